Background: an optimization exercise with open tools, aiming at small area, a short achievable clock period and few clock cycles per item. Do not read the settings as production practice.
RTL that was checked went through simulation tests only; none was proved equivalent to the original.
Runs are listed by start time; runs that overlapped did not see each other's results, and the first one shown may already differ from the original design.
Some runs may be left out. An edit can pass the tests and still lose a function that they never use.
No functional check of the RTL was part of runs 1, 3 to 6, 8 to 13, 16, 17, 20 to 26, 29 to 32, 34, 36, 39, 40, 45 and 46.

==> flow/design.v <==
module register (
    input wire clk,
    input wire load,
    input wire inc,
    input wire clr,
    input wire [15:0] data_in,
    output wire [15:0] data_out
);
reg [15:0] tmp;
always @(posedge clk) begin
    if (clr) tmp <= 16'b0;
    else if (load) tmp <= data_in;
    else if (inc) tmp <= tmp + 1;
    else tmp <= tmp;
end
assign data_out = tmp;
endmodule
module flipflop (
    input wire set,
    input wire clear,
    input wire clk,
    output wire Q
);
    reg tmp;
    always @(posedge clk) begin
        if (set) tmp <= 1'b1;
        else if (clear) tmp <= 1'b0;
        else tmp <= tmp;
    end
    assign Q = tmp;
endmodule
module mult (
    input [15:0] a,
    input [15:0] b,
    output wire[15:0] product
);
    reg [31:0] tmp;
    reg sign;
    reg [15:0]a_norm;
    reg [15:0]b_norm;
    always @(*) begin
        sign = a[15] ^ b[15];
        a_norm = a;
        b_norm = b;
        if(a[15]) 
            a_norm = -a;
        if(b[15]) 
            b_norm = -b;
        tmp = a_norm * b_norm;
        if(sign) 
            tmp = -tmp;
    end
    assign product = tmp[26:11];
endmodule
module adder (
    input wire [15:0]a,
    input wire [15:0]b,
    output wire [15:0]sum
);
    assign sum = a + b;
endmodule
module CMP (
    input wire [15:0] a,
    output wire g,
    output wire e,
    output wire l
);
   assign g = (a > 16'd8);
   assign e = (a == 16'd8);
   assign l = (a < 16'd8); 
endmodule
module ROM (
    input wire [3:0]address,
    output wire [15:0] data_out
);
    reg [15:0]tmp;
    always @(*) begin
        case (address)
            0 : tmp <= -16'd1024;
            1 : tmp <= -16'd170;
            2 : tmp <= -16'd68;
            3 : tmp <= -16'd36;
            4 : tmp <= -16'd23;
            5 : tmp <= -16'd16;
            6 : tmp <= -16'd11;
            7 : tmp <= 16'b0;
            8 : tmp <= 16'b0;
            9 : tmp <= 16'b0;
            10 : tmp <= 16'b0;
            11 : tmp <= 16'b0;
            12 : tmp <= 16'b0;
            13 : tmp <= 16'b0;
            14 : tmp <= 16'b0;
            15 : tmp <= 16'b0;
            default: tmp <= 0;
        endcase
    end
    assign data_out = tmp;
endmodule
module MUX2_1 (
    input wire s,
    input wire [15:0]d0,
    input wire [15:0]d1,
    output wire [15:0]data_out
);
    assign data_out = s ? d1 : d0;
endmodule
module MUX4_2 (
    input wire s1,
    input wire s0,
    input wire [15:0] d3,
    input wire [15:0] d2,
    input wire [15:0] d1,
    input wire [15:0] d0,
    output wire [15:0] data_out
);
    reg [15:0]tmp;
    always @(*) begin
        if (s1 == 1'b1)begin
            if (s0 == 1'b1) tmp <= d3;
            else tmp <= d2;
        end
        else begin
            if (s0 == 1'b1) tmp <= d1;
            else tmp <= d0;
        end
    end
    assign data_out = tmp;
endmodule
module datapath (
    input wire [15:0]v, x,
    input wire clk, reset,
    input wire ld_R1,ld_R2,ld_R4,ld_R5,ld_R6,ld_R7,
    input wire clr_R1,clr_R2,clr_R4,clr_R5,clr_R6,clr_R7,
    input wire inc_R4,
    input wire set_done, clear_done,
    input wire S0, S1, S5,
    output wire is_R4_greater_than_eight,
    output wire done,
    output wire [15:0]final_result
);
    wire [15:0] R1_out, R2_out,R4_out, R5_out, R6_out;
    wire [15:0] mux_0_out, mux_1_out, mux_2_out;
    wire [15:0] mult_result, adder_out;
    wire [15:0] rom_out;
    wire g,e,l;
    wire [15:0] one;
    assign one = 16'b0000100000000000;
    register R1 (.clk(clk), .load(ld_R1), .clr(clr_R1), .inc(1'b0), .data_in(mult_result), .data_out(R1_out));
    register R2 (.clk(clk), .load(ld_R2), .clr(clr_R2), .inc(1'b0), .data_in(v), .data_out(R2_out));
    register R4 (.clk(clk), .load(ld_R4), .clr(clr_R4), .inc(inc_R4), .data_in(16'b0), .data_out(R4_out));
    register R5 (.clk(clk), .load(ld_R5), .clr(clr_R5), .inc(1'b0), .data_in(mux_0_out), .data_out(R5_out));
    register R6 (.clk(clk), .load(ld_R6), .clr(clr_R6), .inc(1'b0), .data_in(adder_out), .data_out(R6_out));
    register R7 (.clk(clk), .load(ld_R7), .clr(clr_R7), .inc(1'b0), .data_in(mult_result), .data_out(final_result));
    ROM rom (.address(R4_out[3:0]), .data_out(rom_out));
    CMP cmp (.a(R4_out), .g(g), .e(e), .l(l));
    or or_gate(is_R4_greater_than_eight, g, e);
    flipflop is_done (.set(set_done), .clear(clear_done), .clk(clk), .Q(done));
    adder add (.a(R5_out), .b(R6_out), .sum(adder_out));
    mult multiplier (.a(mux_1_out), .b(mux_2_out), .product(mult_result));
    MUX2_1 mux_0 (.s(S5), .d0(one), .d1(mult_result), .data_out(mux_0_out));
    MUX4_2 mux_1 (.s1(S1), .s0(S0), .d0(x), .d1(R5_out), .d2(R5_out), .d3(R6_out), .data_out(mux_1_out));
    MUX4_2 mux_2 (.s1(S1), .s0(S0), .d0(x), .d1(rom_out), .d2(R1_out), .d3(R2_out), .data_out(mux_2_out));
endmodule
module control_unit (
    input wire reset,
    input wire clk,
    input wire start,
    input wire is_R4_greater_than_eight,
    output wire set_done, clear_done,
    output wire ld_R1, clr_R1,
    output wire ld_R2, clr_R2,
    output wire ld_R4, clr_R4, inc_R4,
    output wire ld_R5, clr_R5,
    output wire ld_R6, clr_R6,
    output wire ld_R7, clr_R7,
    output wire S0, S1, S5
    );
    parameter PRE1 = 3'b000;
    parameter PRE2 = 3'b001;
    parameter INIT = 3'b010;
    parameter CALC1 = 3'b011;
    parameter CALC2 = 3'b100;
    parameter FIN = 3'b101;
    reg [2:0]next_state;
    reg [2:0]state;
    assign set_done = (state == FIN) && !reset;
    assign clear_done = (state == INIT) || reset || ((state == PRE1) && start);
    assign ld_R1 = (state == INIT);
    assign clr_R1 = (reset);
    assign ld_R2 = (state == INIT);
    assign clr_R2 = reset;
    assign ld_R4 = 0;
    assign clr_R4 = ((state == INIT) || reset);
    assign inc_R4 = (state == CALC2);
    assign ld_R5 = ((state == INIT) || (state == CALC1) || (state == CALC2));
    assign clr_R5 = reset;
    assign ld_R6 = (state == CALC1);
    assign clr_R6 = ((state == INIT) || reset);
    assign ld_R7 = (state == FIN);
    assign clr_R7 = reset;
    assign S1 = ((state == CALC2) || (state == FIN));
    assign S0 = ((state == CALC1) || (state == FIN));
    assign S5 = (state != INIT);
    always @(*) begin
            case (state)
            PRE1:begin
                if(start) next_state =  PRE2;
                else next_state = PRE1;
            end 
            PRE2:begin
                if(start) next_state = PRE2;
                else next_state = INIT;
            end
            INIT: next_state = CALC1;
            CALC1: begin
                if (is_R4_greater_than_eight) next_state = FIN;
                else next_state = CALC2;
            end
            CALC2: next_state = CALC1;
            FIN : next_state = PRE1;
            default: next_state = PRE1;
        endcase
    end
    always @(posedge clk) begin
        if (reset) state <= PRE1;
        else state <= next_state;
    end
endmodule
module main (
    input wire [15:0] v, x,
    input wire clk, reset, start,
    output wire done,
    output wire [15:0]final_result
);
    wire ld_R1, ld_R2, ld_R4, ld_R5, ld_R6, ld_R7;
    wire clr_R1, clr_R2, clr_R4, clr_R5, clr_R6, clr_R7;
    wire inc_R4;
    wire set_done, clear_done;
    wire S0, S1, S5;
    wire is_R4_greater_than_eight;
    wire [2:0] next_state;
    datapath dp(.v(v), .x(x), .clk(clk), .reset(reset),
    .ld_R1(ld_R1), .ld_R2(ld_R2), .ld_R4(ld_R4), .ld_R5(ld_R5), .ld_R6(ld_R6), .ld_R7(ld_R7)
    , .clr_R1(clr_R1), .clr_R2(clr_R2), .clr_R4(clr_R4),
    .clr_R5(clr_R5), .clr_R6(clr_R6), .clr_R7(clr_R7),
    .inc_R4(inc_R4), .set_done(set_done), .clear_done(clear_done),
    .S0(S0), .S1(S1), .S5(S5), .is_R4_greater_than_eight(is_R4_greater_than_eight),
    .done(done), .final_result(final_result));
    control_unit cu(.reset(reset),
    .clk(clk), .start(start), .is_R4_greater_than_eight(is_R4_greater_than_eight),
    .set_done(set_done), .clear_done(clear_done),
    .ld_R1(ld_R1), .ld_R2(ld_R2), .ld_R4(ld_R4), .ld_R5(ld_R5),
    .ld_R6(ld_R6), .ld_R7(ld_R7),
    .clr_R1(clr_R1), .clr_R2(clr_R2), .clr_R4(clr_R4),
    .clr_R5(clr_R5), .clr_R6(clr_R6), .clr_R7(clr_R7),
    .inc_R4(inc_R4),
    .S0(S0), .S1(S1), .S5(S5));
endmodule
==> flow/run.sh <==
#!/bin/bash
# synth_recipe.tcl (not shown) runs the flow's synth.tcl, then flattens the netlist and writes it again
# the make line also repeats each setting of config.mk as NAME=value (left out here)
make -C /OpenROAD-flow-scripts/flow DESIGN_CONFIG=/design/flow/config.mk WORK_HOME=/design/flow/orfs CLKGATE_MAP_FILE= SYNTH_SCRIPT=/design/flow/synth_recipe.tcl finish
==> flow/config.mk <==
export PLATFORM = sky130hd
export DESIGN_NAME = main
export DESIGN_NICKNAME = main
export VERILOG_FILES = /design/flow/design.v
export SDC_FILE = /design/flow/constraint.sdc
export NUM_CORES = 4
export LEC_CHECK = 0
export CAP_MARGIN = 20
export CORE_MARGIN = 2
export CORE_UTILIZATION = 40
export SLEW_MARGIN = 20
==> flow/constraint.sdc <==
create_clock -name core_clock -period 13.0 [get_ports {clk}]
set_input_delay 2.6000 -clock core_clock [delete_from_list [all_inputs] [get_ports {clk}]]
set_output_delay 2.6000 -clock core_clock [all_outputs]
set_load 0.01 [all_outputs]
==> run summary, run 1 <==
status=complete, no violations; Slowest-stage cell, CP=nor4_1; Worst R2R Setup Slack=2.06 ns; met2 Use GR=40.2%; crit path launch=x[0]; vias in the first global route=12300; Simple-Gate Fraction of Synth Area=18.3%; Setup Buffers After CTS=0; clock latency on the worst-skew pair=0.36 ns; Core ar.=34700 sq um; Adder-Cell Fraction of Synth Area=35.3%; Initial Util=40.8%; post-synthesis mux area share=1.96%; Mapped Nets=2003; GR Util met1=33.3%; synthesized area=14200 sq um; first-pass GRT wire length=69100 um; Synth Instances=roughly 1700; Mapped Avg Cell Area=8.42 sq um; Setup TNS=0 ns; XOR/XNOR share of the synthesized area=under 10%; CP most frequent cell=fa_1; Post-synth top flop=dfxtp_1; Worst-Margin Slew=1.08 ns; Max Cap Violations=0; H-tree levels=3; initial antenna violation count=0; drt first pass iters=7; die width=192 um; flops & latches, synth=110; Worst R2R Start=cu.state[1]; RR Endpoint=dp.R5.tmp[15]; CP required=about 13 ns; clock root buffer master=clkbuf_16; die area=36900 sq um; clk sinks=110; kind of start point of the critical path=primary input; minimum clock period=~12 ns; Setup crit end kind=flip-flop; Post-route DRC=0; pin count of the biggest net entering global routing=50; share of cells above drive strength 1=6.49%; Synth cell types=77; Post-synth EDFFs=0; post-cts sizing count=0; main combinational cell family by area after synthesis=adder cells; GPL Wtd Cong=0.945; Final Setup Violations=0; Tot GR Track Use=between 20 and 25%; Top Ports=52; critical path class=primary input to flip-flop; Routed Antenna Nets=0; global route hottest layer=met2; data arrival time of the critical path=12.19 ns; drt first-iter violations=896; Nets=2058; HPWL Detailed=about 34000 um; DRT Wirelength=42700 um; Final Cycle Share=91.5%; Die Span Y=192 um; Ys Warns=6; antenna cells=0; Port Buf Inserts=51; DR WL/cell=between 15 and 20 um; Hold Buf Count CTS=0; register area share after synthesis=15.6%; max incr delay on CP=0.74 ns; via/cell ratio=~5.4; Fin. Hold Viols=0; worst r2r path cells=30; CTS Buf Count=9; Compound-Gate Fraction of Synth Area=13.6%; Area Overhead vs Synth=11.2%; CTS tree=built; Async SR Flop Fraction=0%; worst hold path class=flip-flop to flip-flop; hold_sp=dp.R1.tmp[10]; Hold EP=dp.R1.tmp[10]; DR vias=11900; met3 usage=between 3 and 4%; Remaining Overflow, GRT=0; final slew viol count=0; Clock Path Buffers=2; clock slew at reported path FFs=roughly 0.07 ns; Crit Path Max Fanout=9; Fmax=84.1 MHz; Hold Path Depth=2; headroom to the max-slew limit=27.7%; minimum hold slack=0.464 ns; std cell rows=68; setup skew after layout=around 0.011 ns; RSZ-0062 raised after global routing=no
-- worst max-delay path: cells and delay by family --
kind | cells | cell delay, ns
xor gates and xnor gates | 1 | 0.73
and+or+nand+nor | 7 | 2.44
adders and majority gates | 7 | 3.33
AOI/OAI and AO/OA | 8 | 1.89
buffers and inverters | 7 | 1.21
-- worst max path at each step --
stage,cells after the start,endpoint,slack (ns)
after floorplan,28,dp.R5.tmp[15],2.00
after global placement,30,dp.R5.tmp[15],0.99
after detailed placement,30,dp.R5.tmp[15],0.87
after CTS,30,dp.R5.tmp[15],1.17
after global routing,29,dp.R7.tmp[14],0.49
final,30,dp.R5.tmp[15],1.11
-- state kept, by name, summed over array words and instances (netlist names), 3 cells and up --
register	count
dp.R4.tmp	16
dp.R5.tmp	16
dp.R2.tmp	16
dp.mux_2.d1	10
dp.R7.tmp	16
dp.R6.tmp	16
dp.R1.tmp	16
cu.state	3
-- Yosys cell counts (14+ instances only) --
library cell	number	area (sq um)
nand3_1	17	85.1
inv_1	251	942
o21ai_0	57	285
o22ai_1	18	113
nor2_1	201	754
a22o_1	23	201
nor2b_1	19	119
nand2b_1	38	238
a211oi_1	19	143
clkbuf_1	56	210
and2_1	16	100
xor2_1	38	333
dfxtp_1	110	2200
a21oi_1	62	310
nand2_1	169	634
fa_1	187	3740
xnor2_1	62	543
a22oi_1	14	105
nor3_1	21	105
ha_1	100	1250
-- cell type report --
class | count | area, sq um
inverters | 253 | 950
clock inverters | 5 | 75.1
fillers | 3496 | 19000
well taps | 455 | 569
clock buffers | 11 | 243
multi-input cells | 1252 | 10800
flip-flops and latches | 110 | 2200
repair buffers | 110 | 948
-- layer usage --
metal  part of all wire, %  wire length [um]  up-vias
li1                      -                 -     5583
met3                   5.7              2430       75
met2                    46             19700      383
met1                    45             19200     5893
met4                   3.1              1320        0
met5                     0                 0        -
-- cells by family after synthesis --
| family | Yosys count |
|---|---|
| AO/OA/AOI/OAI | 287 |
| XOR/XNOR | 104 |
| AND/OR/NAND/NOR | 555 |
| multiplexers | 19 |
| flip-flops | 110 |
| buffers and inverters | 319 |
| adder cells (fa/ha/maj) | 287 |
-- per-stage QoR --
| stage | util [%] | cells | worst slack, ns | cell area [sq um] |
|---|---|---|---|---|
| floorplan | - | 1681 | 2.00 | 14200 |
| global placement | 44.4 | 2180 | 0.988 | 15400 |
| detailed placement | 44.4 | 2180 | 0.868 | 15400 |
| CTS | 45.4 | 2196 | 1.17 | 15700 |
| global route | 45.4 | 2196 | 0.492 | 15700 |
| finish | 45.4 | 2196 | 1.11 | 15700 |
-- cells in the final DEF, fill, tap and decap left out, drive strengths merged, types with 50 or more instances in the layout --
master | synthesis | layout
nor2 | 202 | 202
nand2 | 170 | 170
o21ai | 60 | 60
inv | 251 | 254
a21oi | 62 | 62
xnor2 | 63 | 63
fa | 187 | 187
buf | 10 | 60
ha | 100 | 100
dfxtp | 110 | 110
clkdlybuf4s50 | 0 | 50
Power of run 1 is not shown: default switching activity piles up to over one toggle a cycle in this logic, so the estimate is an artifact.
==> run 2, diff against run 1 <==
==> flow/design.v (replaced) <==
module main (
    input wire [15:0] v, x,
    input wire clk, reset, start,
    output wire done,
    output wire [15:0] final_result
);
    reg [2:0] ph;
    reg done_r;
    reg [14:0] X2;
    reg [13:0] T;
    reg [15:0] F;
    wire [13:0] m1 = X2[14:1] + X2[0];
    wire [20:0] p170 = {m1, 7'b0} + {m1, 5'b0} + {m1, 3'b0} + {m1, 1'b0};
    wire [19:0] p68  = {T, 6'b0} + {T, 2'b0} + 20'd2047;
    wire [18:0] p36  = {T, 5'b0} + {T, 2'b0};
    wire [18:0] p23  = {T, 4'b0} + {T, 3'b0} - T + 19'd2047;
    wire [13:0] accm = F[13:0] - T;
    reg signed [13:0] A;
    reg signed [15:0] B;
    reg rnd;
    always @(*) begin
        A = x[13:0]; B = {{2{x[13]}}, x[13:0]}; rnd = 1'b0;
        case (ph)
            3'd1: begin A = {3'b0, p170[20:11]}; B = {1'b0, X2}; end
            3'd2: begin A = {5'b0, p68[19:11]};  B = {1'b0, X2}; rnd = 1'b1; end
            3'd3: begin A = {6'b0, p36[18:11]};  B = {1'b0, X2}; end
            3'd4: begin A = {6'b0, p23[18:11]};  B = {1'b0, X2}; rnd = 1'b1; end
            3'd5: begin A = accm; B = v; end
            default: ;
        endcase
    end
    wire signed [11:0] R = {1'b0, {11{rnd}}};
    wire signed [29:0] P = A * B + R;
    wire add = (ph == 3'd2) || (ph == 3'd4);
    wire [13:0] acc_a = (ph == 3'd1) ? 14'd2048 : F[13:0];
    wire [13:0] acc_b = (ph == 3'd1) ? m1 : T;
    wire [13:0] acc_n = add ? acc_a + acc_b : acc_a - acc_b;
    always @(posedge clk) begin
        if (reset) begin
            ph <= 3'd0;
            done_r <= 1'b0;
        end else begin
            case (ph)
                3'd0: if (start) begin ph <= 3'd1; done_r <= 1'b0; end
                3'd5: begin ph <= 3'd0; done_r <= 1'b1; end
                default: ph <= ph + 3'd1;
            endcase
        end
    end
    always @(posedge clk) begin
        if (ph == 3'd0) X2 <= P[25:11];
        if (ph != 3'd0 && ph != 3'd5) T <= P[24:11];
        if (ph == 3'd5) F <= P[26:11];
        else if (ph != 3'd0) F <= {{2{acc_n[13]}}, acc_n};
    end
    assign done = done_r;
    assign final_result = F;
endmodule
==> run 2 against run 1 <==
  * Largest cell class unchanged
  * Highest routed layer unchanged
  * Synthesized cell count up 4.4%
  * Synthesized area increased by 6.9%
  * Still clean on timing, DRC and antenna
  * Clock skew down 0.0017 ns
==> run summary, run 2 <==
pin count of the biggest net entering global routing=36 (-28%); post-cts sizing count=0 (unchanged); hold_sp=done_r; area fraction of the dominant cell type after synthesis=30.5% (+4.1 points); DR vias=12200 (+2.0%); CP most frequent cell=fa_1; Top Ports=52 (unchanged); top flop regs=F x16, X2 x15, T x14; Crit Path Max Fanout=15 (+6); top cells by count, synth=inv_1, fa_1, ha_1; clock slew at reported path FFs=0.08 ns (about the same); Synth cell types=75 (-2.6%); Mapped Nets=2209 (+10%); leading area contributor after synthesis=fa_1; die area=39400 sq um (+6.8%); Routed Antenna Nets=0 (unchanged); Initial Util=40.4% (-0.40 points); CTS tree=built; Post-route DRC=0 (unchanged); register area share after synthesis=9.46% (-6.1 points); CTS Buf Count=5 (-4); post-route cell area=16400 sq um (+4.3%); most frequent cells in the layout=inv_1, fa_1, ha_1, nor2_1, nand2_1; drt first pass iters=5 (-2); worst hold path class=flip-flop to flip-flop; data arrival time of the critical path=12.16 ns (-0.03 ns); Remaining Overflow, GRT=0 (unchanged); Core ar.=37500 sq um (+8.0%); Post-synth top flop=edfxtp_1; Fin. Hold Viols=0 (unchanged); Setup TNS=0 ns (unchanged); Worst R2R Setup Slack=0.91 ns (-1.15 ns); RSZ-0062 raised after global routing=no; top cells by area, synth=fa_1, ha_1, edfxtp_1; top-count cell post-synth=inv_1; final slew viol count=0 (unchanged); Hold Path Depth=2 (unchanged); synthesized area=15100 sq um (+6.9%); Final Setup Violations=0 (unchanged); Fmax=82.7 MHz (-1.6%); critical path class=flip-flop to flip-flop; RR Endpoint=F[9]; worst r2r path cells=40 (+33%); GPL Wtd Cong=0.912 (-3.5%); max reg flops=16; Slowest-stage cell, CP=nor3b_1; share of cells above drive strength 1=3.36% (-3.1 points); Async SR Flop Fraction=0% (unchanged); Tot GR Track Use=23.4% (-1.0 points); Setup Buffers After CTS=0 (unchanged); H-tree levels=2 (-1); HPWL Detailed=36200 um (+7.1%); DRT Wirelength=44000 um (+3.3%); flops & latches, synth=49 (-55%); max incr delay on CP=0.64 ns (-0.10 ns); commonest non-fill, non-tap cell in the layout=inv_1; initial antenna violation count=0 (unchanged); Synth Instances=1755 (+4.4%); DR WL/cell=19.2 um (-1.2%); Mapped Avg Cell Area=8.63 sq um (+2.4%); headroom to the max-slew limit=29.6% (+1.9 points); Die Span Y=199 um (+3.3%); Setup crit end kind=flip-flop; Nets=2237 (+8.7%); Port Buf Inserts=49 (-3.9%); die width=199 um (+3.3%); antenna cells=0 (unchanged); Worst R2R Start=X2[0]; vias in the first global route=12500 (+1.6%); Hold EP=done_r; clock latency on the worst-skew pair=0.31 ns (-0.05 ns); Area Overhead vs Synth=8.50%; std cell rows=71 (+4.4%); CP required=13.07 ns (-0.23 ns); first-pass GRT wire length=70100 um (+1.5%); clock root buffer master=clkbuf_16; minimum clock period=12.09 ns (+0.194 ns); Final Cycle Share=93.0% (+1.5 points); Ys Warns=1 (-5); setup skew after layout=0.00936 ns (-0.00172 ns); Post-synth EDFFs=45 (+45); Top reg by flops=F; drt first-iter violations=859 (-4.1%); via/cell ratio=5.30 (-2.4%); Post-DP Area=16300 sq um (+5.4%); clk sinks=49 (-55%); Hold Buf Count CTS=0 (unchanged); Worst-Margin Slew=1.05 ns (-0.0249 ns); Max Cap Violations=0 (unchanged); kind of start point of the critical path=flip-flop; status=complete, no violations; Clock Path Buffers=2 (unchanged)
-- run 2: changes by cell type after synthesis, moves of 22 or more --
cell	before	now
a22o_1	23	0
and2_1	16	38
dfxtp_1	110	4
edfxtp_1	0	45
fa_1	187	231
ha_1	100	188
inv_1	251	356
nand2_1	169	137
nor2_1	201	170
-- run 2: layout make-up --
| cell class | instances | area, sq um |
|---|---|---|
| inverter | 357 | 1340 |
| clock buffer | 5 | 125 |
| clock inverter | 3 | 41.3 |
| fill | 3765 | 21100 |
| multi-input combinational | 1296 | 12200 |
| sequential | 49 | 1430 |
| tap | 511 | 639 |
| timing repair buffer | 74 | 678 |
-- run 2: metal layers --
| metal | up-vias | routed length (um) | global-route usage, % |
|---|---|---|---|
| li1 | 5669 | - | - |
| met1 | 6056 | 19300 | 31.2 |
| met5 | - | 0 | 0 |
| met2 | 353 | 20600 | 38.8 |
| met3 | 95 | 2110 | 2.20 |
| met4 | 0 | 2020 | 10.1 |
-- run 2: cell families after synthesis --
group / synth area share [%]
fa+ha+maj: 46.2
buf+inv: 10.2
compound gates: 11.4
flops: 9.46
xor+xnor: 6.06
mux: 0.636
simple gates: 16.0
-- run 2: how the worst max path moves through the flow --
stage | startpoint | cells after the start | to
floorplan | X2[0] | 41 | F[15]
global placement | X2[0] | 40 | F[9]
detailed placement | X2[0] | 40 | F[9]
CTS | X2[0] | 40 | F[9]
global route | X2[0] | 40 | F[9]
finish | X2[0] | 40 | F[9]
-- run 2: worst max-delay path, delay by kind of cell, from the launching register on --
| kind | cells | cell delay (ns) |
|---|---|---|
| muxes | 1 | 0.31 |
| adders and majority gates | 12 | 5.17 |
| DFF | 1 | 0.42 |
| AOI/OAI and AO/OA | 15 | 3.84 |
| buffers and inverters | 5 | 0.25 |
| and+or+nand+nor | 5 | 1.15 |
| xor gates and xnor gates | 2 | 0.70 |
-- run 2: metrics by stage --
| stage | utilization [%] | hold slack (ns) | std cells | worst slack (ns) |
|---|---|---|---|---|
| after floorplan | - | 0.515 | 1755 | 2.52 |
| after global placement | 43.4 | 0.491 | 2287 | 1.10 |
| after detailed placement | 43.4 | 0.503 | 2287 | 0.967 |
| after CTS | 43.8 | 0.515 | 2295 | 0.938 |
| after global routing | 43.8 | 0.530 | 2295 | 0.361 |
| final | 43.8 | 0.504 | 2295 | 0.912 |
Testbench counts for the RTL of run 2, summed over its fixed seeds: cycles 14,400, items 2,400.
Power of run 2 is left out for the same reason.
==> run 3, diff against run 2 <==
==> flow/design.v (replaced) <==
module bmul (
    input wire [13:0] a,
    input wire [15:0] b,
    input wire rnd,
    output wire [26:0] s,
    output wire [26:0] c
);
    wire [14:0] ae = {a, 1'b0};
    wire [16:0] be = {b[15], b};
    wire n0 = ae[2];
    wire o0 = ae[1] ^ ae[0];
    wire t0 = (ae[2] & ~ae[1] & ~ae[0]) | (~ae[2] & ae[1] & ae[0]);
    wire p0_0 = (o0 & be[0]) ^ n0;
    wire p0_1 = ((o0 & be[1]) | (t0 & be[0])) ^ n0;
    wire p0_2 = ((o0 & be[2]) | (t0 & be[1])) ^ n0;
    wire p0_3 = ((o0 & be[3]) | (t0 & be[2])) ^ n0;
    wire p0_4 = ((o0 & be[4]) | (t0 & be[3])) ^ n0;
    wire p0_5 = ((o0 & be[5]) | (t0 & be[4])) ^ n0;
    wire p0_6 = ((o0 & be[6]) | (t0 & be[5])) ^ n0;
    wire p0_7 = ((o0 & be[7]) | (t0 & be[6])) ^ n0;
    wire p0_8 = ((o0 & be[8]) | (t0 & be[7])) ^ n0;
    wire p0_9 = ((o0 & be[9]) | (t0 & be[8])) ^ n0;
    wire p0_10 = ((o0 & be[10]) | (t0 & be[9])) ^ n0;
    wire p0_11 = ((o0 & be[11]) | (t0 & be[10])) ^ n0;
    wire p0_12 = ((o0 & be[12]) | (t0 & be[11])) ^ n0;
    wire p0_13 = ((o0 & be[13]) | (t0 & be[12])) ^ n0;
    wire p0_14 = ((o0 & be[14]) | (t0 & be[13])) ^ n0;
    wire p0_15 = ((o0 & be[15]) | (t0 & be[14])) ^ n0;
    wire p0_16 = ~(((o0 & be[16]) | (t0 & be[15])) ^ n0);
    wire n1 = ae[4];
    wire o1 = ae[3] ^ ae[2];
    wire t1 = (ae[4] & ~ae[3] & ~ae[2]) | (~ae[4] & ae[3] & ae[2]);
    wire p1_0 = (o1 & be[0]) ^ n1;
    wire p1_1 = ((o1 & be[1]) | (t1 & be[0])) ^ n1;
    wire p1_2 = ((o1 & be[2]) | (t1 & be[1])) ^ n1;
    wire p1_3 = ((o1 & be[3]) | (t1 & be[2])) ^ n1;
    wire p1_4 = ((o1 & be[4]) | (t1 & be[3])) ^ n1;
    wire p1_5 = ((o1 & be[5]) | (t1 & be[4])) ^ n1;
    wire p1_6 = ((o1 & be[6]) | (t1 & be[5])) ^ n1;
    wire p1_7 = ((o1 & be[7]) | (t1 & be[6])) ^ n1;
    wire p1_8 = ((o1 & be[8]) | (t1 & be[7])) ^ n1;
    wire p1_9 = ((o1 & be[9]) | (t1 & be[8])) ^ n1;
    wire p1_10 = ((o1 & be[10]) | (t1 & be[9])) ^ n1;
    wire p1_11 = ((o1 & be[11]) | (t1 & be[10])) ^ n1;
    wire p1_12 = ((o1 & be[12]) | (t1 & be[11])) ^ n1;
    wire p1_13 = ((o1 & be[13]) | (t1 & be[12])) ^ n1;
    wire p1_14 = ((o1 & be[14]) | (t1 & be[13])) ^ n1;
    wire p1_15 = ((o1 & be[15]) | (t1 & be[14])) ^ n1;
    wire p1_16 = ~(((o1 & be[16]) | (t1 & be[15])) ^ n1);
    wire n2 = ae[6];
    wire o2 = ae[5] ^ ae[4];
    wire t2 = (ae[6] & ~ae[5] & ~ae[4]) | (~ae[6] & ae[5] & ae[4]);
    wire p2_0 = (o2 & be[0]) ^ n2;
    wire p2_1 = ((o2 & be[1]) | (t2 & be[0])) ^ n2;
    wire p2_2 = ((o2 & be[2]) | (t2 & be[1])) ^ n2;
    wire p2_3 = ((o2 & be[3]) | (t2 & be[2])) ^ n2;
    wire p2_4 = ((o2 & be[4]) | (t2 & be[3])) ^ n2;
    wire p2_5 = ((o2 & be[5]) | (t2 & be[4])) ^ n2;
    wire p2_6 = ((o2 & be[6]) | (t2 & be[5])) ^ n2;
    wire p2_7 = ((o2 & be[7]) | (t2 & be[6])) ^ n2;
    wire p2_8 = ((o2 & be[8]) | (t2 & be[7])) ^ n2;
    wire p2_9 = ((o2 & be[9]) | (t2 & be[8])) ^ n2;
    wire p2_10 = ((o2 & be[10]) | (t2 & be[9])) ^ n2;
    wire p2_11 = ((o2 & be[11]) | (t2 & be[10])) ^ n2;
    wire p2_12 = ((o2 & be[12]) | (t2 & be[11])) ^ n2;
    wire p2_13 = ((o2 & be[13]) | (t2 & be[12])) ^ n2;
    wire p2_14 = ((o2 & be[14]) | (t2 & be[13])) ^ n2;
    wire p2_15 = ((o2 & be[15]) | (t2 & be[14])) ^ n2;
    wire p2_16 = ~(((o2 & be[16]) | (t2 & be[15])) ^ n2);
    wire n3 = ae[8];
    wire o3 = ae[7] ^ ae[6];
    wire t3 = (ae[8] & ~ae[7] & ~ae[6]) | (~ae[8] & ae[7] & ae[6]);
    wire p3_0 = (o3 & be[0]) ^ n3;
    wire p3_1 = ((o3 & be[1]) | (t3 & be[0])) ^ n3;
    wire p3_2 = ((o3 & be[2]) | (t3 & be[1])) ^ n3;
    wire p3_3 = ((o3 & be[3]) | (t3 & be[2])) ^ n3;
    wire p3_4 = ((o3 & be[4]) | (t3 & be[3])) ^ n3;
    wire p3_5 = ((o3 & be[5]) | (t3 & be[4])) ^ n3;
    wire p3_6 = ((o3 & be[6]) | (t3 & be[5])) ^ n3;
    wire p3_7 = ((o3 & be[7]) | (t3 & be[6])) ^ n3;
    wire p3_8 = ((o3 & be[8]) | (t3 & be[7])) ^ n3;
    wire p3_9 = ((o3 & be[9]) | (t3 & be[8])) ^ n3;
    wire p3_10 = ((o3 & be[10]) | (t3 & be[9])) ^ n3;
    wire p3_11 = ((o3 & be[11]) | (t3 & be[10])) ^ n3;
    wire p3_12 = ((o3 & be[12]) | (t3 & be[11])) ^ n3;
    wire p3_13 = ((o3 & be[13]) | (t3 & be[12])) ^ n3;
    wire p3_14 = ((o3 & be[14]) | (t3 & be[13])) ^ n3;
    wire p3_15 = ((o3 & be[15]) | (t3 & be[14])) ^ n3;
    wire p3_16 = ~(((o3 & be[16]) | (t3 & be[15])) ^ n3);
    wire n4 = ae[10];
    wire o4 = ae[9] ^ ae[8];
    wire t4 = (ae[10] & ~ae[9] & ~ae[8]) | (~ae[10] & ae[9] & ae[8]);
    wire p4_0 = (o4 & be[0]) ^ n4;
    wire p4_1 = ((o4 & be[1]) | (t4 & be[0])) ^ n4;
    wire p4_2 = ((o4 & be[2]) | (t4 & be[1])) ^ n4;
    wire p4_3 = ((o4 & be[3]) | (t4 & be[2])) ^ n4;
    wire p4_4 = ((o4 & be[4]) | (t4 & be[3])) ^ n4;
    wire p4_5 = ((o4 & be[5]) | (t4 & be[4])) ^ n4;
    wire p4_6 = ((o4 & be[6]) | (t4 & be[5])) ^ n4;
    wire p4_7 = ((o4 & be[7]) | (t4 & be[6])) ^ n4;
    wire p4_8 = ((o4 & be[8]) | (t4 & be[7])) ^ n4;
    wire p4_9 = ((o4 & be[9]) | (t4 & be[8])) ^ n4;
    wire p4_10 = ((o4 & be[10]) | (t4 & be[9])) ^ n4;
    wire p4_11 = ((o4 & be[11]) | (t4 & be[10])) ^ n4;
    wire p4_12 = ((o4 & be[12]) | (t4 & be[11])) ^ n4;
    wire p4_13 = ((o4 & be[13]) | (t4 & be[12])) ^ n4;
    wire p4_14 = ((o4 & be[14]) | (t4 & be[13])) ^ n4;
    wire p4_15 = ((o4 & be[15]) | (t4 & be[14])) ^ n4;
    wire p4_16 = ~(((o4 & be[16]) | (t4 & be[15])) ^ n4);
    wire n5 = ae[12];
    wire o5 = ae[11] ^ ae[10];
    wire t5 = (ae[12] & ~ae[11] & ~ae[10]) | (~ae[12] & ae[11] & ae[10]);
    wire p5_0 = (o5 & be[0]) ^ n5;
    wire p5_1 = ((o5 & be[1]) | (t5 & be[0])) ^ n5;
    wire p5_2 = ((o5 & be[2]) | (t5 & be[1])) ^ n5;
    wire p5_3 = ((o5 & be[3]) | (t5 & be[2])) ^ n5;
    wire p5_4 = ((o5 & be[4]) | (t5 & be[3])) ^ n5;
    wire p5_5 = ((o5 & be[5]) | (t5 & be[4])) ^ n5;
    wire p5_6 = ((o5 & be[6]) | (t5 & be[5])) ^ n5;
    wire p5_7 = ((o5 & be[7]) | (t5 & be[6])) ^ n5;
    wire p5_8 = ((o5 & be[8]) | (t5 & be[7])) ^ n5;
    wire p5_9 = ((o5 & be[9]) | (t5 & be[8])) ^ n5;
    wire p5_10 = ((o5 & be[10]) | (t5 & be[9])) ^ n5;
    wire p5_11 = ((o5 & be[11]) | (t5 & be[10])) ^ n5;
    wire p5_12 = ((o5 & be[12]) | (t5 & be[11])) ^ n5;
    wire p5_13 = ((o5 & be[13]) | (t5 & be[12])) ^ n5;
    wire p5_14 = ((o5 & be[14]) | (t5 & be[13])) ^ n5;
    wire p5_15 = ((o5 & be[15]) | (t5 & be[14])) ^ n5;
    wire p5_16 = ~(((o5 & be[16]) | (t5 & be[15])) ^ n5);
    wire n6 = ae[14];
    wire o6 = ae[13] ^ ae[12];
    wire t6 = (ae[14] & ~ae[13] & ~ae[12]) | (~ae[14] & ae[13] & ae[12]);
    wire p6_0 = (o6 & be[0]) ^ n6;
    wire p6_1 = ((o6 & be[1]) | (t6 & be[0])) ^ n6;
    wire p6_2 = ((o6 & be[2]) | (t6 & be[1])) ^ n6;
    wire p6_3 = ((o6 & be[3]) | (t6 & be[2])) ^ n6;
    wire p6_4 = ((o6 & be[4]) | (t6 & be[3])) ^ n6;
    wire p6_5 = ((o6 & be[5]) | (t6 & be[4])) ^ n6;
    wire p6_6 = ((o6 & be[6]) | (t6 & be[5])) ^ n6;
    wire p6_7 = ((o6 & be[7]) | (t6 & be[6])) ^ n6;
    wire p6_8 = ((o6 & be[8]) | (t6 & be[7])) ^ n6;
    wire p6_9 = ((o6 & be[9]) | (t6 & be[8])) ^ n6;
    wire p6_10 = ((o6 & be[10]) | (t6 & be[9])) ^ n6;
    wire p6_11 = ((o6 & be[11]) | (t6 & be[10])) ^ n6;
    wire p6_12 = ((o6 & be[12]) | (t6 & be[11])) ^ n6;
    wire p6_13 = ((o6 & be[13]) | (t6 & be[12])) ^ n6;
    wire p6_14 = ((o6 & be[14]) | (t6 & be[13])) ^ n6;
    wire w1 = rnd ^ n0 ^ p0_0;
    wire w2 = (rnd & n0) | (rnd & p0_0) | (n0 & p0_0);
    wire w3 = rnd ^ n1 ^ p0_2;
    wire w4 = (rnd & n1) | (rnd & p0_2) | (n1 & p0_2);
    wire w5 = rnd ^ p0_3 ^ p1_1;
    wire w6 = (rnd & p0_3) | (rnd & p1_1) | (p0_3 & p1_1);
    wire w7 = rnd ^ n2 ^ p0_4;
    wire w8 = (rnd & n2) | (rnd & p0_4) | (n2 & p0_4);
    wire w9 = rnd ^ p0_5 ^ p1_3;
    wire w10 = (rnd & p0_5) | (rnd & p1_3) | (p0_5 & p1_3);
    wire w11 = rnd ^ n3 ^ p0_6;
    wire w12 = (rnd & n3) | (rnd & p0_6) | (n3 & p0_6);
    wire w13 = p1_4 ^ p2_2 ^ p3_0;
    wire w14 = (p1_4 & p2_2) | (p1_4 & p3_0) | (p2_2 & p3_0);
    wire w15 = rnd ^ p0_7 ^ p1_5;
    wire w16 = (rnd & p0_7) | (rnd & p1_5) | (p0_7 & p1_5);
    wire w17 = rnd ^ n4 ^ p0_8;
    wire w18 = (rnd & n4) | (rnd & p0_8) | (n4 & p0_8);
    wire w19 = p1_6 ^ p2_4 ^ p3_2;
    wire w20 = (p1_6 & p2_4) | (p1_6 & p3_2) | (p2_4 & p3_2);
    wire w21 = rnd ^ p0_9 ^ p1_7;
    wire w22 = (rnd & p0_9) | (rnd & p1_7) | (p0_9 & p1_7);
    wire w23 = p2_5 ^ p3_3 ^ p4_1;
    wire w24 = (p2_5 & p3_3) | (p2_5 & p4_1) | (p3_3 & p4_1);
    wire w25 = rnd ^ n5 ^ p0_10;
    wire w26 = (rnd & n5) | (rnd & p0_10) | (n5 & p0_10);
    wire w27 = p1_8 ^ p2_6 ^ p3_4;
    wire w28 = (p1_8 & p2_6) | (p1_8 & p3_4) | (p2_6 & p3_4);
    wire w29 = p0_11 ^ p1_9 ^ p2_7;
    wire w30 = (p0_11 & p1_9) | (p0_11 & p2_7) | (p1_9 & p2_7);
    wire w31 = p3_5 ^ p4_3 ^ p5_1;
    wire w32 = (p3_5 & p4_3) | (p3_5 & p5_1) | (p4_3 & p5_1);
    wire w33 = n6 ^ p0_12 ^ p1_10;
    wire w34 = (n6 & p0_12) | (n6 & p1_10) | (p0_12 & p1_10);
    wire w35 = p2_8 ^ p3_6 ^ p4_4;
    wire w36 = (p2_8 & p3_6) | (p2_8 & p4_4) | (p3_6 & p4_4);
    wire w37 = p0_13 ^ p1_11 ^ p2_9;
    wire w38 = (p0_13 & p1_11) | (p0_13 & p2_9) | (p1_11 & p2_9);
    wire w39 = p3_7 ^ p4_5 ^ p5_3;
    wire w40 = (p3_7 & p4_5) | (p3_7 & p5_3) | (p4_5 & p5_3);
    wire w41 = p0_14 ^ p1_12 ^ p2_10;
    wire w42 = (p0_14 & p1_12) | (p0_14 & p2_10) | (p1_12 & p2_10);
    wire w43 = p3_8 ^ p4_6 ^ p5_4;
    wire w44 = (p3_8 & p4_6) | (p3_8 & p5_4) | (p4_6 & p5_4);
    wire w45 = p0_15 ^ p1_13 ^ p2_11;
    wire w46 = (p0_15 & p1_13) | (p0_15 & p2_11) | (p1_13 & p2_11);
    wire w47 = p3_9 ^ p4_7 ^ p5_5;
    wire w48 = (p3_9 & p4_7) | (p3_9 & p5_5) | (p4_7 & p5_5);
    wire w49 = 1'b1 ^ p0_16 ^ p1_14;
    wire w50 = (1'b1 & p0_16) | (1'b1 & p1_14) | (p0_16 & p1_14);
    wire w51 = p2_12 ^ p3_10 ^ p4_8;
    wire w52 = (p2_12 & p3_10) | (p2_12 & p4_8) | (p3_10 & p4_8);
    wire w53 = 1'b1 ^ p1_15 ^ p2_13;
    wire w54 = (1'b1 & p1_15) | (1'b1 & p2_13) | (p1_15 & p2_13);
    wire w55 = p3_11 ^ p4_9 ^ p5_7;
    wire w56 = (p3_11 & p4_9) | (p3_11 & p5_7) | (p4_9 & p5_7);
    wire w57 = p1_16 ^ p2_14 ^ p3_12;
    wire w58 = (p1_16 & p2_14) | (p1_16 & p3_12) | (p2_14 & p3_12);
    wire w59 = p4_10 ^ p5_8 ^ p6_6;
    wire w60 = (p4_10 & p5_8) | (p4_10 & p6_6) | (p5_8 & p6_6);
    wire w61 = 1'b1 ^ p2_15 ^ p3_13;
    wire w62 = (1'b1 & p2_15) | (1'b1 & p3_13) | (p2_15 & p3_13);
    wire w63 = p4_11 ^ p5_9 ^ p6_7;
    wire w64 = (p4_11 & p5_9) | (p4_11 & p6_7) | (p5_9 & p6_7);
    wire w65 = p2_16 ^ p3_14 ^ p4_12;
    wire w66 = (p2_16 & p3_14) | (p2_16 & p4_12) | (p3_14 & p4_12);
    wire w67 = 1'b1 ^ p3_15 ^ p4_13;
    wire w68 = (1'b1 & p3_15) | (1'b1 & p4_13) | (p3_15 & p4_13);
    wire w69 = p3_16 ^ p4_14 ^ p5_12;
    wire w70 = (p3_16 & p4_14) | (p3_16 & p5_12) | (p4_14 & p5_12);
    wire w71 = 1'b1 ^ p4_15 ^ p5_13;
    wire w72 = (1'b1 & p4_15) | (1'b1 & p5_13) | (p4_15 & p5_13);
    wire w73 = p4_16 ^ p5_14 ^ p6_12;
    wire w74 = (p4_16 & p5_14) | (p4_16 & p6_12) | (p5_14 & p6_12);
    wire w75 = 1'b1 ^ p5_15 ^ p6_13;
    wire w76 = (1'b1 & p5_15) | (1'b1 & p6_13) | (p5_15 & p6_13);
    wire w77 = rnd ^ p0_1 ^ w2;
    wire w78 = (rnd & p0_1) | (rnd & w2) | (p0_1 & w2);
    wire w79 = p1_2 ^ p2_0 ^ w6;
    wire w80 = (p1_2 & p2_0) | (p1_2 & w6) | (p2_0 & w6);
    wire w81 = p2_1 ^ w8 ^ w9;
    wire w82 = (p2_1 & w8) | (p2_1 & w9) | (w8 & w9);
    wire w83 = w10 ^ w11 ^ w13;
    wire w84 = (w10 & w11) | (w10 & w13) | (w11 & w13);
    wire w85 = p2_3 ^ p3_1 ^ w12;
    wire w86 = (p2_3 & p3_1) | (p2_3 & w12) | (p3_1 & w12);
    wire w87 = p4_0 ^ w16 ^ w17;
    wire w88 = (p4_0 & w16) | (p4_0 & w17) | (w16 & w17);
    wire w89 = w18 ^ w20 ^ w21;
    wire w90 = (w18 & w20) | (w18 & w21) | (w20 & w21);
    wire w91 = p4_2 ^ p5_0 ^ w22;
    wire w92 = (p4_2 & p5_0) | (p4_2 & w22) | (p5_0 & w22);
    wire w93 = w24 ^ w25 ^ w27;
    wire w94 = (w24 & w25) | (w24 & w27) | (w25 & w27);
    wire w95 = w26 ^ w28 ^ w29;
    wire w96 = (w26 & w28) | (w26 & w29) | (w28 & w29);
    wire w97 = p5_2 ^ p6_0 ^ w30;
    wire w98 = (p5_2 & p6_0) | (p5_2 & w30) | (p6_0 & w30);
    wire w99 = w32 ^ w33 ^ w35;
    wire w100 = (w32 & w33) | (w32 & w35) | (w33 & w35);
    wire w101 = p6_1 ^ w34 ^ w36;
    wire w102 = (p6_1 & w34) | (p6_1 & w36) | (w34 & w36);
    wire w103 = p6_2 ^ w38 ^ w40;
    wire w104 = (p6_2 & w38) | (p6_2 & w40) | (w38 & w40);
    wire w105 = p6_3 ^ w42 ^ w44;
    wire w106 = (p6_3 & w42) | (p6_3 & w44) | (w42 & w44);
    wire w107 = p5_6 ^ p6_4 ^ w46;
    wire w108 = (p5_6 & p6_4) | (p5_6 & w46) | (p6_4 & w46);
    wire w109 = w48 ^ w49 ^ w51;
    wire w110 = (w48 & w49) | (w48 & w51) | (w49 & w51);
    wire w111 = p6_5 ^ w50 ^ w52;
    wire w112 = (p6_5 & w50) | (p6_5 & w52) | (w50 & w52);
    wire w113 = w54 ^ w56 ^ w57;
    wire w114 = (w54 & w56) | (w54 & w57) | (w56 & w57);
    wire w115 = w58 ^ w60 ^ w61;
    wire w116 = (w58 & w60) | (w58 & w61) | (w60 & w61);
    wire w117 = p5_10 ^ p6_8 ^ w62;
    wire w118 = (p5_10 & p6_8) | (p5_10 & w62) | (p6_8 & w62);
    wire w119 = p5_11 ^ p6_9 ^ w66;
    wire w120 = (p5_11 & p6_9) | (p5_11 & w66) | (p6_9 & w66);
    wire w121 = p6_10 ^ w68 ^ w69;
    wire w122 = (p6_10 & w68) | (p6_10 & w69) | (w68 & w69);
    wire w123 = p6_11 ^ w70 ^ w71;
    wire w124 = (p6_11 & w70) | (p6_11 & w71) | (w70 & w71);
    wire w125 = p5_16 ^ p6_14 ^ w76;
    wire w126 = (p5_16 & p6_14) | (p5_16 & w76) | (p6_14 & w76);
    wire w127 = p1_0 ^ w3 ^ w78;
    wire w128 = (p1_0 & w3) | (p1_0 & w78) | (w3 & w78);
    wire w129 = w14 ^ w15 ^ w84;
    wire w130 = (w14 & w15) | (w14 & w84) | (w15 & w84);
    wire w131 = w19 ^ w86 ^ w87;
    wire w132 = (w19 & w86) | (w19 & w87) | (w86 & w87);
    wire w133 = w23 ^ w88 ^ w89;
    wire w134 = (w23 & w88) | (w23 & w89) | (w88 & w89);
    wire w135 = w90 ^ w91 ^ w93;
    wire w136 = (w90 & w91) | (w90 & w93) | (w91 & w93);
    wire w137 = w31 ^ w92 ^ w94;
    wire w138 = (w31 & w92) | (w31 & w94) | (w92 & w94);
    wire w139 = w96 ^ w97 ^ w99;
    wire w140 = (w96 & w97) | (w96 & w99) | (w97 & w99);
    wire w141 = w37 ^ w39 ^ w98;
    wire w142 = (w37 & w39) | (w37 & w98) | (w39 & w98);
    wire w143 = w41 ^ w43 ^ w102;
    wire w144 = (w41 & w43) | (w41 & w102) | (w43 & w102);
    wire w145 = w45 ^ w47 ^ w104;
    wire w146 = (w45 & w47) | (w45 & w104) | (w47 & w104);
    wire w147 = w106 ^ w107 ^ w109;
    wire w148 = (w106 & w107) | (w106 & w109) | (w107 & w109);
    wire w149 = w53 ^ w55 ^ w108;
    wire w150 = (w53 & w55) | (w53 & w108) | (w55 & w108);
    wire w151 = w59 ^ w112 ^ w113;
    wire w152 = (w59 & w112) | (w59 & w113) | (w112 & w113);
    wire w153 = w63 ^ w114 ^ w115;
    wire w154 = (w63 & w114) | (w63 & w115) | (w114 & w115);
    wire w155 = w64 ^ w65 ^ w116;
    wire w156 = (w64 & w65) | (w64 & w116) | (w65 & w116);
    wire w157 = w67 ^ w118 ^ w119;
    wire w158 = (w67 & w118) | (w67 & w119) | (w118 & w119);
    wire w159 = w72 ^ w73 ^ w124;
    wire w160 = (w72 & w73) | (w72 & w124) | (w73 & w124);
    wire w161 = w4 ^ w5 ^ w128;
    wire w162 = (w4 & w5) | (w4 & w128) | (w5 & w128);
    wire w163 = w95 ^ w136 ^ w137;
    wire w164 = (w95 & w136) | (w95 & w137) | (w136 & w137);
    wire w165 = w100 ^ w101 ^ w140;
    wire w166 = (w100 & w101) | (w100 & w140) | (w101 & w140);
    wire w167 = w103 ^ w142 ^ w143;
    wire w168 = (w103 & w142) | (w103 & w143) | (w142 & w143);
    wire w169 = w105 ^ w144 ^ w145;
    wire w170 = (w105 & w144) | (w105 & w145) | (w144 & w145);
    wire w171 = w110 ^ w111 ^ w148;
    wire w172 = (w110 & w111) | (w110 & w148) | (w111 & w148);
    wire w173 = w117 ^ w154 ^ w155;
    wire w174 = (w117 & w154) | (w117 & w155) | (w154 & w155);
    wire w175 = w120 ^ w121 ^ w158;
    wire w176 = (w120 & w121) | (w120 & w158) | (w121 & w158);
    wire w177 = w74 ^ w75 ^ w160;
    wire w178 = (w74 & w75) | (w74 & w160) | (w75 & w160);
    wire w179 = w7 ^ w79 ^ w162;
    wire w180 = (w7 & w79) | (w7 & w162) | (w79 & w162);
    wire w181 = w138 ^ w139 ^ w164;
    wire w182 = (w138 & w139) | (w138 & w164) | (w139 & w164);
    wire w183 = w146 ^ w147 ^ w170;
    wire w184 = (w146 & w147) | (w146 & w170) | (w147 & w170);
    wire w185 = w150 ^ w151 ^ w172;
    wire w186 = (w150 & w151) | (w150 & w172) | (w151 & w172);
    wire w187 = w156 ^ w157 ^ w174;
    wire w188 = (w156 & w157) | (w156 & w174) | (w157 & w174);
    wire w189 = w122 ^ w123 ^ w176;
    wire w190 = (w122 & w123) | (w122 & w176) | (w123 & w176);
    wire w191 = w80 ^ w81 ^ w180;
    wire w192 = (w80 & w81) | (w80 & w180) | (w81 & w180);
    wire w193 = w141 ^ w165 ^ w182;
    wire w194 = (w141 & w165) | (w141 & w182) | (w165 & w182);
    wire w195 = w149 ^ w171 ^ w184;
    wire w196 = (w149 & w171) | (w149 & w184) | (w171 & w184);
    wire w197 = w152 ^ w153 ^ w186;
    wire w198 = (w152 & w153) | (w152 & w186) | (w153 & w186);
    wire w199 = w82 ^ w83 ^ w192;
    wire w200 = (w82 & w83) | (w82 & w192) | (w83 & w192);
    wire w201 = w166 ^ w167 ^ w194;
    wire w202 = (w166 & w167) | (w166 & w194) | (w167 & w194);
    wire w203 = w85 ^ w129 ^ w200;
    wire w204 = (w85 & w129) | (w85 & w200) | (w129 & w200);
    wire w205 = w168 ^ w169 ^ w202;
    wire w206 = (w168 & w169) | (w168 & w202) | (w169 & w202);
    wire w207 = w130 ^ w131 ^ w204;
    wire w208 = (w130 & w131) | (w130 & w204) | (w131 & w204);
    wire w209 = w132 ^ w133 ^ w208;
    wire w210 = (w132 & w133) | (w132 & w208) | (w133 & w208);
    wire w211 = w134 ^ w135 ^ w210;
    wire w212 = (w134 & w135) | (w134 & w210) | (w135 & w210);
    assign s = {w125, w177, w159, w189, w175, w187, w173, w197, w185, w195, w183, w205, w201, w193, w181, w212, w211, w209, w207, w203, w199, w191, w179, w161, w127, w77, w1};
    assign c = {w178, 1'b0, w190, 1'b0, w188, 1'b0, w198, 1'b0, w196, 1'b0, w206, 1'b0, 1'b0, 1'b0, 1'b0, w163, 1'b0, 1'b0, 1'b0, 1'b0, 1'b0, 1'b0, 1'b0, 1'b0, 1'b0, 1'b0, 1'b0};
endmodule
module main (
    input wire [15:0] v, x,
    input wire clk, reset, start,
    output wire done,
    output wire [15:0] final_result
);
    reg [2:0] ph;
    reg done_r;
    reg [14:0] X2;
    reg [13:0] T;
    reg [15:0] F;
    wire [20:0] p85  = {X2, 6'b0} + {X2, 4'b0} + {X2, 2'b0} + X2 + (X2[0] ? 21'd85 : 21'd0);
    wire [17:0] p17  = {T, 4'b0} + T + 18'd511;
    wire [17:0] p9   = {T, 3'b0} + T;
    wire [18:0] p23  = {T, 4'b0} + {T, 2'b0} + {T, 1'b0} + T + 19'd2047;
    wire [13:0] accm = F[13:0] - T;
    reg [13:0] A;
    reg [15:0] B;
    reg rnd;
    always @(*) begin
        A = x[13:0]; B = {{2{x[13]}}, x[13:0]}; rnd = 1'b0;
        case (ph)
            3'd1: begin A = {4'b0, p85[20:11]}; B = {1'b0, X2}; end
            3'd2: begin A = {5'b0, p17[17:9]};  B = {1'b0, X2}; rnd = 1'b1; end
            3'd3: begin A = {8'b0, p9[14:9]};   B = {1'b0, X2}; end
            3'd4: begin A = {11'b0, p23[13:11]}; B = {1'b0, X2}; rnd = 1'b1; end
            3'd5: begin A = accm; B = v; end
            default: ;
        endcase
    end
    wire [26:0] ps, pc;
    bmul mul (.a(A), .b(B), .rnd(rnd), .s(ps), .c(pc));
    wire [26:0] P = ps + pc;
    wire add = (ph == 3'd2) || (ph == 3'd4);
    wire [13:0] m1 = X2[14:1] + X2[0];
    wire [13:0] acc_a = (ph == 3'd1) ? 14'd2048 : F[13:0];
    wire [13:0] acc_b = (ph == 3'd1) ? m1 : T;
    wire [13:0] acc_n = add ? acc_a + acc_b : acc_a - acc_b;
    always @(posedge clk) begin
        if (reset) begin
            ph <= 3'd0;
            done_r <= 1'b0;
        end else begin
            case (ph)
                3'd0: if (start) begin ph <= 3'd1; done_r <= 1'b0; end
                3'd5: begin ph <= 3'd0; done_r <= 1'b1; end
                default: ph <= ph + 3'd1;
            endcase
        end
    end
    always @(posedge clk) begin
        if (ph == 3'd0) X2 <= P[25:11];
        if (ph != 3'd0 && ph != 3'd5) T <= P[24:11];
        if (ph == 3'd5) F <= P[26:11];
        else if (ph != 3'd0) F <= {{2{acc_n[13]}}, acc_n};
    end
    assign done = done_r;
    assign final_result = F;
endmodule
--- a/flow/config.mk
+++ b/flow/config.mk
@@ -6,4 +6,5 @@
 export NUM_CORES = 4
 export LEC_CHECK = 0
+export ABC_CLOCK_PERIOD_IN_PS = 4000
 export CAP_MARGIN = 20
 export CORE_MARGIN = 2
==> run 3 against run 2 <==
  * Sequential cell count unchanged
  * Design area is 5.3% lower
  * Die area is 4.6% lower
  * Hold slack improved by 0.0080 ns
  * Cell count down 1.0%
  * Setup slack better by 0.54 ns
  * Critical path depth is 1 lower
  * Utilization decreased by 0.063 points
  * Routed wire length is 12% higher
  * First-iteration DRC count grew 83%
  * Maximum frequency increased by 4.6%
  * Synthesized cell count is 5.2% higher
  * Critical path type unchanged
  * Critical endpoint is now F[15]
  * Largest cell class unchanged
==> run summary, run 3 <==
H-tree levels=2 (unchanged); Setup crit end kind=flip-flop; RSZ-0062 raised after global routing=no; Top reg by flops=F; Worst-Margin Slew=0.962 ns (-0.0924 ns); final slew viol count=0 (unchanged); Final Cycle Share=88.9% (-4.1 points); Top Ports=52 (unchanged); Ys Warns=1 (unchanged); Final Setup Violations=0 (unchanged); pin count of the biggest net entering global routing=60 (+67%); DRT Wirelength=49500 um (+12%); clk sinks=49 (unchanged); Post-synth top flop=edfxtp_1; Remaining Overflow, GRT=0 (unchanged); Mapped Nets=2149 (-2.7%); Setup Buffers After CTS=0 (unchanged); Post-route DRC=0 (unchanged); synthesized area=14400 sq um (-4.7%); headroom to the max-slew limit=35.8% (+6.2 points); max incr delay on CP=0.73 ns (+0.09 ns); dpl cells=2264 (-1.0%); CTS Buf Count=5 (unchanged); status=complete, no violations; top cells by area, synth=fa_1, ha_1, edfxtp_1; Synth cell types=86 (+15%); max reg flops=16 (unchanged); Core ar.=35600 sq um (-5.1%); minimum clock period=11.55 ns (-0.537 ns); Fmax=86.6 MHz (+4.6%); vias in the first global route=13200 (+5.7%); Routed Antenna Nets=0 (unchanged); setup skew after layout=0.0159 ns (+0.00650 ns); Setup TNS=0 ns (unchanged); clock latency on the worst-skew pair=0.32 ns (about the same); kind of start point of the critical path=flip-flop; die width=194 um (-2.3%); Crit Path Max Fanout=16 (+1); commonest non-fill, non-tap cell in the layout=inv_1; Tot GR Track Use=25.8% (+2.4 points); share of cells above drive strength 1=5.80% (+2.4 points); first-pass GRT wire length=76500 um (+9.2%); Non-Filler Instances=2272 (-1.0%); most frequent cells in the layout=inv_1, o21ai_0, a21oi_1, ha_1, fa_1; Final Core Density=43.7% (-0.063 points); worst hold path class=flip-flop to flip-flop; register area share after synthesis=9.92% (+0.47 points); Nets=2113 (-5.5%); Initial Util=40.6% (+0.18 points); post-cts sizing count=0 (unchanged); drt first-iter violations=1570 (+83%); leading area contributor after synthesis=fa_1; antenna cells=0 (unchanged); Slowest-stage cell, CP=nor2_1; HPWL Detailed=37600 um (+3.8%); Die Span Y=194 um (-2.3%); flops & latches, synth=49 (unchanged); Clock Path Buffers=2 (unchanged); via/cell ratio=6.20 (+17%); area fraction of the dominant cell type after synthesis=17.9% (-13 points); DR WL/cell=21.8 um (+14%); top flop regs=F x16, X2 x15, T x14; DR vias=14100 (+16%); drt first pass iters=6 (+1); Async SR Flop Fraction=0% (unchanged); clock slew at reported path FFs=0.08 ns (about the same); top-count cell post-synth=inv_1; Hold Buf Count CTS=0 (unchanged); Mapped Avg Cell Area=7.81 sq um (-9.4%); CP required=13.02 ns (-0.05 ns); Post-DP Area=15400 sq um (-5.3%); post-route cell area=15600 sq um (-5.3%); die area=37600 sq um (-4.6%); CP most frequent cell=fa_1; Area Overhead vs Synth=7.87%; clock root buffer master=clkbuf_16; initial antenna violation count=0 (unchanged); Synth Instances=1846 (+5.2%); Max Cap Violations=0 (unchanged); data arrival time of the critical path=11.57 ns (-0.59 ns); Port Buf Inserts=49 (unchanged); top cells by count, synth=inv_1, o21ai_0, a21oi_1; CTS tree=built; GPL Wtd Cong=0.924 (+1.3%); Fin. Hold Viols=0 (unchanged); Post-synth EDFFs=45 (unchanged); critical path class=flip-flop to flip-flop; std cell rows=69 (-2.8%)
[run 3: critical path: cells and delay by family, from the launching register on]
| family | cells | cell delay (ns) |
|---|---|---|
| AOI/OAI and AO/OA | 14 | 3.07 |
| DFF | 1 | 0.56 |
| and+or+nand+nor | 5 | 1.62 |
| xor gates and xnor gates | 4 | 0.71 |
| buffers and inverters | 5 | 0.72 |
| adders and majority gates | 11 | 4.55 |
[run 3: cell type report]
cell class | instances | area [sq um]
multi-input cells | 1468 | 11800
clock buffers | 5 | 125
repair buffers | 95 | 836
fillers | 3584 | 20000
clock inverters | 3 | 43.8
well taps | 461 | 577
flip-flops and latches | 49 | 1430
inverters | 191 | 717
[run 3: worst paths after layout]
kind / slack (ns) / from / depth (start not counted) / endpoint
max: 1.45 / X2[4] / 39 / F[15]
min: 0.51 / done_r / 2 / done_r
min reg2reg: 0.51 / done_r / 2 / done_r
max reg2reg: 1.45 / X2[4] / 39 / F[15]
[run 3: through the flow]
step	hold WS, ns	setup slack [ns]
final	0.512	1.45
after global routing	0.575	0.668
after CTS	0.512	1.51
after detailed placement	0.500	1.54
after global placement	0.487	1.63
after floorplan	0.515	3.05
[run 3: per-layer routing]
metal  global-route usage, %  part of all wire, %
met4                    9.34                  3.6
met5                       0                    0
met1                    35.8                   43
met2                    41.1                   45
met3                    3.32                  7.6
[run 3: cell families (layout without fill, tap and decap cells)]
family,Yosys count,in the layout,synth area share (%)
AO/OA/AOI/OAI,639,639,29.2
XOR/XNOR,84,84,5.15
buffers and inverters,329,294,8.78
AND/OR/NAND/NOR,447,447,14.8
multiplexers,7,7,0.555
adder cells (fa/ha/maj),291,291,31.6
flip-flops,49,49,9.92
Power of run 3 is left out for the same reason.
==> run 4, diff against run 3 <==
--- a/flow/config.mk
+++ b/flow/config.mk
@@ -6,5 +6,4 @@
 export NUM_CORES = 4
 export LEC_CHECK = 0
-export ABC_CLOCK_PERIOD_IN_PS = 4000
 export CAP_MARGIN = 20
 export CORE_MARGIN = 2
==> run 4 against run 3 <==
  * Maximum frequency is the same
  * Utilization is the same
  * Critical path depth is the same
  * First-iteration DRC count is the same
  * Setup slack is the same
  * Critical path type unchanged
  * Critical endpoint unchanged
==> run summary, run 4 <==
status=complete, no violations; Top Ports=52 (unchanged); Ys Warns=1 (unchanged); die width=194 um (unchanged); Hold Buf Count CTS=0 (unchanged); drt first pass iters=6 (unchanged); critical path endpoint=F[15]; RSZ-0062 raised after global routing=no; Final Cycle Share=88.9% (unchanged); CP required=13.02 ns (about the same); top-count cell post-synth=inv_1; dpl cells=2264 (unchanged); vias in the first global route=13200 (unchanged); Post-synth top flop=edfxtp_1; Setup Buffers After CTS=0 (unchanged); drt first-iter violations=1570 (unchanged); final slew viol count=0 (unchanged); Die Span Y=194 um (unchanged); pin count of the biggest net entering global routing=60 (unchanged); crit path launch=X2[4]; synthesized area=14400 sq um (unchanged); CP most frequent cell=fa_1; minimum clock period=11.55 ns (unchanged); leading area contributor after synthesis=fa_1; Remaining Overflow, GRT=0 (unchanged); most frequent cells in the layout=inv_1, o21ai_0, a21oi_1, ha_1, fa_1; sequential cell area=1430 sq um (unchanged); Worst R2R Setup Slack=1.45 ns (about the same); DR WL/cell=21.8 um (unchanged); Mapped Avg Cell Area=7.81 sq um (unchanged); Mapped Nets=2149 (unchanged); max incr delay on CP=0.73 ns (about the same); Post-route DRC=0 (unchanged); clk sinks=49 (unchanged); via/cell ratio=6.20 (unchanged); worst r2r path cells=39 (unchanged); Final Core Density=43.7% (unchanged); Area Overhead vs Synth=7.87% (unchanged); Slowest-stage cell, CP=nor2_1; initial antenna violation count=0 (unchanged); Routed Antenna Nets=0 (unchanged); Crit Path Max Fanout=16 (unchanged); kind of start point of the critical path=flip-flop; DRT Wirelength=49500 um (unchanged); clock latency on the worst-skew pair=0.32 ns (about the same); flops & latches, synth=49 (unchanged); Synth cell types=86 (unchanged); first-pass GRT wire length=76500 um (unchanged); std cell rows=69 (unchanged); Setup TNS=0 ns (unchanged); Post-DP Area=15400 sq um (unchanged); clock root buffer master=clkbuf_16; Worst-Margin Slew=0.962 ns (unchanged); Async SR Flop Fraction=0% (unchanged); DR vias=14100 (unchanged); Max Cap Violations=0 (unchanged); Worst R2R Start=X2[4]; GPL Wtd Cong=0.924 (unchanged); register area share after synthesis=9.92% (unchanged); Final Setup Violations=0 (unchanged); Non-Filler Instances=2272 (unchanged); Port Buf Inserts=49 (unchanged); headroom to the max-slew limit=35.8% (unchanged); Synth Instances=1846 (unchanged); die area=37600 sq um (unchanged); top flop regs=F x16, X2 x15, T x14; antenna cells=0 (unchanged); top cells by area, synth=fa_1, ha_1, edfxtp_1; top cells by count, synth=inv_1, o21ai_0, a21oi_1; Top reg by flops=F; commonest non-fill, non-tap cell in the layout=inv_1; H-tree levels=2 (unchanged); worst hold path class=flip-flop to flip-flop; Multi-input gate area=11800 sq um (unchanged); post-route cell area=15600 sq um (unchanged); Clock Path Buffers=2 (unchanged); clock slew at reported path FFs=0.08 ns (about the same); Fmax=86.6 MHz (unchanged); max reg flops=16 (unchanged); share of cells above drive strength 1=5.80% (unchanged); Nets=2113 (unchanged); CTS Buf Count=5 (unchanged); Fin. Hold Viols=0 (unchanged); data arrival time of the critical path=11.57 ns (about the same); post-cts sizing count=0 (unchanged); Post-synth EDFFs=45 (unchanged); Setup crit end kind=flip-flop; HPWL Detailed=37600 um (unchanged); critical path class=flip-flop to flip-flop; Initial Util=40.6% (unchanged); area fraction of the dominant cell type after synthesis=17.9% (unchanged); RR Endpoint=F[15]; Tot GR Track Use=25.8% (unchanged); # fillers=3584 (unchanged); Core ar.=35600 sq um (unchanged); CTS tree=built; setup skew after layout=0.0159 ns (unchanged)
[run 4: cell counts in the layout (fill, tap and decap cells not counted)]
Identical to the previous run, type by type.
[run 4: area by class of cell]
class	count	share of cell area [%]
clock buffer	5	0.804
clock inverter	3	0.281
inverter	191	4.61
multi-input combinational	1468	76.0
sequential	49	9.20
tap	461	3.71
timing repair buffer	95	5.37
[run 4: how the worst min path moves through the flow]
stage / endpoint / cells past startpoint / startpoint / slack (ns)
floorplan: done_r / 2 / done_r / 0.52
global placement: done_r / 2 / done_r / 0.49
detailed placement: done_r / 2 / done_r / 0.50
CTS: done_r / 2 / done_r / 0.51
global route: done_r / 2 / done_r / 0.57
finish: done_r / 2 / done_r / 0.51
[run 4: cell families (layout without fill, tap and decap cells)]
logic type / Yosys count / count (layout) / synth area share, %
xor gates and xnor gates: 84 / 84 / 5.15
buffers and inverters: 329 / 294 / 8.78
adders and majority gates: 291 / 291 / 31.6
AOI/OAI and AO/OA: 639 / 639 / 29.2
muxes: 7 / 7 / 0.555
and+or+nand+nor: 447 / 447 / 14.8
DFF: 49 / 49 / 9.92
[run 4: through the flow]
| stage | hold slack [ns] | setup WS [ns] |
|---|---|---|
| floorplan | 0.515 | 3.05 |
| detailed placement | 0.500 | 1.54 |
| finish | 0.512 | 1.45 |
| global placement | 0.487 | 1.63 |
| CTS | 0.512 | 1.51 |
| global route | 0.575 | 0.668 |
[run 4: critical path: cells and delay by family (launching register included)]
| kind | cells | cell delay (ns) |
|---|---|---|
| buf+inv | 5 | 0.72 |
| fa+ha+maj | 11 | 4.55 |
| simple gates | 5 | 1.62 |
| flops | 1 | 0.56 |
| compound gates | 14 | 3.07 |
| xor+xnor | 4 | 0.71 |
[run 4: routing by layer]
metal  part of all wire (%)  GRT usage (%)
met5                      0              0
met4                    3.6           9.34
met3                    7.6           3.32
met2                     45           41.1
met1                     43           35.8
Power of run 4 is left out for the same reason.
--- run 5: outline of the changes from run 4 ---
flow/design.v: 421 -> 540 lines; modules unchanged: 0
  bmul: edited, 362 -> 481 lines, not shown
  main: edited, 59 -> 59 lines
==> module main, changes in run 5 <==
@@ -29,7 +29,7 @@
         endcase
     end
-    wire [26:0] ps, pc;
-    bmul mul (.a(A), .b(B), .rnd(rnd), .s(ps), .c(pc));
-    wire [26:0] P = ps + pc;
+    wire [15:0] Ph;
+    bmul mul (.a(A), .b(B), .rnd(rnd), .p(Ph));
+    wire [26:0] P = {Ph, 11'b0};
     wire add = (ph == 3'd2) || (ph == 3'd4);
     wire [13:0] m1 = X2[14:1] + X2[0];
==> run 5 against run 4 <==
  * Hold slack better by 0.0068 ns
  * Still clean
  * Critical path depth up 3
  * Non-clock buffer count down 10
  * Register-to-register slack better by 1.1 ns
  * Die area down 2.1%
  * Design area down 2.4%
  * Utilization up 0.12 points
  * Clock-buffer cell count unchanged
==> run summary, run 5 <==
status=complete, no violations; leading area contributor after synthesis=fa_1; main combinational cell family by area after synthesis=adder cells; Fmax=95.5 MHz (+10%); antenna cells=0 (unchanged); top cells by area, synth=fa_1, ha_1, edfxtp_1; commonest non-fill, non-tap cell in the layout=inv_1; flops & latches, synth=49 (unchanged); DR vias=13700 (-2.4%); drt first-iter violations=1404 (-11%); clock slew at reported path FFs=0.07 ns (about the same); Compound-Gate Fraction of Synth Area=27.7% (-1.5 points); post-cts sizing count=0 (unchanged); most frequent cells in the layout=inv_1, a21oi_1, nand2_1, ha_1, fa_1; XOR/XNOR share of the synthesized area=4.72% (-0.44 points); clock latency on the worst-skew pair=0.31 ns (about the same); setup skew after layout=0.00548 ns (-0.0104 ns); Initial Util=40.8% (+0.20 points); via/cell ratio=6.19 (-0.12%); Die Span Y=192 um (-1.1%); Worst-Margin Slew=1.07 ns (+0.112 ns); top flop regs=F x16, X2 x15, T x14; RSZ-0062 raised after global routing=no; DRT Wirelength=48500 um (-1.9%); std cell rows=68 (-1.4%); Top reg by flops=F; Post-synth top flop=edfxtp_1; minimum clock period=10.47 ns (-1.08 ns); first-pass GRT wire length=75600 um (-1.3%); Setup crit end kind=flip-flop; Final Cycle Share=80.6% (-8.3 points); Core ar.=34600 sq um (-2.6%); max reg flops=16 (unchanged); Hold Path Depth=2 (unchanged); Final Setup Violations=0 (unchanged); Setup Buffers After CTS=0 (unchanged); Max Cap Violations=0 (unchanged); die width=192 um (-1.1%); Slowest-stage cell, CP=a21oi_2; Clock Path Buffers=2 (unchanged); worst hold path class=flip-flop to flip-flop; area fraction of the dominant cell type after synthesis=18.6% (+0.68 points); Mapped Avg Cell Area=7.91 sq um (+1.2%); vias in the first global route=13000 (-1.5%); Buf+Inv Stages, Crit Path=5 (unchanged); stages on the worst setup path=42 (+7.7%); Crit Path Max Fanout=14 (-2); Hold Buf Count CTS=0 (unchanged); Port Buf Inserts=49 (unchanged); critical path class=flip-flop to flip-flop; Post-route DRC=0 (unchanged); # fillers=3487 (-2.7%); H-tree levels=2 (unchanged); Mapped Nets=2092 (-2.7%); DR WL/cell=21.9 um (+0.38%); HPWL Detailed=37900 um (+0.93%); Setup TNS=0 ns (unchanged); Tot GR Track Use=26.5% (+0.72 points); GPL Wtd Cong=0.951 (+3.0%); final slew viol count=0 (unchanged); Simple-Gate Fraction of Synth Area=15.7% (+0.89 points); Nets=2071 (-2.0%); drt first pass iters=9 (+3); Synth cell types=94 (+9.3%); Ys Warns=1 (unchanged); data arrival time of the critical path=10.54 ns (-1.03 ns); Routed Antenna Nets=0 (unchanged); share of cells above drive strength 1=5.16% (-0.64 points); top-count cell post-synth=inv_1; top cells by count, synth=inv_1, a21oi_1, nand2_1; register area share after synthesis=10.1% (+0.22 points); Post-synth EDFFs=45 (unchanged); CTS Buf Count=5 (unchanged); pin count of the biggest net entering global routing=41 (-32%); synthesized area=14100 sq um (-2.2%); headroom to the max-slew limit=28.1% (-7.8 points); CP required=13.07 ns (+0.05 ns); worst r2r path cells=42 (+7.7%); CTS tree=built; Adder-Cell Fraction of Synth Area=31.7% (+0.17 points); post-synthesis mux area share=1.24% (+0.69 points); Area Overhead vs Synth=7.61%; Synth Instances=1785 (-3.3%); max incr delay on CP=0.82 ns (+0.09 ns); initial antenna violation count=0 (unchanged); die area=36800 sq um (-2.1%); clock root buffer master=clkbuf_16; Top delay family on crit path=compound AO/OA/AOI/OAI gates; kind of start point of the critical path=flip-flop; clk sinks=49 (unchanged); Fin. Hold Viols=0 (unchanged); Remaining Overflow, GRT=0 (unchanged); Top Ports=52 (unchanged); Async SR Flop Fraction=0% (unchanged)
-- run 5: through the flow --
stage / hold WS, ns / instances / setup slack (ns) / instance area, sq um / utilization, %
floorplan: 0.515 / 1785 / 4.11 / 14100 / -
global placement: 0.495 / 2211 / 2.44 / 15000 / 43.3
detailed placement: 0.503 / 2212 / 2.38 / 15000 / 43.4
CTS: 0.520 / 2220 / 2.53 / 15200 / 43.8
global route: 0.553 / 2220 / 1.70 / 15200 / 43.9
finish: 0.519 / 2220 / 2.53 / 15200 / 43.9
-- run 5: worst min-delay path, delay by kind of cell (launching register included) --
kind,cells,cell delay [ns]
AND/OR/NAND/NOR,1,0.10
flip-flops,1,0.32
AO/OA/AOI/OAI,1,0.06
-- run 5: cell families (layout without fill, tap and decap cells) --
| logic type | Yosys count | count (layout) |
|---|---|---|
| DFF | 49 | 49 |
| buffers and inverters | 316 | 296 |
| AOI/OAI and AO/OA | 583 | 583 |
| muxes | 17 | 17 |
| xor gates and xnor gates | 76 | 76 |
| and+or+nand+nor | 463 | 463 |
| adders and majority gates | 281 | 281 |
-- run 5: worst paths after layout --
| check | start | end | slack, ns |
|---|---|---|---|
| worst min-delay path | done_r | done_r | 0.52 |
| worst max register to register | T[1] | F[14] | 2.53 |
| worst min register to register | done_r | done_r | 0.52 |
| worst max-delay path | T[1] | F[14] | 2.53 |
-- run 5: area by class of cell --
type	instances	area [sq um]	area share (%)
Timing Repair Buffer	85	761	5.01
Tap cell	455	569	3.75
Clock buffer	5	125	0.824
Sequential cell	49	1430	9.42
Inverter	203	762	5.02
Clock inverter	3	41.3	0.272
Multi-Input combinational cell	1420	11500	75.7
-- run 5: routing by layer --
metal	up-vias	routed length (um)	global-route usage, %	share of wire, %
li1	6391	-	-	-
met1	6604	21100	36.3	43
met2	640	22200	43.2	46
met3	106	3300	2.32	6.8
met4	0	1990	10.5	4.1
met5	-	0	0	0
Power of run 5 is left out for the same reason.
==> run 6, diff against run 5 <==
--- a/flow/config.mk
+++ b/flow/config.mk
@@ -6,4 +6,5 @@
 export NUM_CORES = 4
 export LEC_CHECK = 0
+export ABC_AREA = 1
 export CAP_MARGIN = 20
 export CORE_MARGIN = 2
==> run 6 against run 5 <==
  * Still clean
  * Utilization fell by 0.43 points
  * Hold slack got worse by 0.0088 ns
  * Critical path depth rose by 11
  * Clock skew rose by 0.0032 ns
  * Critical path type unchanged
==> run summary, run 6 <==
Top delay family on crit path=adder cells; Hold Path Depth=2 (unchanged); top cells by count, synth=nand2_1, inv_1, nand3_1; Fin. Hold Viols=0 (unchanged); DR WL/cell=18.6 um (-15%); Mapped Nets=2199 (+5.1%); clock slew at reported path FFs=0.08 ns (about the same); CTS Buf Count=5 (unchanged); Post-synth top flop=edfxtp_1; Core ar.=33300 sq um (-3.9%); first-pass GRT wire length=69000 um (-8.7%); Worst R2R Setup Slack=2.81 ns (+0.28 ns); Final Cycle Share=78.4% (-2.2 points); DRT Wirelength=43700 um (-10%); synthesized area=13400 sq um (-5.1%); clock latency on the worst-skew pair=0.31 ns (about the same); antenna cells=0 (unchanged); Top Ports=52 (unchanged); CTS tree=built; vias in the first global route=12600 (-3.2%); register area share after synthesis=10.7% (+0.54 points); Max Cap Violations=0 (unchanged); Crit Path Max Fanout=17 (+3); Post-synth EDFFs=45 (unchanged); Routed Antenna Nets=0 (unchanged); top cells by area, synth=fa_1, ha_1, nand2_1; Final WS setup=2.81 ns (+0.283 ns); setup skew after layout=0.00866 ns (+0.00319 ns); Worst R2R Start=X2[3]; kind of start point of the critical path=flip-flop; drt first pass iters=6 (-3); area fraction of the dominant cell type after synthesis=19.6% (+0.99 points); final slew viol count=0 (unchanged); data arrival time of the critical path=10.34 ns (-0.20 ns); Buf+Inv Stages, Crit Path=8 (+3); Hold Buf Count CTS=0 (unchanged); critical path class=flip-flop to flip-flop; commonest non-fill, non-tap cell in the layout=nand2_1; Initial Util=40.3% (-0.50 points); post-cts sizing count=0 (unchanged); status=complete, no violations; Fmax=98.1 MHz (+2.8%); RSZ-0062 raised after global routing=no; Clock Path Buffers=2 (unchanged); leading area contributor after synthesis=fa_1; pin count of the biggest net entering global routing=42 (+2.4%); Port Buf Inserts=49 (unchanged); CP most frequent cell=nand2_1; Setup TNS=0 ns (unchanged); die area=35000 sq um (-5.0%); CP required=13.15 ns (+0.08 ns); hold_sp=done_r; minimum hold slack=0.510 ns (-0.00879 ns); Mapped Avg Cell Area=7.08 sq um (-10%); Tot GR Track Use=25.1% (-1.4 points); std cell rows=67 (-1.5%); most frequent cells in the layout=nand2_1, inv_1, nand3_1, ha_1, fa_1; Top reg by flops=F; minimum clock period=10.19 ns (-0.283 ns); Synth Instances=1892 (+6.0%); Async SR Flop Fraction=0% (unchanged); Setup crit end kind=flip-flop; Final Setup Violations=0 (unchanged); max reg flops=16 (unchanged); Worst-Margin Slew=1.03 ns (-0.0449 ns); clock root buffer master=clkbuf_16; DP Worst Slack=2.68 ns (+0.296 ns); initial antenna violation count=0 (unchanged); GPL Wtd Cong=0.932 (-2.1%); Die Span Y=187 um (-2.5%); Nets=2210 (+6.7%); top flop regs=F x16, X2 x15, T x14; headroom to the max-slew limit=31.2% (+3.1 points); flops & latches, synth=49 (unchanged); top-count cell post-synth=nand2_1; Area Overhead vs Synth=7.87%; share of cells above drive strength 1=4.41% (-0.74 points); Post-route DRC=0 (unchanged); Hold EP=done_r; Ys Warns=1 (unchanged); Remaining Overflow, GRT=0 (unchanged); worst hold path class=flip-flop to flip-flop; worst r2r path cells=53 (+26%); drt first-iter violations=1041 (-26%); die width=187 um (-2.5%); Slowest-stage cell, CP=nand4_2; Setup Buffers After CTS=0 (unchanged); via/cell ratio=5.44 (-12%); max incr delay on CP=0.62 ns (-0.20 ns); Final Core Density=43.4% (-0.43 points); clk sinks=49 (unchanged); DR vias=12800 (-7.0%); Synth cell types=52 (-45%); HPWL Detailed=34900 um (-8.1%); H-tree levels=2 (unchanged); RR Endpoint=F[12]
==> run 6: worst register-to-register path, delay by kind of cell (launching register included) <==
family | cells | cell delay, ns
xor+xnor | 1 | 0.40
buf+inv | 8 | 0.50
flops | 1 | 0.59
simple gates | 31 | 3.51
fa+ha+maj | 10 | 4.51
compound gates | 3 | 0.52
==> run 6: cells by family (layout without fill, tap and decap cells) <==
| group | Yosys count | after routing | synth area share [%] |
|---|---|---|---|
| buffers and inverters | 406 | 418 | 11.6 |
| XOR/XNOR | 113 | 113 | 7.39 |
| adder cells (fa/ha/maj) | 272 | 272 | 32.7 |
| flip-flops | 49 | 49 | 10.7 |
| AO/OA/AOI/OAI | 270 | 270 | 12.8 |
| AND/OR/NAND/NOR | 782 | 782 | 24.8 |
==> run 6: per-stage QoR <==
stage | area (sq um) | instances
6_report | 14500 | 2352
5_1_grt | 14500 | 2352
4_1_cts | 14500 | 2352
3_5_place_dp | 14300 | 2344
3_3_place_gp | 14300 | 2344
2_1_floorplan | 13400 | 1892
==> run 6: routing by layer <==
| layer | global-route usage [%] | share of wire (%) |
|---|---|---|
| met1 | 30.5 | 41 |
| met2 | 44.1 | 48 |
| met3 | 3.30 | 6.4 |
| met4 | 11.9 | 4.8 |
| met5 | 0 | 0 |
==> run 6: cell type report <==
type	count	area, sq um
Timing Repair Buffer	60	573
Multi-Input combinational cell	1437	10400
Tap cell	448	561
Inverter	350	1310
Clock buffer	5	125
Sequential cell	49	1430
Fill cell	3476	18800
Clock inverter	3	41.3
==> run 6: how the worst max path moves through the flow <==
stage	start	endpoint	slack, ns	cells past startpoint
3_5_place_dp	v[0]	F[12]	2.68	32
5_1_grt	X2[3]	F[12]	2.05	53
2_1_floorplan	X2[3]	F[13]	4.36	55
4_1_cts	X2[3]	F[12]	2.88	53
3_3_place_gp	v[0]	F[12]	2.75	32
6_report	X2[3]	F[12]	2.81	53
Power of run 6 is left out for the same reason.
==> run 7, diff against run 6 <==
--- a/flow/design.v
+++ b/flow/design.v
@@ -491,9 +491,31 @@
     reg [13:0] T;
     reg [15:0] F;
-    wire [20:0] p85  = {X2, 6'b0} + {X2, 4'b0} + {X2, 2'b0} + X2 + (X2[0] ? 21'd85 : 21'd0);
-    wire [17:0] p17  = {T, 4'b0} + T + 18'd511;
-    wire [17:0] p9   = {T, 3'b0} + T;
-    wire [18:0] p23  = {T, 4'b0} + {T, 2'b0} + {T, 1'b0} + T + 19'd2047;
-    wire [13:0] accm = F[13:0] - T;
+    wire ph1 = (ph == 3'd1);
+    wire ph2 = (ph == 3'd2);
+    wire ph3 = (ph == 3'd3);
+    wire ph4 = (ph == 3'd4);
+    wire ph5 = (ph == 3'd5);
+    wire [20:0] r0 = {X2, 6'b0};
+    wire [20:0] r1 = {2'b0, X2, 4'b0};
+    wire [20:0] r2 = {4'b0, X2, 2'b0};
+    wire [20:0] r3 = {6'b0, X2};
+    wire [20:0] r4 = {14'b0, X2[0], 1'b0, X2[0], 1'b0, X2[0], 1'b0, X2[0]};
+    wire [20:0] s0 = r0 ^ r1 ^ r2;
+    wire [20:0] c0 = {(r0[19:0] & r1[19:0]) | (r0[19:0] & r2[19:0]) | (r1[19:0] & r2[19:0]), 1'b0};
+    wire [20:0] s1 = s0 ^ c0 ^ r3;
+    wire [20:0] c1 = {(s0[19:0] & c0[19:0]) | (s0[19:0] & r3[19:0]) | (c0[19:0] & r3[19:0]), 1'b0};
+    wire [20:0] p85 = s1 + c1 + r4;
+    wire [9:0] u1 = p85[20:11];
+    wire [17:0] q = (ph2 ? {T, 4'b0} : {1'b0, T, 3'b0}) + {4'b0, T} + {9'b0, {9{ph2}}};
+    wire [8:0] a23 = q[17:9];
+    wire [8:0] t9 = T[8:0];
+    wire k1 = (t9 != 9'd0), k2 = (t9 >= 9'd90), k3 = (t9 >= 9'd179);
+    wire k4 = (t9 >= 9'd268), k5 = (t9 >= 9'd357), k6 = (t9 >= 9'd446);
+    wire [2:0] a4 = {k4, (k2 & ~k4) | k6, (k1 & ~k2) | (k3 & ~k4) | (k5 & ~k6)};
+    wire sub = ph3 | ph5;
+    wire [13:0] acc_a = ph1 ? 14'd2048 : F[13:0];
+    wire [13:0] acc_b = ph1 ? {1'b1, ~X2[14:1]} : (sub ? ~T : T);
+    wire acc_ci = ph1 ? ~X2[0] : sub;
+    wire [13:0] acc_n = acc_a + acc_b + {13'b0, acc_ci};
     reg [13:0] A;
     reg [15:0] B;
@@ -501,21 +523,12 @@
     always @(*) begin
         A = x[13:0]; B = {{2{x[13]}}, x[13:0]}; rnd = 1'b0;
-        case (ph)
-            3'd1: begin A = {4'b0, p85[20:11]}; B = {1'b0, X2}; end
-            3'd2: begin A = {5'b0, p17[17:9]};  B = {1'b0, X2}; rnd = 1'b1; end
-            3'd3: begin A = {8'b0, p9[14:9]};   B = {1'b0, X2}; end
-            3'd4: begin A = {11'b0, p23[13:11]}; B = {1'b0, X2}; rnd = 1'b1; end
-            3'd5: begin A = accm; B = v; end
-            default: ;
-        endcase
+        if (ph1) begin A = {4'b0, u1}; B = {1'b0, X2}; end
+        if (ph2) begin A = {5'b0, a23}; B = {1'b0, X2}; rnd = 1'b1; end
+        if (ph3) begin A = {5'b0, a23}; B = {1'b0, X2}; end
+        if (ph4) begin A = {11'b0, a4}; B = {1'b0, X2}; rnd = 1'b1; end
+        if (ph5) begin A = acc_n; B = v; end
     end
-    wire [15:0] Ph;
-    bmul mul (.a(A), .b(B), .rnd(rnd), .p(Ph));
-    wire [26:0] P = {Ph, 11'b0};
-    wire add = (ph == 3'd2) || (ph == 3'd4);
-    wire [13:0] m1 = X2[14:1] + X2[0];
-    wire [13:0] acc_a = (ph == 3'd1) ? 14'd2048 : F[13:0];
-    wire [13:0] acc_b = (ph == 3'd1) ? m1 : T;
-    wire [13:0] acc_n = add ? acc_a + acc_b : acc_a - acc_b;
+    wire [15:0] P;
+    bmul mul (.a(A), .b(B), .rnd(rnd), .p(P));
     always @(posedge clk) begin
         if (reset) begin
@@ -531,8 +544,8 @@
     end
     always @(posedge clk) begin
-        if (ph == 3'd0) X2 <= P[25:11];
-        if (ph != 3'd0 && ph != 3'd5) T <= P[24:11];
-        if (ph == 3'd5) F <= P[26:11];
-        else if (ph != 3'd0) F <= {{2{acc_n[13]}}, acc_n};
+        if (ph == 3'd0) X2 <= P[14:0];
+        T <= P[13:0];
+        if (ph5) F <= P;
+        else if (ph != 3'd0) F[13:0] <= acc_n;
     end
     assign done = done_r;
==> run 7 against run 6 <==
  * Global-route usage decreased by 1.1 points
  * Still clean
  * Clock-buffer cell count increased by 2
  * Setup slack improved by 0.17 ns
  * Maximum frequency increased by 1.7%
==> run summary, run 7 <==
status=complete, no violations; data arrival time of the critical path=10.16 ns (-0.18 ns); flops & latches, synth=49 (unchanged); Tot GR Track Use=24.0% (-1.1 points); minimum clock period=10.02 ns (-0.173 ns); Hold Buf Count CTS=0 (unchanged); Post-route DRC=0 (unchanged); commonest non-fill, non-tap cell in the layout=nand2_1; GPL Wtd Cong=0.899 (-3.5%); Top reg by flops=F; max incr delay on CP=0.58 ns (-0.04 ns); post-route cell area=12400 sq um (-14%); Initial Util=40.8% (+0.49 points); clock latency on the worst-skew pair=0.30 ns (about the same); CTS Buf Count=5 (unchanged); CP most frequent cell=fa_1; Mapped Nets=1846 (-16%); antenna cells=0 (unchanged); most frequent cells in the layout=nand2_1, inv_1, fa_1, xor2_1, ha_1; DR vias=10400 (-18%); DRT Wirelength=34300 um (-21%); Worst-Margin Slew=1.00 ns (-0.0248 ns); Port Buf Inserts=49 (unchanged); share of cells above drive strength 1=5.67% (+1.3 points); clk sinks=49 (unchanged); DR WL/cell=17.1 um (-7.7%); Final Setup Violations=0 (unchanged); Core ar.=27900 sq um (-16%); pin count of the biggest net entering global routing=44 (+4.8%); CP required=13.14 ns (about the same); Final Cycle Share=77.0% (-1.3 points); max reg flops=16 (unchanged); register area share after synthesis=11.4% (+0.69 points); Nets=1874 (-15%); setup skew after layout=0.0122 ns (+0.00358 ns); Compound-Gate Fraction of Synth Area=14.1% (+1.3 points); Post-DP Area=12200 sq um (-15%); top-count cell post-synth=nand2_1; Die Span Y=172 um (-7.8%); post-synthesis mux area share=0% (unchanged); post-cts sizing count=0 (unchanged); Clock Path Buffers=2 (unchanged); Setup TNS=0 ns (unchanged); headroom to the max-slew limit=33.0% (+1.8 points); Setup crit end kind=flip-flop; Area Overhead vs Synth=9.14%; leading area contributor after synthesis=fa_1; Fmax=99.8 MHz (+1.7%); std cell rows=61 (-9.0%); final slew viol count=0 (unchanged); Simple-Gate Fraction of Synth Area=23.0% (-1.8 points); sequential cell area=1290 sq um (-9.8%); first-pass GRT wire length=55000 um (-20%); initial antenna violation count=0 (unchanged); RSZ-0062 raised after global routing=no; Max Cap Violations=0 (unchanged); Setup Buffers After CTS=0 (unchanged); Crit Path Max Fanout=9 (-8); worst hold path class=flip-flop to flip-flop; top cells by count, synth=nand2_1, inv_1, fa_1; Adder-Cell Fraction of Synth Area=31.8% (-0.93 points); XOR/XNOR share of the synthesized area=8.30% (+0.91 points); main combinational cell family by area after synthesis=adder cells; die area=29700 sq um (-15%); Routed Antenna Nets=0 (unchanged); Mapped Avg Cell Area=7.12 sq um (+0.51%); Ys Warns=1 (unchanged); Top Ports=52 (unchanged); Post-synth EDFFs=31 (-31%); Async SR Flop Fraction=0% (unchanged); clock slew at reported path FFs=0.08 ns (about the same); drt first-iter violations=904 (-13%); Remaining Overflow, GRT=0 (unchanged); drt first pass iters=5 (-1); critical path class=flip-flop to flip-flop; Fin. Hold Viols=0 (unchanged); clock root buffer master=clkbuf_16; Multi-input gate area=8770 sq um (-16%); synthesized area=11400 sq um (-15%); via/cell ratio=5.21 (-4.1%); die width=172 um (-7.8%); # fillers=2844 (-18%); Slowest-stage cell, CP=fa_1; Synth Instances=1595 (-16%); vias in the first global route=10100 (-20%); area fraction of the dominant cell type after synthesis=21.3% (+1.8 points); H-tree levels=2 (unchanged); CTS tree=built; Post-synth top flop=edfxtp_1; top flop regs=F x16, X2 x15, T x14; Synth cell types=53 (+1.9%); kind of start point of the critical path=flip-flop; top cells by area, synth=fa_1, nand2_1, ha_1; HPWL Detailed=27500 um (-21%)
## run 7: area by class of cell
type                       count  area share (%)
inverter                     272            8.34
sequential                    49            10.4
clock buffer                   7            1.41
timing repair buffer          69            5.17
clock inverter                 1          0.0707
multi-input combinational   1226            70.8
tap                          378            3.82
## run 7: per-stage QoR
step | hold WS [ns] | util, % | worst slack, ns | cells
global placement | 0.458 | 43.8 | 3.05 | 1994
finish | 0.467 | 44.5 | 2.98 | 2002
global route | 0.495 | 44.5 | 2.15 | 2002
CTS | 0.470 | 44.5 | 2.98 | 2002
floorplan | 0.470 | - | 4.47 | 1595
detailed placement | 0.457 | 43.8 | 3.03 | 1994
## run 7: final timing paths
check | slack (ns) | cells past startpoint | endpoint | startpoint
worst max register to register | 2.98 | 42 | F[13] | X2[5]
worst max-delay path | 2.98 | 42 | F[13] | X2[5]
worst min register to register | 0.47 | 2 | done_r | done_r
worst min-delay path | 0.47 | 2 | done_r | done_r
## run 7: routing by layer
metal | wire length, um | track usage (%) | up-vias
li1 | - | - | 5135
met1 | 16200 | 35.3 | 4901
met2 | 15300 | 38.5 | 359
met3 | 2150 | 2.24 | 40
met4 | 638 | 4.60 | 0
met5 | 0 | 0 | -
## run 7: kinds of logic (layout without fill, tap and decap cells)
family,Yosys count,after routing
xor+xnor,106,106
fa+ha+maj,216,216
simple gates,632,632
flops,49,49
compound gates,272,272
buf+inv,320,349
## run 7: critical path, delay by kind of cell, from the launching register on
kind / cells / cell delay (ns)
AOI/OAI and AO/OA: 10 / 1.42
adders and majority gates: 10 / 4.42
DFF: 1 / 0.56
buffers and inverters: 7 / 0.94
xor gates and xnor gates: 2 / 0.46
and+or+nand+nor: 13 / 2.04
Testbench counts for the RTL of run 7, summed over its fixed seeds: cycles 14,400, items 2,400.
Power of run 7 is left out for the same reason.
--- run 8: outline of the changes from run 7 ---
flow/design.v: 553 -> 842 lines; modules unchanged: 0
  bmul: edited, 481 -> 518 lines, shown in part
  pre85: new, 147 lines, not shown
  pre2: new, 119 lines, not shown
  main: edited, 72 -> 58 lines, not shown
==> module bmul, changes in run 8, first 28 of 706 lines <==
@@ -2,10 +2,13 @@
     input wire [13:0] a,
     input wire [15:0] b,
+    input wire neg,
     input wire rnd,
+    input wire [15:0] ea,
+    input wire [8:0] eb,
     output wire [15:0] p
 );
     wire [16:0] be = {b, 1'b0};
     wire [14:0] ae = {a[13], a};
-    wire n0 = be[2];
+    wire n0 = be[2] ^ neg;
     wire o0 = be[1] ^ be[0];
     wire t0 = (be[2] & ~be[1] & ~be[0]) | (~be[2] & be[1] & be[0]);
@@ -25,5 +28,5 @@
     wire p0_13 = ((o0 & ae[13]) | (t0 & ae[12])) ^ n0;
     wire p0_14 = ~(((o0 & ae[14]) | (t0 & ae[13])) ^ n0);
-    wire n1 = be[4];
+    wire n1 = be[4] ^ neg;
     wire o1 = be[3] ^ be[2];
     wire t1 = (be[4] & ~be[3] & ~be[2]) | (~be[4] & be[3] & be[2]);
@@ -43,5 +46,5 @@
     wire p1_13 = ((o1 & ae[13]) | (t1 & ae[12])) ^ n1;
     wire p1_14 = ~(((o1 & ae[14]) | (t1 & ae[13])) ^ n1);
-    wire n2 = be[6];
+    wire n2 = be[6] ^ neg;
     wire o2 = be[5] ^ be[4];
--- a/flow/config.mk
+++ b/flow/config.mk
@@ -10,3 +10,4 @@
 export CORE_MARGIN = 2
 export CORE_UTILIZATION = 40
+export SETUP_SLACK_MARGIN = 5
 export SLEW_MARGIN = 20
==> run 8 against run 7 <==
  * Still clean on timing, DRC and antenna
  * Die area decreased by 0.51%
  * Non-clock buffer count rose by 50
  * Setup slack worse by 0.17 ns
  * Hold slack better by 0.011 ns
  * Synthesized area is 0.52% lower
  * Design area rose by 8.1%
  * Cell count fell by 0.80%
  * Largest cell class unchanged
==> run summary, run 8 <==
Remaining Overflow, GRT=0 (unchanged); clock latency on the worst-skew pair=0.30 ns (about the same); std cell rows=61 (unchanged); die width=172 um (-0.26%); DRT Wirelength=34800 um (+1.4%); flops & latches, synth=49 (unchanged); initial antenna violation count=0 (unchanged); Die Span Y=172 um (-0.26%); Core ar.=27800 sq um (-0.27%); DR WL/cell=17.5 um (+2.2%); Setup crit end kind=flip-flop; CTS Buf Count=5 (unchanged); via/cell ratio=5.20 (-0.14%); # fillers=2744 (-3.5%); Synth Instances=1523 (-4.5%); first-pass GRT wire length=55700 um (+1.3%); clock slew at reported path FFs=0.07 ns (about the same); final slew viol count=0 (unchanged); area fraction of the dominant cell type after synthesis=28.5% (+7.2 points); H-tree levels=2 (unchanged); Post-synth top flop=edfxtp_1; Worst-Margin Slew=0.956 ns (-0.0486 ns); Setup TNS=0 ns (unchanged); Tot GR Track Use=24.5% (+0.48 points); Post-route DRC=0 (unchanged); CTS tree=built; Top reg by flops=F; Routed Antenna Nets=0 (unchanged); Final Setup Violations=0 (unchanged); critical path class=flip-flop to flip-flop; kind of start point of the critical path=flip-flop; Max Cap Violations=0 (unchanged); Fmax=98.2 MHz (-1.7%); Port Buf Inserts=49 (unchanged); CP required=13.05 ns (-0.09 ns); Post-synth EDFFs=31 (unchanged); drt first-iter violations=773 (-14%); Mapped Nets=1766 (-4.3%); top-count cell post-synth=nand2_1; vias in the first global route=10200 (+0.82%); worst hold path class=flip-flop to flip-flop; GPL Wtd Cong=0.906 (+0.80%); status=complete, no violations; Area Overhead vs Synth=18.6%; Initial Util=40.7% (-0.10 points); Final Cycle Share=78.4% (+1.3 points); Synth cell types=51 (-3.8%); Crit Path Max Fanout=4 (-5); Mapped Avg Cell Area=7.42 sq um (+4.2%); synthesized area=11300 sq um (-0.52%); data arrival time of the critical path=10.24 ns (+0.08 ns); DR vias=10300 (-0.94%); share of cells above drive strength 1=15.7% (+10 points); minimum clock period=10.19 ns (+0.169 ns); max reg flops=16 (unchanged); drt first pass iters=6 (+1); setup skew after layout=0.00959 ns (-0.00266 ns); top cells by area, synth=fa_1, nand2_1, inv_1; RSZ-0062 raised after global routing=yes; commonest non-fill, non-tap cell in the layout=nand2_1; Final WS setup=2.81 ns (-0.169 ns); clk sinks=49 (unchanged); Slowest-stage cell, CP=fa_1; Clock Path Buffers=2 (unchanged); register area share after synthesis=11.4% (+0.059 points); DP Worst Slack=1.64 ns (-1.39 ns); HPWL Detailed=27400 um (-0.44%); leading area contributor after synthesis=fa_1; antenna cells=0 (unchanged); max incr delay on CP=0.56 ns (-0.02 ns); most frequent cells in the layout=nand2_1, inv_1, fa_1, xor2_1, nor2_1; headroom to the max-slew limit=36.2% (+3.2 points); pin count of the biggest net entering global routing=35 (-20%); top flop regs=F x16, X2 x15, T x14; Hold Buf Count CTS=0 (unchanged); Ys Warns=1 (unchanged); die area=29600 sq um (-0.51%); Final Core Density=48.2% (+3.7 points); Async SR Flop Fraction=0% (unchanged); clock root buffer master=clkbuf_16; top cells by count, synth=nand2_1, inv_1, fa_1; Fin. Hold Viols=0 (unchanged); Nets=1850 (-1.3%); Top Ports=52 (unchanged); CP most frequent cell=fa_2
run 8: changes by cell type after synthesis, moves of 12 or more:
| cell | previous run | this run |
|---|---|---|
| o211ai_1 | 17 | 0 |
| a21oi_1 | 60 | 42 |
| ha_1 | 95 | 47 |
| xor2_1 | 96 | 108 |
| nand2_1 | 438 | 394 |
| o21ai_1 | 42 | 6 |
| fa_1 | 121 | 161 |
| inv_1 | 246 | 300 |
| a31oi_1 | 14 | 1 |
| o22ai_1 | 28 | 64 |
run 8: final timing paths:
check | slack, ns | to | startpoint | cells past startpoint
min reg2reg | 0.48 | done_r | done_r | 2
min | 0.48 | done_r | done_r | 2
max reg2reg | 2.81 | F[15] | X2[0] | 50
max | 2.81 | F[15] | X2[0] | 50
run 8: kinds of logic (layout without fill, tap and decap cells):
group                    Yosys count  count (layout)  share of synthesized area [%]
AO/OA/AOI/OAI                    210             210                           11.3
multiplexers                       1               1                         0.0886
flip-flops                        49              49                           11.4
buffers and inverters            362             447                           12.6
adder cells (fa/ha/maj)          208             208                           33.7
XOR/XNOR                         128             128                           10.3
AND/OR/NAND/NOR                  565             565                           20.5
run 8: metrics by stage:
| stage | area (sq um) | hold WS, ns | std cells |
|---|---|---|---|
| 2_1_floorplan | 11400 | 0.488 | 1523 |
| 3_3_place_gp | 12200 | 0.469 | 1923 |
| 3_5_place_dp | 12200 | 0.470 | 1923 |
| 4_1_cts | 13100 | 0.480 | 1976 |
| 5_1_grt | 13400 | 0.510 | 1986 |
| 6_report | 13400 | 0.478 | 1986 |
run 8: layer usage:
layer	part of all wire (%)	vias to the layer above	GRT usage, %
li1	-	4854	-
met1	43	4999	34.1
met2	47	421	40.8
met3	7.1	63	2.98
met4	3.1	0	5.74
met5	0	-	0
run 8: cell type report:
cell class	count	area (sq um)	share of cell area, %
Clock inverter	3	21.3	0.159
Clock buffer	5	125	0.934
Multi-Input combinational cell	1112	9160	68.3
Timing Repair Buffer	119	1120	8.34
Inverter	320	1210	9.06
Sequential cell	49	1290	9.64
Tap cell	378	473	3.53
run 8: repair_timing:
action,in CTS,in global routing
resized for setup,82,54
setup buffers,45,10
pin swaps,40,30
endpoints found under the setup margin,45,45
run 8: critical path: cells and delay by family, from the launching register on:
kind                     cells  cell delay (ns)
flip-flops                   1             0.49
XOR/XNOR                     3             0.46
AO/OA/AOI/OAI                6             0.55
buffers and inverters        7             0.53
AND/OR/NAND/NOR             15             1.46
adder cells (fa/ha/maj)     19             6.42
Power of run 8 is left out for the same reason.
==> run 9, diff against run 8 <==
--- a/flow/config.mk
+++ b/flow/config.mk
@@ -10,4 +10,3 @@
 export CORE_MARGIN = 2
 export CORE_UTILIZATION = 40
-export SETUP_SLACK_MARGIN = 5
 export SLEW_MARGIN = 20
==> run 9 against run 8 <==
  * Non-clock buffer count is 54 lower
  * First-iteration DRC count is 2.8% higher
  * Setup slack worse by 1.4 ns
  * Utilization is 3.8 points lower
  * Hold slack better by 0.0084 ns
  * Global-route usage is 0.17 points higher
  * Via count is 3.4% lower
==> run summary, run 9 <==
status=complete, no violations; Synth Instances=1523 (unchanged); Mapped Nets=1766 (unchanged); max reg flops=16 (unchanged); die width=172 um (unchanged); Initial Util=40.7% (unchanged); Post-synth top flop=edfxtp_1; Mapped Avg Cell Area=7.42 sq um (unchanged); worst r2r path cells=51 (+2.0%); CTS Buf Count=5 (unchanged); Routed Antenna Nets=0 (unchanged); kind of start point of the critical path=flip-flop; Post-synth EDFFs=31 (unchanged); Top delay family on crit path=adder cells; die area=29600 sq um (unchanged); post-cts sizing count=0 (-100%); DRT Wirelength=34900 um (+0.29%); top cells by area, synth=fa_1, nand2_1, inv_1; Final Setup Violations=0 (unchanged); register area share after synthesis=11.4% (unchanged); Post-route DRC=0 (unchanged); Hold Buf Count CTS=0 (unchanged); std cell rows=61 (unchanged); DP Worst Slack=1.41 ns (-0.228 ns); area fraction of the dominant cell type after synthesis=28.5% (unchanged); Setup Buffers After CTS=0 (-100%); flops & latches, synth=49 (unchanged); Clock Path Buffers=2 (unchanged); Worst-Margin Slew=0.899 ns (-0.0570 ns); clock latency on the worst-skew pair=0.31 ns (about the same); Ys Warns=1 (unchanged); most frequent cells in the layout=nand2_1, inv_1, fa_1, xor2_1, nor2_1; Slowest-stage cell, CP=edfxtp_1; Setup TNS=0 ns (unchanged); minimum hold slack=0.487 ns (+0.00838 ns); Worst R2R Start=X2[2]; synthesized area=11300 sq um (unchanged); Final WS setup=1.44 ns (-1.38 ns); Buf+Inv Stages, Crit Path=8 (+1); worst hold path class=flip-flop to flip-flop; Core ar.=27800 sq um (unchanged); Synth cell types=51 (unchanged); Top reg by flops=F; commonest non-fill, non-tap cell in the layout=nand2_1; Setup crit end kind=flip-flop; clock root buffer master=clkbuf_16; HPWL Detailed=28000 um (+2.2%); Hold Path Depth=2 (unchanged); Fmax=86.5 MHz (-12%); Nets=1796 (-2.9%); drt first-iter violations=795 (+2.8%); CP required=13.06 ns (about the same); # fillers=2890 (+5.3%); Area Overhead vs Synth=9.19%; stages on the worst setup path=51 (+2.0%); vias in the first global route=10100 (-1.1%); leading area contributor after synthesis=fa_1; pin count of the biggest net entering global routing=35 (unchanged); Crit Path Max Fanout=16 (+12); H-tree levels=2 (unchanged); top flop regs=F x16, X2 x15, T x14; data arrival time of the critical path=11.62 ns (+1.38 ns); share of cells above drive strength 1=5.21% (-11 points); Tot GR Track Use=24.7% (+0.17 points); headroom to the max-slew limit=40.0% (+3.9 points); max incr delay on CP=0.57 ns (about the same); DR WL/cell=18.1 um (+3.1%); RSZ-0062 raised after global routing=no; hold_sp=done_r; minimum clock period=11.56 ns (+1.38 ns); top cells by count, synth=nand2_1, inv_1, fa_1; DR vias=9984 (-3.4%); Top Ports=52 (unchanged); setup skew after layout=0.00950 ns (-0.0000853 ns); first-pass GRT wire length=55600 um (-0.15%); antenna cells=0 (unchanged); Fin. Hold Viols=0 (unchanged); drt first pass iters=5 (-1); CTS tree=built; via/cell ratio=5.17 (-0.72%); GPL Wtd Cong=0.907 (+0.12%); Die Span Y=172 um (unchanged); final slew viol count=0 (unchanged); Port Buf Inserts=49 (unchanged); Final Cycle Share=88.9% (+11 points); Remaining Overflow, GRT=0 (unchanged); top-count cell post-synth=nand2_1; crit path launch=X2[2]; clk sinks=49 (unchanged); clock slew at reported path FFs=0.08 ns (about the same); CP most frequent cell=fa_1; Max Cap Violations=0 (unchanged); Async SR Flop Fraction=0% (unchanged); initial antenna violation count=0 (unchanged); critical path class=flip-flop to flip-flop
run 9: cell counts after synthesis:
No cell type changed its count.
run 9: logic make-up (layout without fill, tap and decap cells):
kind of cell               Yosys count  in the layout  share of synthesized area [%]
xor gates and xnor gates           128            128                           10.3
AOI/OAI and AO/OA                  210            210                           11.3
buffers and inverters              362            393                           12.6
DFF                                 49             49                           11.4
and+or+nand+nor                    565            565                           20.5
adders and majority gates          208            208                           33.7
muxes                                1              1                         0.0886
run 9: cell type report:
type,instances,area [sq um],area share [%]
clock inverters,2,38.8,0.314
well taps,378,473,3.83
clock buffers,6,129,1.04
flip-flops and latches,49,1290,10.5
inverters,320,1210,9.80
multi-input cells,1112,8580,69.6
repair buffers,65,611,4.95
run 9: metrics by stage:
step	cell area (sq um)	util, %	std cells
6_report	12300	44.4	1932
5_1_grt	12300	44.4	1932
2_1_floorplan	11300	-	1523
3_5_place_dp	12200	43.8	1924
3_3_place_gp	12200	43.8	1924
4_1_cts	12300	44.4	1932
run 9: final timing paths:
check	endpoint	slack (ns)
worst max-delay path	F[15]	1.44
worst min-delay path	done_r	0.49
worst max register to register	F[15]	1.44
worst min register to register	done_r	0.49
run 9: metal layers:
metal / vias up / routed length, um / track usage, % / part of all wire, %
met2: 387 / 16300 / 41.3 / 47
li1: 4745 / - / - / -
met1: 4787 / 15200 / 34.2 / 43
met3: 65 / 2380 / 2.45 / 6.8
met4: 0 / 993 / 6.54 / 2.8
met5: - / 0 / 0 / 0
run 9: tightest hold or removal path, delay by kind of cell, from the launching register on:
family         cells  cell delay (ns)
AO/OA/AOI/OAI      2             0.13
flip-flops         1             0.31
Power of run 9 is left out for the same reason.
--- run 10: outline of the changes from run 9 ---
flow/design.v: 842 -> 976 lines; modules unchanged: 1
  bmul: edited, 518 -> 587 lines, not shown
  pre85: edited, 147 -> 196 lines, not shown
  pre2: edited, 119 -> 135 lines, not shown
==> run 10 against run 9 <==
  * Still clean on timing, DRC and antenna
  * Synthesized cell count rose by 13%
  * Clock-buffer cell count did not move
  * Sequential cell count did not move
  * Global-route usage fell by 0.41 points
  * Non-clock buffer count fell by 6
  * Critical path depth fell by 6
  * Register-to-register slack improved by 1.6 ns
  * Hold slack improved by 0.0020 ns
  * Clock skew fell by 0.0011 ns
  * Cell count rose by 10%
  * Critical path type unchanged
  * Critical endpoint unchanged
==> run summary, run 10 <==
status=complete, no violations; Die Span Y=178 um (+3.5%); critical path class=flip-flop to flip-flop; Fin. Hold Viols=0 (unchanged); final slew viol count=0 (unchanged); Routed Antenna Nets=0 (unchanged); top flop regs=F x16, X2 x15, T x14; std cell rows=63 (+3.3%); initial antenna violation count=0 (unchanged); CTS tree=built; Mapped Nets=2012 (+14%); Remaining Overflow, GRT=0 (unchanged); clock root buffer master=clkbuf_16; Clock Path Buffers=2 (unchanged); Mapped Avg Cell Area=7.03 sq um (-5.2%); DR vias=11100 (+11%); antenna cells=0 (unchanged); flops & latches, synth=49 (unchanged); DP Worst Slack=2.94 ns (+1.53 ns); Worst-Margin Slew=0.972 ns (+0.0729 ns); Final WS setup=3.02 ns (+1.59 ns); Setup Buffers After CTS=0 (unchanged); H-tree levels=2 (unchanged); Tot GR Track Use=24.2% (-0.41 points); Ys Warns=1 (unchanged); share of cells above drive strength 1=3.57% (-1.6 points); sequential cell area=1290 sq um (unchanged); CP required=13.06 ns (about the same); data arrival time of the critical path=10.04 ns (-1.58 ns); worst hold path class=flip-flop to flip-flop; die width=178 um (+3.5%); Slowest-stage cell, CP=nand4_1; max incr delay on CP=0.73 ns (+0.16 ns); Async SR Flop Fraction=0% (unchanged); register area share after synthesis=10.7% (-0.77 points); leading area contributor after synthesis=fa_1; drt first pass iters=7 (+2); Fmax=100 MHz (+16%); Hold Buf Count CTS=0 (unchanged); Top Ports=52 (unchanged); Top reg by flops=F; clk sinks=49 (unchanged); Post-synth top flop=edfxtp_1; drt first-iter violations=879 (+11%); top cells by area, synth=fa_1, nand2_1, ha_1; clock latency on the worst-skew pair=0.30 ns (about the same); synthesized area=12100 sq um (+7.2%); CP most frequent cell=nor2_1; area fraction of the dominant cell type after synthesis=22.6% (-5.9 points); post-cts sizing count=0 (unchanged); Area Overhead vs Synth=7.95%; Nets=2027 (+13%); DR WL/cell=17.2 um (-4.5%); kind of start point of the critical path=flip-flop; via/cell ratio=5.21 (+0.86%); minimum clock period=9.98 ns (-1.59 ns); first-pass GRT wire length=59400 um (+6.8%); Max Cap Violations=0 (unchanged); Post-synth EDFFs=31 (unchanged); HPWL Detailed=29500 um (+5.2%); max reg flops=16 (unchanged); # fillers=3035 (+5.0%); Post-DP Area=12900 sq um (+6.2%); die area=31700 sq um (+7.1%); Crit Path Max Fanout=31 (+15); headroom to the max-slew limit=35.2% (-4.9 points); setup skew after layout=0.00841 ns (-0.00109 ns); Final Setup Violations=0 (unchanged); post-route cell area=13100 sq um (+6.0%); Multi-input gate area=9420 sq um (+9.8%); CTS Buf Count=5 (unchanged); DRT Wirelength=36700 um (+5.3%); commonest non-fill, non-tap cell in the layout=nand2_1; pin count of the biggest net entering global routing=36 (+2.9%); Post-route DRC=0 (unchanged); RSZ-0062 raised after global routing=no; Synth Instances=1723 (+13%); Core ar.=29700 sq um (+7.0%); Port Buf Inserts=49 (unchanged); Setup crit end kind=flip-flop; Initial Util=40.8% (+0.11 points); clock slew at reported path FFs=0.07 ns (about the same); most frequent cells in the layout=nand2_1, inv_1, fa_1, ha_1, nor2_1; Setup TNS=0 ns (unchanged); vias in the first global route=11300 (+12%); top-count cell post-synth=nand2_1; GPL Wtd Cong=0.929 (+2.4%); Synth cell types=52 (+2.0%); top cells by count, synth=nand2_1, inv_1, fa_1; Final Cycle Share=76.7% (-12 points)
run 10: metrics by stage:
step,hold slack (ns),util (%),std cells
after global routing,0.518,44.0,2129
after global placement,0.469,43.5,2121
after detailed placement,0.474,43.5,2121
after floorplan,0.488,-,1723
final,0.489,44.0,2129
after CTS,0.489,44.0,2129
run 10: cells by family (layout without fill, tap and decap cells):
family | Yosys count | in the layout | share of synthesized area, %
adder cells (fa/ha/maj) | 254 | 254 | 34.7
AO/OA/AOI/OAI | 199 | 199 | 9.50
buffers and inverters | 360 | 376 | 11.6
XOR/XNOR | 111 | 111 | 8.09
AND/OR/NAND/NOR | 748 | 748 | 25.3
flip-flops | 49 | 49 | 10.7
multiplexers | 2 | 2 | 0.165
run 10: area by class of cell:
type | instances | share of cell area [%]
Timing Repair Buffer | 59 | 4.32
Tap cell | 390 | 3.73
Inverter | 309 | 8.87
Clock inverter | 2 | 0.105
Multi-Input combinational cell | 1314 | 72.0
Sequential cell | 49 | 9.87
Clock buffer | 6 | 1.06
run 10: metal layers:
metal / GRT usage (%) / share of wire [%] / vias to the layer above
met3: 3.41 / 6.3 / 73
li1: - / - / 5378
met5: 0 / 0 / -
met1: 32.8 / 45 / 5273
met2: 40.1 / 46 / 373
met4: 7.41 / 3.1 / 0
run 10: final timing paths:
| kind | slack [ns] | cells after the start | end | from |
|---|---|---|---|---|
| worst min-delay path | 0.49 | 2 | done_r | done_r |
| worst max-delay path | 3.02 | 45 | F[15] | ph[0] |
| worst min register to register | 0.49 | 2 | done_r | done_r |
| worst max register to register | 3.02 | 45 | F[15] | ph[0] |
run 10: worst max-delay path, delay by kind of cell (launching register included):
kind                     cells  cell delay, ns
XOR/XNOR                     1            0.20
AO/OA/AOI/OAI                7            1.28
buffers and inverters        4            1.13
flip-flops                   1            0.34
adder cells (fa/ha/maj)      8            3.45
AND/OR/NAND/NOR             25            3.28
Power of run 10 is left out for the same reason.
==> run 11, diff against run 10 <==
--- a/flow/config.mk
+++ b/flow/config.mk
@@ -10,3 +10,4 @@
 export CORE_MARGIN = 2
 export CORE_UTILIZATION = 40
+export SETUP_SLACK_MARGIN = 5
 export SLEW_MARGIN = 20
==> run 11 against run 10 <==
  * Die area is the same
  * Maximum frequency grew 14%
  * Setup slack gained 1.2 ns
  * Sequential cell count is the same
  * Via count grew 6.3%
  * Design area grew 13%
  * Utilization grew 5.9 points
  * Cell count grew 4.7%
  * Clock-buffer cell count shrank 1
  * Sequential share of layout area shrank 1.2 points
  * Critical path type unchanged
  * Synthesized area is the same
  * Non-clock buffer count grew 101
==> run summary, run 11 <==
Fin. Hold Viols=0 (unchanged); Routed Antenna Nets=0 (unchanged); max reg flops=16 (unchanged); Nets=2128 (+5.0%); Setup crit end kind=flip-flop; Post-DP Area=13000 sq um (+0.72%); Core ar.=29700 sq um (unchanged); status=complete, no violations; initial antenna violation count=0 (unchanged); DP Worst Slack=2.98 ns (+0.0429 ns); dpl cells=2122 (+0.047%); Max Cap Violations=0 (unchanged); DR WL/cell=17.6 um (+1.8%); Area Overhead vs Synth=22.3%; Hold Buf Count CTS=0 (unchanged); clock slew at reported path FFs=0.07 ns (about the same); Post-synth top flop=edfxtp_1; Final Cycle Share=67.4% (-9.4 points); area fraction of the dominant cell type after synthesis=22.6% (unchanged); Slowest-stage cell, CP=fa_2; CTS Buf Count=5 (unchanged); DRT Wirelength=39200 um (+6.6%); Post-synth EDFFs=31 (unchanged); Crit Path Max Fanout=3 (-90%); setup skew after layout=0.0101 ns (+0.00166 ns); headroom to the max-slew limit=46.1% (+11 points); share of cells above drive strength 1=18.0% (+14 points); std cell rows=63 (unchanged); kind of start point of the critical path=flip-flop; clock root buffer master=clkbuf_16; Synth cell types=52 (unchanged); CP required=13.06 ns (about the same); minimum clock period=8.76 ns (-1.22 ns); H-tree levels=2 (unchanged); commonest non-fill, non-tap cell in the layout=nand2_1; die width=178 um (unchanged); synthesized area=12100 sq um (unchanged); GPL Wtd Cong=0.921 (-0.83%); worst r2r path cells=50 (+11%); DR vias=11800 (+6.3%); Clock Path Buffers=2 (unchanged); Non-Filler Instances=2230 (+4.7%); Mapped Avg Cell Area=7.03 sq um (unchanged); worst hold path class=flip-flop to flip-flop; data arrival time of the critical path=8.82 ns (-1.22 ns); via/cell ratio=5.29 (+1.5%); Worst-Margin Slew=0.806 ns (-0.167 ns); register area share after synthesis=10.7% (unchanged); CTS tree=built; Synth Instances=1723 (unchanged); first-pass GRT wire length=61200 um (+3.0%); max incr delay on CP=0.54 ns (-0.19 ns); Top Ports=52 (unchanged); top cells by area, synth=fa_1, nand2_1, ha_1; Port Buf Inserts=49 (unchanged); Mapped Nets=2012 (unchanged); Fmax=114 MHz (+14%); clk sinks=49 (unchanged); drt first-iter violations=920 (+4.7%); vias in the first global route=11600 (+3.4%); top-count cell post-synth=nand2_1; RSZ-0062 raised after global routing=yes; drt first pass iters=5 (-2); top flop regs=F x16, X2 x15, T x14; Hold Path Depth=2 (unchanged); Initial Util=40.8% (unchanged); Top reg by flops=F; top cells by count, synth=nand2_1, inv_1, fa_1; Final WS setup=4.24 ns (+1.22 ns); critical path class=flip-flop to flip-flop; Ys Warns=1 (unchanged); pin count of the biggest net entering global routing=36 (unchanged); flops & latches, synth=49 (unchanged); antenna cells=0 (unchanged); Setup TNS=0 ns (unchanged); clock latency on the worst-skew pair=0.30 ns (about the same); Die Span Y=178 um (unchanged); Async SR Flop Fraction=0% (unchanged); HPWL Detailed=29600 um (+0.60%); most frequent cells in the layout=nand2_1, inv_1, fa_1, ha_1, buf_4; Final Setup Violations=0 (unchanged); final slew viol count=0 (unchanged); Post-route DRC=0 (unchanged); Tot GR Track Use=24.9% (+0.67 points); leading area contributor after synthesis=fa_1; post-route cell area=14800 sq um (+13%); Remaining Overflow, GRT=0 (unchanged); die area=31700 sq um (unchanged)
[run 11: cell counts after synthesis]
Identical to the previous run, type by type.
[run 11: final cells by class]
cell class / count / area (sq um)
inverter: 309 / 1170
clock inverter: 3 / 43.8
tap: 390 / 488
sequential: 49 / 1290
clock buffer: 5 / 125
timing repair buffer: 160 / 1440
multi-input combinational: 1314 / 10300
fill: 2859 / 14900
[run 11: repair_timing]
| item | in CTS | in global routing |
|---|---|---|
| resized for setup | 94 | 128 |
| setup endpoints to repair | 44 | 43 |
| buffers inserted | 69 | 31 |
| pin swaps | 37 | 49 |
[run 11: critical path: cells and delay by family, from the launching register on]
family	cells	cell delay, ns
compound gates	7	1.02
xor+xnor	1	0.19
fa+ha+maj	10	3.95
buf+inv	12	1.06
flops	1	0.48
simple gates	20	1.82
[run 11: per-layer routing]
layer / up-vias / GRT usage, % / share of wire (%)
met5: - / 0 / 0
met4: 0 / 7.65 / 3.5
met3: 90 / 2.96 / 7.1
met2: 455 / 42.3 / 47
met1: 5673 / 33.2 / 42
li1: 5576 / - / -
[run 11: cells by family (layout without fill, tap and decap cells)]
logic type,after synthesis,after routing,synth area share [%]
and+or+nand+nor,748,748,25.3
buffers and inverters,360,477,11.6
adders and majority gates,254,254,34.7
AOI/OAI and AO/OA,199,199,9.50
xor gates and xnor gates,111,111,8.09
DFF,49,49,10.7
muxes,2,2,0.165
[run 11: worst paths after layout]
check / start / endpoint / slack, ns
max reg2reg: X2[2] / X2[11] / 4.24
min: done_r / done_r / 0.49
max: X2[2] / X2[11] / 4.24
min reg2reg: done_r / done_r / 0.49
[run 11: through the flow]
step | hold slack, ns | util, %
after floorplan | 0.488 | -
after global placement | 0.467 | 43.8
after detailed placement | 0.478 | 43.8
after CTS | 0.494 | 47.5
after global routing | 0.510 | 49.9
final | 0.486 | 49.9
Power of run 11 is left out for the same reason.
==> run 12, diff against run 11 <==
--- a/flow/config.mk
+++ b/flow/config.mk
@@ -6,8 +6,6 @@
 export NUM_CORES = 4
 export LEC_CHECK = 0
-export ABC_AREA = 1
 export CAP_MARGIN = 20
 export CORE_MARGIN = 2
 export CORE_UTILIZATION = 40
-export SETUP_SLACK_MARGIN = 5
 export SLEW_MARGIN = 20
==> run 12 against run 11 <==
  * Critical path type unchanged
  * Cell count shrank 19%
  * Maximum frequency shrank 17%
  * Non-clock buffer count shrank 73
  * Clock-buffer cell count grew 1
  * Design area shrank 11%
  * Utilization shrank 5.4 points
  * Sequential cell count is the same
  * Sequential share of layout area grew 1.0 points
  * Largest cell class unchanged
  * Still clean on timing, DRC and antenna
  * Global-route usage shrank 0.85 points
==> run summary, run 12 <==
pin count of the biggest net entering global routing=36 (unchanged); leading area contributor after synthesis=fa_1; CTS Buf Count=5 (unchanged); clock slew at reported path FFs=0.08 ns (about the same); GPL Wtd Cong=0.922 (+0.16%); clk sinks=49 (unchanged); CTS tree=built; Max Cap Violations=0 (unchanged); max incr delay on CP=0.58 ns (+0.04 ns); top-count cell post-synth=inv_1; Top Ports=52 (unchanged); Die Span Y=178 um (+0.18%); Compound-Gate Fraction of Synth Area=18.2% (+8.7 points); top cells by area, synth=fa_1, ha_1, xnor2_1; critical path class=flip-flop to flip-flop; clock root buffer master=clkbuf_16; Async SR Flop Fraction=0% (unchanged); # fillers=2973 (+4.0%); first-pass GRT wire length=58500 um (-4.3%); max reg flops=16 (unchanged); Post-DP Area=13100 sq um (+0.40%); Top reg by flops=F; share of cells above drive strength 1=7.17% (-11 points); vias in the first global route=10200 (-12%); post-route cell area=13200 sq um (-11%); drt first pass iters=7 (+2); Post-route DRC=0 (unchanged); Fin. Hold Viols=0 (unchanged); minimum clock period=10.51 ns (+1.75 ns); post-cts sizing count=0 (-100%); H-tree levels=2 (unchanged); Crit Path Max Fanout=30 (+27); Setup Buffers After CTS=0 (-100%); Ys Warns=1 (unchanged); Port Buf Inserts=49 (unchanged); drt first-iter violations=896 (-2.6%); worst r2r path cells=38 (-24%); area fraction of the dominant cell type after synthesis=22.6% (-0.082 points); Hold Buf Count CTS=0 (unchanged); worst hold path class=flip-flop to flip-flop; DR WL/cell=20.4 um (+16%); register area share after synthesis=10.6% (-0.038 points); Post-synth EDFFs=31 (unchanged); Simple-Gate Fraction of Synth Area=11.5% (-14 points); Post-synth top flop=edfxtp_1; commonest non-fill, non-tap cell in the layout=inv_1; Setup TNS=0 ns (unchanged); DP Worst Slack=2.57 ns (-0.416 ns); std cell rows=63 (unchanged); Worst-Margin Slew=1.12 ns (+0.313 ns); Buf+Inv Stages, Crit Path=6 (-6); via/cell ratio=5.64 (+6.7%); Final Core Density=44.4% (-5.4 points); Area Overhead vs Synth=8.93%; initial antenna violation count=0 (unchanged); Top delay family on crit path=adder cells; die area=31800 sq um (+0.35%); DRT Wirelength=36700 um (-6.3%); most frequent cells in the layout=inv_1, fa_1, xnor2_1, ha_1, a21oi_1; Remaining Overflow, GRT=0 (unchanged); Synth Instances=1389 (-19%); Hold Path Depth=2 (unchanged); Initial Util=40.8% (about the same); synthesized area=12200 sq um (+0.36%); Fmax=95.1 MHz (-17%); final slew viol count=0 (unchanged); Slowest-stage cell, CP=nand2b_2; stages on the worst setup path=38 (-24%); clock latency on the worst-skew pair=0.32 ns (+0.02 ns); Tot GR Track Use=24.1% (-0.85 points); data arrival time of the critical path=10.59 ns (+1.77 ns); RSZ-0062 raised after global routing=no; die width=178 um (+0.18%); Setup crit end kind=flip-flop; HPWL Detailed=28600 um (-3.4%); status=complete, no violations; Mapped Avg Cell Area=8.75 sq um (+24%); post-synthesis mux area share=2.51% (+2.3 points); headroom to the max-slew limit=25.4% (-21 points); CP required=13.07 ns (about the same); Final Setup Violations=0 (unchanged); top flop regs=F x16, X2 x15, T x14; CP most frequent cell=fa_1; antenna cells=0 (unchanged); XOR/XNOR share of the synthesized area=13.4% (+5.4 points); DR vias=10200 (-14%); Final WS setup=2.49 ns (-1.75 ns); Final Cycle Share=80.9% (+13 points); main combinational cell family by area after synthesis=adder cells; top cells by count, synth=inv_1, fa_1, xnor2_1; Clock Path Buffers=2 (unchanged); flops & latches, synth=49 (unchanged); Nets=1697 (-20%); setup skew after layout=0.00774 ns (-0.00233 ns); Adder-Cell Fraction of Synth Area=34.6% (-0.13 points); Routed Antenna Nets=0 (unchanged); Mapped Nets=1678 (-17%); kind of start point of the critical path=flip-flop; Synth cell types=83 (+60%); Core ar.=29800 sq um (+0.27%)
==> run 12: through the flow <==
| stage | cells | hold slack (ns) |
|---|---|---|
| floorplan | 1389 | 0.525 |
| global placement | 1791 | 0.475 |
| detailed placement | 1791 | 0.496 |
| CTS | 1799 | 0.513 |
| global route | 1799 | 0.543 |
| finish | 1799 | 0.501 |
==> run 12: path summary, 6_finish.rpt <==
| path | start | end | slack, ns |
|---|---|---|---|
| hold / removal | done_r | done_r | 0.50 |
| setup reg to reg | ph[2] | F[13] | 2.49 |
| setup / recovery | ph[2] | F[13] | 2.49 |
| hold reg to reg | done_r | done_r | 0.50 |
==> run 12: routing by layer <==
| layer | routed length, um | vias up | track usage (%) |
|---|---|---|---|
| li1 | - | 4738 | - |
| met5 | 0 | - | 0 |
| met2 | 16800 | 337 | 38.4 |
| met1 | 16800 | 5020 | 34.1 |
| met4 | 1060 | 0 | 6.50 |
| met3 | 2120 | 56 | 3.32 |
==> run 12: area by class of cell <==
class	instances	area (sq um)	area share, %
multi-input cells	1064	9760	73.7
inverters	201	754	5.70
repair buffers	87	776	5.86
clock buffers	6	150	1.13
clock inverters	2	20.0	0.151
well taps	390	488	3.68
flip-flops and latches	49	1290	9.75
==> run 12: cell families (layout without fill, tap and decap cells) <==
logic type                 after synthesis  after routing
xor gates and xnor gates               184            184
buffers and inverters                  276            296
muxes                                   29             29
adders and majority gates              254            254
and+or+nand+nor                        282            282
AOI/OAI and AO/OA                      315            315
DFF                                     49             49
==> run 12: worst reg2reg max path, delay by kind of cell, from the launching register on <==
family | cells | cell delay [ns]
fa+ha+maj | 8 | 3.29
buf+inv | 6 | 1.55
xor+xnor | 3 | 0.47
simple gates | 4 | 1.00
compound gates | 15 | 3.22
mux | 2 | 0.45
flops | 1 | 0.31
Power of run 12 is left out for the same reason.
==> run 13, diff against run 12 <==
--- a/flow/config.mk
+++ b/flow/config.mk
@@ -9,3 +9,4 @@
 export CORE_MARGIN = 2
 export CORE_UTILIZATION = 40
+export SETUP_SLACK_MARGIN = 5
 export SLEW_MARGIN = 20
==> run 13 against run 12 <==
  * Still clean on timing, DRC and antenna
  * Register-to-register slack better by 1.8 ns
  * Utilization up 6.7 points
  * Setup slack better by 1.8 ns
  * Synthesized cell count unchanged
  * Via count up 6.7%
  * First-iteration DRC count unchanged
  * Sequential share of layout area down 1.2 points
  * Global-route usage up 1.9 points
  * Synthesized area unchanged
  * Hold slack better by 0.0066 ns
  * Die area unchanged
  * Critical path type unchanged
  * Critical endpoint unchanged
==> run summary, run 13 <==
share of cells above drive strength 1=22.7% (+16 points); Die Span Y=178 um (unchanged); pin count of the biggest net entering global routing=41 (+14%); Hold EP=done_r; Mapped Avg Cell Area=8.75 sq um (unchanged); Ys Warns=1 (unchanged); max incr delay on CP=0.54 ns (-0.04 ns); final slew viol count=0 (unchanged); post-route cell area=15200 sq um (+15%); DR vias=10800 (+6.7%); drt first-iter violations=896 (unchanged); die width=178 um (unchanged); clock latency on the worst-skew pair=0.31 ns (about the same); Async SR Flop Fraction=0% (unchanged); Setup crit end kind=flip-flop; Initial Util=40.8% (unchanged); critical path class=flip-flop to flip-flop; headroom to the max-slew limit=27.3% (+1.9 points); Fin. Hold Viols=0 (unchanged); sequential cell area=1300 sq um (+0.48%); Top Ports=52 (unchanged); DRT Wirelength=40300 um (+9.7%); Mapped Nets=1678 (unchanged); met3 usage=3.54% (+0.21 points); CTS Buf Count=5 (unchanged); Hold Buf Count CTS=0 (unchanged); RR Endpoint=F[13]; H-tree levels=2 (unchanged); synthesized area=12200 sq um (unchanged); RSZ-0062 raised after global routing=yes; max reg flops=16 (unchanged); worst hold path class=flip-flop to flip-flop; hold_sp=done_r; setup skew after layout=0.0101 ns (+0.00238 ns); Top reg by flops=F; met2 Use GR=42.7% (+4.3 points); Routed Antenna Nets=0 (unchanged); Hold Path Depth=2 (unchanged); Worst R2R Setup Slack=4.30 ns (+1.81 ns); GPL Wtd Cong=0.879 (-4.8%); Port Buf Inserts=49 (unchanged); Area Overhead vs Synth=25.4%; Clock Path Buffers=2 (unchanged); clock slew at reported path FFs=0.08 ns (about the same); minimum clock period=8.70 ns (-1.81 ns); kind of start point of the critical path=flip-flop; Max Cap Violations=0 (unchanged); top flop regs=F x16, X2 x15, T x14; leading area contributor after synthesis=fa_1; commonest non-fill, non-tap cell in the layout=inv_1; Slowest-stage cell, CP=fa_1; Nets=1796 (+5.8%); std cell rows=63 (unchanged); Remaining Overflow, GRT=0 (unchanged); flops & latches, synth=49 (unchanged); die area=31800 sq um (unchanged); CP required=13.06 ns (about the same); Worst-Margin Slew=1.09 ns (-0.0282 ns); Synth Instances=1389 (unchanged); Post-route DRC=0 (unchanged); most frequent cells in the layout=inv_1, xnor2_1, fa_1, buf_4, ha_1; # fillers=2766 (-7.0%); Core ar.=29800 sq um (unchanged); area fraction of the dominant cell type after synthesis=22.6% (unchanged); Multi-input gate area=10800 sq um (+11%); first-pass GRT wire length=63500 um (+8.4%); CTS tree=built; HPWL Detailed=28300 um (-0.94%); Synth cell types=83 (unchanged); Worst R2R Start=ph[0]; Fmax=115 MHz (+21%); via/cell ratio=5.71 (+1.2%); Post-synth EDFFs=31 (unchanged); register area share after synthesis=10.6% (unchanged); GR Util met1=35.4% (+1.3 points); Tot GR Track Use=26.0% (+1.9 points); Post-synth top flop=edfxtp_1; clk sinks=49 (unchanged); Post-DP Area=13200 sq um (+1.0%); DR WL/cell=21.2 um (+4.0%); Crit Path Max Fanout=7 (-77%); vias in the first global route=11300 (+11%); drt first pass iters=6 (-1); Final Cycle Share=66.9% (-14 points); global route hottest layer=met2; status=complete, no violations; data arrival time of the critical path=8.76 ns (-1.83 ns); top cells by area, synth=fa_1, ha_1, xnor2_1; clock root buffer master=clkbuf_16; Setup TNS=0 ns (unchanged); top cells by count, synth=inv_1, fa_1, xnor2_1; antenna cells=0 (unchanged); initial antenna violation count=0 (unchanged); top-count cell post-synth=inv_1; worst r2r path cells=40 (+5.3%); Final Setup Violations=0 (unchanged)
-- run 13: worst max path at each step --
| stage | slack, ns | cells after the start | from | to |
|---|---|---|---|---|
| floorplan | 4.61 | 27 | x[1] | F[13] |
| global placement | 3.20 | 27 | x[1] | F[13] |
| detailed placement | 3.19 | 27 | x[1] | F[13] |
| CTS | 4.41 | 40 | ph[0] | F[13] |
| global route | 3.97 | 40 | ph[0] | F[13] |
| finish | 4.30 | 40 | ph[0] | F[13] |
-- run 13: kinds of logic (layout without fill, tap and decap cells) --
logic type | after synthesis | after routing | share of synthesized area (%)
AO/OA/AOI/OAI | 315 | 315 | 18.2
XOR/XNOR | 184 | 184 | 13.4
adder cells (fa/ha/maj) | 254 | 254 | 34.6
buffers and inverters | 276 | 395 | 9.16
flip-flops | 49 | 49 | 10.6
multiplexers | 29 | 29 | 2.51
AND/OR/NAND/NOR | 282 | 282 | 11.5
-- run 13: area by class of cell --
cell class / count / share of cell area, %
multi-input cells: 1064 / 70.8
flip-flops and latches: 49 / 8.51
repair buffers: 185 / 11.3
well taps: 390 / 3.20
inverters: 201 / 5.05
clock inverters: 3 / 0.189
clock buffers: 5 / 0.821
repair inverters: 1 / 0.0575
-- run 13: stage by stage --
step | instances | hold slack (ns) | util (%) | setup WS [ns]
after CTS | 1882 | 0.516 | 50.1 | 4.41
final | 1898 | 0.507 | 51.2 | 4.30
after global placement | 1783 | 0.467 | 44.3 | 3.20
after floorplan | 1389 | 0.510 | - | 4.61
after detailed placement | 1783 | 0.497 | 44.3 | 3.19
after global routing | 1898 | 0.575 | 51.2 | 3.97
-- run 13: what timing repair did --
item / CTS / global route
setup endpoints to repair: 45 / 45
gates cloned: 4 / 0
pin swaps: 84 / 44
setup buffers: 87 / 16
gates resized for setup: 159 / 34
-- run 13: per-layer routing --
metal	wire, um	vias to the layer above
met5	0	-
met4	1360	0
met3	2510	90
met2	18900	408
met1	17500	5399
li1	-	4938
-- run 13: worst max-delay path, delay by kind of cell (launching register included) --
kind | cells | cell delay, ns
xor+xnor | 3 | 0.38
fa+ha+maj | 9 | 3.29
compound gates | 14 | 2.78
buf+inv | 7 | 0.65
mux | 2 | 0.39
flops | 1 | 0.34
simple gates | 5 | 0.57
Power of run 13 is left out for the same reason.
--- run 14: outline of the changes from run 13 ---
flow/design.v: 976 -> 990 lines; modules unchanged: 1
  bmul: edited, 587 -> 562 lines, not shown
  pre2: edited, 135 -> 170 lines, not shown
  main: edited, 58 -> 62 lines, not shown
--- a/flow/config.mk
+++ b/flow/config.mk
@@ -6,4 +6,5 @@
 export NUM_CORES = 4
 export LEC_CHECK = 0
+export ABC_AREA = 1
 export CAP_MARGIN = 20
 export CORE_MARGIN = 2
==> run 14 against run 13 <==
  * Hold slack worse by 0.040 ns
  * Synthesized cell count grew 22%
  * Clock-buffer cell count is the same
  * Synthesized area fell by 1.1%
  * Critical path type unchanged
  * Global-route usage is 1.0 points lower
  * Sequential cell count is 3 higher
  * First-iteration DRC count is 4.2% lower
  * Design area decreased by 2.7%
  * Still clean on timing, DRC and antenna
  * Via count is 6.7% higher
==> run summary, run 14 <==
RSZ-0062 raised after global routing=yes; minimum clock period=8.34 ns (-0.359 ns); headroom to the max-slew limit=37.9% (+11 points); DR vias=11600 (+6.7%); Post-route DRC=0 (unchanged); Post-synth EDFFs=31 (unchanged); top cells by area, synth=fa_1, nand2_1, ha_1; kind of start point of the critical path=flip-flop; data arrival time of the critical path=8.48 ns (-0.28 ns); Top Layer Used=met5; status=complete, no violations; drt first pass iters=6 (unchanged); Tot GR Track Use=25.0% (-1.0 points); top flop regs=F x16, X2 x15, T x14; Top Ports=52 (unchanged); setup skew after layout=0.00605 ns (-0.00408 ns); initial antenna violation count=1 (+1); clock latency on the worst-skew pair=0.30 ns (about the same); pin count of the biggest net entering global routing=33 (-20%); Buf+Inv Stages, Crit Path=19 (+12); max incr delay on CP=0.51 ns (-0.03 ns); worst hold path class=flip-flop to flip-flop; Crit Path Max Fanout=5 (-2); top-count cell post-synth=nand2_1; register area share after synthesis=11.2% (+0.62 points); Routed Antenna Nets=0 (unchanged); Max Cap Violations=0 (unchanged); synthesized area=12000 sq um (-1.1%); Die Span Y=177 um (-0.55%); most frequent cells in the layout=nand2_1, inv_1, fa_1, buf_4, ha_1; H-tree levels=2 (unchanged); flops & latches, synth=52 (+6.1%); Nets=2110 (+17%); Synth Instances=1692 (+22%); CP most frequent cell=buf_4; Remaining Overflow, GRT=0 (unchanged); clk sinks=52 (+6.1%); leading area contributor after synthesis=fa_1; CTS Buf Count=5 (unchanged); CTS tree=built; Setup crit end kind=flip-flop; Core ar.=29600 sq um (-0.53%); std cell rows=63 (unchanged); dpl cells=2107 (+18%); critical path class=flip-flop to flip-flop; crit path launch=X2[4]; GPL Wtd Cong=0.885 (+0.72%); met2 wire length=17900 um (-5.0%); Synth cell types=50 (-40%); Async SR Flop Fraction=0% (unchanged); via/cell ratio=5.21 (-8.7%); Initial Util=40.6% (-0.24 points); vias in the first global route=11300 (-0.82%); hold_sp=done_r; Worst-Margin Slew=0.930 ns (-0.161 ns); Worst R2R Start=X2[4]; wire length on met3=2860 um (+14%); clock root buffer master=clkbuf_16; Clock Path Buffers=2 (unchanged); Top reg by flops=F; Final Cycle Share=64.1% (-2.8 points); top cells by count, synth=nand2_1, inv_1, fa_1; Hold Buf Count CTS=0 (unchanged); drt first-iter violations=858 (-4.2%); Setup TNS=0 ns (unchanged); sequential cell area=1360 sq um (+4.7%); Slowest-stage cell, CP=fa_1; # fillers=2937 (+6.2%); max reg flops=16 (unchanged); die area=31500 sq um (-1.1%); final slew viol count=0 (unchanged); Fmax=120 MHz (+4.3%); HPWL Detailed=28500 um (+0.61%); Non-Filler Instances=2219 (+17%); Final Setup Violations=0 (unchanged); Ys Warns=1 (unchanged); Mapped Nets=1974 (+18%); Area Overhead vs Synth=23.4%; Post-synth top flop=edfxtp_1; DR WL/cell=17.5 um (-17%); share of cells above drive strength 1=20.7% (-2.0 points); die width=177 um (-0.55%); antenna cells=0 (unchanged); commonest non-fill, non-tap cell in the layout=nand2_1; CP required=13.14 ns (+0.08 ns); area fraction of the dominant cell type after synthesis=23.1% (+0.59 points); first-pass GRT wire length=60500 um (-4.6%); Multi-input gate area=10000 sq um (-7.2%); DRT Wirelength=38900 um (-3.5%); Mapped Avg Cell Area=7.10 sq um (-19%); Top delay family on crit path=adder cells; wl on met1=16600 um (-4.9%); Fin. Hold Viols=0 (unchanged); Port Buf Inserts=49 (unchanged); clock slew at reported path FFs=0.08 ns (about the same)
run 14: cell types whose count changed after synthesis, moves of 18 or more:
| cell | delta |
|---|---|
| nand2_1 | +444 |
| xnor2_1 | -126 |
| inv_1 | +109 |
| nand3_1 | +70 |
| a21oi_1 | -42 |
| o22ai_1 | -42 |
| xor2_1 | +32 |
| nand2_2 | +27 |
| mux2i_1 | -21 |
| and3_1 | -20 |
| clkbuf_1 | -20 |
| nor2b_1 | -18 |
run 14: final timing paths:
| check | slack [ns] | depth (start not counted) | endpoint |
|---|---|---|---|
| worst min register to register | 0.47 | 2 | done_r |
| worst max register to register | 4.66 | 41 | F[5] |
| worst min-delay path | 0.47 | 2 | done_r |
| worst max-delay path | 4.66 | 41 | F[5] |
run 14: timing repair:
action	in CTS	in global routing
cloned	3	0
resized for setup	141	98
endpoints found under the setup margin	32	38
pin swaps	36	51
setup buffers	84	17
run 14: kinds of logic after synthesis:
kind of cell	count (synthesis)	synth area share, %
compound gates	181	9.06
xor+xnor	88	6.47
fa+ha+maj	247	34.4
buf+inv	368	12.2
flops	52	11.2
simple gates	756	26.6
run 14: cell type report:
class	count	share of cell area, %
clock buffers	5	0.843
clock inverters	3	0.177
inverters	324	8.42
multi-input cells	1273	67.5
flip-flops and latches	52	9.16
well taps	390	3.29
repair buffers	172	10.6
run 14: worst register-to-register path: cells and delay by family (launching register included):
family / cells / cell delay (ns)
buffers and inverters: 19 / 2.12
AND/OR/NAND/NOR: 5 / 0.60
AO/OA/AOI/OAI: 6 / 1.07
adder cells (fa/ha/maj): 10 / 3.84
XOR/XNOR: 1 / 0.16
flip-flops: 1 / 0.43
run 14: stage by stage:
stage / hold WS [ns] / utilization (%) / cell area (sq um) / worst slack [ns]
2_1_floorplan: 0.477 / - / 12000 / 5.03
3_3_place_gp: 0.452 / 43.5 / 12900 / 3.65
4_1_cts: 0.472 / 48.3 / 14300 / 4.90
6_report: 0.468 / 50.1 / 14800 / 4.66
3_5_place_dp: 0.461 / 43.5 / 12900 / 3.64
5_1_grt: 0.535 / 50.1 / 14800 / 4.40
run 14: per-layer routing:
metal / vias to the layer above / GRT usage [%]
met5: - / 0
met1: 5524 / 33.3
met4: 2 / 8.16
met2: 442 / 40.8
met3: 93 / 4.61
li1: 5504 / -
Testbench counts for the RTL of run 14, summed over its fixed seeds: cycles 14,400, items 2,400.
Power of run 14 is left out for the same reason.
==> run 15, diff against run 14 <==
==> flow/design.v: back to that of run 7 <==
==> run 15 against run 14 <==
  * Register-to-register slack got worse by 0.62 ns
  * Synthesized area fell by 5.5%
  * Routed wire length fell by 7.2%
  * Critical path depth fell by 5
  * Via count fell by 5.2%
==> run summary, run 15 <==
status=complete, no violations; top-count cell post-synth=nand2_1; clock latency on the worst-skew pair=0.30 ns (about the same); max reg flops=16 (unchanged); Post-route DRC=0 (unchanged); via/cell ratio=5.28 (+1.3%); Final Setup Violations=0 (unchanged); H-tree levels=2 (unchanged); Nets=1948 (-7.7%); DRT Wirelength=36000 um (-7.2%); Slowest-stage cell, CP=fa_1; Async SR Flop Fraction=0% (unchanged); leading area contributor after synthesis=fa_1; Synth Instances=1595 (-5.7%); Area Overhead vs Synth=20.3%; Fin. Hold Viols=0 (unchanged); pin count of the biggest net entering global routing=44 (+33%); drt first pass iters=6 (unchanged); Die Span Y=172 um (-2.7%); CTS Buf Count=5 (unchanged); DR vias=11000 (-5.2%); Hold Buf Count CTS=0 (unchanged); max incr delay on CP=0.47 ns (-0.04 ns); initial antenna violation count=0 (-1); share of cells above drive strength 1=16.7% (-4.1 points); critical path class=primary input to flip-flop; clock root buffer master=clkbuf_16; Top Ports=52 (unchanged); Remaining Overflow, GRT=0 (unchanged); Ys Warns=1 (unchanged); DR WL/cell=17.4 um (-0.85%); antenna cells=0 (unchanged); Synth cell types=53 (+6.0%); Tot GR Track Use=24.5% (-0.41 points); GPL Wtd Cong=0.904 (+2.1%); Setup crit end kind=flip-flop; Core ar.=27900 sq um (-6.0%); kind of start point of the critical path=primary input; HPWL Detailed=27400 um (-3.8%); Setup TNS=0 ns (unchanged); Mapped Nets=1846 (-6.5%); first-pass GRT wire length=55800 um (-7.8%); Initial Util=40.8% (+0.20 points); CP required=13.04 ns (-0.10 ns); synthesized area=11400 sq um (-5.5%); Clock Path Buffers=2 (unchanged); Port Buf Inserts=49 (unchanged); Post-synth top flop=edfxtp_1; Post-synth EDFFs=31 (unchanged); Crit Path Max Fanout=13 (+8); top cells by area, synth=fa_1, nand2_1, ha_1; Fmax=112 MHz (-6.9%); Top reg by flops=F; most frequent cells in the layout=nand2_1, inv_1, fa_1, xor2_1, ha_1; worst hold path class=flip-flop to flip-flop; area fraction of the dominant cell type after synthesis=21.3% (-1.8 points); die area=29700 sq um (-5.4%); register area share after synthesis=11.4% (+0.13 points); die width=172 um (-2.7%); clock slew at reported path FFs=0.07 ns (about the same); commonest non-fill, non-tap cell in the layout=nand2_1; data arrival time of the critical path=9.00 ns (+0.52 ns); RSZ-0062 raised after global routing=yes; CTS tree=built; final slew viol count=0 (unchanged); flops & latches, synth=49 (-5.8%); top flop regs=F x16, X2 x15, T x14; headroom to the max-slew limit=47.5% (+9.6 points); vias in the first global route=10200 (-9.2%); CP most frequent cell=fa_2; Worst-Margin Slew=0.785 ns (-0.145 ns); setup skew after layout=0.0111 ns (+0.00502 ns); drt first-iter violations=917 (+6.9%); std cell rows=61 (-3.2%); top cells by count, synth=nand2_1, inv_1, fa_1; Max Cap Violations=0 (unchanged); clk sinks=49 (-5.8%); Final Cycle Share=68.9% (+4.7 points); Mapped Avg Cell Area=7.12 sq um (+0.20%); Routed Antenna Nets=0 (unchanged); minimum clock period=8.95 ns (+0.615 ns)
## run 15: cell count changes after synthesis, sizes merged, moves of 14 or more
cell / delta
o21ai: +57
a31oi: +14
fa: -18
nand2: -104
o211ai: +17
nand3: -20
xor2: +17
inv: -49
## run 15: area by class of cell
type | instances | area [sq um]
Clock buffer | 6 | 139
Clock inverter | 2 | 37.5
Fill cell | 2743 | 14200
Inverter | 272 | 1060
Multi-Input combinational cell | 1226 | 9370
Sequential cell | 49 | 1290
Tap cell | 378 | 473
Timing Repair Buffer | 143 | 1280
## run 15: worst paths after layout
kind	slack [ns]	start	cells after the start	to
worst min register to register	0.47	done_r	2	done_r
worst max-delay path	4.05	x[7]	36	F[10]
worst min-delay path	0.47	done_r	2	done_r
worst max register to register	4.05	X2[3]	52	F[10]
## run 15: stage by stage
step	hold WS [ns]	util, %	worst slack (ns)	area [sq um]	std cells
after floorplan	0.470	-	4.71	11500	1595
after global placement	0.453	44.1	3.38	12300	1990
after detailed placement	0.455	44.1	3.30	12300	1990
after CTS	0.470	47.2	4.13	13100	2050
after global routing	0.506	49.0	3.69	13700	2076
final	0.467	49.0	4.05	13700	2076
## run 15: worst max-delay path: cells and delay by family
family | cells | cell delay, ns
xor gates and xnor gates | 1 | 0.17
AOI/OAI and AO/OA | 8 | 1.13
and+or+nand+nor | 10 | 0.83
adders and majority gates | 6 | 2.41
buffers and inverters | 11 | 1.82
## run 15: layer usage
layer  vias up  GRT usage [%]  part of all wire, %
li1       5283              -                    -
met1      5204           34.8                   44
met2       410           39.4                   46
met3        61           3.48                  7.5
met4         0           5.92                  2.2
met5         -              0                    0
## run 15: logic make-up after synthesis
kind of cell / synth area share, %
buffers and inverters: 11.4
AOI/OAI and AO/OA: 14.1
and+or+nand+nor: 23.0
xor gates and xnor gates: 8.30
DFF: 11.4
adders and majority gates: 31.8
## run 15: what timing repair did
action	CTS	global route
resized for setup	79	62
cloned	0	1
endpoints found under the setup margin	39	41
pin swaps	55	40
buffers inserted	52	25
Testbench counts for the RTL of run 15, summed over its fixed seeds: cycles 14,400, items 2,400.
Power of run 15 is left out for the same reason.
--- run 16: outline of the changes from run 15 ---
flow/design.v: 553 -> 627 lines; modules unchanged: 0
  bmul: edited, 481 -> 403 lines, not shown
  pre85: new, 87 lines, not shown
  pre2: new, 75 lines, not shown
  main: edited, 72 -> 62 lines, not shown
==> run 16 against run 15 <==
  * Still clean
  * Die area is 16% higher
  * Non-clock buffer count is 54 higher
  * Register-to-register slack better by 1.2 ns
  * Design area is 21% higher
  * First-iteration DRC count is 12% higher
  * Setup slack better by 1.1 ns
  * Critical path type unchanged
  * Highest routed layer unchanged
==> run summary, run 16 <==
data arrival time of the critical path=7.88 ns (-1.12 ns); worst hold path class=flip-flop to flip-flop; kind of start point of the critical path=primary input; register area share after synthesis=10.2% (-1.2 points); Clock Path Buffers=2 (unchanged); die area=34600 sq um (+16%); status=complete, no violations; die width=186 um (+7.9%); max reg flops=16 (unchanged); HPWL Detailed=37500 um (+37%); clock latency on the worst-skew pair=0.30 ns (about the same); synthesized area=13300 sq um (+17%); antenna cells=0 (unchanged); Final Setup Violations=0 (unchanged); top cells by area, synth=fa_1, nand2_1, ha_1; Post-route DRC=0 (unchanged); leading area contributor after synthesis=fa_1; Tot GR Track Use=28.0% (+3.4 points); DR vias=13700 (+25%); setup skew after layout=0.00997 ns (-0.00110 ns); pin count of the biggest net entering global routing=38 (-14%); Remaining Overflow, GRT=0 (unchanged); CTS tree=built; DR WL/cell=19.3 um (+11%); share of cells above drive strength 1=18.9% (+2.2 points); DRT Wirelength=49700 um (+38%); top flop regs=F x16, X2 x15, T x14; Synth Instances=1973 (+24%); Routed Antenna Nets=0 (unchanged); drt first-iter violations=1027 (+12%); Async SR Flop Fraction=0% (unchanged); crit path launch=x[13]; RSZ-0062 raised after global routing=yes; Worst R2R Start=X2[4]; Area Overhead vs Synth=24.2%; CTS Buf Count=5 (unchanged); clock root buffer master=clkbuf_16; final slew viol count=0 (unchanged); Ys Warns=1 (unchanged); Max Cap Violations=0 (unchanged); first-pass GRT wire length=72300 um (+30%); Core ar.=32600 sq um (+17%); top cells by count, synth=nand2_1, inv_1, fa_1; Top reg by flops=F; std cell rows=66 (+8.2%); Final Cycle Share=60.3% (-8.6 points); top-count cell post-synth=nand2_1; post-route cell area=16500 sq um (+21%); Top Ports=52 (unchanged); critical path endpoint=X2[13]; Die Span Y=186 um (+7.9%); Post-synth top flop=edfxtp_1; flops & latches, synth=52 (+6.1%); Mapped Nets=2253 (+22%); Setup TNS=0 ns (unchanged); most frequent cells in the layout=nand2_1, inv_1, fa_1, buf_4, nand3_1; H-tree levels=2 (unchanged); initial antenna violation count=0 (unchanged); Worst R2R Setup Slack=5.23 ns (+1.18 ns); Synth cell types=61 (+15%); Fin. Hold Viols=0 (unchanged); Port Buf Inserts=49 (unchanged); Hold Buf Count CTS=0 (unchanged); commonest non-fill, non-tap cell in the layout=nand2_1; Setup crit end kind=flip-flop; Nets=2414 (+24%); via/cell ratio=5.30 (+0.48%); minimum hold slack=0.494 ns (+0.0277 ns); RR Endpoint=X2[13]; Final WS setup=5.17 ns (+1.12 ns); CP required=13.05 ns (about the same); area fraction of the dominant cell type after synthesis=20.5% (-0.82 points); Initial Util=40.7% (-0.076 points); Fmax=128 MHz (+14%); Post-synth EDFFs=31 (unchanged); DP Worst Slack=3.94 ns (+0.642 ns); headroom to the max-slew limit=38.1% (-9.4 points); GPL Wtd Cong=0.971 (+7.4%); Worst-Margin Slew=0.927 ns (+0.142 ns); vias in the first global route=12700 (+24%); worst r2r path cells=37 (-29%); Crit Path Max Fanout=5 (-8); clock slew at reported path FFs=0.08 ns (about the same); critical path class=primary input to flip-flop; Mapped Avg Cell Area=6.73 sq um (-5.5%); Post-DP Area=14200 sq um (+16%); minimum clock period=7.83 ns (-1.12 ns); drt first pass iters=5 (-1); clk sinks=52 (+6.1%)
[run 16: cell types whose count changed in the layout (fill, tap and decap cells not counted), moves of 16 or more]
cell and change:
o211ai_1 -16, nand2_2 +20, nand2_1 +179, buf_4 +43, inv_1 +92, fa_1 +28
nand3_1 +42
[run 16: cell type report]
cell class                 count  area (sq um)
fill                        3267         16100
multi-input combinational   1506         11200
timing repair buffer         197          1810
inverter                     372          1440
sequential                    52          1350
tap                          442           553
clock buffer                   5           125
clock inverter                 3          46.3
[run 16: metrics by stage]
stage | instances | utilization (%)
floorplan | 1973 | -
global placement | 2437 | 43.5
detailed placement | 2437 | 43.5
CTS | 2488 | 45.8
global route | 2577 | 50.5
finish | 2577 | 50.5
[run 16: what timing repair did]
action,in CTS,in global routing
setup endpoints to repair,37,36
resized for setup,52,195
gates cloned,0,3
pin swaps,16,86
buffers inserted,43,86
[run 16: cells by family after synthesis]
family,Yosys count,synth area share (%)
buffers and inverters,417,12.4
adder cells (fa/ha/maj),245,30.8
flip-flops,52,10.2
AND/OR/NAND/NOR,921,29.3
AO/OA/AOI/OAI,249,11.1
XOR/XNOR,89,6.19
[run 16: worst min path at each step]
stage / from / end / slack, ns / depth (start not counted)
floorplan: p[3] / p[4] / 0.45 / 2
global placement: done_r / done_r / 0.46 / 2
detailed placement: done_r / done_r / 0.47 / 2
CTS: done_r / done_r / 0.48 / 2
global route: p[3] / p[4] / 0.53 / 2
finish: done_r / done_r / 0.49 / 2
[run 16: worst max-delay path, cell delays in order]
cell	delay (ns)
clkdlybuf4s50_1	0.50
nand2_4	0.10
buf_12	0.17
o21ai_0	0.08
buf_4	0.25
nand2_1	0.10
xor2_1	0.24
fa_1	0.47
fa_1	0.54
inv_2	0.05
fa_2	0.35
inv_2	0.06
fa_1	0.39
fa_1	0.54
ha_4	0.24
a21oi_4	0.15
inv_2	0.07
a21oi_2	0.13
o21a_1	0.19
o21ai_1	0.08
a31oi_1	0.24
nand3_1	0.14
and2_1	0.19
[run 16: routing by layer]
layer / vias up / wire length (um) / GRT usage, %
met5: - / 0 / 0
met3: 124 / 4030 / 4.42
met4: 0 / 2330 / 9.89
met1: 6519 / 20000 / 36.3
met2: 549 / 23400 / 47.3
li1: 6476 / - / -
Power of run 16 is left out for the same reason.
==> run 17: too many edits to list; what changed since run 16 <==
flow/design.v: 627 -> 935 lines; modules unchanged: 1
  bmul: edited, 403 -> 507 lines, not shown
  pre85: edited, 87 -> 196 lines, not shown
  pre2: edited, 75 -> 170 lines, not shown
==> run 17 against run 16 <==
  * Clock skew fell by 0.0048 ns
  * Register-to-register slack got worse by 1.3 ns
  * Sequential cell count did not move
  * Maximum frequency fell by 13%
  * Still clean on timing, DRC and antenna
  * Clock-buffer cell count did not move
==> run summary, run 17 <==
Worst R2R Setup Slack=3.96 ns (-1.27 ns); std cell rows=61 (-7.6%); top-count cell post-synth=nand2_1; Slowest-stage cell, CP=fa_1; Worst R2R Start=X2[4]; Tot GR Track Use=23.4% (-4.5 points); share of cells above drive strength 1=18.2% (-0.66 points); Crit Path Max Fanout=5 (unchanged); post-route cell area=14000 sq um (-15%); CTS tree=built; minimum hold slack=0.472 ns (-0.0221 ns); max reg flops=16 (unchanged); headroom to the max-slew limit=35.4% (-2.7 points); RSZ-0062 raised after global routing=yes; top flop regs=F x16, X2 x15, T x14; clock root buffer master=clkbuf_16; Top Layer Used=met4; top cells by area, synth=fa_1, nand2_1, inv_1; first-pass GRT wire length=55700 um (-23%); H-tree levels=2 (unchanged); Multi-input gate area=9330 sq um (-16%); pin count of the biggest net entering global routing=38 (unchanged); commonest non-fill, non-tap cell in the layout=nand2_1; Ys Warns=1 (unchanged); Fmax=111 MHz (-13%); Synth Instances=1575 (-20%); most frequent cells in the layout=nand2_1, inv_1, fa_1, buf_4, xor2_1; Setup TNS=0 ns (unchanged); CP required=13.06 ns (about the same); clock slew at reported path FFs=0.08 ns (about the same); area fraction of the dominant cell type after synthesis=26.9% (+6.4 points); Nets=1963 (-19%); Hold EP=done_r; Final Cycle Share=69.5% (+9.3 points); Worst-Margin Slew=0.968 ns (+0.0405 ns); Remaining Overflow, GRT=0 (unchanged); DRT Wirelength=35500 um (-29%); status=complete, no violations; Post-synth EDFFs=31 (unchanged); Core ar.=28000 sq um (-14%); Mapped Avg Cell Area=7.28 sq um (+8.3%); met2 wire length=16400 um (-30%); data arrival time of the critical path=9.10 ns (+1.22 ns); Final Setup Violations=0 (unchanged); flops & latches, synth=52 (unchanged); Async SR Flop Fraction=0% (unchanged); clock latency on the worst-skew pair=0.31 ns (about the same); wl on met1=15700 um (-22%); leading area contributor after synthesis=fa_1; Area Overhead vs Synth=22.1%; DR vias=10800 (-21%); worst hold path class=flip-flop to flip-flop; Die Span Y=173 um (-6.9%); top cells by count, synth=nand2_1, inv_1, fa_1; vias in the first global route=10400 (-18%); Port Buf Inserts=49 (unchanged); Non-Filler Instances=2080 (-19%); RR Endpoint=F[14]; max incr delay on CP=0.60 ns (+0.06 ns); initial antenna violation count=0 (unchanged); Synth cell types=51 (-16%); CTS Buf Count=5 (unchanged); hold_sp=done_r; critical path class=flip-flop to flip-flop; clk sinks=52 (unchanged); via/cell ratio=5.17 (-2.5%); drt first-iter violations=887 (-14%); sequential cell area=1360 sq um (+0.28%); Mapped Nets=1837 (-18%); register area share after synthesis=11.8% (+1.6 points); crit path launch=X2[4]; final slew viol count=0 (unchanged); CP most frequent cell=inv_2; setup skew after layout=0.00517 ns (-0.00480 ns); die area=30100 sq um (-13%); HPWL Detailed=26900 um (-28%); dpl cells=1970 (-19%); GPL Wtd Cong=0.909 (-6.4%); wire length on met3=2170 um (-46%); minimum clock period=9.04 ns (+1.20 ns); Fin. Hold Viols=0 (unchanged); Initial Util=41.0% (+0.28 points); Post-DP Area=12500 sq um (-12%); Top Ports=52 (unchanged); DR WL/cell=17.1 um (-12%); Max Cap Violations=0 (unchanged); antenna cells=0 (unchanged); Routed Antenna Nets=0 (unchanged); Top reg by flops=F; Clock Path Buffers=2 (unchanged); Hold Path Depth=2 (unchanged); die width=173 um (-6.9%); Post-synth top flop=edfxtp_1; synthesized area=11500 sq um (-14%); kind of start point of the critical path=flip-flop; # fillers=2753 (-16%); worst r2r path cells=49 (+32%); drt first pass iters=7 (+2); Post-route DRC=0 (unchanged); Setup crit end kind=flip-flop
run 17: changes by cell type in the layout (fill, tap and decap cells not counted), sizes merged, moves of 11 or more:
cell and delta:
nand2 -206, ha -36, inv -55, fa +18
nor2 -18, buf -35, xor2 +11, a21oi -50
nand4 -11, nand3 -22, o21ai -28, o22ai +30
run 17: logic make-up (layout without fill, tap and decap cells):
| group | count (synthesis) | after routing | share of synthesized area (%) |
|---|---|---|---|
| AOI/OAI and AO/OA | 184 | 185 | 9.59 |
| xor gates and xnor gates | 100 | 100 | 7.93 |
| adders and majority gates | 227 | 227 | 34.8 |
| buffers and inverters | 359 | 485 | 12.2 |
| DFF | 52 | 52 | 11.8 |
| muxes | 2 | 2 | 0.175 |
| and+or+nand+nor | 651 | 651 | 23.5 |
run 17: layout make-up:
| type | instances | area share [%] |
|---|---|---|
| multi-input cells | 1165 | 66.7 |
| repair buffers | 162 | 10.5 |
| flip-flops and latches | 52 | 9.68 |
| inverters | 315 | 8.73 |
| well taps | 378 | 3.38 |
| clock buffers | 5 | 0.894 |
| clock inverters | 3 | 0.206 |
run 17: stage by stage:
stage | worst slack (ns) | util, %
after global routing | 3.67 | 50.0
final | 3.96 | 50.0
after global placement | 3.29 | 44.5
after CTS | 4.01 | 48.8
after detailed placement | 3.17 | 44.5
after floorplan | 4.56 | -
run 17: worst max path at each step:
stage / endpoint / slack, ns
floorplan: F[5] / 4.56
global placement: X2[14] / 3.29
detailed placement: X2[14] / 3.17
CTS: F[5] / 4.01
global route: F[6] / 3.67
finish: F[14] / 3.96
run 17: routing by layer:
layer / up-vias / global-route usage [%]
met5: - / 0
met4: 0 / 7.31
met3: 59 / 2.65
met2: 375 / 38.6
met1: 5211 / 32.4
li1: 5109 / -
run 17: what timing repair did:
action                     in CTS  in global routing
pin swaps                      66                 31
setup buffers                  74                 26
setup endpoints to repair      45                 45
resized for setup             118                 35
cloned                          2                  0
hold buffers                    0                  0
run 17: critical path: cells and delay by family (launching register included):
kind            cells  cell delay, ns
simple gates       14            1.54
xor+xnor            1            0.09
compound gates      5            0.73
fa+ha+maj          13            4.80
flops               1            0.50
buf+inv            16            1.12
Power of run 17 is left out for the same reason.
==> run 18, diff against run 17 <==
==> flow/design.v: back to that of run 14 <==
--- a/flow/config.mk
+++ b/flow/config.mk
@@ -9,5 +9,5 @@
 export CAP_MARGIN = 20
 export CORE_MARGIN = 2
-export CORE_UTILIZATION = 40
+export CORE_UTILIZATION = 60
 export SETUP_SLACK_MARGIN = 5
 export SLEW_MARGIN = 20
==> run 18 against run 17 <==
  * Die area fell by 30%
  * Sequential share of layout area shrank 0.41 points
  * Register-to-register slack better by 0.75 ns
  * Via count grew 10%
  * Utilization increased by 25 points
  * Synthesized cell count increased by 7.4%
  * Still clean
  * Setup slack better by 0.75 ns
  * Largest cell class unchanged
==> run summary, run 18 <==
critical path class=flip-flop to flip-flop; top-count cell post-synth=nand2_1; H-tree levels=2 (unchanged); CP most frequent cell=nand2_2; Fin. Hold Viols=0 (unchanged); Slowest-stage cell, CP=fa_1; Synth cell types=50 (-2.0%); Final Core Density=74.9% (+25 points); Remaining Overflow, GRT=0 (unchanged); worst r2r path cells=44 (-10%); Mapped Avg Cell Area=7.10 sq um (-2.5%); Die Span Y=146 um (-16%); setup skew after layout=0.00637 ns (+0.00120 ns); Post-synth EDFFs=31 (unchanged); pin count of the biggest net entering global routing=37 (-2.6%); top cells by area, synth=fa_1, nand2_1, ha_1; Tot GR Track Use=35.0% (+12 points); HPWL Detailed=26900 um (about the same); worst hold path class=flip-flop to flip-flop; # fillers=1548 (-44%); global route hottest layer=met2; DR WL/cell=18.3 um (+7.2%); Worst-Margin Slew=1.08 ns (+0.112 ns); GR Util met1=47.2% (+15 points); Final Setup Violations=0 (unchanged); Core ar.=19600 sq um (-30%); Synth Instances=1692 (+7.4%); Post-synth top flop=edfxtp_1; Clock Path Buffers=2 (unchanged); minimum clock period=8.29 ns (-0.751 ns); top flop regs=F x16, X2 x15, T x14; clock latency on the worst-skew pair=0.30 ns (about the same); top cells by count, synth=nand2_1, inv_1, fa_1; area fraction of the dominant cell type after synthesis=23.1% (-3.7 points); std cell rows=51 (-16%); Area Overhead vs Synth=22.1% (about the same); RR Endpoint=F[5]; sequential cell area=1360 sq um (+0.37%); drt first pass iters=6 (-1); GPL Wtd Cong=0.960 (+5.6%); Crit Path Max Fanout=4 (-1); Non-Filler Instances=2107 (+1.3%); Worst R2R Start=X2[3]; die area=21200 sq um (-30%); initial antenna violation count=0 (unchanged); synthesized area=12000 sq um (+4.8%); final slew viol count=0 (unchanged); Routed Antenna Nets=0 (unchanged); data arrival time of the critical path=8.32 ns (-0.78 ns); max incr delay on CP=0.53 ns (-0.07 ns); Multi-input gate area=9950 sq um (+6.6%); critical path endpoint=F[5]; Setup crit end kind=flip-flop; drt first-iter violations=1404 (+58%); RSZ-0062 raised after global routing=yes; DR vias=11900 (+10%); Port Buf Inserts=49 (unchanged); first-pass GRT wire length=58000 um (+4.2%); Async SR Flop Fraction=0% (unchanged); Top reg by flops=F; Ys Warns=1 (unchanged); flops & latches, synth=52 (unchanged); Final Cycle Share=63.8% (-5.8 points); antenna cells=0 (unchanged); vias in the first global route=10900 (+4.7%); CTS Buf Count=5 (unchanged); met2 Use GR=55.9% (+17 points); headroom to the max-slew limit=27.9% (-7.5 points); most frequent cells in the layout=nand2_1, inv_1, fa_1, buf_4, ha_1; CTS tree=built; Mapped Nets=1974 (+7.5%); status=complete, no violations; clock slew at reported path FFs=0.08 ns (about the same); CP required=13.03 ns (-0.03 ns); DRT Wirelength=38500 um (+8.6%); die width=146 um (-16%); dpl cells=1982 (+0.61%); Max Cap Violations=0 (unchanged); register area share after synthesis=11.2% (-0.54 points); Initial Util=61.4% (+20 points); Setup TNS=0 ns (unchanged); Nets=2123 (+8.2%); max reg flops=16 (unchanged); via/cell ratio=5.63 (+8.8%); Post-route DRC=0 (unchanged); share of cells above drive strength 1=21.2% (+3.0 points); clk sinks=52 (unchanged); leading area contributor after synthesis=fa_1; Fmax=121 MHz (+9.1%); clock root buffer master=clkbuf_16; kind of start point of the critical path=flip-flop; Worst R2R Setup Slack=4.71 ns (+0.75 ns); Top Ports=52 (unchanged); commonest non-fill, non-tap cell in the layout=nand2_1; crit path launch=X2[3]; met3 usage=6.43% (+3.8 points)
==> run 18: what timing repair did <==
| item | in CTS | in global routing |
|---|---|---|
| hold buffers | 0 | 0 |
| setup buffers | 87 | 27 |
| cloned | 2 | 1 |
| pin swaps | 52 | 65 |
| endpoints found under the setup margin | 32 | 32 |
| gates resized for setup | 126 | 105 |
| hold endpoints to repair | 0 | 0 |
==> run 18: stage by stage <==
step | setup slack [ns] | cell area [sq um] | hold slack, ns
after floorplan | 5.03 | 12000 | 0.477
after global placement | 3.75 | 12700 | 0.448
after detailed placement | 3.69 | 12700 | 0.457
after CTS | 4.88 | 14100 | 0.469
after global routing | 4.43 | 14700 | 0.519
final | 4.71 | 14700 | 0.463
==> run 18: critical path, delay by kind of cell (launching register included) <==
kind / cells / cell delay (ns)
adders and majority gates: 11 / 4.74
and+or+nand+nor: 20 / 1.77
buffers and inverters: 8 / 0.55
AOI/OAI and AO/OA: 5 / 0.47
DFF: 1 / 0.47
==> run 18: area by class of cell <==
class / count / area share [%]
clock buffer: 7 / 1.05
clock inverter: 1 / 0.0597
inverter: 324 / 8.48
multi-input combinational: 1273 / 67.8
sequential: 52 / 9.26
tap: 265 / 2.26
timing repair buffer: 185 / 11.1
==> run 18: layer usage <==
| metal | vias up | wire, um |
|---|---|---|
| met5 | - | 0 |
| met4 | 0 | 2000 |
| met3 | 142 | 3800 |
| met2 | 674 | 17600 |
| met1 | 5508 | 15100 |
| li1 | 5531 | - |
==> run 18: worst min-delay path by stage <==
| stage | from | to | slack (ns) | cells after the start |
|---|---|---|---|---|
| 2_1_floorplan | done_r | done_r | 0.48 | 2 |
| 3_3_place_gp | done_r | done_r | 0.45 | 2 |
| 3_5_place_dp | done_r | done_r | 0.46 | 2 |
| 4_1_cts | done_r | done_r | 0.47 | 2 |
| 5_1_grt | done_r | done_r | 0.52 | 2 |
| 6_report | done_r | done_r | 0.46 | 2 |
==> run 18: cell families after synthesis <==
kind of cell             count (synthesis)  share of synthesized area, %
buffers and inverters                  368                          12.2
XOR/XNOR                                88                          6.47
AO/OA/AOI/OAI                          181                          9.06
AND/OR/NAND/NOR                        756                          26.6
adder cells (fa/ha/maj)                247                          34.4
flip-flops                              52                          11.2
Testbench counts for the RTL of run 18, summed over its fixed seeds: cycles 14,400, items 2,400.
Power of run 18 is left out for the same reason.
==> run 19, diff against run 18 <==
==> flow/design.v: back to that of run 7 <==
==> run 19 against run 18 <==
  * Synthesized cell count down 5.7%
  * Sequential cell count is 3 lower
  * Synthesized area decreased by 5.5%
  * Setup slack worse by 0.60 ns
  * Hold slack improved by 0.012 ns
  * Maximum frequency is 6.8% lower
  * Cell count decreased by 7.8%
  * Register-to-register slack worse by 0.57 ns
  * First-iteration DRC count is 18% lower
==> run summary, run 19 <==
worst hold path class=flip-flop to flip-flop; Setup crit end kind=flip-flop; drt first-iter violations=1147 (-18%); minimum clock period=8.89 ns (+0.600 ns); Final Setup Violations=0 (unchanged); minimum hold slack=0.476 ns (+0.0124 ns); Max Cap Violations=0 (unchanged); CTS Buf Count=5 (unchanged); clock slew at reported path FFs=0.08 ns (about the same); Post-route DRC=0 (unchanged); Mapped Avg Cell Area=7.12 sq um (+0.20%); XOR/XNOR share of the synthesized area=8.30% (+1.8 points); Nets=1958 (-7.8%); antenna cells=0 (unchanged); clk sinks=49 (-5.8%); Crit Path Max Fanout=16 (+12); Final WS setup=4.11 ns (-0.600 ns); Synth cell types=53 (+6.0%); Worst R2R Start=X2[4]; Worst-Margin Slew=0.867 ns (-0.214 ns); top cells by count, synth=nand2_1, inv_1, fa_1; max reg flops=16 (unchanged); Clock Path Buffers=2 (unchanged); max incr delay on CP=0.54 ns (about the same); Post-synth EDFFs=31 (unchanged); Routed Antenna Nets=0 (unchanged); Async SR Flop Fraction=0% (unchanged); DRT Wirelength=36700 um (-4.8%); top-count cell post-synth=nand2_1; Port Buf Inserts=49 (unchanged); Die Span Y=142 um (-2.7%); status=complete, no violations; Setup TNS=0 ns (unchanged); Non-Filler Instances=1942 (-7.8%); CP required=13.07 ns (+0.04 ns); Worst R2R Setup Slack=4.14 ns (-0.57 ns); Fmax=113 MHz (-6.8%); Compound-Gate Fraction of Synth Area=14.1% (+5.0 points); flops & latches, synth=49 (-5.8%); DP Worst Slack=3.24 ns (-0.451 ns); post-synthesis mux area share=0% (unchanged); die width=142 um (-2.7%); initial antenna violation count=0 (unchanged); critical path class=primary input to flip-flop; Hold EP=done_r; H-tree levels=2 (unchanged); commonest non-fill, non-tap cell in the layout=nand2_1; worst r2r path cells=48 (+9.1%); die area=20000 sq um (-5.4%); Simple-Gate Fraction of Synth Area=23.0% (-3.6 points); synthesized area=11400 sq um (-5.5%); clock root buffer master=clkbuf_16; RSZ-0062 raised after global routing=yes; Slowest-stage cell, CP=clkdlybuf4s50_1; dpl cells=1842 (-7.1%); Ys Warns=1 (unchanged); Initial Util=60.9% (-0.46 points); Adder-Cell Fraction of Synth Area=31.8% (-2.6 points); RR Endpoint=F[12]; Remaining Overflow, GRT=0 (unchanged); DR WL/cell=18.9 um (+3.3%); hold_sp=done_r; area fraction of the dominant cell type after synthesis=21.3% (-1.8 points); HPWL Detailed=26800 um (-0.15%); vias in the first global route=10600 (-2.9%); Fin. Hold Viols=0 (unchanged); main combinational cell family by area after synthesis=adder cells; leading area contributor after synthesis=fa_1; top flop regs=F x16, X2 x15, T x14; headroom to the max-slew limit=42.1% (+14 points); kind of start point of the critical path=primary input; DR vias=11400 (-4.1%); data arrival time of the critical path=8.96 ns (+0.64 ns); first-pass GRT wire length=55400 um (-4.6%); Core ar.=18600 sq um (-4.8%); via/cell ratio=5.85 (+4.0%); Area Overhead vs Synth=21.6%; drt first pass iters=6 (unchanged); top cells by area, synth=fa_1, nand2_1, ha_1; Final Cycle Share=68.4% (+4.6 points); clock latency on the worst-skew pair=0.31 ns (about the same); Top reg by flops=F; most frequent cells in the layout=nand2_1, inv_1, fa_1, xor2_1, ha_1; Hold Path Depth=2 (unchanged); Post-synth top flop=edfxtp_1; Mapped Nets=1846 (-6.5%); Synth Instances=1595 (-5.7%); setup skew after layout=0.00902 ns (+0.00265 ns); final slew viol count=0 (unchanged); Top Ports=52 (unchanged); register area share after synthesis=11.4% (+0.13 points); share of cells above drive strength 1=19.2% (-2.0 points); Tot GR Track Use=35.3% (+0.37 points); CTS tree=built; pin count of the biggest net entering global routing=44 (+19%); GPL Wtd Cong=0.966 (+0.67%); std cell rows=50 (-2.0%)
[run 19: changes by cell type after synthesis, sizes merged, moves of 13 or more]
cell | before | now
a31oi | 0 | 14
fa | 139 | 121
ha | 108 | 95
inv | 318 | 269
nand2 | 549 | 445
nand3 | 90 | 70
nor2 | 76 | 89
o211ai | 1 | 18
o21ai | 71 | 128
xor2 | 79 | 96
[run 19: layout make-up]
type,instances,area (sq um)
clock buffer,5,125
fill,1546,4830
multi-input combinational,1226,9590
clock inverter,3,68.8
tap,234,293
sequential,49,1290
timing repair buffer,153,1380
inverter,272,1050
[run 19: how the worst max path moves through the flow]
stage	start	endpoint	slack, ns	depth (start not counted)
3_3_place_gp	x[11]	F[13]	3.30	34
6_report	x[5]	F[12]	4.11	36
4_1_cts	X2[4]	F[13]	4.21	50
2_1_floorplan	X2[2]	F[13]	4.71	51
5_1_grt	X2[4]	F[15]	3.83	47
3_5_place_dp	x[11]	F[13]	3.24	34
[run 19: logic make-up (layout without fill, tap and decap cells)]
| family | after synthesis | in the layout |
|---|---|---|
| simple gates | 632 | 632 |
| fa+ha+maj | 216 | 216 |
| flops | 49 | 49 |
| buf+inv | 320 | 433 |
| compound gates | 272 | 272 |
| xor+xnor | 106 | 106 |
[run 19: layer usage]
metal | up-vias | wire length, um | track usage (%)
met1 | 5405 | 14200 | 46.1
met5 | - | 0 | 0
met2 | 551 | 18200 | 62.3
li1 | 5288 | - | -
met4 | 0 | 1480 | 12.2
met3 | 120 | 2740 | 2.77
[run 19: critical path: cells and delay by family]
kind | cells | cell delay (ns)
AOI/OAI and AO/OA | 7 | 0.79
xor gates and xnor gates | 2 | 0.35
adders and majority gates | 6 | 2.54
and+or+nand+nor | 11 | 1.14
buffers and inverters | 10 | 1.48
[run 19: what timing repair did]
action | 4_1_cts | 5_1_grt
gates resized for setup | 94 | 104
gates cloned | 0 | 1
setup buffers | 51 | 40
hold buffers | 0 | 0
pin swaps | 53 | 49
setup endpoints to repair | 40 | 40
[run 19: metrics by stage]
step	utilization, %	area [sq um]
final	74.1	13800
after global routing	74.1	13800
after CTS	70.0	13000
after detailed placement	64.7	12100
after global placement	64.7	12100
after floorplan	-	11500
Testbench counts for the RTL of run 19, summed over its fixed seeds: cycles 14,400, items 2,400.
Power of run 19 is left out for the same reason.
## Run 20: large edit since run 19, in outline
flow/design.v: 553 -> 823 lines; modules unchanged: 0
  bmul: edited, 481 -> 395 lines, shown in part
  pre85: new, 196 lines, not shown
  pre2: new, 170 lines, not shown
  main: edited, 72 -> 62 lines, not shown
==> module bmul, changes in run 20, first 27 of 684 lines <==
@@ -1,11 +1,13 @@
 module bmul (
-    input wire [13:0] a,
-    input wire [15:0] b,
-    input wire rnd,
+    input wire [15:0] a,
+    input wire [13:0] b,
+    input wire neg,
+    input wire [15:0] ea,
+    input wire [8:0] eb,
     output wire [15:0] p
 );
-    wire [16:0] be = {b, 1'b0};
-    wire [14:0] ae = {a[13], a};
-    wire n0 = be[2];
+    wire [14:0] be = {b, 1'b0};
+    wire [16:0] ae = {a[15], a};
+    wire n0 = be[2] ^ neg;
     wire o0 = be[1] ^ be[0];
     wire t0 = (be[2] & ~be[1] & ~be[0]) | (~be[2] & be[1] & be[0]);
@@ -24,6 +26,8 @@
     wire p0_12 = ((o0 & ae[12]) | (t0 & ae[11])) ^ n0;
     wire p0_13 = ((o0 & ae[13]) | (t0 & ae[12])) ^ n0;
-    wire p0_14 = ~(((o0 & ae[14]) | (t0 & ae[13])) ^ n0);
-    wire n1 = be[4];
+    wire p0_14 = ((o0 & ae[14]) | (t0 & ae[13])) ^ n0;
+    wire p0_15 = ((o0 & ae[15]) | (t0 & ae[14])) ^ n0;
--- a/flow/config.mk
+++ b/flow/config.mk
@@ -9,5 +9,5 @@
 export CAP_MARGIN = 20
 export CORE_MARGIN = 2
-export CORE_UTILIZATION = 60
+export CORE_UTILIZATION = 40
 export SETUP_SLACK_MARGIN = 5
 export SLEW_MARGIN = 20
==> run 20 against run 19 <==
  * Critical endpoint is now F[15]
  * Critical path type is now flip-flop to flip-flop
  * Synthesized cell count up 10%
  * Design area up 10%
  * Largest cell class unchanged
  * Sequential cell count up 3
  * Clock skew about the same
  * Cell count up 15%
  * Maximum frequency up 8.7%
  * Global-route usage down 8.9 points
==> run summary, run 20 <==
status=complete, no violations; CP required=13.04 ns (-0.03 ns); clock latency on the worst-skew pair=0.30 ns (about the same); Fmax=122 MHz (+8.7%); clock root buffer master=clkbuf_16; Worst-Margin Slew=1.07 ns (+0.207 ns); commonest non-fill, non-tap cell in the layout=nand2_1; Clock Path Buffers=2 (unchanged); Async SR Flop Fraction=0% (unchanged); worst r2r path cells=42 (-13%); RR Endpoint=F[15]; HPWL Detailed=34500 um (+29%); Post-synth EDFFs=31 (unchanged); Nets=2124 (+8.5%); CTS tree=built; Final Cycle Share=62.9% (-5.5 points); Core ar.=30700 sq um (+65%); first-pass GRT wire length=67100 um (+21%); final slew viol count=0 (unchanged); clk sinks=52 (+6.1%); Tot GR Track Use=26.4% (-8.9 points); most frequent cells in the layout=nand2_1, inv_1, fa_1, nand3_1, xor2_1; std cell rows=64 (+28%); H-tree levels=2 (unchanged); top cells by count, synth=nand2_1, inv_1, fa_1; DR WL/cell=19.7 um (+4.2%); Worst R2R Start=X2[2]; Ys Warns=1 (unchanged); Fin. Hold Viols=0 (unchanged); share of cells above drive strength 1=20.0% (+0.84 points); Setup TNS=0 ns (unchanged); sequential cell area=1350 sq um (+4.6%); Die Span Y=181 um (+28%); Remaining Overflow, GRT=0 (unchanged); GR Util met1=36.6% (-9.4 points); hold_sp=done_r; pin count of the biggest net entering global routing=38 (-14%); setup skew after layout=0.00941 ns (+0.000398 ns); Max Cap Violations=0 (unchanged); Initial Util=40.9% (-20 points); Final Core Density=49.5% (-25 points); top-count cell post-synth=nand2_1; critical path class=flip-flop to flip-flop; max incr delay on CP=0.57 ns (+0.03 ns); headroom to the max-slew limit=28.4% (-14 points); data arrival time of the critical path=8.21 ns (-0.75 ns); Synth cell types=55 (+3.8%); CP most frequent cell=nand2_1; register area share after synthesis=10.8% (-0.62 points); Final Setup Violations=0 (unchanged); Hold EP=done_r; kind of start point of the critical path=flip-flop; RSZ-0062 raised after global routing=yes; Hold Buf Count CTS=0 (unchanged); DR vias=12200 (+7.6%); antenna cells=0 (unchanged); worst hold path class=flip-flop to flip-flop; # fillers=3034 (+96%); die area=32900 sq um (+64%); met2 Use GR=42.8% (-20 points); Hold Path Depth=2 (unchanged); leading area contributor after synthesis=fa_1; initial antenna violation count=0 (unchanged); Port Buf Inserts=49 (unchanged); met3 usage=3.12% (+0.36 points); global route hottest layer=met2; clock slew at reported path FFs=0.08 ns (about the same); synthesized area=12600 sq um (+11%); top flop regs=F x16, X2 x15, T x14; Multi-input gate area=10700 sq um (+11%); drt first-iter violations=925 (-19%); top cells by area, synth=fa_1, nand2_1, ha_1; Mapped Avg Cell Area=7.15 sq um (+0.39%); CTS Buf Count=5 (unchanged); Worst R2R Setup Slack=4.83 ns (+0.69 ns); Post-route DRC=0 (unchanged); Slowest-stage cell, CP=edfxtp_1; GPL Wtd Cong=0.919 (-4.9%); die width=181 um (+28%); flops & latches, synth=52 (+6.1%); drt first pass iters=5 (-1); Routed Antenna Nets=0 (unchanged); Crit Path Max Fanout=5 (-11); DRT Wirelength=44100 um (+20%); Synth Instances=1759 (+10%); vias in the first global route=11700 (+9.9%); area fraction of the dominant cell type after synthesis=21.7% (+0.32 points); max reg flops=16 (unchanged); Post-synth top flop=edfxtp_1; Mapped Nets=2038 (+10%); minimum clock period=8.17 ns (-0.715 ns); via/cell ratio=5.45 (-6.8%); Area Overhead vs Synth=21.2%; Top reg by flops=F; Top Ports=52 (unchanged); Setup crit end kind=flip-flop
-- run 20: how the worst max path moves through the flow --
stage	from	to	depth (start not counted)
global placement	X2[2]	F[15]	40
CTS	X2[2]	F[15]	42
detailed placement	X2[4]	F[15]	40
finish	X2[2]	F[15]	42
floorplan	p[2]	X2[13]	39
global route	X2[2]	X2[14]	44
-- run 20: metal layers --
layer | vias up | wire length (um) | part of all wire [%]
li1 | 5706 | - | -
met1 | 5883 | 19200 | 43
met2 | 524 | 20100 | 46
met3 | 111 | 3030 | 6.9
met4 | 0 | 1790 | 4.0
met5 | - | 0 | 0
-- run 20: final cells by class --
| class | instances | share of cell area, % |
|---|---|---|
| clock buffers | 7 | 0.936 |
| well taps | 396 | 3.25 |
| repair inverters | 1 | 0.0493 |
| repair buffers | 127 | 7.66 |
| inverters | 358 | 9.03 |
| clock inverters | 1 | 0.0493 |
| multi-input cells | 1300 | 70.1 |
| flip-flops and latches | 52 | 8.87 |
-- run 20: critical path, delay by kind of cell (launching register included) --
kind | cells | cell delay, ns
AO/OA/AOI/OAI | 6 | 0.79
XOR/XNOR | 2 | 0.46
adder cells (fa/ha/maj) | 10 | 4.10
buffers and inverters | 10 | 0.84
flip-flops | 1 | 0.57
AND/OR/NAND/NOR | 14 | 1.15
-- run 20: cell families (layout without fill, tap and decap cells) --
group	after synthesis	count (layout)	share of synthesized area, %
adder cells (fa/ha/maj)	244	244	32.4
multiplexers	2	2	0.159
flip-flops	52	52	10.8
buffers and inverters	407	494	12.8
AO/OA/AOI/OAI	229	229	10.8
AND/OR/NAND/NOR	710	710	24.4
XOR/XNOR	115	115	8.58
-- run 20: through the flow --
step	std cells	setup slack (ns)	hold slack (ns)	instance area (sq um)
final	2242	4.83	0.478	15200
after global routing	2242	4.43	0.527	15200
after CTS	2221	4.89	0.483	14500
after detailed placement	2176	3.50	0.472	13400
after global placement	2176	3.53	0.457	13400
after floorplan	1759	5.38	0.453	12600
-- run 20: timing repair --
action                                  in CTS  in global routing
setup buffers                               36                 21
resized for setup                          155                173
endpoints found under the setup margin      45                 43
pin swaps                                   61                 83
cloned                                       1                  0
Power of run 20 is left out for the same reason.
--- run 21: outline of the changes from run 20 ---
flow/design.v: 823 -> 768 lines; modules unchanged: 2
  bmul: edited, 395 -> 341 lines, not shown
  main: edited, 62 -> 61 lines, not shown
==> run 21 against run 20 <==
  * Still clean on timing, DRC and antenna
  * Non-clock buffer count increased by 17
  * Synthesized cell count grew 2.6%
  * Synthesized area about the same
  * Die area hardly changed
  * Hold slack got worse by 0.024 ns
  * Cell count increased by 3.1%
  * Maximum frequency rose by 4.2%
==> run summary, run 21 <==
commonest non-fill, non-tap cell in the layout=nand2_1; DR vias=12700 (+3.8%); RSZ-0062 raised after global routing=yes; top cells by count, synth=nand2_1, inv_1, nand3_1; clock slew at reported path FFs=0.07 ns (about the same); drt first-iter violations=1091 (+18%); leading area contributor after synthesis=fa_1; Max Cap Violations=0 (unchanged); DR WL/cell=19.1 um (-2.7%); Post-DP Area=13400 sq um (about the same); Top Ports=52 (unchanged); Final Setup Violations=0 (unchanged); headroom to the max-slew limit=35.5% (+7.1 points); Fmax=128 MHz (+4.2%); CTS tree=built; HPWL Detailed=34000 um (-1.4%); Mapped Avg Cell Area=6.97 sq um (-2.5%); Area Overhead vs Synth=21.5%; RR Endpoint=F[7]; antenna cells=0 (unchanged); Post-synth top flop=edfxtp_1; post-route cell area=15300 sq um (+0.31%); top cells by area, synth=fa_1, nand2_1, ha_1; Worst R2R Start=X2[4]; max reg flops=16 (unchanged); register area share after synthesis=10.7% (about the same); CTS Buf Count=5 (unchanged); Hold EP=done_r; minimum clock period=7.84 ns (-0.332 ns); Hold Buf Count CTS=0 (unchanged); setup skew after layout=0.00280 ns (-0.00661 ns); die area=32900 sq um (about the same); Initial Util=40.9% (about the same); share of cells above drive strength 1=18.7% (-1.4 points); Post-route DRC=0 (unchanged); kind of start point of the critical path=flip-flop; final slew viol count=0 (unchanged); Nets=2182 (+2.7%); H-tree levels=2 (unchanged); most frequent cells in the layout=nand2_1, inv_1, nand3_1, fa_1, ha_1; worst hold path class=flip-flop to flip-flop; synthesized area=12600 sq um (about the same); Hold Path Depth=2 (unchanged); crit path launch=X2[4]; flops & latches, synth=52 (unchanged); Synth Instances=1805 (+2.6%); drt first pass iters=6 (+1); CP required=13.02 ns (-0.02 ns); Synth cell types=59 (+7.3%); clk sinks=52 (unchanged); vias in the first global route=12100 (+3.8%); Final Cycle Share=60.3% (-2.6 points); Routed Antenna Nets=0 (unchanged); top flop regs=F x16, X2 x15, T x14; Setup TNS=0 ns (unchanged); CP most frequent cell=fa_1; area fraction of the dominant cell type after synthesis=18.5% (-3.2 points); Setup crit end kind=flip-flop; top-count cell post-synth=nand2_1; initial antenna violation count=1 (+1); max incr delay on CP=0.59 ns (+0.02 ns); Worst-Margin Slew=0.968 ns (-0.106 ns); first-pass GRT wire length=67100 um (about the same); Port Buf Inserts=49 (unchanged); die width=181 um (about the same); Fin. Hold Viols=0 (unchanged); Mapped Nets=2072 (+1.7%); GPL Wtd Cong=0.982 (+7.0%); Worst R2R Setup Slack=5.16 ns (+0.33 ns); Slowest-stage cell, CP=fa_1; DP Worst Slack=3.98 ns (+0.477 ns); Core ar.=30700 sq um (unchanged); Tot GR Track Use=26.1% (-0.33 points); Ys Warns=1 (unchanged); Remaining Overflow, GRT=0 (unchanged); Top reg by flops=F; std cell rows=64 (unchanged); Async SR Flop Fraction=0% (unchanged); Crit Path Max Fanout=7 (+2); Die Span Y=181 um (about the same); clock root buffer master=clkbuf_16; hold_sp=done_r; critical path class=flip-flop to flip-flop; clock latency on the worst-skew pair=0.29 ns (about the same); Final WS setup=5.16 ns (+0.332 ns); data arrival time of the critical path=7.86 ns (-0.35 ns); DRT Wirelength=44200 um (+0.30%); worst r2r path cells=40 (-4.8%); pin count of the biggest net entering global routing=55 (+45%); Post-synth EDFFs=31 (unchanged); Clock Path Buffers=2 (unchanged); via/cell ratio=5.49 (+0.70%); status=complete, no violations
[run 21: cell types whose count changed in the layout (fill, tap and decap cells not counted), moves of 12 or more]
cell / before / now
nand3_1: 105 / 162
nand2_1: 378 / 427
inv_1: 299 / 259
buf_4: 63 / 84
inv_2: 49 / 28
xor2_1: 96 / 78
fa_2: 15 / 3
nor2_1: 68 / 80
o21ai_0: 41 / 53
[run 21: kinds of logic after synthesis]
group | share of synthesized area, %
and+or+nand+nor | 28.9
buffers and inverters | 11.0
AOI/OAI and AO/OA | 12.1
adders and majority gates | 30.0
xor gates and xnor gates | 7.28
DFF | 10.7
[run 21: layout make-up]
class | instances | area [sq um]
multi-input combinational | 1412 | 10800
tap | 396 | 495
timing repair buffer | 144 | 1260
timing repair inverter | 1 | 7.51
fill | 3044 | 15500
sequential | 52 | 1360
clock inverter | 2 | 16.3
inverter | 299 | 1160
clock buffer | 6 | 129
[run 21: layer usage]
layer | vias to the layer above | track usage [%] | routed length [um]
met5 | - | 0 | 0
met4 | 0 | 6.50 | 1050
met3 | 69 | 4.15 | 3770
met2 | 482 | 41.4 | 20000
met1 | 6103 | 37.0 | 19400
li1 | 6040 | - | -
[run 21: critical path: cells and delay by family (launching register included)]
family / cells / cell delay [ns]
compound gates: 8 / 1.08
simple gates: 11 / 1.00
flops: 1 / 0.53
xor+xnor: 3 / 0.56
fa+ha+maj: 9 / 3.68
buf+inv: 9 / 0.68
[run 21: worst max path at each step]
stage	slack [ns]	end	depth (start not counted)
after global routing	4.92	F[9]	38
after CTS	4.99	F[7]	37
after detailed placement	3.98	F[10]	36
final	5.16	F[7]	40
after global placement	4.00	X2[11]	35
after floorplan	5.49	X2[13]	35
[run 21: metrics by stage]
step           instances  utilization, %  hold WS (ns)
2_1_floorplan       1805               -         0.460
3_3_place_gp        2223            43.7         0.438
3_5_place_dp        2223            43.7         0.448
4_1_cts             2260            45.8         0.461
5_1_grt             2312            49.7         0.488
6_report            2312            49.7         0.454
[run 21: timing repair]
action	CTS	global route
setup endpoints to repair	45	43
buffers inserted	28	49
pin swaps	10	73
resized for setup	61	194
hold endpoints to repair	0	0
cloned	1	3
Power of run 21 is left out for the same reason.
## Run 22: large edit since run 21, in outline
flow/design.v: 768 -> 778 lines; modules unchanged: 2
  bmul: edited, 341 -> 351 lines, not shown
  main: edited, 61 -> 61 lines, not shown
--- a/flow/config.mk
+++ b/flow/config.mk
@@ -10,4 +10,4 @@
 export CORE_MARGIN = 2
 export CORE_UTILIZATION = 40
-export SETUP_SLACK_MARGIN = 5
+export SETUP_SLACK_MARGIN = 3.5
 export SLEW_MARGIN = 20
==> run 22 against run 21 <==
  * Still clean on timing, DRC and antenna
  * Global-route usage is 0.98 points lower
  * Synthesized cell count is 0.50% higher
  * Hold slack better by 0.010 ns
  * Sequential share of layout area is 1.1 points higher
  * Clock skew is 0.0034 ns higher
  * Non-clock buffer count is 83 lower
  * Critical path type is now primary input to flip-flop
  * Largest cell class unchanged
==> run summary, run 22 <==
Synth Instances=1814 (+0.50%); status=complete, no violations; Clock Path Buffers=2 (unchanged); Hold Path Depth=2 (unchanged); commonest non-fill, non-tap cell in the layout=nand2_1; leading area contributor after synthesis=fa_1; vias in the first global route=11600 (-4.5%); max reg flops=16 (unchanged); final slew viol count=0 (unchanged); drt first-iter violations=1056 (-3.2%); post-cts sizing count=0 (-100%); Non-Filler Instances=2242 (-3.0%); initial antenna violation count=1 (unchanged); DR vias=12000 (-5.7%); share of cells above drive strength 1=5.53% (-13 points); Fin. Hold Viols=0 (unchanged); critical path cell sequence=clkdlybuf4s50_1 > nand2_1 > o21ai_1 > a21oi_2 > inv_2 > nor2_2 > inv_1 > o22ai_1 > xor2_1 > fa_1 > fa_1 > fa_1 > fa_1 > ha_1 > a21oi_1 > o21ai_0 > inv_1 > a21oi_1 > a211oi_1 > nand3_1 > and2_1; Hold Buf Count CTS=0 (unchanged); Die Span Y=180 um (-0.47%); Slowest-stage cell, CP=nor2_2; data arrival time of the critical path=8.88 ns (+1.02 ns); H-tree levels=2 (unchanged); headroom to the max-slew limit=31.8% (-3.6 points); GPL Wtd Cong=0.961 (-2.2%); dpl cells=2233 (+0.45%); RSZ-0062 raised after global routing=no; flops & latches, synth=52 (unchanged); Worst-Margin Slew=1.02 ns (+0.0509 ns); Buf+Inv Stages, Crit Path=4 (-5); CTS Buf Count=5 (unchanged); area fraction of the dominant cell type after synthesis=19.1% (+0.66 points); # fillers=3235 (+6.3%); most frequent cells in the layout=nand2_1, inv_1, fa_1, ha_1, nor2_1; Nets=2113 (-3.2%); die width=180 um (-0.47%); worst r2r path cells=43 (+7.5%); critical path class=primary input to flip-flop; Setup crit end kind=flip-flop; Final Setup Violations=0 (unchanged); Post-synth top flop=edfxtp_1; Post-synth EDFFs=31 (unchanged); Post-route DRC=0 (unchanged); minimum clock period=8.83 ns (+0.989 ns); Fmax=113 MHz (-11%); HPWL Detailed=33700 um (-1.0%); minimum hold slack=0.464 ns (+0.0100 ns); Setup TNS=0 ns (unchanged); drt first pass iters=5 (-1); std cell rows=64 (unchanged); CTS tree=built; DR WL/cell=18.3 um (-4.5%); max incr delay on CP=0.56 ns (-0.03 ns); worst hold path class=flip-flop to flip-flop; Port Buf Inserts=49 (unchanged); Area Overhead vs Synth=8.09%; Crit Path Max Fanout=11 (+4); first-pass GRT wire length=64400 um (-4.1%); Max Cap Violations=0 (unchanged); Ys Warns=1 (unchanged); clk sinks=52 (unchanged); Initial Util=40.7% (-0.18 points); pin count of the biggest net entering global routing=54 (-1.8%); Core ar.=30600 sq um (-0.52%); Top delay family on crit path=adder cells; top flop regs=F x16, X2 x15, T x14; top cells by count, synth=nand2_1, inv_1, fa_1; Final Cycle Share=67.9% (+7.6 points); DRT Wirelength=41000 um (-7.4%); stages on the worst setup path=21 (-48%); clock slew at reported path FFs=0.07 ns (about the same); die area=32600 sq um (-0.94%); Synth cell types=55 (-6.8%); setup skew after layout=0.00617 ns (+0.00337 ns); Mapped Nets=2083 (+0.53%); CP most frequent cell=fa_1; Async SR Flop Fraction=0% (unchanged); CP required=13.05 ns (+0.03 ns); Top Ports=52 (unchanged); Routed Antenna Nets=0 (unchanged); Setup Buffers After CTS=0 (-100%); Tot GR Track Use=25.1% (-0.98 points); Remaining Overflow, GRT=0 (unchanged); post-route cell area=13500 sq um (-12%); via/cell ratio=5.34 (-2.8%); kind of start point of the critical path=primary input; clock latency on the worst-skew pair=0.30 ns (about the same); Mapped Avg Cell Area=6.87 sq um (-1.4%); top cells by area, synth=fa_1, nand2_1, ha_1; Top reg by flops=F; top-count cell post-synth=nand2_1; Post-DP Area=13300 sq um (-0.98%); clock root buffer master=clkbuf_16; register area share after synthesis=10.8% (+0.10 points); synthesized area=12500 sq um (-0.96%)
==> run 22: cell count changes after synthesis, moves of 5 or more <==
cell     before  now
nand2_1     454  503
nand2_4       5    0
o22ai_1      54   48
nor3_1       11   16
nor2_2        4    9
o21a_1        3    8
o21ai_0      69   78
inv_1       279  326
inv_2        15    9
buf_2        21   14
nand3_1     171   96
or2_2         9   14
==> run 22: area by class of cell <==
| type | instances | area, sq um | share of cell area (%) |
|---|---|---|---|
| repair buffers | 61 | 581 | 4.31 |
| inverters | 337 | 1270 | 9.43 |
| diodes | 1 | 2.50 | 0.0186 |
| clock inverters | 2 | 16.3 | 0.121 |
| multi-input cells | 1387 | 9620 | 71.4 |
| flip-flops and latches | 52 | 1350 | 10.0 |
| well taps | 396 | 495 | 3.68 |
| clock buffers | 6 | 129 | 0.957 |
==> run 22: worst register-to-register path, delay by kind of cell (launching register included) <==
| family | cells | cell delay (ns) |
|---|---|---|
| AND/OR/NAND/NOR | 19 | 2.01 |
| buffers and inverters | 8 | 0.47 |
| adder cells (fa/ha/maj) | 10 | 4.35 |
| flip-flops | 1 | 0.60 |
| AO/OA/AOI/OAI | 4 | 0.64 |
| XOR/XNOR | 2 | 0.52 |
==> run 22: worst paths after layout <==
kind / startpoint / end / slack, ns
setup / recovery: x[0] / X2[12] / 4.17
setup reg to reg: X2[4] / F[7] / 4.25
hold / removal: done_r / done_r / 0.46
hold reg to reg: done_r / done_r / 0.46
==> run 22: through the flow <==
stage               utilization, %  setup WS [ns]
CTS                           44.0           4.14
detailed placement            43.5           3.86
global placement              43.5           3.88
finish                        44.0           4.17
global route                  44.0           3.58
floorplan                        -           4.95
==> run 22: cells by family (layout without fill, tap and decap cells) <==
family | after synthesis | in the layout | synth area share [%]
flops | 52 | 52 | 10.8
xor+xnor | 101 | 101 | 7.40
buf+inv | 375 | 406 | 11.9
simple gates | 798 | 798 | 27.3
fa+ha+maj | 234 | 234 | 30.7
other cells | 0 | 1 | 0
compound gates | 254 | 254 | 11.8
==> run 22: metal layers <==
layer | part of all wire (%) | global-route usage [%]
met5 | 0 | 0
met4 | 1.9 | 5.00
met3 | 7.3 | 3.76
met2 | 45 | 40.3
met1 | 46 | 35.9
Power of run 22 is left out for the same reason.
==> run 23, diff against run 22 <==
==> flow/design.v: back to that of run 21 <==
==> run 23 against run 22 <==
  * Routed wire length increased by 0.62%
  * Utilization up 0.21 points
  * Non-clock buffer count up 6
  * Critical path depth up 13
  * Clock-buffer cell count did not move
  * Design area rose by 1.0%
  * Die area is 0.94% higher
  * Clock skew decreased by 0.0025 ns
  * Synthesized cell count fell by 0.50%
  * Largest cell class unchanged
==> run summary, run 23 <==
share of cells above drive strength 1=6.49% (+0.96 points); drt first-iter violations=1121 (+6.2%); most frequent cells in the layout=nand2_1, inv_1, nand3_1, fa_1, ha_1; top flop regs=F x16, X2 x15, T x14; Crit Path Max Fanout=16 (+5); CP required=13.05 ns (about the same); Initial Util=40.9% (+0.18 points); minimum clock period=8.90 ns (+0.0653 ns); max reg flops=16 (unchanged); std cell rows=64 (unchanged); DR vias=12100 (+1.1%); first-pass GRT wire length=65700 um (+2.0%); top-count cell post-synth=nand2_1; die width=181 um (+0.47%); max incr delay on CP=0.58 ns (+0.02 ns); GPL Wtd Cong=0.982 (+2.3%); Worst-Margin Slew=1.07 ns (+0.0501 ns); Post-synth EDFFs=31 (unchanged); flops & latches, synth=52 (unchanged); Core ar.=30700 sq um (+0.52%); # fillers=3201 (-1.1%); area fraction of the dominant cell type after synthesis=18.5% (-0.66 points); Worst R2R Setup Slack=4.10 ns (-0.15 ns); Routed Antenna Nets=0 (unchanged); DRT Wirelength=41200 um (+0.62%); crit path launch=X2[3]; Top reg by flops=F; synthesized area=12600 sq um (+0.96%); antenna cells=0 (-1); HPWL Detailed=34000 um (+1.0%); Tot GR Track Use=25.4% (+0.27 points); headroom to the max-slew limit=28.7% (-3.1 points); worst r2r path cells=34 (-21%); worst hold path class=flip-flop to flip-flop; die area=32900 sq um (+0.94%); leading area contributor after synthesis=fa_1; Post-route DRC=0 (unchanged); CTS Buf Count=5 (unchanged); Nets=2101 (-0.57%); commonest non-fill, non-tap cell in the layout=nand2_1; Mapped Nets=2072 (-0.53%); Hold Buf Count CTS=0 (unchanged); H-tree levels=2 (unchanged); status=complete, no violations; data arrival time of the critical path=8.94 ns (+0.06 ns); Top delay family on crit path=adder cells; initial antenna violation count=1 (unchanged); register area share after synthesis=10.7% (-0.10 points); clock slew at reported path FFs=0.07 ns (about the same); setup skew after layout=0.00371 ns (-0.00245 ns); via/cell ratio=5.43 (+1.6%); final slew viol count=0 (unchanged); Multi-input gate area=9850 sq um (+2.4%); Top Ports=52 (unchanged); kind of start point of the critical path=flip-flop; Mapped Avg Cell Area=6.97 sq um (+1.5%); Setup Buffers After CTS=0 (unchanged); top cells by count, synth=nand2_1, inv_1, nand3_1; Final Cycle Share=68.4% (+0.50 points); RSZ-0062 raised after global routing=no; Area Overhead vs Synth=8.13% (about the same); Synth cell types=59 (+7.3%); clock latency on the worst-skew pair=0.29 ns (about the same); Die Span Y=181 um (+0.47%); critical path class=flip-flop to flip-flop; DR WL/cell=18.5 um (+1.1%); stages on the worst setup path=34 (+62%); Port Buf Inserts=49 (unchanged); Setup TNS=0 ns (unchanged); RR Endpoint=X2[11]; vias in the first global route=11900 (+2.7%); Max Cap Violations=0 (unchanged); sequential cell area=1350 sq um (about the same); Slowest-stage cell, CP=edfxtp_1; Buf+Inv Stages, Crit Path=7 (+3); Fin. Hold Viols=0 (unchanged); Remaining Overflow, GRT=0 (unchanged); pin count of the biggest net entering global routing=55 (+1.9%); Async SR Flop Fraction=0% (unchanged); Setup crit end kind=flip-flop; Post-synth top flop=edfxtp_1; clock root buffer master=clkbuf_16; critical path endpoint=X2[11]; clk sinks=52 (unchanged); Worst R2R Start=X2[3]; Ys Warns=1 (unchanged); Final Setup Violations=0 (unchanged); Fmax=112 MHz (-0.73%); post-cts sizing count=0 (unchanged); CTS tree=built; Clock Path Buffers=2 (unchanged); hold_sp=done_r; Synth Instances=1805 (-0.50%); drt first pass iters=5 (unchanged); top cells by area, synth=fa_1, nand2_1, ha_1
## run 23: cell count changes in the layout (fill, tap and decap cells not counted), moves of 6 or more
cell,before,now
buf_4,12,18
inv_1,326,279
inv_2,9,15
nand2_1,503,454
nand3_1,96,170
o21ai_0,78,69
o22ai_1,48,54
## run 23: area by class of cell
| type | count | share of cell area, % |
|---|---|---|
| Clock inverter | 2 | 0.120 |
| Timing Repair Buffer | 67 | 4.60 |
| Clock buffer | 6 | 0.948 |
| Sequential cell | 52 | 9.95 |
| Inverter | 299 | 8.33 |
| Multi-Input combinational cell | 1409 | 72.4 |
| Tap cell | 396 | 3.64 |
## run 23: worst min-delay path by stage
| stage | endpoint | slack, ns | cells past startpoint |
|---|---|---|---|
| finish | done_r | 0.46 | 2 |
| CTS | done_r | 0.46 | 2 |
| detailed placement | done_r | 0.45 | 2 |
| global placement | done_r | 0.44 | 2 |
| floorplan | F[14] | 0.46 | 0 |
| global route | done_r | 0.49 | 2 |
## run 23: logic make-up after synthesis
family,after synthesis,synth area share [%]
simple gates,822,28.9
buf+inv,344,11.0
compound gates,256,12.1
fa+ha+maj,232,30.0
xor+xnor,99,7.28
flops,52,10.7
## run 23: metrics by stage
step                      util [%]  hold WS (ns)  area, sq um  std cells  worst slack, ns
after CTS                     44.2         0.461        13600       2231             3.91
final                         44.2         0.455        13600       2231             4.10
after global routing          44.2         0.488        13600       2231             3.60
after detailed placement      43.7         0.448        13400       2223             3.98
after global placement        43.7         0.438        13400       2223             4.00
after floorplan                  -         0.460        12600       1805             5.49
## run 23: metal layers
metal	routed length (um)	GRT usage (%)	up-vias	share of wire, %
li1	-	-	5876	-
met1	18500	35.8	5718	45
met2	18300	40.4	444	44
met3	3400	4.27	67	8.2
met4	1020	6.18	0	2.5
met5	0	0	-	0
## run 23: tightest hold or removal path: stages, from the launching register on
cell     delay, ns
dfxtp_1       0.31
inv_1         0.05
a21oi_1       0.05
Power of run 23 is left out for the same reason.
==> run 24: too many edits to list; what changed since run 23 <==
flow/design.v: 768 -> 810 lines; modules unchanged: 2
  bmul: edited, 341 -> 383 lines, not shown
  main: edited, 61 -> 61 lines, not shown
==> run 24 against run 23 <==
  * Utilization shrank 0.23 points
  * Non-clock buffer count shrank 2
  * Synthesized area grew 1.7%
  * Design area grew 2.1%
  * Critical path depth shrank 10
  * Synthesized cell count is essentially flat
  * Sequential cell count is the same
  * Global-route usage shrank 0.37 points
==> run summary, run 24 <==
Top Layer Used=met4; Async SR Flop Fraction=0% (unchanged); wl on met1=17800 um (-4.0%); Top Ports=52 (unchanged); top cells by count, synth=nand2_1, inv_1, xor2_1; hold_sp=done_r; clock latency on the worst-skew pair=0.30 ns (about the same); worst r2r path cells=35 (+2.9%); minimum clock period=8.91 ns (+0.0114 ns); top-count cell post-synth=nand2_1; DR WL/cell=18.3 um (-0.85%); RR Endpoint=F[15]; Slowest-stage cell, CP=xor2_2; clk sinks=52 (unchanged); std cell rows=65 (+1.6%); most frequent cells in the layout=nand2_1, inv_1, xor2_1, fa_1, ha_1; kind of start point of the critical path=primary input; Setup TNS=0 ns (unchanged); Initial Util=40.5% (-0.38 points); status=complete, no violations; top flop regs=F x16, X2 x15, T x14; Post-route DRC=0 (unchanged); Worst R2R Start=X2[9]; GPL Wtd Cong=0.964 (-1.8%); critical path class=primary input to flip-flop; Post-synth EDFFs=31 (unchanged); Setup crit end kind=flip-flop; Ys Warns=1 (unchanged); Hold Buf Count CTS=0 (unchanged); Mapped Avg Cell Area=7.08 sq um (+1.6%); Synth cell types=55 (-6.8%); top cells by area, synth=fa_1, nand2_1, ha_1; die area=33400 sq um (+1.6%); worst hold path class=flip-flop to flip-flop; Crit Path Max Fanout=11 (-5); pin count of the biggest net entering global routing=52 (-5.5%); initial antenna violation count=0 (-1); headroom to the max-slew limit=31.2% (+2.5 points); Fmax=112 MHz (-0.13%); Core ar.=31600 sq um (+2.6%); critical path cell sequence=clkdlybuf4s50_1 > nand2_1 > a21boi_0 > nand2_1 > xor2_2 > inv_2 > xor2_1 > fa_1 > fa_1 > inv_1 > fa_1 > inv_1 > fa_1 > inv_1 > ha_1 > a21oi_1 > inv_1 > nor2_1 > nand2_1 > a21oi_1 > o21ai_2 > a21oi_1 > nand3b_1 > nand2_1; Final Cycle Share=68.5% (+0.088 points); HPWL Detailed=34500 um (+1.5%); Mapped Nets=2086 (+0.68%); antenna cells=0 (unchanged); Tot GR Track Use=25.0% (-0.37 points); Hold Path Depth=2 (unchanged); Area Overhead vs Synth=8.58%; drt first pass iters=6 (+1); Routed Antenna Nets=0 (unchanged); leading area contributor after synthesis=fa_1; share of cells above drive strength 1=4.35% (-2.1 points); setup skew after layout=0.0125 ns (+0.00879 ns); final slew viol count=0 (unchanged); vias in the first global route=11700 (-1.8%); flops & latches, synth=52 (unchanged); clock root buffer master=clkbuf_16; Port Buf Inserts=49 (unchanged); clock slew at reported path FFs=0.07 ns (about the same); DRT Wirelength=41100 um (-0.32%); commonest non-fill, non-tap cell in the layout=nand2_1; DR vias=11900 (-1.4%); Hold EP=done_r; Post-synth top flop=edfxtp_1; RSZ-0062 raised after global routing=no; data arrival time of the critical path=8.92 ns (-0.02 ns); max reg flops=16 (unchanged); Final Setup Violations=0 (unchanged); H-tree levels=2 (unchanged); Remaining Overflow, GRT=0 (unchanged); CTS tree=built; area fraction of the dominant cell type after synthesis=19.9% (+1.4 points); CP required=13.01 ns (-0.04 ns); Clock Path Buffers=2 (unchanged); Die Span Y=183 um (+0.81%); Synth Instances=1806 (+0.055%); Fin. Hold Viols=0 (unchanged); register area share after synthesis=10.6% (-0.18 points); wire length on met3=2770 um (-18%); # fillers=3337 (+4.2%); Worst-Margin Slew=1.03 ns (-0.0374 ns); via/cell ratio=5.32 (-1.9%); Worst R2R Setup Slack=4.22 ns (+0.12 ns); drt first-iter violations=1193 (+6.4%); max incr delay on CP=0.70 ns (+0.12 ns); synthesized area=12800 sq um (+1.7%); CTS Buf Count=5 (unchanged); die width=183 um (+0.81%); Max Cap Violations=0 (unchanged); Final Core Density=44.0% (-0.23 points); Nets=2120 (+0.90%); first-pass GRT wire length=65000 um (-1.1%); met2 wire length=19000 um (+3.8%); Top reg by flops=F
==> run 24: worst max-delay path by stage <==
stage / depth (start not counted) / end / slack, ns / start
after floorplan: 23 / F[15] / 5.68 / x[9]
after global placement: 34 / F[15] / 3.80 / X2[9]
after detailed placement: 34 / F[15] / 3.77 / X2[9]
after CTS: 34 / F[15] / 3.71 / X2[9]
after global routing: 36 / F[15] / 3.67 / X2[4]
final: 24 / F[15] / 4.09 / x[7]
==> run 24: area by class of cell <==
type	instances	area [sq um]	area share (%)
clock buffer	5	125	0.901
tap	402	503	3.62
sequential	52	1350	9.74
clock inverter	3	28.8	0.207
multi-input combinational	1368	9950	71.7
timing repair buffer	65	611	4.40
inverter	348	1310	9.44
==> run 24: what timing repair did <==
action,in CTS,in global routing
endpoints found under the setup margin,0,2
setup buffers,0,4
resized for setup,0,0
==> run 24: metal layers <==
metal / vias up / GRT usage [%]
met2: 444 / 41.8
met5: - / 0
met1: 5647 / 33.8
li1: 5767 / -
met3: 76 / 2.84
met4: 0 / 8.13
==> run 24: critical path, delay by kind of cell <==
kind	cells	cell delay [ns]
adder cells (fa/ha/maj)	5	2.23
AO/OA/AOI/OAI	5	1.22
buffers and inverters	6	0.99
XOR/XNOR	2	0.97
AND/OR/NAND/NOR	6	0.88
==> run 24: cell families after synthesis <==
family	count (synthesis)	share of synthesized area, %
adder cells (fa/ha/maj)	245	31.4
AO/OA/AOI/OAI	271	12.5
flip-flops	52	10.6
AND/OR/NAND/NOR	708	23.3
buffers and inverters	386	11.6
XOR/XNOR	143	10.6
multiplexers	1	0.0783
==> run 24: metrics by stage <==
step | instance area, sq um | hold slack [ns] | setup slack, ns | cells
2_1_floorplan | 12800 | 0.471 | 5.68 | 1806
3_3_place_gp | 13700 | 0.438 | 3.80 | 2231
5_1_grt | 13900 | 0.467 | 3.67 | 2243
4_1_cts | 13900 | 0.451 | 3.71 | 2239
6_report | 13900 | 0.448 | 4.09 | 2243
3_5_place_dp | 13700 | 0.440 | 3.77 | 2231
Power of run 24 is left out for the same reason.
==> run 25, diff against run 24 <==
==> flow/design.v: back to that of run 21 <==
--- a/flow/config.mk
+++ b/flow/config.mk
@@ -10,4 +10,5 @@
 export CORE_MARGIN = 2
 export CORE_UTILIZATION = 40
-export SETUP_SLACK_MARGIN = 3.5
+export SETUP_SLACK_MARGIN = 5
 export SLEW_MARGIN = 20
+export TNS_END_PERCENT = 5
==> run 25 against run 24 <==
  * Still clean on timing, DRC and antenna
  * Hold slack gained 0.0050 ns
  * Design area grew 7.1%
  * Utilization up 4.4 points
  * Register-to-register slack better by 0.80 ns
  * Synthesized area down 1.6%
  * Routed wire length is 6.9% higher
  * Non-clock buffer count up 59
  * Via count grew 5.5%
  * Setup slack better by 0.82 ns
  * Critical endpoint is now F[6]
==> run summary, run 25 <==
worst hold path class=flip-flop to flip-flop; HPWL Detailed=34000 um (-1.5%); Remaining Overflow, GRT=0 (unchanged); pin count of the biggest net entering global routing=55 (+5.8%); die area=32900 sq um (-1.6%); Port Buf Inserts=49 (unchanged); first-pass GRT wire length=67100 um (+3.3%); dpl cells=2223 (-0.36%); sequential cell area=1360 sq um (+0.55%); Post-synth EDFFs=31 (unchanged); Final Setup Violations=0 (unchanged); Compound-Gate Fraction of Synth Area=12.1% (-0.43 points); Mapped Nets=2072 (-0.67%); Non-Filler Instances=2292 (+2.2%); clock root buffer master=clkbuf_16; status=complete, no violations; critical path class=primary input to flip-flop; area fraction of the dominant cell type after synthesis=18.5% (-1.4 points); synthesized area=12600 sq um (-1.6%); leading area contributor after synthesis=fa_1; XOR/XNOR share of the synthesized area=7.28% (-3.3 points); Async SR Flop Fraction=0% (unchanged); Initial Util=40.9% (+0.38 points); clock latency on the worst-skew pair=0.30 ns (about the same); std cell rows=64 (-1.5%); Area Overhead vs Synth=18.2%; via/cell ratio=5.49 (+3.3%); Mapped Avg Cell Area=6.97 sq um (-1.6%); clk sinks=52 (unchanged); Synth Instances=1805 (-0.055%); die width=181 um (-0.81%); Top Ports=52 (unchanged); minimum clock period=8.09 ns (-0.822 ns); data arrival time of the critical path=8.13 ns (-0.79 ns); Synth cell types=59 (+7.3%); Crit Path Max Fanout=18 (+7); wire length on met3=4050 um (+46%); antenna cells=0 (unchanged); Simple-Gate Fraction of Synth Area=28.9% (+5.6 points); Adder-Cell Fraction of Synth Area=30.0% (-1.4 points); Ys Warns=1 (unchanged); clock slew at reported path FFs=0.07 ns (about the same); share of cells above drive strength 1=15.5% (+11 points); register area share after synthesis=10.7% (+0.18 points); RSZ-0062 raised after global routing=yes; Final Cycle Share=62.2% (-6.3 points); Fin. Hold Viols=0 (unchanged); initial antenna violation count=1 (+1); Final Core Density=48.4% (+4.4 points); top flop regs=F x16, X2 x15, T x14; kind of start point of the critical path=primary input; commonest non-fill, non-tap cell in the layout=nand2_1; Post-route DRC=0 (unchanged); minimum hold slack=0.453 ns (+0.00501 ns); Top reg by flops=F; H-tree levels=2 (unchanged); top-count cell post-synth=nand2_1; Tot GR Track Use=26.1% (+1.1 points); DR WL/cell=19.2 um (+4.7%); vias in the first global route=12100 (+3.7%); Clock Path Buffers=2 (unchanged); CP required=13.05 ns (+0.04 ns); DRT Wirelength=43900 um (+6.9%); Nets=2162 (+2.0%); top cells by count, synth=nand2_1, inv_1, nand3_1; Die Span Y=181 um (-0.81%); drt first-iter violations=1264 (+6.0%); post-synthesis mux area share=0% (-0.078 points); headroom to the max-slew limit=35.4% (+4.2 points); Fmax=124 MHz (+10%); Max Cap Violations=0 (unchanged); CTS Buf Count=5 (unchanged); Post-synth top flop=edfxtp_1; DR vias=12600 (+5.5%); drt first pass iters=6 (unchanged); wl on met1=19000 um (+7.1%); Setup crit end kind=flip-flop; top cells by area, synth=fa_1, nand2_1, ha_1; main combinational cell family by area after synthesis=adder cells; met2 wire length=19700 um (+3.5%); max reg flops=16 (unchanged); most frequent cells in the layout=nand2_1, inv_1, nand3_1, fa_1, ha_1; GPL Wtd Cong=0.982 (+1.9%); final slew viol count=0 (unchanged); Top Layer Used=met4; Routed Antenna Nets=0 (unchanged); setup skew after layout=0.00516 ns (-0.00735 ns); Worst-Margin Slew=0.969 ns (-0.0629 ns); flops & latches, synth=52 (unchanged); # fillers=3077 (-7.8%); CTS tree=built; Core ar.=30700 sq um (-2.6%); Setup TNS=0 ns (unchanged); Multi-input gate area=10600 sq um (+6.5%)
run 25: final timing paths:
path	slack [ns]	from	end	cells after the start
hold reg to reg	0.45	done_r	done_r	2
setup reg to reg	5.02	X2[7]	F[7]	37
hold / removal	0.45	done_r	done_r	2
setup / recovery	4.91	x[9]	F[6]	24
run 25: layout make-up:
cell class                      instances  area share, %
Clock buffer                            6          0.867
Clock inverter                          2          0.109
Inverter                              299           7.82
Multi-Input combinational cell       1412           71.3
Sequential cell                        52           9.15
Tap cell                              396           3.33
Timing Repair Buffer                  124           7.40
Timing Repair inverter                  1         0.0505
run 25: cell families after synthesis:
| group | after synthesis |
|---|---|
| buffers and inverters | 344 |
| AO/OA/AOI/OAI | 256 |
| flip-flops | 52 |
| XOR/XNOR | 99 |
| AND/OR/NAND/NOR | 822 |
| adder cells (fa/ha/maj) | 232 |
run 25: routing by layer:
layer,vias to the layer above,GRT usage (%)
li1,6011,-
met1,5979,37.0
met4,0,6.50
met3,72,4.15
met5,-,0
met2,530,41.3
run 25: worst max-delay path: stages:
cell and delay (ns):
clkdlybuf4s50_1 0.40, nand2_1 0.14, nand2_1 0.09, inv_1 0.37, nand2_4 0.18, xor2_2 0.17, buf_4 0.23, inv_2 0.33
nand3_1 0.14, nand2_1 0.12, ha_1 0.16, inv_1 0.05, fa_1 0.49, inv_1 0.06, fa_1 0.54, fa_1 0.44
ha_2 0.37, a21oi_2 0.25, o21ai_0 0.17, a21oi_1 0.26, a21boi_2 0.24, nand3_1 0.11, nand3_1 0.15, nand2_1 0.07
run 25: what timing repair did:
item,in CTS,in global routing
setup buffers,28,29
setup endpoints to repair,45,43
resized for setup,58,131
gates cloned,1,3
pin swaps,9,68
hold buffers,0,0
run 25: per-stage QoR:
| step | setup WS, ns | area, sq um |
|---|---|---|
| detailed placement | 3.98 | 13400 |
| finish | 4.91 | 14900 |
| floorplan | 5.49 | 12600 |
| global placement | 4.00 | 13400 |
| global route | 4.71 | 14900 |
| CTS | 4.97 | 14100 |
Power of run 25 is left out for the same reason.
--- run 26: outline of the changes from run 25 ---
flow/design.v: 768 -> 786 lines; modules unchanged: 0
  bmul: edited, 341 -> 562 lines, shown in part
  pre85: edited, 196 -> 87 lines, not shown
  pre2: edited, 170 -> 75 lines, not shown
  main: edited, 61 -> 62 lines, not shown
==> module bmul, changes in run 26, first 13 of 696 lines <==
@@ -1,10 +1,12 @@
 module bmul (
-    input wire [15:0] a,
-    input wire [13:0] b,
+    input wire [13:0] a,
+    input wire [15:0] b,
     input wire neg,
+    input wire [15:0] ea,
+    input wire [8:0] eb,
     output wire [15:0] p
 );
-    wire [14:0] be = {b, 1'b0};
-    wire [16:0] ae = {a[15], a};
removed: flow/run.sh
==> flow/flow/run.sh (new file) <==
#!/bin/bash
# The standard layout, with plain buffers on the ports instead of the delay
# cells buffer_ports picks by default. Every tool's output goes to
# standard_flow.log in this folder.
set -euo pipefail
export BUFFER_PORTS_ARGS="-buffer_cell sky130_fd_sc_hd__buf_2"
bash standard.sh > standard_flow.log 2>&1
==> flow/standard.sh (new file) <==
#!/bin/bash
# synth_recipe.tcl (not shown) runs the flow's synth.tcl, then flattens the netlist and writes it again
# the make line also repeats each setting of config.mk as NAME=value (left out here)
make -C /OpenROAD-flow-scripts/flow DESIGN_CONFIG=/design/flow/config.mk WORK_HOME=/design/flow/orfs CLKGATE_MAP_FILE= SYNTH_SCRIPT=/design/flow/synth_recipe.tcl "${@:-finish}"
--- a/flow/config.mk
+++ b/flow/config.mk
@@ -10,5 +10,4 @@
 export CORE_MARGIN = 2
 export CORE_UTILIZATION = 40
-export SETUP_SLACK_MARGIN = 5
+export SETUP_SLACK_MARGIN = 3.5
 export SLEW_MARGIN = 20
-export TNS_END_PERCENT = 5
==> run 26 against run 25 <==
  * Still clean
  * Utilization fell by 4.6 points
  * Clock skew rose by 0.0028 ns
  * Clock-buffer cell count fell by 1
  * Critical path type unchanged
==> run summary, run 26 <==
status=complete, no violations; Post-route DRC=0 (unchanged); Setup TNS=0 ns (unchanged); Tot GR Track Use=23.2% (-2.9 points); Buf+Inv Stages, Crit Path=7 (+1); headroom to the max-slew limit=25.1% (-10 points); HPWL Detailed=29000 um (-15%); flops & latches, synth=52 (unchanged); Max Cap Violations=0 (unchanged); Final Cycle Share=68.7% (+6.5 points); initial antenna violation count=1 (unchanged); critical path class=primary input to flip-flop; top-count cell post-synth=nand2_1; RR Endpoint=X2[14]; via/cell ratio=5.10 (-7.2%); final slew viol count=0 (unchanged); Core ar.=29900 sq um (-2.8%); Hold Path Depth=2 (unchanged); GPL Wtd Cong=0.916 (-6.7%); first-pass GRT wire length=57100 um (-15%); Simple-Gate Fraction of Synth Area=24.2% (-4.7 points); Synth cell types=50 (-15%); Post-synth top flop=edfxtp_1; clk sinks=52 (unchanged); Top delay family on crit path=adder cells; max reg flops=16 (unchanged); leading area contributor after synthesis=fa_1; CTS tree=built; Worst R2R Start=p[2]; die width=179 um (-1.5%); minimum clock period=8.93 ns (+0.844 ns); max incr delay on CP=0.49 ns (-0.05 ns); clock root buffer master=clkbuf_16; top cells by area, synth=fa_1, nand2_1, ha_1; Mapped Avg Cell Area=7.11 sq um (+2.1%); Hold EP=done_r; CP required=13.03 ns (-0.02 ns); hold_sp=done_r; Fmax=112 MHz (-9.5%); Setup crit end kind=flip-flop; DRT Wirelength=35400 um (-19%); CTS Buf Count=5 (unchanged); H-tree levels=2 (unchanged); antenna cells=0 (unchanged); DR WL/cell=16.6 um (-14%); post-synthesis mux area share=0% (unchanged); Async SR Flop Fraction=0% (unchanged); data arrival time of the critical path=8.96 ns (+0.83 ns); Ys Warns=1 (unchanged); Crit Path Max Fanout=9 (-9); Remaining Overflow, GRT=0 (unchanged); clock slew at reported path FFs=0.07 ns (about the same); Top Ports=52 (unchanged); DR vias=10900 (-13%); most frequent cells in the layout=nand2_1, inv_1, fa_1, ha_1, xor2_1; main combinational cell family by area after synthesis=adder cells; commonest non-fill, non-tap cell in the layout=nand2_1; worst r2r path cells=39 (+5.4%); top flop regs=F x16, X2 x15, T x14; Adder-Cell Fraction of Synth Area=33.6% (+3.6 points); Top reg by flops=F; Worst-Margin Slew=1.12 ns (+0.151 ns); Routed Antenna Nets=0 (unchanged); Worst R2R Setup Slack=4.19 ns (-0.83 ns); setup skew after layout=0.00798 ns (+0.00282 ns); Nets=2029 (-6.2%); top cells by count, synth=nand2_1, inv_1, fa_1; Compound-Gate Fraction of Synth Area=10.3% (-1.7 points); RSZ-0062 raised after global routing=no; XOR/XNOR share of the synthesized area=8.24% (+0.96 points); Area Overhead vs Synth=7.01%; Final Setup Violations=0 (unchanged); register area share after synthesis=11.1% (+0.33 points); Post-synth EDFFs=31 (unchanged); vias in the first global route=10600 (-13%); area fraction of the dominant cell type after synthesis=22.5% (+4.0 points); Synth Instances=1716 (-4.9%); std cell rows=63 (-1.6%); drt first-iter violations=810 (-36%); Initial Util=40.9% (-0.051 points); die area=31900 sq um (-2.9%); Port Buf Inserts=49 (unchanged); share of cells above drive strength 1=7.72% (-7.8 points); synthesized area=12200 sq um (-3.0%); Fin. Hold Viols=0 (unchanged); Die Span Y=179 um (-1.5%); Mapped Nets=1997 (-3.6%); Slowest-stage cell, CP=nor2_1; clock latency on the worst-skew pair=0.30 ns (about the same); drt first pass iters=5 (-1); kind of start point of the critical path=primary input; worst hold path class=flip-flop to flip-flop; pin count of the biggest net entering global routing=38 (-31%); Clock Path Buffers=2 (unchanged)
-- run 26: metrics by stage --
step                worst slack (ns)  area [sq um]  hold WS (ns)  std cells  utilization [%]
global route                    3.59         13100         0.509       2139             43.7
CTS                             3.91         13000         0.489       2133             43.5
finish                          4.07         13100         0.485       2139             43.7
detailed placement              3.80         12800         0.471       2125             42.9
floorplan                       4.92         12200         0.477       1716                -
global placement                3.91         12800         0.460       2125             42.9
-- run 26: worst min-delay path, delay by kind of cell, from the launching register on --
kind / cells / cell delay, ns
flops: 1 / 0.32
simple gates: 1 / 0.06
compound gates: 1 / 0.06
-- run 26: per-layer routing --
metal | share of wire (%) | up-vias | global-route usage (%)
li1 | - | 5395 | -
met1 | 45 | 5154 | 31.8
met2 | 47 | 318 | 38.8
met3 | 6.6 | 44 | 2.99
met4 | 2.2 | 0 | 5.49
met5 | 0 | - | 0
-- run 26: logic make-up after synthesis --
group / Yosys count
compound gates: 214
flops: 52
fa+ha+maj: 246
xor+xnor: 111
simple gates: 701
buf+inv: 392
-- run 26: worst max-delay path by stage --
| stage | to | start | cells after the start | slack (ns) |
|---|---|---|---|---|
| 2_1_floorplan | F[14] | x[3] | 29 | 4.92 |
| 3_3_place_gp | X2[14] | x[2] | 32 | 3.91 |
| 3_5_place_dp | X2[14] | x[2] | 32 | 3.80 |
| 4_1_cts | X2[14] | p[2] | 40 | 3.91 |
| 5_1_grt | X2[13] | X2[0] | 46 | 3.59 |
| 6_report | X2[14] | x[2] | 32 | 4.07 |
-- run 26: what timing repair did --
item	in CTS	in global routing
gates resized for setup	0	3
hold buffers	0	0
setup endpoints to repair	0	8
setup buffers	0	6
-- run 26: area by class of cell --
cell class / count / area (sq um)
Clock buffer: 5 / 125
Clock inverter: 3 / 42.5
Fill cell: 3134 / 16800
Inverter: 348 / 1310
Multi-Input combinational cell: 1272 / 9340
Sequential cell: 52 / 1350
Tap cell: 390 / 488
Timing Repair Buffer: 69 / 408
Power of run 26 is left out for the same reason.
==> run 27, diff against run 26 <==
==> flow/design.v: back to that of run 14 <==
==> run 27 against run 26 <==
  * Cell count down 1.2%
  * Die area down 1.5%
  * Utilization down 0.42 points
  * Register-to-register slack worse by 0.12 ns
==> run summary, run 27 <==
Max Cap Violations=0 (unchanged); die width=177 um (-0.74%); top-count cell post-synth=nand2_1; setup skew after layout=0.00715 ns (-0.000832 ns); drt first pass iters=5 (unchanged); sequential cell area=1350 sq um (unchanged); Routed Antenna Nets=0 (unchanged); status=complete, no violations; clock root buffer master=clkbuf_16; pin count of the biggest net entering global routing=37 (-2.6%); Final Cycle Share=68.7% (about the same); Die Span Y=177 um (-0.74%); Fmax=112 MHz (about the same); top cells by count, synth=nand2_1, inv_1, fa_1; worst hold path class=flip-flop to flip-flop; clock slew at reported path FFs=0.08 ns (about the same); CP most frequent cell=nand2_1; first-pass GRT wire length=55600 um (-2.6%); die area=31500 sq um (-1.5%); Setup TNS=0 ns (unchanged); H-tree levels=2 (unchanged); Top Ports=52 (unchanged); Non-Filler Instances=2113 (-1.2%); flops & latches, synth=52 (unchanged); data arrival time of the critical path=9.06 ns (+0.10 ns); Tot GR Track Use=22.6% (-0.54 points); Mapped Avg Cell Area=7.10 sq um (-0.11%); Final WS setup=4.07 ns (-0.00295 ns); share of cells above drive strength 1=9.05% (+1.3 points); final slew viol count=0 (unchanged); Final Setup Violations=0 (unchanged); GPL Wtd Cong=0.866 (-5.4%); clk sinks=52 (unchanged); Worst-Margin Slew=1.14 ns (+0.0200 ns); Area Overhead vs Synth=6.77%; most frequent cells in the layout=nand2_1, inv_1, fa_1, ha_1, nand3_1; max reg flops=16 (unchanged); clock latency on the worst-skew pair=0.30 ns (about the same); CTS tree=built; CP required=13.13 ns (+0.10 ns); top flop regs=F x16, X2 x15, T x14; Mapped Nets=1974 (-1.2%); Top reg by flops=F; Fin. Hold Viols=0 (unchanged); minimum clock period=8.93 ns (+0.00295 ns); DR vias=10900 (-0.31%); Clock Path Buffers=2 (unchanged); minimum hold slack=0.478 ns (-0.00690 ns); top cells by area, synth=fa_1, nand2_1, ha_1; drt first-iter violations=898 (+11%); Crit Path Max Fanout=10 (+1); Synth Instances=1692 (-1.4%); initial antenna violation count=0 (-1); headroom to the max-slew limit=23.2% (-1.9 points); leading area contributor after synthesis=fa_1; Port Buf Inserts=49 (unchanged); Remaining Overflow, GRT=0 (unchanged); DP Worst Slack=3.46 ns (-0.344 ns); max incr delay on CP=0.56 ns (+0.07 ns); critical path class=flip-flop to flip-flop; Setup crit end kind=flip-flop; Ys Warns=1 (unchanged); dpl cells=2105 (-0.94%); Post-synth EDFFs=31 (unchanged); Core ar.=29600 sq um (-0.79%); register area share after synthesis=11.2% (+0.17 points); std cell rows=63 (unchanged); RSZ-0062 raised after global routing=yes; Nets=2004 (-1.2%); Async SR Flop Fraction=0% (unchanged); HPWL Detailed=28100 um (-3.1%); Slowest-stage cell, CP=fa_1; vias in the first global route=10400 (-1.6%); area fraction of the dominant cell type after synthesis=23.1% (+0.68 points); via/cell ratio=5.15 (+0.92%); Synth cell types=50 (unchanged); CTS Buf Count=5 (unchanged); antenna cells=0 (unchanged); Multi-input gate area=9210 sq um (-1.4%); # fillers=3088 (-1.5%); commonest non-fill, non-tap cell in the layout=nand2_1; kind of start point of the critical path=flip-flop; Post-synth top flop=edfxtp_1; Initial Util=40.6% (-0.29 points); Post-route DRC=0 (unchanged); DRT Wirelength=34600 um (-2.3%); DR WL/cell=16.4 um (-1.1%); synthesized area=12000 sq um (-1.5%); Setup Buffers After CTS=0 (unchanged)
run 27: changes by cell type after synthesis, moves of 7 or more:
| cell | before | now |
|---|---|---|
| nand2_1 | 477 | 518 |
| nand2_2 | 1 | 28 |
| inv_1 | 331 | 305 |
| o22ai_1 | 58 | 35 |
| nor2_1 | 88 | 66 |
| xor2_1 | 98 | 78 |
| nand3_1 | 76 | 87 |
| a21oi_1 | 55 | 45 |
| nand4_1 | 12 | 4 |
| a22o_1 | 0 | 7 |
run 27: per-layer routing:
| metal | global-route usage, % | share of wire (%) | up-vias |
|---|---|---|---|
| met5 | 0 | 0 | - |
| met4 | 3.38 | 1.4 | 0 |
| met3 | 2.63 | 6.1 | 35 |
| met2 | 38.1 | 47 | 369 |
| met1 | 31.8 | 46 | 5179 |
| li1 | - | - | 5294 |
run 27: through the flow:
step	utilization, %	area [sq um]
final	43.3	12800
after global routing	43.3	12800
after CTS	43.3	12800
after detailed placement	42.6	12600
after global placement	42.6	12600
after floorplan	-	12000
run 27: critical path: cells and delay by family, from the launching register on:
family                   cells  cell delay [ns]
AO/OA/AOI/OAI                5             1.09
flip-flops                   1             0.50
AND/OR/NAND/NOR             18             1.83
buffers and inverters        9             0.81
adder cells (fa/ha/maj)     11             4.52
run 27: cell type report:
class,instances,area share [%]
clock buffer,7,1.36
clock inverter,1,0.0682
inverter,324,9.52
multi-input combinational,1272,71.8
sequential,52,10.5
tap,390,3.80
timing repair buffer,67,2.96
run 27: path summary, 6_finish.rpt:
path	startpoint	end	slack, ns	depth (start not counted)
max	X2[1]	F[5]	4.07	43
min	done_r	done_r	0.48	2
max reg2reg	X2[1]	F[5]	4.07	43
min reg2reg	done_r	done_r	0.48	2
run 27: kinds of logic (layout without fill, tap and decap cells):
family	after synthesis	count (layout)	share of synthesized area, %
DFF	52	52	11.2
AOI/OAI and AO/OA	181	181	9.06
and+or+nand+nor	756	756	26.6
adders and majority gates	247	247	34.4
xor gates and xnor gates	88	88	6.47
buffers and inverters	368	399	12.2
run 27: repair_timing:
action                     in CTS  in global routing
hold buffers                    0                  0
resized for setup               0                  2
setup endpoints to repair       0                  5
hold endpoints to repair        0                  0
Testbench counts for the RTL of run 27, summed over its fixed seeds: cycles 14,400, items 2,400.
Power of run 27 is left out for the same reason.
==> run 28, diff against run 27 <==
==> flow/run.sh (new file) <==
#!/bin/bash
# synth_recipe.tcl (not shown) runs the flow's synth.tcl, then flattens the netlist and writes it again
# the make line also repeats each setting of config.mk as NAME=value (left out here)
make -C /OpenROAD-flow-scripts/flow DESIGN_CONFIG=/design/flow/config.mk WORK_HOME=/design/flow/orfs CLKGATE_MAP_FILE= SYNTH_SCRIPT=/design/flow/synth_recipe.tcl finish
removed: flow/flow/run.sh
removed: flow/standard.sh
==> run 28 against run 27 <==
  * Still clean
  * Synthesized cell count stayed put
  * Die area stayed put
  * Routed wire length is 1.4% higher
  * Non-clock buffer count is 2 higher
  * Utilization is 0.79 points higher
  * Global-route usage is 0.42 points higher
  * Via count is 0.64% lower
  * Sequential cell count stayed put
  * Hold slack worse by 0.012 ns
==> run summary, run 28 <==
status=complete, no violations; CP most frequent cell=nand2_1; leading area contributor after synthesis=fa_1; most frequent cells in the layout=nand2_1, inv_1, fa_1, ha_1, nand3_1; DR WL/cell=16.6 um (+1.3%); die area=31500 sq um (unchanged); Top reg by flops=F; Worst-Margin Slew=0.904 ns (-0.236 ns); H-tree levels=2 (unchanged); Async SR Flop Fraction=0% (unchanged); Top Ports=52 (unchanged); post-cts sizing count=0 (unchanged); CP required=13.06 ns (-0.07 ns); drt first-iter violations=867 (-3.5%); flops & latches, synth=52 (unchanged); # fillers=3149 (+2.0%); headroom to the max-slew limit=39.6% (+16 points); Setup Buffers After CTS=0 (unchanged); Synth Instances=1692 (unchanged); top cells by count, synth=nand2_1, inv_1, fa_1; Remaining Overflow, GRT=0 (unchanged); data arrival time of the critical path=9.10 ns (+0.04 ns); max reg flops=16 (unchanged); Routed Antenna Nets=0 (unchanged); Post-synth top flop=edfxtp_1; Final Cycle Share=69.5% (+0.80 points); Crit Path Max Fanout=9 (-1); area fraction of the dominant cell type after synthesis=23.1% (unchanged); Tot GR Track Use=23.0% (+0.42 points); kind of start point of the critical path=primary input; DR vias=10800 (-0.64%); Area Overhead vs Synth=8.71%; Fmax=111 MHz (-1.1%); initial antenna violation count=0 (unchanged); final slew viol count=0 (unchanged); minimum clock period=9.04 ns (+0.104 ns); share of cells above drive strength 1=6.26% (-2.8 points); Setup TNS=0 ns (unchanged); Clock Path Buffers=2 (unchanged); Fin. Hold Viols=0 (unchanged); CTS Buf Count=5 (unchanged); top cells by area, synth=fa_1, nand2_1, ha_1; top-count cell post-synth=nand2_1; Initial Util=40.6% (unchanged); CTS tree=built; std cell rows=63 (unchanged); Post-route DRC=0 (unchanged); top flop regs=F x16, X2 x15, T x14; critical path class=primary input to flip-flop; clk sinks=52 (unchanged); worst hold path class=flip-flop to flip-flop; GPL Wtd Cong=0.885 (+2.1%); via/cell ratio=5.11 (-0.74%); Synth cell types=50 (unchanged); clock slew at reported path FFs=0.08 ns (about the same); vias in the first global route=10400 (-0.048%); synthesized area=12000 sq um (unchanged); drt first pass iters=5 (unchanged); first-pass GRT wire length=56300 um (+1.3%); register area share after synthesis=11.2% (unchanged); clock latency on the worst-skew pair=0.30 ns (about the same); Setup crit end kind=flip-flop; Die Span Y=177 um (unchanged); Hold Buf Count CTS=0 (unchanged); die width=177 um (unchanged); Final Setup Violations=0 (unchanged); antenna cells=0 (unchanged); Port Buf Inserts=49 (unchanged); Slowest-stage cell, CP=a21oi_1; DRT Wirelength=35100 um (+1.4%); Mapped Avg Cell Area=7.10 sq um (unchanged); Max Cap Violations=0 (unchanged); Mapped Nets=1974 (unchanged); Core ar.=29600 sq um (unchanged); pin count of the biggest net entering global routing=33 (-11%); Nets=2006 (+0.10%); RSZ-0062 raised after global routing=no; max incr delay on CP=0.55 ns (about the same); commonest non-fill, non-tap cell in the layout=nand2_1; setup skew after layout=0.00500 ns (-0.00215 ns); HPWL Detailed=28500 um (+1.4%); clock root buffer master=clkbuf_16; Ys Warns=1 (unchanged); Post-synth EDFFs=31 (unchanged)
[run 28: cell counts after synthesis]
Identical to the previous run, type by type.
[run 28: area by class of cell]
cell class,instances,area [sq um],share of cell area [%]
Multi-Input combinational cell,1272,9220,70.5
Inverter,324,1220,9.35
Timing Repair Buffer,69,641,4.90
Clock inverter,3,26.3,0.201
Clock buffer,5,125,0.957
Sequential cell,52,1350,10.3
Tap cell,390,488,3.73
[run 28: critical path: cells and delay by family]
family          cells  cell delay (ns)
buf+inv             6             1.16
compound gates      5             1.51
simple gates       16             1.61
fa+ha+maj           5             2.21
[run 28: metal layers]
layer  vias up  share of wire, %  global-route usage [%]
met3        44               6.5                    3.96
met2       312                46                    38.2
li1       5287                 -                       -
met4         0               2.2                    4.51
met5         -                 0                       0
met1      5164                45                    31.7
[run 28: worst paths after layout]
kind	startpoint	endpoint	slack (ns)	depth (start not counted)
min reg2reg	done_r	done_r	0.47	2
max reg2reg	X2[1]	F[5]	4.11	43
min	done_r	done_r	0.47	2
max	x[9]	F[15]	3.96	32
[run 28: cells by family after synthesis]
group	Yosys count	synth area share (%)
simple gates	756	26.6
fa+ha+maj	247	34.4
compound gates	181	9.06
flops	52	11.2
buf+inv	368	12.2
xor+xnor	88	6.47
[run 28: per-stage QoR]
| step | std cells | instance area, sq um | setup WS, ns | hold WS (ns) | util (%) |
|---|---|---|---|---|---|
| after global routing | 2115 | 13100 | 3.51 | 0.535 | 44.1 |
| after detailed placement | 2107 | 12900 | 3.64 | 0.461 | 43.5 |
| after CTS | 2115 | 13100 | 3.95 | 0.472 | 44.0 |
| after global placement | 2107 | 12900 | 3.65 | 0.452 | 43.5 |
| after floorplan | 1692 | 12000 | 5.03 | 0.477 | - |
| final | 2115 | 13100 | 3.96 | 0.467 | 44.1 |
Power of run 28 is left out for the same reason.
==> run 29, diff against run 28 <==
==> flow/design.v: back to that of run 21 <==
==> flow/flow/run.sh (new file) <==
#!/bin/bash
# The standard layout, with plain buffers on the ports instead of the delay
# cells buffer_ports picks by default. Every tool's output goes to
# standard_flow.log in this folder.
set -euo pipefail
export BUFFER_PORTS_ARGS="-buffer_cell sky130_fd_sc_hd__buf_2"
bash standard.sh > standard_flow.log 2>&1
==> flow/standard.sh (new file) <==
#!/bin/bash
# synth_recipe.tcl (not shown) runs the flow's synth.tcl, then flattens the netlist and writes it again
# the make line also repeats each setting of config.mk as NAME=value (left out here)
make -C /OpenROAD-flow-scripts/flow DESIGN_CONFIG=/design/flow/config.mk WORK_HOME=/design/flow/orfs CLKGATE_MAP_FILE= SYNTH_SCRIPT=/design/flow/synth_recipe.tcl "${@:-finish}"
--- a/flow/config.mk
+++ b/flow/config.mk
@@ -10,4 +10,4 @@
 export CORE_MARGIN = 2
 export CORE_UTILIZATION = 40
-export SETUP_SLACK_MARGIN = 3.5
+export SETUP_SLACK_MARGIN = 4
 export SLEW_MARGIN = 20
removed: flow/run.sh
==> run 29 against run 28 <==
  * Utilization is 0.21 points lower
  * Register-to-register slack improved by 0.32 ns
  * Die area rose by 4.5%
  * Critical endpoint is now F[12]
==> run summary, run 29 <==
status=complete, no violations; Async SR Flop Fraction=0% (unchanged); Area Overhead vs Synth=7.29%; Mapped Avg Cell Area=6.97 sq um (-1.9%); via/cell ratio=5.42 (+6.1%); top cells by area, synth=fa_1, nand2_1, ha_1; CP required=13.02 ns (-0.04 ns); Max Cap Violations=0 (unchanged); Mapped Nets=2072 (+5.0%); Slowest-stage cell, CP=edfxtp_1; worst hold path class=flip-flop to flip-flop; headroom to the max-slew limit=33.2% (-6.4 points); clock latency on the worst-skew pair=0.30 ns (about the same); Worst R2R Setup Slack=4.43 ns (+0.32 ns); DRT Wirelength=41200 um (+17%); die area=32900 sq um (+4.5%); area fraction of the dominant cell type after synthesis=18.5% (-4.7 points); critical path endpoint=F[12]; register area share after synthesis=10.7% (-0.50 points); antenna cells=0 (unchanged); Clock Path Buffers=2 (unchanged); Setup TNS=0 ns (unchanged); Fmax=117 MHz (+5.4%); Synth cell types=59 (+18%); Worst-Margin Slew=1.00 ns (+0.0987 ns); kind of start point of the critical path=flip-flop; Ys Warns=1 (unchanged); data arrival time of the critical path=8.59 ns (-0.51 ns); HPWL Detailed=34000 um (+19%); CTS Buf Count=5 (unchanged); max incr delay on CP=0.57 ns (+0.02 ns); # fillers=3171 (+0.70%); initial antenna violation count=0 (unchanged); Post-route DRC=0 (unchanged); max reg flops=16 (unchanged); Worst R2R Start=X2[10]; Fin. Hold Viols=0 (unchanged); Post-synth top flop=edfxtp_1; critical path class=flip-flop to flip-flop; CP most frequent cell=fa_1; clock root buffer master=clkbuf_16; crit path launch=X2[10]; Routed Antenna Nets=0 (unchanged); Nets=2114 (+5.4%); RR Endpoint=F[12]; clock slew at reported path FFs=0.07 ns (about the same); Remaining Overflow, GRT=0 (unchanged); DR vias=12200 (+13%); CTS tree=built; Die Span Y=181 um (+2.2%); Final Cycle Share=66.0% (-3.6 points); synthesized area=12600 sq um (+4.6%); Top Ports=52 (unchanged); die width=181 um (+2.2%); first-pass GRT wire length=64900 um (+15%); vias in the first global route=11600 (+12%); commonest non-fill, non-tap cell in the layout=nand2_1; RSZ-0062 raised after global routing=no; std cell rows=64 (+1.6%); share of cells above drive strength 1=10.1% (+3.8 points); final slew viol count=0 (unchanged); worst r2r path cells=34 (-21%); top-count cell post-synth=nand2_1; top cells by count, synth=nand2_1, inv_1, nand3_1; flops & latches, synth=52 (unchanged); Top reg by flops=F; GPL Wtd Cong=0.914 (+3.3%); most frequent cells in the layout=nand2_1, inv_1, nand3_1, fa_1, ha_1; drt first pass iters=6 (+1); Synth Instances=1805 (+6.7%); H-tree levels=2 (unchanged); DR WL/cell=18.4 um (+11%); leading area contributor after synthesis=fa_1; Port Buf Inserts=49 (unchanged); setup skew after layout=0.00652 ns (+0.00152 ns); Post-synth EDFFs=31 (unchanged); pin count of the biggest net entering global routing=54 (+64%); Core ar.=30700 sq um (+3.7%); Final Setup Violations=0 (unchanged); minimum clock period=8.57 ns (-0.462 ns); Hold Buf Count CTS=0 (unchanged); drt first-iter violations=1052 (+21%); post-route cell area=13500 sq um (+3.3%); Tot GR Track Use=25.3% (+2.2 points); Crit Path Max Fanout=18 (+9); clk sinks=52 (unchanged); top flop regs=F x16, X2 x15, T x14; Setup crit end kind=flip-flop; Initial Util=40.9% (+0.35 points); Post-DP Area=13200 sq um (+2.5%)
run 29: cell count changes after synthesis, sizes merged, moves of 7 or more:
cell,change
nand3,+88
nand2,-64
a21oi,+26
nor2,+26
fa,-23
o22ai,+22
inv,-21
xor2,+13
o21ai,+12
ha,+8
a22o,-7
a31oi,+7
run 29: per-layer routing:
metal  track usage [%]  vias to the layer above  routed length (um)
li1                  -                     5910                   -
met1              35.6                     5755               18700
met2              40.5                      457               18600
met3              4.70                       38                3360
met4              4.94                        0                 586
met5                 0                        -                   0
run 29: critical path, delay by kind of cell (launching register included):
family | cells | cell delay (ns)
fa+ha+maj | 9 | 3.99
simple gates | 9 | 1.22
compound gates | 6 | 1.21
buf+inv | 9 | 1.13
flops | 1 | 0.57
xor+xnor | 1 | 0.14
run 29: worst min path at each step:
| stage | end | from | cells past startpoint | slack, ns |
|---|---|---|---|---|
| 3_5_place_dp | done_r | done_r | 2 | 0.45 |
| 3_3_place_gp | done_r | done_r | 2 | 0.44 |
| 5_1_grt | done_r | done_r | 2 | 0.50 |
| 2_1_floorplan | F[14] | p[5] | 0 | 0.46 |
| 6_report | done_r | done_r | 2 | 0.46 |
| 4_1_cts | done_r | done_r | 2 | 0.46 |
run 29: kinds of logic (layout without fill, tap and decap cells):
| logic type | after synthesis | in the layout | share of synthesized area (%) |
|---|---|---|---|
| compound gates | 256 | 256 | 12.1 |
| xor+xnor | 99 | 99 | 7.28 |
| fa+ha+maj | 232 | 232 | 30.0 |
| buf+inv | 344 | 387 | 11.0 |
| flops | 52 | 52 | 10.7 |
| simple gates | 822 | 822 | 28.9 |
run 29: layout make-up:
type                       instances  area [sq um]  share of cell area (%)
tap                              396           495                    3.67
multi-input combinational       1409          9860                    73.1
clock inverter                     3          46.3                   0.343
sequential                        52          1350                    10.0
clock buffer                       5           125                   0.927
inverter                         299          1130                    8.39
timing repair buffer              80           478                    3.54
run 29: per-stage QoR:
step	std cells	hold WS [ns]	setup slack, ns	utilization, %
2_1_floorplan	1805	0.460	5.49	-
3_3_place_gp	2226	0.438	4.35	43.0
3_5_place_dp	2226	0.448	4.33	43.0
4_1_cts	2234	0.460	4.25	43.6
5_1_grt	2244	0.501	4.00	43.9
6_report	2244	0.457	4.43	43.9
run 29: timing repair:
item	4_1_cts	5_1_grt
setup endpoints to repair	0	22
buffers inserted	0	10
gates resized for setup	0	7
Power of run 29 is left out for the same reason.
==> run 30, diff against run 29 <==
==> flow/design.v: back to that of run 22 <==
--- a/flow/config.mk
+++ b/flow/config.mk
@@ -10,4 +10,4 @@
 export CORE_MARGIN = 2
 export CORE_UTILIZATION = 40
-export SETUP_SLACK_MARGIN = 4
+export SETUP_SLACK_MARGIN = 3.5
 export SLEW_MARGIN = 20
==> run 30 against run 29 <==
  * Still clean on timing, DRC and antenna
  * Cell count down 0.18%
  * Synthesized area shrank 0.96%
  * Clock-buffer cell count unchanged
  * Setup slack got worse by 0.25 ns
  * Sequential cell count did not move
  * Utilization is 0.67 points lower
  * Clock skew increased by 0.0024 ns
  * Non-clock buffer count down 20
  * Sequential share of layout area up 0.21 points
  * Highest routed layer unchanged
==> run summary, run 30 <==
top cells by area, synth=fa_1, nand2_1, ha_1; Fin. Hold Viols=0 (unchanged); Synth Instances=1814 (+0.50%); Mapped Nets=2083 (+0.53%); Area Overhead vs Synth=6.11%; XOR/XNOR share of the synthesized area=7.40% (+0.12 points); CTS Buf Count=5 (unchanged); register area share after synthesis=10.8% (+0.10 points); Synth cell types=55 (-6.8%); die width=180 um (-0.47%); headroom to the max-slew limit=41.7% (+8.6 points); flops & latches, synth=52 (unchanged); Nets=2112 (-0.095%); DP Worst Slack=4.22 ns (-0.115 ns); DR vias=12000 (-1.3%); Setup TNS=0 ns (unchanged); CTS tree=built; worst r2r path cells=43 (+26%); Fmax=113 MHz (-2.9%); Top Ports=52 (unchanged); Port Buf Inserts=49 (unchanged); top flop regs=F x16, X2 x15, T x14; clk sinks=52 (unchanged); first-pass GRT wire length=63700 um (-1.8%); clock latency on the worst-skew pair=0.31 ns (about the same); Crit Path Max Fanout=16 (-2); Post-synth top flop=edfxtp_1; Hold Buf Count CTS=0 (unchanged); GPL Wtd Cong=0.943 (+3.2%); Post-route DRC=0 (unchanged); Slowest-stage cell, CP=edfxtp_1; top-count cell post-synth=nand2_1; Ys Warns=1 (unchanged); H-tree levels=2 (unchanged); setup skew after layout=0.00887 ns (+0.00235 ns); clock slew at reported path FFs=0.08 ns (about the same); vias in the first global route=11500 (-0.73%); Final WS setup=4.17 ns (-0.254 ns); Worst R2R Setup Slack=4.17 ns (-0.25 ns); RSZ-0062 raised after global routing=no; Core ar.=30600 sq um (-0.52%); Remaining Overflow, GRT=0 (unchanged); Setup Buffers After CTS=0 (unchanged); CP required=13.15 ns (+0.13 ns); Simple-Gate Fraction of Synth Area=27.3% (-1.5 points); Final Setup Violations=0 (unchanged); clock root buffer master=clkbuf_16; final slew viol count=0 (unchanged); top cells by count, synth=nand2_1, inv_1, fa_1; Adder-Cell Fraction of Synth Area=30.7% (+0.67 points); main combinational cell family by area after synthesis=adder cells; status=complete, no violations; critical path class=flip-flop to flip-flop; initial antenna violation count=0 (unchanged); Top reg by flops=F; sequential cell area=1350 sq um (unchanged); max incr delay on CP=0.65 ns (+0.08 ns); wire length on met3=2630 um (-22%); drt first-iter violations=1028 (-2.3%); worst hold path class=flip-flop to flip-flop; Multi-input gate area=9620 sq um (-2.5%); met2 wire length=19200 um (+3.0%); share of cells above drive strength 1=8.19% (-1.9 points); leading area contributor after synthesis=fa_1; wl on met1=17500 um (-6.6%); Post-DP Area=13100 sq um (-1.2%); Routed Antenna Nets=0 (unchanged); Post-synth EDFFs=31 (unchanged); RR Endpoint=F[7]; synthesized area=12500 sq um (-0.96%); # fillers=3180 (+0.28%); Hold Path Depth=2 (unchanged); Worst R2R Start=X2[6]; Hold EP=done_r; antenna cells=0 (unchanged); Clock Path Buffers=2 (unchanged); drt first pass iters=5 (-1); most frequent cells in the layout=nand2_1, inv_1, fa_1, ha_1, nor2_1; Mapped Avg Cell Area=6.87 sq um (-1.4%); pin count of the biggest net entering global routing=54 (unchanged); Die Span Y=180 um (-0.47%); die area=32600 sq um (-0.94%); kind of start point of the critical path=flip-flop; Tot GR Track Use=24.7% (-0.57 points); Final Cycle Share=67.9% (+2.0 points); DRT Wirelength=40500 um (-1.7%); area fraction of the dominant cell type after synthesis=19.1% (+0.66 points); Max Cap Violations=0 (unchanged); post-route cell area=13200 sq um (-2.0%); data arrival time of the critical path=8.98 ns (+0.39 ns); DR WL/cell=18.1 um (-1.6%); Top Layer Used=met4; Initial Util=40.7% (-0.18 points); hold_sp=done_r; HPWL Detailed=33200 um (-2.5%); post-synthesis mux area share=0% (unchanged); Async SR Flop Fraction=0% (unchanged); Worst-Margin Slew=0.871 ns (-0.131 ns); std cell rows=64 (unchanged); max reg flops=16 (unchanged); post-cts sizing count=0 (unchanged); via/cell ratio=5.36 (-1.1%); minimum clock period=8.83 ns (+0.254 ns); Setup crit end kind=flip-flop; commonest non-fill, non-tap cell in the layout=nand2_1; Compound-Gate Fraction of Synth Area=11.8% (-0.27 points)
-- run 30: cell count changes in the layout (fill, tap and decap cells not counted), moves of 6 or more --
cell,change
nand2_1,+52
inv_1,+47
inv_2,-6
o22ai_1,-6
buf_4,-20
nand3_1,-74
o21ai_0,+9
-- run 30: kinds of logic (layout without fill, tap and decap cells) --
kind of cell	count (synthesis)	after routing
AND/OR/NAND/NOR	798	798
buffers and inverters	375	405
AO/OA/AOI/OAI	254	254
adder cells (fa/ha/maj)	234	234
XOR/XNOR	101	101
flip-flops	52	52
-- run 30: worst max-delay path, delay by kind of cell (launching register included) --
kind	cells	cell delay, ns
buffers and inverters	8	0.46
and+or+nand+nor	19	2.06
xor gates and xnor gates	2	0.52
adders and majority gates	10	4.33
DFF	1	0.65
AOI/OAI and AO/OA	4	0.64
-- run 30: how the worst max path moves through the flow --
stage                     depth (start not counted)    to  startpoint
after floorplan                                  44  F[7]       X2[5]
after global placement                           43  F[7]       X2[5]
after detailed placement                         43  F[7]       X2[5]
after CTS                                        43  F[7]       X2[5]
after global routing                             44  F[7]       X2[5]
final                                            43  F[7]       X2[6]
-- run 30: per-layer routing --
layer / GRT usage (%) / vias to the layer above
met4: 8.10 / 0
met1: 33.4 / 5693
met3: 2.18 / 69
li1: - / 5772
met2: 41.7 / 469
met5: 0 / -
-- run 30: cell type report --
type,count,share of cell area [%]
clock buffer,5,0.947
clock inverter,3,0.218
inverter,337,9.61
multi-input combinational,1387,72.8
sequential,52,10.2
tap,396,3.75
timing repair buffer,60,2.48
-- run 30: metrics by stage --
step           utilization, %  hold slack, ns  std cells
4_1_cts                  43.2           0.459       2240
5_1_grt                  43.2           0.472       2240
6_report                 43.2           0.452       2240
2_1_floorplan               -           0.471       1814
3_5_place_dp             42.7           0.448       2232
3_3_place_gp             42.7           0.445       2232
Power of run 30 is left out for the same reason.
==> run 31: too many edits to list; what changed since run 30 <==
flow/design.v: 778 -> 881 lines; modules unchanged: 0
  bmul: edited, 351 -> 562 lines, not shown
  pre85: edited, 196 -> 87 lines, not shown
  pre2: edited, 170 -> 170 lines, not shown
  main: edited, 61 -> 62 lines, not shown
==> run 31 against run 30 <==
  * Setup slack worse by 0.057 ns
  * Still clean on timing, DRC and antenna
  * Sequential share of layout area is 0.17 points higher
  * Design area is 1.7% lower
  * Largest cell class unchanged
  * Hold slack better by 0.022 ns
  * Non-clock buffer count is 5 higher
  * Register-to-register slack worse by 0.03 ns
  * Die area is 2.5% lower
  * Synthesized cell count is 7.2% lower
  * Critical path depth is 9 lower
==> run summary, run 31 <==
clock slew at reported path FFs=0.08 ns (about the same); Tot GR Track Use=23.4% (-1.3 points); Setup TNS=0 ns (unchanged); HPWL Detailed=29700 um (-11%); Fmax=113 MHz (-0.64%); antenna cells=0 (unchanged); DR vias=10800 (-9.7%); Port Buf Inserts=49 (unchanged); minimum clock period=8.88 ns (+0.0572 ns); Setup crit end kind=flip-flop; Crit Path Max Fanout=8 (-8); Core ar.=29800 sq um (-2.6%); top cells by count, synth=nand2_1, inv_1, fa_1; Top reg by flops=F; flops & latches, synth=52 (unchanged); CP required=13.05 ns (-0.10 ns); Ys Warns=1 (unchanged); top cells by area, synth=fa_1, nand2_1, ha_1; GPL Wtd Cong=0.896 (-5.0%); CP most frequent cell=inv_1; die width=178 um (-1.3%); Final Cycle Share=68.3% (+0.44 points); commonest non-fill, non-tap cell in the layout=nand2_1; Mapped Nets=1966 (-5.6%); die area=31700 sq um (-2.5%); worst r2r path cells=39 (-9.3%); DRT Wirelength=36200 um (-11%); drt first pass iters=5 (unchanged); setup skew after layout=0.0152 ns (+0.00636 ns); max reg flops=16 (unchanged); Worst R2R Setup Slack=4.14 ns (-0.03 ns); critical path class=primary input to flip-flop; Area Overhead vs Synth=7.02%; Final Setup Violations=0 (unchanged); drt first-iter violations=986 (-4.1%); data arrival time of the critical path=8.93 ns (-0.05 ns); Hold EP=done_r; clock latency on the worst-skew pair=0.30 ns (about the same); Post-synth EDFFs=31 (unchanged); clk sinks=52 (unchanged); Synth Instances=1684 (-7.2%); synthesized area=12100 sq um (-2.6%); final slew viol count=0 (unchanged); leading area contributor after synthesis=fa_1; Worst R2R Start=X2[11]; Fin. Hold Viols=0 (unchanged); most frequent cells in the layout=nand2_1, inv_1, fa_1, ha_1, xor2_1; first-pass GRT wire length=56800 um (-11%); headroom to the max-slew limit=38.1% (-3.6 points); Synth cell types=53 (-3.6%); Async SR Flop Fraction=0% (unchanged); top flop regs=F x16, X2 x15, T x14; RSZ-0062 raised after global routing=no; top-count cell post-synth=nand2_1; std cell rows=63 (-1.6%); CTS Buf Count=5 (unchanged); Clock Path Buffers=2 (unchanged); initial antenna violation count=0 (unchanged); Hold Buf Count CTS=0 (unchanged); share of cells above drive strength 1=8.75% (+0.56 points); H-tree levels=2 (unchanged); Multi-input gate area=9290 sq um (-3.4%); Top Ports=52 (unchanged); Slowest-stage cell, CP=fa_1; vias in the first global route=10400 (-9.9%); pin count of the biggest net entering global routing=37 (-31%); worst hold path class=flip-flop to flip-flop; sequential cell area=1350 sq um (about the same); CTS tree=built; Worst-Margin Slew=0.928 ns (+0.0567 ns); Nets=1996 (-5.5%); Post-synth top flop=edfxtp_1; Hold Path Depth=2 (unchanged); via/cell ratio=5.15 (-3.9%); Mapped Avg Cell Area=7.21 sq um (+4.9%); hold_sp=done_r; # fillers=3126 (-1.7%); kind of start point of the critical path=primary input; status=complete, no violations; Max Cap Violations=0 (unchanged); clock root buffer master=clkbuf_16; RR Endpoint=X2[14]; Post-route DRC=0 (unchanged); area fraction of the dominant cell type after synthesis=22.8% (+3.6 points); Die Span Y=178 um (-1.3%); register area share after synthesis=11.1% (+0.29 points); Remaining Overflow, GRT=0 (unchanged); Initial Util=40.7% (about the same); max incr delay on CP=0.49 ns (-0.16 ns); Routed Antenna Nets=0 (unchanged); DR WL/cell=17.2 um (-4.9%)
==> run 31: cell count changes after synthesis, sizes merged, moves of 6 or more <==
cell | previous run | this run
o22ai | 48 | 58
buf | 24 | 30
ha | 115 | 109
nand3 | 100 | 88
nor3 | 17 | 7
nor2 | 108 | 85
o21ai | 89 | 64
fa | 119 | 138
a21oi | 84 | 56
o21a | 8 | 1
nand2 | 530 | 484
==> run 31: layout make-up <==
type                    instances  share of cell area [%]
repair buffers                 65                    2.91
well taps                     390                    3.76
inverters                     341                    9.91
flip-flops and latches         52                    10.4
multi-input cells            1249                    71.6
clock inverters                 2                   0.462
clock buffers                   6                   0.992
==> run 31: critical path, delay by kind of cell <==
kind | cells | cell delay, ns
fa+ha+maj | 6 | 2.42
compound gates | 10 | 1.82
simple gates | 8 | 0.95
buf+inv | 9 | 0.89
xor+xnor | 1 | 0.24
==> run 31: metrics by stage <==
step	instance area [sq um]	util, %	std cells	setup WS (ns)	hold slack [ns]
3_3_place_gp	12700	42.8	2096	3.60	0.469
5_1_grt	13000	43.6	2105	3.52	0.512
6_report	13000	43.6	2105	4.12	0.474
4_1_cts	12900	43.4	2104	3.69	0.473
2_1_floorplan	12100	-	1684	4.63	0.477
3_5_place_dp	12700	42.8	2096	3.47	0.461
==> run 31: cells by family (layout without fill, tap and decap cells) <==
group                    count (synthesis)  after routing  synth area share [%]
XOR/XNOR                               102            102                  7.55
AO/OA/AOI/OAI                          198            198                  10.1
adder cells (fa/ha/maj)                247            247                  34.0
AND/OR/NAND/NOR                        702            702                  24.7
flip-flops                              52             52                  11.1
buffers and inverters                  383            414                  12.5
==> run 31: worst max-delay path by stage <==
stage	from	to	slack, ns	depth (start not counted)
6_report	x[1]	X2[14]	4.12	34
5_1_grt	X2[11]	X2[14]	3.52	39
4_1_cts	p[2]	X2[14]	3.69	47
3_5_place_dp	x[1]	X2[14]	3.47	32
3_3_place_gp	x[1]	X2[14]	3.60	34
2_1_floorplan	p[2]	F[14]	4.63	46
==> run 31: metal layers <==
metal / routed length [um] / GRT usage [%]
met3: 2950 / 3.67
met4: 798 / 5.69
met2: 16200 / 37.0
met1: 16200 / 33.6
met5: 0 / 0
==> run 31: what timing repair did <==
item | 4_1_cts | 5_1_grt
setup endpoints to repair | 2 | 14
pin swaps | 0 | 1
buffers inserted | 0 | 1
cloned | 0 | 0
resized for setup | 1 | 12
Power of run 31 is left out for the same reason.
==> run 32, diff against run 31 <==
==> flow/design.v: back to that of run 24 <==
==> run 32 against run 31 <==
  * Synthesized area up 5.4%
  * Non-clock buffer count is 2 lower
  * Global-route usage increased by 1.6 points
  * Largest cell class unchanged
  * Highest routed layer unchanged
  * Still clean on timing, DRC and antenna
  * Routed wire length is 13% higher
  * Critical endpoint is now F[15]
  * Sequential cell count unchanged
  * Maximum frequency down 1.2%
==> run summary, run 32 <==
commonest non-fill, non-tap cell in the layout=nand2_1; first-pass GRT wire length=64700 um (+14%); most frequent cells in the layout=nand2_1, inv_1, xor2_1, fa_1, ha_1; std cell rows=65 (+3.2%); Post-synth top flop=edfxtp_1; CTS tree=built; final slew viol count=0 (unchanged); headroom to the max-slew limit=40.0% (+2.0 points); Initial Util=40.5% (-0.20 points); setup skew after layout=0.0118 ns (-0.00347 ns); clock latency on the worst-skew pair=0.30 ns (about the same); Core ar.=31600 sq um (+5.9%); Hold Buf Count CTS=0 (unchanged); Nets=2118 (+6.1%); Top reg by flops=F; GPL Wtd Cong=0.989 (+10%); initial antenna violation count=0 (unchanged); critical path class=flip-flop to flip-flop; clock slew at reported path FFs=0.08 ns (about the same); Mapped Avg Cell Area=7.08 sq um (-1.7%); die area=33400 sq um (+5.2%); vias in the first global route=11700 (+12%); area fraction of the dominant cell type after synthesis=19.9% (-2.9 points); CP required=13.01 ns (-0.04 ns); kind of start point of the critical path=flip-flop; Top Ports=52 (unchanged); Max Cap Violations=0 (unchanged); Async SR Flop Fraction=0% (unchanged); Post-synth EDFFs=31 (unchanged); Remaining Overflow, GRT=0 (unchanged); clock root buffer master=clkbuf_16; top cells by count, synth=nand2_1, inv_1, xor2_1; Setup crit end kind=flip-flop; Final Setup Violations=0 (unchanged); Synth Instances=1806 (+7.2%); Final Cycle Share=69.2% (+0.84 points); Area Overhead vs Synth=6.55%; Slowest-stage cell, CP=nand4_1; top-count cell post-synth=nand2_1; data arrival time of the critical path=9.00 ns (+0.07 ns); worst hold path class=flip-flop to flip-flop; drt first-iter violations=778 (-21%); RSZ-0062 raised after global routing=no; DR vias=12000 (+10%); Worst-Margin Slew=0.899 ns (-0.0294 ns); share of cells above drive strength 1=6.91% (-1.8 points); dpl cells=2233 (+6.5%); Clock Path Buffers=2 (unchanged); Tot GR Track Use=25.0% (+1.6 points); Non-Filler Instances=2241 (+6.5%); pin count of the biggest net entering global routing=52 (+41%); Synth cell types=55 (+3.8%); status=complete, no violations; die width=183 um (+2.6%); antenna cells=0 (unchanged); top flop regs=F x16, X2 x15, T x14; minimum hold slack=0.448 ns (-0.0263 ns); DRT Wirelength=41000 um (+13%); DR WL/cell=18.3 um (+6.4%); Port Buf Inserts=49 (unchanged); Post-route DRC=0 (unchanged); Mapped Nets=2086 (+6.1%); post-cts sizing count=0 (-1); max reg flops=16 (unchanged); top cells by area, synth=fa_1, nand2_1, ha_1; max incr delay on CP=0.67 ns (+0.18 ns); flops & latches, synth=52 (unchanged); via/cell ratio=5.34 (+3.6%); Die Span Y=183 um (+2.6%); Setup Buffers After CTS=0 (unchanged); Setup TNS=0 ns (unchanged); Fmax=111 MHz (-1.2%); clk sinks=52 (unchanged); minimum clock period=8.99 ns (+0.109 ns); register area share after synthesis=10.6% (-0.57 points); CTS Buf Count=5 (unchanged); drt first pass iters=5 (unchanged); leading area contributor after synthesis=fa_1; Fin. Hold Viols=0 (unchanged); synthesized area=12800 sq um (+5.4%); Crit Path Max Fanout=13 (+5); HPWL Detailed=34200 um (+15%); H-tree levels=2 (unchanged); Ys Warns=1 (unchanged); Routed Antenna Nets=0 (unchanged)
[run 32: changes by cell type after synthesis, sizes merged, moves of 11 or more]
cell	delta
a21oi	+20
fa	-11
o21ai	+28
a22oi	+11
nor2	+23
nand2	-35
xor2	+44
[run 32: final timing paths]
path	endpoint	cells past startpoint	slack, ns	startpoint
max	F[15]	35	4.01	X2[4]
max reg2reg	F[15]	35	4.01	X2[4]
min reg2reg	done_r	2	0.45	done_r
min	done_r	2	0.45	done_r
[run 32: layout make-up]
type                    count  area [sq um]
fillers                  3320         17900
inverters                 348          1310
clock inverters             3          28.8
flip-flops and latches     52          1350
well taps                 402           503
multi-input cells        1368          9950
clock buffers               5           125
repair buffers             63           350
[run 32: logic make-up after synthesis]
logic type | after synthesis | share of synthesized area, %
muxes | 1 | 0.0783
and+or+nand+nor | 708 | 23.3
AOI/OAI and AO/OA | 271 | 12.5
adders and majority gates | 245 | 31.4
buffers and inverters | 386 | 11.6
DFF | 52 | 10.6
xor gates and xnor gates | 143 | 10.6
[run 32: layer usage]
layer	track usage [%]	vias to the layer above	routed length [um]
li1	-	5775	-
met1	33.6	5712	17600
met2	41.4	386	18800
met3	2.16	86	2430
met4	11.2	0	2110
met5	0	-	0
[run 32: worst max-delay path: cells and delay by family, from the launching register on]
| family | cells | cell delay, ns |
|---|---|---|
| fa+ha+maj | 10 | 4.14 |
| simple gates | 10 | 1.91 |
| compound gates | 5 | 0.90 |
| buf+inv | 8 | 0.77 |
| flops | 1 | 0.60 |
| xor+xnor | 2 | 0.33 |
[run 32: through the flow]
| stage | instance area (sq um) | util [%] | worst slack (ns) |
|---|---|---|---|
| 6_report | 13600 | 43.2 | 4.01 |
| 5_1_grt | 13600 | 43.2 | 3.58 |
| 4_1_cts | 13600 | 43.2 | 4.07 |
| 3_5_place_dp | 13500 | 42.7 | 4.10 |
| 3_3_place_gp | 13500 | 42.7 | 4.12 |
| 2_1_floorplan | 12800 | - | 5.68 |
Power of run 32 is left out for the same reason.
==> run 33, diff against run 32 <==
==> flow/design.v: back to that of run 14 <==
==> flow/flow/run.sh (replaced) <==
#!/bin/bash
# The standard layout (standard.sh) with two changes:
#  - the ports get plain buf_2 buffers instead of the delay cells buffer_ports
#    picks by default (every port still gets its buffer);
#  - after the standard synthesis, flow/polopt.py chooses the polarity of each
#    full-adder cell (a full adder is self-dual) so that fewer inverters are
#    needed between adder cells. Registers and their names are untouched.
# Each tool's output goes to its own log file in this folder.
set -euo pipefail
export BUFFER_PORTS_ARGS="-buffer_cell sky130_fd_sc_hd__buf_2"
RES="$PWD/orfs/results/sky130hd/main/base"
bash standard.sh "$RES/1_2_yosys.v" > synth.log 2>&1
python3 flow/polopt.py "$RES/1_2_yosys.v" "$RES/1_2_yosys_pol.v" > polopt.log 2>&1
mv "$RES/1_2_yosys_pol.v" "$RES/1_2_yosys.v"
bash standard.sh > standard_flow.log 2>&1
==> flow/flow/polopt.py (new file) <==
#!/usr/bin/env python3
"""Full-adder polarity pass for a Yosys gate netlist (one flat module).

A full adder is self-dual: FA(~a,~b,~c) = (~sum, ~cout). Yosys's adder
extraction leaves inverters between adder cells; this pass chooses, for each
sky130 fa cell, whether to use it in inverted form so that as few inverters as
possible are needed, then rebuilds the inverters (one per signal and polarity).
The logic function of every net that is a port or a register input is unchanged.

usage: polopt.py IN.v OUT.v
"""
import re, sys
from collections import defaultdict

src = open(sys.argv[1]).read()
m = re.search(r'module\s+(\w+)\s*\((.*?)\);(.*)endmodule', src, re.S)
top, portlist, body = m.group(1), m.group(2), m.group(3)

# statements: declarations and cell instances
cell_re = re.compile(r'\s*(sky130_fd_sc_hd__\w+)\s+(\S+)\s*\((.*?)\);', re.S)
decl_re = re.compile(r'\s*(input|output|inout|wire)\b[^;]*;', re.S)
pin_re = re.compile(r'\.(\w+)\(\s*([^()]*?)\s*\)')

stmts = []
pos = 0
decls = []
cells = []
for mm in re.finditer(r'[^;]*;', body, re.S):
    st = mm.group(0)
    if decl_re.fullmatch(st):
        decls.append(st.strip())
    else:
        cm = cell_re.fullmatch(st)
        if not cm:
            if st.strip():
                raise SystemExit("unparsed statement: " + st.strip()[:200])
            continue
        pins = dict(pin_re.findall(cm.group(3)))
        cells.append([cm.group(1), cm.group(2), pins])

OUTPINS = {'X', 'Y', 'Q', 'Q_N', 'SUM', 'COUT', 'HI', 'LO'}
def is_inv(t):
    return re.match(r'sky130_fd_sc_hd__(clk)?inv_\d+$', t) is not None
def is_fa(t):
    return re.match(r'sky130_fd_sc_hd__fa_\d+$', t) is not None

outputs = set()
for d in decls:
    if d.startswith('output'):
        mm = re.match(r'output\s*(\[(\d+):(\d+)\])?\s*(\w+)\s*;', d)
        if mm.group(1):
            hi, lo = int(mm.group(2)), int(mm.group(3))
            for i in range(min(hi, lo), max(hi, lo) + 1):
                outputs.add(f"{mm.group(4)}[{i}]")
        else:
            outputs.add(mm.group(4))

# driver map
drv = {}
for c in cells:
    for p, n in c[2].items():
        if p in OUTPINS:
            drv[n] = c
inv_of = {}   # inverter output net -> input net
for c in cells:
    if is_inv(c[0]):
        inv_of[c[2]['Y']] = c[2]['A']

def root(n):
    """(root net, polarity): n == root ^ pol"""
    pol = 0
    while n in inv_of:
        n = inv_of[n]
        pol ^= 1
    return n, pol

# inverters that drive an output port stay as they are (their net names are fixed)
keep_inv = set()
for c in cells:
    if is_inv(c[0]) and c[2]['Y'] in outputs:
        keep_inv.add(c[1])

fas = [c for c in cells if is_fa(c[0])]
fa_of_out = {}
for c in fas:
    fa_of_out[c[2]['SUM']] = c
    fa_of_out[c[2]['COUT']] = c

# consumers: every input pin of a non-inverter cell (and kept inverters), wanting (root, pol)
cons = []   # [cell, pin, root, pol]
for c in cells:
    if is_inv(c[0]) and c[1] not in keep_inv:
        continue
    for p, n in c[2].items():
        if p in OUTPINS or n == '':
            continue
        r, q = root(n)
        cons.append([c, p, r, q])
cons_by_root = defaultdict(list)
for k in cons:
    cons_by_root[k[2]].append(k)

flip = {c[1]: 0 for c in fas}
def is_const(r):
    return r in ("1'h0", "1'h1", "1'b0", "1'b1")

def phys_pol(r):
    c = fa_of_out.get(r)
    return flip[c[1]] if c is not None else 0

def need(k):
    """polarity (relative to the root's function) this consumer needs"""
    c = k[0]
    return k[3] ^ (flip[c[1]] if is_fa(c[0]) else 0)

def root_cost(r):
    if is_const(r):
        return 0
    pp = phys_pol(r)
    return 1 if any(need(k) != pp for k in cons_by_root[r]) else 0

def local_roots(c):
    rs = set()
    for p in ('A', 'B', 'CIN'):
        rs.add(root(c[2][p])[0])
    rs.add(c[2]['SUM']); rs.add(c[2]['COUT'])
    return rs

total0 = sum(root_cost(r) for r in cons_by_root)
improved = True
rounds = 0
while improved and rounds < 50:
    improved = False
    rounds += 1
    for c in fas:
        rs = local_roots(c)
        before = sum(root_cost(r) for r in rs)
        flip[c[1]] ^= 1
        after = sum(root_cost(r) for r in rs)
        if after < before:
            improved = True
        else:
            flip[c[1]] ^= 1
total1 = sum(root_cost(r) for r in cons_by_root)
ninv0 = sum(1 for c in cells if is_inv(c[0]))
sys.stderr.write(f"polopt: {ninv0} inverters before; signals needing an inverter {total0} -> {total1}; "
                 f"{sum(flip.values())} of {len(fas)} adders flipped\n")

# rebuild
new_cells = []
inv_net = {}
newwires = []
def inverted(r):
    if r in ("1'h0", "1'b0"):
        return "1'h1"
    if r in ("1'h1", "1'b1"):
        return "1'h0"
    if r not in inv_net:
        nm = f"_polinv{len(inv_net)}_"
        inv_net[r] = nm
        newwires.append(nm)
        new_cells.append(['sky130_fd_sc_hd__inv_1', f"_polinv_cell{len(inv_net)}_", {'A': r, 'Y': nm}])
    return inv_net[r]

for c in cells:
    if is_inv(c[0]) and c[1] not in keep_inv:
        continue
    new_cells.append(c)
for k in cons:
    c, p, r, q = k
    want = need(k)
    c[2][p] = r if want == phys_pol(r) else inverted(r)
# a flipped adder keeps its output nets: they now carry the inverted function, which
# phys_pol accounts for; every consumer was rewired above.

out = [f"module {top}({portlist});"]
out += ["  " + d for d in decls]
out += [f"  wire {w};" for w in newwires]
for t, nm, pins in new_cells:
    pl = ",\n".join(f"    .{p}({n}{' ' if n.startswith(chr(92)) else ''})" for p, n in pins.items())
    out.append(f"  {t} {nm} (\n{pl}\n  );")
out.append("endmodule")
open(sys.argv[2], 'w').write("\n".join(out) + "\n")
==> run 33 against run 32 <==
  * Sequential share of layout area increased by 0.91 points
  * First-iteration DRC count increased by 12%
  * Clock skew decreased by 0.0053 ns
  * Design area decreased by 8.5%
  * Die area decreased by 8.8%
  * Routed wire length decreased by 16%
  * Register-to-register slack improved by 0.03 ns
==> run summary, run 33 <==
max incr delay on CP=0.53 ns (-0.14 ns); CP most frequent cell=nand2_1; Ys Warns=1 (unchanged); clock root buffer master=clkbuf_16; Worst R2R Start=X2[2]; DRT Wirelength=34300 um (-16%); top flop regs=F x16, X2 x15, T x14; Core ar.=28700 sq um (-9.0%); Top reg by flops=F; Tot GR Track Use=23.1% (-1.9 points); headroom to the max-slew limit=25.4% (-15 points); Worst R2R Setup Slack=4.04 ns (+0.03 ns); Port Buf Inserts=49 (unchanged); initial antenna violation count=0 (unchanged); GPL Wtd Cong=0.885 (-10%); Remaining Overflow, GRT=0 (unchanged); share of cells above drive strength 1=9.33% (+2.4 points); critical path class=flip-flop to flip-flop; CTS tree=built; Hold Path Depth=2 (unchanged); Setup crit end kind=flip-flop; HPWL Detailed=27400 um (-20%); Final Setup Violations=0 (unchanged); Post-route DRC=0 (unchanged); worst hold path class=flip-flop to flip-flop; antenna cells=0 (unchanged); std cell rows=62 (-4.6%); max reg flops=16 (unchanged); Routed Antenna Nets=0 (unchanged); die area=30500 sq um (-8.8%); worst r2r path cells=44 (+26%); status=complete, no violations; commonest non-fill, non-tap cell in the layout=nand2_1; Die Span Y=175 um (-4.5%); Synth Instances=1591 (-12%); Mapped Nets=1873 (-10%); data arrival time of the critical path=9.03 ns (+0.03 ns); CTS Buf Count=5 (unchanged); synthesized area=11600 sq um (-9.0%); Hold EP=done_r; setup skew after layout=0.00644 ns (-0.00531 ns); clk sinks=52 (unchanged); dpl cells=1999 (-10%); Max Cap Violations=0 (unchanged); final slew viol count=0 (unchanged); Slowest-stage cell, CP=fa_1; DR WL/cell=17.0 um (-6.8%); drt first pass iters=5 (unchanged); vias in the first global route=10400 (-11%); RR Endpoint=F[15]; Setup TNS=0 ns (unchanged); RSZ-0062 raised after global routing=yes; CP required=13.07 ns (+0.06 ns); Non-Filler Instances=2014 (-10%); Nets=1911 (-9.8%); kind of start point of the critical path=flip-flop; Crit Path Max Fanout=10 (-3); clock latency on the worst-skew pair=0.31 ns (about the same); minimum clock period=8.96 ns (-0.0341 ns); Final Cycle Share=68.9% (-0.26 points); pin count of the biggest net entering global routing=38 (-27%); via/cell ratio=5.22 (-2.2%); Initial Util=40.5% (about the same); hold_sp=done_r; Worst-Margin Slew=1.11 ns (+0.208 ns); Mapped Avg Cell Area=7.31 sq um (+3.3%); H-tree levels=2 (unchanged); Area Overhead vs Synth=7.16%; clock slew at reported path FFs=0.08 ns (about the same); first-pass GRT wire length=55200 um (-15%); Fin. Hold Viols=0 (unchanged); drt first-iter violations=870 (+12%); die width=175 um (-4.5%); Clock Path Buffers=2 (unchanged); Top Ports=52 (unchanged); Fmax=112 MHz (+0.38%); most frequent cells in the layout=nand2_1, inv_1, fa_1, ha_1, nand3_1; Hold Buf Count CTS=0 (unchanged); DR vias=10500 (-12%)
run 33: metal layers:
| metal | up-vias | GRT usage, % | wire length, um |
|---|---|---|---|
| li1 | 5089 | - | - |
| met1 | 5006 | 32.6 | 15700 |
| met2 | 361 | 37.6 | 15700 |
| met3 | 58 | 2.17 | 1970 |
| met4 | 0 | 6.94 | 918 |
| met5 | - | 0 | 0 |
run 33: worst max-delay path by stage:
stage	startpoint	endpoint	slack (ns)	cells after the start
3_5_place_dp	x[1]	F[15]	3.96	29
2_1_floorplan	p[2]	X2[12]	5.06	50
3_3_place_gp	x[1]	F[15]	4.04	29
5_1_grt	X2[2]	F[15]	3.45	44
4_1_cts	p[2]	F[15]	3.94	50
6_report	X2[2]	F[15]	4.04	44
run 33: through the flow:
stage | util [%] | hold slack [ns] | setup WS, ns | instance area (sq um)
detailed placement | 42.7 | 0.460 | 3.96 | 12300
finish | 43.4 | 0.463 | 4.04 | 12500
global placement | 42.7 | 0.451 | 4.04 | 12300
global route | 43.4 | 0.527 | 3.45 | 12500
floorplan | - | 0.477 | 5.06 | 11600
CTS | 43.2 | 0.472 | 3.94 | 12400
run 33: final cells by class:
| class | instances | area [sq um] |
|---|---|---|
| Multi-Input combinational cell | 1272 | 9200 |
| Clock inverter | 3 | 28.8 |
| Timing Repair Buffer | 73 | 429 |
| Fill cell | 3015 | 16200 |
| Timing Repair inverter | 2 | 12.5 |
| Clock buffer | 5 | 125 |
| Inverter | 223 | 845 |
| Tap cell | 384 | 480 |
| Sequential cell | 52 | 1350 |
run 33: repair_timing:
| action | in CTS | in global routing |
|---|---|---|
| buffers inserted | 0 | 5 |
| resized for setup | 0 | 4 |
| setup endpoints to repair | 0 | 19 |
run 33: worst max-delay path, delay by kind of cell, from the launching register on:
family,cells,cell delay (ns)
adder cells (fa/ha/maj),10,4.21
AND/OR/NAND/NOR,23,2.20
AO/OA/AOI/OAI,6,1.22
buffers and inverters,5,0.56
flip-flops,1,0.48
Testbench counts for the RTL of run 33, summed over its fixed seeds: cycles 14,400, items 2,400.
Power of run 33 is left out for the same reason.
==> run 34, diff against run 33 <==
==> flow/design.v: back to that of run 21 <==
--- a/flow/flow/run.sh
+++ b/flow/flow/run.sh
@@ -5,5 +5,7 @@
 #  - after the standard synthesis, flow/polopt.py chooses the polarity of each
 #    full-adder cell (a full adder is self-dual) so that fewer inverters are
-#    needed between adder cells. Registers and their names are untouched.
+#    needed between adder cells, and rebuilds a half adder from plain gates
+#    (xnor2, nand2) where its outputs are wanted inverted. Registers and their
+#    names are untouched.
 # Each tool's output goes to its own log file in this folder.
 set -euo pipefail
--- a/flow/flow/polopt.py
+++ b/flow/flow/polopt.py
@@ -147,4 +147,26 @@
                  f"{sum(flip.values())} of {len(fas)} adders flipped\n")
 
+# half adders whose outputs are wanted inverted: build them from plain gates
+# (xnor2 / nand2 give the inverted sum / carry directly), when that is smaller
+def is_ha(t):
+    return re.match(r'sky130_fd_sc_hd__ha_\d+$', t) is not None
+ha_remap = {}   # HA cell name -> {'SUM': set(pols), 'COUT': set(pols)}
+for c in cells:
+    if not is_ha(c[0]):
+        continue
+    needs = {}
+    for p in ('SUM', 'COUT'):
+        r = c[2].get(p, '')
+        needs[p] = {need(k) for k in cons_by_root.get(r, [])} if r else set()
+    # area: ha 12.5, inv 3.75, xor2/xnor2 8.76, and2 6.26, nand2 3.75
+    keep = 12.51 + 3.75 * (1 in needs['SUM']) + 3.75 * (1 in needs['COUT'])
+    if len(needs['SUM']) > 1 or len(needs['COUT']) > 1:
+        continue
+    gates = 0.0
+    gates += 8.76 if needs['SUM'] else 0.0
+    gates += (3.75 if needs['COUT'] == {1} else 6.26) if needs['COUT'] else 0.0
+    if gates < keep:
+        ha_remap[c[1]] = needs
+
 # rebuild
 new_cells = []
@@ -163,6 +185,19 @@
     return inv_net[r]
 
+gate_out = {}   # (root net, polarity) -> replacement net driven by a plain gate
+pending = []    # plain gates replacing half adders; built once the adders' inputs are rewired
 for c in cells:
     if is_inv(c[0]) and c[1] not in keep_inv:
+        continue
+    if c[1] in ha_remap:
+        needs = ha_remap[c[1]]
+        for p, pols in needs.items():
+            if not pols:
+                continue
+            pol = next(iter(pols))
+            nm = f"_polg{len(gate_out)}_"
+            newwires.append(nm)
+            gate_out[(c[2][p], pol)] = nm
+            pending.append((c, p, pol, nm, len(gate_out)))
         continue
     new_cells.append(c)
@@ -170,5 +205,15 @@
     c, p, r, q = k
     want = need(k)
-    c[2][p] = r if want == phys_pol(r) else inverted(r)
+    if (r, want) in gate_out:
+        c[2][p] = gate_out[(r, want)]
+    else:
+        c[2][p] = r if want == phys_pol(r) else inverted(r)
+for c, p, pol, nm, i in pending:
+    a, b = c[2]['A'], c[2]['B']
+    if p == 'SUM':
+        t = 'sky130_fd_sc_hd__xnor2_1' if pol else 'sky130_fd_sc_hd__xor2_1'
+    else:
+        t = 'sky130_fd_sc_hd__nand2_1' if pol else 'sky130_fd_sc_hd__and2_1'
+    new_cells.append([t, f"_polg_cell{i}_", {'A': a, 'B': b, ('Y' if pol else 'X'): nm}])
 # a flipped adder keeps its output nets: they now carry the inverted function, which
 # phys_pol accounts for; every consumer was rewired above.
--- a/flow/config.mk
+++ b/flow/config.mk
@@ -10,4 +10,4 @@
 export CORE_MARGIN = 2
 export CORE_UTILIZATION = 40
-export SETUP_SLACK_MARGIN = 3.5
+export SETUP_SLACK_MARGIN = 4
 export SLEW_MARGIN = 20
==> run 34 against run 33 <==
  * Clock-buffer cell count unchanged
  * Utilization up 1.0 points
  * Synthesized cell count up 7.2%
  * Setup slack better by 0.34 ns
  * Sequential cell count unchanged
  * Maximum frequency up 4.0%
  * Design area up 6.0%
==> run summary, run 34 <==
status=complete, no violations; Initial Util=40.8% (+0.29 points); GPL Wtd Cong=0.997 (+13%); CTS Buf Count=5 (unchanged); CP most frequent cell=fa_1; Mapped Nets=1957 (+4.5%); max incr delay on CP=0.63 ns (+0.10 ns); RSZ-0062 raised after global routing=no; final slew viol count=0 (unchanged); Setup TNS=0 ns (unchanged); clock latency on the worst-skew pair=0.30 ns (about the same); Port Buf Inserts=49 (unchanged); Remaining Overflow, GRT=0 (unchanged); DR WL/cell=18.8 um (+11%); vias in the first global route=11200 (+7.4%); initial antenna violation count=0 (unchanged); Setup crit end kind=flip-flop; Worst R2R Start=X2[7]; sequential cell area=1360 sq um (+0.37%); Top Ports=52 (unchanged); Nets=2008 (+5.1%); DR vias=12000 (+15%); DRT Wirelength=40500 um (+18%); Crit Path Max Fanout=19 (+9); Fin. Hold Viols=0 (unchanged); Synth Instances=1705 (+7.2%); crit path launch=X2[7]; HPWL Detailed=32700 um (+19%); antenna cells=0 (unchanged); data arrival time of the critical path=8.66 ns (-0.37 ns); drt first-iter violations=1168 (+34%); Post-route DRC=0 (unchanged); setup skew after layout=0.00787 ns (+0.00143 ns); Core ar.=29700 sq um (+3.5%); Max Cap Violations=0 (unchanged); most frequent cells in the layout=nand2_1, inv_1, nand3_1, fa_1, ha_1; share of cells above drive strength 1=10.5% (+1.1 points); via/cell ratio=5.61 (+7.5%); clk sinks=52 (unchanged); die width=178 um (+2.1%); # fillers=3009 (-0.20%); Clock Path Buffers=2 (unchanged); headroom to the max-slew limit=26.2% (+0.73 points); Top reg by flops=F; commonest non-fill, non-tap cell in the layout=nand2_1; top flop regs=F x16, X2 x15, T x14; die area=31700 sq um (+4.2%); clock slew at reported path FFs=0.07 ns (about the same); hold_sp=done_r; Final Cycle Share=66.3% (-2.6 points); Multi-input gate area=9880 sq um (+7.4%); critical path class=flip-flop to flip-flop; max reg flops=16 (unchanged); Routed Antenna Nets=0 (unchanged); Tot GR Track Use=25.4% (+2.3 points); pin count of the biggest net entering global routing=55 (+45%); Final Setup Violations=0 (unchanged); first-pass GRT wire length=61900 um (+12%); Worst-Margin Slew=1.11 ns (+0.000687 ns); Ys Warns=1 (unchanged); CP required=13.04 ns (-0.03 ns); clock root buffer master=clkbuf_16; CTS tree=built; Fmax=116 MHz (+4.0%); Die Span Y=178 um (+2.1%); std cell rows=63 (+1.6%); Slowest-stage cell, CP=edfxtp_1; worst hold path class=flip-flop to flip-flop; minimum clock period=8.62 ns (-0.342 ns); Area Overhead vs Synth=8.91%; drt first pass iters=6 (+1); synthesized area=12100 sq um (+4.3%); Mapped Avg Cell Area=7.12 sq um (-2.7%); kind of start point of the critical path=flip-flop; H-tree levels=2 (unchanged)
-- run 34: what timing repair did --
action | 4_1_cts | 5_1_grt
hold buffers | 0 | 0
gates resized for setup | 4 | 14
setup endpoints to repair | 39 | 31
hold endpoints to repair | 0 | 0
buffers inserted | 0 | 20
cloned | 0 | 2
-- run 34: final cells by class --
cell class,count,area share [%]
clock buffers,5,0.947
flip-flops and latches,52,10.3
well taps,390,3.69
multi-input cells,1421,74.8
repair inverters,2,0.0758
repair buffers,87,4.11
inverters,187,5.45
clock inverters,3,0.682
-- run 34: per-layer routing --
layer / share of wire, % / GRT usage (%)
met1: 45 / 36.1
met2: 44 / 40.0
met3: 8.5 / 3.88
met4: 2.6 / 7.17
met5: 0 / 0
-- run 34: per-stage QoR --
stage / utilization [%] / hold WS [ns] / cell area, sq um / worst slack, ns / std cells
2_1_floorplan: - / 0.460 / 12100 / 5.53 / 1705
3_3_place_gp: 42.9 / 0.438 / 12700 / 3.44 / 2117
3_5_place_dp: 42.9 / 0.452 / 12700 / 3.38 / 2117
4_1_cts: 43.7 / 0.462 / 13000 / 4.12 / 2125
5_1_grt: 44.5 / 0.497 / 13200 / 4.04 / 2147
6_report: 44.5 / 0.465 / 13200 / 4.38 / 2147
-- run 34: path summary, 6_finish.rpt --
check        slack, ns  depth (start not counted)      to
max               4.38                         31    F[6]
min               0.46                          2  done_r
max reg2reg       4.38                         31    F[6]
min reg2reg       0.46                          2  done_r
-- run 34: worst max-delay path: cells and delay by family, from the launching register on --
family / cells / cell delay [ns]
buf+inv: 5 / 0.85
simple gates: 7 / 0.93
compound gates: 8 / 1.62
xor+xnor: 1 / 0.14
fa+ha+maj: 10 / 4.16
flops: 1 / 0.63
Power of run 34 is left out for the same reason.
==> run 35, diff against run 34 <==
==> flow/design.v: back to that of run 14 <==
--- a/flow/config.mk
+++ b/flow/config.mk
@@ -10,4 +10,4 @@
 export CORE_MARGIN = 2
 export CORE_UTILIZATION = 40
-export SETUP_SLACK_MARGIN = 4
+export SETUP_SLACK_MARGIN = 3.5
 export SLEW_MARGIN = 20
==> run 35 against run 34 <==
  * Sequential cell count unchanged
  * Utilization shrank 1.2 points
  * Maximum frequency decreased by 3.5%
  * Design area decreased by 6.5%
  * Global-route usage decreased by 2.8 points
  * Still clean
  * Non-clock buffer count fell by 13
  * Critical path type unchanged
  * Critical path depth grew 10
  * Hold slack better by 0.0080 ns
  * Largest cell class unchanged
  * Clock-buffer cell count is the same
==> run summary, run 35 <==
Hold Path Depth=2 (unchanged); initial antenna violation count=0 (unchanged); Mapped Avg Cell Area=7.27 sq um (+2.2%); RR Endpoint=F[6]; clock latency on the worst-skew pair=0.30 ns (about the same); Setup crit end kind=flip-flop; Max Cap Violations=0 (unchanged); Final Cycle Share=68.7% (+2.4 points); share of cells above drive strength 1=9.43% (-1.0 points); DRT Wirelength=33900 um (-16%); Final Setup Violations=0 (unchanged); Setup TNS=0 ns (unchanged); Worst-Margin Slew=1.09 ns (-0.0174 ns); Routed Antenna Nets=0 (unchanged); Post-DP Area=12100 sq um (-4.8%); top flop regs=F x16, X2 x15, T x14; CTS tree=built; Top Ports=52 (unchanged); Crit Path Max Fanout=11 (-8); commonest non-fill, non-tap cell in the layout=nand2_1; Nets=1877 (-6.5%); headroom to the max-slew limit=26.5% (+0.39 points); Remaining Overflow, GRT=0 (unchanged); setup skew after layout=0.00621 ns (-0.00167 ns); Mapped Nets=1838 (-6.1%); Die Span Y=174 um (-2.5%); Fin. Hold Viols=0 (unchanged); data arrival time of the critical path=8.95 ns (+0.29 ns); drt first pass iters=5 (-1); minimum clock period=8.93 ns (+0.316 ns); CTS Buf Count=5 (unchanged); # fillers=2988 (-0.70%); Hold Buf Count CTS=0 (unchanged); post-route cell area=12400 sq um (-6.5%); Tot GR Track Use=22.6% (-2.8 points); vias in the first global route=9867 (-12%); max reg flops=16 (unchanged); Fmax=112 MHz (-3.5%); die area=30100 sq um (-5.0%); Worst R2R Setup Slack=4.07 ns (-0.32 ns); CP most frequent cell=nand2_1; most frequent cells in the layout=nand2_1, inv_1, fa_1, xor2_1, nand3_1; DR WL/cell=16.9 um (-10%); H-tree levels=2 (unchanged); antenna cells=0 (unchanged); Top reg by flops=F; clock root buffer master=clkbuf_16; sequential cell area=1350 sq um (-0.37%); Area Overhead vs Synth=7.32%; Worst R2R Start=X2[1]; pin count of the biggest net entering global routing=34 (-38%); std cell rows=62 (-1.6%); minimum hold slack=0.473 ns (+0.00796 ns); crit path launch=X2[1]; max incr delay on CP=0.56 ns (-0.07 ns); Post-route DRC=0 (unchanged); drt first-iter violations=904 (-23%); Ys Warns=1 (unchanged); RSZ-0062 raised after global routing=no; DR vias=10400 (-14%); final slew viol count=0 (unchanged); Synth Instances=1583 (-7.2%); synthesized area=11500 sq um (-5.1%); Clock Path Buffers=2 (unchanged); worst r2r path cells=41 (+32%); HPWL Detailed=27200 um (-17%); Port Buf Inserts=49 (unchanged); via/cell ratio=5.19 (-7.5%); CP required=13.02 ns (-0.02 ns); clk sinks=52 (unchanged); GPL Wtd Cong=0.875 (-12%); status=complete, no violations; critical path endpoint=F[6]; die width=174 um (-2.5%); worst hold path class=flip-flop to flip-flop; Core ar.=28500 sq um (-3.9%); clock slew at reported path FFs=0.07 ns (about the same); critical path class=flip-flop to flip-flop; Multi-input gate area=9200 sq um (-6.9%); first-pass GRT wire length=53800 um (-13%); Slowest-stage cell, CP=fa_1; kind of start point of the critical path=flip-flop; Initial Util=40.3% (-0.51 points)
## run 35: changes by cell type in the layout (fill, tap and decap cells not counted), moves of 19 or more
cell	delta
nand3_1	-83
nand2_1	+75
nor2_1	-31
a21oi_1	-30
fa_1	+23
ha_1	-20
o22ai_1	-19
## run 35: how the worst min path moves through the flow
| stage | from | endpoint | slack [ns] |
|---|---|---|---|
| floorplan | done_r | done_r | 0.48 |
| global placement | done_r | done_r | 0.45 |
| detailed placement | done_r | done_r | 0.47 |
| CTS | done_r | done_r | 0.48 |
| global route | done_r | done_r | 0.53 |
| finish | done_r | done_r | 0.47 |
## run 35: timing repair
| action | 4_1_cts | 5_1_grt |
|---|---|---|
| gates resized for setup | 0 | 5 |
| setup endpoints to repair | 0 | 24 |
| buffers inserted | 0 | 5 |
## run 35: metal layers
metal,global-route usage [%],wire length [um],vias to the layer above
li1,-,-,5089
met1,32.8,15400,4912
met2,37.2,15700,376
met3,2.39,2280,41
met4,3.64,476,0
met5,0,0,-
## run 35: area by class of cell
type                    instances  area share (%)
clock buffers                   5            1.01
clock inverters                 3           0.162
inverters                     191            5.87
multi-input cells            1296            74.5
flip-flops and latches         52            10.9
well taps                     384            3.89
repair buffers                 74            3.54
repair inverters                2          0.0810
## run 35: stage by stage
stage	setup WS, ns	utilization [%]	instances
CTS	3.83	43.0	2000
global route	3.50	43.3	2007
finish	4.07	43.3	2007
floorplan	4.99	-	1583
detailed placement	3.85	42.5	1992
global placement	3.98	42.5	1992
## run 35: critical path, delay by kind of cell (launching register included)
family | cells | cell delay, ns
compound gates | 6 | 1.21
xor+xnor | 1 | 0.10
fa+ha+maj | 11 | 4.73
buf+inv | 4 | 0.42
flops | 1 | 0.50
simple gates | 19 | 1.68
Testbench counts for the RTL of run 35, summed over its fixed seeds: cycles 14,400, items 2,400.
Power of run 35 is left out for the same reason.
==> run 36, diff against run 35 <==
==> flow/design.v: back to that of run 22 <==
==> run 36 against run 35 <==
  * Via count grew 10%
  * Critical path depth shrank 2
  * Sequential share of layout area shrank 0.27 points
  * Non-clock buffer count shrank 14
  * Synthesized area grew 3.8%
  * Clock-buffer cell count grew 1
  * Global-route usage grew 3.3 points
  * Sequential cell count is the same
==> run summary, run 36 <==
final slew viol count=0 (unchanged); max incr delay on CP=0.61 ns (+0.05 ns); Non-Filler Instances=2115 (+5.4%); status=complete, no violations; Worst-Margin Slew=0.892 ns (-0.198 ns); Setup crit end kind=flip-flop; Fin. Hold Viols=0 (unchanged); Post-DP Area=12500 sq um (+3.4%); Area Overhead vs Synth=6.22%; antenna cells=0 (unchanged); setup skew after layout=0.00509 ns (-0.00112 ns); Final Cycle Share=65.9% (-2.8 points); share of cells above drive strength 1=8.17% (-1.3 points); drt first pass iters=5 (unchanged); most frequent cells in the layout=nand2_1, inv_1, fa_1, xor2_1, ha_1; GPL Wtd Cong=0.948 (+8.3%); Initial Util=40.5% (+0.19 points); Core ar.=29500 sq um (+3.3%); Final WS setup=4.44 ns (+0.369 ns); CTS tree=built; std cell rows=63 (+1.6%); H-tree levels=2 (unchanged); die width=177 um (+1.8%); Tot GR Track Use=25.9% (+3.3 points); DP Worst Slack=4.01 ns (+0.157 ns); top flop regs=F x16, X2 x15, T x14; Nets=1977 (+5.3%); minimum clock period=8.56 ns (-0.369 ns); dpl cells=2107 (+5.8%); Port Buf Inserts=49 (unchanged); Die Span Y=177 um (+1.8%); clock latency on the worst-skew pair=0.31 ns (about the same); DR vias=11500 (+10%); Remaining Overflow, GRT=0 (unchanged); Fmax=117 MHz (+4.3%); pin count of the biggest net entering global routing=54 (+59%); Mapped Nets=1948 (+6.0%); Mapped Avg Cell Area=7.05 sq um (-3.1%); data arrival time of the critical path=8.60 ns (-0.35 ns); Post-route DRC=0 (unchanged); Final Setup Violations=0 (unchanged); die area=31300 sq um (+3.7%); Hold Buf Count CTS=0 (unchanged); Ys Warns=1 (unchanged); Slowest-stage cell, CP=edfxtp_1; Clock Path Buffers=2 (unchanged); worst hold path class=flip-flop to flip-flop; via/cell ratio=5.43 (+4.6%); first-pass GRT wire length=62100 um (+15%); drt first-iter violations=1087 (+20%); CP most frequent cell=nand2_1; synthesized area=11900 sq um (+3.8%); vias in the first global route=11100 (+12%); critical path class=flip-flop to flip-flop; Setup TNS=0 ns (unchanged); initial antenna violation count=0 (unchanged); RSZ-0062 raised after global routing=no; DRT Wirelength=39700 um (+17%); Top reg by flops=F; Max Cap Violations=0 (unchanged); clk sinks=52 (unchanged); post-route cell area=12700 sq um (+2.7%); # fillers=3085 (+3.2%); clock root buffer master=clkbuf_16; Top Ports=52 (unchanged); CTS Buf Count=5 (unchanged); HPWL Detailed=32100 um (+18%); CP required=13.04 ns (+0.02 ns); Synth Instances=1695 (+7.1%); max reg flops=16 (unchanged); headroom to the max-slew limit=40.2% (+14 points); kind of start point of the critical path=flip-flop; Crit Path Max Fanout=16 (+5); clock slew at reported path FFs=0.07 ns (about the same); Routed Antenna Nets=0 (unchanged); DR WL/cell=18.8 um (+11%); commonest non-fill, non-tap cell in the layout=nand2_1
run 36: through the flow:
| stage | utilization, % | hold slack [ns] |
|---|---|---|
| finish | 43.0 | 0.447 |
| floorplan | - | 0.471 |
| global placement | 42.5 | 0.439 |
| CTS | 43.0 | 0.450 |
| detailed placement | 42.5 | 0.439 |
| global route | 43.0 | 0.461 |
run 36: area by class of cell:
class | instances | area, sq um | area share (%)
clock buffer | 6 | 129 | 1.02
clock inverter | 2 | 13.8 | 0.108
inverter | 205 | 769 | 6.07
multi-input combinational | 1400 | 9600 | 75.7
sequential | 52 | 1350 | 10.7
tap | 390 | 488 | 3.85
timing repair buffer | 60 | 328 | 2.58
run 36: path summary, 6_finish.rpt:
check	startpoint	to	slack (ns)	depth (start not counted)
hold reg to reg	done_r	done_r	0.45	2
hold / removal	done_r	done_r	0.45	2
setup reg to reg	X2[4]	F[7]	4.44	39
setup / recovery	X2[4]	F[7]	4.44	39
run 36: metal layers:
layer / global-route usage (%) / vias up / part of all wire, %
met1: 36.2 / 5416 / 45
met3: 4.79 / 67 / 8.6
met2: 41.0 / 470 / 44
met4: 7.16 / 0 / 2.8
met5: 0 / - / 0
li1: - / 5527 / -
run 36: worst max-delay path, delay by kind of cell, from the launching register on:
| kind | cells | cell delay (ns) |
|---|---|---|
| fa+ha+maj | 10 | 4.26 |
| buf+inv | 4 | 0.27 |
| simple gates | 19 | 2.10 |
| flops | 1 | 0.61 |
| compound gates | 4 | 0.65 |
| xor+xnor | 2 | 0.38 |
run 36: what timing repair did:
action                                  4_1_cts  5_1_grt
gates resized for setup                       0        1
endpoints found under the setup margin        0        7
buffers inserted                              0        0
Power of run 36 is left out for the same reason.
==> run 37, diff against run 36 <==
==> flow/design.v: back to that of run 14 <==
--- a/flow/config.mk
+++ b/flow/config.mk
@@ -10,4 +10,4 @@
 export CORE_MARGIN = 2
 export CORE_UTILIZATION = 40
-export SETUP_SLACK_MARGIN = 3.5
+export SETUP_SLACK_MARGIN = 4.5
 export SLEW_MARGIN = 20
==> run 37 against run 36 <==
  * Clock-buffer cell count is 1 lower
  * Synthesized area is 3.6% lower
  * Synthesized cell count is 6.6% lower
  * Critical endpoint is now F[6]
==> run summary, run 37 <==
status=complete, no violations; kind of start point of the critical path=flip-flop; Synth Instances=1583 (-6.6%); Top Ports=52 (unchanged); Area Overhead vs Synth=15.0%; clock latency on the worst-skew pair=0.30 ns (about the same); data arrival time of the critical path=8.30 ns (-0.30 ns); DR WL/cell=17.2 um (-8.5%); setup skew after layout=0.00526 ns (+0.000176 ns); RR Endpoint=F[6]; stages on the worst setup path=38 (-2.6%); antenna cells=0 (unchanged); Port Buf Inserts=49 (unchanged); Worst R2R Start=X2[3]; minimum clock period=8.27 ns (-0.293 ns); Setup TNS=0 ns (unchanged); Clock Path Buffers=2 (unchanged); Setup crit end kind=flip-flop; Remaining Overflow, GRT=0 (unchanged); crit path launch=X2[3]; dpl cells=1992 (-5.5%); clock slew at reported path FFs=0.08 ns (about the same); Mapped Avg Cell Area=7.27 sq um (+3.2%); CTS tree=built; initial antenna violation count=0 (unchanged); share of cells above drive strength 1=17.5% (+9.3 points); die area=30100 sq um (-3.5%); drt first-iter violations=1026 (-5.6%); GPL Wtd Cong=0.875 (-7.7%); H-tree levels=2 (unchanged); most frequent cells in the layout=nand2_1, inv_1, fa_1, xor2_1, nand3_1; Nets=1939 (-1.9%); via/cell ratio=5.20 (-4.3%); final slew viol count=0 (unchanged); Max Cap Violations=0 (unchanged); Worst R2R Setup Slack=4.73 ns (+0.29 ns); clk sinks=52 (unchanged); Core ar.=28500 sq um (-3.2%); pin count of the biggest net entering global routing=34 (-37%); die width=174 um (-1.8%); Mapped Nets=1838 (-5.6%); Ys Warns=1 (unchanged); headroom to the max-slew limit=23.5% (-17 points); Fmax=121 MHz (+3.5%); HPWL Detailed=27200 um (-15%); drt first pass iters=6 (+1); vias in the first global route=9978 (-10%); Initial Util=40.3% (-0.19 points); Post-route DRC=0 (unchanged); DP Worst Slack=3.85 ns (-0.157 ns); Top reg by flops=F; Post-DP Area=12100 sq um (-3.2%); clock root buffer master=clkbuf_16; Die Span Y=174 um (-1.8%); CTS Buf Count=5 (unchanged); Crit Path Max Fanout=7 (-9); post-route cell area=13200 sq um (+4.4%); DR vias=10700 (-6.4%); synthesized area=11500 sq um (-3.6%); first-pass GRT wire length=54400 um (-12%); Tot GR Track Use=22.9% (-3.0 points); worst r2r path cells=38 (-2.6%); Final Cycle Share=63.6% (-2.3 points); Slowest-stage cell, CP=fa_1; Final WS setup=4.73 ns (+0.293 ns); Buf+Inv Stages, Crit Path=3 (-1); DRT Wirelength=35500 um (-10%); commonest non-fill, non-tap cell in the layout=nand2_1; Fin. Hold Viols=0 (unchanged); critical path class=flip-flop to flip-flop; max incr delay on CP=0.58 ns (-0.03 ns); Non-Filler Instances=2069 (-2.2%); critical path endpoint=F[6]; std cell rows=62 (-1.6%); # fillers=2916 (-5.5%); top flop regs=F x16, X2 x15, T x14; CP required=13.03 ns (about the same); Multi-input gate area=9540 sq um (-0.68%); Final Setup Violations=0 (unchanged); Routed Antenna Nets=0 (unchanged); max reg flops=16 (unchanged); sequential cell area=1360 sq um (+0.28%); worst hold path class=flip-flop to flip-flop; Top delay family on crit path=adder cells; Worst-Margin Slew=1.13 ns (+0.243 ns); CP most frequent cell=nand2_2; RSZ-0062 raised after global routing=no
==> run 37: worst min-delay path, cell delays in order, from the launching register on <==
cell	delay, ns
dfxtp_1	0.31
nand2_1	0.06
a21oi_1	0.05
==> run 37: worst min path at each step <==
stage	from	end	cells past startpoint
after floorplan	done_r	done_r	2
after global placement	done_r	done_r	2
after detailed placement	done_r	done_r	2
after CTS	done_r	done_r	2
after global routing	done_r	done_r	2
final	done_r	done_r	2
==> run 37: metal layers <==
metal | vias up | routed length (um) | GRT usage (%)
li1 | 5214 | - | -
met1 | 5097 | 15700 | 33.0
met2 | 382 | 16500 | 37.6
met3 | 56 | 2550 | 2.81
met4 | 0 | 731 | 3.89
met5 | - | 0 | 0
==> run 37: final cells by class <==
type | count | area share (%)
Tap cell | 384 | 3.63
Clock buffer | 5 | 0.945
Timing Repair Buffer | 136 | 7.41
Multi-Input combinational cell | 1296 | 72.1
Clock inverter | 3 | 0.151
Inverter | 191 | 5.46
Sequential cell | 52 | 10.3
Timing Repair inverter | 2 | 0.0945
==> run 37: metrics by stage <==
stage / hold WS (ns) / util [%]
3_3_place_gp: 0.448 / 42.5
5_1_grt: 0.529 / 46.4
3_5_place_dp: 0.466 / 42.5
2_1_floorplan: 0.477 / -
4_1_cts: 0.477 / 43.6
6_report: 0.472 / 46.4
==> run 37: timing repair <==
action                     CTS  global route
gates resized for setup     13            97
buffers inserted            12            54
pin swaps                    2            50
gates cloned                 2             1
hold buffers                 0             0
setup endpoints to repair   30            30
Testbench counts for the RTL of run 37, summed over its fixed seeds: cycles 14,400, items 2,400.
Power of run 37 is left out for the same reason.
==> run 38, diff against run 37 <==
--- a/flow/config.mk
+++ b/flow/config.mk
@@ -10,4 +10,4 @@
 export CORE_MARGIN = 2
 export CORE_UTILIZATION = 40
-export SETUP_SLACK_MARGIN = 4.5
+export SETUP_SLACK_MARGIN = 3.0
 export SLEW_MARGIN = 20
==> run 38 against run 37 <==
  * Clock skew up 0.00096 ns
  * Global-route usage shrank 0.30 points
  * Die area is the same
  * Sequential cell count unchanged
  * Utilization fell by 3.4 points
  * Largest cell class unchanged
  * Maximum frequency decreased by 10%
  * Critical path depth is 10 higher
  * Critical path type unchanged
  * First-iteration DRC count is 9.8% lower
  * Sequential share of layout area increased by 0.75 points
==> run summary, run 38 <==
worst hold path class=flip-flop to flip-flop; status=complete, no violations; Port Buf Inserts=49 (unchanged); DR WL/cell=16.8 um (-2.3%); clock slew at reported path FFs=0.08 ns (about the same); data arrival time of the critical path=9.27 ns (+0.97 ns); clock latency on the worst-skew pair=0.30 ns (about the same); # fillers=2992 (+2.6%); pin count of the biggest net entering global routing=34 (unchanged); GPL Wtd Cong=0.875 (unchanged); Ys Warns=1 (unchanged); Mapped Nets=1838 (unchanged); die width=174 um (unchanged); CTS Buf Count=5 (unchanged); via/cell ratio=5.19 (-0.14%); wire length on met3=2310 um (-9.5%); Setup crit end kind=flip-flop; Crit Path Max Fanout=27 (+20); setup skew after layout=0.00622 ns (+0.000961 ns); commonest non-fill, non-tap cell in the layout=nand2_1; Routed Antenna Nets=0 (unchanged); most frequent cells in the layout=nand2_1, inv_1, fa_1, xor2_1, nand3_1; final slew viol count=0 (unchanged); max incr delay on CP=0.59 ns (about the same); Clock Path Buffers=2 (unchanged); max reg flops=16 (unchanged); Top Layer Used=met4; Hold Buf Count CTS=0 (unchanged); Max Cap Violations=0 (unchanged); Fin. Hold Viols=0 (unchanged); clk sinks=52 (unchanged); DR vias=10400 (-3.5%); Worst-Margin Slew=1.11 ns (-0.0287 ns); Top Ports=52 (unchanged); Mapped Avg Cell Area=7.27 sq um (unchanged); minimum hold slack=0.473 ns (+0.000889 ns); share of cells above drive strength 1=8.91% (-8.6 points); met2 wire length=15700 um (-5.3%); minimum clock period=9.21 ns (+0.935 ns); antenna cells=0 (unchanged); top flop regs=F x16, X2 x15, T x14; Initial Util=40.3% (unchanged); Tot GR Track Use=22.6% (-0.30 points); std cell rows=62 (unchanged); synthesized area=11500 sq um (unchanged); clock root buffer master=clkbuf_16; first-pass GRT wire length=53800 um (-1.1%); Setup Buffers After CTS=0 (-12); Final Setup Violations=0 (unchanged); CP most frequent cell=nand2_1; kind of start point of the critical path=flip-flop; RSZ-0062 raised after global routing=no; Core ar.=28500 sq um (unchanged); CTS tree=built; initial antenna violation count=0 (unchanged); Synth Instances=1583 (unchanged); drt first-iter violations=925 (-9.8%); wl on met1=15100 um (-4.0%); Remaining Overflow, GRT=0 (unchanged); DRT Wirelength=33600 um (-5.5%); Top reg by flops=F; Slowest-stage cell, CP=fa_1; Fmax=109 MHz (-10%); HPWL Detailed=27200 um (unchanged); CP required=13.06 ns (+0.03 ns); post-cts sizing count=0 (-13); Nets=1870 (-3.6%); Post-route DRC=0 (unchanged); Die Span Y=174 um (unchanged); Setup TNS=0 ns (unchanged); headroom to the max-slew limit=25.5% (+1.9 points); vias in the first global route=9867 (-1.1%); Final Cycle Share=70.8% (+7.2 points); Area Overhead vs Synth=6.70%; H-tree levels=2 (unchanged); drt first pass iters=7 (+1); die area=30100 sq um (unchanged); critical path class=flip-flop to flip-flop
run 38: critical path: cells and delay by family (launching register included):
family                   cells  cell delay [ns]
adder cells (fa/ha/maj)      8             3.51
buffers and inverters        5             1.05
AND/OR/NAND/NOR             28             2.48
AO/OA/AOI/OAI                7             1.62
flip-flops                   1             0.30
run 38: final timing paths:
path / startpoint / end / slack (ns) / cells past startpoint
max reg2reg: p[2] / F[15] / 3.79 / 48
min: done_r / done_r / 0.47 / 2
min reg2reg: done_r / done_r / 0.47 / 2
max: p[2] / F[15] / 3.79 / 48
run 38: area by class of cell:
class / count / area (sq um) / share of cell area [%]
Sequential cell: 52 / 1350 / 11.0
Tap cell: 384 / 480 / 3.91
Clock buffer: 5 / 125 / 1.02
Multi-Input combinational cell: 1296 / 9190 / 74.8
Timing Repair Buffer: 69 / 395 / 3.22
Inverter: 191 / 717 / 5.84
Clock inverter: 3 / 20.0 / 0.163
run 38: routing by layer:
metal / GRT usage [%] / up-vias
met5: 0 / -
met4: 3.64 / 0
met3: 2.39 / 45
met2: 37.2 / 391
met1: 32.8 / 4867
li1: - / 5073
run 38: per-stage QoR:
step	util [%]	setup slack, ns	instances	cell area [sq um]
global route	43.0	3.00	2000	12300
global placement	42.5	3.98	1992	12100
CTS	43.0	3.83	2000	12300
detailed placement	42.5	3.85	1992	12100
finish	43.0	3.79	2000	12300
floorplan	-	4.99	1583	11500
Power of run 38 is left out for the same reason.
==> run 39, diff against run 38 <==
==> flow/design.v: back to that of run 22 <==
--- a/flow/config.mk
+++ b/flow/config.mk
@@ -10,4 +10,4 @@
 export CORE_MARGIN = 2
 export CORE_UTILIZATION = 40
-export SETUP_SLACK_MARGIN = 3.0
+export SETUP_SLACK_MARGIN = 4.0
 export SLEW_MARGIN = 20
==> run 39 against run 38 <==
  * Cell count up 6.1%
  * Global-route usage is 3.3 points higher
  * First-iteration DRC count up 21%
  * Synthesized cell count rose by 7.1%
  * Still clean
  * Synthesized area grew 3.8%
  * Die area rose by 3.7%
  * Critical path type unchanged
  * Critical endpoint is now X2[13]
  * Via count is 11% higher
  * Design area grew 3.8%
  * Routed wire length grew 19%
  * Utilization rose by 0.23 points
  * Clock skew decreased by 0.0025 ns
  * Critical path depth shrank 12
==> run summary, run 39 <==
Ys Warns=1 (unchanged); clock slew at reported path FFs=0.07 ns (about the same); crit path launch=X2[4]; DRT Wirelength=40000 um (+19%); Top delay family on crit path=adder cells; kind of start point of the critical path=flip-flop; most frequent cells in the layout=nand2_1, inv_1, fa_1, ha_1; die area=31300 sq um (+3.7%); pin count of the biggest net entering global routing=54 (+59%); Slowest-stage cell, CP=edfxtp_1; Tot GR Track Use=25.9% (+3.3 points); std cell rows=63 (+1.6%); Non-Filler Instances=2122 (+6.1%); via/cell ratio=5.43 (+4.6%); antenna cells=0 (unchanged); post-route cell area=12700 sq um (+3.8%); Fin. Hold Viols=0 (unchanged); DR WL/cell=18.8 um (+12%); Post-route DRC=0 (unchanged); stages on the worst setup path=36 (-25%); Die Span Y=177 um (+1.8%); Area Overhead vs Synth=6.76% (about the same); Post-DP Area=12500 sq um (+3.4%); Clock Path Buffers=2 (unchanged); Setup TNS=0 ns (unchanged); RSZ-0062 raised after global routing=no; Setup crit end kind=flip-flop; Top Ports=52 (unchanged); worst r2r path cells=36 (-25%); RR Endpoint=X2[13]; max reg flops=16 (unchanged); Routed Antenna Nets=0 (unchanged); Core ar.=29500 sq um (+3.3%); clk sinks=52 (unchanged); Final Setup Violations=0 (unchanged); H-tree levels=2 (unchanged); initial antenna violation count=0 (unchanged); CTS Buf Count=5 (unchanged); # fillers=3079 (+2.9%); headroom to the max-slew limit=41.5% (+16 points); critical path class=flip-flop to flip-flop; Mapped Avg Cell Area=7.05 sq um (-3.1%); drt first pass iters=6 (-1); setup skew after layout=0.00369 ns (-0.00253 ns); minimum clock period=8.49 ns (-0.713 ns); Mapped Nets=1948 (+6.0%); dpl cells=2107 (+5.8%); DR vias=11500 (+11%); worst hold path class=flip-flop to flip-flop; vias in the first global route=11100 (+12%); clock root buffer master=clkbuf_16; Port Buf Inserts=49 (unchanged); status=complete, no violations; commonest non-fill, non-tap cell in the layout=nand2_1; Final Cycle Share=65.3% (-5.5 points); Worst R2R Start=X2[4]; Final WS setup=4.51 ns (+0.713 ns); CTS tree=built; Remaining Overflow, GRT=0 (unchanged); synthesized area=11900 sq um (+3.8%); share of cells above drive strength 1=8.66% (-0.25 points); DP Worst Slack=4.01 ns (+0.157 ns); Synth Instances=1695 (+7.1%); Top reg by flops=F; Nets=1984 (+6.1%); critical path endpoint=X2[13]; Worst-Margin Slew=0.875 ns (-0.232 ns); CP required=13.06 ns (about the same); HPWL Detailed=32100 um (+18%); drt first-iter violations=1118 (+21%); Worst R2R Setup Slack=4.51 ns (+0.71 ns); die width=177 um (+1.8%); Crit Path Max Fanout=16 (-41%); clock latency on the worst-skew pair=0.30 ns (about the same); first-pass GRT wire length=62100 um (+15%); Max Cap Violations=0 (unchanged); Buf+Inv Stages, Crit Path=3 (-2); Fmax=118 MHz (+8.4%); top flop regs=F x16, X2 x15, T x14; data arrival time of the critical path=8.55 ns (-0.72 ns); GPL Wtd Cong=0.948 (+8.3%); final slew viol count=0 (unchanged); max incr delay on CP=0.56 ns (-0.03 ns); Initial Util=40.5% (+0.19 points)
## run 39: worst min-delay path by stage
| stage | from | to | slack (ns) | cells after the start |
|---|---|---|---|---|
| after global routing | done_r | done_r | 0.46 | 2 |
| after CTS | done_r | done_r | 0.45 | 2 |
| after floorplan | done_r | done_r | 0.47 | 2 |
| after global placement | done_r | done_r | 0.44 | 2 |
| final | done_r | done_r | 0.45 | 2 |
| after detailed placement | done_r | done_r | 0.44 | 2 |
## run 39: through the flow
step | hold WS (ns) | util [%]
4_1_cts | 0.450 | 43.0
3_5_place_dp | 0.439 | 42.5
2_1_floorplan | 0.471 | -
3_3_place_gp | 0.439 | 42.5
5_1_grt | 0.461 | 43.2
6_report | 0.447 | 43.2
## run 39: tightest hold or removal path: cells and delay by family (launching register included)
kind | cells | cell delay (ns)
AOI/OAI and AO/OA | 1 | 0.05
buffers and inverters | 1 | 0.05
DFF | 1 | 0.31
## run 39: layer usage
metal	routed length (um)	up-vias	global-route usage (%)
li1	-	5541	-
met1	18000	5430	36.2
met2	17600	476	41.0
met3	3310	65	4.79
met4	1060	0	7.16
met5	0	-	0
## run 39: final cells by class
cell class | count | area, sq um | area share, %
clock buffers | 6 | 129 | 1.01
clock inverters | 2 | 13.8 | 0.108
inverters | 205 | 773 | 6.06
multi-input cells | 1400 | 9610 | 75.4
flip-flops and latches | 52 | 1360 | 10.6
well taps | 390 | 488 | 3.83
repair buffers | 66 | 373 | 2.92
repair inverters | 1 | 5.00 | 0.0393
## run 39: timing repair
| action | in CTS | in global routing |
|---|---|---|
| hold buffers | 0 | 0 |
| setup buffers | 0 | 6 |
| cloned | 0 | 1 |
| pin swaps | 0 | 0 |
| resized for setup | 1 | 3 |
| setup endpoints to repair | 2 | 5 |
Power of run 39 is left out for the same reason.
==> run 40, diff against run 39 <==
--- a/flow/config.mk
+++ b/flow/config.mk
@@ -10,4 +10,4 @@
 export CORE_MARGIN = 2
 export CORE_UTILIZATION = 40
-export SETUP_SLACK_MARGIN = 4.0
+export SETUP_SLACK_MARGIN = 3.0
 export SLEW_MARGIN = 20
==> run 40 against run 39 <==
  * Clock-buffer cell count unchanged
  * Register-to-register slack worse by 0.51 ns
  * Still clean on timing, DRC and antenna
  * Global-route usage unchanged
  * Die area unchanged
  * Cell count down 0.33%
  * Maximum frequency down 5.7%
  * First-iteration DRC count down 2.8%
  * Sequential cell count unchanged
  * Non-clock buffer count down 6
  * Clock skew up 0.0011 ns
  * Utilization down 0.22 points
  * Synthesized cell count unchanged
==> run summary, run 40 <==
Core ar.=29500 sq um (unchanged); headroom to the max-slew limit=28.2% (-13 points); CP required=13.04 ns (-0.02 ns); Nets=1977 (-0.35%); Final Cycle Share=69.3% (+3.9 points); Remaining Overflow, GRT=0 (unchanged); Hold Buf Count CTS=0 (unchanged); GPL Wtd Cong=0.948 (unchanged); kind of start point of the critical path=flip-flop; drt first-iter violations=1087 (-2.8%); CTS tree=built; die width=177 um (unchanged); Fmax=111 MHz (-5.7%); die area=31300 sq um (unchanged); final slew viol count=0 (unchanged); vias in the first global route=11100 (unchanged); setup skew after layout=0.00481 ns (+0.00112 ns); RR Endpoint=F[7]; Die Span Y=177 um (unchanged); crit path launch=p[2]; worst r2r path cells=35 (-2.8%); Area Overhead vs Synth=6.21%; Max Cap Violations=0 (unchanged); DRT Wirelength=39700 um (-0.64%); initial antenna violation count=0 (unchanged); Top delay family on crit path=adder cells; first-pass GRT wire length=62100 um (unchanged); Top reg by flops=F; RSZ-0062 raised after global routing=no; Initial Util=40.5% (unchanged); minimum clock period=9.00 ns (+0.511 ns); status=complete, no violations; critical path class=flip-flop to flip-flop; clock slew at reported path FFs=0.07 ns (about the same); clock root buffer master=clkbuf_16; std cell rows=63 (unchanged); # fillers=3086 (+0.23%); pin count of the biggest net entering global routing=54 (unchanged); Synth Instances=1695 (unchanged); Hold EP=done_r; Slowest-stage cell, CP=dfxtp_1; Setup crit end kind=flip-flop; Multi-input gate area=9600 sq um (about the same); share of cells above drive strength 1=8.12% (-0.54 points); sequential cell area=1350 sq um (-0.28%); Hold Path Depth=2 (unchanged); worst hold path class=flip-flop to flip-flop; Worst R2R Setup Slack=4.00 ns (-0.51 ns); antenna cells=0 (unchanged); Final WS setup=4.00 ns (-0.511 ns); Top Ports=52 (unchanged); max reg flops=16 (unchanged); Worst-Margin Slew=1.07 ns (+0.200 ns); Setup Buffers After CTS=0 (unchanged); Mapped Nets=1948 (unchanged); commonest non-fill, non-tap cell in the layout=nand2_1; Port Buf Inserts=49 (unchanged); Clock Path Buffers=2 (unchanged); post-cts sizing count=0 (-1); Setup TNS=0 ns (unchanged); DR vias=11500 (-0.29%); Buf+Inv Stages, Crit Path=5 (+2); top flop regs=F x16, X2 x15, T x14; hold_sp=done_r; Ys Warns=1 (unchanged); HPWL Detailed=32100 um (unchanged); DR WL/cell=18.8 um (-0.31%); H-tree levels=2 (unchanged); CP most frequent cell=nand2_1; drt first pass iters=5 (-1); Crit Path Max Fanout=27 (+11); most frequent cells in the layout=nand2_1, inv_1, fa_1, xor2_1, ha_1; Routed Antenna Nets=0 (unchanged); Mapped Avg Cell Area=7.05 sq um (unchanged); Tot GR Track Use=25.9% (unchanged); DP Worst Slack=4.01 ns (unchanged); CTS Buf Count=5 (unchanged); synthesized area=11900 sq um (unchanged); Post-route DRC=0 (unchanged); clock latency on the worst-skew pair=0.31 ns (about the same); max incr delay on CP=1.03 ns (+0.47 ns); Fin. Hold Viols=0 (unchanged); via/cell ratio=5.43 (about the same); clk sinks=52 (unchanged); Final Core Density=43.0% (-0.22 points); data arrival time of the critical path=9.04 ns (+0.49 ns); Final Setup Violations=0 (unchanged); Worst R2R Start=p[2]
-- run 40: worst reg2reg max path, delay by kind of cell (launching register included) --
| family | cells | cell delay (ns) |
|---|---|---|
| buf+inv | 5 | 0.94 |
| compound gates | 7 | 1.26 |
| flops | 1 | 1.03 |
| simple gates | 14 | 1.93 |
| fa+ha+maj | 8 | 3.34 |
| xor+xnor | 1 | 0.23 |
-- run 40: how the worst max path moves through the flow --
stage          depth (start not counted)  slack (ns)  endpoint
3_3_place_gp                          34        4.13      F[7]
3_5_place_dp                          34        4.01      F[7]
5_1_grt                               35        3.25      F[7]
6_report                              35        4.00      F[7]
4_1_cts                               34        3.97      F[7]
2_1_floorplan                         41        5.30      F[7]
-- run 40: cell type report --
cell class,instances,share of cell area (%)
Sequential cell,52,10.7
Tap cell,390,3.85
Timing Repair Buffer,60,2.58
Multi-Input combinational cell,1400,75.7
Inverter,205,6.07
Clock inverter,2,0.109
Clock buffer,6,1.02
-- run 40: stage by stage --
stage	cells	hold WS, ns	cell area, sq um
2_1_floorplan	1695	0.471	11900
4_1_cts	2115	0.450	12700
3_3_place_gp	2107	0.439	12500
5_1_grt	2115	0.461	12700
3_5_place_dp	2107	0.439	12500
6_report	2115	0.447	12700
-- run 40: layer usage --
layer / global-route usage, % / vias up / part of all wire, %
met5: 0 / - / 0
met1: 36.2 / 5416 / 45
met3: 4.79 / 67 / 8.6
met4: 7.16 / 0 / 2.8
li1: - / 5526 / -
met2: 41.0 / 470 / 44
Power of run 40 is left out for the same reason.
==> run 41, diff against run 40 <==
--- a/flow/design.v
+++ b/flow/design.v
@@ -432,117 +432,8 @@
     wire w77 = X2[12] ^ X2[14];
     wire w78 = X2[12] & X2[14];
-    wire w79 = X2[0] & X2[0];
-    wire w80 = X2[0] ^ X2[0];
-    wire w81 = w45 & X2[0];
-    wire w82 = w45 ^ X2[0];
-    wire w83 = w46 & w47;
-    wire w84 = w46 ^ w47;
-    wire w85 = w48 & w49;
-    wire w86 = w48 ^ w49;
-    wire w87 = w50 & w51;
-    wire w88 = w50 ^ w51;
-    wire w89 = w52 & w53;
-    wire w90 = w52 ^ w53;
-    wire w91 = w54 & w55;
-    wire w92 = w54 ^ w55;
-    wire w93 = w56 & w57;
-    wire w94 = w56 ^ w57;
-    wire w95 = w58 & w59;
-    wire w96 = w58 ^ w59;
-    wire w97 = w60 & w61;
-    wire w98 = w60 ^ w61;
-    wire w99 = w62 & w63;
-    wire w100 = w62 ^ w63;
-    wire w101 = w64 & w65;
-    wire w102 = w64 ^ w65;
-    wire w103 = w66 & w67;
-    wire w104 = w66 ^ w67;
-    wire w105 = w68 & w69;
-    wire w106 = w68 ^ w69;
-    wire w107 = w70 & w71;
-    wire w108 = w70 ^ w71;
-    wire w109 = w72 & w73;
-    wire w110 = w72 ^ w73;
-    wire w111 = w74 & w75;
-    wire w112 = w74 ^ w75;
-    wire w113 = w76 & w77;
-    wire w114 = w76 ^ w77;
-    wire w115 = w78 & X2[13];
-    wire w116 = w78 ^ X2[13];
-    wire w117 = X2[1] & w79;
-    wire w118 = w83 | (w84 & w81);
-    wire w119 = w84 & w82;
-    wire w120 = w87 | (w88 & w85);
-    wire w121 = w88 & w86;
-    wire w122 = w91 | (w92 & w89);
-    wire w123 = w92 & w90;
-    wire w124 = w95 | (w96 & w93);
-    wire w125 = w96 & w94;
-    wire w126 = w99 | (w100 & w97);
-    wire w127 = w100 & w98;
-    wire w128 = w103 | (w104 & w101);
-    wire w129 = w104 & w102;
-    wire w130 = w107 | (w108 & w105);
-    wire w131 = w108 & w106;
-    wire w132 = w111 | (w112 & w109);
-    wire w133 = w112 & w110;
-    wire w134 = w115 | (w116 & w113);
-    wire w135 = w116 & w114;
-    wire w136 = w81 | (w82 & w117);
-    wire w137 = w118 | (w119 & w117);
-    wire w138 = w89 | (w90 & w120);
-    wire w139 = w90 & w121;
-    wire w140 = w122 | (w123 & w120);
-    wire w141 = w123 & w121;
-    wire w142 = w97 | (w98 & w124);
-    wire w143 = w98 & w125;
-    wire w144 = w126 | (w127 & w124);
-    wire w145 = w127 & w125;
-    wire w146 = w105 | (w106 & w128);
-    wire w147 = w106 & w129;
-    wire w148 = w130 | (w131 & w128);
-    wire w149 = w131 & w129;
-    wire w150 = w113 | (w114 & w132);
-    wire w151 = w114 & w133;
-    wire w152 = w134 | (w135 & w132);
-    wire w153 = w135 & w133;
-    wire w154 = w85 | (w86 & w137);
-    wire w155 = w120 | (w121 & w137);
-    wire w156 = w138 | (w139 & w137);
-    wire w157 = w140 | (w141 & w137);
-    wire w158 = w101 | (w102 & w144);
-    wire w159 = w102 & w145;
-    wire w160 = w128 | (w129 & w144);
-    wire w161 = w129 & w145;
-    wire w162 = w146 | (w147 & w144);
-    wire w163 = w147 & w145;
-    wire w164 = w148 | (w149 & w144);
-    wire w165 = w149 & w145;
-    wire w166 = X2[14] & w152;
-    wire w167 = X2[14] & w153;
-    wire w168 = w93 | (w94 & w157);
-    wire w169 = w124 | (w125 & w157);
-    wire w170 = w142 | (w143 & w157);
-    wire w171 = w144 | (w145 & w157);
-    wire w172 = w158 | (w159 & w157);
-    wire w173 = w160 | (w161 & w157);
-    wire w174 = w162 | (w163 & w157);
-    wire w175 = w164 | (w165 & w157);
-    wire w176 = w109 | (w110 & w175);
-    wire w177 = w132 | (w133 & w175);
-    wire w178 = w150 | (w151 & w175);
-    wire w179 = w152 | (w153 & w175);
-    wire w180 = w166 | (w167 & w175);
-    wire w181 = w100 ^ w170;
-    wire w182 = w102 ^ w171;
-    wire w183 = w104 ^ w172;
-    wire w184 = w106 ^ w173;
-    wire w185 = w108 ^ w174;
-    wire w186 = w110 ^ w175;
-    wire w187 = w112 ^ w176;
-    wire w188 = w114 ^ w177;
-    wire w189 = w116 ^ w178;
-    wire w190 = X2[14] ^ w179;
-    assign u1 = {w190, w189, w188, w187, w186, w185, w184, w183, w182, w181};
+    wire [20:0] sx = {X2[14], w78, w76, w74, w72, w70, w68, w66, w64, w62, w60, w58, w56, w54, w52, w50, w48, w46, w45, X2[1], X2[0]};
+    wire [20:0] sy = {1'b0, X2[13], w77, w75, w73, w71, w69, w67, w65, w63, w61, w59, w57, w55, w53, w51, w49, w47, X2[0], 1'b0, X2[0]};
+    wire [20:0] sum = sx + sy;
+    assign u1 = sum[20:11];
 endmodule
 module pre2 (
@@ -552,5 +443,5 @@
 );
     wire [13:0] Tn = T ^ {14{~s}};
-    wire sx = ~s & Tn[13];
+    wire sgn = ~s & Tn[13];
     wire m3 = ~s & Tn[0];
     wire m4 = s ? T[0] : Tn[1];
@@ -567,5 +458,5 @@
     wire m15 = s ? T[11] : Tn[12];
     wire m16 = s ? T[12] : Tn[13];
-    wire m17 = s ? T[13] : sx;
+    wire m17 = s ? T[13] : sgn;
     wire w1 = s ^ ~s;
     wire w2 = s & ~s;
@@ -608,12 +499,12 @@
     wire w39 = m13 ^ Tn[13];
     wire w40 = m13 & Tn[13];
-    wire w41 = m14 ^ sx;
-    wire w42 = m14 & sx;
-    wire w43 = m15 ^ sx;
-    wire w44 = m15 & sx;
-    wire w45 = m16 ^ sx;
-    wire w46 = m16 & sx;
-    wire w47 = m17 ^ sx;
-    wire w48 = m17 & sx;
+    wire w41 = m14 ^ sgn;
+    wire w42 = m14 & sgn;
+    wire w43 = m15 ^ sgn;
+    wire w44 = m15 & sgn;
+    wire w45 = m16 ^ sgn;
+    wire w46 = m16 & sgn;
+    wire w47 = m17 ^ sgn;
+    wire w48 = m17 & sgn;
     wire w49 = w13 & Tn[0];
     wire w50 = w13 ^ Tn[0];
--- a/flow/config.mk
+++ b/flow/config.mk
@@ -10,4 +10,4 @@
 export CORE_MARGIN = 2
 export CORE_UTILIZATION = 40
-export SETUP_SLACK_MARGIN = 3.0
+export SETUP_SLACK_MARGIN = 3.5
 export SLEW_MARGIN = 20
==> run 41 against run 40 <==
  * Still clean
  * Routed wire length is 0.58% lower
  * Clock skew grew 0.0044 ns
  * Clock-buffer cell count shrank 1
  * Critical path depth shrank 2
  * Sequential share of layout area about the same
  * Cell count grew 1.0%
  * Register-to-register slack better by 0.20 ns
  * Maximum frequency is 2.2% higher
  * Synthesized area decreased by 0.56%
  * Utilization up 0.20 points
  * Global-route usage fell by 0.38 points
  * Sequential cell count is the same
  * Critical path type unchanged
  * Critical endpoint unchanged
==> run summary, run 41 <==
commonest non-fill, non-tap cell in the layout=nand2_1; CTS Buf Count=5 (unchanged); Setup crit end kind=flip-flop; DP Worst Slack=3.69 ns (-0.325 ns); worst hold path class=flip-flop to flip-flop; minimum clock period=8.81 ns (-0.195 ns); std cell rows=63 (unchanged); Worst R2R Setup Slack=4.19 ns (+0.20 ns); Hold Path Depth=2 (unchanged); Hold EP=done_r; RSZ-0062 raised after global routing=no; Setup Buffers After CTS=0 (unchanged); first-pass GRT wire length=61600 um (-0.85%); Tot GR Track Use=25.5% (-0.38 points); Die Span Y=176 um (-0.27%); Crit Path Max Fanout=16 (-41%); top flop regs=F x16, X2 x15, T x14; final slew viol count=0 (unchanged); clock root buffer master=clkbuf_16; headroom to the max-slew limit=33.0% (+4.7 points); initial antenna violation count=0 (unchanged); clock slew at reported path FFs=0.08 ns (about the same); Mapped Avg Cell Area=6.93 sq um (-1.7%); Fin. Hold Viols=0 (unchanged); Final Setup Violations=0 (unchanged); Synth Instances=1715 (+1.2%); Clock Path Buffers=2 (unchanged); Worst R2R Start=X2[4]; status=complete, no violations; setup skew after layout=0.00917 ns (+0.00437 ns); share of cells above drive strength 1=6.07% (-2.0 points); die width=176 um (-0.27%); antenna cells=0 (unchanged); Final Cycle Share=67.8% (-1.5 points); via/cell ratio=5.38 (-0.95%); Fmax=114 MHz (+2.2%); Area Overhead vs Synth=7.01%; Mapped Nets=1970 (+1.1%); Setup TNS=0 ns (unchanged); GPL Wtd Cong=0.959 (+1.1%); CP most frequent cell=nand2_1; Max Cap Violations=0 (unchanged); Slowest-stage cell, CP=nand4_1; post-cts sizing count=0 (unchanged); worst r2r path cells=33 (-5.7%); most frequent cells in the layout=nand2_1, inv_1, fa_1, xor2_1, nor2_1; Port Buf Inserts=49 (unchanged); H-tree levels=2 (unchanged); clock latency on the worst-skew pair=0.30 ns (about the same); Nets=2001 (+1.2%); critical path class=flip-flop to flip-flop; RR Endpoint=F[7]; Core ar.=29400 sq um (-0.27%); Top Ports=52 (unchanged); DRT Wirelength=39500 um (-0.58%); CTS tree=built; HPWL Detailed=32500 um (+1.2%); Top reg by flops=F; Routed Antenna Nets=0 (unchanged); kind of start point of the critical path=flip-flop; Hold Buf Count CTS=0 (unchanged); DR vias=11500 (+0.078%); max reg flops=16 (unchanged); hold_sp=done_r; vias in the first global route=11300 (+1.7%); Ys Warns=1 (unchanged); clk sinks=52 (unchanged); Final WS setup=4.19 ns (+0.195 ns); DR WL/cell=18.5 um (-1.6%); pin count of the biggest net entering global routing=50 (-7.4%); drt first-iter violations=1186 (+9.1%); Post-route DRC=0 (unchanged); die area=31100 sq um (-0.54%); Worst-Margin Slew=1.00 ns (-0.0733 ns); max incr delay on CP=0.78 ns (-0.25 ns); data arrival time of the critical path=8.96 ns (-0.08 ns); CP required=13.16 ns (+0.12 ns); Initial Util=40.4% (-0.12 points); drt first pass iters=5 (unchanged); Remaining Overflow, GRT=0 (unchanged); synthesized area=11900 sq um (-0.56%)
run 41: area by class of cell:
class | instances | area [sq um]
clock inverters | 3 | 28.8
clock buffers | 5 | 125
repair buffers | 66 | 373
inverters | 213 | 800
fillers | 3099 | 16700
well taps | 390 | 488
multi-input cells | 1408 | 9540
flip-flops and latches | 52 | 1350
run 41: worst max path at each step:
stage          startpoint  endpoint  slack [ns]
6_report            X2[4]      F[7]        4.19
3_3_place_gp         p[2]    X2[13]        3.73
3_5_place_dp         p[2]      F[7]        3.69
2_1_floorplan        p[2]     F[15]        5.25
4_1_cts              p[2]      F[7]        3.65
5_1_grt             X2[4]    X2[13]        3.58
run 41: layer usage:
metal	GRT usage [%]	wire length [um]	vias up
li1	-	-	5589
met1	33.1	16600	5403
met4	9.61	1560	0
met3	2.43	2350	81
met2	44.2	18900	415
met5	0	0	-
run 41: critical path, delay by kind of cell, from the launching register on:
family,cells,cell delay [ns]
xor gates and xnor gates,1,0.46
and+or+nand+nor,16,2.57
DFF,1,0.59
adders and majority gates,9,3.85
AOI/OAI and AO/OA,5,1.03
buffers and inverters,2,0.12
run 41: stage by stage:
stage / hold WS, ns / cell area, sq um / cells / utilization [%]
floorplan: 0.471 / 11900 / 1715 / -
global placement: 0.435 / 12500 / 2127 / 42.6
detailed placement: 0.443 / 12500 / 2127 / 42.6
CTS: 0.455 / 12700 / 2135 / 43.2
global route: 0.467 / 12700 / 2137 / 43.2
finish: 0.450 / 12700 / 2137 / 43.2
Testbench counts for the RTL of run 41, summed over its fixed seeds: cycles 14,400, items 2,400.
Power of run 41 is left out for the same reason.
==> run 42, diff against run 41 <==
--- a/flow/config.mk
+++ b/flow/config.mk
@@ -10,4 +10,4 @@
 export CORE_MARGIN = 2
 export CORE_UTILIZATION = 40
-export SETUP_SLACK_MARGIN = 3.5
+export SETUP_SLACK_MARGIN = 4.0
 export SLEW_MARGIN = 20
==> run 42 against run 41 <==
  * Critical path type is now primary input to flip-flop
  * First-iteration DRC count shrank 12%
  * Critical path depth fell by 6
  * Non-clock buffer count rose by 6
  * Design area up 0.49%
  * Sequential cell count unchanged
  * Utilization up 0.21 points
  * Register-to-register slack better by 0.45 ns
  * Maximum frequency rose by 4.6%
  * Routed wire length is 0.15% lower
  * Die area is the same
  * Cell count up 0.28%
==> run summary, run 42 <==
Max Cap Violations=0 (unchanged); kind of start point of the critical path=primary input; hold_sp=done_r; Nets=2007 (+0.30%); CTS Buf Count=5 (unchanged); # fillers=3092 (-0.23%); Core ar.=29400 sq um (unchanged); Top Ports=52 (unchanged); final slew viol count=0 (unchanged); DR WL/cell=18.4 um (-0.43%); DR vias=11600 (+0.61%); Synth Instances=1715 (unchanged); most frequent cells in the layout=nand2_1, inv_1, fa_1, nor2_1, xor2_1; Remaining Overflow, GRT=0 (unchanged); Routed Antenna Nets=0 (unchanged); RSZ-0062 raised after global routing=no; headroom to the max-slew limit=36.4% (+3.4 points); Final Setup Violations=0 (unchanged); Fmax=119 MHz (+4.6%); pin count of the biggest net entering global routing=50 (unchanged); Area Overhead vs Synth=7.53%; Ys Warns=1 (unchanged); Mapped Nets=1970 (unchanged); Die Span Y=176 um (unchanged); Tot GR Track Use=25.6% (about the same); vias in the first global route=11300 (-0.027%); clock latency on the worst-skew pair=0.30 ns (about the same); status=complete, no violations; Crit Path Max Fanout=8 (-8); Top reg by flops=F; CTS tree=built; worst hold path class=flip-flop to flip-flop; Clock Path Buffers=2 (unchanged); HPWL Detailed=32500 um (unchanged); critical path endpoint=F[15]; data arrival time of the critical path=8.51 ns (-0.45 ns); die width=176 um (unchanged); via/cell ratio=5.39 (+0.33%); H-tree levels=2 (unchanged); share of cells above drive strength 1=6.56% (+0.49 points); Hold Buf Count CTS=0 (unchanged); drt first-iter violations=1044 (-12%); die area=31100 sq um (unchanged); first-pass GRT wire length=61600 um (about the same); Final Cycle Share=64.8% (-3.0 points); Post-route DRC=0 (unchanged); Setup crit end kind=flip-flop; Mapped Avg Cell Area=6.93 sq um (unchanged); drt first pass iters=5 (unchanged); clk sinks=52 (unchanged); Port Buf Inserts=49 (unchanged); Worst-Margin Slew=0.951 ns (-0.0504 ns); Worst R2R Start=p[2]; Worst R2R Setup Slack=4.64 ns (+0.45 ns); std cell rows=63 (unchanged); Initial Util=40.4% (unchanged); critical path class=primary input to flip-flop; top flop regs=F x16, X2 x15, T x14; crit path launch=x[5]; clock root buffer master=clkbuf_16; clock slew at reported path FFs=0.08 ns (about the same); GPL Wtd Cong=0.959 (unchanged); setup skew after layout=0.00820 ns (-0.000978 ns); RR Endpoint=X2[13]; Setup TNS=0 ns (unchanged); synthesized area=11900 sq um (unchanged); minimum clock period=8.42 ns (-0.389 ns); max reg flops=16 (unchanged); antenna cells=0 (unchanged); DRT Wirelength=39400 um (-0.15%); commonest non-fill, non-tap cell in the layout=nand2_1; Fin. Hold Viols=0 (unchanged); worst r2r path cells=38 (+15%); CP required=13.09 ns (-0.07 ns); initial antenna violation count=0 (unchanged)
==> run 42: worst min path at each step <==
stage	end	slack, ns	cells past startpoint
2_1_floorplan	done_r	0.47	2
4_1_cts	done_r	0.45	2
5_1_grt	done_r	0.47	2
6_report	done_r	0.45	2
3_5_place_dp	done_r	0.44	2
3_3_place_gp	done_r	0.44	2
==> run 42: cell type report <==
type,instances,area (sq um),share of cell area (%)
Tap cell,390,488,3.82
Inverter,213,803,6.29
Sequential cell,52,1350,10.6
Multi-Input combinational cell,1408,9560,74.8
Timing Repair Buffer,72,418,3.27
Clock inverter,3,28.8,0.225
Clock buffer,5,125,0.980
==> run 42: metal layers <==
| metal | wire length [um] | global-route usage (%) | vias to the layer above |
|---|---|---|---|
| li1 | - | - | 5603 |
| met1 | 16600 | 33.1 | 5435 |
| met2 | 18700 | 43.9 | 423 |
| met3 | 2420 | 2.58 | 97 |
| met4 | 1720 | 10.0 | 0 |
| met5 | 0 | 0 | - |
==> run 42: through the flow <==
step	instance area [sq um]	instances	hold WS, ns	setup slack, ns	utilization [%]
global route	12800	2143	0.467	4.00	43.4
finish	12800	2143	0.451	4.58	43.4
CTS	12700	2138	0.455	4.25	43.2
floorplan	11900	1715	0.471	5.25	-
global placement	12500	2127	0.435	3.73	42.6
detailed placement	12500	2127	0.443	3.69	42.6
==> run 42: what timing repair did <==
action                                  4_1_cts  5_1_grt
pin swaps                                     1        1
gates resized for setup                       0        4
endpoints found under the setup margin       16       15
buffers inserted                              3        5
==> run 42: critical path, cell delays in order <==
cell and delay (ns):
buf_2 0.10, nand2_1 0.10, nand2_1 0.08, a21oi_1 0.31, inv_1 0.16, nor2_1 0.19, nand2_1 0.07, o21ai_1 0.42
inv_1 0.33, o22ai_1 0.27, xor2_1 0.20, fa_1 0.48, fa_1 0.40, inv_1 0.08, fa_1 0.43, fa_1 0.45
ha_1 0.40, nand2_1 0.14, nor2_1 0.07, inv_1 0.07, nor2_1 0.06, o21a_1 0.11, a2111oi_0 0.32, nand2_1 0.18
nand2_1 0.09, o211ai_1 0.09, xor2_1 0.30
Power of run 42 is left out for the same reason.
==> run 43, diff against run 42 <==
--- a/flow/config.mk
+++ b/flow/config.mk
@@ -12,2 +12,3 @@
 export SETUP_SLACK_MARGIN = 4.0
 export SLEW_MARGIN = 20
+export SYNTH_HIERARCHICAL = 1
==> run 43 against run 42 <==
  * Setup slack got worse by 0.017 ns
  * Routed wire length rose by 0.89%
  * Synthesized area rose by 7.4%
  * Synthesized cell count grew 4.5%
  * Die area grew 7.2%
  * Critical path depth up 7
  * Via count increased by 3.1%
  * Global-route usage decreased by 1.6 points
  * Clock-buffer cell count did not move
  * First-iteration DRC count up 3.4%
==> run summary, run 43 <==
status=complete, no violations; via/cell ratio=5.43 (+0.67%); Area Overhead vs Synth=4.67%; Tot GR Track Use=23.9% (-1.6 points); DRT Wirelength=39800 um (+0.89%); clk sinks=52 (unchanged); RR Endpoint=F[12]; RSZ-0062 raised after global routing=no; synthesized area=12800 sq um (+7.4%); Setup TNS=0 ns (unchanged); most frequent cells in the layout=nand2_1, inv_1, nor2_1, xor2_1, fa_1; Fin. Hold Viols=0 (unchanged); first-pass GRT wire length=62300 um (+1.2%); Die Span Y=183 um (+3.6%); max reg flops=16 (unchanged); CP required=13.03 ns (-0.06 ns); initial antenna violation count=0 (unchanged); Setup crit end kind=flip-flop; Crit Path Max Fanout=16 (+8); drt first pass iters=6 (+1); CP most frequent cell=nand2_1; Hold EP=done_r; Core ar.=31500 sq um (+7.0%); Hold Buf Count CTS=0 (unchanged); Final Setup Violations=0 (unchanged); worst r2r path cells=34 (-11%); worst hold path class=flip-flop to flip-flop; Nets=2049 (+2.1%); clock latency on the worst-skew pair=0.30 ns (about the same); CTS Buf Count=5 (unchanged); Mapped Avg Cell Area=7.12 sq um (+2.8%); top flop regs=F x16, X2 x15, T x14; clock slew at reported path FFs=0.08 ns (about the same); HPWL Detailed=32600 um (+0.56%); drt first-iter violations=1079 (+3.4%); kind of start point of the critical path=flip-flop; Fmax=119 MHz (-0.20%); minimum clock period=8.44 ns (+0.0167 ns); Final Core Density=42.4% (-1.0 points); Final Cycle Share=64.9% (+0.13 points); commonest non-fill, non-tap cell in the layout=nand2_1; Post-route DRC=0 (unchanged); share of cells above drive strength 1=8.53% (+2.0 points); DR WL/cell=18.1 um (-1.5%); DR vias=11900 (+3.1%); Worst-Margin Slew=1.08 ns (+0.131 ns); Remaining Overflow, GRT=0 (unchanged); Synth Instances=1792 (+4.5%); Hold Path Depth=2 (unchanged); Multi-input gate area=10100 sq um (+6.1%); clock root buffer master=clkbuf_16; die area=33300 sq um (+7.2%); Port Buf Inserts=49 (unchanged); Routed Antenna Nets=0 (unchanged); GPL Wtd Cong=0.967 (+0.90%); CTS tree=built; critical path class=flip-flop to flip-flop; Clock Path Buffers=2 (unchanged); Worst R2R Start=X2[4]; data arrival time of the critical path=8.47 ns (-0.04 ns); Initial Util=40.5% (+0.14 points); pin count of the biggest net entering global routing=54 (+8.0%); setup skew after layout=0.0115 ns (+0.00326 ns); H-tree levels=2 (unchanged); die width=183 um (+3.6%); Max Cap Violations=0 (unchanged); Ys Warns=7 (+6); Slowest-stage cell, CP=inv_1; crit path launch=X2[4]; hold_sp=done_r; std cell rows=65 (+3.2%); final slew viol count=0 (unchanged); Top Ports=52 (unchanged); headroom to the max-slew limit=27.9% (-8.5 points); # fillers=3228 (+4.4%); Top reg by flops=F; antenna cells=0 (unchanged); max incr delay on CP=0.61 ns (+0.13 ns); vias in the first global route=11200 (-0.78%); sequential cell area=1350 sq um (unchanged); Mapped Nets=2049 (+4.0%); Worst R2R Setup Slack=4.56 ns (-0.08 ns)
[run 43: layer usage]
layer | vias up | share of wire, % | routed length (um) | global-route usage, %
li1 | 5773 | - | - | -
met1 | 5630 | 45 | 18100 | 34.8
met2 | 461 | 44 | 17400 | 37.2
met3 | 54 | 7.4 | 2960 | 2.45
met4 | 0 | 3.3 | 1300 | 7.77
met5 | - | 0 | 0 | 0
[run 43: area by class of cell]
cell class	instances	area share [%]
Multi-Input combinational cell	1436	75.9
Sequential cell	52	10.1
Inverter	241	6.83
Tap cell	402	3.77
Timing Repair Buffer	56	2.23
Clock buffer	5	0.937
Clock inverter	3	0.206
[run 43: how the worst max path moves through the flow]
stage,to,depth (start not counted)
3_5_place_dp,F[13],24
6_report,F[12],34
5_1_grt,F[12],34
4_1_cts,F[13],35
2_1_floorplan,F[10],36
3_3_place_gp,F[13],24
[run 43: worst max-delay path: cells and delay by family, from the launching register on]
family / cells / cell delay, ns
compound gates: 4 / 0.69
flops: 1 / 0.57
xor+xnor: 1 / 0.20
buf+inv: 4 / 0.85
fa+ha+maj: 9 / 3.86
simple gates: 16 / 1.99
[run 43: metrics by stage]
stage	std cells	hold slack (ns)	setup slack [ns]	area, sq um
floorplan	1792	0.448	5.45	12800
global placement	2185	0.462	4.53	13200
detailed placement	2185	0.472	4.44	13200
CTS	2193	0.479	4.63	13300
global route	2195	0.505	4.04	13400
finish	2195	0.478	4.56	13400
[run 43: repair_timing]
item / in CTS / in global routing
setup buffers: 0 / 2
resized for setup: 0 / 2
endpoints found under the setup margin: 0 / 2
hold endpoints to repair: 0 / 0
Power of run 43 is left out for the same reason.
==> run 44, diff against run 43 <==
==> flow/flow/run.sh (replaced) <==
#!/bin/bash
# The standard layout (standard.sh) with three changes:
#  - the ports get plain buf_2 buffers instead of the delay cells buffer_ports
#    picks by default (every port still gets its buffer);
#  - after the standard synthesis, flow/polopt.py chooses the polarity of each
#    full-adder cell (a full adder is self-dual) so that fewer inverters are
#    needed between adder cells, and rebuilds a half adder from plain gates
#    (xnor2, nand2) where its outputs are wanted inverted;
#  - flow/remap.sh maps the plain logic between registers and adder cells
#    again with an area-oriented ABC script; the timing repair of the layout
#    steps sizes it afterwards.
# Registers, adder cells and their names are untouched.
# Each tool's output goes to its own log file in this folder.
set -euo pipefail
export BUFFER_PORTS_ARGS="-buffer_cell sky130_fd_sc_hd__buf_2"
RES="$PWD/orfs/results/sky130hd/main/base"
bash standard.sh "$RES/1_2_yosys.v" > synth.log 2>&1
python3 flow/polopt.py "$RES/1_2_yosys.v" "$RES/1_2_yosys_pol.v" > polopt.log 2>&1
bash flow/remap.sh "$RES/1_2_yosys_pol.v" "$RES/1_2_yosys_remap.v" '+strash;dch;amap;topo;upsize,-c;dnsize,-c' > remap.log 2>&1
rm -f "$RES/1_2_yosys_pol.v"
mv "$RES/1_2_yosys_remap.v" "$RES/1_2_yosys.v"
bash standard.sh > standard_flow.log 2>&1
==> flow/flow/remap.sh (new file) <==
#!/bin/bash
# Maps the synthesized netlist's plain logic again with ABC, keeping every
# register, full adder and half adder instance (and its name) as it is.
# usage: remap.sh IN.v OUT.v ABC_SCRIPT
set -euo pipefail
LIB="$FLOW_HOME/platforms/sky130hd/lib/sky130_fd_sc_hd__tt_025C_1v80.lib"
DONT_USE=""
for c in sky130_fd_sc_hd__lpflow_bleeder_1 sky130_fd_sc_hd__lpflow_clkbufkapwr_1 sky130_fd_sc_hd__lpflow_clkbufkapwr_16 sky130_fd_sc_hd__lpflow_clkbufkapwr_2 sky130_fd_sc_hd__lpflow_clkbufkapwr_4 sky130_fd_sc_hd__lpflow_clkbufkapwr_8 sky130_fd_sc_hd__lpflow_clkinvkapwr_1 sky130_fd_sc_hd__lpflow_clkinvkapwr_16 sky130_fd_sc_hd__lpflow_clkinvkapwr_2 sky130_fd_sc_hd__lpflow_clkinvkapwr_4 sky130_fd_sc_hd__lpflow_clkinvkapwr_8 sky130_fd_sc_hd__lpflow_decapkapwr_12 sky130_fd_sc_hd__lpflow_decapkapwr_3 sky130_fd_sc_hd__lpflow_decapkapwr_4 sky130_fd_sc_hd__lpflow_decapkapwr_6 sky130_fd_sc_hd__lpflow_decapkapwr_8 sky130_fd_sc_hd__lpflow_inputiso0n_1 sky130_fd_sc_hd__lpflow_inputiso0p_1 sky130_fd_sc_hd__lpflow_inputiso1n_1 sky130_fd_sc_hd__lpflow_inputiso1p_1 sky130_fd_sc_hd__lpflow_inputisolatch_1 sky130_fd_sc_hd__lpflow_isobufsrc_1 sky130_fd_sc_hd__lpflow_isobufsrc_16 sky130_fd_sc_hd__lpflow_isobufsrc_2 sky130_fd_sc_hd__lpflow_isobufsrc_4 sky130_fd_sc_hd__lpflow_isobufsrc_8 sky130_fd_sc_hd__lpflow_isobufsrckapwr_16 sky130_fd_sc_hd__lpflow_lsbuf_lh_hl_isowell_tap_1 sky130_fd_sc_hd__lpflow_lsbuf_lh_hl_isowell_tap_2 sky130_fd_sc_hd__lpflow_lsbuf_lh_hl_isowell_tap_4 sky130_fd_sc_hd__lpflow_lsbuf_lh_isowell_4 sky130_fd_sc_hd__lpflow_lsbuf_lh_isowell_tap_1 sky130_fd_sc_hd__lpflow_lsbuf_lh_isowell_tap_2 sky130_fd_sc_hd__lpflow_lsbuf_lh_isowell_tap_4 sky130_fd_sc_hd__probe_p_8 sky130_fd_sc_hd__probec_p_8 ; do DONT_USE="$DONT_USE -dont_use $c"; done
cat > remap.ys <<EOT
read_liberty -ignore_miss_func $LIB
read_verilog $1
hierarchy -top main
setattr -mod -set keep_hierarchy 1 sky130_fd_sc_hd__fa_1 sky130_fd_sc_hd__ha_1 sky130_fd_sc_hd__dfxtp_1 sky130_fd_sc_hd__edfxtp_1 sky130_fd_sc_hd__conb_1
flatten
opt_clean
abc -liberty $LIB $DONT_USE -script $3
opt_clean -purge
select main
write_verilog -selected -noattr -noexpr -nohex -nodec $2
EOT
"$FLOW_HOME/../tools/install/yosys/bin/yosys" -s remap.ys
--- a/flow/config.mk
+++ b/flow/config.mk
@@ -12,3 +12,2 @@
 export SETUP_SLACK_MARGIN = 4.0
 export SLEW_MARGIN = 20
-export SYNTH_HIERARCHICAL = 1
==> run 44 against run 43 <==
  * Sequential cell count unchanged
  * Setup slack got worse by 0.56 ns
  * Non-clock buffer count increased by 75
  * Critical path depth increased by 6
  * Cell count decreased by 21%
  * Synthesized cell count decreased by 29%
  * Hold slack got worse by 0.00074 ns
  * Design area decreased by 6.2%
==> run summary, run 44 <==
RSZ-0062 raised after global routing=yes; minimum clock period=8.99 ns (+0.557 ns); status=complete, no violations; Final Cycle Share=69.2% (+4.3 points); Core ar.=25300 sq um (-20%); Slowest-stage cell, CP=fa_1; Fmax=111 MHz (-6.2%); RR Endpoint=F[15]; Worst R2R Start=X2[3]; data arrival time of the critical path=9.05 ns (+0.58 ns); antenna cells=0 (unchanged); first-pass GRT wire length=55100 um (-12%); pin count of the biggest net entering global routing=40 (-26%); Tot GR Track Use=26.3% (+2.4 points); Setup TNS=0 ns (unchanged); Remaining Overflow, GRT=0 (unchanged); CTS Buf Count=5 (unchanged); critical path endpoint=F[15]; Ys Warns=1 (-6); commonest non-fill, non-tap cell in the layout=nor2_1; Fin. Hold Viols=0 (unchanged); drt first-iter violations=804 (-25%); initial antenna violation count=0 (unchanged); most frequent cells in the layout=nor2_1, a21oi_1, o22ai_1, fa_1, clkinv_1; Area Overhead vs Synth=21.3%; headroom to the max-slew limit=35.5% (+7.6 points); Post-route DRC=0 (unchanged); Setup crit end kind=flip-flop; Mapped Avg Cell Area=8.10 sq um (+14%); HPWL Detailed=26500 um (-19%); setup skew after layout=0.00978 ns (-0.00168 ns); # fillers=2472 (-23%); Top Ports=52 (unchanged); DRT Wirelength=35800 um (-9.9%); CTS tree=built; Crit Path Max Fanout=6 (-10); stages on the worst setup path=40 (+18%); crit path launch=X2[3]; DR WL/cell=20.5 um (+13%); vias in the first global route=10000 (-10%); Synth Instances=1275 (-29%); Buf+Inv Stages, Crit Path=5 (+1); Routed Antenna Nets=0 (unchanged); Final Setup Violations=0 (unchanged); Hold Buf Count CTS=0 (unchanged); H-tree levels=2 (unchanged); DR vias=10700 (-10%); max incr delay on CP=0.57 ns (-0.04 ns); clock latency on the worst-skew pair=0.31 ns (about the same); Multi-input gate area=9170 sq um (-9.5%); worst hold path class=flip-flop to flip-flop; clk sinks=52 (unchanged); Max Cap Violations=0 (unchanged); sequential cell area=1360 sq um (+0.37%); Initial Util=40.9% (+0.35 points); GPL Wtd Cong=0.932 (-3.6%); Top delay family on crit path=adder cells; Clock Path Buffers=2 (unchanged); synthesized area=10300 sq um (-19%); Mapped Nets=1530 (-25%); Port Buf Inserts=49 (unchanged); max reg flops=16 (unchanged); Die Span Y=165 um (-9.8%); final slew viol count=0 (unchanged); share of cells above drive strength 1=20.1% (+12 points); top flop regs=F x16, X2 x15, T x14; critical path class=flip-flop to flip-flop; kind of start point of the critical path=flip-flop; worst r2r path cells=40 (+18%); die width=165 um (-9.8%); CP required=13.05 ns (+0.02 ns); clock slew at reported path FFs=0.07 ns (about the same); Worst-Margin Slew=0.968 ns (-0.114 ns); Worst R2R Setup Slack=4.01 ns (-0.56 ns); CP most frequent cell=fa_1; clock root buffer master=clkbuf_16; minimum hold slack=0.478 ns (-0.000736 ns); via/cell ratio=6.12 (+13%); die area=27100 sq um (-19%); Nets=1668 (-19%); Top reg by flops=F; drt first pass iters=7 (+1); std cell rows=58 (-11%)
## run 44: changes by cell type in the layout (fill, tap and decap cells not counted), sizes merged, moves of 20 or more
cell	delta
nand2	-436
buf	+73
nand3	-116
xnor2	-20
clkinv	+104
o22ai	+30
xor2	-122
nor2	+69
a21oi	+105
inv	-223
nor2b	+23
## run 44: tightest hold or removal path, cell delays in order, from the launching register on
cell     delay (ns)
dfxtp_1        0.33
nor2_1         0.04
nor2_1         0.07
## run 44: cell type report
type,count,area share [%]
Tap cell,330,3.30
Sequential cell,52,10.8
Clock inverter,2,0.110
Clock buffer,6,1.11
Timing Repair Buffer,131,7.59
Multi-Input combinational cell,1101,73.3
Inverter,122,3.80
## run 44: repair_timing
item / in CTS / in global routing
gates resized for setup: 53 / 101
setup endpoints to repair: 44 / 44
gates cloned: 0 / 1
pin swaps: 12 / 42
buffers inserted: 19 / 24
## run 44: worst min path at each step
stage             end    from  cells after the start
2_1_floorplan    p[5]    p[4]                      2
3_3_place_gp   done_r  done_r                      2
3_5_place_dp   done_r  done_r                      2
4_1_cts        done_r  done_r                      2
5_1_grt        done_r  done_r                      2
6_report       done_r  done_r                      2
## run 44: per-stage QoR
step           cell area [sq um]  util (%)  setup slack [ns]  std cells
2_1_floorplan              10300         -              4.03       1275
3_3_place_gp               11300      44.8              2.79       1692
3_5_place_dp               11300      44.8              2.71       1692
4_1_cts                    11900      47.1              3.76       1719
5_1_grt                    12500      49.6              3.66       1744
6_report                   12500      49.6              4.01       1744
## run 44: per-layer routing
metal  track usage, %  up-vias  share of wire, %
met2             45.7      399                49
met3             2.18       42               5.9
li1                 -     5047                 -
met5                0        -                 0
met1             35.7     5193                43
met4             5.85        0               1.7
Power of run 44 is left out for the same reason.
==> run 45, diff against run 44 <==
--- a/flow/design.v
+++ b/flow/design.v
@@ -616,10 +616,10 @@
     reg done_r;
     reg [14:0] X2;
-    reg [13:0] T;
+    reg [14:0] T;    
     reg [15:0] F;
     wire [9:0] u1;
-    pre85 p85 (.X2(X2), .u1(u1));
+    pre85 p85 (.X2(T), .u1(u1));    
     wire [8:0] a23;
-    pre2 p23 (.T(T), .s(p[2]), .q(a23));
+    pre2 p23 (.T(T[13:0]), .s(p[2]), .q(a23));
     wire [8:0] t9 = T[8:0];
     wire k1 = (t9 != 9'd0), k2 = (t9 >= 9'd90), k3 = (t9 >= 9'd179);
@@ -627,8 +627,8 @@
     wire [2:0] a4 = {k4, (k2 & ~k4) | k6, (k1 & ~k2) | (k3 & ~k4) | (k5 & ~k6)};
     wire [13:0] ra = p[1] ? 14'd2048 : F[13:0];
-    wire [13:0] rb = p[1] ? {1'b1, ~X2[14:1]} : T;
+    wire [13:0] rb = p[1] ? {1'b1, ~T[14:1]} : T[13:0];
     wire [14:0] rc;
     wire [13:0] acc_n;
-    assign rc[0] = p[1] & ~X2[0];
+    assign rc[0] = p[1] & ~T[0];
     genvar i;
     generate
@@ -638,5 +638,5 @@
         end
     endgenerate
-    wire [13:0] accf = F[13:0] + T;
+    wire [13:0] accf = F[13:0] + T[13:0];
     wire [13:0] A = ({14{p[0]}} & x[13:0]) | ({14{p[1]}} & {4'b0, u1}) |
                     ({14{p[2] | p[3]}} & {5'b0, a23}) | ({14{p[4]}} & {11'b0, a4}) |
@@ -661,5 +661,5 @@
     always @(posedge clk) begin
         if (p[0]) X2 <= P[14:0];
-        T <= P[13:0];
+        T <= P[14:0];
         if (p[5]) F <= P;
         else if (!p[0]) F[13:0] <= acc_n;
==> flow/flow/run.sh (replaced) <==
#!/bin/bash
# The standard layout (standard.sh) with two changes:
#  - the ports get plain buf_2 buffers instead of the delay cells buffer_ports
#    picks by default (every port still gets its buffer);
#  - after the standard synthesis, flow/polopt.py chooses the polarity of each
#    full-adder cell (a full adder is self-dual) so that fewer inverters are
#    needed between adder cells, and rebuilds a half adder from plain gates
#    (xnor2, nand2) where its outputs are wanted inverted. Registers and their
#    names are untouched.
# Each tool's output goes to its own log file in this folder.
set -euo pipefail
export BUFFER_PORTS_ARGS="-buffer_cell sky130_fd_sc_hd__buf_2"
RES="$PWD/orfs/results/sky130hd/main/base"
bash standard.sh "$RES/1_2_yosys.v" > synth.log 2>&1
python3 flow/polopt.py "$RES/1_2_yosys.v" "$RES/1_2_yosys_pol.v" > polopt.log 2>&1
mv "$RES/1_2_yosys_pol.v" "$RES/1_2_yosys.v"
bash standard.sh > standard_flow.log 2>&1
removed: flow/flow/remap.sh
==> run 45 against run 44 <==
  * Global-route usage decreased by 1.7 points
  * Sequential cell count up 1
  * Clock skew grew 0.0042 ns
  * Routed wire length rose by 6.0%
  * Non-clock buffer count decreased by 64
  * Via count grew 9.2%
  * Synthesized area is 17% higher
  * Critical endpoint is now F[13]
  * Largest cell class unchanged
==> run summary, run 45 <==
headroom to the max-slew limit=43.1% (+7.6 points); Nets=2023 (+21%); RR Endpoint=F[13]; synthesized area=12100 sq um (+17%); worst r2r path cells=31 (-23%); Clock Path Buffers=2 (unchanged); Fmax=118 MHz (+6.3%); commonest non-fill, non-tap cell in the layout=nand2_1; final slew viol count=0 (unchanged); # fillers=3085 (+25%); most frequent cells in the layout=nand2_1, inv_1, fa_1, nand3_1, ha_1; crit path launch=T[4]; Final Cycle Share=65.1% (-4.1 points); die area=31600 sq um (+17%); kind of start point of the critical path=flip-flop; via/cell ratio=5.41 (-12%); DR WL/cell=17.6 um (-14%); Synth Instances=1738 (+36%); Ys Warns=1 (unchanged); DRT Wirelength=38000 um (+6.0%); Slowest-stage cell, CP=dfxtp_1; drt first-iter violations=1075 (+34%); Routed Antenna Nets=0 (unchanged); GPL Wtd Cong=0.930 (-0.19%); initial antenna violation count=0 (unchanged); worst hold path class=flip-flop to flip-flop; std cell rows=63 (+8.6%); first-pass GRT wire length=60400 um (+9.7%); Setup crit end kind=flip-flop; Top Ports=52 (unchanged); data arrival time of the critical path=8.52 ns (-0.53 ns); max incr delay on CP=0.88 ns (+0.31 ns); Hold Buf Count CTS=0 (unchanged); die width=178 um (+8.0%); Worst-Margin Slew=0.853 ns (-0.115 ns); Worst R2R Start=T[4]; max reg flops=16 (unchanged); minimum clock period=8.46 ns (-0.536 ns); critical path class=flip-flop to flip-flop; Post-DP Area=12700 sq um (+13%); drt first pass iters=5 (-2); share of cells above drive strength 1=8.09% (-12 points); Port Buf Inserts=49 (unchanged); Final Setup Violations=0 (unchanged); Area Overhead vs Synth=6.68%; RSZ-0062 raised after global routing=yes; CP required=13.07 ns (+0.02 ns); Setup TNS=0 ns (unchanged); CP most frequent cell=fa_1; Die Span Y=178 um (+8.0%); Mapped Nets=1995 (+30%); Initial Util=40.7% (-0.17 points); Top reg by flops=F; CTS Buf Count=5 (unchanged); Mapped Avg Cell Area=6.96 sq um (-14%); clock latency on the worst-skew pair=0.31 ns (about the same); post-route cell area=12900 sq um (+3.1%); clk sinks=53 (+1.9%); sequential cell area=1370 sq um (+1.1%); Core ar.=29700 sq um (+18%); antenna cells=0 (unchanged); Fin. Hold Viols=0 (unchanged); pin count of the biggest net entering global routing=52 (+30%); status=complete, no violations; vias in the first global route=11200 (+12%); Tot GR Track Use=24.6% (-1.7 points); clock slew at reported path FFs=0.08 ns (about the same); clock root buffer master=clkbuf_16; Crit Path Max Fanout=16 (+10); top flop regs=F x16, T x15, X2 x15; CTS tree=built; Worst R2R Setup Slack=4.54 ns (+0.54 ns); Multi-input gate area=9710 sq um (+5.9%); Remaining Overflow, GRT=0 (unchanged); critical path endpoint=F[13]; H-tree levels=2 (unchanged); setup skew after layout=0.0140 ns (+0.00418 ns); Post-route DRC=0 (unchanged); HPWL Detailed=30600 um (+15%); Max Cap Violations=0 (unchanged); DR vias=11700 (+9.2%)
run 45: layout make-up:
class | count | share of cell area (%)
clock buffers | 5 | 0.970
clock inverters | 3 | 0.223
inverters | 211 | 6.17
multi-input cells | 1428 | 75.3
flip-flops and latches | 53 | 10.6
well taps | 390 | 3.78
repair buffers | 67 | 2.95
run 45: how the worst min path moves through the flow:
stage | startpoint | to | slack [ns] | depth (start not counted)
floorplan | done_r | done_r | 0.48 | 2
global placement | done_r | done_r | 0.47 | 2
detailed placement | done_r | done_r | 0.47 | 2
CTS | done_r | done_r | 0.48 | 2
global route | done_r | done_r | 0.51 | 2
finish | done_r | done_r | 0.48 | 2
run 45: worst max-delay path: cells and delay by family (launching register included):
family                   cells  cell delay, ns
AO/OA/AOI/OAI                6            1.03
flip-flops                   1            0.88
XOR/XNOR                     1            0.20
adder cells (fa/ha/maj)      9            3.91
AND/OR/NAND/NOR             12            1.57
buffers and inverters        3            0.64
run 45: metrics by stage:
step	utilization, %	cells	worst slack, ns	hold slack, ns
2_1_floorplan	-	1738	5.56	0.477
3_3_place_gp	42.8	2147	4.29	0.470
3_5_place_dp	42.8	2147	4.26	0.471
4_1_cts	43.3	2155	4.23	0.482
5_1_grt	43.4	2157	4.00	0.511
6_report	43.4	2157	4.54	0.485
run 45: what timing repair did:
action / in CTS / in global routing
resized for setup: 0 / 2
buffers inserted: 0 / 2
setup endpoints to repair: 0 / 30
run 45: routing by layer:
layer	vias to the layer above	wire, um	track usage [%]
li1	5677	-	-
met1	5498	17100	34.5
met2	426	17500	40.3
met3	66	2410	2.96
met4	0	881	5.98
met5	-	0	0
Power of run 45 is left out for the same reason.
--- run 46: outline of the changes from run 45 ---
flow/design.v: 669 -> 667 lines; modules unchanged: 2
  bmul: edited, 351 -> 349 lines, not shown
  main: edited, 61 -> 61 lines, not shown
==> run 46 against run 45 <==
  * Sequential cell count is 1 lower
  * Via count is 6.5% lower
  * Clock-buffer cell count is 2 higher
  * Synthesized cell count is 12% lower
  * Maximum frequency is 7.3% lower
  * Cell count is 7.0% lower
  * Register-to-register slack worse by 0.61 ns
  * First-iteration DRC count is 6.0% lower
  * Critical path depth is 2 higher
  * Setup slack worse by 0.66 ns
  * Hold slack worse by 0.030 ns
  * Clock skew is 0.0064 ns lower
  * Critical endpoint is now F[7]
  * Highest routed layer unchanged
==> run summary, run 46 <==
status=complete, no violations; minimum clock period=9.12 ns (+0.661 ns); critical path class=primary input to flip-flop; dpl cells=1918 (-11%); Non-Filler Instances=2005 (-7.0%); RSZ-0062 raised after global routing=yes; DRT Wirelength=38000 um (+0.13%); pin count of the biggest net entering global routing=37 (-29%); DR WL/cell=19.0 um (+7.7%); via/cell ratio=5.44 (+0.61%); Fmax=110 MHz (-7.3%); Nets=1865 (-7.8%); most frequent cells in the layout=nand2_1, inv_1, xor2_1, fa_1, o21ai_0; kind of start point of the critical path=primary input; Top Ports=52 (unchanged); DR vias=10900 (-6.5%); Clock Path Buffers=2 (unchanged); Setup crit end kind=flip-flop; worst r2r path cells=41 (+32%); first-pass GRT wire length=59600 um (-1.4%); synthesized area=11300 sq um (-6.8%); Final Setup Violations=0 (unchanged); Crit Path Max Fanout=9 (-7); max incr delay on CP=0.50 ns (-0.38 ns); drt first pass iters=5 (unchanged); Mapped Nets=1762 (-12%); H-tree levels=2 (unchanged); crit path launch=x[2]; Core ar.=27800 sq um (-6.5%); HPWL Detailed=28700 um (-6.3%); GPL Wtd Cong=0.934 (+0.35%); worst hold path class=flip-flop to flip-flop; CP required=13.05 ns (-0.02 ns); Routed Antenna Nets=0 (unchanged); clk sinks=52 (-1.9%); vias in the first global route=10800 (-3.7%); final slew viol count=0 (unchanged); die area=29500 sq um (-6.7%); CTS Buf Count=5 (unchanged); CTS tree=built; std cell rows=61 (-3.2%); commonest non-fill, non-tap cell in the layout=nand2_1; Port Buf Inserts=49 (unchanged); initial antenna violation count=0 (unchanged); data arrival time of the critical path=9.16 ns (+0.64 ns); Ys Warns=1 (unchanged); Worst-Margin Slew=0.776 ns (-0.0768 ns); Hold Buf Count CTS=0 (unchanged); Fin. Hold Viols=0 (unchanged); Remaining Overflow, GRT=0 (unchanged); top flop regs=F x16, X2 x15, T x14; max reg flops=16 (unchanged); Slowest-stage cell, CP=fa_1; Top reg by flops=F; hold_sp=done_r; drt first-iter violations=1010 (-6.0%); Hold Path Depth=2 (unchanged); Final Cycle Share=70.1% (+5.1 points); Die Span Y=172 um (-3.4%); Worst R2R Start=X2[6]; Worst R2R Setup Slack=3.93 ns (-0.61 ns); critical path endpoint=F[7]; Area Overhead vs Synth=19.0%; share of cells above drive strength 1=21.1% (+13 points); Max Cap Violations=0 (unchanged); CP most frequent cell=fa_2; Post-route DRC=0 (unchanged); headroom to the max-slew limit=48.1% (+5.0 points); antenna cells=0 (unchanged); clock latency on the worst-skew pair=0.29 ns (-0.02 ns); clock slew at reported path FFs=0.07 ns (about the same); RR Endpoint=F[7]; setup skew after layout=0.00755 ns (-0.00641 ns); Mapped Avg Cell Area=7.40 sq um (+6.3%); Setup TNS=0 ns (unchanged); Tot GR Track Use=26.4% (+1.8 points); die width=172 um (-3.4%); clock root buffer master=clkbuf_16; Initial Util=40.6% (-0.13 points); Synth Instances=1523 (-12%)
[run 46: how the worst min path moves through the flow]
stage / to
floorplan: done_r
global placement: done_r
detailed placement: done_r
CTS: done_r
global route: done_r
finish: done_r
[run 46: timing repair]
action | 4_1_cts | 5_1_grt
gates cloned | 1 | 0
buffers inserted | 60 | 18
endpoints found under the hold margin | 0 | 0
gates resized for setup | 125 | 68
setup endpoints to repair | 44 | 39
pin swaps | 41 | 28
[run 46: critical path, delay by kind of cell]
family                   cells  cell delay [ns]
AO/OA/AOI/OAI                3             0.43
XOR/XNOR                     1             0.21
adder cells (fa/ha/maj)     12             4.25
buffers and inverters        6             0.53
AND/OR/NAND/NOR             11             1.11
[run 46: cell type report]
| type | count | area (sq um) |
|---|---|---|
| Sequential cell | 52 | 1360 |
| Multi-Input combinational cell | 1203 | 9540 |
| Inverter | 227 | 900 |
| Clock buffer | 7 | 133 |
| Timing Repair Buffer | 137 | 1000 |
| Clock inverter | 1 | 8.76 |
| Fill cell | 2841 | 14400 |
| Tap cell | 378 | 473 |
[run 46: metrics by stage]
stage	instance area (sq um)	hold slack [ns]	utilization (%)	setup slack [ns]
finish	13400	0.454	48.3	3.88
global route	13400	0.487	48.3	3.67
CTS	13000	0.456	46.9	3.92
detailed placement	11900	0.446	42.9	2.86
global placement	11900	0.436	42.9	2.83
floorplan	11300	0.471	-	4.03
[run 46: layer usage]
layer	wire [um]	track usage [%]	vias to the layer above
li1	-	-	5120
met1	15700	34.0	5221
met2	17900	45.1	472
met3	2510	2.68	98
met4	1860	11.5	0
met5	0	0	-
Power of run 46 is left out for the same reason.
==> run 47, diff against run 46 <==
==> flow/design.v: back to that of run 41 <==
--- a/flow/config.mk
+++ b/flow/config.mk
@@ -10,4 +10,4 @@
 export CORE_MARGIN = 2
 export CORE_UTILIZATION = 40
-export SETUP_SLACK_MARGIN = 4.0
+export SETUP_SLACK_MARGIN = 4.5
 export SLEW_MARGIN = 20
==> run 47 against run 46 <==
  * Cell count up 7.1%
  * Routed wire length is 4.8% higher
  * Utilization is 4.4 points lower
  * Setup slack gained 0.87 ns
==> run summary, run 47 <==
status=complete, no violations; data arrival time of the critical path=8.34 ns (-0.82 ns); CP required=13.09 ns (+0.04 ns); Worst-Margin Slew=0.930 ns (+0.154 ns); worst r2r path cells=43 (+4.9%); Initial Util=40.4% (-0.18 points); Core ar.=29400 sq um (+5.8%); clock latency on the worst-skew pair=0.30 ns (about the same); first-pass GRT wire length=61800 um (+3.6%); RR Endpoint=F[15]; Tot GR Track Use=25.6% (-0.76 points); Top reg by flops=F; worst hold path class=flip-flop to flip-flop; Routed Antenna Nets=0 (unchanged); drt first pass iters=6 (+1); # fillers=3086 (+8.6%); Die Span Y=176 um (+2.6%); synthesized area=11900 sq um (+5.4%); initial antenna violation count=0 (unchanged); setup skew after layout=0.00871 ns (+0.00116 ns); Nets=2012 (+7.9%); top flop regs=F x16, X2 x15, T x14; Clock Path Buffers=2 (unchanged); kind of start point of the critical path=primary input; DRT Wirelength=39800 um (+4.8%); minimum clock period=8.25 ns (-0.872 ns); Setup TNS=0 ns (unchanged); GPL Wtd Cong=0.959 (+2.7%); CTS Buf Count=5 (unchanged); Final Setup Violations=0 (unchanged); Mapped Avg Cell Area=6.93 sq um (-6.4%); via/cell ratio=5.37 (-1.4%); GR Util met1=33.2% (-0.80 points); H-tree levels=2 (unchanged); critical path class=primary input to flip-flop; std cell rows=63 (+3.3%); Max Cap Violations=0 (unchanged); pin count of the biggest net entering global routing=50 (+35%); Crit Path Max Fanout=10 (+1); share of cells above drive strength 1=7.68% (-13 points); CTS tree=built; headroom to the max-slew limit=37.8% (-10 points); hold_sp=done_r; Hold Path Depth=2 (unchanged); Mapped Nets=1970 (+12%); die width=176 um (+2.6%); Remaining Overflow, GRT=0 (unchanged); Worst R2R Setup Slack=4.91 ns (+0.98 ns); drt first-iter violations=1072 (+6.1%); met3 usage=2.71% (+0.035 points); Post-route DRC=0 (unchanged); most frequent cells in the layout=nand2_1, inv_1, fa_1, xor2_1, nor2_1; Hold Buf Count CTS=0 (unchanged); final slew viol count=0 (unchanged); Setup crit end kind=flip-flop; Port Buf Inserts=49 (unchanged); clk sinks=52 (unchanged); clock slew at reported path FFs=0.08 ns (about the same); Worst R2R Start=p[2]; max reg flops=16 (unchanged); die area=31100 sq um (+5.2%); Hold EP=done_r; global route hottest layer=met2; met2 Use GR=44.1% (-1.0 points); Area Overhead vs Synth=8.67%; Fin. Hold Viols=0 (unchanged); Final Cycle Share=63.4% (-6.7 points); Fmax=121 MHz (+11%); Top Ports=52 (unchanged); RSZ-0062 raised after global routing=yes; DR WL/cell=18.5 um (-2.2%); Synth Instances=1715 (+13%); HPWL Detailed=32500 um (+13%); antenna cells=0 (unchanged); commonest non-fill, non-tap cell in the layout=nand2_1; vias in the first global route=11300 (+4.3%); DR vias=11500 (+5.6%); Ys Warns=1 (unchanged); clock root buffer master=clkbuf_16
[run 47: changes by cell type in the layout (fill, tap and decap cells not counted), moves of 17 or more]
cell	before	now
xor2_1	124	105
o22ai_1	62	42
nor2_1	78	103
o21ai_1	6	23
buf_4	76	25
nand3_1	69	86
ha_1	63	98
nand2_2	35	5
a21oi_1	50	79
inv_2	17	0
nand3_2	18	0
nand2_1	318	531
[run 47: layout make-up]
| type | count | area (sq um) | share of cell area (%) |
|---|---|---|---|
| inverters | 213 | 807 | 6.25 |
| well taps | 390 | 488 | 3.78 |
| repair buffers | 77 | 489 | 3.79 |
| flip-flops and latches | 52 | 1350 | 10.5 |
| multi-input cells | 1408 | 9610 | 74.5 |
| clock buffers | 5 | 125 | 0.969 |
| clock inverters | 3 | 28.8 | 0.223 |
[run 47: per-stage QoR]
stage	setup WS, ns	cells	hold WS (ns)	area [sq um]	util (%)
3_3_place_gp	3.73	2127	0.435	12500	42.6
2_1_floorplan	5.25	1715	0.471	11900	-
6_report	4.75	2148	0.450	12900	43.9
4_1_cts	4.51	2144	0.455	12800	43.4
3_5_place_dp	3.69	2127	0.443	12500	42.6
5_1_grt	4.48	2148	0.467	12900	43.9
[run 47: worst max path at each step]
stage,start,endpoint
2_1_floorplan,p[2],F[15]
3_3_place_gp,p[2],X2[13]
4_1_cts,X2[8],F[7]
6_report,x[3],F[15]
5_1_grt,x[7],X2[13]
3_5_place_dp,p[2],F[7]
[run 47: layer usage]
layer | up-vias | share of wire, %
met2 | 416 | 48
met4 | 0 | 4.3
met1 | 5401 | 42
met3 | 94 | 6.5
li1 | 5614 | -
met5 | - | 0
[run 47: critical path, stage by stage]
cell and delay, ns:
buf_2 0.10, nand2_1 0.08, nand2_1 0.07, a21oi_1 0.34
xor2_2 0.60, inv_1 0.45, xor2_1 0.43, fa_1 0.49
fa_1 0.40, inv_1 0.08, fa_1 0.43, fa_1 0.50
ha_2 0.31, nand2_1 0.12, nor2_1 0.07, inv_1 0.07
nor2_1 0.06, o21a_1 0.11, a2111oi_1 0.29, nand2_1 0.17
nand2_1 0.10, o211ai_1 0.10, xor2_1 0.32
[run 47: repair_timing]
| action | in CTS | in global routing |
|---|---|---|
| buffers inserted | 9 | 3 |
| gates resized for setup | 1 | 25 |
| setup endpoints to repair | 45 | 31 |
| hold endpoints to repair | 0 | 0 |
| pin swaps | 2 | 2 |
| cloned | 0 | 1 |
Testbench counts for the RTL of run 47, summed over its fixed seeds: cycles 14,400, items 2,400.
Power of run 47 is left out for the same reason.

## port drivers added, routing unchanged
The results above use ideal ports. As a check the final layouts listed here were re-extracted and re-timed, cells and wires unchanged.
Step 1, drivers: a clkbuf_16 drives clk and a buf_2 each remaining input, both assumed.
Step 2 also shifts input and output timing later by t, the mid clock arrival at the registers, as if the neighbouring blocks saw the same clock.
a / b / c = no drivers / after step 1 / after step 2; a / b = the first two.
run | t, ns | slack for setup (ns) | worst setup path after step 2 | latest minus earliest clock arrival (ns)
run 1 | 0.403 | 1.107 / 1.131 / 0.728 | input to register | 0.011 / 0.011
run 2 | 0.349 | 0.912 / 0.912 / 0.912 | register to register | 0.010 / 0.010
run 3 | 0.347 | 1.449 / 1.449 / 1.449 | register to register | 0.016 / 0.016
run 4 | 0.347 | 1.449 / 1.449 / 1.449 | register to register | 0.016 / 0.016
run 5 | 0.346 | 2.528 / 2.528 / 2.286 | input to register | 0.005 / 0.005
run 6 | 0.350 | 2.811 / 2.811 / 2.657 | input to register | 0.009 / 0.009
run 7 | 0.335 | 2.984 / 2.984 / 2.984 | register to register | 0.012 / 0.012
run 8 | 0.335 | 2.814 / 2.814 / 2.814 | register to register | 0.009 / 0.010
run 9 | 0.342 | 1.439 / 1.439 / 1.439 | register to register | 0.009 / 0.009
run 10 | 0.338 | 3.024 / 3.024 / 2.885 | input to register | 0.009 / 0.008
run 11 | 0.336 | 4.242 / 4.242 / 3.967 | input to register | 0.010 / 0.010
run 12 | 0.351 | 2.488 / 2.488 / 2.488 | register to register | 0.008 / 0.008
run 13 | 0.345 | 4.302 / 4.302 / 4.018 | input to register | 0.010 / 0.010
run 14 | 0.339 | 4.661 / 4.661 / 4.449 | input to register | 0.006 / 0.006
run 15 | 0.342 | 4.046 / 4.047 / 3.726 | input to register | 0.011 / 0.011
run 16 | 0.330 | 5.165 / 5.176 / 4.846 | input to register | 0.010 / 0.010
run 17 | 0.343 | 3.961 / 3.961 / 3.751 | input to register | 0.005 / 0.006
run 18 | 0.337 | 4.712 / 4.712 / 4.528 | input to register | 0.007 / 0.006
run 19 | 0.339 | 4.111 / 4.123 / 3.785 | input to register | 0.009 / 0.009
run 20 | 0.327 | 4.826 / 4.826 / 4.574 | input to register | 0.009 / 0.010
run 21 | 0.331 | 5.158 / 5.158 / 4.864 | input to register | 0.003 / 0.003
run 22 | 0.334 | 4.169 / 4.176 / 3.842 | input to register | 0.007 / 0.006
run 23 | 0.330 | 4.104 / 4.104 / 3.895 | input to register | 0.003 / 0.004
run 24 | 0.333 | 4.093 / 4.105 / 3.772 | input to register | 0.012 / 0.013
run 25 | 0.331 | 4.915 / 4.927 / 4.596 | input to register | 0.005 / 0.006
run 26 | 0.339 | 4.071 / 4.093 / 3.754 | input to register | 0.008 / 0.008
run 27 | 0.336 | 4.068 / 4.068 / 3.806 | input to register | 0.008 / 0.007
run 28 | 0.340 | 3.964 / 3.980 / 3.640 | input to register | 0.005 / 0.005
run 29 | 0.337 | 4.426 / 4.426 / 4.426 | register to register | 0.006 / 0.007
run 30 | 0.340 | 4.172 / 4.172 / 4.172 | register to register | 0.009 / 0.009
run 31 | 0.336 | 4.115 / 4.126 / 3.790 | input to register | 0.015 / 0.015
run 32 | 0.333 | 4.006 / 4.006 / 4.006 | register to register | 0.012 / 0.012
run 33 | 0.348 | 4.040 / 4.040 / 3.896 | input to register | 0.006 / 0.006
run 34 | 0.327 | 4.383 / 4.383 / 4.292 | input to register | 0.008 / 0.008
run 35 | 0.337 | 4.067 / 4.067 / 3.849 | input to register | 0.007 / 0.006
run 36 | 0.335 | 4.436 / 4.436 / 4.185 | input to register | 0.006 / 0.006
run 37 | 0.339 | 4.729 / 4.729 / 4.511 | input to register | 0.005 / 0.006
run 38 | 0.335 | 3.793 / 3.793 / 3.793 | register to register | 0.006 / 0.006
run 39 | 0.334 | 4.506 / 4.506 / 4.210 | input to register | 0.003 / 0.004
run 40 | 0.335 | 3.996 / 3.996 / 3.996 | register to register | 0.005 / 0.005
run 41 | 0.338 | 4.191 / 4.191 / 4.163 | input to register | 0.009 / 0.009
run 42 | 0.337 | 4.580 / 4.596 / 4.259 | input to register | 0.009 / 0.008
run 43 | 0.331 | 4.563 / 4.563 / 4.295 | input to register | 0.011 / 0.011
run 44 | 0.348 | 4.006 / 4.006 / 3.903 | input to register | 0.009 / 0.009
run 45 | 0.342 | 4.543 / 4.543 / 4.360 | input to register | 0.014 / 0.014
run 46 | 0.327 | 3.881 / 3.893 / 3.566 | input to register | 0.008 / 0.007
run 47 | 0.337 | 4.753 / 4.771 / 4.434 | input to register | 0.008 / 0.008
After both steps setup and hold are still met in every run listed. The setup slack of run 1, which loses most, moves by +0.024 ns with the drivers and by -0.379 ns with both steps.
